What follows belongs to an exercise in optimizing a design on an open flow for small area and a short achievable clock period; a production flow would make more cautious choices. Where RTL was checked, it was by simulation tests only, not by an equivalence proof against the original. The runs stand in the order in which they began. Some may have run side by side, so a run need not build on the results above it, and the first need not be the original design. Some runs may be left out. An edit can pass the tests and still lose a function that they never use. No functional check of the RTL was part of runs 3 to 12, 23, 24, 35, 38, 44 to 46, 49 and 50. Power and IR drop assume default switching activity.

==> design.v <==
module fp_add (
  input logic         clk,
  input logic         rst,
  input logic         in_vld,
  input logic [31:0]  a,
  input logic [31:0]  b,
  output logic        sum_vld,
  output logic [31:0] sum
);
  localparam OVFL_BIT_POS     = 24;
  localparam IMPLICIT_BIT_POS = 23;
  localparam PIPELINE_DLY     = 7;
  logic a_sign_q;
  logic a_sign_q2;
  logic b_sign_q;
  logic b_sign_q2;
  logic [7:0] a_exp;
  logic [7:0] b_exp;
  logic [7:0] exp_norm;
  logic [7:0] exp_norm_q;
  logic [7:0] exp_norm_q2;
  logic [7:0] exp_norm_q3;
  logic [7:0] exp_norm_q4;
  logic [7:0] exp_norm_adj;
  logic a_exp_larger;
  logic [7:0] exp_diff;
  logic [22:0] a_mant_q;
  logic [22:0] b_mant_q;
  logic [23:0] a_mant_norm;
  logic [23:0] b_mant_norm;
  logic [22:0] sum_mant_adj;
  logic signed [24:0] a_mant_norm_signed;
  logic signed [24:0] b_mant_norm_signed;
  logic signed [25:0] sum_mant_signed;
  logic        [24:0] sum_mant_unsigned;
  logic [PIPELINE_DLY-1:0] sum_vld_sr;
  logic final_sign;
  logic final_sign_q;
  logic imp_bit;
  logic [4:0] mant_msb;
  assign a_exp = a[30:23];
  assign b_exp = b[30:23];
  always_ff @(posedge clk) begin
    if (rst) begin
      sum_vld_sr <= '0;
    end else begin
      sum_vld_sr <= {sum_vld_sr[$size(sum_vld_sr)-2:0], in_vld};
    end
  end
  assign sum_vld = sum_vld_sr[$size(sum_vld_sr)-1];
  always_ff @(posedge clk) begin
    a_sign_q <= a[31];
    b_sign_q <= b[31];
    a_mant_q <= a[22:0];
    b_mant_q <= b[22:0];
    if (a_exp >= b_exp) begin
      a_exp_larger <= 1;
      exp_norm     <= a_exp;
      exp_diff     <= a_exp - b_exp;
    end else begin
      a_exp_larger <= 0;
      exp_norm     <= b_exp;
      exp_diff     <= b_exp - a_exp;
    end
    a_sign_q2   <= a_sign_q;
    b_sign_q2   <= b_sign_q;
    exp_norm_q  <= exp_norm;
    a_mant_norm <= (a_exp_larger ) ? {1'b1, a_mant_q} : {1'b1, a_mant_q} >> exp_diff;
    b_mant_norm <= (!a_exp_larger) ? {1'b1, b_mant_q} : {1'b1, b_mant_q} >> exp_diff;
    exp_norm_q2        <= exp_norm_q;
    a_mant_norm_signed <= a_sign_q2 ? -a_mant_norm : a_mant_norm;
    b_mant_norm_signed <= b_sign_q2 ? -b_mant_norm : b_mant_norm;
    exp_norm_q3     <= exp_norm_q2;
    final_sign      <= sum_mant_signed[$size(sum_mant_signed)-1];
    sum_mant_signed <= a_mant_norm_signed + b_mant_norm_signed;
    final_sign_q      <= final_sign;
    exp_norm_q4       <= exp_norm_q3;
    sum_mant_unsigned <= sum_mant_signed[$size(sum_mant_signed)-1] ? -sum_mant_signed : sum_mant_signed[$size(sum_mant_signed)-2:0];
    if (!sum_mant_unsigned[OVFL_BIT_POS] && !sum_mant_unsigned[IMPLICIT_BIT_POS]) begin
      if (sum_mant_unsigned[$size(sum_mant_adj)-1:0] == '0) begin
        sum_mant_adj <= '0;
        exp_norm_adj <= '0;
      end else begin
        sum_mant_adj <= sum_mant_unsigned[$size(sum_mant_adj)-1:0] << ($size(sum_mant_adj) - mant_msb);
        exp_norm_adj <= exp_norm_q4 - ($size(sum_mant_adj) - mant_msb);
      end
    end else if (sum_mant_unsigned[OVFL_BIT_POS]) begin
      exp_norm_adj <= exp_norm_q4 + 1;
      sum_mant_adj <= sum_mant_unsigned[OVFL_BIT_POS-1:1];
    end else begin
      exp_norm_adj <= exp_norm_q4;
      sum_mant_adj <= sum_mant_unsigned[$size(sum_mant_adj)-1:0];
    end
    sum <= {final_sign_q, exp_norm_adj, sum_mant_adj};
  end
  always_comb begin
    mant_msb = 0;
    for (int i = 0; i < $size(sum_mant_adj); i++) begin
      if (sum_mant_unsigned[i]) begin
        mant_msb = i;
      end
    end
  end
endmodule
==> run.sh <==
#!/bin/bash
# synth_recipe.tcl (not shown) runs the flow's synth.tcl, then flattens the netlist and writes it again
# the make line also repeats each setting of config.mk as NAME=value (left out here)
make -C /OpenROAD-flow-scripts/flow DESIGN_CONFIG=/design/flow/config.mk WORK_HOME=/design/flow/orfs CLKGATE_MAP_FILE= SYNTH_SCRIPT=/design/flow/synth_recipe.tcl finish
==> config.mk <==
export PLATFORM = sky130hd
export DESIGN_NAME = fp_add
export DESIGN_NICKNAME = fp_add
export VERILOG_FILES = /design/flow/design.v
export SDC_FILE = /design/flow/constraint.sdc
export NUM_CORES = 4
export LEC_CHECK = 0
export CAP_MARGIN = 20
export CORE_MARGIN = 2
export CORE_UTILIZATION = 40
export PLACE_DENSITY = 0.6
export SLEW_MARGIN = 20
==> constraint.sdc <==
create_clock -name core_clock -period 3.5 [get_ports {clk}]
set_input_delay 0.7000 -clock core_clock [delete_from_list [all_inputs] [get_ports {clk}]]
set_output_delay 0.7000 -clock core_clock [all_outputs]
set_load 0.01 [all_outputs]
==> results of run 1 <==
final timing paths:
kind,startpoint,cells after the start,endpoint,slack (ns)
worst min-delay path,exp_norm_q3[1],0,exp_norm_q4[1],0.32
worst max-delay path,a[23],12,exp_diff[7],0.28
worst max register to register,sum_mant_unsigned[11],14,exp_norm_adj[6],0.29
worst min register to register,exp_norm_q3[1],0,exp_norm_q4[1],0.32
cells by family after synthesis:
kind of cell / after synthesis / share of synthesized area
and+or+nand+nor: 426 / 0.1338
buffers and inverters: 166 / 0.04464
muxes: 74 / 0.08134
AOI/OAI and AO/OA: 428 / 0.1968
xor gates and xnor gates: 102 / 0.06037
DFF: 320 / 0.4329
adders and majority gates: 57 / 0.05022
final cells by class:
class	count	area [µm²]	area share
Multi-Input combinational cell	1087	7734	0.4392
Timing Repair Buffer	147	1351	0.07675
Inverter	76	285.3	0.01620
Clock inverter	15	245.2	0.01393
Sequential cell	320	6409	0.3640
Tap cell	468	585.6	0.03326
Clock buffer	48	997.2	0.05664
per-layer routing:
layer	track usage	vias up	wire, µm	share of wire
met1	0.2612	5543	16790	0.46
met4	0.07604	0	1033	0.028
met5	0	-	0	0
li1	-	5863	-	-
met3	0.03029	67	2276	0.062
met2	0.2983	410	16620	0.45
power by group through the flow:
stage / clock network (µW) / logic [µW] / registers (µW)
global route: 4180 / 7150 / 5810
finish: 3890 / 6490 / 5670
detailed placement: 0 / 6420 / 5750
floorplan: 0 / 4800 / 5310
global placement: 0 / 6440 / 5720
CTS: 4010 / 6450 / 5680
synthesized netlist by cell type, types with 17 or more instances:
| library cell | n |
|---|---|
| a21oi_1 | 62 |
| mux4_2 | 36 |
| nand3_1 | 50 |
| a211oi_1 | 17 |
| nor3_1 | 19 |
| nor2_1 | 97 |
| o21ai_0 | 112 |
| o22ai_1 | 29 |
| ha_1 | 53 |
| xnor2_1 | 87 |
| mux2i_1 | 28 |
| nor2b_1 | 18 |
| a22oi_1 | 19 |
| o31ai_1 | 24 |
| nand2_1 | 157 |
| dfxtp_1 | 320 |
| inv_1 | 71 |
| clkbuf_1 | 63 |
through the flow:
stage	TNS (ns)	area, µm²	std cells
global route	0	17610	2161
CTS	0	17610	2161
detailed placement	-0.3976	16360	2098
finish	0	17610	2161
global placement	-0.6281	16360	2098
floorplan	0	14800	1573
layout by cell type (no fill, tap or decap), types with 17 or more instances in the layout:
cell | Yosys | layout
dfxtp_1 | 320 | 318
nand2_1 | 157 | 157
o21ai_0 | 112 | 112
clkdlybuf4s50_1 | 0 | 99
nor2_1 | 97 | 96
xnor2_1 | 87 | 87
inv_1 | 71 | 71
a21oi_1 | 62 | 62
ha_1 | 53 | 53
nand3_1 | 50 | 50
buf_4 | 3 | 48
clkbuf_16 | 0 | 37
mux4_2 | 36 | 36
o22ai_1 | 29 | 29
mux2i_1 | 28 | 28
o31ai_1 | 24 | 24
nor3_1 | 19 | 19
a22oi_1 | 19 | 19
nor2b_1 | 18 | 18
a211oi_1 | 17 | 17
state kept, by name, indices dropped and copies added, names as in the netlist, 23 cells and up:
signal              cells
sum                    32
b_mant_norm_signed     25
b_mant_q               23
a_mant_norm            24
a_mant_q               23
a_mant_norm_signed     25
sum_mant_signed        26
b_mant_norm            24
sum_mant_unsigned      25
sum_mant_adj           23
==> flow_summary_export.csv, run 1 <==
group,metric,value,unit
cts,cts_buffers,35,
cts,cts_root_buf,"clkbuf_16",
global_route,grt_max_degree,56,
routing,drc_errors,0,
yosys,synth_top_area_cell,"dfxtp_1",
timing,worst_pin_slew,1.046,ns
timing,finalSetupViolCount,0,
yosys,synth.cell_area,14800,µm²
power,sw_frac_of_total,0.3737,
placed_design,gp_congestion,0.9160,
placed_design,place_ws,-0.2148,ns
timing,min_period_over_period,0.9193,
cts,post_cts_buffers,0,
routing,via_per_inst,5.499,
routing,first_pass_iters,7,
global_route,antenna_found_initial,0,
cts,h-tree-depth,2,
power,peakVddDrop,363.6,µV
floorplanning,ioPinCount,100,
global_route,grt_pass1_wl,58910,µm
setup_path,critical-path-slowest-cell,"clkdlybuf4s50_1",
finish,final_util,0.4821,
power,clockPowerShare,0.242,
floorplanning,die_w,196.3,µm
timing,clock_skew,0.01366,ns
routing,ant_nets,0,
power,p_per_area,911.5,nW/µm²
cts,clk_pin_slew,0.05,ns
yosys,ys_top_cells_by_area,"dfxtp_1, mux4_2, xnor2_1, ha_1, nand2_1",
yosys,synthArstFlopShare,0,
yosys,synth.distinct_cells,76,
setup_path,crit_family,"compound AO/OA/AOI/OAI gates",
flow_run,drv_cap,0,
finish,area_growth,18.98,%
routing,drtIter0Drc,1006,
floorplanning,core,36520,µm²
routing,num_vias,11880,
global_route,grt_usage,0.1898,
cts,clkSinkCount,320,
setup_path,worstSetupStartpointType,"primary input",
timing,rsz0062_at_grt,"no",
cts,postCtsHoldBufs,0,
outcome,status,"timing/DRC/antenna clean",
yosys,yosys_warnings,1,
cts,clockBufferDepth,3,
setup_path,crit_buf_inv,2,
yosys,synth_edf_count,0,
floorplanning,core.rowCount,70,
finish,fill_cells,3439,
floorplanning,die_h,196.3,µm
timing,finalWorstSetupSlack,0.2825,ns
timing,final_hold_viol_count,0,
yosys,synth_nets,1697,
finish,layout-drive-gt1-share,0.1087,
power,p_total,16050,µW
routing,drt_wl_total,36720,µm
yosys,ys_seq_elements,320,
placed_design,hpwl,27780,µm
power,seqPwrFrac,0.353,
power,p_leak,0.006972,µW
setup_path,arrival,3.67,ns
cts,cts_resized,0,
timing,drv_slew,0,
finish,antenna_cells,0,
setup_path,max_stage_delay,0.53,ns
power,internal-power,10050,µW
setup_path,critPathMaxFanout,7,
power,comb_power_share,0.405,
yosys,synthCells,1573,
global_route,grt-ovfl-total,0,
cts,cts_tree,"done",
yosys,synth_area_per_cell,9.407,µm²
yosys,yosysTopAreaCellShare,0.4329,
setup_path,crit_required,3.96,ns
power,power.switching,5998,µW
setup_path,endpoint_kind,"flop",
yosys,ys.flop_type,"dfxtp_1",
floorplanning,dieArea,38550,µm²
finish,fin_nets,1791,
timing,fin_hold_ws,0.3160,ns
yosys,synth.yosys.seq_area_share,0.4329,
routing,detail_route.wl_per_cell,16.99,µm
cts,clk-insertion-delay-late,0.53,ns
timing,finalWorstPathRequiredPeriod,3.218,ns
floorplanning,initial_utilization,0.4052,
placed_design,port_buffers,99,
worst_hold_path,min_path_type,"reg2reg",
timing,max_freq,310.8,MHz
setup_path,critical_path_class,"in2reg",
global_route,first_global_vias,11140,
timing,maxSlewHeadroom,0.3017,
setup_path,path_cells,"clkdlybuf4s50_1 -> inv_1 -> ha_1 -> fa_1 -> o31ai_1 -> o22a_1 -> a31o_2 -> mux2_2 -> a2bb2oi_1 -> nand3b_1 -> a21oi_1 -> xnor2_1",
==> run 2, diff against run 1 <==
==> design.v (replaced) <==
module fp_add (
  input  logic        clk,
  input  logic        rst,
  input  logic        in_vld,
  input  logic [31:0] a,
  input  logic [31:0] b,
  output logic        sum_vld,
  output logic [31:0] sum
);
  logic        swap;
  logic [31:0] x, y;
  logic [7:0]  d;
  logic [23:0] ys;
  logic        sub;
  logic [24:0] u;
  assign swap = a[30:0] < b[30:0];
  assign x    = swap ? b : a;
  assign y    = swap ? a : b;
  assign d    = x[30:23] - y[30:23];
  assign ys   = (d[7:5] != 3'd0) ? 24'd0 : ({1'b1, y[22:0]} >> d[4:0]);
  assign sub  = a[31] ^ b[31];
  assign u    = sub ? ({1'b0, 1'b1, x[22:0]} - {1'b0, ys})
                    : ({1'b0, 1'b1, x[22:0]} + {1'b0, ys});
  logic        vld_q;
  logic        sign_q;
  logic [7:0]  e_q;
  logic [24:0] u_q;
  always_ff @(posedge clk) begin
    if (rst) vld_q <= 1'b0;
    else     vld_q <= in_vld;
    sign_q <= x[31];
    e_q    <= x[30:23];
    u_q    <= u;
  end
  logic [24:0] n0, n1, n2, n3, n4, n5;
  logic [4:0]  lz;
  assign n0    = u_q;
  assign lz[4] = n0[24:9] == 16'd0;
  assign n1    = lz[4] ? {n0[8:0], 16'd0} : n0;
  assign lz[3] = n1[24:17] == 8'd0;
  assign n2    = lz[3] ? {n1[16:0], 8'd0} : n1;
  assign lz[2] = n2[24:21] == 4'd0;
  assign n3    = lz[2] ? {n2[20:0], 4'd0} : n2;
  assign lz[1] = n3[24:23] == 2'd0;
  assign n4    = lz[1] ? {n3[22:0], 2'd0} : n3;
  assign lz[0] = !n4[24];
  assign n5    = lz[0] ? {n4[23:0], 1'b0} : n4;
  logic zero;
  assign zero = !n5[24];
  assign sum_vld = vld_q;
  assign sum     = zero ? 32'd0 : {sign_q, e_q + 8'd1 - {3'd0, lz}, n5[23:1]};
endmodule
==> flow_summary_export.csv, run 2 <==
group,metric,value,unit
finish,regArea,706.9,µm²
routing,num_vias,10700,
timing,maxSlewHeadroom,0.4969,
setup_path,max_stage_delay,0.48,ns
outcome,status,"finished with violations",
yosys,synth.cell_area,7811,µm²
flow_run,drv_cap,0,
global_route,grt_max_degree,58,
yosys,synth_nets,1219,
placed_design,hpwl,25810,µm
timing,min_period_over_period,2.312,
setup_path,critPathMaxFanout,4,
timing,finalSetupViolCount,57,
routing,ant_nets,0,
yosys,synth.yosys.seq_area_share,0.08970,
power,p_leak,0.006609,µW
finish,reg_top3,"u_q: 25 flops, e_q: 8 flops",
yosys,synthArstFlopShare,0,
routing,via_per_inst,5.668,
floorplanning,die_h,143.7,µm
setup_path,crit_family,"compound AO/OA/AOI/OAI gates",
setup_path,crit_required,3.71,ns
floorplanning,initial_utilization,0.4040,
yosys,synth.distinct_cells,84,
timing,finalWorstPathRequiredPeriod,8.093,ns
power,p_per_area,785.3,nW/µm²
floorplanning,core,19330,µm²
yosys,yosysTopAreaCellShare,0.1205,
floorplanning,core.rowCount,51,
power,power.switching,5213,µW
cts,clk_pin_slew,0.06,ns
finish,fill_cells,1447,
setup_path,crit_buf_inv,2,
setup_path,crit_end,"u_q[24]",
yosys,ys.flop_type,"dfxtp_1",
finish,antenna_cells,0,
yosys,yosys_warnings,1,
cts,h-tree-depth,2,
setup_path,arrival,8.30,ns
power,sw_frac_of_total,0.4514,
timing,max_freq,123.6,MHz
timing,drv_slew,0,
global_route,grt_usage,0.3214,
global_route,grt_pass1_wl,52850,µm
setup_path,endpoint_kind,"flop",
yosys,ys_top_cells_by_area,"mux2i_1, ha_1, dfxtp_1, nand2_1, a21oi_1",
global_route,first_global_vias,10680,
setup_path,critPathLaunch,"a[14]",
setup_path,critical_path_class,"in2reg",
floorplanning,ioPinCount,100,
yosys,synthCells,1084,
finish,final_cell_mix,"buf_4, nand2_1, mux2i_1",
setup_path,worstSetupStartpointType,"primary input",
power,peakVddDrop,534.3,µV
yosys,synth.most_common_cell,"nand2_1",
global_route,antenna_found_initial,0,
placed_design,port_buffers,99,
floorplanning,dieArea,20660,µm²
finish,layout-drive-gt1-share,0.5465,
power,internal-power,6336,µW
yosys,synth_top_area_cell,"mux2i_1",
cts,cts_tree,"done",
routing,first_pass_iters,5,
cts,clkSinkCount,35,
timing,fin_hold_ws,0.6877,ns
placed_design,place_ws,-5.366,ns
routing,drc_errors,0,
finish,top_register,"u_q",
yosys,synth_area_per_cell,7.206,µm²
finish,fin_nets,1757,
finish,multiInputGateArea,8456,µm²
finish,final_common_cell,"buf_4",
finish,area_growth,88.27,%
timing,final_hold_viol_count,0,
cts,clockBufferDepth,2,
cts,cts_buffers,5,
power,comb_power_share,0.892,
worst_hold_path,min_path_type,"in2reg",
yosys,synth_edf_count,0,
power,clockPowerShare,0.045,
yosys,synthTopCellsByCount,"nand2_1, a21oi_1, mux2i_1",
placed_design,gp_congestion,0.9734,
finish,largest_reg_flops,25,
setup_path,cp.depth,32,
timing,worst_pin_slew,0.7547,ns
timing,finalWorstSetupSlack,-4.593,ns
floorplanning,die_w,143.7,µm
routing,drtIter0Drc,621,
power,p_total,11550,µW
yosys,ys_seq_elements,35,
setup_path,critical-path-slowest-cell,"mux4_2",
global_route,grt-ovfl-total,0,
power,seqPwrFrac,0.063,
cts,cts_root_buf,"clkbuf_16",
outcome,failed_checks,"negative setup slack",
timing,rsz0062_at_grt,"yes",
routing,drt_wl_total,34230,µm
routing,detail_route.wl_per_cell,18.13,µm
-- run 2: changes by cell type after synthesis, moves of 18 or more --
cell	change
a21oi_1	+33
a22oi_1	-18
clkbuf_1	-32
dfxtp_1	-285
inv_1	-21
mux2i_1	+66
mux4_2	-20
nand2_1	-28
nand3_1	-19
o21ai_0	-38
xnor2_1	-64
-- run 2: metal layers --
layer	GRT usage	vias up	share of wire
met2	0.5717	322	0.50
met3	0.03232	82	0.042
met5	0	-	0
met4	0.1594	0	0.052
li1	-	5158	-
met1	0.3845	5139	0.41
-- run 2: repair_timing --
| item | CTS | global route |
|---|---|---|
| hold endpoints to repair | 0 | 0 |
| setup buffers | 73 | 35 |
| endpoints found under the setup margin | 57 | 57 |
| hold buffers | 0 | 0 |
| gates cloned | 2 | 1 |
| pin swaps | 110 | 63 |
| resized for setup | 504 | 94 |
-- run 2: kinds of logic (layout without fill, tap and decap cells) --
group	Yosys count	after routing	synth area share
xor gates and xnor gates	35	35	0.04101
adders and majority gates	68	68	0.1108
muxes	130	130	0.1959
and+or+nand+nor	353	354	0.2124
DFF	35	35	0.08970
AOI/OAI and AO/OA	352	352	0.2914
buffers and inverters	111	649	0.05879
-- run 2: worst min path at each step --
stage               cells after the start  slack, ns   from  endpoint
finish                                  3       0.69  a[29]    e_q[6]
global placement                        2       1.24    rst     vld_q
CTS                                     3       0.68  a[29]    e_q[6]
global route                            3       0.73  a[29]    e_q[6]
detailed placement                      2       1.25    rst     vld_q
floorplan                               1       0.77    rst     vld_q
-- run 2: layout make-up --
class / instances / share of cell area
Inverter: 53 / 0.01727
Sequential cell: 35 / 0.04807
Clock buffer: 5 / 0.008508
Tap cell: 265 / 0.02255
Timing Repair Buffer: 588 / 0.3257
Multi-Input combinational cell: 939 / 0.5750
Clock inverter: 3 / 0.002978
-- run 2: power by group through the flow --
stage | combinational [µW] | sequential, µW | clock, µW
2_1_floorplan | 5140 | 717 | 0
3_3_place_gp | 8280 | 708 | 0
6_report | 10300 | 730 | 520
5_1_grt | 11000 | 744 | 544
3_5_place_dp | 8360 | 718 | 0
4_1_cts | 9060 | 725 | 532
-- run 2: stage by stage --
step	instance area, µm²	TNS, ns	std cells	util
2_1_floorplan	8972	-111.31	1084	-
3_3_place_gp	12970	-139.40	1804	0.6709
3_5_place_dp	12970	-144.45	1804	0.6709
4_1_cts	14170	-121.54	1876	0.7327
5_1_grt	14710	-135.83	1888	0.7606
6_report	14710	-127.23	1888	0.7606
==> run 3, diff against run 2 <==
==> design.v (replaced) <==
module fp_add (
  input  logic        clk,
  input  logic        rst,
  input  logic        in_vld,
  input  logic [31:0] a,
  input  logic [31:0] b,
  output logic        sum_vld,
  output logic [31:0] sum
);
  localparam bit CUT1 = 1;   
  localparam bit CUT2 = 1;   
  localparam bit CUT3 = 1;   
  localparam bit CUT4 = 1;   
  localparam bit CUT5 = 1;   
  logic        swap;
  logic [31:0] x, y;
  logic [7:0]  dd;
  logic        sub;
  assign swap = a[30:0] < b[30:0];
  assign x    = swap ? b : a;
  assign y    = swap ? a : b;
  assign dd   = swap ? b[30:23] - a[30:23] : a[30:23] - b[30:23];
  assign sub  = a[31] ^ b[31];
  logic        v1, s1, sub1, far1;
  logic [7:0]  e1;
  logic [22:0] mx1, my1;
  logic [4:0]  d1;
  if (CUT1) begin : g_cut1
    always_ff @(posedge clk) begin
      if (rst) v1 <= 1'b0;
      else     v1 <= in_vld;
      s1   <= x[31];
      e1   <= x[30:23];
      mx1  <= x[22:0];
      my1  <= y[22:0];
      d1   <= dd[4:0];
      far1 <= dd[7:5] != 3'd0;
      sub1 <= sub;
    end
  end else begin : g_nocut1
    assign v1   = in_vld;
    assign s1   = x[31];
    assign e1   = x[30:23];
    assign mx1  = x[22:0];
    assign my1  = y[22:0];
    assign d1   = dd[4:0];
    assign far1 = dd[7:5] != 3'd0;
    assign sub1 = sub;
  end
  logic [23:0] ys;
  assign ys = far1 ? 24'd0 : ({1'b1, my1} >> d1);
  logic        v2, s2, sub2;
  logic [7:0]  e2;
  logic [22:0] mx2;
  logic [23:0] ys2;
  if (CUT2) begin : g_cut2
    always_ff @(posedge clk) begin
      if (rst) v2 <= 1'b0;
      else     v2 <= v1;
      s2   <= s1;
      e2   <= e1;
      mx2  <= mx1;
      ys2  <= ys;
      sub2 <= sub1;
    end
  end else begin : g_nocut2
    assign v2   = v1;
    assign s2   = s1;
    assign e2   = e1;
    assign mx2  = mx1;
    assign ys2  = ys;
    assign sub2 = sub1;
  end
  logic [24:0] u;
  assign u = sub2 ? ({2'b01, mx2} - {1'b0, ys2}) : ({2'b01, mx2} + {1'b0, ys2});
  logic        v3, s3;
  logic [7:0]  e3;
  logic [24:0] u3;
  if (CUT3) begin : g_cut3
    always_ff @(posedge clk) begin
      if (rst) v3 <= 1'b0;
      else     v3 <= v2;
      s3 <= s2;
      e3 <= e2;
      u3 <= u;
    end
  end else begin : g_nocut3
    assign v3 = v2;
    assign s3 = s2;
    assign e3 = e2;
    assign u3 = u;
  end
  logic [24:0] n1, n2;
  logic [1:0]  lzh;
  assign lzh[1] = u3[24:9] == 16'd0;
  assign n1     = lzh[1] ? {u3[8:0], 16'd0} : u3;
  assign lzh[0] = n1[24:17] == 8'd0;
  assign n2     = lzh[0] ? {n1[16:0], 8'd0} : n1;
  logic        v4, s4;
  logic [7:0]  e4;
  logic [24:0] n24;
  logic [1:0]  lzh4;
  if (CUT4) begin : g_cut4
    always_ff @(posedge clk) begin
      if (rst) v4 <= 1'b0;
      else     v4 <= v3;
      s4   <= s3;
      e4   <= e3;
      n24  <= n2;
      lzh4 <= lzh;
    end
  end else begin : g_nocut4
    assign v4   = v3;
    assign s4   = s3;
    assign e4   = e3;
    assign n24  = n2;
    assign lzh4 = lzh;
  end
  logic [24:0] n3, n4, n5;
  logic [2:0]  lzl;
  assign lzl[2] = n24[24:21] == 4'd0;
  assign n3     = lzl[2] ? {n24[20:0], 4'd0} : n24;
  assign lzl[1] = n3[24:23] == 2'd0;
  assign n4     = lzl[1] ? {n3[22:0], 2'd0} : n3;
  assign lzl[0] = !n4[24];
  assign n5     = lzl[0] ? {n4[23:0], 1'b0} : n4;
  logic        nz;
  logic [31:0] res;
  assign nz  = n5[24];
  assign res = {s4 & nz, (e4 + 8'd1 - {3'd0, lzh4, lzl}) & {8{nz}}, n5[23:1]};
  if (CUT5) begin : g_cut5
    always_ff @(posedge clk) begin
      if (rst) sum_vld <= 1'b0;
      else     sum_vld <= v4;
      sum <= res;
    end
  end else begin : g_nocut5
    assign sum_vld = v4;
    assign sum     = res;
  end
endmodule
==> flow_summary_export.csv, run 3 <==
group,metric,value,unit
floorplanning,initial_utilization,0.4062,
routing,via_per_inst,4.906,
routing,detail_route.wl_per_cell,13.58,µm
flow_run,drv_cap,0,
yosys,ys_top_cells_by_area,"dfxtp_1, ha_1, mux2i_1, mux2_2, nand2_1",
timing,drv_slew,0,
finish,final_cell_mix,"dfxtp_1, clkdlybuf4s50_1, nand2_1",
global_route,grt_usage,0.1522,
setup_path,r2r_cells,15,
power,power.switching,3946,µW
global_route,antenna_found_initial,0,
yosys,synth.yosys.seq_area_share,0.4299,
finish,reg_top3,"sum: 32 flops, n24: 25 flops, u3: 25 flops",
global_route,first_global_vias,7299,
setup_path,critical_path_class,"reg2reg",
setup_path,arrival,3.79,ns
timing,final_hold_viol_count,0,
timing,max_freq,298.1,MHz
finish,layout-drive-gt1-share,0.1219,
routing,num_vias,7722,
global_route,grt_use_met3,0.02455,
power,clockPowerShare,0.223,
power,peakVddDrop,501.8,µV
setup_path,reg2reg_to,"u3[23]",
worst_hold_path,hold_depth,0,
floorplanning,core.rowCount,59,
timing,fin_hold_ws,0.3252,ns
yosys,synth.distinct_cells,67,
placed_design,hpwl,16800,µm
yosys,synth_area_per_cell,9.507,µm²
global_route,met1_usage,0.2027,
finish,antenna_cells,0,
yosys,synth_edf_count,0,
routing,drc_errors,0,
setup_path,crit_required,3.94,ns
yosys,synth_nets,1250,
cts,clk-insertion-delay-late,0.51,ns
yosys,synth.cell_area,10520,µm²
floorplanning,core,25910,µm²
finish,regArea,4527,µm²
placed_design,port_buffers,99,
setup_path,worstSetupStartpointType,"flop",
cts,cts_tree,"done",
yosys,synthTopCellsByCount,"dfxtp_1, nand2_1, nor2_1",
cts,h-tree-depth,1,
yosys,ys_seq_elements,226,
cts,cts_root_buf,"clkbuf_16",
finish,fill_cells,2427,
global_route,grt_busiest_layer,"met2",
placed_design,place_ws,-0.05998,ns
setup_path,critPathLaunch,"ys2[4]",
global_route,grt_pass1_wl,35410,µm
timing,rsz0062_at_grt,"yes",
cts,clk_pin_slew,0.06,ns
cts,clockBufferDepth,3,
setup_path,r2r-start,"ys2[4]",
power,p_leak,0.005510,µW
finish,final_common_cell,"dfxtp_1",
worst_hold_path,min_to,"e3[1]",
cts,cts_buffers,25,
yosys,ys.flop_type,"dfxtp_1",
setup_path,r2r_setup_slack,0.15,ns
power,p_per_area,875.9,nW/µm²
worst_hold_path,min_path_type,"reg2reg",
floorplanning,die_w,166.2,µm
cts,postCtsHoldBufs,0,
timing,maxSlewHeadroom,0.4404,
yosys,yosysTopAreaCellShare,0.4299,
yosys,yosys_warnings,1,
worst_hold_path,min_from,"e2[1]",
finish,largest_reg_flops,32,
yosys,synth_top_area_cell,"dfxtp_1",
setup_path,critPathMaxFanout,5,
setup_path,crit_end,"u3[23]",
global_route,grt-ovfl-total,0,
timing,finalSetupViolCount,0,
outcome,status,"timing/DRC/antenna clean",
routing,drtIter0Drc,377,
finish,multiInputGateArea,5569,µm²
yosys,synthArstFlopShare,0,
cts,clkSinkCount,226,
finish,top_register,"sum",
floorplanning,ioPinCount,100,
timing,clock_skew,0.009329,ns
power,internal-power,7327,µW
power,comb_power_share,0.440,
power,seqPwrFrac,0.338,
floorplanning,die_h,166.2,µm
finish,final_util,0.4967,
timing,min_period_over_period,0.9585,
routing,first_pass_iters,4,
timing,worst_pin_slew,0.8383,ns
yosys,synthCells,1107,
global_route,met2_usage,0.2569,
finish,area_growth,22.30,%
global_route,grt_max_degree,53,
power,sw_frac_of_total,0.3501,
finish,fin_nets,1365,
yosys,synth.most_common_cell,"dfxtp_1",
routing,ant_nets,0,
routing,drt_wl_total,21370,µm
floorplanning,dieArea,27620,µm²
placed_design,gp_congestion,0.9431,
timing,finalWorstPathRequiredPeriod,3.355,ns
timing,finalWorstSetupSlack,0.1451,ns
setup_path,endpoint_kind,"flop",
[run 3: cell types whose count changed in the layout (fill, tap and decap cells not counted), sizes merged, moves of 28 or more]
cell,before,now
a21oi,96,68
buf,556,36
clkdlybuf4s50,8,99
dfxtp,35,226
mux2,20,51
mux2i,94,54
nand2,129,98
[run 3: critical path, stage by stage (launching register included)]
cell	delay, ns
dfxtp_2	0.33
or3_4	0.38
or2_4	0.27
nor4_4	0.14
nand2_2	0.10
nor4b_4	0.30
nor2_1	0.09
xnor2_1	0.13
ha_1	0.37
a21o_1	0.20
a21oi_2	0.15
nand2_1	0.07
a21oi_2	0.15
o21ai_2	0.10
o41ai_2	0.30
xor2_1	0.18
[run 3: stage by stage]
stage	std cells	area (µm²)	total power [µW]	setup TNS, ns
final	1574	12870	11270	0
after global routing	1574	12870	12120	-0.05926
after CTS	1572	12800	11280	0
after detailed placement	1528	12000	8702	-1.108
after global placement	1528	12000	8656	-0.4296
after floorplan	1107	10520	7234	0
[run 3: repair_timing]
item | 4_1_cts | 5_1_grt
setup buffers | 0 | 2
setup endpoints to repair | 0 | 7
hold endpoints to repair | 0 | 0
gates resized for setup | 0 | 12
[run 3: area by class of cell]
class / count / share of cell area
Clock buffer: 30 / 0.05162
Multi-Input combinational cell: 759 / 0.4327
Tap cell: 335 / 0.03257
Inverter: 75 / 0.02187
Timing Repair Buffer: 135 / 0.09896
Clock inverter: 14 / 0.01060
Sequential cell: 226 / 0.3517
[run 3: logic make-up (layout without fill, tap and decap cells)]
group                      after synthesis  count (layout)  share of synthesized area
AOI/OAI and AO/OA                      226             226                     0.1338
xor gates and xnor gates                55              55                    0.04649
adders and majority gates               76              76                    0.09321
buffers and inverters                  122             254                    0.04696
DFF                                    226             226                     0.4299
muxes                                  110             110                     0.1166
and+or+nand+nor                        292             292                     0.1330
[run 3: power by group through the flow]
stage / Sequential, µW / Clock, µW / Combinational [µW]
after floorplan: 3740 / 0 / 3490
after global placement: 3850 / 0 / 4810
after detailed placement: 3860 / 0 / 4840
after CTS: 3800 / 2600 / 4880
after global routing: 3880 / 2690 / 5550
final: 3810 / 2510 / 4960
[run 3: layer usage]
layer  vias up  wire, µm
met3        32       811
met1      3462     10180
li1       4064         -
met2       164      9930
met4         0       450
met5         -         0
==> run 4, diff against run 3 <==
--- a/config.mk
+++ b/config.mk
@@ -6,4 +6,5 @@
 export NUM_CORES = 4
 export LEC_CHECK = 0
+export ABC_AREA = 1
 export CAP_MARGIN = 20
 export CORE_MARGIN = 2
==> flow_summary_export.csv, run 4 <==
group,metric,value,unit
global_route,met1_usage,0.2424,
routing,routed-wl-met3,1175,µm
cts,cts_resized,0,
timing,max_freq,324.3,MHz
global_route,grt_pass1_wl,44440,µm
routing,m1WireLength,13030,µm
timing,worst_pin_slew,0.6313,ns
setup_path,arrival,3.51,ns
finish,top_register,"sum",
worst_hold_path,min_from,"e2[5]",
setup_path,reg2reg_to,"sum[30]",
cts,cts_root_buf,"clkbuf_16",
power,seqPwrFrac,0.307,
outcome,status,"timing/DRC/antenna clean",
global_route,grt_usage,0.1789,
yosys,synthArstFlopShare,0,
routing,drtIter0Drc,516,
placed_design,port_buffers,99,
yosys,ys_seq_elements,226,
cts,post_cts_buffers,0,
yosys,synth_nets,1698,
global_route,grt_use_met3,0.02067,
timing,final_hold_viol_count,0,
finish,reg_top3,"sum: 32 flops, n24: 25 flops, u3: 25 flops",
finish,largest_reg_flops,32,
floorplanning,core,27930,µm²
setup_path,r2r-start,"n24[23]",
global_route,met2_usage,0.3008,
timing,drv_slew,0,
routing,topRoutingLayerUsed,"met4",
timing,finalWorstPathRequiredPeriod,3.084,ns
yosys,synth.cell_area,11440,µm²
yosys,ys_top_cells_by_area,"dfxtp_1, nand2_1, ha_1, inv_1, o21ai_0",
yosys,yosys_warnings,1,
routing,wl_met2,12670,µm
floorplanning,die_w,173.1,µm
cts,postCtsHoldBufs,0,
routing,num_vias,9645,
routing,ant_nets,0,
timing,clock_skew,0.01706,ns
floorplanning,core.rowCount,61,
power,p_total,12190,µW
floorplanning,initial_utilization,0.4095,
floorplanning,die_h,173.1,µm
finish,fin_nets,1787,
yosys,synth.distinct_cells,47,
finish,area_growth,19.11,%
global_route,first_global_vias,9045,
routing,detail_route.wl_per_cell,13.47,µm
timing,maxSlewHeadroom,0.5787,
cts,cts_tree,"done",
flow_run,drv_cap,0,
yosys,synthTopCellsByCount,"nand2_1, dfxtp_1, inv_1",
setup_path,worstSetupStartpointType,"flop",
power,clockPowerShare,0.231,
global_route,antenna_found_initial,0,
worst_hold_path,min_to,"e3[5]",
setup_path,crit_buf_inv,4,
worst_hold_path,hold_depth,0,
yosys,synth.yosys.seq_area_share,0.3955,
cts,clockBufferDepth,3,
power,sw_frac_of_total,0.4087,
power,p_leak,0.006629,µW
cts,clkSinkCount,226,
yosys,synthCells,1555,
cts,clk_pin_slew,0.06,ns
setup_path,crit_family,"simple AND/OR/NAND/NOR gates",
power,internal-power,7210,µW
power,peakVddDrop,403.9,µV
routing,drc_errors,0,
floorplanning,ioPinCount,100,
yosys,synth_area_per_cell,7.356,µm²
timing,rsz0062_at_grt,"no",
floorplanning,dieArea,29970,µm²
yosys,yosysTopAreaCellShare,0.3955,
placed_design,gp_congestion,0.9115,
setup_path,r2r_setup_slack,0.42,ns
setup_path,crit_required,3.93,ns
finish,layout-drive-gt1-share,0.06859,
global_route,grt_busiest_layer,"met2",
setup_path,critPathMaxFanout,11,
yosys,synth_edf_count,0,
timing,min_period_over_period,0.8811,
setup_path,critical_path_class,"reg2reg",
cts,h-tree-depth,1,
routing,first_pass_iters,5,
power,power.switching,4984,µW
finish,antenna_cells,0,
routing,drt_wl_total,27470,µm
finish,final_util,0.4877,
finish,final_common_cell,"nand2_1",
yosys,ys.flop_type,"dfxtp_1",
worst_hold_path,min_path_type,"reg2reg",
global_route,grt-ovfl-total,0,
global_route,grt_max_degree,47,
cts,clk-insertion-delay-late,0.54,ns
setup_path,max_stage_delay,0.41,ns
cts,cts_buffers,26,
yosys,synth_top_area_cell,"dfxtp_1",
timing,finalSetupViolCount,0,
routing,via_per_inst,4.728,
setup_path,critical-path-slowest-cell,"o21ai_2",
yosys,synth.most_common_cell,"nand2_1",
setup_path,r2r_cells,18,
power,comb_power_share,0.462,
power,p_per_area,895.0,nW/µm²
setup_path,endpoint_kind,"flop",
timing,timing.setup.tns,0,ns
finish,final_cell_mix,"nand2_1, dfxtp_1, inv_1",
placed_design,hpwl,22330,µm
setup_path,path_cells,"inv_2 -> nand4_2 -> o21ai_1 -> inv_1 -> o21ai_2 -> ha_1 -> ha_1 -> inv_1 -> fa_1 -> nor2_1 -> o21ai_0 -> nand2_1 -> nand2_1 -> nand2_1 -> a21oi_1 -> or2_2 -> nand3_1 -> inv_1",
## run 4: cell count changes after synthesis, sizes merged, moves of 8 or more
| cell | before | now |
|---|---|---|
| nor2 | 95 | 129 |
| mux2 | 51 | 0 |
| a21o | 12 | 4 |
| o21ai | 66 | 169 |
| nand2 | 98 | 446 |
| nor2b | 28 | 0 |
| mux2i | 54 | 12 |
| xnor2 | 40 | 16 |
| a221o | 8 | 0 |
| nand3 | 17 | 70 |
| a211oi | 30 | 1 |
| xor2 | 15 | 36 |
| inv | 74 | 194 |
| buf | 26 | 35 |
## run 4: kinds of logic (layout without fill, tap and decap cells)
logic type	Yosys count	in the layout	synth area share
xor gates and xnor gates	52	52	0.03982
and+or+nand+nor	682	682	0.2483
adders and majority gates	76	76	0.08576
muxes	12	12	0.01050
DFF	226	226	0.3955
buffers and inverters	244	351	0.09024
AOI/OAI and AO/OA	263	263	0.1298
## run 4: how the worst max path moves through the flow
stage,from,endpoint,cells past startpoint
final,n24[23],sum[30],18
after global routing,n24[23],sum[30],18
after CTS,n24[24],sum[30],18
after detailed placement,a[26],mx1[12],11
after global placement,a[26],mx1[12],11
after floorplan,n24[23],sum[30],20
## run 4: power by group through the flow
stage	Sequential [µW]	Combinational (µW)	Clock [µW]
floorplan	3740	4040	0
global placement	3800	5610	0
detailed placement	3800	5640	0
CTS	3750	5670	2900
global route	3800	6410	3010
finish	3740	5640	2820
## run 4: cell type report
class | instances | area, µm²
Inverter | 195 | 737.0
Clock buffer | 27 | 664.4
Tap cell | 378 | 473.0
Clock inverter | 19 | 257.7
Multi-Input combinational cell | 1085 | 5882
Timing Repair Buffer | 110 | 1086
Fill cell | 2834 | 14310
Sequential cell | 226 | 4524
## run 4: worst register-to-register path: stages (launching register included)
cell     delay (ns)
dfxtp_1        0.32
inv_2          0.06
nand4_2        0.15
o21ai_1        0.21
inv_1          0.07
o21ai_2        0.41
ha_1           0.25
ha_1           0.17
inv_1          0.06
fa_1           0.38
nor2_1         0.13
o21ai_0        0.09
nand2_1        0.08
nand2_1        0.06
nand2_1        0.06
a21oi_1        0.07
or2_2          0.27
nand3_1        0.07
inv_1          0.05
## run 4: stage by stage
step	cell area (µm²)	setup slack [ns]	hold WS, ns	std cells
final	13620	0.4163	0.3251	2040
after global routing	13620	0.1505	0.3285	2040
after CTS	13620	0.4160	0.3262	2040
after detailed placement	12700	0.2116	0.3121	1994
after global placement	12700	0.3260	0.3103	1994
after floorplan	11440	0.6579	0.3096	1555
==> run 5, diff against run 4 <==
--- a/config.mk
+++ b/config.mk
@@ -6,8 +6,9 @@
 export NUM_CORES = 4
 export LEC_CHECK = 0
-export ABC_AREA = 1
+export ABC_CLOCK_PERIOD_IN_PS = 2500
 export CAP_MARGIN = 20
 export CORE_MARGIN = 2
 export CORE_UTILIZATION = 40
 export PLACE_DENSITY = 0.6
+export SETUP_SLACK_MARGIN = 1.0
 export SLEW_MARGIN = 20
==> flow_summary_export.csv, run 5 <==
group,metric,value,unit
outcome,status,"timing/DRC/antenna clean",
cts,clk-insertion-delay-late,0.51,ns
timing,max_freq,303.3,MHz
routing,via_per_inst,4.945,
power,p_total,12360,µW
finish,antenna_cells,0,
setup_path,critical_path_class,"reg2reg",
yosys,ys_top_cells_by_area,"dfxtp_1, ha_1, mux2i_1, mux2_2, nand2_1",
cts,cts_buffers,24,
power,clockPowerShare,0.199,
cts,h-tree-depth,1,
finish,top_register,"sum",
finish,fin_nets,1426,
power,sw_frac_of_total,0.3530,
power,seqPwrFrac,0.312,
yosys,ys_seq_elements,226,
timing,rsz0062_at_grt,"yes",
timing,finalWorstPathRequiredPeriod,3.297,ns
yosys,synthArstFlopShare,0,
finish,finalNonFillerCells,1635,
setup_path,worstSetupStartpointType,"flop",
setup_path,critical-path-slowest-cell,"or3_4",
timing,maxSlewHeadroom,0.4381,
finish,layout-drive-gt1-share,0.2785,
floorplanning,core.rowCount,59,
yosys,yosysTopAreaCellShare,0.4299,
power,power.switching,4362,µW
placed_design,port_buffers,99,
yosys,ys.flop_type,"dfxtp_1",
timing,drv_slew,0,
finish,final_cell_mix,"dfxtp_1, nor2_1, nand2_1",
global_route,grt-ovfl-total,0,
routing,drc_errors,0,
placed_design,gp_congestion,0.9644,
routing,drtIter0Drc,253,
floorplanning,core,25910,µm²
power,peakVddDrop,697.5,µV
finish,reg_top3,"sum: 32 flops, n24: 25 flops, u3: 25 flops",
timing,finalWorstSetupSlack,0.2026,ns
setup_path,critPathMaxFanout,4,
floorplanning,ioPinCount,100,
timing,clock_skew,0.01510,ns
global_route,antenna_found_initial,0,
routing,detail_route.wl_per_cell,14.30,µm
finish,largest_reg_flops,32,
yosys,synthCells,1107,
cts,cts_root_buf,"clkbuf_16",
setup_path,crit_required,3.89,ns
yosys,synthTopCellsByCount,"dfxtp_1, nand2_1, nor2_1",
cts,clk_pin_slew,0.06,ns
timing,finalSetupViolCount,0,
cts,clockBufferDepth,3,
floorplanning,dieArea,27620,µm²
routing,ant_nets,0,
yosys,synth_edf_count,0,
yosys,yosys_warnings,1,
yosys,synth.yosys.seq_area_share,0.4299,
timing,worst_pin_slew,0.8418,ns
finish,final_area,14360,µm²
placed_design,dpl_cell_area,12310,µm²
flow_run,drv_cap,0,
global_route,grt_pass1_wl,37630,µm
routing,drt_wl_total,23380,µm
placed_design,place_ws,-0.1111,ns
placed_design,hpwl,16840,µm
floorplanning,initial_utilization,0.4062,
yosys,synth.most_common_cell,"dfxtp_1",
timing,final_hold_viol_count,0,
routing,first_pass_iters,5,
timing,min_period_over_period,0.9421,
power,p_leak,0.006164,µW
finish,final_common_cell,"dfxtp_1",
placed_design,dp.cells,1525,
global_route,grt_usage,0.1598,
worst_hold_path,min_path_type,"reg2reg",
floorplanning,die_w,166.2,µm
power,internal-power,7995,µW
yosys,synth_nets,1250,
global_route,first_global_vias,7933,
setup_path,endpoint_kind,"flop",
timing,fin_hold_ws,0.3229,ns
yosys,synth_area_per_cell,9.507,µm²
yosys,synth.distinct_cells,67,
setup_path,max_stage_delay,0.38,ns
cts,cts_tree,"done",
cts,clkSinkCount,226,
global_route,grt_max_degree,33,
power,p_per_area,860.5,nW/µm²
setup_path,arrival,3.69,ns
power,comb_power_share,0.488,
floorplanning,die_h,166.2,µm
finish,area_growth,36.46,%
routing,num_vias,8085,
setup_path,path_cells,"or3_4 -> or2_4 -> buf_4 -> buf_6 -> nor2_4 -> nor2_1 -> xnor2_1 -> ha_1 -> a21o_1 -> a21oi_2 -> o21ai_1 -> nand2_1 -> a31oi_4 -> o22ai_4 -> buf_4 -> o21ai_2 -> xnor2_1",
yosys,synth.cell_area,10520,µm²
yosys,synth_top_area_cell,"dfxtp_1",
==> run 5: cell count changes after synthesis, sizes merged, moves of 42 or more <==
cell / delta
nand2: -348
o21ai: -103
mux2i: +42
nand3: -53
inv: -120
mux2: +51
==> run 5: worst paths after layout <==
| kind | from | endpoint | slack [ns] | depth (start not counted) |
|---|---|---|---|---|
| min | e3[1] | e4[1] | 0.32 | 0 |
| min reg2reg | e3[1] | e4[1] | 0.32 | 0 |
| max reg2reg | ys2[4] | u3[24] | 0.20 | 17 |
| max | ys2[4] | u3[24] | 0.20 | 17 |
==> run 5: cell families (layout without fill, tap and decap cells) <==
group / Yosys count / count (layout) / synth area share
AND/OR/NAND/NOR: 292 / 292 / 0.1330
adder cells (fa/ha/maj): 76 / 76 / 0.09321
multiplexers: 110 / 110 / 0.1166
XOR/XNOR: 55 / 55 / 0.04649
AO/OA/AOI/OAI: 226 / 226 / 0.1338
buffers and inverters: 122 / 315 / 0.04696
flip-flops: 226 / 226 / 0.4299
==> run 5: final cells by class <==
type,instances,area (µm²)
inverter,75,296.5
tap,335,419.2
clock inverter,10,90.09
sequential,226,4542
multi-input combinational,759,6351
timing repair buffer,197,1957
clock buffer,33,705.7
fill,2269,11550
==> run 5: power by group through the flow <==
stage / sequential (µW) / clock, µW / combinational, µW
final: 3860 / 2460 / 6040
after global routing: 3940 / 2640 / 6620
after CTS: 3860 / 2530 / 5500
after detailed placement: 3910 / 0 / 4990
after global placement: 3890 / 0 / 4960
after floorplan: 3770 / 0 / 3780
==> run 5: routing by layer <==
metal	wire (µm)	track usage	share of wire	vias to the layer above
met5	0	0	0	-
met2	11630	0.2849	0.50	154
met4	555	0.05255	0.024	0
li1	-	-	-	4188
met1	10310	0.1965	0.44	3700
met3	883	0.02526	0.038	43
==> run 5: critical path: cells and delay by family, from the launching register on <==
kind	cells	cell delay, ns
flip-flops	1	0.32
buffers and inverters	3	0.41
AND/OR/NAND/NOR	5	0.97
adder cells (fa/ha/maj)	1	0.37
XOR/XNOR	2	0.25
AO/OA/AOI/OAI	6	0.85
==> run 5: stage by stage <==
stage                     TNS [ns]  utilization
after floorplan                  0            -
after global placement      -1.421       0.4749
after detailed placement    -1.939       0.4749
after CTS                        0       0.5302
after global routing             0       0.5543
final                            0       0.5543
==> run 5: timing repair <==
item,CTS,global route
cloned,2,7
hold buffers,0,0
pin swaps,55,44
buffers inserted,33,25
gates resized for setup,156,95
endpoints found under the setup margin,78,71
==> run 6, diff against run 5 <==
--- a/design.v
+++ b/design.v
@@ -73,5 +73,5 @@
   end
   logic [24:0] u;
-  assign u = sub2 ? ({2'b01, mx2} - {1'b0, ys2}) : ({2'b01, mx2} + {1'b0, ys2});
+  assign u = {2'b01, mx2} + ({1'b0, ys2} ^ {25{sub2}}) + {24'd0, sub2};
   logic        v3, s3;
   logic [7:0]  e3;
--- a/config.mk
+++ b/config.mk
@@ -6,9 +6,8 @@
 export NUM_CORES = 4
 export LEC_CHECK = 0
-export ABC_CLOCK_PERIOD_IN_PS = 2500
 export CAP_MARGIN = 20
 export CORE_MARGIN = 2
 export CORE_UTILIZATION = 40
+export CTS_BUF_LIST = sky130_fd_sc_hd__clkbuf_4
 export PLACE_DENSITY = 0.6
-export SETUP_SLACK_MARGIN = 1.0
 export SLEW_MARGIN = 20
==> flow_summary_export.csv, run 6 <==
group,metric,value,unit
flow_run,drv_cap,0,
yosys,ys_seq_elements,226,
power,p_per_area,741.6,nW/µm²
cts,clk-insertion-delay-late,0.68,ns
yosys,synth_area_per_cell,9.789,µm²
global_route,met2_usage,0.2684,
cts,clkSinkCount,226,
timing,worst_pin_slew,0.7303,ns
global_route,grt_use_met3,0.03241,
yosys,synthArstFlopShare,0,
placed_design,hpwl,16910,µm
finish,final_cell_mix,"dfxtp_1, clkdlybuf4s50_1, nand2_1",
yosys,synth.yosys.seq_area_share,0.4296,
yosys,yosysTopAreaCellShare,0.4296,
cts,h-tree-depth,2,
routing,drc_errors,0,
yosys,ys.flop_type,"dfxtp_1",
timing,finalWorstSetupSlack,0.3492,ns
setup_path,path_cells,"buf_4 -> xor2_1 -> ha_1 -> a21o_1 -> a21oi_1 -> o21bai_1 -> a21o_1 -> a311oi_1 -> o31ai_1 -> xnor2_1",
setup_path,critical_path_class,"reg2reg",
finish,layout-drive-gt1-share,0.1418,
yosys,synth_edf_count,0,
cts,clockBufferDepth,3,
routing,detail_route.wl_per_cell,13.92,µm
setup_path,critPathMaxFanout,15,
floorplanning,die_w,166.3,µm
timing,fin_hold_ws,0.3028,ns
global_route,antenna_found_initial,1,
finish,final_common_cell,"dfxtp_1",
timing,drv_slew,0,
power,peakVddDrop,455.7,µV
yosys,synthTopCellsByCount,"dfxtp_1, nand2_1, a21oi_1",
finish,fill_cells,2505,
cts,cts_buffers,57,
timing,maxSlewHeadroom,0.5125,
finish,reg_top3,"sum: 32 flops, n24: 25 flops, u3: 25 flops",
setup_path,max_stage_delay,0.67,ns
cts,postCtsHoldBufs,0,
finish,largest_reg_flops,32,
global_route,first_global_vias,7668,
global_route,grt_usage,0.1598,
cts,cts_root_buf,"clkbuf_4",
cts,cts_tree,"done",
timing,finalWorstPathRequiredPeriod,3.151,ns
global_route,grt-ovfl-total,0,
yosys,synthCells,1076,
setup_path,worstSetupStartpointType,"flop",
setup_path,crit_family,"compound AO/OA/AOI/OAI gates",
yosys,synth.distinct_cells,66,
timing,rsz0062_at_grt,"no",
setup_path,crit_required,4.01,ns
setup_path,crit_buf_inv,1,
timing,min_period_over_period,0.9002,
global_route,grt_max_degree,51,
cts,clk_pin_slew,0.07,ns
placed_design,gp_congestion,0.8605,
timing,finalSetupViolCount,0,
routing,via_per_inst,4.883,
finish,fin_nets,1355,
cts,cts_resized,0,
worst_hold_path,min_path_type,"reg2reg",
yosys,synth_nets,1217,
placed_design,port_buffers,99,
global_route,grt_pass1_wl,36740,µm
finish,final_util,0.4883,
finish,area_growth,20.46,%
routing,drtIter0Drc,390,
setup_path,arrival,3.66,ns
setup_path,critical-path-slowest-cell,"dfxtp_1",
timing,final_hold_viol_count,0,
floorplanning,core.rowCount,59,
global_route,met1_usage,0.2012,
floorplanning,dieArea,27650,µm²
timing,clock_skew,0.05693,ns
routing,num_vias,7773,
yosys,yosys_warnings,1,
global_route,grt_busiest_layer,"met2",
yosys,synth_top_area_cell,"dfxtp_1",
timing,max_freq,317.4,MHz
routing,drt_wl_total,22160,µm
finish,top_register,"sum",
setup_path,cpMostUsedCell,"a21o_1",
placed_design,place_ws,-0.05022,ns
floorplanning,core,25980,µm²
routing,ant_nets,0,
floorplanning,ioPinCount,100,
routing,first_pass_iters,6,
cts,post_cts_buffers,0,
yosys,synth.most_common_cell,"dfxtp_1",
power,p_leak,0.005538,µW
setup_path,endpoint_kind,"flop",
floorplanning,die_h,166.3,µm
outcome,status,"timing/DRC/antenna clean",
yosys,ys_top_cells_by_area,"dfxtp_1, ha_1, mux2i_1, a21oi_1, mux2_2",
yosys,synth.cell_area,10530,µm²
floorplanning,initial_utilization,0.4053,
run 6: area by class of cell:
class	count	area, µm²	area share
inverters	65	244.0	0.01923
flip-flops and latches	226	4526	0.3567
diodes	2	5.005	0.0003945
repair buffers	125	1199	0.09448
well taps	335	419.2	0.03304
clock inverters	19	107.6	0.008481
clock buffers	81	608.1	0.04793
multi-input cells	739	5579	0.4397
run 6: kinds of logic after synthesis:
kind of cell	after synthesis	share of synthesized area
XOR/XNOR	55	0.04574
flip-flops	226	0.4296
adder cells (fa/ha/maj)	74	0.09076
AO/OA/AOI/OAI	228	0.1366
multiplexers	114	0.1321
buffers and inverters	111	0.04324
AND/OR/NAND/NOR	268	0.1220
run 6: path summary, 6_finish.rpt:
| kind | from | endpoint | slack, ns | cells past startpoint |
|---|---|---|---|---|
| worst max-delay path | sub2 | u3[23] | 0.35 | 10 |
| worst min-delay path | e2[1] | e3[1] | 0.30 | 0 |
| worst max register to register | sub2 | u3[23] | 0.35 | 10 |
| worst min register to register | e2[1] | e3[1] | 0.30 | 0 |
run 6: metrics by stage:
step / power, µW / cell area (µm²) / TNS, ns / cells
floorplan: 6110 / 10530 / 0 / 1076
global route: 10100 / 12690 / 0 / 1592
CTS: 9539 / 12680 / 0 / 1590
global placement: 7303 / 11970 / 0 / 1490
detailed placement: 7319 / 11970 / -0.8739 / 1490
finish: 9409 / 12690 / 0 / 1592
run 6: layer usage:
layer  wire length, µm  vias up  part of all wire
li1                  -     4082                 -
met1             10360     3463              0.47
met3               885       48             0.040
met4               587        0             0.026
met2             10330      180              0.47
met5                 0        -                 0
run 6: power by group:
group / leakage (µW) / total (µW) / switching, µW / internal (µW)
Combinational: 0.00321 / 3470 / 1690 / 1780
Sequential: 0.00190 / 3780 / 490 / 3290
Clock: 0.000430 / 2150 / 1020 / 1140
Total: 0.00554 / 9410 / 3200 / 6210
==> run 7, diff against run 6 <==
--- a/config.mk
+++ b/config.mk
@@ -9,5 +9,6 @@
 export CORE_MARGIN = 2
 export CORE_UTILIZATION = 40
-export CTS_BUF_LIST = sky130_fd_sc_hd__clkbuf_4
+export CTS_BUF_LIST = sky130_fd_sc_hd__clkbuf_8
+export CTS_CLUSTER_SIZE = 40
 export PLACE_DENSITY = 0.6
 export SLEW_MARGIN = 20
==> flow_summary_export.csv, run 7 <==
group,metric,value,unit
power,seqPwrFrac,0.393,
placed_design,gp_congestion,0.8605,
floorplanning,die_h,166.3,µm
timing,maxSlewHeadroom,0.5229,
routing,drt_wl_total,21850,µm
power,internal-power,6460,µW
finish,final_area,12750,µm²
yosys,synthCells,1076,
cts,cts_tree,"done",
timing,timing.setup.tns,0,ns
routing,num_vias,7612,
setup_path,max_stage_delay,0.67,ns
routing,detail_route.wl_per_cell,14.06,µm
power,peakVddDrop,449.7,µV
cts,postCtsHoldBufs,0,
yosys,ys_seq_elements,226,
finish,antenna_cells,0,
finish,largest_reg_flops,32,
timing,clock_skew,0.02339,ns
routing,drtIter0Drc,377,
placed_design,port_buffers,99,
setup_path,critPathMaxFanout,15,
floorplanning,die_w,166.3,µm
timing,drv_slew,0,
setup_path,endpoint_kind,"flop",
cts,clk_pin_slew,0.06,ns
placed_design,hpwl,16910,µm
yosys,yosysTopAreaCellShare,0.4296,
setup_path,crit_family,"compound AO/OA/AOI/OAI gates",
timing,min_period_over_period,0.9048,
setup_path,crit_buf_inv,1,
placed_design,place_ws,-0.05022,ns
finish,layout-drive-gt1-share,0.1181,
yosys,synth_edf_count,0,
yosys,synth_area_per_cell,9.789,µm²
setup_path,crit_required,3.88,ns
setup_path,r2r-start,"sub2",
cts,clkSinkCount,226,
power,sw_frac_of_total,0.3289,
floorplanning,core.rowCount,59,
timing,max_freq,315.8,MHz
floorplanning,ioPinCount,100,
outcome,status,"timing/DRC/antenna clean",
global_route,grt-ovfl-total,0,
cts,h-tree-depth,2,
setup_path,arrival,3.55,ns
timing,finalWorstSetupSlack,0.3333,ns
yosys,synth.distinct_cells,66,
power,p_total,9626,µW
cts,clk-insertion-delay-late,0.52,ns
power,p_per_area,755.2,nW/µm²
global_route,antenna_found_initial,0,
finish,final_cell_mix,"dfxtp_1, clkdlybuf4s50_1, nand2_1",
placed_design,dpl_cell_area,11970,µm²
cts,cts_buffers,38,
routing,ant_nets,0,
finish,top_register,"sum",
global_route,grt_usage,0.1580,
power,comb_power_share,0.361,
finish,fin_nets,1336,
global_route,grt_max_degree,51,
yosys,ys_top_cells_by_area,"dfxtp_1, ha_1, mux2i_1, a21oi_1, mux2_2",
flow_run,drv_cap,0,
global_route,first_global_vias,7469,
cts,clockBufferDepth,3,
floorplanning,initial_utilization,0.4053,
yosys,synthTopCellsByCount,"dfxtp_1, nand2_1, a21oi_1",
finish,fill_cells,2486,
cts,cts_resized,0,
timing,rsz0062_at_grt,"no",
power,power.switching,3166,µW
timing,finalSetupViolCount,0,
timing,worst_pin_slew,0.7147,ns
yosys,synth.most_common_cell,"dfxtp_1",
yosys,synth_nets,1217,
finish,area_growth,21.01,%
setup_path,path_cells,"buf_4 -> xor2_1 -> ha_1 -> a21o_1 -> a21oi_1 -> nor2_1 -> or4_1 -> o31a_2 -> a2111oi_4 -> a211oi_1",
finish,final_common_cell,"dfxtp_1",
routing,drc_errors,0,
global_route,grt_pass1_wl,36180,µm
floorplanning,dieArea,27650,µm²
worst_hold_path,min_path_type,"reg2reg",
finish,finalNonFillerCells,1554,
setup_path,critical_path_class,"reg2reg",
yosys,synth.yosys.seq_area_share,0.4296,
power,clockPowerShare,0.246,
yosys,synth_top_area_cell,"dfxtp_1",
setup_path,critical-path-slowest-cell,"dfxtp_1",
floorplanning,core,25980,µm²
setup_path,worstSetupStartpointType,"flop",
power,p_leak,0.005547,µW
timing,finalWorstPathRequiredPeriod,3.167,ns
yosys,synth.cell_area,10530,µm²
yosys,synthArstFlopShare,0,
yosys,ys.flop_type,"dfxtp_1",
timing,final_hold_viol_count,0,
cts,cts_root_buf,"clkbuf_8",
worst_hold_path,min_from,"e1[0]",
setup_path,critPathLaunch,"sub2",
yosys,yosys_warnings,1,
cts,post_cts_buffers,0,
placed_design,dp.cells,1490,
finish,reg_top3,"sum: 32 flops, n24: 25 flops, u3: 25 flops",
routing,via_per_inst,4.898,
routing,first_pass_iters,4,
run 7: power groups by stage:
stage | sequential (µW) | clock, µW | combinational (µW)
2_1_floorplan | 3700 | 0 | 2410
3_3_place_gp | 3830 | 0 | 3470
3_5_place_dp | 3840 | 0 | 3480
4_1_cts | 3780 | 2450 | 3510
5_1_grt | 3860 | 2580 | 3850
6_report | 3780 | 2370 | 3470
run 7: cells by family (layout without fill, tap and decap cells):
logic type | Yosys count | in the layout | synth area share
buffers and inverters | 111 | 254 | 0.04324
and+or+nand+nor | 268 | 268 | 0.1220
adders and majority gates | 74 | 74 | 0.09076
DFF | 226 | 226 | 0.4296
xor gates and xnor gates | 55 | 55 | 0.04574
AOI/OAI and AO/OA | 228 | 228 | 0.1366
muxes | 114 | 114 | 0.1321
run 7: worst register-to-register path: stages, from the launching register on:
cell and delay, ns:
dfxtp_1 0.67, buf_4 0.35, xor2_1 0.17, ha_1 0.31, a21o_1 0.20, a21oi_1 0.14, nor2_1 0.08, or4_1 0.50
o31a_2 0.16, a2111oi_4 0.34, a211oi_1 0.10
run 7: cell type report:
| type | count | area, µm² | area share |
|---|---|---|---|
| multi-input combinational | 739 | 5579 | 0.4377 |
| tap | 335 | 419.2 | 0.03288 |
| sequential | 226 | 4526 | 0.3551 |
| clock buffer | 45 | 619.3 | 0.04859 |
| timing repair buffer | 125 | 1199 | 0.09404 |
| clock inverter | 19 | 160.2 | 0.01257 |
| inverter | 65 | 244.0 | 0.01914 |
run 7: worst paths after layout:
path	slack [ns]	cells after the start	to
min reg2reg	0.32	0	e2[0]
min	0.32	0	e2[0]
max reg2reg	0.33	10	u3[24]
max	0.33	10	u3[24]
run 7: metal layers:
metal	GRT usage	share of wire
met2	0.2629	0.46
met4	0.06822	0.030
met1	0.2029	0.47
met5	0	0
met3	0.02693	0.040
run 7: through the flow:
stage / hold WS [ns] / util
6_report: 0.3230 / 0.4905
5_1_grt: 0.3270 / 0.4905
4_1_cts: 0.3232 / 0.4905
3_5_place_dp: 0.3121 / 0.4605
3_3_place_gp: 0.3103 / 0.4605
2_1_floorplan: 0.3096 / -
==> run 8, diff against run 7 <==
==> design.v (replaced) <==
module fp_add (
  input  logic        clk,
  input  logic        rst,
  input  logic        in_vld,
  input  logic [31:0] a,
  input  logic [31:0] b,
  output logic        sum_vld,
  output logic [31:0] sum
);
  localparam bit CUT1 = 1;   
  localparam bit CUT2 = 1;   
  localparam bit CUT3 = 1;   
  localparam bit CUT4 = 1;   
  localparam bit CUT5 = 1;   
  function automatic logic lt31(input logic [30:0] xa, input logic [30:0] ya);
    logic [31:0] g, e;
    integer w, i;
    g = {1'b0, ~xa & ya};
    e = {1'b1, ~(xa ^ ya)};
    for (w = 1; w < 32; w = w * 2)
      for (i = 0; i + w < 32; i = i + 2 * w) begin
        g[i] = g[i + w] | (e[i + w] & g[i]);
        e[i] = e[i + w] & e[i];
      end
    lt31 = g[0];
  endfunction
  function automatic logic [24:0] psum25(input logic [24:0] gi, input logic [24:0] pi,
                                         input logic ci);
    logic [25:0] g, p;
    integer w, i;
    g = {gi, ci};
    p = {pi, 1'b0};
    for (w = 1; w < 26; w = w * 2)
      for (i = 25; i >= 0; i--)
        if ((i / w) % 2 == 1) begin
          g[i] = g[i] | (p[i] & g[(i / w) * w - 1]);
          p[i] = p[i] & p[(i / w) * w - 1];
        end
    psum25 = pi ^ g[24:0];
  endfunction
  logic        swap;
  logic [31:0] x, y;
  logic [7:0]  dd;
  logic        sub;
  logic [8:0]  dab, dba;
  assign swap = lt31(a[30:0], b[30:0]);
  assign x    = swap ? b : a;
  assign y    = swap ? a : b;
  assign dab  = {1'b0, a[30:23]} - {1'b0, b[30:23]};
  assign dba  = {1'b0, b[30:23]} - {1'b0, a[30:23]};
  assign dd   = dab[8] ? dba[7:0] : dab[7:0];
  assign sub  = a[31] ^ b[31];
  logic        v1, s1, sub1, far1;
  logic [7:0]  e1;
  logic [22:0] mx1, my1;
  logic [4:0]  d1;
  if (CUT1) begin : g_cut1
    always_ff @(posedge clk) begin
      if (rst) v1 <= 1'b0;
      else     v1 <= in_vld;
      s1   <= x[31];
      e1   <= x[30:23];
      mx1  <= x[22:0];
      my1  <= y[22:0];
      d1   <= dd[4:0];
      far1 <= dd[7:5] != 3'd0;
      sub1 <= sub;
    end
  end else begin : g_nocut1
    assign v1   = in_vld;
    assign s1   = x[31];
    assign e1   = x[30:23];
    assign mx1  = x[22:0];
    assign my1  = y[22:0];
    assign d1   = dd[4:0];
    assign far1 = dd[7:5] != 3'd0;
    assign sub1 = sub;
  end
  logic [23:0] ys;
  logic [24:0] yo, gg, pp;
  assign ys = far1 ? 24'd0 : ({1'b1, my1} >> d1);
  assign yo = {1'b0, ys} ^ {25{sub1}};
  assign gg = {2'b01, mx1} & yo;
  assign pp = {2'b01, mx1} ^ yo;
  logic        v2, s2, c2;
  logic [7:0]  e2;
  logic [24:0] g2, p2;
  if (CUT2) begin : g_cut2
    always_ff @(posedge clk) begin
      if (rst) v2 <= 1'b0;
      else     v2 <= v1;
      s2 <= s1;
      e2 <= e1;
      g2 <= gg;
      p2 <= pp;
      c2 <= sub1;
    end
  end else begin : g_nocut2
    assign v2 = v1;
    assign s2 = s1;
    assign e2 = e1;
    assign g2 = gg;
    assign p2 = pp;
    assign c2 = sub1;
  end
  logic [24:0] u;
  assign u = psum25(g2, p2, c2);
  logic        v3, s3;
  logic [7:0]  e3;
  logic [24:0] u3;
  if (CUT3) begin : g_cut3
    always_ff @(posedge clk) begin
      if (rst) v3 <= 1'b0;
      else     v3 <= v2;
      s3 <= s2;
      e3 <= e2;
      u3 <= u;
    end
  end else begin : g_nocut3
    assign v3 = v2;
    assign s3 = s2;
    assign e3 = e2;
    assign u3 = u;
  end
  logic [24:0] n1, n2, n3;
  logic [2:0]  lzh;
  logic [7:0]  eh;
  assign lzh[2] = u3[24:9] == 16'd0;
  assign n1     = lzh[2] ? {u3[8:0], 16'd0} : u3;
  assign lzh[1] = n1[24:17] == 8'd0;
  assign n2     = lzh[1] ? {n1[16:0], 8'd0} : n1;
  assign lzh[0] = n2[24:21] == 4'd0;
  assign n3     = lzh[0] ? {n2[20:0], 4'd0} : n2;
  assign eh     = e3 + 8'd1 - {3'd0, lzh, 2'd0};
  logic        v4, s4;
  logic [7:0]  e4;
  logic [24:0] n34;
  if (CUT4) begin : g_cut4
    always_ff @(posedge clk) begin
      if (rst) v4 <= 1'b0;
      else     v4 <= v3;
      s4  <= s3;
      e4  <= eh;
      n34 <= n3;
    end
  end else begin : g_nocut4
    assign v4  = v3;
    assign s4  = s3;
    assign e4  = eh;
    assign n34 = n3;
  end
  logic [24:0] n4, n5;
  logic [1:0]  lzl;
  assign lzl[1] = n34[24:23] == 2'd0;
  assign n4     = lzl[1] ? {n34[22:0], 2'd0} : n34;
  assign lzl[0] = !n4[24];
  assign n5     = lzl[0] ? {n4[23:0], 1'b0} : n4;
  logic        nz;
  logic [31:0] res;
  assign nz  = n5[24];
  assign res = {s4 & nz, (e4 - {6'd0, lzl}) & {8{nz}}, n5[23:1]};
  if (CUT5) begin : g_cut5
    always_ff @(posedge clk) begin
      if (rst) sum_vld <= 1'b0;
      else     sum_vld <= v4;
      sum <= res;
    end
  end else begin : g_nocut5
    assign sum_vld = v4;
    assign sum     = res;
  end
endmodule
--- a/config.mk
+++ b/config.mk
@@ -9,6 +9,5 @@
 export CORE_MARGIN = 2
 export CORE_UTILIZATION = 40
-export CTS_BUF_LIST = sky130_fd_sc_hd__clkbuf_8
-export CTS_CLUSTER_SIZE = 40
 export PLACE_DENSITY = 0.6
+export SETUP_SLACK_MARGIN = 0.7
 export SLEW_MARGIN = 20
==> flow_summary_export.csv, run 8 <==
group,metric,value,unit
finish,layout-drive-gt1-share,0.2169,
setup_path,crit_end,"e4[7]",
timing,timing.setup.tns,0,ns
timing,finalWorstPathRequiredPeriod,2.756,ns
finish,final_cell_mix,"dfxtp_1, ha_1, mux2i_1",
setup_path,critPathMaxFanout,3,
floorplanning,core,25980,µm²
setup_path,critical_path_class,"reg2reg",
cts,cts_root_buf,"clkbuf_16",
power,internal-power,6714,µW
cts,clkSinkCount,225,
floorplanning,core.rowCount,59,
finish,top_register,"sum",
yosys,synth.cell_area,10540,µm²
yosys,ys_top_cells_by_area,"dfxtp_1, ha_1, mux2i_1, mux2_4, mux4_2",
floorplanning,initial_utilization,0.4056,
routing,first_pass_iters,5,
finish,finalNonFillerCells,1483,
worst_hold_path,min_to,"e3[2]",
setup_path,path_cells,"or3_4 -> or3b_4 -> o21ai_2 -> nor2_2 -> nor2_4 -> inv_2 -> ha_4 -> inv_2 -> ha_4 -> inv_2 -> a21o_1 -> a21oi_2 -> o21bai_1 -> a21oi_1 -> xnor2_1",
power,peakVddDrop,500.4,µV
global_route,grt_usage,0.1559,
yosys,synth_edf_count,0,
yosys,synth-adder-area-share,0.09830,
cts,cts_tree,"done",
setup_path,r2r_cells,15,
setup_path,r2r_setup_slack,0.74,ns
global_route,grt_max_degree,30,
yosys,synth_nets,1126,
setup_path,reg2reg_to,"e4[7]",
timing,final_hold_viol_count,0,
yosys,synth_top_family_by_area,"multiplexers",
yosys,synth_top_area_cell,"dfxtp_1",
yosys,synth.yosys.seq_area_share,0.4274,
setup_path,r2r-start,"u3[14]",
global_route,grt_pass1_wl,36020,µm
timing,min_period_over_period,0.7874,
yosys,ys.flop_type,"dfxtp_1",
yosys,synthCells,978,
finish,fin_nets,1279,
setup_path,critPathLaunch,"u3[14]",
timing,finalSetupViolCount,0,
power,sw_frac_of_total,0.3114,
power,p_per_area,725.6,nW/µm²
finish,final_util,0.5170,
power,p_total,9749,µW
timing,worst_pin_slew,0.9834,ns
flow_run,drv_cap,0,
timing,maxSlewHeadroom,0.3435,
yosys,synth-compound-area-share,0.1178,
setup_path,arrival,3.19,ns
setup_path,worstSetupStartpointType,"flop",
cts,h-tree-depth,1,
cts,clockBufferDepth,3,
yosys,synth_xor_area_frac,0.05069,
global_route,antenna_found_initial,0,
setup_path,crit_family,"simple AND/OR/NAND/NOR gates",
floorplanning,die_w,166.3,µm
yosys,synth_simple_gate_area_frac,0.08667,
placed_design,dp.cells,1410,
setup_path,cp.depth,15,
routing,ant_nets,0,
outcome,status,"timing/DRC/antenna clean",
cts,cts_buffers,25,
finish,reg_top3,"sum: 32 flops, n34: 25 flops, u3: 25 flops",
routing,num_vias,7295,
cts,clk-insertion-delay-late,0.51,ns
timing,drv_slew,0,
power,p_leak,0.006079,µW
worst_hold_path,hold_depth,0,
yosys,synthTopCellsByCount,"dfxtp_1, ha_1, inv_1",
power,power.switching,3035,µW
placed_design,hpwl,16270,µm
setup_path,critical-path-slowest-cell,"or3_4",
routing,drc_errors,0,
floorplanning,die_h,166.3,µm
cts,postCtsHoldBufs,0,
yosys,synthArstFlopShare,0,
timing,max_freq,362.9,MHz
floorplanning,ioPinCount,100,
finish,final_common_cell,"dfxtp_1",
finish,largest_reg_flops,32,
setup_path,endpoint_kind,"flop",
finish,fill_cells,2321,
setup_path,max_stage_delay,0.40,ns
finish,antenna_cells,0,
timing,rsz0062_at_grt,"yes",
routing,via_per_inst,4.919,
setup_path,crit_buf_inv,3,
yosys,synth.distinct_cells,68,
cts,clk_pin_slew,0.06,ns
yosys,yosys_warnings,1,
yosys,synth.most_common_cell,"dfxtp_1",
power,clockPowerShare,0.267,
yosys,ys_seq_elements,225,
yosys,synth_area_per_cell,10.78,µm²
routing,drtIter0Drc,355,
routing,detail_route.wl_per_cell,14.80,µm
setup_path,crit_required,3.93,ns
placed_design,gp_congestion,0.8910,
finish,area_growth,27.48,%
floorplanning,dieArea,27660,µm²
power,seqPwrFrac,0.418,
placed_design,port_buffers,99,
power,comb_power_share,0.316,
global_route,grt-ovfl-total,0,
finish,final_area,13440,µm²
setup_path,cpMostUsedCell,"inv_2",
routing,drt_wl_total,21940,µm
placed_design,dpl_cell_area,12030,µm²
worst_hold_path,min_from,"e2[2]",
yosys,synthMuxAreaShare,0.1656,
yosys,yosysTopAreaCellShare,0.4274,
global_route,first_global_vias,7179,
timing,clock_skew,0.01473,ns
worst_hold_path,min_path_type,"reg2reg",
[run 8: changes by cell type after synthesis, sizes merged, moves of 7 or more]
cell / previous run / this run
a21oi: 72 / 59
o21ai: 65 / 29
nand2: 90 / 48
a211o: 2 / 11
xnor2: 22 / 33
a211oi: 22 / 12
mux2: 50 / 57
clkbuf: 25 / 14
nand3: 19 / 8
nor2: 70 / 58
mux2i: 49 / 63
ha: 70 / 78
nor2b: 34 / 20
[run 8: repair_timing]
item | in CTS | in global routing
gates cloned | 4 | 0
gates resized for setup | 79 | 39
setup endpoints to repair | 64 | 60
pin swaps | 22 | 25
setup buffers | 19 | 6
[run 8: kinds of logic (layout without fill, tap and decap cells)]
| kind of cell | Yosys count | after routing |
|---|---|---|
| flops | 225 | 225 |
| simple gates | 187 | 187 |
| compound gates | 185 | 185 |
| mux | 134 | 134 |
| buf+inv | 105 | 275 |
| fa+ha+maj | 81 | 81 |
| xor+xnor | 61 | 61 |
[run 8: power groups by stage]
stage          combinational (µW)  clock, µW  sequential, µW
2_1_floorplan                2060          0            3890
3_3_place_gp                 2900          0            4110
3_5_place_dp                 2920          0            4110
4_1_cts                      3050       2660            4060
5_1_grt                      3410       2790            4180
6_report                     3080       2600            4070
[run 8: cell type report]
class                      instances  area [µm²]  area share
tap                              335       419.2     0.03120
multi-input combinational        648        5784      0.4305
sequential                       225        4516      0.3361
clock buffer                      37       750.7     0.05588
timing repair buffer             163        1610      0.1199
clock inverter                     7       92.59    0.006891
inverter                          68       262.8     0.01956
[run 8: worst reg2reg max path, delay by kind of cell (launching register included)]
kind	cells	cell delay (ns)
AO/OA/AOI/OAI	5	0.75
XOR/XNOR	1	0.13
adder cells (fa/ha/maj)	2	0.35
buffers and inverters	3	0.16
flip-flops	1	0.32
AND/OR/NAND/NOR	4	1.00
[run 8: metal layers]
metal	part of all wire	track usage	routed length (µm)
met1	0.46	0.1999	10050
met2	0.48	0.2717	10520
met3	0.033	0.02073	714
met4	0.030	0.05135	661
met5	0	0	0
[run 8: metrics by stage]
step / setup WS (ns) / hold slack [ns]
finish: 0.7442 / 0.3251
global route: 0.6182 / 0.3343
CTS: 0.7014 / 0.3266
detailed placement: -0.1793 / 0.3128
global placement: -0.09826 / 0.3128
floorplan: 0.6492 / 0.3096
==> run 9, diff against run 8 <==
--- a/config.mk
+++ b/config.mk
@@ -10,4 +10,3 @@
 export CORE_UTILIZATION = 40
 export PLACE_DENSITY = 0.6
-export SETUP_SLACK_MARGIN = 0.7
 export SLEW_MARGIN = 20
==> flow_summary_export.csv, run 9 <==
group,metric,value,unit
routing,drtIter0Drc,257,
cts,clkSinkCount,225,
finish,final_common_cell,"dfxtp_1",
yosys,synthArstFlopShare,0,
routing,first_pass_iters,5,
setup_path,critical-path-slowest-cell,"or3b_1",
floorplanning,initial_utilization,0.4056,
timing,worst_pin_slew,0.9447,ns
timing,drv_slew,0,
yosys,synth.distinct_cells,68,
yosys,synth-compound-area-share,0.1178,
power,p_per_area,740.4,nW/µm²
routing,ant_nets,0,
setup_path,critical_path_class,"reg2reg",
yosys,synth_edf_count,0,
global_route,grt_pass1_wl,34850,µm
finish,fin_nets,1271,
timing,rsz0062_at_grt,"no",
yosys,synth_xor_area_frac,0.05069,
worst_hold_path,hold_depth,0,
finish,final_util,0.5000,
worst_hold_path,min_path_type,"reg2reg",
finish,antenna_cells,0,
finish,final_cell_mix,"dfxtp_1, clkdlybuf4s50_1, ha_1",
setup_path,r2r-start,"u3[13]",
yosys,synth_simple_gate_area_frac,0.08667,
routing,drt_wl_total,20930,µm
finish,largest_reg_flops,32,
setup_path,crit_family,"simple AND/OR/NAND/NOR gates",
finish,top_register,"sum",
timing,finalSetupViolCount,0,
yosys,ys.flop_type,"dfxtp_1",
yosys,ys_seq_elements,225,
yosys,synthTopCellsByCount,"dfxtp_1, ha_1, inv_1",
setup_path,endpoint_kind,"flop",
floorplanning,die_w,166.3,µm
cts,clockBufferDepth,3,
yosys,synth_top_area_cell,"dfxtp_1",
cts,postCtsHoldBufs,0,
yosys,yosysTopAreaCellShare,0.4274,
setup_path,path_cells,"or3_1 -> or3b_1 -> o21ai_0 -> nor2_1 -> nor2_4 -> inv_2 -> ha_1 -> inv_1 -> ha_1 -> inv_1 -> a21o_1 -> a21oi_1 -> o21bai_1 -> a21oi_1 -> xnor2_1",
global_route,first_global_vias,7218,
routing,detail_route.wl_per_cell,14.19,µm
timing,min_period_over_period,0.9120,
cts,cts_buffers,24,
cts,clk-insertion-delay-late,0.51,ns
setup_path,worstSetupStartpointType,"flop",
setup_path,reg2reg_to,"e4[7]",
power,p_leak,0.005849,µW
finish,area_growth,23.27,%
setup_path,crit_required,3.93,ns
yosys,synth.cell_area,10540,µm²
timing,max_freq,313.3,MHz
worst_hold_path,min_to,"e3[7]",
setup_path,critPathMaxFanout,10,
global_route,grt_usage,0.1494,
timing,maxSlewHeadroom,0.3693,
finish,reg_top3,"sum: 32 flops, n34: 25 flops, u3: 25 flops",
timing,final_hold_viol_count,0,
cts,h-tree-depth,1,
cts,cts_tree,"done",
cts,clk_pin_slew,0.06,ns
setup_path,arrival,3.62,ns
floorplanning,dieArea,27660,µm²
setup_path,max_stage_delay,0.45,ns
worst_hold_path,min_from,"e2[7]",
routing,via_per_inst,4.885,
yosys,synth_nets,1126,
floorplanning,core,25980,µm²
yosys,synth_area_per_cell,10.78,µm²
yosys,synth_top_family_by_area,"multiplexers",
floorplanning,ioPinCount,100,
global_route,grt_max_degree,29,
yosys,synthMuxAreaShare,0.1656,
yosys,yosys_warnings,1,
setup_path,crit_buf_inv,3,
yosys,synth.most_common_cell,"dfxtp_1",
timing,finalWorstPathRequiredPeriod,3.192,ns
power,p_total,9619,µW
flow_run,drv_cap,0,
placed_design,gp_congestion,0.9303,
timing,clock_skew,0.01055,ns
routing,num_vias,7205,
yosys,synth-adder-area-share,0.09830,
finish,layout-drive-gt1-share,0.1614,
global_route,antenna_found_initial,0,
yosys,synthCells,978,
power,peakVddDrop,486.7,µV
placed_design,hpwl,16630,µm
floorplanning,core.rowCount,59,
floorplanning,die_h,166.3,µm
finish,fill_cells,2439,
placed_design,port_buffers,99,
routing,drc_errors,0,
outcome,status,"timing/DRC/antenna clean",
setup_path,r2r_cells,15,
cts,cts_root_buf,"clkbuf_16",
yosys,ys_top_cells_by_area,"dfxtp_1, ha_1, mux2i_1, mux2_4, mux4_2",
setup_path,r2r_setup_slack,0.31,ns
yosys,synth.yosys.seq_area_share,0.4274,
global_route,grt-ovfl-total,0,
## run 9: changes by cell type in the layout (fill, tap and decap cells not counted), moves of 11 or more
| cell | change |
|---|---|
| inv_2 | -11 |
| dlymetal6s2s_1 | -11 |
| clkdlybuf4s50_1 | +45 |
| inv_1 | +12 |
| ha_1 | +14 |
| dlygate4sd2_1 | -25 |
| ha_4 | -13 |
## run 9: worst register-to-register path, delay by kind of cell, from the launching register on
kind | cells | cell delay (ns)
AND/OR/NAND/NOR | 4 | 1.21
AO/OA/AOI/OAI | 5 | 0.82
adder cells (fa/ha/maj) | 2 | 0.46
flip-flops | 1 | 0.32
buffers and inverters | 3 | 0.19
XOR/XNOR | 1 | 0.13
## run 9: cell type report
cell class / count / area, µm² / share of cell area
tap: 335 / 419.2 / 0.03226
multi-input combinational: 648 / 5499 / 0.4233
clock inverter: 11 / 165.2 / 0.01271
inverter: 68 / 255.2 / 0.01965
sequential: 225 / 4504 / 0.3467
timing repair buffer: 156 / 1456 / 0.1121
clock buffer: 32 / 691.9 / 0.05326
## run 9: report_power, final
part           switching, µW  total (µW)  internal [µW]
Combinational           1310        2920           1610
Sequential               665        4040           3370
Clock                    972        2660           1680
## run 9: how the worst max path moves through the flow
stage,to,from,slack [ns],depth (start not counted)
finish,e4[7],u3[13],0.31,15
global route,e4[7],u3[13],0.05,15
CTS,e4[7],u3[9],0.25,15
detailed placement,mx1[0],a[9],-0.18,12
global placement,mx1[1],a[27],-0.13,12
floorplan,sum[29],n34[23],0.25,11
## run 9: layer usage
layer	global-route usage	vias up	wire length, µm
li1	-	3727	-
met1	0.1901	3270	9634
met2	0.2618	160	9886
met3	0.02264	48	865
met4	0.04573	0	547
met5	0	-	0
## run 9: what timing repair did
| item | CTS | global route |
|---|---|---|
| setup buffers | 0 | 0 |
| endpoints found under the setup margin | 0 | 1 |
| gates resized for setup | 0 | 1 |
## run 9: per-stage QoR
stage	cell area (µm²)	std cells	TNS [ns]	hold slack, ns	setup WS [ns]
floorplan	10540	978	0	0.3096	0.2493
global placement	12130	1432	-5.438	0.3143	-0.1304
detailed placement	12130	1432	-7.827	0.3128	-0.1781
CTS	12990	1475	0	0.3270	0.2533
global route	12990	1475	0	0.3314	0.05136
finish	12990	1475	0	0.3262	0.3078
==> run 10, diff against run 9 <==
--- a/config.mk
+++ b/config.mk
@@ -10,3 +10,4 @@
 export CORE_UTILIZATION = 40
 export PLACE_DENSITY = 0.6
+export SETUP_SLACK_MARGIN = 1.4
 export SLEW_MARGIN = 20
==> flow_summary_export.csv, run 10 <==
group,metric,value,unit
setup_path,r2r-start,"u3[14]",
timing,max_freq,369.7,MHz
routing,drt_wl_total,23740,µm
yosys,synth_edf_count,0,
timing,rsz0062_at_grt,"yes",
global_route,grt_usage,0.1639,
yosys,synthArstFlopShare,0,
setup_path,critical_path_class,"reg2reg",
placed_design,gp_congestion,0.9086,
routing,ant_nets,0,
power,clockPowerShare,0.232,
setup_path,critPathLaunch,"u3[14]",
global_route,grt_max_degree,29,
finish,layout-drive-gt1-share,0.3574,
finish,largest_reg_flops,32,
timing,worst_pin_slew,0.8384,ns
routing,num_vias,7731,
worst_hold_path,min_path_type,"reg2reg",
yosys,synthTopCellsByCount,"dfxtp_1, ha_1, inv_1",
cts,cts_tree,"done",
global_route,antenna_found_initial,0,
yosys,synth.yosys.seq_area_share,0.4274,
global_route,grt_pass1_wl,38040,µm
finish,final_util,0.5644,
placed_design,port_buffers,99,
finish,reg_top3,"sum: 32 flops, n34: 25 flops, u3: 25 flops",
floorplanning,die_w,166.3,µm
cts,clk_pin_slew,0.06,ns
yosys,ys_top_cells_by_area,"dfxtp_1, ha_1, mux2i_1, mux2_4, mux4_2",
setup_path,worstSetupStartpointType,"flop",
setup_path,arrival,3.13,ns
finish,antenna_cells,0,
global_route,grt-ovfl-total,0,
timing,drv_slew,0,
yosys,synthCells,978,
routing,drtIter0Drc,370,
finish,final_area,14670,µm²
timing,final_hold_viol_count,0,
yosys,synth.distinct_cells,68,
yosys,synth_nets,1126,
floorplanning,ioPinCount,100,
power,p_per_area,700.6,nW/µm²
yosys,synth_top_area_cell,"dfxtp_1",
setup_path,endpoint_kind,"flop",
yosys,ys.flop_type,"dfxtp_1",
power,internal-power,6932,µW
finish,area_growth,39.17,%
power,comb_power_share,0.371,
cts,cts_root_buf,"clkbuf_16",
power,peakVddDrop,518.6,µV
worst_hold_path,min_from,"s2",
cts,h-tree-depth,1,
finish,final_common_cell,"dfxtp_1",
global_route,first_global_vias,7745,
yosys,yosys_warnings,1,
cts,clockBufferDepth,3,
placed_design,place_ws,-0.1081,ns
flow_run,drv_cap,0,
power,p_leak,0.006485,µW
power,power.switching,3343,µW
routing,drc_errors,0,
routing,first_pass_iters,5,
timing,timing.setup.tns,0,ns
finish,final_cell_mix,"dfxtp_1, buf_4, ha_1",
yosys,synth.most_common_cell,"dfxtp_1",
outcome,status,"timing/DRC/antenna clean",
timing,clock_skew,0.01017,ns
cts,clk-insertion-delay-late,0.51,ns
setup_path,r2r_cells,15,
finish,fin_nets,1350,
routing,detail_route.wl_per_cell,15.27,µm
floorplanning,initial_utilization,0.4056,
cts,postCtsHoldBufs,0,
yosys,yosysTopAreaCellShare,0.4274,
floorplanning,die_h,166.3,µm
power,seqPwrFrac,0.397,
yosys,synth.cell_area,10540,µm²
setup_path,crit_required,3.93,ns
worst_hold_path,hold_depth,0,
timing,maxSlewHeadroom,0.4368,
power,sw_frac_of_total,0.3254,
floorplanning,core.rowCount,59,
setup_path,critPathMaxFanout,2,
finish,top_register,"sum",
cts,clkSinkCount,225,
cts,cts_buffers,25,
timing,min_period_over_period,0.7728,
placed_design,dpl_cell_area,12200,µm²
yosys,synth_area_per_cell,10.78,µm²
routing,via_per_inst,4.972,
timing,finalSetupViolCount,0,
timing,finalWorstSetupSlack,0.7950,ns
yosys,ys_seq_elements,225,
floorplanning,core,25980,µm²
floorplanning,dieArea,27660,µm²
timing,finalWorstPathRequiredPeriod,2.705,ns
placed_design,hpwl,16220,µm
run 10: power by group through the flow:
stage	Combinational, µW	Clock, µW	Sequential (µW)
floorplan	2120	0	3900
global placement	2980	0	4080
detailed placement	3000	0	4080
CTS	3560	2460	4030
global route	4180	2570	4170
finish	3810	2390	4080
run 10: layout make-up:
cell class / count / area, µm²
well taps: 335 / 419.2
clock inverters: 10 / 85.08
fillers: 2232 / 11320
clock buffers: 35 / 673.1
multi-input cells: 649 / 6431
inverters: 68 / 286.5
repair inverters: 1 / 7.507
repair buffers: 232 / 2221
flip-flops and latches: 225 / 4543
run 10: repair_timing:
| item | CTS | global route |
|---|---|---|
| pin swaps | 77 | 69 |
| endpoints found under the setup margin | 137 | 119 |
| resized for setup | 242 | 108 |
| cloned | 7 | 0 |
| hold endpoints to repair | 0 | 0 |
| setup buffers | 70 | 19 |
run 10: stage by stage:
| stage | hold slack [ns] | power, µW | cells |
|---|---|---|---|
| 6_report | 0.3223 | 10270 | 1555 |
| 4_1_cts | 0.3208 | 10050 | 1536 |
| 3_3_place_gp | 0.3118 | 7065 | 1414 |
| 5_1_grt | 0.3293 | 10930 | 1555 |
| 2_1_floorplan | 0.3096 | 6025 | 978 |
| 3_5_place_dp | 0.3121 | 7087 | 1414 |
run 10: final timing paths:
kind | to | slack, ns
max | e4[7] | 0.80
min | s3 | 0.32
max reg2reg | e4[7] | 0.80
min reg2reg | s3 | 0.32
run 10: kinds of logic (layout without fill, tap and decap cells):
family	Yosys count	count (layout)	share of synthesized area
flops	225	225	0.4274
buf+inv	105	346	0.05354
mux	134	134	0.1656
compound gates	185	186	0.1178
xor+xnor	61	61	0.05070
fa+ha+maj	81	81	0.09830
simple gates	187	187	0.08667
run 10: worst max-delay path, stage by stage (launching register included):
cell and delay, ns:
dfxtp_2 0.32, or3_4 0.39, or3b_4 0.39, o21ai_2 0.13
nor2_2 0.07, nor2_4 0.15, inv_2 0.07, ha_4 0.22
inv_2 0.06, ha_4 0.13, inv_2 0.03, a21o_1 0.17
a21oi_2 0.13, o21bai_1 0.07, a21oi_1 0.16, xnor2_1 0.14
run 10: metal layers:
metal,vias up,global-route usage,share of wire
met5,-,0,0
met3,67,0.02574,0.042
met2,208,0.2865,0.48
met4,0,0.05772,0.035
met1,3552,0.2055,0.44
li1,3904,-,-
==> run 11, diff against run 10 <==
--- a/config.mk
+++ b/config.mk
@@ -10,4 +10,4 @@
 export CORE_UTILIZATION = 40
 export PLACE_DENSITY = 0.6
-export SETUP_SLACK_MARGIN = 1.4
+export SETUP_SLACK_MARGIN = 1.0
 export SLEW_MARGIN = 20
==> flow_summary_export.csv, run 11 <==
group,metric,value,unit
outcome,status,"timing/DRC/antenna clean",
timing,max_freq,366.9,MHz
cts,clk-insertion-delay-late,0.51,ns
yosys,synthCells,978,
placed_design,gp_congestion,0.9094,
finish,top_register,"sum",
timing,final_hold_viol_count,0,
finish,layout-drive-gt1-share,0.2650,
finish,final_common_cell,"dfxtp_1",
timing,min_period_over_period,0.7786,
finish,area_growth,30.39,%
power,peakVddDrop,533.2,µV
cts,clk_pin_slew,0.06,ns
finish,largest_reg_flops,32,
worst_hold_path,min_path_type,"reg2reg",
yosys,ys_seq_elements,225,
yosys,synth_edf_count,0,
timing,finalSetupViolCount,0,
setup_path,worstSetupStartpointType,"flop",
placed_design,hpwl,16310,µm
yosys,synthArstFlopShare,0,
setup_path,endpoint_kind,"flop",
finish,finalNonFillerCells,1501,
placed_design,dp.cells,1417,
routing,via_per_inst,4.971,
setup_path,critical-path-slowest-cell,"or3_4",
floorplanning,initial_utilization,0.4056,
placed_design,port_buffers,99,
power,comb_power_share,0.330,
routing,num_vias,7461,
floorplanning,die_h,166.3,µm
power,p_per_area,717.7,nW/µm²
timing,rsz0062_at_grt,"yes",
timing,worst_pin_slew,0.8449,ns
cts,cts_tree,"done",
power,clockPowerShare,0.257,
setup_path,critPathMaxFanout,3,
global_route,grt_max_degree,29,
setup_path,critical_path_class,"reg2reg",
finish,antenna_cells,0,
timing,maxSlewHeadroom,0.4324,
yosys,synth.cell_area,10540,µm²
power,p_leak,0.006209,µW
floorplanning,die_w,166.3,µm
cts,cts_root_buf,"clkbuf_16",
floorplanning,core,25980,µm²
cts,postCtsHoldBufs,0,
timing,clock_skew,0.009043,ns
routing,detail_route.wl_per_cell,14.98,µm
routing,first_pass_iters,4,
yosys,synth.most_common_cell,"dfxtp_1",
floorplanning,ioPinCount,100,
routing,drc_errors,0,
power,internal-power,6735,µW
flow_run,drv_cap,0,
finish,final_cell_mix,"dfxtp_1, mux2i_1, buf_4",
yosys,yosys_warnings,1,
global_route,grt-ovfl-total,0,
timing,drv_slew,0,
power,power.switching,3127,µW
setup_path,path_cells,"or3_4 -> or3b_4 -> o21ai_2 -> nor2_2 -> nor2_4 -> inv_2 -> ha_4 -> inv_4 -> ha_4 -> inv_2 -> a21o_1 -> a21oi_2 -> o21bai_1 -> a21oi_1 -> xnor2_1",
yosys,synth.distinct_cells,68,
setup_path,crit_required,3.93,ns
finish,fin_nets,1296,
setup_path,arrival,3.16,ns
cts,clkSinkCount,225,
timing,timing.setup.tns,0,ns
finish,reg_top3,"sum: 32 flops, n34: 25 flops, u3: 25 flops",
global_route,grt_pass1_wl,35820,µm
global_route,first_global_vias,7422,
global_route,grt_usage,0.1547,
routing,ant_nets,0,
yosys,synthTopCellsByCount,"dfxtp_1, ha_1, inv_1",
timing,finalWorstPathRequiredPeriod,2.725,ns
global_route,antenna_found_initial,0,
power,sw_frac_of_total,0.3171,
yosys,synth_top_area_cell,"dfxtp_1",
power,seqPwrFrac,0.413,
yosys,synth.yosys.seq_area_share,0.4274,
floorplanning,dieArea,27660,µm²
setup_path,max_stage_delay,0.41,ns
cts,cts_buffers,25,
yosys,yosysTopAreaCellShare,0.4274,
cts,clockBufferDepth,3,
yosys,ys.flop_type,"dfxtp_1",
floorplanning,core.rowCount,59,
routing,drtIter0Drc,349,
yosys,ys_top_cells_by_area,"dfxtp_1, ha_1, mux2i_1, mux2_4, mux4_2",
yosys,synth_area_per_cell,10.78,µm²
cts,h-tree-depth,1,
yosys,synth_nets,1126,
routing,drt_wl_total,22480,µm
[run 11: cell counts after synthesis]
Identical to the previous run, type by type.
[run 11: worst paths after layout]
path / start / to / slack, ns / cells after the start
worst max register to register: u3[13] / e4[7] / 0.77 / 15
worst max-delay path: u3[13] / e4[7] / 0.77 / 15
worst min-delay path: e1[5] / e2[5] / 0.32 / 0
worst min register to register: e1[5] / e2[5] / 0.32 / 0
[run 11: power by group through the flow]
stage	Combinational, µW	Clock, µW	Sequential (µW)
final	3250	2530	4080
after global routing	3590	2700	4170
after CTS	3140	2600	4040
after detailed placement	2980	0	4080
after global placement	2970	0	4070
after floorplan	2070	0	3890
[run 11: kinds of logic after synthesis]
family | after synthesis | synth area share
AND/OR/NAND/NOR | 187 | 0.08667
flip-flops | 225 | 0.4274
AO/OA/AOI/OAI | 185 | 0.1178
multiplexers | 134 | 0.1656
XOR/XNOR | 61 | 0.05070
buffers and inverters | 105 | 0.05354
adder cells (fa/ha/maj) | 81 | 0.09830
[run 11: metrics by stage]
stage | power, µW | area, µm² | hold slack, ns | utilization | setup WS (ns)
after floorplan | 5960 | 10670 | 0.3096 | - | 0.6492
after global placement | 7037 | 12140 | 0.3112 | 0.4672 | -0.07981
after detailed placement | 7062 | 12140 | 0.3128 | 0.4672 | -0.1259
after CTS | 9787 | 13440 | 0.3179 | 0.5174 | 0.8117
after global routing | 10460 | 13740 | 0.3310 | 0.5288 | 0.6791
final | 9862 | 13740 | 0.3225 | 0.5288 | 0.7748
[run 11: cell type report]
type                       instances  area (µm²)
sequential                       225        4526
inverter                          68       274.0
multi-input combinational        648        5981
tap                              335       419.2
fill                            2293       12240
clock buffer                      35       703.2
clock inverter                    10       105.1
timing repair buffer             180        1734
[run 11: layer usage]
layer,wire length [µm],share of wire,GRT usage,vias to the layer above
li1,-,-,-,3789
met1,10020,0.45,0.1967,3411
met2,10540,0.47,0.2623,204
met3,935,0.042,0.02502,57
met4,982,0.044,0.06334,0
met5,0,0,0,-
[run 11: what timing repair did]
item | 4_1_cts | 5_1_grt
cloned | 2 | 2
setup endpoints to repair | 91 | 84
pin swaps | 38 | 35
buffers inserted | 24 | 11
resized for setup | 155 | 89
[run 11: worst max-delay path, delay by kind of cell (launching register included)]
family,cells,cell delay (ns)
and+or+nand+nor,4,1.03
AOI/OAI and AO/OA,5,0.66
adders and majority gates,2,0.35
DFF,1,0.32
buffers and inverters,3,0.15
xor gates and xnor gates,1,0.14
==> run 12, diff against run 11 <==
==> flow/run.sh (new file) <==
#!/bin/bash
# The standard layout, with the ports buffered by the smallest plain buffer
# (buf_1) instead of the delay buffer ORFS picks by default.
set -euo pipefail
bash standard.sh BUFFER_PORTS_ARGS="-buffer_cell sky130_fd_sc_hd__buf_1" finish > standard.log 2>&1
==> standard.sh (new file) <==
#!/bin/bash
# synth_recipe.tcl (not shown) runs the flow's synth.tcl, then flattens the netlist and writes it again
# the make line also repeats each setting of config.mk as NAME=value (left out here)
make -C /OpenROAD-flow-scripts/flow DESIGN_CONFIG=/design/flow/config.mk WORK_HOME=/design/flow/orfs CLKGATE_MAP_FILE= SYNTH_SCRIPT=/design/flow/synth_recipe.tcl "${@:-finish}"
--- a/config.mk
+++ b/config.mk
@@ -10,4 +10,4 @@
 export CORE_UTILIZATION = 40
 export PLACE_DENSITY = 0.6
-export SETUP_SLACK_MARGIN = 1.0
+export SETUP_SLACK_MARGIN = 0.7
 export SLEW_MARGIN = 20
removed: run.sh
==> flow_summary_export.csv, run 12 <==
group,metric,value,unit
timing,final_hold_viol_count,0,
timing,drv_slew,0,
placed_design,gp_congestion,0.8906,
flow_run,drv_cap,0,
floorplanning,core,25980,µm²
placed_design,dpl_cell_area,11330,µm²
finish,final_util,0.4780,
cts,h-tree-depth,1,
yosys,ys.flop_type,"dfxtp_1",
setup_path,r2r_cells,15,
global_route,grt_usage,0.1447,
cts,clk-insertion-delay-late,0.52,ns
global_route,grt-ovfl-total,0,
yosys,synth_nets,1126,
global_route,grt_max_degree,30,
yosys,yosysTopAreaCellShare,0.4274,
worst_hold_path,min_path_type,"reg2reg",
setup_path,critical-path-slowest-cell,"or3_4",
timing,min_period_over_period,0.7955,
timing,finalWorstSetupSlack,0.7158,ns
timing,max_freq,359.2,MHz
timing,timing.setup.tns,0,ns
placed_design,port_buffers,99,
routing,drt_wl_total,20710,µm
yosys,synth_edf_count,0,
yosys,synthArstFlopShare,0,
routing,num_vias,7097,
cts,cts_root_buf,"clkbuf_16",
yosys,synth.cell_area,10540,µm²
yosys,synthTopCellsByCount,"dfxtp_1, ha_1, inv_1",
timing,rsz0062_at_grt,"yes",
yosys,yosys_warnings,1,
setup_path,path_cells,"or3_4 -> or3b_4 -> o21ai_2 -> nor2_2 -> nor2_4 -> inv_2 -> ha_4 -> inv_4 -> ha_4 -> inv_2 -> a21o_1 -> a21oi_2 -> o21bai_1 -> a21oi_1 -> xnor2_1",
setup_path,critical_path_class,"reg2reg",
cts,cts_buffers,24,
power,p_per_area,754.1,nW/µm²
finish,fin_nets,1254,
floorplanning,initial_utilization,0.4056,
global_route,first_global_vias,6869,
finish,final_cell_mix,"dfxtp_1, buf_1, ha_1",
timing,finalSetupViolCount,0,
floorplanning,die_h,166.3,µm
timing,worst_pin_slew,0.9012,ns
yosys,synthCells,978,
cts,clockBufferDepth,3,
setup_path,max_stage_delay,0.39,ns
setup_path,critPathMaxFanout,3,
cts,clk_pin_slew,0.06,ns
power,peakVddDrop,429.7,µV
finish,reg_top3,"sum: 32 flops, n34: 25 flops, u3: 25 flops",
placed_design,place_ws,0.1345,ns
routing,ant_nets,0,
global_route,grt_pass1_wl,33530,µm
floorplanning,dieArea,27660,µm²
setup_path,endpoint_kind,"flop",
floorplanning,ioPinCount,100,
floorplanning,die_w,166.3,µm
cts,clkSinkCount,225,
yosys,synth.yosys.seq_area_share,0.4274,
finish,final_common_cell,"dfxtp_1",
yosys,ys_seq_elements,225,
setup_path,crit_required,3.94,ns
yosys,synth_top_area_cell,"dfxtp_1",
global_route,antenna_found_initial,0,
routing,first_pass_iters,4,
finish,top_register,"sum",
finish,area_growth,17.86,%
routing,via_per_inst,4.864,
finish,final_area,12420,µm²
setup_path,arrival,3.23,ns
timing,finalWorstPathRequiredPeriod,2.784,ns
outcome,status,"timing/DRC/antenna clean",
setup_path,worstSetupStartpointType,"flop",
power,p_leak,0.005516,µW
finish,layout-drive-gt1-share,0.1797,
yosys,synth.most_common_cell,"dfxtp_1",
routing,detail_route.wl_per_cell,14.19,µm
routing,drc_errors,0,
worst_hold_path,hold_depth,0,
floorplanning,core.rowCount,59,
placed_design,hpwl,15720,µm
finish,antenna_cells,0,
cts,cts_tree,"done",
yosys,synth_area_per_cell,10.78,µm²
timing,clock_skew,0.01051,ns
yosys,ys_top_cells_by_area,"dfxtp_1, ha_1, mux2i_1, mux2_4, mux4_2",
routing,drtIter0Drc,409,
finish,largest_reg_flops,32,
timing,maxSlewHeadroom,0.3946,
yosys,synth.distinct_cells,68,
run 12: final timing paths:
check / slack [ns] / end / from
max: 0.72 / e4[7] / u3[14]
min: 0.33 / s3 / s2
max reg2reg: 0.72 / e4[7] / u3[14]
min reg2reg: 0.33 / s3 / s2
run 12: routing by layer:
metal	wire (µm)	GRT usage
met4	589	0.05060
met2	9617	0.2401
met3	833	0.02383
met1	9664	0.1915
met5	0	0
run 12: layout make-up:
class | count | area, µm²
Tap cell | 335 | 419.2
Clock inverter | 10 | 113.9
Sequential cell | 225 | 4514
Inverter | 68 | 269.0
Multi-Input combinational cell | 648 | 5633
Clock buffer | 34 | 719.4
Fill cell | 2447 | 13560
Timing Repair Buffer | 139 | 752.0
run 12: timing repair:
action | 4_1_cts | 5_1_grt
cloned | 0 | 2
setup buffers | 1 | 14
endpoints found under the hold margin | 0 | 0
pin swaps | 1 | 13
setup endpoints to repair | 10 | 25
resized for setup | 3 | 25
hold buffers | 0 | 0
run 12: worst max-delay path: cells and delay by family, from the launching register on:
kind	cells	cell delay (ns)
buf+inv	3	0.15
simple gates	4	1.00
flops	1	0.32
compound gates	5	0.74
xor+xnor	1	0.13
fa+ha+maj	2	0.35
run 12: cell families (layout without fill, tap and decap cells):
group	count (synthesis)	in the layout	synth area share
buf+inv	105	251	0.05354
mux	134	134	0.1656
simple gates	187	187	0.08667
xor+xnor	61	61	0.05070
fa+ha+maj	81	81	0.09830
flops	225	225	0.4274
compound gates	185	185	0.1178
run 12: through the flow:
stage | hold WS (ns) | power, µW | instances
after CTS | 0.3250 | 9353 | 1443
after floorplan | 0.3096 | 5949 | 978
after global routing | 0.3286 | 9976 | 1459
final | 0.3252 | 9367 | 1459
after global placement | 0.3127 | 6700 | 1398
after detailed placement | 0.3121 | 6724 | 1398
run 12: report_power, final:
group	switching (µW)	internal, µW	total (µW)
Combinational	1330	1380	2710
Sequential	686	3380	4070
Clock	1000	1580	2580
Total	3020	6340	9370
==> run 13, diff against run 12 <==
--- a/design.v
+++ b/design.v
@@ -60,5 +60,5 @@
       else     v1 <= in_vld;
       s1   <= x[31];
-      e1   <= x[30:23];
+      e1   <= dab[8] ? b[30:23] : a[30:23];
       mx1  <= x[22:0];
       my1  <= y[22:0];
@@ -70,5 +70,5 @@
     assign v1   = in_vld;
     assign s1   = x[31];
-    assign e1   = x[30:23];
+    assign e1   = dab[8] ? b[30:23] : a[30:23];
     assign mx1  = x[22:0];
     assign my1  = y[22:0];
@@ -125,5 +125,4 @@
   logic [24:0] n1, n2, n3;
   logic [2:0]  lzh;
-  logic [7:0]  eh;
   assign lzh[2] = u3[24:9] == 16'd0;
   assign n1     = lzh[2] ? {u3[8:0], 16'd0} : u3;
@@ -132,7 +131,7 @@
   assign lzh[0] = n2[24:21] == 4'd0;
   assign n3     = lzh[0] ? {n2[20:0], 4'd0} : n2;
-  assign eh     = e3 + 8'd1 - {3'd0, lzh, 2'd0};
   logic        v4, s4;
   logic [7:0]  e4;
+  logic [2:0]  lzh4;
   logic [24:0] n34;
   if (CUT4) begin : g_cut4
@@ -141,12 +140,14 @@
       else     v4 <= v3;
       s4  <= s3;
-      e4  <= eh;
-      n34 <= n3;
+      e4   <= e3 + 8'd1;
+      lzh4 <= lzh;
+      n34  <= n3;
     end
   end else begin : g_nocut4
     assign v4  = v3;
     assign s4  = s3;
-    assign e4  = eh;
-    assign n34 = n3;
+    assign e4   = e3 + 8'd1;
+    assign lzh4 = lzh;
+    assign n34  = n3;
   end
   logic [24:0] n4, n5;
@@ -159,5 +160,5 @@
   logic [31:0] res;
   assign nz  = n5[24];
-  assign res = {s4 & nz, (e4 - {6'd0, lzl}) & {8{nz}}, n5[23:1]};
+  assign res = {s4 & nz, (e4 - {3'd0, lzh4, lzl}) & {8{nz}}, n5[23:1]};
   if (CUT5) begin : g_cut5
     always_ff @(posedge clk) begin
==> run.sh (new file) <==
#!/bin/bash
# synth_recipe.tcl (not shown) runs the flow's synth.tcl, then flattens the netlist and writes it again
# the make line also repeats each setting of config.mk as NAME=value (left out here)
make -C /OpenROAD-flow-scripts/flow DESIGN_CONFIG=/design/flow/config.mk WORK_HOME=/design/flow/orfs CLKGATE_MAP_FILE= SYNTH_SCRIPT=/design/flow/synth_recipe.tcl finish
removed: flow/run.sh
removed: standard.sh
==> flow_summary_export.csv, run 13 <==
group,metric,value,unit
outcome,status,"timing/DRC/antenna clean",
yosys,synth_area_per_cell,10.28,µm²
routing,drc_errors,0,
setup_path,critical_path_class,"in2reg",
finish,fill_cells,2432,
routing,num_vias,7382,
yosys,ys_seq_elements,228,
power,p_per_area,751.0,nW/µm²
floorplanning,core.rowCount,59,
finish,final_area,12820,µm²
finish,final_common_cell,"dfxtp_1",
cts,cts_tree,"done",
yosys,synth.cell_area,10410,µm²
global_route,grt_max_degree,26,
floorplanning,die_h,165.3,µm
power,internal-power,6593,µW
yosys,synthCells,1013,
finish,top_register,"sum",
flow_run,drv_cap,0,
routing,via_per_inst,4.998,
finish,final_util,0.4963,
cts,clk_pin_slew,0.06,ns
routing,first_pass_iters,4,
power,power.switching,3038,µW
yosys,synthArstFlopShare,0,
timing,timing.setup.tns,0,ns
worst_hold_path,min_path_type,"reg2reg",
power,p_total,9631,µW
floorplanning,initial_utilization,0.4029,
routing,ant_nets,0,
yosys,synth.most_common_cell,"dfxtp_1",
placed_design,hpwl,17210,µm
finish,reg_top3,"sum: 32 flops, n34: 25 flops, u3: 25 flops",
finish,area_growth,23.18,%
power,clockPowerShare,0.282,
timing,finalSetupViolCount,0,
yosys,yosys_warnings,1,
floorplanning,dieArea,27330,µm²
global_route,antenna_found_initial,0,
placed_design,port_buffers,99,
global_route,grt-ovfl-total,0,
finish,final_cell_mix,"dfxtp_1, clkdlybuf4s50_1, ha_1",
yosys,synth_top_area_cell,"dfxtp_1",
yosys,ys_top_cells_by_area,"dfxtp_1, ha_1, mux2_2, mux2i_1, mux4_2",
cts,cts_root_buf,"clkbuf_16",
floorplanning,die_w,165.3,µm
yosys,ys.flop_type,"dfxtp_1",
floorplanning,ioPinCount,100,
timing,finalWorstPathRequiredPeriod,2.718,ns
routing,drtIter0Drc,261,
finish,largest_reg_flops,32,
yosys,synth.yosys.seq_area_share,0.4385,
timing,fin_hold_ws,0.3243,ns
cts,h-tree-depth,1,
yosys,synth_nets,1155,
finish,finalNonFillerCells,1477,
timing,min_period_over_period,0.7766,
timing,max_freq,367.9,MHz
routing,drt_wl_total,22170,µm
timing,maxSlewHeadroom,0.5149,
setup_path,critPathMaxFanout,18,
power,comb_power_share,0.301,
timing,drv_slew,0,
cts,cts_buffers,26,
yosys,synthTopCellsByCount,"dfxtp_1, ha_1, inv_1, mux2_2, mux2i_1",
power,peakVddDrop,515.9,µV
setup_path,crit_required,3.91,ns
finish,antenna_cells,0,
timing,clock_skew,0.009008,ns
timing,finalWorstSetupSlack,0.7820,ns
global_route,first_global_vias,7126,
finish,layout-drive-gt1-share,0.1541,
timing,rsz0062_at_grt,"no",
yosys,synth.distinct_cells,70,
yosys,synth_edf_count,0,
placed_design,gp_congestion,0.9240,
timing,worst_pin_slew,0.7266,ns
power,p_leak,0.005433,µW
cts,clkSinkCount,228,
setup_path,arrival,3.13,ns
floorplanning,core,25840,µm²
cts,clockBufferDepth,3,
yosys,yosysTopAreaCellShare,0.4385,
finish,fin_nets,1266,
setup_path,endpoint_kind,"flop",
placed_design,place_ws,0.01102,ns
routing,detail_route.wl_per_cell,15.01,µm
timing,final_hold_viol_count,0,
placed_design,dpl_cell_area,11810,µm²
power,sw_frac_of_total,0.3154,
cts,postCtsHoldBufs,0,
global_route,grt_pass1_wl,36030,µm
global_route,grt_usage,0.1652,
cts,clk-insertion-delay-late,0.53,ns
placed_design,dp.cells,1426,
power,seqPwrFrac,0.416,
setup_path,worstSetupStartpointType,"primary input",
==> run 13: changes by cell type in the layout (fill, tap and decap cells not counted), sizes merged, moves of 8 or more <==
cell / delta
buf: -110
clkdlybuf4s50: +99
a22oi: +17
o21ai: +14
a211oi: -10
nand2: +10
a211o: -8
a221o: -8
mux2: +8
nor3: +8
o211ai: +8
==> run 13: layout make-up <==
class	instances	area [µm²]	area share
clock inverters	12	157.7	0.01229
clock buffers	34	720.7	0.05620
well taps	335	419.2	0.03269
repair buffers	123	1216	0.09484
inverters	67	259.0	0.02020
multi-input cells	678	5484	0.4277
flip-flops and latches	228	4567	0.3561
==> run 13: cells by family after synthesis <==
logic type,after synthesis,share of synthesized area
multiplexers,138,0.1561
AO/OA/AOI/OAI,193,0.1198
flip-flops,228,0.4385
adder cells (fa/ha/maj),75,0.09231
buffers and inverters,107,0.04351
XOR/XNOR,54,0.04543
AND/OR/NAND/NOR,218,0.1043
==> run 13: layer usage <==
metal / share of wire / track usage
met2: 0.48 / 0.2839
met1: 0.45 / 0.2127
met4: 0.022 / 0.05133
met3: 0.041 / 0.02697
met5: 0 / 0
==> run 13: timing repair <==
| action | in CTS | in global routing |
|---|---|---|
| hold endpoints to repair | 0 | 0 |
| buffers inserted | 2 | 2 |
| setup endpoints to repair | 49 | 54 |
| pin swaps | 0 | 1 |
| gates cloned | 1 | 0 |
| resized for setup | 6 | 15 |
==> run 13: power by group through the flow <==
stage / registers, µW / logic (µW) / clock network (µW)
after floorplan: 3890 / 1940 / 0
after global placement: 4060 / 2850 / 0
after detailed placement: 4060 / 2880 / 0
after CTS: 4010 / 2920 / 2800
after global routing: 4110 / 3250 / 2910
final: 4010 / 2900 / 2720
==> run 13: critical path: stages <==
cell and delay, ns:
clkdlybuf4s50_1 0.51, inv_1 0.07, ha_2 0.38, nand3_2 0.12
nor3_2 0.23, buf_4 0.17, o21ai_0 0.08, o21bai_1 0.23
a31oi_4 0.06, buf_4 0.16, buf_12 0.14, mux2_2 0.27
==> run 13: worst paths after layout <==
kind / from / depth (start not counted) / slack (ns) / endpoint
worst max-delay path: a[26] / 12 / 0.78 / mx1[4]
worst min-delay path: e1[0] / 0 / 0.32 / e2[0]
worst max register to register: u3[21] / 6 / 0.84 / n34[12]
worst min register to register: e1[0] / 0 / 0.32 / e2[0]
==> run 14, diff against run 13 <==
==> flow/run.sh (new file) <==
#!/bin/bash
# The standard layout, with the ports buffered by the smallest plain buffer
# (buf_1) instead of the delay buffer ORFS picks by default.
set -euo pipefail
bash standard.sh BUFFER_PORTS_ARGS="-buffer_cell sky130_fd_sc_hd__buf_1" finish > standard.log 2>&1
==> standard.sh (new file) <==
#!/bin/bash
# synth_recipe.tcl (not shown) runs the flow's synth.tcl, then flattens the netlist and writes it again
# the make line also repeats each setting of config.mk as NAME=value (left out here)
make -C /OpenROAD-flow-scripts/flow DESIGN_CONFIG=/design/flow/config.mk WORK_HOME=/design/flow/orfs CLKGATE_MAP_FILE= SYNTH_SCRIPT=/design/flow/synth_recipe.tcl "${@:-finish}"
removed: run.sh
==> flow_summary_export.csv, run 14 <==
group,metric,value,unit
setup_path,critical-path-slowest-cell,"or4_1",
floorplanning,initial_utilization,0.4029,
yosys,synth_edf_count,0,
yosys,synthCells,1013,
setup_path,path_cells,"or4_1 -> or2_0 -> a21oi_2 -> mux2_1 -> mux2i_1 -> o21ai_1",
placed_design,dpl_cell_area,11140,µm²
placed_design,dp.cells,1420,
cts,cts_root_buf,"clkbuf_16",
finish,final_cell_mix,"dfxtp_1, buf_1, ha_1",
yosys,yosys_warnings,1,
power,internal-power,6178,µW
routing,detail_route.wl_per_cell,14.56,µm
global_route,antenna_found_initial,0,
finish,final_area,11970,µm²
power,comb_power_share,0.281,
timing,finalSetupViolCount,0,
cts,clk-insertion-delay-late,0.52,ns
timing,maxSlewHeadroom,0.5328,
cts,post_cts_buffers,0,
yosys,synthTopCellsByCount,"dfxtp_1, ha_1, inv_1, mux2_2, mux2i_1",
yosys,synth.most_common_cell,"dfxtp_1",
yosys,synth_top_area_cell,"dfxtp_1",
finish,layout-drive-gt1-share,0.1320,
floorplanning,dieArea,27330,µm²
setup_path,critical_path_class,"reg2reg",
yosys,synth.distinct_cells,70,
power,peakVddDrop,513.9,µV
timing,finalWorstPathRequiredPeriod,2.637,ns
setup_path,crit_family,"simple AND/OR/NAND/NOR gates",
routing,drt_wl_total,21320,µm
global_route,grt-ovfl-total,0,
cts,clkSinkCount,228,
finish,fin_nets,1254,
power,p_leak,0.005061,µW
setup_path,max_stage_delay,0.69,ns
cts,clockBufferDepth,3,
global_route,grt_usage,0.1577,
global_route,grt_max_degree,31,
setup_path,crit_buf_inv,0,
yosys,synthArstFlopShare,0,
floorplanning,core.rowCount,59,
finish,final_common_cell,"dfxtp_1",
yosys,yosysTopAreaCellShare,0.4385,
floorplanning,ioPinCount,100,
setup_path,arrival,3.02,ns
routing,drtIter0Drc,392,
yosys,ys_seq_elements,228,
timing,rsz0062_at_grt,"no",
setup_path,critPathMaxFanout,8,
cts,clk_pin_slew,0.06,ns
cts,cts_buffers,24,
outcome,status,"timing/DRC/antenna clean",
flow_run,drv_cap,0,
routing,first_pass_iters,5,
finish,top_register,"sum",
finish,antenna_cells,0,
finish,finalNonFillerCells,1464,
timing,worst_pin_slew,0.6998,ns
yosys,synth_nets,1155,
timing,min_period_over_period,0.7535,
worst_hold_path,min_path_type,"reg2reg",
power,sw_frac_of_total,0.3241,
timing,max_freq,379.2,MHz
yosys,ys.flop_type,"dfxtp_1",
global_route,grt_pass1_wl,34890,µm
power,seqPwrFrac,0.437,
finish,final_util,0.4633,
setup_path,worstSetupStartpointType,"flop",
finish,reg_top3,"sum: 32 flops, n34: 25 flops, u3: 25 flops",
finish,fill_cells,2519,
floorplanning,core,25840,µm²
timing,clock_skew,0.01447,ns
routing,num_vias,7250,
yosys,ys_top_cells_by_area,"dfxtp_1, ha_1, mux2_2, mux2i_1, mux4_2",
global_route,first_global_vias,7044,
finish,area_growth,14.99,%
routing,via_per_inst,4.952,
timing,drv_slew,0,
power,clockPowerShare,0.281,
setup_path,crit_required,3.89,ns
cts,h-tree-depth,1,
yosys,synth.cell_area,10410,µm²
timing,final_hold_viol_count,0,
power,p_per_area,763.6,nW/µm²
timing,timing.setup.tns,0,ns
placed_design,hpwl,16690,µm
routing,ant_nets,0,
placed_design,port_buffers,99,
finish,largest_reg_flops,32,
setup_path,endpoint_kind,"flop",
cts,cts_tree,"done",
floorplanning,die_w,165.3,µm
yosys,synth.yosys.seq_area_share,0.4385,
yosys,synth_area_per_cell,10.28,µm²
floorplanning,die_h,165.3,µm
power,power.switching,2963,µW
routing,drc_errors,0,
placed_design,gp_congestion,0.9593,
## run 14: path summary, 6_finish.rpt
| path | from | endpoint | slack (ns) | depth (start not counted) |
|---|---|---|---|---|
| setup / recovery | u3[21] | n34[12] | 0.86 | 6 |
| hold / removal | e2[5] | e3[5] | 0.33 | 0 |
| setup reg to reg | u3[21] | n34[12] | 0.86 | 6 |
| hold reg to reg | e2[5] | e3[5] | 0.33 | 0 |
## run 14: cell families (layout without fill, tap and decap cells)
kind of cell             after synthesis  after routing  share of synthesized area
AO/OA/AOI/OAI                        193            193                     0.1198
XOR/XNOR                              54             54                    0.04543
adder cells (fa/ha/maj)               75             75                    0.09231
buffers and inverters                107            223                    0.04351
flip-flops                           228            228                     0.4385
multiplexers                         138            138                     0.1561
AND/OR/NAND/NOR                      218            218                     0.1043
## run 14: layer usage
metal | GRT usage | vias up | wire length, µm
met5 | 0 | - | 0
met4 | 0.05956 | 0 | 676
met3 | 0.02522 | 45 | 944
met2 | 0.2623 | 164 | 9797
met1 | 0.2063 | 3266 | 9897
li1 | - | 3775 | -
## run 14: through the flow
step                total power (µW)  worst slack [ns]  hold WS (ns)
global placement                6603            0.3931        0.3126
global route                    9760            0.7600        0.3285
CTS                             9241            0.7397        0.3261
detailed placement              6636            0.3547        0.3121
finish                          9140            0.8628        0.3254
floorplan                       5825            0.7262        0.3096
## run 14: what timing repair did
item	CTS	global route
hold buffers	0	0
cloned	0	0
gates resized for setup	1	2
setup endpoints to repair	2	3
## run 14: layout make-up
class	instances	area [µm²]	share of cell area
repair buffers	113	486.7	0.04066
inverters	67	259.0	0.02164
clock buffers	31	666.9	0.05571
multi-input cells	678	5414	0.4523
clock inverters	12	157.7	0.01317
well taps	335	419.2	0.03502
flip-flops and latches	228	4567	0.3815
## run 14: worst register-to-register path, stage by stage, from the launching register on
cell and delay (ns):
dfxtp_1 0.32, or4_1 0.69, or2_0 0.39, a21oi_2 0.41, mux2_1 0.39, mux2i_1 0.23, o21ai_1 0.09
## run 14: power groups by stage
| stage | Clock [µW] | Sequential [µW] | Combinational (µW) |
|---|---|---|---|
| after CTS | 2640 | 4000 | 2600 |
| final | 2570 | 4000 | 2570 |
| after global placement | 0 | 4060 | 2540 |
| after detailed placement | 0 | 4060 | 2580 |
| after floorplan | 0 | 3890 | 1940 |
| after global routing | 2760 | 4100 | 2900 |
==> run 15, diff against run 14 <==
--- a/design.v
+++ b/design.v
@@ -13,9 +13,9 @@
   localparam bit CUT4 = 1;   
   localparam bit CUT5 = 1;   
-  function automatic logic lt31(input logic [30:0] xa, input logic [30:0] ya);
+  function automatic logic lt32(input logic [31:0] xa, input logic [31:0] ya);
     logic [31:0] g, e;
     integer w, i;
-    g = {1'b0, ~xa & ya};
-    e = {1'b1, ~(xa ^ ya)};
+    g = ~xa & ya;
+    e = ~(xa ^ ya);
     for (w = 1; w < 32; w = w * 2)
       for (i = 0; i + w < 32; i = i + 2 * w) begin
@@ -23,5 +23,5 @@
         e[i] = e[i + w] & e[i];
       end
-    lt31 = g[0];
+    lt32 = g[0];
   endfunction
   function automatic logic [24:0] psum25(input logic [24:0] gi, input logic [24:0] pi,
@@ -39,17 +39,17 @@
     psum25 = pi ^ g[24:0];
   endfunction
-  logic        swap;
+  logic        swap, sub, ls;
   logic [31:0] x, y;
+  logic [8:0]  dab, dba;
   logic [7:0]  dd;
-  logic        sub;
-  logic [8:0]  dab, dba;
-  assign swap = lt31(a[30:0], b[30:0]);
+  assign dab  = {1'b0, a[30:23]} - {1'b0, b[30:23]};
+  assign dba  = {1'b0, b[30:23]} - {1'b0, a[30:23]};
+  assign swap = dab[8];
   assign x    = swap ? b : a;
   assign y    = swap ? a : b;
-  assign dab  = {1'b0, a[30:23]} - {1'b0, b[30:23]};
-  assign dba  = {1'b0, b[30:23]} - {1'b0, a[30:23]};
-  assign dd   = dab[8] ? dba[7:0] : dab[7:0];
+  assign dd   = swap ? dba[7:0] : dab[7:0];
   assign sub  = a[31] ^ b[31];
-  logic        v1, s1, sub1, far1;
+  assign ls   = sub & (a[30:23] == b[30:23]) & lt32({9'd0, a[22:0]}, {9'd0, b[22:0]});
+  logic        v1, s1, sub1, ls1, far1;
   logic [7:0]  e1;
   logic [22:0] mx1, my1;
@@ -59,6 +59,6 @@
       if (rst) v1 <= 1'b0;
       else     v1 <= in_vld;
-      s1   <= x[31];
-      e1   <= dab[8] ? b[30:23] : a[30:23];
+      s1   <= ls ? b[31] : x[31];
+      e1   <= x[30:23];
       mx1  <= x[22:0];
       my1  <= y[22:0];
@@ -66,9 +66,10 @@
       far1 <= dd[7:5] != 3'd0;
       sub1 <= sub;
+      ls1  <= ls;
     end
   end else begin : g_nocut1
     assign v1   = in_vld;
-    assign s1   = x[31];
-    assign e1   = dab[8] ? b[30:23] : a[30:23];
+    assign s1   = ls ? b[31] : x[31];
+    assign e1   = x[30:23];
     assign mx1  = x[22:0];
     assign my1  = y[22:0];
@@ -76,11 +77,13 @@
     assign far1 = dd[7:5] != 3'd0;
     assign sub1 = sub;
+    assign ls1  = ls;
   end
   logic [23:0] ys;
-  logic [24:0] yo, gg, pp;
+  logic [24:0] xo, yo, gg, pp;
   assign ys = far1 ? 24'd0 : ({1'b1, my1} >> d1);
-  assign yo = {1'b0, ys} ^ {25{sub1}};
-  assign gg = {2'b01, mx1} & yo;
-  assign pp = {2'b01, mx1} ^ yo;
+  assign xo = {2'b01, mx1} ^ {25{ls1}};
+  assign yo = {1'b0, ys} ^ {25{sub1 & ~ls1}};
+  assign gg = xo & yo;
+  assign pp = xo ^ yo;
   logic        v2, s2, c2;
   logic [7:0]  e2;
==> flow_summary_export.csv, run 15 <==
group,metric,value,unit
routing,m1WireLength,9499,µm
global_route,grt_pass1_wl,32430,µm
yosys,ys_top_cells_by_area,"dfxtp_1, ha_1, mux2i_1, mux4_2, mux2_2",
yosys,synth.cell_area,10480,µm²
power,peakVddDrop,443.7,µV
finish,final_cell_mix,"dfxtp_1, buf_1, ha_1",
cts,clk-insertion-delay-late,0.52,ns
power,sw_frac_of_total,0.3146,
routing,drt_wl_total,19810,µm
finish,fill_cells,2434,
yosys,synth_nets,1157,
yosys,synthTopCellsByCount,"dfxtp_1, ha_1, nand2_1",
power,p_per_area,773.8,nW/µm²
cts,cts_tree,"done",
routing,via_per_inst,4.892,
outcome,status,"timing/DRC/antenna clean",
floorplanning,die_h,165.9,µm
finish,finalNonFillerCells,1457,
cts,h-tree-depth,1,
yosys,yosysTopAreaCellShare,0.4393,
placed_design,gp_congestion,0.9095,
global_route,met2_usage,0.2288,
global_route,antenna_found_initial,0,
yosys,synthArstFlopShare,0,
setup_path,critical_path_class,"in2reg",
setup_path,endpoint_kind,"flop",
global_route,grt_use_met3,0.02479,
cts,clk_pin_slew,0.06,ns
timing,drv_slew,0,
timing,worst_pin_slew,1.005,ns
yosys,ys.flop_type,"dfxtp_1",
yosys,synth.most_common_cell,"dfxtp_1",
flow_run,drv_cap,0,
timing,clock_skew,0.01609,ns
floorplanning,core.rowCount,59,
routing,first_pass_iters,5,
power,power.switching,2937,µW
timing,max_freq,380.2,MHz
cts,cts_buffers,25,
floorplanning,dieArea,27510,µm²
finish,final_common_cell,"dfxtp_1",
timing,final_hold_viol_count,0,
finish,top_register,"sum",
setup_path,crit_required,3.95,ns
floorplanning,core,25910,µm²
cts,clockBufferDepth,3,
placed_design,dp.cells,1414,
floorplanning,ioPinCount,100,
setup_path,critPathMaxFanout,25,
timing,rsz0062_at_grt,"yes",
power,clockPowerShare,0.293,
global_route,first_global_vias,6716,
yosys,yosys_warnings,1,
timing,maxSlewHeadroom,0.3289,
finish,fin_nets,1248,
finish,layout-drive-gt1-share,0.1150,
routing,detail_route.wl_per_cell,13.60,µm
global_route,grt-ovfl-total,0,
power,p_leak,0.005175,µW
timing,timing.setup.tns,0,ns
placed_design,port_buffers,99,
routing,wl_met2,8912,µm
global_route,grt_max_degree,76,
power,seqPwrFrac,0.437,
power,internal-power,6401,µW
worst_hold_path,min_path_type,"reg2reg",
routing,drtIter0Drc,336,
timing,finalSetupViolCount,0,
routing,topRoutingLayerUsed,"met4",
finish,antenna_cells,0,
yosys,synth.distinct_cells,61,
yosys,ys_seq_elements,230,
cts,cts_root_buf,"clkbuf_16",
floorplanning,die_w,165.9,µm
timing,finalWorstPathRequiredPeriod,2.630,ns
setup_path,worstSetupStartpointType,"primary input",
power,comb_power_share,0.270,
global_route,grt_usage,0.1389,
routing,drc_errors,0,
yosys,synth_edf_count,0,
cts,clkSinkCount,230,
cts,postCtsHoldBufs,0,
yosys,synth_area_per_cell,10.33,µm²
yosys,synth.yosys.seq_area_share,0.4393,
yosys,synthCells,1015,
floorplanning,initial_utilization,0.4045,
routing,routed-wl-met3,907,µm
setup_path,arrival,3.08,ns
routing,ant_nets,0,
global_route,met1_usage,0.1861,
placed_design,hpwl,15270,µm
finish,area_growth,15.15,%
global_route,grt_busiest_layer,"met2",
finish,largest_reg_flops,32,
yosys,synth_top_area_cell,"dfxtp_1",
routing,num_vias,7127,
timing,min_period_over_period,0.7514,
## run 15: cell types whose count changed after synthesis, sizes merged, moves of 11 or more
cell / delta
xnor2: +11
a22oi: -11
nand2: +11
o21ai: +13
xor2: +15
mux2: -29
## run 15: repair_timing
action,4_1_cts,5_1_grt
buffers inserted,0,0
setup endpoints to repair,10,12
gates resized for setup,1,5
pin swaps,0,1
## run 15: worst max-delay path: stages
cell      delay (ns)
buf_1           0.09
inv_1           0.06
ha_1            0.36
a21o_1          0.20
a21o_1          0.17
a21oi_1         0.26
o21a_4          0.38
mux2i_1         0.13
a221o_1         0.30
a221oi_1        0.30
xnor2_1         0.15
## run 15: through the flow
| step | utilization | power, µW | setup slack [ns] | hold WS (ns) | cell area, µm² |
|---|---|---|---|---|---|
| after floorplan | - | 5886 | 0.7103 | 0.3096 | 10480 |
| after global placement | 0.4308 | 6632 | 0.3954 | 0.3111 | 11160 |
| after detailed placement | 0.4308 | 6666 | 0.3288 | 0.3121 | 11160 |
| after CTS | 0.4650 | 9433 | 0.7328 | 0.3255 | 12050 |
| after global routing | 0.4658 | 9930 | 0.6726 | 0.3298 | 12070 |
| final | 0.4658 | 9339 | 0.8701 | 0.3252 | 12070 |
## run 15: cell type report
class,instances,area [µm²],share of cell area
well taps,335,419.2,0.03473
clock inverters,9,153.9,0.01275
inverters,63,239.0,0.01980
flip-flops and latches,230,4607,0.3817
clock buffers,34,729.5,0.06044
repair buffers,106,440.4,0.03649
multi-input cells,680,5480,0.4541
## run 15: worst paths after layout
check             slack (ns)  depth (start not counted)   start  endpoint
hold / removal          0.33                          0   e2[4]     e3[4]
setup / recovery        0.87                         11   a[28]     d1[3]
hold reg to reg         0.33                          0   e2[4]     e3[4]
setup reg to reg        0.87                          6  u3[17]   n34[12]
## run 15: cells by family (layout without fill, tap and decap cells)
logic type	count (synthesis)	count (layout)	share of synthesized area
DFF	230	230	0.4393
and+or+nand+nor	214	214	0.1000
AOI/OAI and AO/OA	195	195	0.1197
muxes	116	116	0.1417
buffers and inverters	105	212	0.04071
xor gates and xnor gates	80	80	0.06685
adders and majority gates	75	75	0.09168
## run 15: power groups by stage
stage / Sequential (µW) / Combinational (µW) / Clock (µW)
floorplan: 3940 / 1950 / 0
global placement: 4130 / 2500 / 0
detailed placement: 4140 / 2530 / 0
CTS: 4080 / 2550 / 2810
global route: 4180 / 2840 / 2910
finish: 4080 / 2520 / 2740
==> run 16, diff against run 15 <==
--- a/config.mk
+++ b/config.mk
@@ -9,4 +9,6 @@
 export CORE_MARGIN = 2
 export CORE_UTILIZATION = 40
+export CTS_CLUSTER_DIAMETER = 80
+export CTS_CLUSTER_SIZE = 30
 export PLACE_DENSITY = 0.6
 export SETUP_SLACK_MARGIN = 0.7
==> flow_summary_export.csv, run 16 <==
group,metric,value,unit
yosys,synth_edf_count,0,
floorplanning,die_h,165.9,µm
setup_path,r2r_setup_slack,0.88,ns
power,clockPowerShare,0.210,
finish,layout-drive-gt1-share,0.1006,
finish,final_common_cell,"dfxtp_1",
yosys,ys_top_cells_by_area,"dfxtp_1, ha_1, mux2i_1, mux4_2, mux2_2",
global_route,grt_pass1_wl,32020,µm
routing,num_vias,7016,
timing,clock_skew,0.02399,ns
placed_design,dp.cells,1414,
power,p_leak,0.004973,µW
power,internal-power,5483,µW
finish,top_register,"sum",
placed_design,port_buffers,99,
cts,clockBufferDepth,3,
cts,cts_root_buf,"clkbuf_16",
floorplanning,dieArea,27510,µm²
timing,maxSlewHeadroom,0.3279,
routing,drc_errors,0,
timing,drv_slew,0,
finish,fill_cells,2464,
placed_design,gp_congestion,0.9095,
yosys,synth.yosys.seq_area_share,0.4393,
floorplanning,die_w,165.9,µm
setup_path,arrival,3.05,ns
setup_path,critPathMaxFanout,13,
power,sw_frac_of_total,0.3425,
timing,timing.setup.tns,0,ns
setup_path,crit_required,3.90,ns
cts,h-tree-depth,1,
outcome,status,"timing/DRC/antenna clean",
floorplanning,initial_utilization,0.4045,
placed_design,dpl_cell_area,11160,µm²
global_route,antenna_found_initial,0,
routing,first_pass_iters,4,
cts,cts_tree,"done",
yosys,yosysTopAreaCellShare,0.4393,
power,peakVddDrop,535.1,µV
worst_hold_path,min_path_type,"reg2reg",
setup_path,critical_path_class,"in2reg",
yosys,synth.most_common_cell,"dfxtp_1",
cts,clkSinkCount,230,
routing,ant_nets,0,
finish,multiInputGateArea,5489,µm²
global_route,grt-ovfl-total,0,
finish,final_area,11670,µm²
power,seqPwrFrac,0.488,
yosys,synth_nets,1157,
setup_path,worstSetupStartpointType,"primary input",
yosys,yosys_warnings,1,
yosys,synth_area_per_cell,10.33,µm²
yosys,synthTopCellsByCount,"dfxtp_1, ha_1, nand2_1",
yosys,synthArstFlopShare,0,
yosys,ys.flop_type,"dfxtp_1",
yosys,synthCells,1015,
routing,drt_wl_total,19550,µm
power,p_per_area,714.4,nW/µm²
setup_path,endpoint_kind,"flop",
yosys,ys_seq_elements,230,
finish,regArea,4607,µm²
timing,final_hold_viol_count,0,
cts,postCtsHoldBufs,0,
power,comb_power_share,0.302,
timing,min_period_over_period,0.7564,
routing,via_per_inst,4.879,
finish,final_cell_mix,"dfxtp_1, buf_1, ha_1",
global_route,first_global_vias,6581,
power,power.switching,2856,µW
floorplanning,ioPinCount,100,
cts,clk-insertion-delay-late,0.49,ns
timing,finalWorstPathRequiredPeriod,2.647,ns
global_route,grt_usage,0.1373,
finish,area_growth,11.36,%
timing,worst_pin_slew,1.007,ns
cts,cts_buffers,14,
worst_hold_path,hold_depth,0,
setup_path,r2r_cells,6,
finish,antenna_cells,0,
floorplanning,core,25910,µm²
yosys,synth_top_area_cell,"dfxtp_1",
yosys,synth.distinct_cells,61,
timing,max_freq,377.7,MHz
placed_design,hpwl,15270,µm
floorplanning,core.rowCount,59,
flow_run,drv_cap,0,
timing,finalSetupViolCount,0,
finish,largest_reg_flops,32,
yosys,synth.cell_area,10480,µm²
routing,detail_route.wl_per_cell,13.59,µm
timing,rsz0062_at_grt,"yes",
finish,finalNonFillerCells,1438,
global_route,grt_max_degree,76,
routing,drtIter0Drc,320,
cts,clk_pin_slew,0.10,ns
finish,fin_nets,1238,
-- run 16: cell counts after synthesis --
Identical to the previous run, type by type.
-- run 16: cell families (layout without fill, tap and decap cells) --
group	after synthesis	in the layout	share of synthesized area
DFF	230	230	0.4393
and+or+nand+nor	214	214	0.1000
AOI/OAI and AO/OA	195	196	0.1197
muxes	116	116	0.1417
buffers and inverters	105	192	0.04071
xor gates and xnor gates	80	80	0.06685
adders and majority gates	75	75	0.09168
-- run 16: worst paths after layout --
check,startpoint,endpoint
min,e1[3],e2[3]
max reg2reg,u3[17],n34[12]
min reg2reg,e1[3],e2[3]
max,a[28],d1[3]
-- run 16: through the flow --
step	power, µW	utilization	worst slack, ns	hold WS, ns
2_1_floorplan	5886	-	0.7103	0.3096
3_3_place_gp	6632	0.4308	0.3954	0.3111
3_5_place_dp	6666	0.4308	0.3288	0.3121
4_1_cts	8438	0.4493	0.7221	0.3347
5_1_grt	8930	0.4505	0.6688	0.3336
6_report	8339	0.4505	0.8525	0.3287
-- run 16: power groups by stage --
stage               Sequential [µW]  Clock, µW  Combinational [µW]
floorplan                      3940          0                1950
global placement               4130          0                2500
detailed placement             4140          0                2530
CTS                            4070       1820                2540
global route                   4170       1910                2840
finish                         4070       1750                2520
-- run 16: critical path: stages --
cell and delay [ns]:
buf_1 0.09, inv_1 0.06, ha_1 0.36, a21o_1 0.20, a21o_1 0.17, a21oi_1 0.30, o21a_4 0.32, mux2i_1 0.11
a221o_1 0.30, a221oi_1 0.30, xnor2_1 0.15
-- run 16: timing repair --
action                     4_1_cts  5_1_grt
setup endpoints to repair       11       13
gates resized for setup          1        5
buffers inserted                 0        0
gates cloned                     0        1
-- run 16: area by class of cell --
cell class / instances / area share
clock buffer: 16 / 0.03248
inverter: 63 / 0.02047
tap: 335 / 0.03591
timing repair buffer: 106 / 0.03773
clock inverter: 7 / 0.008468
multi-input combinational: 681 / 0.4703
sequential: 230 / 0.3947
-- run 16: routing by layer --
metal,up-vias,routed length [µm],part of all wire,global-route usage
li1,3698,-,-,-
met3,24,898,0.046,0.02359
met1,3151,9428,0.48,0.1880
met5,-,0,0,0
met4,0,346,0.018,0.03516
met2,143,8874,0.45,0.2257
==> run 17, diff against run 16 <==
--- a/config.mk
+++ b/config.mk
@@ -8,8 +8,8 @@
 export CAP_MARGIN = 20
 export CORE_MARGIN = 2
-export CORE_UTILIZATION = 40
+export CORE_UTILIZATION = 60
 export CTS_CLUSTER_DIAMETER = 80
 export CTS_CLUSTER_SIZE = 30
-export PLACE_DENSITY = 0.6
-export SETUP_SLACK_MARGIN = 0.7
+export PLACE_DENSITY = 0.75
+export SETUP_SLACK_MARGIN = 1.0
 export SLEW_MARGIN = 20
==> flow_summary_export.csv, run 17 <==
group,metric,value,unit
finish,largest_reg_flops,32,
yosys,synth.most_common_cell,"dfxtp_1",
floorplanning,core,17180,µm²
timing,min_period_over_period,0.7053,
setup_path,worstSetupStartpointType,"flop",
setup_path,r2r-start,"d1[0]",
finish,final_common_cell,"dfxtp_1",
flow_run,drv_cap,0,
placed_design,gp_congestion,0.9330,
finish,top_register,"sum",
routing,drtIter0Drc,349,
floorplanning,die_h,136.2,µm
finish,final_cell_mix,"dfxtp_1, buf_1, ha_1",
yosys,synth.cell_area,10480,µm²
cts,h-tree-depth,1,
timing,final_hold_viol_count,0,
floorplanning,core.rowCount,48,
timing,drv_slew,0,
setup_path,arrival,2.83,ns
timing,max_freq,405.1,MHz
setup_path,endpoint_kind,"flop",
cts,clk-insertion-delay-late,0.47,ns
cts,cts_root_buf,"clkbuf_16",
outcome,status,"timing/DRC/antenna clean",
yosys,synth_area_per_cell,10.33,µm²
routing,detail_route.wl_per_cell,14.73,µm
cts,clockBufferDepth,3,
yosys,synthArstFlopShare,0,
floorplanning,die_w,136.2,µm
setup_path,crit_required,3.86,ns
floorplanning,initial_utilization,0.6102,
routing,via_per_inst,5.489,
cts,postCtsHoldBufs,0,
global_route,first_global_vias,6798,
placed_design,hpwl,14700,µm
routing,drt_wl_total,19770,µm
yosys,yosys_warnings,1,
floorplanning,ioPinCount,100,
setup_path,critPathMaxFanout,8,
finish,layout-drive-gt1-share,0.1307,
yosys,synthCells,1015,
timing,timing.setup.tns,0,ns
power,p_per_area,702.6,nW/µm²
global_route,antenna_found_initial,0,
timing,worst_pin_slew,1.030,ns
floorplanning,dieArea,18540,µm²
timing,maxSlewHeadroom,0.3122,
finish,antenna_cells,0,
cts,cts_buffers,12,
finish,fill_cells,1392,
cts,clk_pin_slew,0.10,ns
timing,finalWorstPathRequiredPeriod,2.469,ns
finish,finalNonFillerCells,1342,
global_route,grt_max_degree,81,
routing,first_pass_iters,4,
yosys,synth_top_area_cell,"dfxtp_1",
timing,finalSetupViolCount,0,
setup_path,critPathLaunch,"d1[0]",
finish,fin_nets,1255,
routing,num_vias,7366,
yosys,ys_top_cells_by_area,"dfxtp_1, ha_1, mux2i_1, mux4_2, mux2_2",
yosys,ys_seq_elements,230,
placed_design,port_buffers,99,
global_route,grt_usage,0.2114,
routing,ant_nets,0,
power,peakVddDrop,397.2,µV
routing,drc_errors,0,
yosys,yosysTopAreaCellShare,0.4393,
cts,clkSinkCount,230,
yosys,synth_nets,1157,
global_route,grt-ovfl-total,0,
power,p_leak,0.005063,µW
yosys,synth_edf_count,0,
placed_design,dp.cells,1305,
yosys,ys.flop_type,"dfxtp_1",
worst_hold_path,min_path_type,"reg2reg",
timing,clock_skew,0.01140,ns
finish,area_growth,12.13,%
yosys,synth.yosys.seq_area_share,0.4393,
yosys,synthTopCellsByCount,"dfxtp_1, ha_1, nand2_1",
setup_path,critical_path_class,"reg2reg",
global_route,grt_pass1_wl,32020,µm
yosys,synth.distinct_cells,61,
cts,cts_tree,"done",
timing,rsz0062_at_grt,"yes",
worst_hold_path,min_from,"e2[7]",
==> run 17: cell counts after synthesis <==
No cell type changed its count.
==> run 17: path summary, 6_finish.rpt <==
kind | to | slack, ns | depth (start not counted)
setup / recovery | p2[1] | 1.03 | 10
hold / removal | e3[7] | 0.33 | 0
setup reg to reg | p2[1] | 1.03 | 10
hold reg to reg | e3[7] | 0.33 | 0
==> run 17: area by class of cell <==
class                   count  area (µm²)  share of cell area
clock buffers              13       325.3             0.02768
inverters                  63       251.5             0.02140
repair buffers            125       630.6             0.05366
clock inverters             5       57.56            0.004897
multi-input cells         681        5592              0.4758
well taps                 225       281.5             0.02395
flip-flops and latches    230        4614              0.3926
==> run 17: repair_timing <==
action	in CTS	in global routing
resized for setup	17	14
endpoints found under the setup margin	46	19
buffers inserted	2	15
cloned	1	1
pin swaps	2	23
==> run 17: metrics by stage <==
stage | hold slack [ns] | power [µW] | setup slack (ns) | instance area [µm²] | utilization
2_1_floorplan | 0.3096 | 5914 | 0.8797 | 10590 | -
5_1_grt | 0.3287 | 8819 | 0.9342 | 11750 | 0.6842
3_5_place_dp | 0.3121 | 6636 | 0.4475 | 11090 | 0.6455
3_3_place_gp | 0.3118 | 6574 | 0.4846 | 11090 | 0.6455
6_report | 0.3261 | 8257 | 1.031 | 11750 | 0.6842
4_1_cts | 0.3257 | 8212 | 1.001 | 11580 | 0.6742
==> run 17: routing by layer <==
layer | GRT usage | up-vias | wire [µm]
met3 | 0.02796 | 44 | 700
met2 | 0.3666 | 167 | 9561
met5 | 0 | - | 0
li1 | - | 3748 | -
met1 | 0.2746 | 3407 | 9041
met4 | 0.06481 | 0 | 462
==> run 17: power breakdown <==
group | switching [µW] | internal, µW
Sequential | 655 | 3430
Combinational | 1340 | 1300
Clock | 833 | 701
Total | 2830 | 5430
==> run 17: logic make-up after synthesis <==
family | after synthesis | share of synthesized area
flip-flops | 230 | 0.4393
AND/OR/NAND/NOR | 214 | 0.1000
AO/OA/AOI/OAI | 195 | 0.1197
multiplexers | 116 | 0.1417
buffers and inverters | 105 | 0.04071
XOR/XNOR | 80 | 0.06685
adder cells (fa/ha/maj) | 75 | 0.09168
==> run 17: critical path: stages, from the launching register on <==
cell and delay [ns]:
dfxtp_4 0.38, buf_12 0.14, buf_12 0.14, mux4_2 0.51, mux2_4 0.30, nand2_2 0.07
o21ai_1 0.08, a21oi_1 0.17, nor2_1 0.07, xnor2_1 0.25, ha_1 0.28
==> run 18, diff against run 17 <==
--- a/config.mk
+++ b/config.mk
@@ -8,8 +8,8 @@
 export CAP_MARGIN = 20
 export CORE_MARGIN = 2
-export CORE_UTILIZATION = 60
+export CORE_UTILIZATION = 40
 export CTS_CLUSTER_DIAMETER = 80
 export CTS_CLUSTER_SIZE = 30
-export PLACE_DENSITY = 0.75
-export SETUP_SLACK_MARGIN = 1.0
+export PLACE_DENSITY = 0.6
+export SETUP_SLACK_MARGIN = 1.3
 export SLEW_MARGIN = 20
==> flow_summary_export.csv, run 18 <==
group,metric,value,unit
timing,final_hold_viol_count,0,
yosys,synth_top_area_cell,"dfxtp_1",
yosys,synth.distinct_cells,61,
timing,finalWorstPathRequiredPeriod,2.367,ns
cts,clkSinkCount,230,
global_route,first_global_vias,7237,
routing,drtIter0Drc,317,
routing,detail_route.wl_per_cell,14.91,µm
routing,ant_nets,0,
finish,largest_reg_flops,32,
yosys,synthCells,1015,
finish,fin_nets,1301,
floorplanning,initial_utilization,0.4045,
timing,timing.setup.tns,0,ns
global_route,grt-ovfl-total,0,
finish,final_common_cell,"dfxtp_1",
cts,cts_tree,"done",
timing,finalSetupViolCount,0,
cts,clk-insertion-delay-late,0.50,ns
flow_run,drv_cap,0,
yosys,ys_top_cells_by_area,"dfxtp_1, ha_1, mux2i_1, mux4_2, mux2_2",
timing,fin_hold_ws,0.3286,ns
worst_hold_path,min_path_type,"reg2reg",
timing,min_period_over_period,0.6763,
cts,cts_buffers,14,
yosys,synth.yosys.seq_area_share,0.4393,
yosys,synth_nets,1157,
finish,top_register,"sum",
yosys,ys.flop_type,"dfxtp_1",
global_route,grt_pass1_wl,35760,µm
yosys,synth_edf_count,0,
global_route,met1_usage,0.1994,
yosys,yosys_warnings,1,
global_route,grt_max_degree,38,
yosys,synth.cell_area,10480,µm²
timing,maxSlewHeadroom,0.5610,
setup_path,crit_required,3.89,ns
timing,drv_slew,0,
global_route,grt_use_met3,0.02288,
setup_path,endpoint_kind,"flop",
global_route,grt_usage,0.1554,
floorplanning,die_h,165.9,µm
routing,via_per_inst,4.978,
cts,h-tree-depth,1,
global_route,grt_busiest_layer,"met2",
finish,final_cell_mix,"dfxtp_1, buf_1, nand2_1",
floorplanning,die_w,165.9,µm
floorplanning,core,25910,µm²
setup_path,r2r_cells,7,
setup_path,critPathMaxFanout,7,
routing,drc_errors,0,
global_route,met2_usage,0.2675,
power,peakVddDrop,464.3,µV
placed_design,hpwl,15860,µm
setup_path,arrival,2.76,ns
timing,clock_skew,0.02878,ns
placed_design,port_buffers,99,
finish,layout-drive-gt1-share,0.2296,
routing,drt_wl_total,22390,µm
yosys,synthTopCellsByCount,"dfxtp_1, ha_1, nand2_1",
worst_hold_path,hold_depth,0,
setup_path,worstSetupStartpointType,"flop",
global_route,antenna_found_initial,0,
yosys,synth_area_per_cell,10.33,µm²
power,p_leak,0.005420,µW
cts,cts_root_buf,"clkbuf_16",
floorplanning,dieArea,27510,µm²
timing,worst_pin_slew,0.6585,ns
timing,max_freq,422.4,MHz
cts,clk_pin_slew,0.10,ns
finish,area_growth,22.31,%
floorplanning,ioPinCount,100,
power,p_per_area,699.2,nW/µm²
routing,first_pass_iters,5,
routing,num_vias,7477,
yosys,synth.most_common_cell,"dfxtp_1",
yosys,ys_seq_elements,230,
finish,antenna_cells,0,
yosys,synthArstFlopShare,0,
floorplanning,core.rowCount,59,
outcome,status,"timing/DRC/antenna clean",
setup_path,critical_path_class,"reg2reg",
timing,rsz0062_at_grt,"yes",
cts,clockBufferDepth,3,
placed_design,gp_congestion,0.8846,
yosys,yosysTopAreaCellShare,0.4393,
-- run 18: cell count changes in the layout (fill, tap and decap cells not counted), sizes merged --
cell,change
clkbuf,+6
inv,+2
buf,+41
nand2b,+1
-- run 18: path summary, 6_finish.rpt --
check | from | endpoint | slack, ns
setup / recovery | d1[0] | p2[2] | 1.13
hold / removal | e2[1] | e3[1] | 0.33
setup reg to reg | d1[0] | p2[2] | 1.13
hold reg to reg | e2[1] | e3[1] | 0.33
-- run 18: what timing repair did --
| item | CTS | global route |
|---|---|---|
| cloned | 4 | 0 |
| endpoints found under the setup margin | 100 | 78 |
| setup buffers | 39 | 22 |
| gates resized for setup | 65 | 61 |
| pin swaps | 29 | 46 |
| hold buffers | 0 | 0 |
-- run 18: power by group --
part	internal, µW	switching [µW]
Clock	844	921
Combinational	1550	1480
Sequential	3440	733
-- run 18: critical path, stage by stage (launching register included) --
cell,delay (ns)
dfxtp_4,0.42
buf_12,0.15
mux4_2,0.53
mux4_2,0.50
a21oi_2,0.16
nor2_1,0.07
xnor2_1,0.20
ha_1,0.25
-- run 18: cells by family (layout without fill, tap and decap cells) --
group	count (synthesis)	count (layout)	synth area share
AOI/OAI and AO/OA	195	196	0.1197
xor gates and xnor gates	80	80	0.06685
adders and majority gates	75	75	0.09168
buffers and inverters	105	255	0.04071
DFF	230	230	0.4393
muxes	116	116	0.1417
and+or+nand+nor	214	215	0.1000
-- run 18: per-layer routing --
| metal | wire (µm) | up-vias |
|---|---|---|
| li1 | - | 3828 |
| met1 | 10060 | 3385 |
| met2 | 10580 | 210 |
| met3 | 969 | 54 |
| met4 | 777 | 0 |
| met5 | 0 | - |
-- run 18: final cells by class --
class | count | area, µm²
clock buffers | 17 | 392.9
clock inverters | 7 | 80.08
fillers | 2379 | 13090
inverters | 63 | 256.5
multi-input cells | 682 | 5996
flip-flops and latches | 230 | 4626
well taps | 335 | 419.2
repair buffers | 168 | 1050
-- run 18: through the flow --
step           total power [µW]  worst slack [ns]    util  cells  area (µm²)
2_1_floorplan              6005            0.8797       -   1015       10710
3_3_place_gp               6743            0.4497  0.4358   1413       11290
3_5_place_dp               6767            0.4007  0.4358   1413       11290
4_1_cts                    8801             1.105  0.4774   1480       12370
5_1_grt                    9577             1.067  0.4948   1502       12820
6_report                   8964             1.133  0.4948   1502       12820
==> run 19, diff against run 18 <==
--- a/design.v
+++ b/design.v
@@ -25,4 +25,19 @@
     lt32 = g[0];
   endfunction
+  function automatic logic [7:0] sub8(input logic [7:0] xa, input logic [7:0] ya);
+    logic [8:0] g, p;
+    logic [7:0] h;
+    integer w, i;
+    h = xa ^ ~ya;
+    g = {xa & ~ya, 1'b1};
+    p = {h, 1'b0};
+    for (w = 1; w < 9; w = w * 2)
+      for (i = 8; i >= 0; i--)
+        if ((i / w) % 2 == 1) begin
+          g[i] = g[i] | (p[i] & g[(i / w) * w - 1]);
+          p[i] = p[i] & p[(i / w) * w - 1];
+        end
+    sub8 = h ^ g[7:0];
+  endfunction
   function automatic logic [24:0] psum25(input logic [24:0] gi, input logic [24:0] pi,
                                          input logic ci);
@@ -45,8 +60,8 @@
   assign dab  = {1'b0, a[30:23]} - {1'b0, b[30:23]};
   assign dba  = {1'b0, b[30:23]} - {1'b0, a[30:23]};
-  assign swap = dab[8];
+  assign swap = lt32({24'd0, a[30:23]}, {24'd0, b[30:23]});
   assign x    = swap ? b : a;
   assign y    = swap ? a : b;
-  assign dd   = swap ? dba[7:0] : dab[7:0];
+  assign dd   = dab[8] ? dba[7:0] : dab[7:0];
   assign sub  = a[31] ^ b[31];
   assign ls   = sub & (a[30:23] == b[30:23]) & lt32({9'd0, a[22:0]}, {9'd0, b[22:0]});
@@ -163,5 +178,5 @@
   logic [31:0] res;
   assign nz  = n5[24];
-  assign res = {s4 & nz, (e4 - {3'd0, lzh4, lzl}) & {8{nz}}, n5[23:1]};
+  assign res = {s4 & nz, sub8(e4, {3'd0, lzh4, lzl}) & {8{nz}}, n5[23:1]};
   if (CUT5) begin : g_cut5
     always_ff @(posedge clk) begin
--- a/config.mk
+++ b/config.mk
@@ -12,4 +12,4 @@
 export CTS_CLUSTER_SIZE = 30
 export PLACE_DENSITY = 0.6
-export SETUP_SLACK_MARGIN = 1.3
+export SETUP_SLACK_MARGIN = 1.15
 export SLEW_MARGIN = 20
==> flow_summary_export.csv, run 19 <==
group,metric,value,unit
outcome,status,"timing/DRC/antenna clean",
global_route,met2_usage,0.2421,
finish,area_growth,16.03,%
global_route,grt-ovfl-total,0,
finish,fin_nets,1312,
yosys,synth_edf_count,0,
routing,first_pass_iters,5,
cts,cts_tree,"done",
global_route,grt_max_degree,75,
placed_design,dp.cells,1462,
routing,m1WireLength,10180,µm
timing,clock_skew,0.02009,ns
floorplanning,dieArea,27600,µm²
power,p_total,8692,µW
setup_path,worstSetupStartpointType,"primary input",
yosys,synthTopCellsByCount,"dfxtp_1, mux2i_1, ha_1, nand2_1, nor2_1",
placed_design,port_buffers,99,
global_route,met1_usage,0.1982,
power,p_per_area,712.5,nW/µm²
timing,timing.setup.tns,0,ns
setup_path,endpoint_kind,"flop",
global_route,grt_busiest_layer,"met2",
setup_path,crit_required,3.87,ns
cts,clkSinkCount,230,
floorplanning,die_w,166.1,µm
routing,routed-wl-met3,926,µm
cts,clk_pin_slew,0.10,ns
setup_path,reg2reg_to,"n34[15]",
finish,antenna_cells,0,
floorplanning,core.rowCount,59,
yosys,synth.cell_area,10510,µm²
routing,via_per_inst,4.981,
routing,drc_errors,0,
setup_path,critPathMaxFanout,3,
timing,finalWorstPathRequiredPeriod,2.385,ns
yosys,yosysTopAreaCellShare,0.4379,
yosys,synth.yosys.seq_area_share,0.4379,
cts,clockBufferDepth,3,
setup_path,r2r-start,"u3[11]",
flow_run,drv_cap,0,
global_route,antenna_found_initial,0,
yosys,synth_top_area_cell,"dfxtp_1",
yosys,ys.flop_type,"dfxtp_1",
placed_design,dpl_cell_area,11280,µm²
finish,finalNonFillerCells,1510,
global_route,grt_pass1_wl,34510,µm
setup_path,r2r_setup_slack,1.16,ns
cts,h-tree-depth,1,
timing,max_freq,419.3,MHz
cts,cts_buffers,14,
setup_path,critical_path_class,"in2reg",
yosys,synth_nets,1204,
routing,wl_met2,10000,µm
cts,clk-insertion-delay-late,0.50,ns
setup_path,arrival,2.76,ns
placed_design,hpwl,16170,µm
finish,final_common_cell,"dfxtp_1",
yosys,synthCells,1060,
routing,drt_wl_total,21790,µm
global_route,first_global_vias,7058,
setup_path,r2r_cells,7,
placed_design,gp_congestion,0.8656,
worst_hold_path,min_from,"e2[6]",
timing,worst_pin_slew,0.9169,ns
power,p_leak,0.005265,µW
worst_hold_path,min_to,"e3[6]",
finish,final_cell_mix,"dfxtp_1, buf_1, mux2i_1",
global_route,grt_usage,0.1472,
yosys,synth.most_common_cell,"dfxtp_1",
finish,largest_reg_flops,32,
routing,ant_nets,0,
finish,final_area,12200,µm²
cts,cts_root_buf,"clkbuf_16",
global_route,grt_use_met3,0.02383,
timing,final_hold_viol_count,0,
routing,drtIter0Drc,329,
routing,detail_route.wl_per_cell,14.43,µm
finish,layout-drive-gt1-share,0.1149,
floorplanning,ioPinCount,100,
placed_design,place_ws,0.4476,ns
timing,min_period_over_period,0.6813,
worst_hold_path,min_path_type,"reg2reg",
yosys,synth_area_per_cell,9.919,µm²
floorplanning,initial_utilization,0.4058,
yosys,yosys_warnings,1,
yosys,ys_seq_elements,230,
timing,drv_slew,0,
timing,finalWorstSetupSlack,1.115,ns
yosys,synth.distinct_cells,61,
power,peakVddDrop,464.3,µV
timing,finalSetupViolCount,0,
timing,rsz0062_at_grt,"yes",
routing,num_vias,7522,
floorplanning,die_h,166.1,µm
floorplanning,core,25910,µm²
routing,topRoutingLayerUsed,"met4",
worst_hold_path,hold_depth,0,
yosys,ys_top_cells_by_area,"dfxtp_1, ha_1, mux2i_1, mux2_2, xor2_1",
finish,top_register,"sum",
timing,maxSlewHeadroom,0.3841,
cts,postCtsHoldBufs,0,
yosys,synthArstFlopShare,0,
run 19: cell types whose count changed after synthesis, sizes merged, moves of 5 or more:
cell,change
a211o,+6
a21o,-5
buf,-10
clkbuf,+9
mux2i,+25
mux4,-18
nand2b,+6
nand3,+6
nor2,+8
o211ai,+5
or3,+5
run 19: layout make-up:
| type | count | area, µm² |
|---|---|---|
| clock inverters | 8 | 120.1 |
| well taps | 335 | 419.2 |
| clock buffers | 15 | 375.4 |
| inverters | 64 | 252.7 |
| flip-flops and latches | 230 | 4621 |
| repair buffers | 133 | 769.5 |
| multi-input cells | 725 | 5642 |
| fillers | 2500 | 13710 |
run 19: worst max path at each step:
stage / start / to / slack, ns / depth (start not counted)
after global placement: a[23] / my1[0] / 0.49 / 10
after CTS: u3[11] / n34[15] / 1.09 / 7
after global routing: a[23] / far1 / 1.02 / 11
after detailed placement: a[23] / far1 / 0.45 / 11
after floorplan: a[23] / far1 / 0.94 / 10
final: a[23] / far1 / 1.12 / 11
run 19: stage by stage:
stage,util,hold WS [ns]
CTS,0.4595,0.3231
global route,0.4708,0.3165
detailed placement,0.4352,0.3121
finish,0.4708,0.3242
floorplan,-,0.3096
global placement,0.4352,0.3134
run 19: cell families after synthesis:
| family | count (synthesis) | share of synthesized area |
|---|---|---|
| adder cells (fa/ha/maj) | 77 | 0.09449 |
| buffers and inverters | 105 | 0.03784 |
| XOR/XNOR | 80 | 0.06664 |
| AND/OR/NAND/NOR | 241 | 0.1110 |
| multiplexers | 120 | 0.1229 |
| AO/OA/AOI/OAI | 207 | 0.1291 |
| flip-flops | 230 | 0.4379 |
run 19: repair_timing:
action / 4_1_cts / 5_1_grt
hold endpoints to repair: 0 / 0
setup endpoints to repair: 61 / 52
resized for setup: 18 / 26
pin swaps: 7 / 4
buffers inserted: 10 / 11
cloned: 0 / 4
run 19: critical path, stage by stage:
cell      delay [ns]
clkbuf_4        0.16
inv_12          0.03
ha_4            0.16
fa_2            0.37
nand3b_1        0.22
a21oi_2         0.23
buf_4           0.14
nor3_1          0.05
o211ai_1        0.28
nor3b_1         0.30
o31ai_1         0.11
run 19: power breakdown:
group	internal, µW	leakage (µW)	switching [µW]
clock network	856	0.000242	978
logic	1340	0.00309	1440
registers	3440	0.00194	634
total	5640	0.00526	3050
==> run 20, diff against run 19 <==
--- a/config.mk
+++ b/config.mk
@@ -12,4 +12,4 @@
 export CTS_CLUSTER_SIZE = 30
 export PLACE_DENSITY = 0.6
-export SETUP_SLACK_MARGIN = 1.15
+export SETUP_SLACK_MARGIN = 1.0
 export SLEW_MARGIN = 20
==> flow_summary_export.csv, run 20 <==
group,metric,value,unit
outcome,status,"timing/DRC/antenna clean",
cts,clockBufferDepth,3,
setup_path,critical_path_class,"reg2reg",
yosys,synthCells,1060,
power,peakVddDrop,500.7,µV
setup_path,endpoint_kind,"flop",
yosys,yosys_warnings,1,
yosys,synthTopCellsByCount,"dfxtp_1, mux2i_1, ha_1, nand2_1, nor2_1",
global_route,grt_pass1_wl,35090,µm
routing,drtIter0Drc,299,
global_route,grt-ovfl-total,0,
yosys,synth-compound-area-share,0.1291,
setup_path,max_stage_delay,0.56,ns
yosys,yosysTopAreaCellShare,0.4379,
timing,clock_skew,0.03913,ns
finish,area_growth,13.70,%
power,p_leak,0.005120,µW
yosys,synthArstFlopShare,0,
routing,via_per_inst,4.984,
timing,max_freq,409.3,MHz
floorplanning,core.rowCount,59,
floorplanning,ioPinCount,100,
yosys,synth.distinct_cells,61,
placed_design,place_ws,0.5748,ns
finish,fin_nets,1295,
finish,final_common_cell,"dfxtp_1",
floorplanning,die_w,166.1,µm
floorplanning,core,25910,µm²
yosys,synth.yosys.seq_area_share,0.4379,
setup_path,critPathMaxFanout,6,
routing,drc_errors,0,
yosys,synth_nets,1204,
timing,finalWorstSetupSlack,1.057,ns
routing,drt_wl_total,21020,µm
setup_path,crit_required,3.90,ns
timing,drv_slew,0,
yosys,ys.flop_type,"dfxtp_1",
global_route,grt_max_degree,73,
setup_path,critical-path-slowest-cell,"or4_4",
setup_path,crit_family,"simple AND/OR/NAND/NOR gates",
routing,ant_nets,0,
flow_run,drv_cap,0,
finish,largest_reg_flops,32,
finish,multiInputGateArea,5614,µm²
cts,cts_buffers,14,
global_route,grt_usage,0.1490,
cts,h-tree-depth,1,
finish,layout-drive-gt1-share,0.09680,
cts,cts_tree,"done",
finish,antenna_cells,0,
finish,final_area,11950,µm²
placed_design,port_buffers,99,
finish,regArea,4609,µm²
global_route,antenna_found_initial,0,
yosys,synth_top_area_cell,"dfxtp_1",
timing,rsz0062_at_grt,"yes",
cts,postCtsHoldBufs,0,
finish,fill_cells,2498,
yosys,synth_xor_area_frac,0.06664,
yosys,synth_area_per_cell,9.919,µm²
setup_path,path_cells,"or4_4 -> or3_4 -> o31ai_4 -> o21ai_4 -> mux2i_2 -> nor2_1 -> a221o_1",
placed_design,dpl_cell_area,11240,µm²
yosys,synth_top_family_by_area,"compound AO/OA/AOI/OAI gates",
timing,finalSetupViolCount,0,
finish,final_cell_mix,"dfxtp_1, buf_1, mux2i_1",
yosys,synth.most_common_cell,"dfxtp_1",
setup_path,arrival,2.84,ns
floorplanning,die_h,166.1,µm
setup_path,crit_buf_inv,0,
global_route,first_global_vias,7294,
placed_design,hpwl,16110,µm
cts,clk_pin_slew,0.11,ns
placed_design,dp.cells,1461,
finish,finalNonFillerCells,1492,
timing,timing.setup.tns,0,ns
yosys,ys_top_cells_by_area,"dfxtp_1, ha_1, mux2i_1, mux2_2, xor2_1",
routing,detail_route.wl_per_cell,14.09,µm
timing,worst_pin_slew,0.9035,ns
timing,maxSlewHeadroom,0.3930,
setup_path,r2r_setup_slack,1.06,ns
worst_hold_path,min_path_type,"reg2reg",
routing,first_pass_iters,5,
setup_path,worstSetupStartpointType,"flop",
timing,final_hold_viol_count,0,
power,p_per_area,718.9,nW/µm²
timing,min_period_over_period,0.6980,
cts,clk-insertion-delay-late,0.50,ns
floorplanning,dieArea,27600,µm²
yosys,synth-adder-area-share,0.09449,
cts,clkSinkCount,230,
finish,top_register,"sum",
cts,cts_root_buf,"clkbuf_16",
placed_design,gp_congestion,0.8923,
timing,finalWorstPathRequiredPeriod,2.443,ns
yosys,ys_seq_elements,230,
floorplanning,initial_utilization,0.4058,
yosys,synth_edf_count,0,
yosys,synthMuxAreaShare,0.1229,
yosys,synth_simple_gate_area_frac,0.1110,
routing,num_vias,7436,
yosys,synth.cell_area,10510,µm²
[run 20: worst paths after layout]
path               start      end  cells past startpoint
setup reg to reg  u3[10]  n34[15]                      7
hold reg to reg    e2[6]    e3[6]                      0
setup / recovery  u3[10]  n34[15]                      7
hold / removal     e2[6]    e3[6]                      0
[run 20: power breakdown]
group | total (µW) | internal [µW] | leakage, µW | switching (µW)
registers | 4070 | 3430 | 0.00193 | 640
logic | 2660 | 1260 | 0.00294 | 1400
clock network | 1860 | 915 | 0.000243 | 949
total | 8590 | 5610 | 0.00512 | 2990
[run 20: worst reg2reg max path: cells and delay by family (launching register included)]
kind | cells | cell delay [ns]
and+or+nand+nor | 3 | 1.00
DFF | 1 | 0.35
muxes | 1 | 0.23
AOI/OAI and AO/OA | 3 | 0.76
[run 20: per-layer routing]
layer / global-route usage / share of wire
met1: 0.1983 / 0.47
met2: 0.2511 / 0.47
met3: 0.02598 / 0.043
met4: 0.03819 / 0.019
met5: 0 / 0
[run 20: layout make-up]
type | count | area share
multi-input cells | 725 | 0.4696
flip-flops and latches | 230 | 0.3856
repair buffers | 116 | 0.04595
well taps | 335 | 0.03506
clock buffers | 15 | 0.03140
inverters | 64 | 0.02010
clock inverters | 7 | 0.01225
[run 20: kinds of logic (layout without fill, tap and decap cells)]
group           after synthesis  count (layout)
fa+ha+maj                    77              77
mux                         120             120
xor+xnor                     80              80
flops                       230             230
simple gates                241             241
buf+inv                     105             202
compound gates              207             207
[run 20: per-stage QoR]
stage / util / hold slack [ns] / power (µW)
final: 0.4613 / 0.2993 / 8593
after CTS: 0.4550 / 0.2959 / 8628
after detailed placement: 0.4339 / 0.3121 / 6716
after global placement: 0.4339 / 0.3146 / 6687
after floorplan: - / 0.3096 / 5927
after global routing: 0.4613 / 0.2951 / 9233
[run 20: what timing repair did]
action,CTS,global route
cloned,0,1
pin swaps,2,6
gates resized for setup,3,24
hold endpoints to repair,0,0
setup endpoints to repair,12,41
buffers inserted,2,6
==> run 21, diff against run 20 <==
--- a/design.v
+++ b/design.v
@@ -25,19 +25,4 @@
     lt32 = g[0];
   endfunction
-  function automatic logic [7:0] sub8(input logic [7:0] xa, input logic [7:0] ya);
-    logic [8:0] g, p;
-    logic [7:0] h;
-    integer w, i;
-    h = xa ^ ~ya;
-    g = {xa & ~ya, 1'b1};
-    p = {h, 1'b0};
-    for (w = 1; w < 9; w = w * 2)
-      for (i = 8; i >= 0; i--)
-        if ((i / w) % 2 == 1) begin
-          g[i] = g[i] | (p[i] & g[(i / w) * w - 1]);
-          p[i] = p[i] & p[(i / w) * w - 1];
-        end
-    sub8 = h ^ g[7:0];
-  endfunction
   function automatic logic [24:0] psum25(input logic [24:0] gi, input logic [24:0] pi,
                                          input logic ci);
@@ -60,8 +45,8 @@
   assign dab  = {1'b0, a[30:23]} - {1'b0, b[30:23]};
   assign dba  = {1'b0, b[30:23]} - {1'b0, a[30:23]};
-  assign swap = lt32({24'd0, a[30:23]}, {24'd0, b[30:23]});
+  assign swap = dab[8];
   assign x    = swap ? b : a;
   assign y    = swap ? a : b;
-  assign dd   = dab[8] ? dba[7:0] : dab[7:0];
+  assign dd   = swap ? dba[7:0] : dab[7:0];
   assign sub  = a[31] ^ b[31];
   assign ls   = sub & (a[30:23] == b[30:23]) & lt32({9'd0, a[22:0]}, {9'd0, b[22:0]});
@@ -178,5 +163,5 @@
   logic [31:0] res;
   assign nz  = n5[24];
-  assign res = {s4 & nz, sub8(e4, {3'd0, lzh4, lzl}) & {8{nz}}, n5[23:1]};
+  assign res = {s4 & nz, (e4 - {3'd0, lzh4, lzl}) & {8{nz}}, n5[23:1]};
   if (CUT5) begin : g_cut5
     always_ff @(posedge clk) begin
==> flow_summary_export.csv, run 21 <==
group,metric,value,unit
outcome,status,"timing/DRC/antenna clean",
yosys,yosysTopAreaCellShare,0.4393,
setup_path,critical-path-slowest-cell,"mux4_2",
yosys,yosys_warnings,1,
floorplanning,core.rowCount,59,
flow_run,drv_cap,0,
timing,rsz0062_at_grt,"yes",
setup_path,crit_required,3.89,ns
setup_path,crit_family,"multiplexers",
finish,fill_cells,2469,
finish,fin_nets,1254,
floorplanning,ioPinCount,100,
setup_path,path_cells,"bufbuf_16 -> mux4_2 -> mux4_2 -> a21oi_2 -> nor2_1 -> xnor2_1 -> ha_1",
placed_design,port_buffers,99,
yosys,ys_seq_elements,230,
power,peakVddDrop,435.3,µV
setup_path,endpoint_kind,"flop",
finish,top_register,"sum",
global_route,antenna_found_initial,0,
global_route,grt-ovfl-total,0,
setup_path,cpMostUsedCell,"mux4_2",
global_route,first_global_vias,6719,
yosys,ys.flop_type,"dfxtp_1",
yosys,synth_nets,1157,
finish,largest_reg_flops,32,
finish,finalNonFillerCells,1454,
setup_path,crit_buf_inv,1,
cts,h-tree-depth,1,
cts,cts_buffers,14,
yosys,synthCells,1015,
routing,num_vias,7119,
timing,maxSlewHeadroom,0.3791,
setup_path,max_stage_delay,0.50,ns
setup_path,critPathMaxFanout,14,
power,p_leak,0.005108,µW
cts,cts_tree,"done",
floorplanning,die_h,165.9,µm
yosys,synthArstFlopShare,0,
global_route,grt_use_met3,0.02383,
floorplanning,initial_utilization,0.4045,
yosys,synth.yosys.seq_area_share,0.4393,
yosys,synth.distinct_cells,61,
routing,first_pass_iters,5,
routing,drc_errors,0,
worst_hold_path,hold_depth,0,
yosys,synth.most_common_cell,"dfxtp_1",
routing,ant_nets,0,
finish,final_cell_mix,"dfxtp_1, buf_1, nand2_1, ha_1, inv_1",
worst_hold_path,min_path_type,"reg2reg",
setup_path,arrival,2.84,ns
finish,layout-drive-gt1-share,0.1332,
routing,via_per_inst,4.896,
yosys,ys_top_cells_by_area,"dfxtp_1, ha_1, mux2i_1, mux4_2, mux2_2",
placed_design,place_ws,0.4297,ns
global_route,grt_usage,0.1414,
routing,drt_wl_total,20110,µm
placed_design,dp.cells,1415,
cts,clockBufferDepth,3,
setup_path,r2r_cells,7,
timing,finalWorstSetupSlack,1.054,ns
worst_hold_path,min_from,"e2[4]",
setup_path,r2r_setup_slack,1.05,ns
finish,final_common_cell,"dfxtp_1",
floorplanning,core,25910,µm²
timing,worst_pin_slew,0.9243,ns
setup_path,worstSetupStartpointType,"flop",
placed_design,hpwl,15260,µm
timing,finalSetupViolCount,0,
yosys,synth.cell_area,10480,µm²
global_route,grt_pass1_wl,32980,µm
cts,cts_root_buf,"clkbuf_16",
timing,min_period_over_period,0.6987,
routing,detail_route.wl_per_cell,13.83,µm
timing,clock_skew,0.03707,ns
global_route,met2_usage,0.2356,
placed_design,gp_congestion,0.8930,
setup_path,r2r-start,"d1[0]",
global_route,met1_usage,0.1905,
yosys,synth_edf_count,0,
finish,area_growth,14.17,%
global_route,grt_max_degree,74,
worst_hold_path,min_to,"e3[4]",
cts,clk_pin_slew,0.10,ns
cts,postCtsHoldBufs,0,
setup_path,critical_path_class,"reg2reg",
global_route,grt_busiest_layer,"met2",
cts,clkSinkCount,230,
power,p_per_area,711.0,nW/µm²
timing,fin_hold_ws,0.3258,ns
timing,final_hold_viol_count,0,
yosys,synth_area_per_cell,10.33,µm²
finish,antenna_cells,0,
yosys,synthTopCellsByCount,"dfxtp_1, ha_1, nand2_1",
timing,drv_slew,0,
yosys,synth_top_area_cell,"dfxtp_1",
timing,finalWorstPathRequiredPeriod,2.446,ns
floorplanning,die_w,165.9,µm
timing,timing.setup.tns,0,ns
floorplanning,dieArea,27510,µm²
setup_path,reg2reg_to,"p2[2]",
cts,clk-insertion-delay-late,0.51,ns
timing,max_freq,408.9,MHz
routing,drtIter0Drc,415,
-- run 21: cell families after synthesis --
logic type,count (synthesis),synth area share
simple gates,214,0.1000
buf+inv,105,0.04071
fa+ha+maj,75,0.09168
xor+xnor,80,0.06685
compound gates,195,0.1197
mux,116,0.1417
flops,230,0.4393
-- run 21: how the worst max path moves through the flow --
| stage | from | to | cells past startpoint |
|---|---|---|---|
| final | d1[0] | p2[2] | 7 |
| after global routing | d1[0] | p2[2] | 7 |
| after CTS | u3[23] | n34[12] | 6 |
| after detailed placement | a[23] | d1[3] | 12 |
| after global placement | a[23] | d1[3] | 12 |
| after floorplan | a[23] | d1[3] | 12 |
-- run 21: cell type report --
cell class | instances | area [µm²] | share of cell area
clock buffer | 17 | 402.9 | 0.03367
clock inverter | 6 | 90.09 | 0.007528
inverter | 63 | 251.5 | 0.02102
multi-input combinational | 681 | 5563 | 0.4649
sequential | 230 | 4614 | 0.3856
tap | 335 | 419.2 | 0.03503
timing repair buffer | 122 | 625.6 | 0.05228
-- run 21: what timing repair did --
item	in CTS	in global routing
pin swaps	4	9
setup endpoints to repair	34	32
gates resized for setup	15	8
gates cloned	1	2
setup buffers	2	11
-- run 21: stage by stage --
stage | instance area [µm²] | utilization | power (µW)
after floorplan | 10590 | - | 5914
after global placement | 11230 | 0.4332 | 6646
after detailed placement | 11230 | 0.4332 | 6679
after CTS | 11820 | 0.4560 | 8552
after global routing | 11970 | 0.4618 | 9099
final | 11970 | 0.4618 | 8508
-- run 21: where the power goes --
part	internal [µW]	leakage, µW	switching [µW]
sequential	3430	0.00193	646
clock	874	0.000241	932
combinational	1290	0.00293	1330
total	5600	0.00511	2910
-- run 21: worst register-to-register path, cell delays in order (launching register included) --
cell       delay [ns]
dfxtp_4          0.40
bufbuf_16        0.30
mux4_2           0.51
mux4_2           0.49
a21oi_2          0.15
nor2_1           0.06
xnor2_1          0.15
ha_1             0.30
-- run 21: metal layers --
layer | vias to the layer above | share of wire
li1 | 3727 | -
met1 | 3208 | 0.48
met2 | 155 | 0.46
met3 | 29 | 0.040
met4 | 0 | 0.022
met5 | - | 0
==> run 22, diff against run 21 <==
--- a/config.mk
+++ b/config.mk
@@ -14,2 +14,3 @@
 export SETUP_SLACK_MARGIN = 1.0
 export SLEW_MARGIN = 20
+export TNS_END_PERCENT = 50
==> flow_summary_export.csv, run 22 <==
group,metric,value,unit
yosys,synth_top_family_by_area,"multiplexers",
timing,min_period_over_period,0.6901,
setup_path,path_cells,"buf_12 -> mux4_2 -> mux2_2 -> nand2_1 -> o21ai_1 -> a21oi_1 -> nor2_2 -> xnor2_2 -> ha_1",
timing,clock_skew,0.01793,ns
finish,final_common_cell,"dfxtp_1",
timing,final_hold_viol_count,0,
placed_design,place_ws,0.3894,ns
routing,first_pass_iters,5,
finish,finalNonFillerCells,1463,
timing,maxSlewHeadroom,0.3396,
yosys,synth_nets,1157,
yosys,synth_area_per_cell,10.33,µm²
yosys,ys_top_cells_by_area,"dfxtp_1, ha_1, mux2i_1, mux4_2, mux2_2",
floorplanning,dieArea,27510,µm²
placed_design,hpwl,15360,µm
setup_path,crit_required,3.89,ns
floorplanning,die_h,165.9,µm
timing,rsz0062_at_grt,"yes",
cts,h-tree-depth,1,
flow_run,drv_cap,0,
power,p_per_area,715.8,nW/µm²
yosys,synth-adder-area-share,0.09168,
cts,cts_root_buf,"clkbuf_16",
yosys,synth.yosys.seq_area_share,0.4393,
timing,finalWorstPathRequiredPeriod,2.415,ns
cts,cts_tree,"done",
placed_design,dp.cells,1416,
global_route,antenna_found_initial,0,
finish,final_util,0.4661,
routing,detail_route.wl_per_cell,13.81,µm
cts,clkSinkCount,230,
finish,fin_nets,1262,
timing,drv_slew,0,
routing,via_per_inst,4.876,
global_route,grt-ovfl-total,0,
yosys,yosys_warnings,1,
finish,final_cell_mix,"dfxtp_1, buf_1, ha_1",
timing,timing.setup.tns,0,ns
yosys,yosysTopAreaCellShare,0.4393,
yosys,ys.flop_type,"dfxtp_1",
yosys,synth.most_common_cell,"dfxtp_1",
yosys,synth_top_area_cell,"dfxtp_1",
cts,cts_buffers,14,
routing,num_vias,7133,
yosys,synth_simple_gate_area_frac,0.1000,
outcome,status,"timing/DRC/antenna clean",
yosys,synth.cell_area,10480,µm²
yosys,synthMuxAreaShare,0.1417,
setup_path,critical_path_class,"reg2reg",
routing,ant_nets,0,
finish,antenna_cells,0,
timing,max_freq,414.0,MHz
global_route,grt_usage,0.1408,
finish,largest_reg_flops,32,
floorplanning,core,25910,µm²
setup_path,arrival,2.81,ns
floorplanning,initial_utilization,0.4045,
yosys,synthArstFlopShare,0,
routing,drc_errors,0,
power,peakVddDrop,494.4,µV
finish,top_register,"sum",
placed_design,gp_congestion,0.8935,
cts,clk_pin_slew,0.10,ns
finish,area_growth,15.22,%
timing,finalWorstSetupSlack,1.085,ns
global_route,first_global_vias,6637,
cts,postCtsHoldBufs,0,
timing,worst_pin_slew,0.9893,ns
cts,clk-insertion-delay-late,0.49,ns
setup_path,critical-path-slowest-cell,"mux4_2",
timing,finalSetupViolCount,0,
floorplanning,ioPinCount,100,
worst_hold_path,min_path_type,"reg2reg",
setup_path,max_stage_delay,0.52,ns
setup_path,critPathMaxFanout,7,
floorplanning,core.rowCount,59,
setup_path,endpoint_kind,"flop",
yosys,ys_seq_elements,230,
routing,drt_wl_total,20200,µm
routing,drtIter0Drc,325,
power,p_leak,0.005149,µW
floorplanning,die_w,165.9,µm
yosys,synth_edf_count,0,
global_route,grt_max_degree,71,
yosys,synth-compound-area-share,0.1197,
cts,clockBufferDepth,3,
setup_path,worstSetupStartpointType,"flop",
yosys,synthCells,1015,
yosys,synth_xor_area_frac,0.06685,
yosys,synth.distinct_cells,61,
yosys,synthTopCellsByCount,"dfxtp_1, ha_1, nand2_1",
placed_design,port_buffers,99,
global_route,grt_pass1_wl,32800,µm
finish,layout-drive-gt1-share,0.1418,
run 22: kinds of logic (layout without fill, tap and decap cells):
| family | after synthesis | in the layout |
|---|---|---|
| DFF | 230 | 230 |
| and+or+nand+nor | 214 | 215 |
| AOI/OAI and AO/OA | 195 | 196 |
| muxes | 116 | 116 |
| buffers and inverters | 105 | 216 |
| xor gates and xnor gates | 80 | 80 |
| adders and majority gates | 75 | 75 |
run 22: metal layers:
layer / share of wire / GRT usage
met1: 0.48 / 0.1961
met2: 0.45 / 0.2241
met3: 0.045 / 0.02359
met4: 0.024 / 0.04348
met5: 0 / 0
run 22: area by class of cell:
type	count	area [µm²]
clock inverter	9	138.9
tap	335	419.2
timing repair buffer	129	658.1
multi-input combinational	682	5622
fill	2479	13830
inverter	63	251.5
sequential	230	4612
clock buffer	15	375.4
run 22: through the flow:
stage                     instance area (µm²)  hold slack (ns)  power [µW]
final                                   12080           0.3289        8645
after global routing                    12080           0.3413        9251
after CTS                               11800           0.3282        8615
after detailed placement                11230           0.3121        6689
after global placement                  11230           0.3125        6657
after floorplan                         10570           0.3096        5908
run 22: repair_timing:
item / in CTS / in global routing
gates resized for setup: 12 / 23
setup buffers: 2 / 17
endpoints found under the setup margin: 35 / 31
gates cloned: 0 / 4
pin swaps: 2 / 17
run 22: worst paths after layout:
check	cells after the start	slack [ns]	start	to
setup / recovery	9	1.08	d1[0]	p2[4]
hold / removal	0	0.33	e1[1]	e2[1]
setup reg to reg	9	1.08	d1[0]	p2[4]
hold reg to reg	0	0.33	e1[1]	e2[1]
run 22: critical path, delay by kind of cell, from the launching register on:
kind | cells | cell delay [ns]
buffers and inverters | 1 | 0.14
XOR/XNOR | 1 | 0.17
flip-flops | 1 | 0.42
AND/OR/NAND/NOR | 2 | 0.15
adder cells (fa/ha/maj) | 1 | 0.29
AO/OA/AOI/OAI | 2 | 0.31
multiplexers | 2 | 0.82
run 22: report_power, final:
group	total [µW]	leakage (µW)	switching [µW]	internal (µW)
sequential	4080	0.00193	656	3420
clock	1880	0.000248	963	920
combinational	2680	0.00297	1360	1320
total	8640	0.00515	2980	5670
==> run 23, diff against run 22 <==
--- a/design.v
+++ b/design.v
@@ -39,5 +39,5 @@
     psum25 = pi ^ g[24:0];
   endfunction
-  logic        swap, sub, ls;
+  logic        swap, sub, eqe;
   logic [31:0] x, y;
   logic [8:0]  dab, dba;
@@ -50,6 +50,6 @@
   assign dd   = swap ? dba[7:0] : dab[7:0];
   assign sub  = a[31] ^ b[31];
-  assign ls   = sub & (a[30:23] == b[30:23]) & lt32({9'd0, a[22:0]}, {9'd0, b[22:0]});
-  logic        v1, s1, sub1, ls1, far1;
+  assign eqe  = dab == 9'd0;
+  logic        v1, s1, sub1, eqe1, far1;
   logic [7:0]  e1;
   logic [22:0] mx1, my1;
@@ -59,5 +59,5 @@
       if (rst) v1 <= 1'b0;
       else     v1 <= in_vld;
-      s1   <= ls ? b[31] : x[31];
+      s1   <= x[31];
       e1   <= x[30:23];
       mx1  <= x[22:0];
@@ -66,9 +66,9 @@
       far1 <= dd[7:5] != 3'd0;
       sub1 <= sub;
-      ls1  <= ls;
+      eqe1 <= eqe;
     end
   end else begin : g_nocut1
     assign v1   = in_vld;
-    assign s1   = ls ? b[31] : x[31];
+    assign s1   = x[31];
     assign e1   = x[30:23];
     assign mx1  = x[22:0];
@@ -77,11 +77,13 @@
     assign far1 = dd[7:5] != 3'd0;
     assign sub1 = sub;
-    assign ls1  = ls;
+    assign eqe1 = eqe;
   end
+  logic        ls;
   logic [23:0] ys;
   logic [24:0] xo, yo, gg, pp;
+  assign ls = sub1 & eqe1 & lt32({9'd0, mx1}, {9'd0, my1});
   assign ys = far1 ? 24'd0 : ({1'b1, my1} >> d1);
-  assign xo = {2'b01, mx1} ^ {25{ls1}};
-  assign yo = {1'b0, ys} ^ {25{sub1 & ~ls1}};
+  assign xo = {2'b01, mx1} ^ {25{ls}};
+  assign yo = {1'b0, ys} ^ {25{sub1 & ~ls}};
   assign gg = xo & yo;
   assign pp = xo ^ yo;
@@ -93,5 +95,5 @@
       if (rst) v2 <= 1'b0;
       else     v2 <= v1;
-      s2 <= s1;
+      s2 <= s1 ^ ls;
       e2 <= e1;
       g2 <= gg;
@@ -101,5 +103,5 @@
   end else begin : g_nocut2
     assign v2 = v1;
-    assign s2 = s1;
+    assign s2 = s1 ^ ls;
     assign e2 = e1;
     assign g2 = gg;
--- a/config.mk
+++ b/config.mk
@@ -14,3 +14,2 @@
 export SETUP_SLACK_MARGIN = 1.0
 export SLEW_MARGIN = 20
-export TNS_END_PERCENT = 50
==> flow_summary_export.csv, run 23 <==
group,metric,value,unit
timing,finalWorstPathRequiredPeriod,2.531,ns
placed_design,hpwl,15930,µm
yosys,yosys_warnings,1,
setup_path,path_cells,"ha_1 -> a21o_1 -> a21o_1 -> nor3_2 -> o21ai_2 -> a22oi_2 -> buf_4 -> nand2_8 -> clkbuf_16 -> xor2_1 -> ha_1",
setup_path,crit_required,3.87,ns
timing,timing.setup.tns,0,ns
power,comb_power_share,0.312,
yosys,synth.most_common_cell,"dfxtp_1",
worst_hold_path,min_path_type,"reg2reg",
timing,clock_skew,0.02950,ns
power,internal-power,5634,µW
setup_path,max_stage_delay,0.36,ns
routing,drtIter0Drc,309,
power,p_leak,0.005279,µW
finish,final_util,0.4818,
cts,clk-insertion-delay-late,0.50,ns
setup_path,cp.depth,11,
power,peakVddDrop,545.6,µV
setup_path,crit_end,"p2[13]",
finish,largest_reg_flops,32,
power,power.switching,2955,µW
setup_path,critPathLaunch,"my1[9]",
yosys,synth_top_area_cell,"dfxtp_1",
setup_path,r2r-start,"my1[9]",
finish,area_growth,18.30,%
global_route,antenna_found_initial,0,
cts,clockBufferDepth,3,
yosys,synthCells,1032,
timing,final_hold_viol_count,0,
yosys,synthArstFlopShare,0,
global_route,grt_max_degree,57,
placed_design,dp.cells,1433,
power,clockPowerShare,0.217,
global_route,grt_usage,0.1494,
setup_path,critPathMaxFanout,6,
yosys,yosysTopAreaCellShare,0.4351,
yosys,synth.distinct_cells,67,
cts,clk_pin_slew,0.10,ns
placed_design,port_buffers,99,
cts,cts_buffers,14,
routing,detail_route.wl_per_cell,15.05,µm
yosys,synth_nets,1174,
floorplanning,ioPinCount,100,
timing,maxSlewHeadroom,0.3409,
yosys,synth.cell_area,10580,µm²
timing,min_period_over_period,0.7231,
finish,finalNonFillerCells,1485,
setup_path,critical-path-slowest-cell,"dfxtp_2",
routing,num_vias,7397,
floorplanning,dieArea,27770,µm²
cts,cts_tree,"done",
routing,ant_nets,0,
floorplanning,core,25980,µm²
setup_path,critical_path_class,"reg2reg",
cts,h-tree-depth,1,
yosys,ys_seq_elements,230,
timing,worst_pin_slew,0.9811,ns
routing,routed-wl-met3,819,µm
routing,drt_wl_total,22350,µm
finish,layout-drive-gt1-share,0.1704,
yosys,synth_edf_count,0,
floorplanning,initial_utilization,0.4072,
routing,topRoutingLayerUsed,"met4",
setup_path,arrival,2.90,ns
setup_path,worstSetupStartpointType,"flop",
outcome,status,"timing/DRC/antenna clean",
timing,drv_slew,0,
global_route,grt-ovfl-total,0,
finish,final_common_cell,"dfxtp_1",
routing,drc_errors,0,
power,seqPwrFrac,0.471,
timing,finalSetupViolCount,0,
finish,top_register,"sum",
flow_run,drv_cap,0,
routing,wl_met2,10660,µm
global_route,grt_pass1_wl,35110,µm
floorplanning,core.rowCount,59,
routing,first_pass_iters,4,
finish,fin_nets,1285,
yosys,synth_area_per_cell,10.25,µm²
yosys,ys_top_cells_by_area,"dfxtp_1, ha_1, mux2i_1, mux2_2, xnor2_1",
setup_path,crit_family,"compound AO/OA/AOI/OAI gates",
cts,postCtsHoldBufs,0,
setup_path,reg2reg_to,"p2[13]",
floorplanning,die_w,166.6,µm
placed_design,gp_congestion,0.9097,
timing,fin_hold_ws,0.3231,ns
setup_path,endpoint_kind,"flop",
finish,final_cell_mix,"dfxtp_1, buf_1, mux2i_1",
cts,clkSinkCount,230,
routing,m1WireLength,10260,µm
cts,cts_root_buf,"clkbuf_16",
setup_path,r2r_cells,11,
power,p_per_area,686.1,nW/µm²
yosys,synthTopCellsByCount,"dfxtp_1, mux2i_1, ha_1",
floorplanning,die_h,166.6,µm
setup_path,r2r_setup_slack,0.97,ns
routing,via_per_inst,4.981,
timing,rsz0062_at_grt,"yes",
power,sw_frac_of_total,0.3441,
finish,antenna_cells,0,
yosys,ys.flop_type,"dfxtp_1",
global_route,first_global_vias,7067,
timing,max_freq,395.1,MHz
setup_path,crit_buf_inv,2,
yosys,synth.yosys.seq_area_share,0.4351,
run 23: what timing repair did:
| item | 4_1_cts | 5_1_grt |
|---|---|---|
| gates cloned | 3 | 8 |
| setup endpoints to repair | 55 | 97 |
| resized for setup | 27 | 46 |
| buffers inserted | 9 | 9 |
| pin swaps | 4 | 28 |
run 23: area by class of cell:
cell class,count,area (µm²)
Clock buffer,15,375.4
Tap cell,335,419.2
Fill cell,2498,13470
Sequential cell,230,4631
Clock inverter,8,152.6
Timing Repair Buffer,138,899.6
Inverter,60,235.2
Multi-Input combinational cell,699,5806
run 23: logic make-up (layout without fill, tap and decap cells):
| logic type | count (synthesis) | count (layout) | share of synthesized area |
|---|---|---|---|
| xor gates and xnor gates | 84 | 84 | 0.06953 |
| adders and majority gates | 75 | 75 | 0.09081 |
| AOI/OAI and AO/OA | 187 | 187 | 0.1162 |
| and+or+nand+nor | 208 | 208 | 0.09696 |
| muxes | 145 | 145 | 0.1496 |
| buffers and inverters | 103 | 221 | 0.04174 |
| DFF | 230 | 230 | 0.4351 |
run 23: power by group through the flow:
stage               registers (µW)  clock network [µW]  logic, µW
finish                        4040                1860       2680
global route                  4140                2050       3030
global placement              4090                   0       2500
CTS                           4030                1950       2590
floorplan                     3910                   0       1960
detailed placement            4100                   0       2530
run 23: worst min-delay path by stage:
stage                     slack (ns)  start  cells past startpoint  endpoint
final                           0.32  e1[4]                      0     e2[4]
after global routing            0.31  e1[4]                      0     e2[4]
after CTS                       0.32  e1[4]                      0     e2[4]
after detailed placement        0.31  e1[5]                      0     e2[5]
after global placement          0.31  e2[7]                      0     e3[7]
after floorplan                 0.31  e1[0]                      0     e2[0]
run 23: per-layer routing:
| layer | track usage | up-vias |
|---|---|---|
| met5 | 0 | - |
| met4 | 0.04123 | 0 |
| met1 | 0.1968 | 3388 |
| met3 | 0.02067 | 36 |
| met2 | 0.2567 | 154 |
| li1 | - | 3819 |
run 23: per-stage QoR:
stage | area, µm² | worst slack [ns] | power, µW
floorplan | 10670 | 0.8488 | 5877
global placement | 11310 | 0.5320 | 6584
detailed placement | 11310 | 0.4985 | 6628
CTS | 12060 | 1.006 | 8575
global route | 12520 | 0.8933 | 9208
finish | 12520 | 0.9690 | 8589
==> run 24, diff against run 23 <==
--- a/config.mk
+++ b/config.mk
@@ -12,4 +12,4 @@
 export CTS_CLUSTER_SIZE = 30
 export PLACE_DENSITY = 0.6
-export SETUP_SLACK_MARGIN = 1.0
+export SETUP_SLACK_MARGIN = 1.15
 export SLEW_MARGIN = 20
==> flow_summary_export.csv, run 24 <==
group,metric,value,unit
worst_hold_path,hold_depth,0,
power,p_per_area,669.8,nW/µm²
placed_design,dp.cells,1433,
timing,finalSetupViolCount,0,
worst_hold_path,min_from,"e1[6]",
cts,cts_root_buf,"clkbuf_16",
timing,min_period_over_period,0.6957,
placed_design,port_buffers,99,
routing,drc_errors,0,
yosys,synthTopCellsByCount,"dfxtp_1, mux2i_1, ha_1",
yosys,synth_edf_count,0,
cts,h-tree-depth,1,
cts,cts_tree,"done",
setup_path,r2r_cells,12,
yosys,synth_top_area_cell,"dfxtp_1",
floorplanning,core.rowCount,59,
cts,clk-insertion-delay-late,0.50,ns
yosys,synth_nets,1174,
timing,finalWorstPathRequiredPeriod,2.435,ns
power,power.switching,3050,µW
setup_path,max_stage_delay,0.34,ns
setup_path,reg2reg_to,"p2[8]",
finish,final_area,13030,µm²
yosys,synth-compound-area-share,0.1162,
cts,clk_pin_slew,0.10,ns
global_route,grt_usage,0.1510,
timing,fin_hold_ws,0.3357,ns
setup_path,r2r-start,"mx1[9]",
floorplanning,dieArea,27770,µm²
yosys,yosys_warnings,1,
finish,fill_cells,2392,
setup_path,critical_path_class,"reg2reg",
flow_run,drv_cap,0,
setup_path,crit_required,3.90,ns
floorplanning,die_w,166.6,µm
power,sw_frac_of_total,0.3493,
cts,cts_buffers,14,
yosys,synthArstFlopShare,0,
yosys,yosysTopAreaCellShare,0.4351,
finish,final_common_cell,"dfxtp_1",
finish,finalNonFillerCells,1497,
floorplanning,ioPinCount,100,
finish,top_register,"sum",
placed_design,gp_congestion,0.8796,
setup_path,critical-path-slowest-cell,"dfxtp_2",
routing,drtIter0Drc,357,
global_route,grt-ovfl-total,0,
floorplanning,initial_utilization,0.4072,
yosys,synth_xor_area_frac,0.06953,
yosys,ys.flop_type,"dfxtp_1",
cts,clockBufferDepth,3,
floorplanning,core,25980,µm²
setup_path,critPathMaxFanout,6,
power,peakVddDrop,434.8,µV
setup_path,r2r_setup_slack,1.07,ns
placed_design,dpl_cell_area,11310,µm²
timing,timing.setup.tns,0,ns
yosys,synth.distinct_cells,67,
setup_path,arrival,2.84,ns
cts,postCtsHoldBufs,0,
power,internal-power,5680,µW
finish,final_cell_mix,"dfxtp_1, buf_1, mux2i_1",
floorplanning,die_h,166.6,µm
yosys,synth.most_common_cell,"dfxtp_1",
setup_path,endpoint_kind,"flop",
timing,drv_slew,0,
worst_hold_path,min_to,"e2[6]",
yosys,ys_top_cells_by_area,"dfxtp_1, ha_1, mux2i_1, mux2_2, xnor2_1",
timing,rsz0062_at_grt,"yes",
yosys,synth_top_family_by_area,"multiplexers",
global_route,grt_pass1_wl,35180,µm
setup_path,path_cells,"inv_2 -> ha_4 -> a21o_1 -> a21o_1 -> nor3_2 -> o21ai_2 -> a22oi_2 -> nand2_2 -> buf_6 -> buf_16 -> xor2_1 -> ha_2",
yosys,synthMuxAreaShare,0.1496,
routing,detail_route.wl_per_cell,15.04,µm
routing,first_pass_iters,5,
timing,maxSlewHeadroom,0.3689,
routing,ant_nets,0,
power,seqPwrFrac,0.464,
outcome,status,"timing/DRC/antenna clean",
yosys,ys_seq_elements,230,
routing,drt_wl_total,22520,µm
timing,worst_pin_slew,0.9394,ns
yosys,synthCells,1032,
setup_path,cpMostUsedCell,"a21o_1",
timing,final_hold_viol_count,0,
routing,num_vias,7473,
routing,via_per_inst,4.992,
yosys,synth_area_per_cell,10.25,µm²
power,p_leak,0.005465,µW
cts,clkSinkCount,230,
global_route,first_global_vias,7002,
power,comb_power_share,0.326,
placed_design,hpwl,15620,µm
finish,largest_reg_flops,32,
yosys,synth.yosys.seq_area_share,0.4351,
yosys,synth_simple_gate_area_frac,0.09696,
global_route,antenna_found_initial,0,
yosys,synth-adder-area-share,0.09081,
timing,max_freq,410.7,MHz
finish,layout-drive-gt1-share,0.2255,
finish,fin_nets,1297,
power,p_total,8730,µW
setup_path,worstSetupStartpointType,"flop",
setup_path,critPathLaunch,"mx1[9]",
power,clockPowerShare,0.210,
finish,area_growth,23.18,%
global_route,grt_max_degree,31,
finish,antenna_cells,0,
timing,clock_skew,0.01946,ns
worst_hold_path,min_path_type,"reg2reg",
yosys,synth.cell_area,10580,µm²
## run 24: cell type report
cell class | count | area, µm² | area share
sequential | 230 | 4644 | 0.3563
inverter | 60 | 239.0 | 0.01834
timing repair buffer | 150 | 1040 | 0.07977
clock inverter | 8 | 126.4 | 0.009696
tap | 335 | 419.2 | 0.03216
clock buffer | 15 | 375.4 | 0.02880
multi-input combinational | 699 | 6190 | 0.4749
## run 24: layer usage
metal,up-vias,global-route usage,wire length [µm]
li1,3848,-,-
met1,3371,0.2007,10180
met2,196,0.2519,10480
met3,58,0.02163,971
met4,0,0.05210,893
met5,-,0,0
## run 24: kinds of logic after synthesis
family | count (synthesis)
flops | 230
simple gates | 208
compound gates | 187
mux | 145
buf+inv | 103
xor+xnor | 84
fa+ha+maj | 75
## run 24: worst max-delay path: cells and delay by family, from the launching register on
| family | cells | cell delay, ns |
|---|---|---|
| AO/OA/AOI/OAI | 4 | 0.62 |
| adder cells (fa/ha/maj) | 2 | 0.49 |
| AND/OR/NAND/NOR | 2 | 0.36 |
| buffers and inverters | 3 | 0.35 |
| flip-flops | 1 | 0.34 |
| XOR/XNOR | 1 | 0.18 |
## run 24: what timing repair did
item                                    CTS  global route
endpoints found under the setup margin  116           121
pin swaps                                50            15
resized for setup                        74           104
setup buffers                            18            13
gates cloned                              6             4
## run 24: power groups by stage
stage                     registers, µW  logic, µW  clock network (µW)
after global routing               4140       3190                1980
after detailed placement           4100       2520                   0
after floorplan                    3910       1960                   0
after global placement             4100       2490                   0
after CTS                          4030       2700                1890
final                              4050       2850                1830
## run 24: per-stage QoR
| stage | setup WS, ns | utilization |
|---|---|---|
| floorplan | 0.8488 | - |
| global placement | 0.5194 | 0.4352 |
| detailed placement | 0.4807 | 0.4352 |
| CTS | 1.007 | 0.4774 |
| global route | 0.9774 | 0.5016 |
| finish | 1.065 | 0.5016 |
## run 24: worst max path at each step
| stage | cells past startpoint | to | slack (ns) |
|---|---|---|---|
| 2_1_floorplan | 11 | d1[2] | 0.85 |
| 3_3_place_gp | 11 | mx1[0] | 0.52 |
| 3_5_place_dp | 11 | my1[1] | 0.48 |
| 4_1_cts | 11 | p2[7] | 1.01 |
| 5_1_grt | 12 | p2[18] | 0.98 |
| 6_report | 12 | p2[8] | 1.07 |
==> run 25, diff against run 24 <==
--- a/design.v
+++ b/design.v
@@ -39,5 +39,5 @@
     psum25 = pi ^ g[24:0];
   endfunction
-  logic        swap, sub, eqe;
+  logic        swap, sub, ls;
   logic [31:0] x, y;
   logic [8:0]  dab, dba;
@@ -50,6 +50,6 @@
   assign dd   = swap ? dba[7:0] : dab[7:0];
   assign sub  = a[31] ^ b[31];
-  assign eqe  = dab == 9'd0;
-  logic        v1, s1, sub1, eqe1, far1;
+  assign ls   = sub & (a[30:23] == b[30:23]) & lt32({9'd0, a[22:0]}, {9'd0, b[22:0]});
+  logic        v1, s1, sub1, ls1, far1;
   logic [7:0]  e1;
   logic [22:0] mx1, my1;
@@ -59,5 +59,5 @@
       if (rst) v1 <= 1'b0;
       else     v1 <= in_vld;
-      s1   <= x[31];
+      s1   <= ls ? b[31] : x[31];
       e1   <= x[30:23];
       mx1  <= x[22:0];
@@ -66,9 +66,9 @@
       far1 <= dd[7:5] != 3'd0;
       sub1 <= sub;
-      eqe1 <= eqe;
+      ls1  <= ls;
     end
   end else begin : g_nocut1
     assign v1   = in_vld;
-    assign s1   = x[31];
+    assign s1   = ls ? b[31] : x[31];
     assign e1   = x[30:23];
     assign mx1  = x[22:0];
@@ -77,13 +77,11 @@
     assign far1 = dd[7:5] != 3'd0;
     assign sub1 = sub;
-    assign eqe1 = eqe;
+    assign ls1  = ls;
   end
-  logic        ls;
   logic [23:0] ys;
   logic [24:0] xo, yo, gg, pp;
-  assign ls = sub1 & eqe1 & lt32({9'd0, mx1}, {9'd0, my1});
   assign ys = far1 ? 24'd0 : ({1'b1, my1} >> d1);
-  assign xo = {2'b01, mx1} ^ {25{ls}};
-  assign yo = {1'b0, ys} ^ {25{sub1 & ~ls}};
+  assign xo = {2'b01, mx1} ^ {25{ls1}};
+  assign yo = {1'b0, ys} ^ {25{sub1 & ~ls1}};
   assign gg = xo & yo;
   assign pp = xo ^ yo;
@@ -95,5 +93,5 @@
       if (rst) v2 <= 1'b0;
       else     v2 <= v1;
-      s2 <= s1 ^ ls;
+      s2 <= s1;
       e2 <= e1;
       g2 <= gg;
@@ -103,5 +101,5 @@
   end else begin : g_nocut2
     assign v2 = v1;
-    assign s2 = s1 ^ ls;
+    assign s2 = s1;
     assign e2 = e1;
     assign g2 = gg;
--- a/config.mk
+++ b/config.mk
@@ -6,4 +6,5 @@
 export NUM_CORES = 4
 export LEC_CHECK = 0
+export ABC_AREA = 1
 export CAP_MARGIN = 20
 export CORE_MARGIN = 2
@@ -12,4 +13,4 @@
 export CTS_CLUSTER_SIZE = 30
 export PLACE_DENSITY = 0.6
-export SETUP_SLACK_MARGIN = 1.15
+export SETUP_SLACK_MARGIN = 1.0
 export SLEW_MARGIN = 20
==> flow_summary_export.csv, run 25 <==
group,metric,value,unit
yosys,synth_top_area_cell,"dfxtp_1",
yosys,ys_seq_elements,230,
power,peakVddDrop,271.4,µV
timing,finalWorstPathRequiredPeriod,2.321,ns
finish,area_growth,10.93,%
global_route,grt_max_degree,51,
yosys,ys_top_cells_by_area,"dfxtp_1, nand2_1, ha_1, xor2_1, o21ai_0",
routing,first_pass_iters,5,
setup_path,r2r-start,"d1[0]",
placed_design,port_buffers,99,
timing,max_freq,430.9,MHz
finish,regArea,4611,µm²
setup_path,critical-path-slowest-cell,"fa_1",
finish,layout-drive-gt1-share,0.04821,
timing,drv_slew,0,
floorplanning,die_h,168.1,µm
global_route,first_global_vias,7638,
power,comb_power_share,0.336,
yosys,synth_xor_area_frac,0.05937,
power,seqPwrFrac,0.458,
yosys,synth_edf_count,0,
setup_path,critPathLaunch,"a[23]",
timing,final_hold_viol_count,0,
routing,drc_errors,0,
outcome,status,"timing/DRC/antenna clean",
floorplanning,dieArea,28250,µm²
yosys,synthMuxAreaShare,0.02231,
power,power.switching,3158,µW
floorplanning,die_w,168.1,µm
global_route,grt-ovfl-total,0,
cts,clk-insertion-delay-late,0.48,ns
yosys,yosys_warnings,1,
worst_hold_path,min_path_type,"reg2reg",
yosys,ys.flop_type,"dfxtp_1",
finish,antenna_cells,0,
finish,final_cell_mix,"nand2_1, dfxtp_1, inv_1",
power,sw_frac_of_total,0.3702,
finish,fin_nets,1587,
yosys,yosysTopAreaCellShare,0.4276,
timing,worst_pin_slew,0.4675,ns
cts,h-tree-depth,1,
power,p_leak,0.005699,µW
routing,drt_wl_total,21690,µm
cts,cts_tree,"done",
setup_path,crit_required,3.87,ns
flow_run,drv_cap,0,
timing,min_period_over_period,0.6631,
yosys,synth_simple_gate_area_frac,0.2131,
timing,clock_skew,0.01261,ns
global_route,antenna_found_initial,0,
setup_path,critPathMaxFanout,15,
power,internal-power,5372,µW
routing,num_vias,8347,
yosys,synthTopCellsByCount,"nand2_1, dfxtp_1, inv_1",
setup_path,arrival,2.69,ns
global_route,grt_usage,0.1509,
yosys,synth-adder-area-share,0.08923,
cts,clkSinkCount,230,
yosys,synth.most_common_cell,"nand2_1",
setup_path,r2r_setup_slack,1.21,ns
yosys,synth-compound-area-share,0.1172,
yosys,synth_top_family_by_area,"simple AND/OR/NAND/NOR gates",
floorplanning,initial_utilization,0.4029,
floorplanning,ioPinCount,100,
routing,via_per_inst,4.655,
finish,top_register,"sum",
yosys,synth.yosys.seq_area_share,0.4276,
cts,clockBufferDepth,3,
routing,ant_nets,0,
setup_path,worstSetupStartpointType,"primary input",
finish,multiInputGateArea,5434,µm²
power,p_total,8530,µW
cts,cts_root_buf,"clkbuf_16",
power,p_per_area,714.1,nW/µm²
setup_path,critical_path_class,"in2reg",
setup_path,endpoint_kind,"flop",
placed_design,hpwl,17060,µm
yosys,synthArstFlopShare,0,
finish,fill_cells,2724,
timing,timing.setup.tns,0,ns
yosys,synth.distinct_cells,44,
timing,rsz0062_at_grt,"no",
timing,finalSetupViolCount,0,
finish,largest_reg_flops,32,
yosys,synthCells,1371,
power,clockPowerShare,0.206,
routing,drtIter0Drc,322,
timing,maxSlewHeadroom,0.6880,
setup_path,max_stage_delay,0.44,ns
yosys,synth.cell_area,10770,µm²
setup_path,path_cells,"buf_1 -> inv_1 -> ha_1 -> fa_1 -> o21ai_1 -> nand2_1 -> nand2_4 -> buf_6 -> nand2_1 -> o21ai_1 -> xor2_1 -> nand4_1",
finish,final_util,0.4470,
finish,final_common_cell,"nand2_1",
cts,cts_buffers,14,
routing,detail_route.wl_per_cell,12.10,µm
floorplanning,core,26730,µm²
yosys,synth_nets,1513,
floorplanning,core.rowCount,60,
cts,clk_pin_slew,0.09,ns
worst_hold_path,min_from,"e2[5]",
yosys,synth_area_per_cell,7.855,µm²
setup_path,crit_buf_inv,3,
setup_path,crit_family,"adder cells",
global_route,grt_pass1_wl,35870,µm
placed_design,gp_congestion,0.9317,
==> run 25: logic make-up after synthesis <==
kind of cell	after synthesis
AOI/OAI and AO/OA	234
xor gates and xnor gates	73
adders and majority gates	75
DFF	230
and+or+nand+nor	542
buffers and inverters	193
muxes	24
==> run 25: repair_timing <==
item / CTS / global route
hold buffers: 0 / 0
setup endpoints to repair: 6 / 85
resized for setup: 3 / 10
gates cloned: 1 / 3
setup buffers: 0 / 2
pin swaps: 0 / 2
==> run 25: power by group through the flow <==
stage                     logic [µW]  registers, µW  clock network [µW]
final                           2860           3910                1760
after CTS                       2830           3910                1830
after detailed placement        2810           3980                   0
after global placement          2790           3960                   0
after global routing            3320           4000                1920
after floorplan                 2140           3880                   0
==> run 25: metal layers <==
layer | track usage | wire length (µm)
met1 | 0.2012 | 10340
met2 | 0.2584 | 10100
met3 | 0.02069 | 759
met4 | 0.03898 | 485
met5 | 0 | 0
==> run 25: layout make-up <==
cell class	instances	area share
clock buffer	17	0.03372
sequential	230	0.3859
inverter	138	0.04399
timing repair inverter	2	0.001047
timing repair buffer	109	0.03833
clock inverter	6	0.006389
tap	341	0.03571
multi-input combinational	950	0.4549
==> run 25: path summary, 6_finish.rpt <==
kind | end | depth (start not counted)
worst min register to register | e3[5] | 0
worst max-delay path | far1 | 12
worst max register to register | p2[7] | 11
worst min-delay path | e3[5] | 0
==> run 25: stage by stage <==
stage | worst slack (ns) | hold slack, ns | std cells | cell area, µm²
after global placement | 0.5998 | 0.3128 | 1764 | 11390
final | 1.179 | 0.3338 | 1793 | 11950
after detailed placement | 0.4919 | 0.3121 | 1764 | 11390
after global routing | 1.023 | 0.3410 | 1793 | 11950
after CTS | 1.009 | 0.3346 | 1788 | 11880
after floorplan | 1.061 | 0.3096 | 1371 | 10770
==> run 26, diff against run 25 <==
--- a/config.mk
+++ b/config.mk
@@ -13,4 +13,4 @@
 export CTS_CLUSTER_SIZE = 30
 export PLACE_DENSITY = 0.6
-export SETUP_SLACK_MARGIN = 1.0
+export SETUP_SLACK_MARGIN = 1.6
 export SLEW_MARGIN = 20
==> flow_summary_export.csv, run 26 <==
group,metric,value,unit
routing,detail_route.wl_per_cell,13.86,µm
floorplanning,dieArea,28250,µm²
global_route,first_global_vias,8346,
power,peakVddDrop,270.0,µV
finish,fill_cells,2488,
worst_hold_path,min_from,"e1[0]",
placed_design,place_ws,0.6823,ns
cts,cts_root_buf,"clkbuf_16",
power,p_total,9682,µW
finish,final_common_cell,"nand2_1",
setup_path,r2r-start,"u3[14]",
cts,clk_pin_slew,0.10,ns
floorplanning,core,26730,µm²
yosys,ys_top_cells_by_area,"dfxtp_1, nand2_1, ha_1, xor2_1, o21ai_0",
floorplanning,initial_utilization,0.4029,
cts,postCtsHoldBufs,0,
global_route,grt_busiest_layer,"met2",
yosys,synthCells,1371,
timing,min_period_over_period,0.6321,
setup_path,r2r_setup_slack,1.29,ns
timing,max_freq,452.0,MHz
cts,cts_buffers,14,
yosys,synth_area_per_cell,7.855,µm²
timing,rsz0062_at_grt,"yes",
timing,worst_pin_slew,0.4791,ns
timing,final_hold_viol_count,0,
routing,drc_errors,0,
yosys,synth_top_area_cell,"dfxtp_1",
worst_hold_path,min_path_type,"reg2reg",
global_route,met1_usage,0.2102,
yosys,yosysTopAreaCellShare,0.4276,
global_route,grt_usage,0.1672,
timing,finalWorstSetupSlack,1.288,ns
placed_design,gp_congestion,0.9094,
global_route,met2_usage,0.2990,
finish,fin_nets,1670,
routing,ant_nets,0,
timing,finalSetupViolCount,0,
global_route,grt_pass1_wl,39470,µm
finish,regArea,4649,µm²
cts,cts_tree,"done",
yosys,synthArstFlopShare,0,
worst_hold_path,hold_depth,0,
global_route,grt-ovfl-total,0,
setup_path,arrival,2.59,ns
power,p_per_area,687.3,nW/µm²
routing,drt_wl_total,26010,µm
setup_path,crit_required,3.88,ns
yosys,synth_nets,1513,
setup_path,reg2reg_to,"n34[12]",
yosys,synth.cell_area,10770,µm²
setup_path,worstSetupStartpointType,"flop",
cts,clockBufferDepth,3,
routing,drtIter0Drc,488,
yosys,yosys_warnings,1,
finish,layout-drive-gt1-share,0.2469,
routing,num_vias,9134,
finish,final_cell_mix,"nand2_1, dfxtp_1, inv_1",
timing,finalWorstPathRequiredPeriod,2.212,ns
routing,first_pass_iters,5,
cts,clkSinkCount,230,
floorplanning,core.rowCount,60,
worst_hold_path,min_to,"e2[0]",
setup_path,endpoint_kind,"flop",
placed_design,hpwl,17550,µm
timing,clock_skew,0.02241,ns
flow_run,drv_cap,0,
global_route,grt_use_met3,0.02092,
global_route,antenna_found_initial,0,
timing,fin_hold_ws,0.3261,ns
yosys,ys_seq_elements,230,
finish,largest_reg_flops,32,
yosys,synth.yosys.seq_area_share,0.4276,
floorplanning,die_h,168.1,µm
routing,via_per_inst,4.869,
setup_path,r2r_cells,16,
finish,multiInputGateArea,6631,µm²
power,p_leak,0.006403,µW
yosys,synth.most_common_cell,"nand2_1",
timing,maxSlewHeadroom,0.6803,
yosys,synth.distinct_cells,44,
setup_path,critPathMaxFanout,12,
yosys,synthTopCellsByCount,"nand2_1, dfxtp_1, inv_1",
cts,h-tree-depth,1,
floorplanning,ioPinCount,100,
timing,timing.setup.tns,0,ns
global_route,grt_max_degree,51,
yosys,ys.flop_type,"dfxtp_1",
finish,area_growth,30.81,%
yosys,synth_edf_count,0,
cts,clk-insertion-delay-late,0.49,ns
outcome,status,"timing/DRC/antenna clean",
placed_design,port_buffers,99,
setup_path,critical_path_class,"reg2reg",
floorplanning,die_w,168.1,µm
finish,antenna_cells,0,
timing,drv_slew,0,
finish,top_register,"sum",
[run 26: cell counts after synthesis]
No cell type changed its count.
[run 26: what timing repair did]
item,CTS,global route
setup endpoints to repair,138,136
resized for setup,139,217
pin swaps,54,113
buffers inserted,41,34
gates cloned,6,9
[run 26: kinds of logic after synthesis]
logic type | share of synthesized area
AOI/OAI and AO/OA | 0.1172
and+or+nand+nor | 0.2131
muxes | 0.02231
xor gates and xnor gates | 0.05937
DFF | 0.4276
adders and majority gates | 0.08923
buffers and inverters | 0.07122
[run 26: stage by stage]
stage / utilization / instances / instance area (µm²)
CTS: 0.4783 / 1833 / 12780
detailed placement: 0.4301 / 1763 / 11490
finish: 0.5271 / 1876 / 14090
global route: 0.5271 / 1876 / 14090
floorplan: - / 1371 / 11010
global placement: 0.4301 / 1763 / 11490
[run 26: worst max-delay path, stage by stage (launching register included)]
cell and delay [ns]:
dfxtp_4 0.38, nor2_4 0.10, nand2_2 0.06, nor2_4 0.18, buf_6 0.13, buf_6 0.08, nand3b_1 0.14, nand2_2 0.13
nand2_2 0.07, nor2_4 0.10, buf_12 0.14, nand3_4 0.08, nand2_4 0.12, nor2_8 0.08, buf_12 0.15, nand3_1 0.09
nand2_1 0.07
[run 26: layer usage]
metal / part of all wire / wire (µm)
met1: 0.43 / 11140
met5: 0 / 0
met2: 0.50 / 12940
met3: 0.039 / 1010
met4: 0.035 / 917
[run 26: where the power goes]
| part | leakage [µW] | internal, µW | switching (µW) |
|---|---|---|---|
| Clock | 0.000217 | 836 | 888 |
| Sequential | 0.00194 | 3470 | 539 |
| Combinational | 0.00425 | 1640 | 2310 |
[run 26: worst max path at each step]
stage	end	slack [ns]	startpoint
2_1_floorplan	far1	1.41	a[23]
3_3_place_gp	my1[1]	0.75	a[23]
3_5_place_dp	my1[0]	0.68	a[23]
4_1_cts	n34[12]	1.40	u3[24]
5_1_grt	n34[16]	1.18	u3[9]
6_report	n34[12]	1.29	u3[14]
[run 26: final cells by class]
class | count | share of cell area
Clock buffer | 19 | 0.02842
Multi-Input combinational cell | 955 | 0.4707
Inverter | 138 | 0.04148
Timing Repair inverter | 6 | 0.003997
Tap cell | 341 | 0.03029
Sequential cell | 230 | 0.3300
Timing Repair Buffer | 183 | 0.09130
Clock inverter | 4 | 0.003730
==> run 27, diff against run 26 <==
--- a/config.mk
+++ b/config.mk
@@ -13,4 +13,4 @@
 export CTS_CLUSTER_SIZE = 30
 export PLACE_DENSITY = 0.6
-export SETUP_SLACK_MARGIN = 1.6
+export SETUP_SLACK_MARGIN = 1.4
 export SLEW_MARGIN = 20
==> flow_summary_export.csv, run 27 <==
group,metric,value,unit
finish,n_sequential_cell,230,
finish,final_area,12930,µm²
setup_path,critPathMaxFanout,18,
setup_path,r2r_setup_slack,1.36,ns
placed_design,hpwl,17480,µm
yosys,yosys_warnings,1,
timing,rsz0062_at_grt,"yes",
setup_path,critPathLaunch,"u3[13]",
setup_path,endpoint_kind,"flop",
timing,timing.setup.tns,0,ns
placed_design,port_buffers,99,
floorplanning,die_w,168.1,µm
power,p_leak,0.006038,µW
setup_path,worstSetupStartpointType,"flop",
yosys,synth_xor_area_frac,0.05937,
yosys,synth-compound-area-share,0.1172,
cts,clockBufferDepth,3,
finish,signal_buffers,137,
finish,final_common_cell,"nand2_1",
floorplanning,dieArea,28250,µm²
yosys,ys.flop_type,"dfxtp_1",
routing,via_per_inst,4.769,
finish,multiInputGateArea,5877,µm²
finish,inverters,142,
finish,area_growth,20.05,%
cts,h-tree-depth,1,
yosys,synth.yosys.seq_area_share,0.4276,
finish,largest_reg_flops,32,
yosys,synth.most_common_cell,"nand2_1",
finish,seq_share,0.3580,
flow_run,drv_cap,0,
floorplanning,core,26730,µm²
setup_path,r2r_cells,12,
cts,cts_root_buf,"clkbuf_16",
outcome,status,"timing/DRC/antenna clean",
finish,non_clock_buffer_area_share,0.06358,
finish,antenna_cells,0,
yosys,synth_top_area_cell,"dfxtp_1",
yosys,synth_area_per_cell,7.855,µm²
yosys,synth-adder-area-share,0.08923,
yosys,synth_nets,1513,
setup_path,crit_end,"n34[15]",
worst_hold_path,min_path_type,"reg2reg",
yosys,synth_top_family_by_area,"simple AND/OR/NAND/NOR gates",
timing,finalWorstPathRequiredPeriod,2.141,ns
floorplanning,die_h,168.1,µm
yosys,synth_edf_count,0,
cts,clk_pin_slew,0.10,ns
floorplanning,ioPinCount,100,
finish,multi_input_area_share,0.4546,
placed_design,dpl_cell_area,11430,µm²
global_route,grt_pass1_wl,37350,µm
finish,finalNonFillerCells,1829,
yosys,synthCells,1371,
power,peakVddDrop,331.2,µV
finish,multi_input_cells,953,
cts,clk-insertion-delay-late,0.50,ns
routing,num_vias,8723,
finish,top_register,"sum",
timing,final_hold_viol_count,0,
placed_design,gp_congestion,0.8746,
power,p_per_area,724.1,nW/µm²
setup_path,critical_path_class,"reg2reg",
routing,drc_errors,0,
floorplanning,taps,341,
finish,layout-drive-gt1-share,0.1344,
routing,first_pass_iters,5,
global_route,grt_usage,0.1584,
timing,maxSlewHeadroom,0.6757,
yosys,yosysTopAreaCellShare,0.4276,
yosys,synthTopCellsByCount,"nand2_1, dfxtp_1, inv_1",
routing,drtIter0Drc,356,
routing,drt_wl_total,23790,µm
routing,ant_nets,0,
global_route,antenna_found_initial,0,
floorplanning,initial_utilization,0.4029,
setup_path,reg2reg_to,"n34[15]",
cts,clkSinkCount,230,
placed_design,dp.cells,1765,
timing,worst_pin_slew,0.4859,ns
yosys,synth_simple_gate_area_frac,0.2131,
timing,drv_slew,0,
timing,min_period_over_period,0.6118,
floorplanning,core.rowCount,60,
routing,detail_route.wl_per_cell,13.01,µm
setup_path,r2r-start,"u3[13]",
global_route,first_global_vias,7967,
yosys,ys_top_cells_by_area,"dfxtp_1, nand2_1, ha_1, xor2_1, o21ai_0",
yosys,synthArstFlopShare,0,
yosys,synthMuxAreaShare,0.02231,
finish,nClkBuffers,16,
setup_path,arrival,2.58,ns
yosys,ys_seq_elements,230,
yosys,synth.distinct_cells,44,
finish,final_cell_mix,"nand2_1, dfxtp_1, inv_1",
yosys,synth.cell_area,10770,µm²
cts,cts_tree,"done",
finish,fin_nets,1621,
setup_path,crit_required,3.94,ns
global_route,grt-ovfl-total,0,
finish,final-clk-cell-share,0.04471,
timing,max_freq,467.0,MHz
global_route,grt_max_degree,55,
finish,largest_class,"multi-input combinational cells",
finish,regArea,4628,µm²
finish,fill_cells,2642,
timing,clock_skew,0.02524,ns
cts,cts_buffers,15,
timing,finalSetupViolCount,0,
[run 27: changes by cell type in the layout (fill, tap and decap cells not counted), sizes merged]
| cell | previous run | this run |
|---|---|---|
| buf | 175 | 132 |
| bufinv | 0 | 2 |
| clkbuf | 27 | 21 |
| clkinv | 8 | 7 |
| clkinvlp | 6 | 3 |
| inv | 134 | 140 |
| nand2 | 369 | 366 |
| nand3 | 74 | 75 |
[run 27: layer usage]
metal	GRT usage	vias up	share of wire
met5	0	-	0
li1	-	4635	-
met1	0.1975	3853	0.45
met4	0.05097	0	0.032
met3	0.02139	48	0.035
met2	0.2833	187	0.49
[run 27: through the flow]
stage,power (µW),setup WS [ns],hold WS (ns),util
final,9362,1.359,0.3237,0.4838
after global routing,10060,1.256,0.3188,0.4838
after CTS,9016,1.343,0.3222,0.4564
after detailed placement,6824,0.6632,0.3121,0.4276
after global placement,6798,0.7338,0.3122,0.4276
after floorplan,6043,1.312,0.3096,-
[run 27: report_power, final]
part	leakage (µW)	total (µW)	internal, µW	switching, µW
Sequential	0.00194	3930	3450	482
Clock	0.000277	2040	1020	1020
Combinational	0.00383	3390	1360	2040
[run 27: how the worst min path moves through the flow]
| stage | start | endpoint | slack [ns] | cells past startpoint |
|---|---|---|---|---|
| floorplan | e1[0] | e2[0] | 0.31 | 0 |
| global placement | e1[2] | e2[2] | 0.31 | 0 |
| detailed placement | e1[2] | e2[2] | 0.31 | 0 |
| CTS | e2[7] | e3[7] | 0.32 | 0 |
| global route | e1[1] | e2[1] | 0.32 | 0 |
| finish | e2[6] | e3[6] | 0.32 | 0 |
[run 27: worst max-delay path: stages (launching register included)]
cell and delay [ns]:
dfxtp_4 0.37, nor2_4 0.11, nand2_2 0.07, nor2_4 0.21
buf_6 0.14, nand3b_1 0.09, nand2_2 0.10, nand2_2 0.07
nor2_4 0.21, nand2_4 0.17, o21ai_0 0.33, nand3_1 0.13
nand2_1 0.09
[run 27: cell families (layout without fill, tap and decap cells)]
family | Yosys count | in the layout
XOR/XNOR | 73 | 73
multiplexers | 24 | 24
AND/OR/NAND/NOR | 542 | 547
buffers and inverters | 193 | 305
AO/OA/AOI/OAI | 234 | 234
flip-flops | 230 | 230
adder cells (fa/ha/maj) | 75 | 75
[run 27: what timing repair did]
action | 4_1_cts | 5_1_grt
cloned | 5 | 8
hold buffers | 0 | 0
pin swaps | 4 | 50
gates resized for setup | 39 | 123
setup endpoints to repair | 122 | 112
setup buffers | 3 | 22
==> run 28, diff against run 27 <==
--- a/config.mk
+++ b/config.mk
@@ -13,4 +13,4 @@
 export CTS_CLUSTER_SIZE = 30
 export PLACE_DENSITY = 0.6
-export SETUP_SLACK_MARGIN = 1.4
+export SETUP_SLACK_MARGIN = 1.2
 export SLEW_MARGIN = 20
==> flow_summary_export.csv, run 28 <==
group,metric,value,unit
outcome,status,"timing/DRC/antenna clean",
cts,h-tree-depth,1,
routing,first_pass_iters,5,
finish,largest_reg_flops,32,
cts,clk-insertion-delay-late,0.49,ns
finish,fin_nets,1594,
finish,layout-drive-gt1-share,0.07055,
yosys,synth.most_common_cell,"nand2_1",
yosys,synth_nets,1513,
timing,finalWorstSetupSlack,1.264,ns
finish,final_common_cell,"nand2_1",
yosys,synth.cell_area,10770,µm²
setup_path,path_cells,"nor2_1 -> nand2_1 -> nor2_4 -> nand3b_1 -> nand2_2 -> nand2_1 -> nor2_4 -> nand3_1 -> nand2_2 -> nor2_8 -> buf_12 -> nand3_1 -> nand2_1",
yosys,ys_top_cells_by_area,"dfxtp_1, nand2_1, ha_1, xor2_1, o21ai_0",
setup_path,critical-path-slowest-cell,"dfxtp_1",
floorplanning,core.rowCount,60,
timing,min_period_over_period,0.6387,
timing,maxSlewHeadroom,0.6809,
setup_path,crit_family,"simple AND/OR/NAND/NOR gates",
finish,final_cell_mix,"nand2_1, dfxtp_1, inv_1",
flow_run,drv_cap,0,
floorplanning,ioPinCount,100,
placed_design,gp_congestion,0.8815,
setup_path,r2r_cells,13,
placed_design,port_buffers,99,
timing,timing.setup.tns,0,ns
setup_path,critPathLaunch,"u3[24]",
yosys,synthArstFlopShare,0,
setup_path,max_stage_delay,0.32,ns
setup_path,crit_end,"n34[12]",
global_route,grt_usage,0.1574,
yosys,ys_seq_elements,230,
global_route,grt-ovfl-total,0,
setup_path,r2r_setup_slack,1.26,ns
yosys,yosys_warnings,1,
setup_path,reg2reg_to,"n34[12]",
finish,antenna_cells,0,
setup_path,worstSetupStartpointType,"flop",
worst_hold_path,min_path_type,"reg2reg",
power,peakVddDrop,295.9,µV
setup_path,critical_path_class,"reg2reg",
timing,finalSetupViolCount,0,
timing,fin_hold_ws,0.3249,ns
cts,clkSinkCount,230,
setup_path,r2r-start,"u3[24]",
floorplanning,initial_utilization,0.4029,
timing,finalWorstPathRequiredPeriod,2.236,ns
routing,via_per_inst,4.665,
global_route,grt_pass1_wl,37210,µm
setup_path,arrival,2.61,ns
setup_path,cp.depth,13,
timing,rsz0062_at_grt,"yes",
floorplanning,dieArea,28250,µm²
timing,drv_slew,0,
routing,drt_wl_total,22620,µm
global_route,grt_max_degree,49,
global_route,first_global_vias,7924,
timing,clock_skew,0.01949,ns
yosys,synth.distinct_cells,44,
timing,worst_pin_slew,0.4769,ns
floorplanning,die_h,168.1,µm
floorplanning,core,26730,µm²
cts,cts_tree,"done",
routing,detail_route.wl_per_cell,12.56,µm
finish,finalNonFillerCells,1801,
routing,ant_nets,0,
routing,num_vias,8401,
cts,clockBufferDepth,3,
yosys,synth.yosys.seq_area_share,0.4276,
placed_design,dp.cells,1765,
setup_path,crit_required,3.87,ns
yosys,synthTopCellsByCount,"nand2_1, dfxtp_1, inv_1",
placed_design,place_ws,0.4749,ns
setup_path,crit_buf_inv,1,
yosys,synth_top_area_cell,"dfxtp_1",
worst_hold_path,hold_depth,0,
setup_path,cpMostUsedCell,"nand2_1",
finish,area_growth,14.26,%
cts,cts_buffers,14,
setup_path,critPathMaxFanout,12,
power,p_leak,0.005793,µW
yosys,synthCells,1371,
routing,drc_errors,0,
finish,top_register,"sum",
cts,clk_pin_slew,0.10,ns
yosys,yosysTopAreaCellShare,0.4276,
global_route,antenna_found_initial,0,
timing,max_freq,447.3,MHz
power,p_per_area,728.7,nW/µm²
setup_path,endpoint_kind,"flop",
yosys,synth_edf_count,0,
yosys,ys.flop_type,"dfxtp_1",
yosys,synth_area_per_cell,7.855,µm²
floorplanning,die_w,168.1,µm
timing,final_hold_viol_count,0,
cts,cts_root_buf,"clkbuf_16",
routing,drtIter0Drc,426,
placed_design,hpwl,17590,µm
finish,final_util,0.4604,
## run 28: cell types whose count changed in the layout (fill, tap and decap cells not counted), sizes merged
cell and change:
clkinvlp +2, clkbuf -3, clkinv -3, nor2 -1, bufinv +1, nand3 -1, inv -5, buf -18
## run 28: cells by family after synthesis
logic type	after synthesis	share of synthesized area
flops	230	0.4276
xor+xnor	73	0.05937
simple gates	542	0.2131
buf+inv	193	0.07122
mux	24	0.02231
fa+ha+maj	75	0.08923
compound gates	234	0.1172
## run 28: power by group
part / total, µW / switching (µW) / leakage (µW) / internal [µW]
registers: 3890 / 452 / 0.00193 / 3440
clock network: 2030 / 937 / 0.000274 / 1100
logic: 3040 / 1900 / 0.00358 / 1150
## run 28: what timing repair did
action	in CTS	in global routing
endpoints found under the setup margin	79	97
hold buffers	0	0
resized for setup	8	53
pin swaps	2	14
gates cloned	4	1
setup buffers	2	5
## run 28: worst min path at each step
stage,to,start,slack (ns)
after CTS,e2[7],e1[7],0.32
after floorplan,e2[0],e1[0],0.31
after global placement,e3[0],e2[0],0.31
after detailed placement,e2[7],e1[7],0.31
final,e2[7],e1[7],0.32
after global routing,e2[3],e1[3],0.33
## run 28: through the flow
step,area (µm²),power [µW]
finish,12300,8966
floorplan,10780,6023
CTS,12060,8944
global placement,11400,6795
global route,12300,9668
detailed placement,11400,6817
## run 28: layout make-up
cell class	instances	area [µm²]
Fill cell	2705	14420
Multi-Input combinational cell	951	5600
Sequential cell	230	4613
Inverter	138	538.0
Timing Repair Buffer	115	533.0
Tap cell	341	426.7
Clock buffer	17	402.9
Clock inverter	7	177.7
Timing Repair inverter	2	12.51
## run 28: layer usage
layer	GRT usage	part of all wire
met5	0	0
met3	0.02022	0.033
met1	0.2028	0.47
met4	0.04535	0.027
met2	0.2767	0.47
==> run 29, diff against run 28 <==
--- a/config.mk
+++ b/config.mk
@@ -13,4 +13,4 @@
 export CTS_CLUSTER_SIZE = 30
 export PLACE_DENSITY = 0.6
-export SETUP_SLACK_MARGIN = 1.2
+export SETUP_SLACK_MARGIN = 1.3
 export SLEW_MARGIN = 20
==> flow_summary_export.csv, run 29 <==
group,metric,value,unit
outcome,status,"timing/DRC/antenna clean",
yosys,ys_top_cells_by_area,"dfxtp_1, nand2_1, ha_1, xor2_1, o21ai_0",
yosys,synth.distinct_cells,44,
yosys,synth_nets,1513,
finish,signal_buffers,125,
yosys,ys_seq_elements,230,
routing,drc_errors,0,
floorplanning,die_h,168.1,µm
power,comb_power_share,0.360,
finish,final-clk-cell-share,0.04049,
routing,drtIter0Drc,542,
finish,n_sequential_cell,230,
routing,detail_route.wl_per_cell,12.79,µm
finish,largest_class,"multi-input combinational cells",
finish,fill_cells,2696,
routing,ant_nets,0,
timing,timing.setup.tns,0,ns
finish,final_common_cell,"nand2_1",
worst_hold_path,min_path_type,"reg2reg",
timing,finalSetupViolCount,0,
finish,top_register,"sum",
flow_run,drv_cap,0,
placed_design,port_buffers,99,
yosys,synth_top_area_cell,"dfxtp_1",
floorplanning,dieArea,28250,µm²
global_route,grt_pass1_wl,36990,µm
power,power.switching,3368,µW
floorplanning,core.rowCount,60,
floorplanning,ioPinCount,100,
setup_path,endpoint_kind,"flop",
yosys,synth_simple_gate_area_frac,0.2131,
setup_path,r2r-start,"u3[21]",
placed_design,gp_congestion,0.8947,
setup_path,crit_end,"n34[19]",
floorplanning,initial_utilization,0.4029,
yosys,synthMuxAreaShare,0.02231,
global_route,grt-ovfl-total,0,
power,p_per_area,719.0,nW/µm²
floorplanning,taps,341,
finish,inverters,141,
cts,clk-insertion-delay-late,0.48,ns
global_route,grt_max_degree,51,
power,p_leak,0.005855,µW
setup_path,r2r_setup_slack,1.34,ns
cts,h-tree-depth,1,
floorplanning,die_w,168.1,µm
yosys,synthTopCellsByCount,"nand2_1, dfxtp_1, inv_1",
setup_path,worstSetupStartpointType,"flop",
placed_design,hpwl,17320,µm
finish,layout-drive-gt1-share,0.1061,
setup_path,crit_required,3.89,ns
power,internal-power,5653,µW
cts,cts_tree,"done",
finish,multiInputGateArea,5732,µm²
global_route,grt_usage,0.1564,
yosys,synth_edf_count,0,
finish,area_growth,16.50,%
setup_path,reg2reg_to,"n34[19]",
global_route,first_global_vias,7790,
timing,final_hold_viol_count,0,
finish,multi_input_cells,951,
global_route,antenna_found_initial,0,
yosys,synth.yosys.seq_area_share,0.4276,
power,seqPwrFrac,0.436,
yosys,yosysTopAreaCellShare,0.4276,
setup_path,arrival,2.55,ns
timing,drv_slew,0,
power,sw_frac_of_total,0.3733,
yosys,synth-compound-area-share,0.1172,
routing,first_pass_iters,6,
finish,nClkBuffers,19,
cts,clockBufferDepth,3,
routing,drt_wl_total,23170,µm
finish,largest_reg_flops,32,
finish,antenna_cells,0,
routing,num_vias,8543,
cts,clk_pin_slew,0.10,ns
timing,maxSlewHeadroom,0.6894,
yosys,synth.cell_area,10770,µm²
finish,non_clock_buffer_area_share,0.05455,
power,peakVddDrop,276.2,µV
setup_path,critical_path_class,"reg2reg",
yosys,synth_area_per_cell,7.855,µm²
cts,cts_root_buf,"clkbuf_16",
finish,seq_share,0.3687,
cts,cts_buffers,14,
finish,final_cell_mix,"nand2_1, dfxtp_1, inv_1",
yosys,synth_xor_area_frac,0.05937,
yosys,synth_top_family_by_area,"simple AND/OR/NAND/NOR gates",
yosys,yosys_warnings,1,
yosys,ys.flop_type,"dfxtp_1",
finish,fin_nets,1605,
setup_path,critPathLaunch,"u3[21]",
yosys,synthCells,1371,
placed_design,place_ws,0.5616,ns
floorplanning,core,26730,µm²
power,clockPowerShare,0.204,
timing,worst_pin_slew,0.4654,ns
yosys,synth.most_common_cell,"nand2_1",
timing,min_period_over_period,0.6177,
yosys,synth-adder-area-share,0.08923,
yosys,synthArstFlopShare,0,
cts,clkSinkCount,230,
routing,via_per_inst,4.715,
timing,finalWorstSetupSlack,1.338,ns
finish,multi_input_area_share,0.4569,
timing,clock_skew,0.01595,ns
setup_path,r2r_cells,13,
timing,finalWorstPathRequiredPeriod,2.162,ns
setup_path,critPathMaxFanout,8,
timing,max_freq,462.5,MHz
timing,rsz0062_at_grt,"yes",
finish,regArea,4626,µm²
## run 29: how the worst min path moves through the flow
| stage | cells past startpoint | endpoint | start | slack, ns |
|---|---|---|---|---|
| 2_1_floorplan | 0 | e2[0] | e1[0] | 0.31 |
| 3_3_place_gp | 0 | e2[2] | e1[2] | 0.31 |
| 3_5_place_dp | 0 | e2[2] | e1[2] | 0.31 |
| 4_1_cts | 0 | e2[2] | e1[2] | 0.32 |
| 5_1_grt | 0 | e2[2] | e1[2] | 0.32 |
| 6_report | 0 | e2[2] | e1[2] | 0.32 |
## run 29: power groups by stage
stage / combinational (µW) / clock (µW) / sequential (µW)
after global placement: 2800 / 0 / 3970
after global routing: 3690 / 1990 / 4030
final: 3250 / 1840 / 3940
after floorplan: 2150 / 0 / 3880
after CTS: 2910 / 1900 / 3920
after detailed placement: 2820 / 0 / 3980
## run 29: cell families after synthesis
group	after synthesis
AND/OR/NAND/NOR	542
AO/OA/AOI/OAI	234
flip-flops	230
buffers and inverters	193
adder cells (fa/ha/maj)	75
XOR/XNOR	73
multiplexers	24
## run 29: worst max-delay path: stages (launching register included)
cell      delay, ns
dfxtp_2        0.33
nor2_1         0.10
nand2_1        0.11
nor2_4         0.28
nand3b_1       0.19
nand2_2        0.14
nand2_2        0.08
nor2_4         0.21
nand3_2        0.13
nand2_4        0.15
nor2_8         0.08
buf_8          0.14
nand3_1        0.08
nand2_1        0.06
## run 29: metal layers
layer	up-vias	part of all wire	wire length, µm	GRT usage
met5	-	0	0	0
met4	0	0.027	628	0.03786
met3	46	0.034	797	0.02280
met2	177	0.47	10920	0.2745
met1	3713	0.47	10830	0.2031
li1	4607	-	-	-
## run 29: stage by stage
step | instances | total power [µW] | hold slack [ns] | util | cell area [µm²]
floorplan | 1371 | 6031 | 0.3096 | - | 10810
CTS | 1796 | 8735 | 0.3193 | 0.4501 | 12030
global route | 1812 | 9708 | 0.3205 | 0.4694 | 12550
global placement | 1764 | 6775 | 0.3122 | 0.4265 | 11400
detailed placement | 1764 | 6802 | 0.3128 | 0.4265 | 11400
finish | 1812 | 9021 | 0.3215 | 0.4694 | 12550
## run 29: what timing repair did
action                                  in CTS  in global routing
pin swaps                                    3                 32
resized for setup                           23                 97
buffers inserted                             3                 12
gates cloned                                 5                  4
hold buffers                                 0                  0
endpoints found under the setup margin     110                 95
==> run 30, diff against run 29 <==
--- a/design.v
+++ b/design.v
@@ -25,4 +25,19 @@
     lt32 = g[0];
   endfunction
+  function automatic logic [7:0] sub8(input logic [7:0] xa, input logic [7:0] ya);
+    logic [8:0] g, p;
+    logic [7:0] h;
+    integer w, i;
+    h = xa ^ ~ya;
+    g = {xa & ~ya, 1'b1};
+    p = {h, 1'b0};
+    for (w = 1; w < 9; w = w * 2)
+      for (i = 8; i >= 0; i--)
+        if ((i / w) % 2 == 1) begin
+          g[i] = g[i] | (p[i] & g[(i / w) * w - 1]);
+          p[i] = p[i] & p[(i / w) * w - 1];
+        end
+    sub8 = h ^ g[7:0];
+  endfunction
   function automatic logic [24:0] psum25(input logic [24:0] gi, input logic [24:0] pi,
                                          input logic ci);
@@ -45,8 +60,8 @@
   assign dab  = {1'b0, a[30:23]} - {1'b0, b[30:23]};
   assign dba  = {1'b0, b[30:23]} - {1'b0, a[30:23]};
-  assign swap = dab[8];
+  assign swap = lt32({24'd0, a[30:23]}, {24'd0, b[30:23]});
   assign x    = swap ? b : a;
   assign y    = swap ? a : b;
-  assign dd   = swap ? dba[7:0] : dab[7:0];
+  assign dd   = dab[8] ? dba[7:0] : dab[7:0];
   assign sub  = a[31] ^ b[31];
   assign ls   = sub & (a[30:23] == b[30:23]) & lt32({9'd0, a[22:0]}, {9'd0, b[22:0]});
@@ -163,5 +178,5 @@
   logic [31:0] res;
   assign nz  = n5[24];
-  assign res = {s4 & nz, (e4 - {3'd0, lzh4, lzl}) & {8{nz}}, n5[23:1]};
+  assign res = {s4 & nz, sub8(e4, {3'd0, lzh4, lzl}) & {8{nz}}, n5[23:1]};
   if (CUT5) begin : g_cut5
     always_ff @(posedge clk) begin
--- a/config.mk
+++ b/config.mk
@@ -13,4 +13,4 @@
 export CTS_CLUSTER_SIZE = 30
 export PLACE_DENSITY = 0.6
-export SETUP_SLACK_MARGIN = 1.3
+export SETUP_SLACK_MARGIN = 1.45
 export SLEW_MARGIN = 20
==> flow_summary_export.csv, run 30 <==
group,metric,value,unit
finish,layout-drive-gt1-share,0.1857,
routing,drt_wl_total,23720,µm
timing,final_hold_viol_count,0,
power,internal-power,5844,µW
routing,wl_met2,11360,µm
power,power.switching,3671,µW
routing,drc_errors,0,
setup_path,arrival,2.54,ns
yosys,synth_top_area_cell,"dfxtp_1",
cts,cts_tree,"done",
cts,postCtsHoldBufs,0,
setup_path,endpoint_kind,"flop",
power,p_total,9515,µW
yosys,yosys_warnings,1,
finish,top_register,"sum",
power,p_leak,0.006123,µW
yosys,synth_nets,1508,
timing,max_freq,476.9,MHz
timing,finalWorstPathRequiredPeriod,2.097,ns
yosys,synth_edf_count,0,
routing,m1WireLength,10810,µm
power,comb_power_share,0.387,
timing,timing.setup.tns,0,ns
routing,detail_route.wl_per_cell,12.87,µm
routing,drtIter0Drc,383,
cts,cts_root_buf,"clkbuf_16",
timing,finalWorstSetupSlack,1.403,ns
power,sw_frac_of_total,0.3858,
worst_hold_path,min_from,"e1[6]",
outcome,status,"timing/DRC/antenna clean",
timing,drv_slew,0,
finish,fill_cells,2534,
floorplanning,die_w,167.7,µm
floorplanning,core,26210,µm²
global_route,grt_max_degree,64,
finish,area_growth,24.35,%
placed_design,place_ws,0.5306,ns
global_route,first_global_vias,8119,
setup_path,reg2reg_to,"n34[15]",
setup_path,r2r_cells,11,
finish,multiInputGateArea,6152,µm²
worst_hold_path,min_path_type,"reg2reg",
yosys,ys_top_cells_by_area,"dfxtp_1, nand2_1, ha_1, xor2_1, inv_1",
yosys,yosysTopAreaCellShare,0.4296,
yosys,synth.yosys.seq_area_share,0.4296,
finish,largest_reg_flops,32,
power,peakVddDrop,319.5,µV
routing,routed-wl-met3,953,µm
floorplanning,dieArea,28120,µm²
finish,fin_nets,1644,
finish,final_common_cell,"nand2_1",
setup_path,critical-path-slowest-cell,"dfxtp_4",
timing,maxSlewHeadroom,0.6869,
setup_path,r2r-start,"u3[14]",
finish,antenna_cells,0,
global_route,grt-ovfl-total,0,
setup_path,path_cells,"nor2_4 -> nand2_2 -> nor2_4 -> nand3b_1 -> nand2_2 -> nand2_2 -> nor2_4 -> nand2_4 -> o21ai_0 -> nand2_1 -> nand2_2",
finish,final_cell_mix,"nand2_1, dfxtp_1, inv_1",
global_route,grt_pass1_wl,37720,µm
finish,regArea,4636,µm²
timing,finalSetupViolCount,0,
routing,ant_nets,0,
floorplanning,initial_utilization,0.4090,
cts,cts_buffers,15,
timing,clock_skew,0.02737,ns
placed_design,hpwl,17310,µm
placed_design,port_buffers,99,
setup_path,cpMostUsedCell,"nand2_2",
flow_run,drv_cap,0,
cts,h-tree-depth,1,
worst_hold_path,hold_depth,0,
setup_path,r2r_setup_slack,1.40,ns
global_route,grt_usage,0.1602,
setup_path,critical_path_class,"reg2reg",
setup_path,max_stage_delay,0.38,ns
setup_path,worstSetupStartpointType,"flop",
yosys,synthCells,1364,
cts,clk_pin_slew,0.10,ns
yosys,synth.cell_area,10720,µm²
timing,rsz0062_at_grt,"yes",
floorplanning,die_h,167.7,µm
global_route,antenna_found_initial,0,
worst_hold_path,min_to,"e2[6]",
timing,min_period_over_period,0.5992,
yosys,synth_area_per_cell,7.858,µm²
placed_design,gp_congestion,0.8825,
power,seqPwrFrac,0.414,
cts,clockBufferDepth,3,
floorplanning,ioPinCount,100,
routing,topRoutingLayerUsed,"met4",
yosys,synthTopCellsByCount,"nand2_1, dfxtp_1, inv_1",
routing,via_per_inst,4.757,
setup_path,crit_required,3.94,ns
yosys,synth.distinct_cells,42,
cts,clk-insertion-delay-late,0.50,ns
timing,worst_pin_slew,0.4690,ns
setup_path,critPathLaunch,"u3[14]",
cts,clkSinkCount,230,
yosys,synth.most_common_cell,"nand2_1",
yosys,synthArstFlopShare,0,
finish,final_util,0.5086,
yosys,ys_seq_elements,230,
routing,first_pass_iters,5,
routing,num_vias,8768,
power,clockPowerShare,0.199,
power,p_per_area,713.9,nW/µm²
yosys,ys.flop_type,"dfxtp_1",
floorplanning,core.rowCount,59,
setup_path,critPathMaxFanout,18,
[run 30: cell type report]
| class | count | share of cell area |
|---|---|---|
| well taps | 335 | 0.03145 |
| inverters | 134 | 0.04112 |
| flip-flops and latches | 230 | 0.3478 |
| repair buffers | 160 | 0.07454 |
| clock inverters | 9 | 0.01220 |
| repair inverters | 4 | 0.002816 |
| clock buffers | 16 | 0.02845 |
| multi-input cells | 955 | 0.4616 |
[run 30: logic make-up after synthesis]
group                      count (synthesis)  synth area share
xor gates and xnor gates                  74           0.06047
adders and majority gates                 77           0.09269
buffers and inverters                    182           0.06666
and+or+nand+nor                          549            0.2163
AOI/OAI and AO/OA                        230            0.1136
muxes                                     22           0.02066
DFF                                      230            0.4296
[run 30: layer usage]
layer / vias to the layer above / track usage
met5: - / 0
met4: 0 / 0.04537
met3: 49 / 0.02553
met2: 197 / 0.2800
met1: 3871 / 0.2047
li1: 4651 / -
[run 30: how the worst max path moves through the flow]
stage / endpoint / slack, ns
5_1_grt: n34[12] / 1.25
3_3_place_gp: mx1[0] / 0.59
3_5_place_dp: my1[3] / 0.53
4_1_cts: p2[4] / 1.36
2_1_floorplan: my1[10] / 1.31
6_report: n34[15] / 1.40
[run 30: metrics by stage]
step / hold slack (ns) / instances / cell area, µm²
finish: 0.3263 / 1843 / 13330
global route: 0.3296 / 1843 / 13330
CTS: 0.3227 / 1803 / 12450
detailed placement: 0.3121 / 1760 / 11600
global placement: 0.3118 / 1760 / 11600
floorplan: 0.3096 / 1364 / 10990
[run 30: worst max-delay path, delay by kind of cell (launching register included)]
kind	cells	cell delay (ns)
compound gates	1	0.33
flops	1	0.38
simple gates	10	1.32
[run 30: power groups by stage]
stage | clock network [µW] | registers (µW) | logic (µW)
3_3_place_gp | 0 | 3950 | 2890
2_1_floorplan | 0 | 3880 | 2210
4_1_cts | 1970 | 3900 | 3140
6_report | 1900 | 3940 | 3680
5_1_grt | 2080 | 4030 | 4140
3_5_place_dp | 0 | 3960 | 2930
[run 30: timing repair]
item,in CTS,in global routing
hold endpoints to repair,0,0
pin swaps,18,71
resized for setup,55,147
setup endpoints to repair,144,66
buffers inserted,13,32
gates cloned,5,8
==> run 31, diff against run 30 <==
--- a/config.mk
+++ b/config.mk
@@ -13,4 +13,4 @@
 export CTS_CLUSTER_SIZE = 30
 export PLACE_DENSITY = 0.6
-export SETUP_SLACK_MARGIN = 1.45
+export SETUP_SLACK_MARGIN = 1.3
 export SLEW_MARGIN = 20
==> flow_summary_export.csv, run 31 <==
group,metric,value,unit
timing,finalSetupViolCount,0,
routing,m1WireLength,10290,µm
power,p_per_area,707.2,nW/µm²
cts,clockBufferDepth,3,
power,p_leak,0.005808,µW
setup_path,reg2reg_to,"n34[12]",
timing,finalWorstPathRequiredPeriod,2.118,ns
routing,first_pass_iters,5,
setup_path,critPathMaxFanout,12,
routing,drt_wl_total,22430,µm
yosys,yosys_warnings,1,
cts,clk-insertion-delay-late,0.49,ns
global_route,antenna_found_initial,0,
global_route,grt_max_degree,31,
yosys,synth_top_area_cell,"dfxtp_1",
yosys,yosysTopAreaCellShare,0.4296,
finish,finalNonFillerCells,1806,
setup_path,critical-path-slowest-cell,"dfxtp_1",
routing,via_per_inst,4.702,
yosys,synth_area_per_cell,7.858,µm²
setup_path,crit_family,"simple AND/OR/NAND/NOR gates",
routing,detail_route.wl_per_cell,12.42,µm
global_route,grt-ovfl-total,0,
timing,max_freq,472.1,MHz
yosys,ys_top_cells_by_area,"dfxtp_1, nand2_1, ha_1, xor2_1, inv_1",
routing,ant_nets,0,
finish,layout-drive-gt1-share,0.1047,
setup_path,critical_path_class,"reg2reg",
setup_path,crit_buf_inv,1,
yosys,synthCells,1364,
worst_hold_path,min_to,"e2[0]",
yosys,synth.cell_area,10720,µm²
setup_path,arrival,2.48,ns
finish,final_common_cell,"nand2_1",
floorplanning,initial_utilization,0.4090,
floorplanning,die_w,167.7,µm
routing,num_vias,8492,
setup_path,max_stage_delay,0.33,ns
timing,rsz0062_at_grt,"no",
floorplanning,ioPinCount,100,
finish,largest_reg_flops,32,
finish,area_growth,16.05,%
finish,antenna_cells,0,
floorplanning,core.rowCount,59,
outcome,status,"timing/DRC/antenna clean",
cts,cts_buffers,14,
cts,cts_root_buf,"clkbuf_16",
yosys,synth_nets,1508,
setup_path,path_cells,"nor2_1 -> nand2_2 -> nor2_4 -> nand3b_1 -> nand2_2 -> nand2_1 -> nor2_4 -> nand3_2 -> nand2_4 -> nor2_8 -> buf_4 -> nand3_1 -> nand2_1",
yosys,synth.distinct_cells,42,
yosys,synth.most_common_cell,"nand2_1",
worst_hold_path,hold_depth,0,
finish,top_register,"sum",
yosys,synth_edf_count,0,
power,peakVddDrop,282.4,µV
setup_path,endpoint_kind,"flop",
placed_design,dp.cells,1765,
global_route,first_global_vias,7870,
floorplanning,dieArea,28120,µm²
timing,worst_pin_slew,0.5769,ns
setup_path,crit_required,3.87,ns
routing,drtIter0Drc,421,
floorplanning,core,26210,µm²
flow_run,drv_cap,0,
cts,cts_tree,"done",
worst_hold_path,min_path_type,"reg2reg",
yosys,ys_seq_elements,230,
cts,clk_pin_slew,0.10,ns
timing,min_period_over_period,0.6052,
setup_path,r2r-start,"u3[17]",
global_route,grt_usage,0.1558,
routing,routed-wl-met3,912,µm
timing,drv_slew,0,
placed_design,port_buffers,99,
finish,fin_nets,1609,
cts,clkSinkCount,230,
yosys,synth.yosys.seq_area_share,0.4296,
finish,final_cell_mix,"nand2_1, dfxtp_1, inv_1",
setup_path,critPathLaunch,"u3[17]",
setup_path,r2r_cells,13,
setup_path,worstSetupStartpointType,"flop",
routing,wl_met2,10650,µm
yosys,synthTopCellsByCount,"nand2_1, dfxtp_1, inv_1",
yosys,synthArstFlopShare,0,
setup_path,r2r_setup_slack,1.38,ns
placed_design,gp_congestion,0.9119,
timing,final_hold_viol_count,0,
worst_hold_path,min_from,"e1[0]",
timing,maxSlewHeadroom,0.6150,
routing,topRoutingLayerUsed,"met4",
timing,clock_skew,0.02101,ns
floorplanning,die_h,167.7,µm
timing,timing.setup.tns,0,ns
yosys,ys.flop_type,"dfxtp_1",
cts,h-tree-depth,1,
routing,drc_errors,0,
placed_design,hpwl,17540,µm
global_route,grt_pass1_wl,36630,µm
run 31: cell counts after synthesis:
No cell type changed its count.
run 31: stage by stage:
step	setup slack [ns]	hold slack [ns]	power (µW)	area, µm²	utilization
6_report	1.382	0.3253	8797	12440	0.4746
5_1_grt	1.252	0.3270	9511	12440	0.4746
4_1_cts	1.302	0.3249	8730	12180	0.4646
3_5_place_dp	0.6892	0.3121	6891	11630	0.4438
3_3_place_gp	0.7045	0.3124	6853	11630	0.4438
2_1_floorplan	1.301	0.3096	6085	10970	-
run 31: timing repair:
action,in CTS,in global routing
gates resized for setup,6,50
hold endpoints to repair,0,0
pin swaps,3,15
hold buffers,0,0
setup buffers,4,8
endpoints found under the setup margin,56,65
cloned,3,4
run 31: layout make-up:
class | instances | area, µm²
multi-input cells | 958 | 5781
inverters | 134 | 519.2
clock buffers | 17 | 382.9
clock inverters | 5 | 83.83
repair inverters | 1 | 7.507
flip-flops and latches | 230 | 4614
well taps | 335 | 419.2
repair buffers | 126 | 630.6
fillers | 2613 | 13770
run 31: worst register-to-register path, stage by stage (launching register included):
cell	delay, ns
dfxtp_1	0.33
nor2_1	0.12
nand2_2	0.10
nor2_4	0.20
nand3b_1	0.16
nand2_2	0.10
nand2_1	0.08
nor2_4	0.22
nand3_2	0.15
nand2_4	0.14
nor2_8	0.06
buf_4	0.17
nand3_1	0.08
nand2_1	0.08
run 31: where the power goes:
group | total [µW] | internal (µW) | switching, µW
clock | 1750 | 835 | 914
combinational | 3150 | 1220 | 1930
sequential | 3900 | 3440 | 462
total | 8800 | 5490 | 3310
run 31: metal layers:
metal	vias to the layer above	global-route usage
met5	-	0
met4	0	0.04234
met3	39	0.02458
met2	187	0.2717
met1	3686	0.2005
li1	4580	-
run 31: cells by family after synthesis:
| group | count (synthesis) | synth area share |
|---|---|---|
| buffers and inverters | 182 | 0.06666 |
| AO/OA/AOI/OAI | 230 | 0.1136 |
| flip-flops | 230 | 0.4296 |
| adder cells (fa/ha/maj) | 77 | 0.09269 |
| multiplexers | 22 | 0.02066 |
| AND/OR/NAND/NOR | 549 | 0.2163 |
| XOR/XNOR | 74 | 0.06047 |
run 31: worst max-delay path by stage:
stage                    to  cells after the start  slack [ns]
floorplan           my1[18]                      7        1.30
global route        n34[12]                     13        1.25
global placement         s1                      9        0.70
detailed placement       s1                      9        0.69
CTS                   p2[4]                      9        1.30
finish              n34[12]                     13        1.38
==> run 32, diff against run 31 <==
--- a/design.v
+++ b/design.v
@@ -143,9 +143,11 @@
   logic [24:0] n1, n2, n3;
   logic [2:0]  lzh;
+  logic [3:0] z4;
   assign lzh[2] = u3[24:9] == 16'd0;
+  assign lzh[1] = lzh[2] ? u3[8:1] == 8'd0 : u3[24:17] == 8'd0;
+  assign z4     = {u3[24:21] == 4'd0, u3[16:13] == 4'd0, u3[8:5] == 4'd0, !u3[0]};
+  assign lzh[0] = z4[~lzh[2:1]];
   assign n1     = lzh[2] ? {u3[8:0], 16'd0} : u3;
-  assign lzh[1] = n1[24:17] == 8'd0;
   assign n2     = lzh[1] ? {n1[16:0], 8'd0} : n1;
-  assign lzh[0] = n2[24:21] == 4'd0;
   assign n3     = lzh[0] ? {n2[20:0], 4'd0} : n2;
   logic        v4, s4;
==> flow_summary_export.csv, run 32 <==
group,metric,value,unit
global_route,first_global_vias,8163,
finish,area_growth,11.60,%
yosys,synth_simple_gate_area_frac,0.2308,
floorplanning,core.rowCount,60,
setup_path,crit_required,3.93,ns
placed_design,gp_congestion,0.8819,
timing,max_freq,472.3,MHz
worst_hold_path,min_path_type,"reg2reg",
routing,ant_nets,0,
power,p_per_area,712.3,nW/µm²
timing,worst_pin_slew,0.6267,ns
yosys,synth-adder-area-share,0.09025,
yosys,synthCells,1423,
setup_path,worstSetupStartpointType,"primary input",
yosys,synth_edf_count,0,
cts,cts_tree,"done",
setup_path,critPathMaxFanout,23,
finish,final_cell_mix,"nand2_1, dfxtp_1, inv_1",
cts,clk-insertion-delay-late,0.51,ns
yosys,synth.distinct_cells,46,
yosys,synth_nets,1567,
yosys,synth.yosys.seq_area_share,0.4183,
placed_design,dp.cells,1817,
timing,fin_hold_ws,0.3125,ns
yosys,synthTopCellsByCount,"nand2_1, dfxtp_1, inv_1",
timing,drv_slew,0,
yosys,ys.flop_type,"dfxtp_1",
timing,clock_skew,0.04549,ns
timing,final_hold_viol_count,0,
finish,antenna_cells,0,
timing,maxSlewHeadroom,0.5822,
global_route,grt_usage,0.1641,
yosys,yosysTopAreaCellShare,0.4183,
finish,top_register,"sum",
floorplanning,die_h,169.9,µm
setup_path,crit_buf_inv,3,
setup_path,path_cells,"buf_1 -> inv_1 -> ha_1 -> a21oi_1 -> o211ai_4 -> clkbuf_16 -> o21ai_0",
timing,finalSetupViolCount,0,
yosys,synth.most_common_cell,"nand2_1",
setup_path,crit_family,"compound AO/OA/AOI/OAI gates",
yosys,synth_top_family_by_area,"simple AND/OR/NAND/NOR gates",
yosys,ys_seq_elements,230,
cts,clkSinkCount,230,
yosys,synth-compound-area-share,0.1088,
floorplanning,ioPinCount,100,
placed_design,place_ws,0.8132,ns
timing,finalWorstSetupSlack,1.383,ns
routing,via_per_inst,4.755,
global_route,grt_max_degree,93,
cts,cts_root_buf,"clkbuf_16",
setup_path,endpoint_kind,"flop",
floorplanning,core,26950,µm²
routing,drt_wl_total,24340,µm
setup_path,critical_path_class,"in2reg",
power,p_leak,0.005887,µW
routing,detail_route.wl_per_cell,13.11,µm
setup_path,critical-path-slowest-cell,"a21oi_1",
finish,final_common_cell,"nand2_1",
yosys,ys_top_cells_by_area,"dfxtp_1, nand2_1, ha_1, inv_1, nand3_1",
power,peakVddDrop,306.4,µV
global_route,grt_pass1_wl,39250,µm
global_route,antenna_found_initial,0,
routing,drtIter0Drc,486,
finish,finalNonFillerCells,1857,
global_route,grt-ovfl-total,0,
floorplanning,initial_utilization,0.4084,
setup_path,max_stage_delay,0.54,ns
yosys,synth_top_area_cell,"dfxtp_1",
yosys,synth_area_per_cell,7.736,µm²
finish,fin_nets,1652,
outcome,status,"timing/DRC/antenna clean",
routing,num_vias,8830,
timing,finalWorstPathRequiredPeriod,2.117,ns
yosys,synth_xor_area_frac,0.05092,
finish,largest_reg_flops,32,
yosys,synthArstFlopShare,0,
timing,rsz0062_at_grt,"yes",
timing,timing.setup.tns,0,ns
finish,layout-drive-gt1-share,0.06530,
cts,clk_pin_slew,0.10,ns
placed_design,hpwl,18190,µm
cts,cts_buffers,15,
cts,clockBufferDepth,3,
yosys,synth.cell_area,11010,µm²
floorplanning,die_w,169.9,µm
cts,h-tree-depth,1,
floorplanning,dieArea,28860,µm²
timing,min_period_over_period,0.6049,
flow_run,drv_cap,0,
yosys,yosys_warnings,1,
yosys,synthMuxAreaShare,0.01819,
setup_path,arrival,2.54,ns
routing,first_pass_iters,5,
routing,drc_errors,0,
placed_design,port_buffers,99,
## run 32: cell count changes after synthesis, sizes merged, moves of 6 or more
| cell | previous run | this run |
|---|---|---|
| nand2 | 347 | 383 |
| buf | 15 | 45 |
| clkbuf | 33 | 8 |
| inv | 132 | 154 |
| o21ai | 125 | 104 |
| nand3 | 75 | 94 |
| nor2 | 106 | 95 |
| o211ai | 4 | 14 |
| xor2 | 61 | 53 |
| a21oi | 77 | 84 |
| or2 | 8 | 15 |
| and2 | 0 | 6 |
## run 32: per-layer routing
| layer | wire length [µm] | global-route usage | up-vias |
|---|---|---|---|
| met2 | 11490 | 0.2802 | 196 |
| met1 | 11520 | 0.2198 | 3899 |
| li1 | - | - | 4712 |
| met4 | 348 | 0.04013 | 0 |
| met5 | 0 | 0 | - |
| met3 | 986 | 0.02209 | 23 |
## run 32: through the flow
step                power, µW  instance area [µm²]    util
finish                   8751                12290  0.4559
global route             9514                12290  0.4559
CTS                      8772                12120  0.4496
detailed placement       6850                11550  0.4287
global placement         6821                11550  0.4287
floorplan                6043                11010       -
## run 32: path summary, 6_finish.rpt
check	from	to	slack, ns	depth (start not counted)
max reg2reg	n34[23]	sum[26]	1.47	11
min	e2[7]	e3[7]	0.31	0
min reg2reg	e2[7]	e3[7]	0.31	0
max	a[28]	mx1[20]	1.38	7
## run 32: what timing repair did
item / CTS / global route
hold buffers: 0 / 0
resized for setup: 6 / 12
pin swaps: 1 / 0
buffers inserted: 0 / 5
setup endpoints to repair: 60 / 100
gates cloned: 3 / 7
## run 32: kinds of logic after synthesis
family,Yosys count
flops,230
mux,20
xor+xnor,64
simple gates,610
fa+ha+maj,77
compound gates,215
buf+inv,207
## run 32: cell type report
type                    count  area [µm²]
repair buffers            116       555.5
multi-input cells         989        5549
repair inverters            2       15.01
inverters                 154       595.6
fillers                  2692       14670
well taps                 341       426.7
clock inverters             8       126.4
clock buffers              17       402.9
flip-flops and latches    230        4614
## run 32: worst reg2reg max path: stages, from the launching register on
cell	delay [ns]
dfxtp_2	0.37
inv_1	0.07
a21oi_2	0.19
buf_6	0.18
ha_1	0.16
inv_1	0.06
nand3_1	0.06
nand2_1	0.08
inv_1	0.07
fa_1	0.40
or2_2	0.30
inv_1	0.05
## run 32: power by group
group	internal (µW)	leakage [µW]	switching [µW]
Combinational	1100	0.00369	1850
Clock	901	0.000258	970
Sequential	3440	0.00193	495
Total	5430	0.00589	3320
==> run 33, diff against run 32 <==
--- a/config.mk
+++ b/config.mk
@@ -10,6 +10,7 @@
 export CORE_MARGIN = 2
 export CORE_UTILIZATION = 40
-export CTS_CLUSTER_DIAMETER = 80
-export CTS_CLUSTER_SIZE = 30
+export CTS_BUF_LIST = sky130_fd_sc_hd__clkbuf_8
+export CTS_CLUSTER_DIAMETER = 60
+export CTS_CLUSTER_SIZE = 20
 export PLACE_DENSITY = 0.6
 export SETUP_SLACK_MARGIN = 1.3
==> flow_summary_export.csv, run 33 <==
group,metric,value,unit
finish,final_common_cell,"nand2_1",
setup_path,worstSetupStartpointType,"flop",
cts,cts_root_buf,"clkbuf_8",
finish,antenna_cells,0,
routing,detail_route.wl_per_cell,12.79,µm
timing,worst_pin_slew,0.5668,ns
global_route,grt_max_degree,93,
finish,fill_cells,2733,
setup_path,critical-path-slowest-cell,"dfxtp_2",
power,sw_frac_of_total,0.3927,
cts,h-tree-depth,1,
setup_path,crit_buf_inv,1,
power,clock_net_power,1600,µW
floorplanning,core,26950,µm²
placed_design,gp_congestion,0.8819,
finish,top_register,"sum",
yosys,synthTopCellsByCount,"nand2_1, dfxtp_1, inv_1",
setup_path,crit_family,"flip-flops",
power,power.switching,3320,µW
yosys,synth_top_area_cell,"dfxtp_1",
global_route,grt_usage,0.1631,
routing,ant_nets,0,
timing,maxSlewHeadroom,0.6217,
yosys,ys_top_cells_by_area,"dfxtp_1, nand2_1, ha_1, inv_1, nand3_1",
power,clockPowerShare,0.189,
finish,area_growth,10.24,%
setup_path,crit_required,3.94,ns
yosys,synth.distinct_cells,46,
yosys,synth_area_per_cell,7.736,µm²
setup_path,arrival,2.50,ns
floorplanning,die_w,169.9,µm
yosys,yosys_warnings,1,
placed_design,port_buffers,99,
timing,drv_slew,0,
setup_path,cpMostUsedCell,"nand3_1",
yosys,synth_edf_count,0,
power,seqPwrFrac,0.464,
routing,via_per_inst,4.695,
routing,drt_wl_total,23850,µm
global_route,grt-ovfl-total,0,
routing,first_pass_iters,6,
timing,final_hold_viol_count,0,
yosys,ys.flop_type,"dfxtp_1",
setup_path,critical_path_class,"reg2reg",
floorplanning,ioPinCount,100,
finish,fin_nets,1653,
yosys,yosysTopAreaCellShare,0.4183,
routing,drtIter0Drc,445,
setup_path,max_stage_delay,0.60,ns
finish,final_area,12140,µm²
timing,max_freq,485.8,MHz
finish,layout-drive-gt1-share,0.06960,
timing,rsz0062_at_grt,"no",
cts,postCtsHoldBufs,0,
power,comb_power_share,0.347,
global_route,antenna_found_initial,0,
routing,drc_errors,0,
cts,cts_tree,"done",
yosys,synthCells,1423,
finish,largest_reg_flops,32,
outcome,status,"timing/DRC/antenna clean",
cts,clkSinkCount,230,
power,pg_comb,2930,µW
yosys,ys_seq_elements,230,
finish,final_cell_mix,"nand2_1, dfxtp_1, inv_1",
timing,min_period_over_period,0.5881,
global_route,grt_pass1_wl,39130,µm
floorplanning,dieArea,28860,µm²
power,p_leak,0.005822,µW
yosys,synth_nets,1567,
yosys,synth.yosys.seq_area_share,0.4183,
cts,cts_buffers,20,
power,p_per_area,696.7,nW/µm²
timing,timing.setup.tns,0,ns
timing,clock_skew,0.02737,ns
floorplanning,core.rowCount,60,
yosys,synthArstFlopShare,0,
floorplanning,initial_utilization,0.4084,
cts,clk_pin_slew,0.11,ns
routing,num_vias,8752,
worst_hold_path,min_path_type,"reg2reg",
yosys,synth.cell_area,11010,µm²
power,peakVddDrop,249.3,µV
power,internal-power,5135,µW
setup_path,path_cells,"clkinvlp_2 -> nand3_1 -> a21oi_1 -> nand3_1 -> nand2_1 -> ha_1",
setup_path,endpoint_kind,"flop",
timing,finalSetupViolCount,0,
global_route,first_global_vias,8164,
power,seq-power,3930,µW
floorplanning,die_h,169.9,µm
cts,clk-insertion-delay-late,0.55,ns
setup_path,critPathMaxFanout,20,
power,power-top-group,"sequential cells",
timing,finalWorstPathRequiredPeriod,2.058,ns
placed_design,hpwl,18190,µm
yosys,synth.most_common_cell,"nand2_1",
placed_design,dpl_cell_area,11550,µm²
cts,clockBufferDepth,3,
flow_run,drv_cap,0,
## run 33: changes by cell type in the layout (fill, tap and decap cells not counted), sizes merged
cell      before  now
clkinvlp       4    6
clkinv         4    3
o211ai        16   15
clkbuf        19   21
inv          156  163
buf          114  112
## run 33: through the flow
step | instances | hold slack [ns] | util | total power, µW | setup WS [ns]
global route | 1864 | 0.3119 | 0.4503 | 9209 | 1.302
floorplan | 1423 | 0.3096 | - | 6043 | 1.303
detailed placement | 1817 | 0.3121 | 0.4287 | 6850 | 0.8132
global placement | 1817 | 0.3125 | 0.4287 | 6821 | 0.8840
finish | 1864 | 0.3302 | 0.4503 | 8454 | 1.442
CTS | 1854 | 0.3002 | 0.4452 | 8471 | 1.300
## run 33: worst register-to-register path: cells and delay by family, from the launching register on
family / cells / cell delay (ns)
AO/OA/AOI/OAI: 1 / 0.12
adder cells (fa/ha/maj): 1 / 0.28
buffers and inverters: 1 / 0.50
flip-flops: 1 / 0.60
AND/OR/NAND/NOR: 3 / 0.44
## run 33: cell type report
type	instances	area, µm²	area share
repair inverters	2	12.51	0.001031
clock inverters	16	151.4	0.01248
well taps	341	426.7	0.03516
repair buffers	113	508.0	0.04186
flip-flops and latches	230	4614	0.3802
clock buffers	20	275.3	0.02268
inverters	154	593.1	0.04887
multi-input cells	988	5554	0.4577
## run 33: timing repair
action                     in CTS  in global routing
buffers inserted                0                  5
cloned                          1                  5
setup endpoints to repair      49                105
resized for setup               5                 14
pin swaps                       1                  1
## run 33: metal layers
metal  GRT usage  part of all wire
met5           0                 0
met4     0.04013             0.022
met3     0.01977             0.035
met2      0.2802              0.46
met1      0.2183              0.48
## run 33: kinds of logic (layout without fill, tap and decap cells)
kind of cell,count (synthesis),after routing,synth area share
AO/OA/AOI/OAI,215,217,0.1088
XOR/XNOR,64,64,0.05092
adder cells (fa/ha/maj),77,77,0.09025
buffers and inverters,207,305,0.08275
flip-flops,230,230,0.4183
multiplexers,20,20,0.01819
AND/OR/NAND/NOR,610,610,0.2308
## run 33: path summary, 6_finish.rpt
| path | start | end | slack [ns] | depth (start not counted) |
|---|---|---|---|---|
| setup / recovery | d1[3] | p2[1] | 1.44 | 6 |
| hold / removal | e2[7] | e3[7] | 0.33 | 0 |
| setup reg to reg | d1[3] | p2[1] | 1.44 | 6 |
| hold reg to reg | e2[7] | e3[7] | 0.33 | 0 |
==> run 34, diff against run 33 <==
--- a/config.mk
+++ b/config.mk
@@ -10,7 +10,7 @@
 export CORE_MARGIN = 2
 export CORE_UTILIZATION = 40
-export CTS_BUF_LIST = sky130_fd_sc_hd__clkbuf_8
-export CTS_CLUSTER_DIAMETER = 60
-export CTS_CLUSTER_SIZE = 20
+export CTS_BUF_LIST = sky130_fd_sc_hd__clkbuf_4 sky130_fd_sc_hd__clkbuf_8
+export CTS_CLUSTER_DIAMETER = 50
+export CTS_CLUSTER_SIZE = 16
 export PLACE_DENSITY = 0.6
 export SETUP_SLACK_MARGIN = 1.3
==> flow_summary_export.csv, run 34 <==
group,metric,value,unit
outcome,status,"timing/DRC/antenna clean",
setup_path,cp.depth,10,
yosys,synth_top_family_by_area,"simple AND/OR/NAND/NOR gates",
yosys,synth-compound-area-share,0.1088,
routing,drt_wl_total,23840,µm
timing,finalWorstSetupSlack,1.464,ns
floorplanning,initial_utilization,0.4084,
routing,via_per_inst,4.725,
routing,num_vias,8817,
finish,final_common_cell,"nand2_1",
finish,regArea,4614,µm²
yosys,synth.cell_area,11010,µm²
yosys,synthTopCellsByCount,"nand2_1, dfxtp_1, inv_1",
timing,drv_slew,0,
yosys,synth_xor_area_frac,0.05092,
finish,largest_reg_flops,32,
power,p_leak,0.005865,µW
finish,layout-drive-gt1-share,0.07082,
yosys,ys.flop_type,"dfxtp_1",
yosys,synthCells,1423,
placed_design,gp_congestion,0.8819,
routing,first_pass_iters,5,
setup_path,crit_buf_inv,4,
yosys,synth.most_common_cell,"nand2_1",
cts,cts_tree,"done",
yosys,synth_area_per_cell,7.736,µm²
timing,maxSlewHeadroom,0.6298,
placed_design,hpwl,18190,µm
finish,fill_cells,2730,
flow_run,drv_cap,0,
finish,antenna_cells,0,
finish,final_cell_mix,"nand2_1, dfxtp_1, inv_1",
power,p_per_area,713.2,nW/µm²
yosys,synth-adder-area-share,0.09025,
timing,clock_skew,0.02248,ns
finish,finalNonFillerCells,1866,
yosys,yosys_warnings,1,
worst_hold_path,hold_depth,0,
yosys,synth_nets,1567,
floorplanning,ioPinCount,100,
worst_hold_path,min_path_type,"reg2reg",
setup_path,cpMostUsedCell,"inv_1",
yosys,ys_seq_elements,230,
floorplanning,die_w,169.9,µm
setup_path,max_stage_delay,0.37,ns
yosys,synth_top_area_cell,"dfxtp_1",
timing,max_freq,491.0,MHz
routing,drc_errors,0,
setup_path,crit_family,"compound AO/OA/AOI/OAI gates",
yosys,ys_top_cells_by_area,"dfxtp_1, nand2_1, ha_1, inv_1, nand3_1",
finish,fin_nets,1653,
cts,clk_pin_slew,0.09,ns
setup_path,critical-path-slowest-cell,"fa_2",
cts,clockBufferDepth,3,
setup_path,r2r_cells,9,
floorplanning,dieArea,28860,µm²
setup_path,arrival,2.46,ns
timing,finalWorstPathRequiredPeriod,2.036,ns
yosys,synth_simple_gate_area_frac,0.2308,
global_route,grt_usage,0.1652,
yosys,synthMuxAreaShare,0.01819,
timing,finalSetupViolCount,0,
global_route,first_global_vias,8252,
finish,final_util,0.4533,
setup_path,path_cells,"buf_1 -> inv_1 -> ha_1 -> fa_2 -> inv_1 -> nor2_1 -> o21ai_2 -> o211ai_4 -> buf_4 -> o21ai_0",
global_route,grt-ovfl-total,0,
routing,drtIter0Drc,439,
placed_design,port_buffers,99,
setup_path,worstSetupStartpointType,"primary input",
cts,cts_buffers,23,
cts,clk-insertion-delay-late,0.55,ns
finish,top_register,"sum",
cts,h-tree-depth,1,
placed_design,dp.cells,1817,
global_route,grt_pass1_wl,39580,µm
yosys,synth_edf_count,0,
global_route,antenna_found_initial,0,
yosys,yosysTopAreaCellShare,0.4183,
yosys,synthArstFlopShare,0,
cts,cts_root_buf,"clkbuf_8",
cts,clkSinkCount,230,
yosys,synth.yosys.seq_area_share,0.4183,
floorplanning,core,26950,µm²
floorplanning,die_h,169.9,µm
timing,rsz0062_at_grt,"no",
setup_path,endpoint_kind,"flop",
timing,worst_pin_slew,0.5547,ns
floorplanning,core.rowCount,60,
cts,postCtsHoldBufs,0,
yosys,synth.distinct_cells,46,
finish,area_growth,10.98,%
setup_path,crit_required,3.93,ns
setup_path,critPathMaxFanout,6,
routing,detail_route.wl_per_cell,12.77,µm
power,peakVddDrop,214.6,µV
timing,timing.setup.tns,0,ns
timing,final_hold_viol_count,0,
routing,ant_nets,0,
finish,multiInputGateArea,5544,µm²
placed_design,place_ws,0.8132,ns
setup_path,critical_path_class,"in2reg",
global_route,grt_max_degree,93,
timing,min_period_over_period,0.5819,
## run 34: changes by cell type in the layout (fill, tap and decap cells not counted), moves of 3 or more
cell       previous run  this run
clkinv_2              1         6
clkbuf_8             20        24
buf_4                10         7
bufinv_16             0         3
inv_1               146       143
inv_12                3         0
## run 34: power breakdown
part,switching (µW),internal [µW]
Clock,948,917
Sequential,499,3440
Combinational,1830,1080
## run 34: metal layers
metal,global-route usage,wire [µm],vias up
met2,0.2852,11050,192
met4,0.04571,448,0
met5,0,0,-
met3,0.02209,1056,37
met1,0.2169,11290,3865
li1,-,-,4723
## run 34: metrics by stage
stage	cell area [µm²]	hold WS [ns]	power (µW)
2_1_floorplan	11010	0.3096	6043
3_3_place_gp	11550	0.3125	6821
3_5_place_dp	11550	0.3121	6850
4_1_cts	12120	0.2970	8772
5_1_grt	12220	0.3114	9482
6_report	12220	0.3201	8712
## run 34: final timing paths
check / slack (ns) / to / startpoint
setup reg to reg: 1.47 / p2[6] / d1[2]
setup / recovery: 1.46 / e1[7] / a[23]
hold / removal: 0.32 / e2[5] / e1[5]
hold reg to reg: 0.32 / e2[5] / e1[5]
## run 34: repair_timing
action / in CTS / in global routing
pin swaps: 1 / 0
resized for setup: 5 / 12
endpoints found under the setup margin: 53 / 99
cloned: 3 / 3
buffers inserted: 0 / 2
## run 34: logic make-up (layout without fill, tap and decap cells)
kind of cell,after synthesis,after routing
AND/OR/NAND/NOR,610,610
flip-flops,230,230
AO/OA/AOI/OAI,215,217
buffers and inverters,207,307
adder cells (fa/ha/maj),77,77
XOR/XNOR,64,64
multiplexers,20,20
## run 34: area by class of cell
class,count,area share
sequential,230,0.3777
clock buffer,25,0.02765
inverter,154,0.04875
timing repair buffer,110,0.03974
multi-input combinational,988,0.4538
clock inverter,16,0.01639
tap,341,0.03492
timing repair inverter,2,0.001024
==> run 35, diff against run 34 <==
--- a/design.v
+++ b/design.v
@@ -68,5 +68,5 @@
   logic        v1, s1, sub1, ls1, far1;
   logic [7:0]  e1;
-  logic [22:0] mx1, my1;
+  logic [22:0] mq1, my1;   
   logic [4:0]  d1;
   if (CUT1) begin : g_cut1
@@ -76,5 +76,5 @@
       s1   <= ls ? b[31] : x[31];
       e1   <= x[30:23];
-      mx1  <= x[22:0];
+      mq1  <= a[22:0] ^ b[22:0];
       my1  <= y[22:0];
       d1   <= dd[4:0];
@@ -87,5 +87,5 @@
     assign s1   = ls ? b[31] : x[31];
     assign e1   = x[30:23];
-    assign mx1  = x[22:0];
+    assign mq1  = a[22:0] ^ b[22:0];
     assign my1  = y[22:0];
     assign d1   = dd[4:0];
@@ -96,4 +96,6 @@
   logic [23:0] ys;
   logic [24:0] xo, yo, gg, pp;
+  logic [22:0] mx1;
+  assign mx1 = mq1 ^ my1;   
   assign ys = far1 ? 24'd0 : ({1'b1, my1} >> d1);
   assign xo = {2'b01, mx1} ^ {25{ls1}};
==> flow_summary_export.csv, run 35 <==
group,metric,value,unit
outcome,status,"timing/DRC/antenna clean",
global_route,grt_pass1_wl,37360,µm
finish,final_common_cell,"nand2_1",
timing,max_freq,478.8,MHz
setup_path,arrival,2.60,ns
global_route,antenna_found_initial,0,
global_route,grt-ovfl-total,0,
placed_design,gp_congestion,0.9152,
timing,min_period_over_period,0.5968,
power,p_leak,0.006296,µW
cts,cts_buffers,25,
timing,timing.setup.tns,0,ns
worst_hold_path,min_path_type,"reg2reg",
yosys,synth.yosys.seq_area_share,0.4148,
finish,antenna_cells,0,
yosys,synth_nets,1624,
setup_path,worstSetupStartpointType,"flop",
power,peakVddDrop,278.1,µV
yosys,synthArstFlopShare,0,
finish,finalNonFillerCells,1970,
routing,first_pass_iters,6,
cts,cts_tree,"done",
routing,drtIter0Drc,522,
finish,top_register,"sum",
routing,via_per_inst,4.552,
finish,final_cell_mix,"nand2_1, dfxtp_1, inv_1",
floorplanning,ioPinCount,100,
timing,final_hold_viol_count,0,
yosys,ys.flop_type,"dfxtp_1",
placed_design,dpl_cell_area,11850,µm²
power,p_per_area,734.5,nW/µm²
yosys,yosys_warnings,1,
timing,finalSetupViolCount,0,
finish,fin_nets,1725,
setup_path,critPathMaxFanout,12,
finish,largest_reg_flops,32,
routing,detail_route.wl_per_cell,11.70,µm
flow_run,drv_cap,0,
finish,final_area,12610,µm²
timing,maxSlewHeadroom,0.6371,
yosys,synthCells,1479,
finish,regArea,4607,µm²
routing,drc_errors,0,
yosys,ys_seq_elements,230,
setup_path,crit_required,4.01,ns
floorplanning,dieArea,29100,µm²
yosys,synth_top_area_cell,"dfxtp_1",
timing,clock_skew,0.02551,ns
yosys,synth_edf_count,0,
placed_design,port_buffers,99,
timing,drv_slew,0,
yosys,synth.most_common_cell,"nand2_1",
floorplanning,initial_utilization,0.4096,
timing,worst_pin_slew,0.5437,ns
global_route,grt_max_degree,49,
cts,clockBufferDepth,3,
finish,layout-drive-gt1-share,0.05820,
routing,ant_nets,0,
routing,num_vias,8967,
floorplanning,core.rowCount,60,
yosys,synth.distinct_cells,36,
cts,h-tree-depth,1,
finish,fill_cells,2772,
global_route,first_global_vias,8053,
global_route,grt_usage,0.1547,
timing,finalWorstPathRequiredPeriod,2.089,ns
cts,clk-insertion-delay-late,0.57,ns
floorplanning,core,27100,µm²
placed_design,hpwl,17680,µm
cts,clk_pin_slew,0.09,ns
cts,postCtsHoldBufs,0,
cts,clkSinkCount,230,
yosys,yosysTopAreaCellShare,0.4148,
floorplanning,die_h,170.6,µm
yosys,synth.cell_area,11100,µm²
floorplanning,die_w,170.6,µm
routing,drt_wl_total,23060,µm
finish,multiInputGateArea,5514,µm²
placed_design,dp.cells,1917,
timing,fin_hold_ws,0.3277,ns
yosys,ys_top_cells_by_area,"dfxtp_1, nand2_1, ha_1, inv_1, nand3_1",
timing,rsz0062_at_grt,"yes",
setup_path,critical_path_class,"reg2reg",
cts,cts_root_buf,"clkbuf_8",
yosys,synth_area_per_cell,7.506,µm²
finish,area_growth,13.57,%
cts,post_cts_buffers,1,
setup_path,endpoint_kind,"flop",
yosys,synthTopCellsByCount,"nand2_1, dfxtp_1, inv_1",
cts,cts_resized,4,
[run 35: changes by cell type after synthesis, sizes merged, moves of 10 or more]
| cell | before | now |
|---|---|---|
| xnor2 | 11 | 31 |
| nor2 | 95 | 105 |
| nand2 | 383 | 365 |
| buf | 45 | 27 |
| inv | 154 | 213 |
| o21ai | 104 | 67 |
| clkbuf | 8 | 18 |
| nand3 | 94 | 145 |
[run 35: logic make-up (layout without fill, tap and decap cells)]
group,count (synthesis),count (layout),share of synthesized area
compound gates,166,166,0.07980
xor+xnor,80,80,0.06312
fa+ha+maj,78,78,0.09062
buf+inv,260,379,0.09096
flops,230,230,0.4148
mux,20,20,0.01803
simple gates,645,645,0.2427
[run 35: where the power goes]
group / leakage (µW) / switching (µW) / total, µW / internal (µW)
sequential: 0.00193 / 479 / 3960 / 3480
combinational: 0.00407 / 2040 / 3320 / 1280
clock: 0.000296 / 1020 / 1980 / 962
[run 35: area by class of cell]
| cell class | count | share of cell area |
|---|---|---|
| Multi-Input combinational cell | 989 | 0.4374 |
| Clock inverter | 16 | 0.01608 |
| Timing Repair inverter | 3 | 0.001786 |
| Timing Repair Buffer | 116 | 0.04575 |
| Inverter | 215 | 0.06550 |
| Tap cell | 372 | 0.03692 |
| Sequential cell | 230 | 0.3654 |
| Clock buffer | 29 | 0.03116 |
[run 35: stage by stage]
step	total power (µW)	utilization	setup slack (ns)
after floorplan	6333	-	1.316
after global placement	7196	0.4374	0.8221
after detailed placement	7219	0.4374	0.8639
after CTS	9248	0.4605	1.315
after global routing	10060	0.4652	1.253
final	9260	0.4652	1.411
[run 35: final timing paths]
| kind | to | depth (start not counted) | startpoint | slack [ns] |
|---|---|---|---|---|
| hold reg to reg | e3[4] | 0 | e2[4] | 0.33 |
| setup / recovery | sum[26] | 10 | n34[23] | 1.41 |
| setup reg to reg | sum[26] | 10 | n34[23] | 1.41 |
| hold / removal | e3[4] | 0 | e2[4] | 0.33 |
[run 35: critical path, cell delays in order, from the launching register on]
cell and delay [ns]:
dfxtp_2 0.35, nor2_4 0.18, buf_12 0.17, inv_1 0.07
ha_1 0.27, nand3_1 0.07, nand2_1 0.09, inv_1 0.05
fa_1 0.43, or2_2 0.30, inv_1 0.05
[run 35: per-layer routing]
layer,global-route usage,share of wire,vias up
met1,0.2054,0.48,3880
met4,0.05723,0.034,0
met5,0,0,-
met2,0.2561,0.46,177
met3,0.02151,0.034,51
li1,-,-,4859
==> run 36, diff against run 35 <==
--- a/design.v
+++ b/design.v
@@ -68,5 +68,5 @@
   logic        v1, s1, sub1, ls1, far1;
   logic [7:0]  e1;
-  logic [22:0] mq1, my1;   
+  logic [22:0] mx1, my1;
   logic [4:0]  d1;
   if (CUT1) begin : g_cut1
@@ -76,5 +76,5 @@
       s1   <= ls ? b[31] : x[31];
       e1   <= x[30:23];
-      mq1  <= a[22:0] ^ b[22:0];
+      mx1  <= x[22:0];
       my1  <= y[22:0];
       d1   <= dd[4:0];
@@ -87,5 +87,5 @@
     assign s1   = ls ? b[31] : x[31];
     assign e1   = x[30:23];
-    assign mq1  = a[22:0] ^ b[22:0];
+    assign mx1  = x[22:0];
     assign my1  = y[22:0];
     assign d1   = dd[4:0];
@@ -96,6 +96,4 @@
   logic [23:0] ys;
   logic [24:0] xo, yo, gg, pp;
-  logic [22:0] mx1;
-  assign mx1 = mq1 ^ my1;   
   assign ys = far1 ? 24'd0 : ({1'b1, my1} >> d1);
   assign xo = {2'b01, mx1} ^ {25{ls1}};
--- a/config.mk
+++ b/config.mk
@@ -13,4 +13,5 @@
 export CTS_CLUSTER_DIAMETER = 50
 export CTS_CLUSTER_SIZE = 16
+export GPL_ROUTABILITY_DRIVEN = 0
 export PLACE_DENSITY = 0.6
 export SETUP_SLACK_MARGIN = 1.3
==> flow_summary_export.csv, run 36 <==
group,metric,value,unit
outcome,status,"timing/DRC/antenna clean",
power,peakVddDrop,277.5,µV
routing,num_vias,8827,
finish,final_common_cell,"nand2_1",
finish,final_cell_mix,"nand2_1, dfxtp_1, inv_1",
power,internal-power,5390,µW
finish,fin_nets,1656,
power,p_per_area,711.1,nW/µm²
finish,antenna_cells,0,
yosys,synth.yosys.seq_area_share,0.4183,
cts,cts_root_buf,"clkbuf_8",
yosys,synth.cell_area,11010,µm²
global_route,grt-ovfl-total,0,
yosys,ys_top_cells_by_area,"dfxtp_1, nand2_1, ha_1, inv_1, nand3_1",
timing,finalSetupViolCount,0,
timing,finalWorstPathRequiredPeriod,2.067,ns
global_route,grt_usage,0.1537,
timing,worst_pin_slew,0.5563,ns
routing,ant_nets,0,
global_route,antenna_found_initial,0,
global_route,grt_max_degree,99,
power,p_total,8681,µW
power,p_leak,0.005844,µW
setup_path,critPathMaxFanout,19,
timing,timing.setup.tns,0,ns
setup_path,critical-path-slowest-cell,"dfxtp_4",
placed_design,port_buffers,99,
setup_path,max_stage_delay,0.42,ns
floorplanning,initial_utilization,0.4084,
yosys,synth.distinct_cells,46,
setup_path,path_cells,"buf_4 -> or2_2 -> o21ai_2 -> nand2_1 -> nand2_1 -> o21ai_0 -> nand2_1 -> nand3_1 -> nand2_1 -> nand2_1 -> nand2_1 -> ha_1",
yosys,synth.most_common_cell,"nand2_1",
timing,finalWorstSetupSlack,1.433,ns
power,seqPwrFrac,0.454,
cts,clkSinkCount,230,
finish,fill_cells,2765,
yosys,yosys_warnings,1,
timing,maxSlewHeadroom,0.6287,
timing,clock_skew,0.02229,ns
placed_design,hpwl,17610,µm
cts,cts_tree,"done",
worst_hold_path,min_path_type,"reg2reg",
floorplanning,die_w,169.9,µm
finish,layout-drive-gt1-share,0.07199,
timing,max_freq,483.8,MHz
setup_path,crit_required,3.95,ns
floorplanning,die_h,169.9,µm
setup_path,crit_buf_inv,1,
placed_design,place_ws,0.8604,ns
floorplanning,core.rowCount,60,
yosys,synth_top_area_cell,"dfxtp_1",
yosys,synth_nets,1567,
yosys,synth_edf_count,0,
yosys,synthCells,1423,
yosys,synthArstFlopShare,0,
cts,clockBufferDepth,3,
yosys,synth_area_per_cell,7.736,µm²
cts,clk_pin_slew,0.09,ns
setup_path,arrival,2.52,ns
routing,drtIter0Drc,468,
setup_path,critical_path_class,"reg2reg",
floorplanning,core,26950,µm²
global_route,first_global_vias,8040,
yosys,ys.flop_type,"dfxtp_1",
routing,first_pass_iters,5,
setup_path,worstSetupStartpointType,"flop",
flow_run,drv_cap,0,
global_route,grt_pass1_wl,36930,µm
timing,final_hold_viol_count,0,
finish,area_growth,10.89,%
yosys,synthTopCellsByCount,"nand2_1, dfxtp_1, inv_1",
cts,cts_buffers,25,
power,clockPowerShare,0.212,
routing,drc_errors,0,
setup_path,crit_family,"simple AND/OR/NAND/NOR gates",
yosys,ys_seq_elements,230,
yosys,yosysTopAreaCellShare,0.4183,
timing,rsz0062_at_grt,"yes",
setup_path,endpoint_kind,"flop",
finish,top_register,"sum",
timing,drv_slew,0,
power,power.switching,3290,µW
cts,h-tree-depth,1,
power,sw_frac_of_total,0.3790,
timing,min_period_over_period,0.5906,
power,comb_power_share,0.334,
routing,via_per_inst,4.723,
routing,drt_wl_total,22800,µm
finish,largest_reg_flops,32,
floorplanning,ioPinCount,100,
routing,detail_route.wl_per_cell,12.20,µm
cts,clk-insertion-delay-late,0.56,ns
setup_path,cpMostUsedCell,"nand2_1",
floorplanning,dieArea,28860,µm²
## run 36: cell types whose count changed in the layout (fill, tap and decap cells not counted), sizes merged, moves of 5 or more
cell | previous run | this run
or2 | 8 | 15
nor2 | 105 | 95
o211ai | 8 | 14
o21ai | 67 | 105
nand3 | 145 | 94
nand2 | 365 | 383
xnor2 | 31 | 11
inv | 216 | 157
and2 | 1 | 6
## run 36: area by class of cell
cell class	instances	area (µm²)	area share
Clock buffer	30	394.1	0.03229
Clock inverter	13	155.1	0.01271
Inverter	154	593.1	0.04859
Multi-Input combinational cell	987	5517	0.4519
Sequential cell	230	4614	0.3780
Tap cell	341	426.7	0.03495
Timing Repair Buffer	112	491.7	0.04028
Timing Repair inverter	2	15.01	0.001230
## run 36: final timing paths
| check | cells after the start | slack [ns] | end | from |
|---|---|---|---|---|
| max reg2reg | 12 | 1.43 | p2[6] | d1[0] |
| max | 12 | 1.43 | p2[6] | d1[0] |
| min | 0 | 0.32 | e2[3] | e1[3] |
| min reg2reg | 0 | 0.32 | e2[3] | e1[3] |
## run 36: kinds of logic after synthesis
group,synth area share
AND/OR/NAND/NOR,0.2308
flip-flops,0.4183
AO/OA/AOI/OAI,0.1088
buffers and inverters,0.08275
adder cells (fa/ha/maj),0.09025
XOR/XNOR,0.05092
multiplexers,0.01819
## run 36: timing repair
action | in CTS | in global routing
setup buffers | 0 | 4
pin swaps | 0 | 1
hold buffers | 0 | 0
cloned | 2 | 3
gates resized for setup | 7 | 8
setup endpoints to repair | 43 | 34
## run 36: power groups by stage
stage	clock (µW)	combinational (µW)	sequential [µW]
floorplan	0	2160	3880
global placement	0	2810	3980
detailed placement	0	2840	3990
CTS	1910	2870	3940
global route	2020	3360	4030
finish	1840	2900	3940
## run 36: metal layers
metal	vias to the layer above	wire (µm)	GRT usage
met5	-	0	0
met4	0	682	0.05574
met2	234	10250	0.2602
met3	52	1072	0.02209
li1	4723	-	-
met1	3818	10790	0.1998
## run 36: per-stage QoR
stage          hold WS, ns  cells  utilization  area, µm²
2_1_floorplan       0.3096   1423            -      11010
3_3_place_gp        0.3122   1817       0.4287      11550
3_5_place_dp        0.3121   1817       0.4287      11550
4_1_cts             0.3049   1862       0.4501      12130
5_1_grt             0.3203   1869       0.4529      12210
6_report            0.3178   1869       0.4529      12210
==> run 37, diff against run 36 <==
--- a/config.mk
+++ b/config.mk
@@ -13,6 +13,5 @@
 export CTS_CLUSTER_DIAMETER = 50
 export CTS_CLUSTER_SIZE = 16
-export GPL_ROUTABILITY_DRIVEN = 0
-export PLACE_DENSITY = 0.6
+export PLACE_DENSITY = 0.75
 export SETUP_SLACK_MARGIN = 1.3
 export SLEW_MARGIN = 20
==> flow_summary_export.csv, run 37 <==
group,metric,value,unit
setup_path,critical_path_class,"reg2reg",
finish,final_common_cell,"nand2_1",
placed_design,hpwl,17590,µm
timing,finalWorstPathRequiredPeriod,2.060,ns
setup_path,arrival,2.51,ns
finish,layout-drive-gt1-share,0.06833,
setup_path,critPathMaxFanout,12,
power,sw_frac_of_total,0.3754,
cts,clk-insertion-delay-late,0.55,ns
timing,worst_pin_slew,0.5771,ns
floorplanning,core,26950,µm²
cts,clk_pin_slew,0.09,ns
power,p_leak,0.005821,µW
timing,final_hold_viol_count,0,
power,peakVddDrop,274.9,µV
cts,cts_buffers,24,
power,seqPwrFrac,0.453,
power,clockPowerShare,0.214,
routing,num_vias,8915,
timing,min_period_over_period,0.5887,
yosys,yosysTopAreaCellShare,0.4183,
floorplanning,die_h,169.9,µm
power,internal-power,5415,µW
routing,drc_errors,0,
yosys,synth_edf_count,0,
setup_path,crit_family,"flip-flops",
floorplanning,core.rowCount,60,
yosys,synth.distinct_cells,46,
setup_path,endpoint_kind,"flop",
floorplanning,die_w,169.9,µm
routing,detail_route.wl_per_cell,12.26,µm
yosys,synth_area_per_cell,7.736,µm²
yosys,ys_top_cells_by_area,"dfxtp_1, nand2_1, ha_1, inv_1, nand3_1",
power,comb_power_share,0.334,
setup_path,cp.depth,6,
cts,clockBufferDepth,3,
worst_hold_path,min_path_type,"reg2reg",
timing,rsz0062_at_grt,"no",
yosys,synthTopCellsByCount,"nand2_1, dfxtp_1, inv_1",
flow_run,drv_cap,0,
setup_path,r2r-start,"d1[4]",
placed_design,gp_congestion,0.9392,
global_route,grt_pass1_wl,38010,µm
yosys,synth_nets,1567,
global_route,grt_max_degree,99,
yosys,synth_top_area_cell,"dfxtp_1",
timing,drv_slew,0,
setup_path,r2r_cells,6,
floorplanning,dieArea,28860,µm²
global_route,antenna_found_initial,0,
yosys,yosys_warnings,1,
outcome,status,"timing/DRC/antenna clean",
global_route,first_global_vias,8197,
finish,area_growth,10.73,%
floorplanning,ioPinCount,100,
yosys,synth.yosys.seq_area_share,0.4183,
finish,multiInputGateArea,5524,µm²
timing,clock_skew,0.03545,ns
setup_path,critPathLaunch,"d1[4]",
setup_path,crit_required,3.95,ns
timing,finalSetupViolCount,0,
finish,top_register,"sum",
cts,h-tree-depth,1,
cts,postCtsHoldBufs,0,
yosys,synth.cell_area,11010,µm²
cts,cts_tree,"done",
setup_path,critical-path-slowest-cell,"dfxtp_1",
finish,regArea,4613,µm²
global_route,grt-ovfl-total,0,
setup_path,crit_buf_inv,1,
setup_path,worstSetupStartpointType,"flop",
routing,ant_nets,0,
yosys,synthCells,1423,
power,p_total,8671,µW
yosys,synthArstFlopShare,0,
timing,maxSlewHeadroom,0.6149,
finish,fin_nets,1651,
timing,max_freq,485.3,MHz
finish,antenna_cells,0,
yosys,synth.most_common_cell,"nand2_1",
routing,drtIter0Drc,564,
routing,drt_wl_total,22840,µm
power,power.switching,3255,µW
floorplanning,initial_utilization,0.4084,
yosys,ys_seq_elements,230,
finish,fill_cells,2698,
setup_path,max_stage_delay,0.45,ns
timing,timing.setup.tns,0,ns
finish,largest_reg_flops,32,
setup_path,path_cells,"nor2_1 -> inv_1 -> a21oi_1 -> o21ai_1 -> xor2_1 -> ha_1",
cts,clkSinkCount,230,
routing,via_per_inst,4.785,
cts,cts_root_buf,"clkbuf_8",
setup_path,crit_end,"p2[12]",
finish,final_cell_mix,"nand2_1, dfxtp_1, inv_1",
power,p_per_area,711.3,nW/µm²
routing,first_pass_iters,8,
setup_path,r2r_setup_slack,1.44,ns
global_route,grt_usage,0.1568,
placed_design,port_buffers,99,
yosys,ys.flop_type,"dfxtp_1",
setup_path,reg2reg_to,"p2[12]",
-- run 37: cell counts after synthesis --
Identical to the previous run, type by type.
-- run 37: kinds of logic (layout without fill, tap and decap cells) --
group	count (synthesis)	count (layout)	share of synthesized area
xor+xnor	64	64	0.05092
mux	20	20	0.01819
flops	230	230	0.4183
simple gates	610	610	0.2308
fa+ha+maj	77	77	0.09025
compound gates	215	216	0.1088
buf+inv	207	305	0.08275
-- run 37: area by class of cell --
cell class,instances,share of cell area
Clock inverter,13,0.01427
Multi-Input combinational cell,987,0.4532
Clock buffer,28,0.03110
Timing Repair Buffer,108,0.03808
Inverter,154,0.04866
Tap cell,341,0.03500
Sequential cell,230,0.3785
Timing Repair inverter,2,0.001232
-- run 37: power groups by stage --
| stage | clock (µW) | combinational (µW) | sequential (µW) |
|---|---|---|---|
| finish | 1850 | 2890 | 3930 |
| global route | 2040 | 3360 | 4010 |
| CTS | 1920 | 2860 | 3930 |
| detailed placement | 0 | 2830 | 3990 |
| global placement | 0 | 2780 | 3970 |
| floorplan | 0 | 2160 | 3880 |
-- run 37: worst min-delay path by stage --
stage / startpoint / endpoint / slack (ns) / cells past startpoint
after floorplan: e1[0] / e2[0] / 0.31 / 0
after global placement: e1[4] / e2[4] / 0.31 / 0
after detailed placement: e1[5] / e2[5] / 0.31 / 0
after CTS: in_vld / v1 / 0.31 / 3
after global routing: in_vld / v1 / 0.33 / 3
final: e2[4] / e3[4] / 0.32 / 0
-- run 37: metal layers --
layer | vias up | GRT usage | part of all wire
li1 | 4709 | - | -
met1 | 3913 | 0.2103 | 0.47
met2 | 253 | 0.2630 | 0.45
met3 | 40 | 0.02419 | 0.057
met4 | 0 | 0.04311 | 0.023
met5 | - | 0 | 0
-- run 37: what timing repair did --
action,CTS,global route
gates resized for setup,6,10
endpoints found under the setup margin,44,65
cloned,2,2
setup buffers,0,2
pin swaps,0,1
-- run 37: stage by stage --
| stage | util | hold slack, ns | worst slack, ns | cells | area (µm²) |
|---|---|---|---|---|---|
| after CTS | 0.4499 | 0.3111 | 1.312 | 1859 | 12120 |
| after global placement | 0.4285 | 0.3131 | 0.8716 | 1816 | 11550 |
| after global routing | 0.4523 | 0.3291 | 1.315 | 1863 | 12190 |
| final | 0.4523 | 0.3234 | 1.440 | 1863 | 12190 |
| after floorplan | - | 0.3096 | 1.303 | 1423 | 11010 |
| after detailed placement | 0.4285 | 0.3121 | 0.8160 | 1816 | 11550 |
==> run 38, diff against run 37 <==
--- a/design.v
+++ b/design.v
@@ -66,5 +66,5 @@
   assign sub  = a[31] ^ b[31];
   assign ls   = sub & (a[30:23] == b[30:23]) & lt32({9'd0, a[22:0]}, {9'd0, b[22:0]});
-  logic        v1, s1, sub1, ls1, far1;
+  logic        v1, s1, sub1, ls1;
   logic [7:0]  e1;
   logic [22:0] mx1, my1;
@@ -78,6 +78,5 @@
       mx1  <= x[22:0];
       my1  <= y[22:0];
-      d1   <= dd[4:0];
-      far1 <= dd[7:5] != 3'd0;
+      d1   <= (dd[7:5] != 3'd0) ? 5'd31 : dd[4:0];   
       sub1 <= sub;
       ls1  <= ls;
@@ -89,6 +88,5 @@
     assign mx1  = x[22:0];
     assign my1  = y[22:0];
-    assign d1   = dd[4:0];
-    assign far1 = dd[7:5] != 3'd0;
+    assign d1   = (dd[7:5] != 3'd0) ? 5'd31 : dd[4:0];
     assign sub1 = sub;
     assign ls1  = ls;
@@ -96,5 +94,5 @@
   logic [23:0] ys;
   logic [24:0] xo, yo, gg, pp;
-  assign ys = far1 ? 24'd0 : ({1'b1, my1} >> d1);
+  assign ys = {1'b1, my1} >> d1;
   assign xo = {2'b01, mx1} ^ {25{ls1}};
   assign yo = {1'b0, ys} ^ {25{sub1 & ~ls1}};
--- a/config.mk
+++ b/config.mk
@@ -13,5 +13,5 @@
 export CTS_CLUSTER_DIAMETER = 50
 export CTS_CLUSTER_SIZE = 16
-export PLACE_DENSITY = 0.75
+export PLACE_DENSITY = 0.6
 export SETUP_SLACK_MARGIN = 1.3
 export SLEW_MARGIN = 20
==> flow_summary_export.csv, run 38 <==
group,metric,value,unit
outcome,status,"timing/DRC/antenna clean",
timing,max_freq,489.8,MHz
cts,cts_tree,"done",
placed_design,place_ws,0.7622,ns
routing,drc_errors,0,
yosys,synthMuxAreaShare,0.01814,
power,p_per_area,665.0,nW/µm²
yosys,synthCells,1435,
yosys,yosys_warnings,1,
routing,first_pass_iters,5,
global_route,grt_max_degree,81,
yosys,synth_simple_gate_area_frac,0.2495,
timing,min_period_over_period,0.5834,
setup_path,worstSetupStartpointType,"flop",
yosys,ys_seq_elements,229,
timing,rsz0062_at_grt,"no",
placed_design,hpwl,18080,µm
placed_design,port_buffers,99,
cts,h-tree-depth,1,
cts,cts_root_buf,"clkbuf_8",
routing,drt_wl_total,23350,µm
setup_path,r2r_cells,8,
timing,finalSetupViolCount,0,
timing,maxSlewHeadroom,0.5625,
routing,num_vias,8766,
yosys,synth_xor_area_frac,0.05159,
timing,timing.setup.tns,0,ns
floorplanning,ioPinCount,100,
yosys,synth.distinct_cells,47,
finish,fin_nets,1672,
cts,postCtsHoldBufs,0,
worst_hold_path,min_path_type,"reg2reg",
power,p_leak,0.005866,µW
global_route,first_global_vias,8097,
floorplanning,dieArea,28930,µm²
flow_run,drv_cap,0,
timing,worst_pin_slew,0.6543,ns
yosys,synth.yosys.seq_area_share,0.4155,
yosys,synth-compound-area-share,0.09366,
setup_path,critical_path_class,"reg2reg",
cts,clk_pin_slew,0.09,ns
finish,final_common_cell,"nand2_1",
yosys,ys_top_cells_by_area,"dfxtp_1, nand2_1, ha_1, nand3_1, inv_1",
routing,via_per_inst,4.658,
cts,clockBufferDepth,3,
setup_path,cpMostUsedCell,"o21ai_1",
yosys,synth_top_area_cell,"dfxtp_1",
finish,area_growth,11.00,%
placed_design,gp_congestion,0.9276,
yosys,synthArstFlopShare,0,
worst_hold_path,hold_depth,0,
setup_path,crit_required,3.92,ns
cts,clk-insertion-delay-late,0.54,ns
timing,clock_skew,0.01639,ns
yosys,synth_top_family_by_area,"simple AND/OR/NAND/NOR gates",
setup_path,critical-path-slowest-cell,"dfxtp_1",
finish,fill_cells,2743,
yosys,synth_area_per_cell,7.689,µm²
yosys,yosysTopAreaCellShare,0.4155,
yosys,synth_nets,1579,
floorplanning,initial_utilization,0.4083,
yosys,ys.flop_type,"dfxtp_1",
setup_path,critPathMaxFanout,26,
yosys,synth.most_common_cell,"nand2_1",
floorplanning,die_w,170.1,µm
cts,clkSinkCount,229,
finish,largest_reg_flops,32,
setup_path,path_cells,"buf_6 -> clkinvlp_4 -> o21ai_1 -> nand2_1 -> a21oi_1 -> o21ai_1 -> xor2_1 -> ha_1",
floorplanning,core.rowCount,60,
yosys,synth-adder-area-share,0.09003,
timing,finalWorstPathRequiredPeriod,2.042,ns
finish,antenna_cells,0,
timing,finalWorstSetupSlack,1.458,ns
finish,top_register,"sum",
global_route,antenna_found_initial,0,
routing,ant_nets,0,
finish,final_cell_mix,"nand2_1, dfxtp_1, inv_1",
routing,detail_route.wl_per_cell,12.40,µm
global_route,grt_usage,0.1604,
global_route,grt-ovfl-total,0,
setup_path,arrival,2.46,ns
finish,final_util,0.4532,
finish,layout-drive-gt1-share,0.06749,
timing,final_hold_viol_count,0,
yosys,synth_edf_count,0,
cts,cts_buffers,23,
global_route,grt_pass1_wl,38480,µm
yosys,synthTopCellsByCount,"nand2_1, dfxtp_1, inv_1",
timing,drv_slew,0,
yosys,synth.cell_area,11030,µm²
routing,drtIter0Drc,598,
floorplanning,die_h,170.1,µm
setup_path,endpoint_kind,"flop",
power,peakVddDrop,253.7,µV
floorplanning,core,27030,µm²
setup_path,max_stage_delay,0.33,ns
[run 38: changes by cell type in the layout (fill, tap and decap cells not counted), moves of 4 or more]
cell      delta
nand2_1     +13
a21oi_1     -11
o211ai_1     -7
nor2_1       -5
o21ai_2      -5
nand3b_1     +4
nand3_1     +16
and2_1       +6
or2_2        -5
[run 38: per-layer routing]
metal	up-vias	track usage	share of wire
met1	3794	0.2143	0.48
met2	168	0.2732	0.46
li1	4764	-	-
met4	0	0.04571	0.024
met3	40	0.01860	0.034
met5	-	0	0
[run 38: layout make-up]
class	count	area [µm²]	share of cell area
Clock buffer	25	344.1	0.02809
Clock inverter	13	143.9	0.01175
Inverter	154	598.1	0.04883
Multi-Input combinational cell	1003	5590	0.4564
Sequential cell	229	4591	0.3748
Tap cell	341	426.7	0.03483
Timing Repair Buffer	113	526.8	0.04301
Timing Repair inverter	4	27.53	0.002247
[run 38: critical path, delay by kind of cell (launching register included)]
kind,cells,cell delay (ns)
AOI/OAI and AO/OA,3,0.49
buffers and inverters,2,0.47
DFF,1,0.33
adders and majority gates,1,0.30
xor gates and xnor gates,1,0.17
and+or+nand+nor,1,0.15
[run 38: final timing paths]
path	slack, ns	start	end
hold / removal	0.33	s3	s4
hold reg to reg	0.33	s3	s4
setup / recovery	1.46	d1[1]	p2[12]
setup reg to reg	1.46	d1[1]	p2[12]
[run 38: report_power, final]
part           switching, µW  leakage (µW)  internal, µW
clock                    941      0.000242           780
combinational           1640       0.00370           985
sequential               419       0.00192          3380
[run 38: timing repair]
action / in CTS / in global routing
setup endpoints to repair: 34 / 99
pin swaps: 0 / 3
resized for setup: 9 / 13
buffers inserted: 0 / 6
gates cloned: 2 / 6
[run 38: kinds of logic (layout without fill, tap and decap cells)]
logic type,after synthesis,count (layout)
adder cells (fa/ha/maj),77,77
buffers and inverters,206,309
AO/OA/AOI/OAI,191,193
multiplexers,20,20
flip-flops,229,229
AND/OR/NAND/NOR,647,648
XOR/XNOR,65,65
[run 38: metrics by stage]
step | hold WS, ns | instance area, µm² | cells | power [µW]
4_1_cts | 0.2963 | 12110 | 1870 | 8203
3_3_place_gp | 0.3103 | 11590 | 1830 | 6413
6_report | 0.3261 | 12250 | 1882 | 8144
3_5_place_dp | 0.3121 | 11590 | 1830 | 6442
2_1_floorplan | 0.3096 | 11040 | 1435 | 5705
5_1_grt | 0.3144 | 12250 | 1882 | 8852
==> run 39, diff against run 38 <==
--- a/design.v
+++ b/design.v
@@ -66,5 +66,5 @@
   assign sub  = a[31] ^ b[31];
   assign ls   = sub & (a[30:23] == b[30:23]) & lt32({9'd0, a[22:0]}, {9'd0, b[22:0]});
-  logic        v1, s1, sub1, ls1;
+  logic        v1, s1, sub1, ls1, far1;
   logic [7:0]  e1;
   logic [22:0] mx1, my1;
@@ -78,5 +78,6 @@
       mx1  <= x[22:0];
       my1  <= y[22:0];
-      d1   <= (dd[7:5] != 3'd0) ? 5'd31 : dd[4:0];   
+      d1   <= dd[4:0];
+      far1 <= dd[7:5] != 3'd0;
       sub1 <= sub;
       ls1  <= ls;
@@ -88,5 +89,6 @@
     assign mx1  = x[22:0];
     assign my1  = y[22:0];
-    assign d1   = (dd[7:5] != 3'd0) ? 5'd31 : dd[4:0];
+    assign d1   = dd[4:0];
+    assign far1 = dd[7:5] != 3'd0;
     assign sub1 = sub;
     assign ls1  = ls;
@@ -94,5 +96,5 @@
   logic [23:0] ys;
   logic [24:0] xo, yo, gg, pp;
-  assign ys = {1'b1, my1} >> d1;
+  assign ys = far1 ? 24'd0 : ({1'b1, my1} >> d1);
   assign xo = {2'b01, mx1} ^ {25{ls1}};
   assign yo = {1'b0, ys} ^ {25{sub1 & ~ls1}};
--- a/config.mk
+++ b/config.mk
@@ -7,5 +7,5 @@
 export LEC_CHECK = 0
 export ABC_AREA = 1
-export CAP_MARGIN = 20
+export CAP_MARGIN = 0
 export CORE_MARGIN = 2
 export CORE_UTILIZATION = 40
@@ -15,3 +15,3 @@
 export PLACE_DENSITY = 0.6
 export SETUP_SLACK_MARGIN = 1.3
-export SLEW_MARGIN = 20
+export SLEW_MARGIN = 0
==> flow_summary_export.csv, run 39 <==
group,metric,value,unit
outcome,status,"timing/DRC/antenna clean",
cts,cts_resized,5,
power,internal-power,5434,µW
yosys,synth-compound-area-share,0.1088,
floorplanning,core.rowCount,60,
cts,clk_pin_slew,0.09,ns
yosys,synth_top_family_by_area,"simple AND/OR/NAND/NOR gates",
floorplanning,initial_utilization,0.4084,
timing,worst_pin_slew,0.5547,ns
placed_design,gp_congestion,0.8819,
setup_path,crit_buf_inv,4,
placed_design,port_buffers,99,
timing,clock_skew,0.02248,ns
cts,clockBufferDepth,3,
global_route,antenna_found_initial,0,
setup_path,r2r_setup_slack,1.47,ns
setup_path,path_cells,"buf_1 -> inv_1 -> ha_1 -> fa_2 -> inv_1 -> nor2_1 -> o21ai_2 -> o211ai_4 -> buf_4 -> o21ai_0",
setup_path,crit_required,3.93,ns
finish,top_register,"sum",
finish,antenna_cells,0,
finish,largest_reg_flops,32,
yosys,synth.cell_area,11010,µm²
timing,finalSetupViolCount,0,
global_route,grt_pass1_wl,39580,µm
floorplanning,die_w,169.9,µm
yosys,synthArstFlopShare,0,
routing,num_vias,8817,
yosys,synth.distinct_cells,46,
yosys,synth_xor_area_frac,0.05092,
timing,final_hold_viol_count,0,
finish,fin_nets,1653,
flow_run,drv_cap,0,
power,power.switching,3279,µW
setup_path,critical-path-slowest-cell,"fa_2",
placed_design,hpwl,18190,µm
yosys,synth_nets,1567,
yosys,synth_top_area_cell,"dfxtp_1",
cts,clk-insertion-delay-late,0.55,ns
floorplanning,core,26950,µm²
global_route,grt_usage,0.1652,
finish,layout-drive-gt1-share,0.07082,
timing,timing.setup.tns,0,ns
finish,final_cell_mix,"nand2_1, dfxtp_1, inv_1",
routing,drtIter0Drc,439,
timing,min_period_over_period,0.5819,
cts,clkSinkCount,230,
yosys,ys_top_cells_by_area,"dfxtp_1, nand2_1, ha_1, inv_1, nand3_1",
yosys,synth.yosys.seq_area_share,0.4183,
cts,cts_tree,"done",
power,peakVddDrop,214.6,µV
yosys,ys_seq_elements,230,
floorplanning,dieArea,28860,µm²
setup_path,critPathMaxFanout,6,
cts,cts_buffers,23,
finish,final_common_cell,"nand2_1",
yosys,synth_simple_gate_area_frac,0.2308,
yosys,synth_area_per_cell,7.736,µm²
worst_hold_path,min_path_type,"reg2reg",
yosys,yosys_warnings,1,
power,sw_frac_of_total,0.3763,
routing,drc_errors,0,
setup_path,cpMostUsedCell,"inv_1",
routing,via_per_inst,4.725,
setup_path,endpoint_kind,"flop",
power,comb_power_share,0.334,
power,p_per_area,713.2,nW/µm²
yosys,synth-adder-area-share,0.09025,
cts,postCtsHoldBufs,0,
timing,drv_slew,0,
power,seqPwrFrac,0.452,
floorplanning,ioPinCount,100,
setup_path,critical_path_class,"in2reg",
setup_path,max_stage_delay,0.37,ns
power,p_leak,0.005865,µW
global_route,grt_max_degree,93,
finish,finalNonFillerCells,1866,
timing,maxSlewHeadroom,0.6298,
finish,area_growth,10.98,%
finish,final_util,0.4533,
timing,rsz0062_at_grt,"no",
cts,post_cts_buffers,0,
routing,ant_nets,0,
routing,detail_route.wl_per_cell,12.77,µm
yosys,synthTopCellsByCount,"nand2_1, dfxtp_1, inv_1",
global_route,grt-ovfl-total,0,
global_route,first_global_vias,8252,
floorplanning,die_h,169.9,µm
yosys,yosysTopAreaCellShare,0.4183,
setup_path,arrival,2.46,ns
cts,cts_root_buf,"clkbuf_8",
yosys,synthMuxAreaShare,0.01819,
yosys,synth_edf_count,0,
routing,first_pass_iters,5,
power,clockPowerShare,0.214,
yosys,ys.flop_type,"dfxtp_1",
cts,h-tree-depth,1,
timing,max_freq,491.0,MHz
placed_design,dp.cells,1817,
routing,drt_wl_total,23840,µm
setup_path,crit_family,"compound AO/OA/AOI/OAI gates",
timing,finalWorstPathRequiredPeriod,2.036,ns
setup_path,worstSetupStartpointType,"primary input",
yosys,synth.most_common_cell,"nand2_1",
yosys,synthCells,1423,
-- run 39: changes by cell type in the layout (fill, tap and decap cells not counted), moves of 3 or more --
cell	delta
clkinvlp_4	-5
or2_2	+5
and2_1	-6
a21oi_1	+12
nand2_2	-4
o211ai_1	+7
clkinv_2	+3
nand3b_1	-4
nand3_1	-16
nand2_1	-13
o21ai_2	+6
nor2_1	+5
a21oi_2	-3
-- run 39: worst register-to-register path, delay by kind of cell, from the launching register on --
kind,cells,cell delay [ns]
compound gates,1,0.39
buf+inv,2,0.59
simple gates,5,0.37
fa+ha+maj,1,0.28
flops,1,0.31
-- run 39: kinds of logic after synthesis --
| group | Yosys count |
|---|---|
| compound gates | 215 |
| xor+xnor | 64 |
| fa+ha+maj | 77 |
| buf+inv | 207 |
| flops | 230 |
| mux | 20 |
| simple gates | 610 |
-- run 39: final timing paths --
| kind | depth (start not counted) | end | from |
|---|---|---|---|
| setup reg to reg | 9 | p2[6] | d1[2] |
| hold / removal | 0 | e2[5] | e1[5] |
| setup / recovery | 10 | e1[7] | a[23] |
| hold reg to reg | 0 | e2[5] | e1[5] |
-- run 39: power by group through the flow --
stage / logic (µW) / registers, µW / clock network [µW]
finish: 2910 / 3940 / 1870
global route: 3410 / 4040 / 2030
CTS: 2890 / 3940 / 1940
detailed placement: 2860 / 3990 / 0
global placement: 2830 / 3990 / 0
floorplan: 2160 / 3880 / 0
-- run 39: layout make-up --
cell class              instances  area (µm²)
fillers                      2730       14730
multi-input cells             988        5544
flip-flops and latches        230        4614
inverters                     154       595.6
repair buffers                110       485.5
well taps                     341       426.7
clock buffers                  25       337.8
clock inverters                16       200.2
repair inverters                2       12.51
-- run 39: stage by stage --
step / area (µm²) / hold WS (ns) / power, µW / setup slack (ns)
2_1_floorplan: 11010 / 0.3096 / 6043 / 1.303
3_3_place_gp: 11550 / 0.3125 / 6821 / 0.8840
3_5_place_dp: 11550 / 0.3121 / 6850 / 0.8132
4_1_cts: 12120 / 0.2970 / 8772 / 1.310
5_1_grt: 12220 / 0.3114 / 9482 / 1.303
6_report: 12220 / 0.3201 / 8712 / 1.464
-- run 39: routing by layer --
| metal | global-route usage | share of wire | up-vias |
|---|---|---|---|
| met1 | 0.2169 | 0.47 | 3865 |
| met4 | 0.04571 | 0.019 | 0 |
| li1 | - | - | 4723 |
| met5 | 0 | 0 | - |
| met2 | 0.2852 | 0.46 | 192 |
| met3 | 0.02209 | 0.044 | 37 |
==> run 40, diff against run 39 <==
--- a/config.mk
+++ b/config.mk
@@ -7,5 +7,5 @@
 export LEC_CHECK = 0
 export ABC_AREA = 1
-export CAP_MARGIN = 0
+export CAP_MARGIN = 20
 export CORE_MARGIN = 2
 export CORE_UTILIZATION = 40
@@ -14,4 +14,4 @@
 export CTS_CLUSTER_SIZE = 16
 export PLACE_DENSITY = 0.6
-export SETUP_SLACK_MARGIN = 1.3
-export SLEW_MARGIN = 0
+export SETUP_SLACK_MARGIN = 1.4
+export SLEW_MARGIN = 20
==> flow_summary_export.csv, run 40 <==
group,metric,value,unit
finish,final_area,12300,µm²
setup_path,crit_family,"simple AND/OR/NAND/NOR gates",
yosys,synth_xor_area_frac,0.05092,
finish,final_common_cell,"nand2_1",
yosys,synth_nets,1567,
finish,multiInputGateArea,5550,µm²
global_route,grt_pass1_wl,37920,µm
cts,cts_buffers,23,
yosys,ys.flop_type,"dfxtp_1",
global_route,met2_usage,0.2767,
setup_path,critPathMaxFanout,47,
timing,drv_slew,0,
global_route,antenna_found_initial,0,
finish,final_util,0.4562,
yosys,synth_edf_count,0,
yosys,ys_seq_elements,230,
timing,timing.setup.tns,0,ns
flow_run,drv_cap,0,
power,p_per_area,707.1,nW/µm²
finish,fill_cells,2736,
placed_design,gp_congestion,0.8943,
floorplanning,die_w,169.9,µm
routing,drc_errors,0,
global_route,grt_usage,0.1585,
finish,largest_reg_flops,32,
routing,detail_route.wl_per_cell,12.42,µm
floorplanning,die_h,169.9,µm
timing,final_hold_viol_count,0,
cts,h-tree-depth,1,
yosys,synth_top_family_by_area,"simple AND/OR/NAND/NOR gates",
setup_path,max_stage_delay,0.40,ns
cts,clk-insertion-delay-late,0.55,ns
routing,num_vias,8820,
setup_path,endpoint_kind,"flop",
placed_design,dpl_cell_area,11580,µm²
finish,antenna_cells,0,
setup_path,arrival,2.48,ns
setup_path,critical_path_class,"in2reg",
timing,min_period_over_period,0.5688,
yosys,synth_simple_gate_area_frac,0.2308,
yosys,synth.most_common_cell,"nand2_1",
timing,finalWorstPathRequiredPeriod,1.991,ns
global_route,grt_max_degree,95,
yosys,synth.distinct_cells,46,
timing,max_freq,502.3,MHz
timing,worst_pin_slew,0.5727,ns
yosys,synth.yosys.seq_area_share,0.4183,
cts,clk_pin_slew,0.09,ns
yosys,synth_area_per_cell,7.736,µm²
finish,top_register,"sum",
yosys,ys_top_cells_by_area,"dfxtp_1, nand2_1, ha_1, inv_1, nand3_1",
outcome,status,"timing/DRC/antenna clean",
setup_path,crit_buf_inv,3,
routing,ant_nets,0,
cts,clkSinkCount,230,
yosys,synth.cell_area,11010,µm²
cts,cts_root_buf,"clkbuf_8",
cts,clockBufferDepth,3,
yosys,synthArstFlopShare,0,
global_route,first_global_vias,8137,
placed_design,hpwl,17940,µm
setup_path,worstSetupStartpointType,"primary input",
finish,fin_nets,1662,
routing,drt_wl_total,23280,µm
yosys,synthCells,1423,
finish,regArea,4614,µm²
setup_path,crit_required,3.99,ns
timing,clock_skew,0.03284,ns
power,peakVddDrop,245.5,µV
yosys,synth-compound-area-share,0.1088,
yosys,yosys_warnings,1,
finish,area_growth,11.70,%
setup_path,cpMostUsedCell,"nand2_1",
yosys,yosysTopAreaCellShare,0.4183,
setup_path,path_cells,"buf_1 -> inv_1 -> ha_1 -> nand2_1 -> nor2_4 -> o21ai_1 -> o211ai_4 -> buf_12 -> nand2_1 -> o21ai_1 -> nand2_1 -> nand2_1",
timing,rsz0062_at_grt,"yes",
floorplanning,dieArea,28860,µm²
floorplanning,initial_utilization,0.4084,
routing,drtIter0Drc,434,
yosys,synthMuxAreaShare,0.01819,
yosys,synthTopCellsByCount,"nand2_1, dfxtp_1, inv_1",
floorplanning,core,26950,µm²
global_route,grt_use_met3,0.02465,
yosys,synth-adder-area-share,0.09025,
global_route,grt_busiest_layer,"met2",
routing,via_per_inst,4.707,
power,p_leak,0.005880,µW
routing,first_pass_iters,5,
power,p_total,8694,µW
placed_design,port_buffers,99,
setup_path,critical-path-slowest-cell,"ha_1",
timing,finalSetupViolCount,0,
worst_hold_path,min_path_type,"reg2reg",
floorplanning,ioPinCount,100,
finish,layout-drive-gt1-share,0.07893,
global_route,met1_usage,0.2018,
yosys,synth_top_area_cell,"dfxtp_1",
global_route,grt-ovfl-total,0,
floorplanning,core.rowCount,60,
finish,final_cell_mix,"nand2_1, dfxtp_1, inv_1",
cts,cts_tree,"done",
timing,maxSlewHeadroom,0.6178,
-- run 40: kinds of logic (layout without fill, tap and decap cells) --
| family | count (synthesis) | in the layout |
|---|---|---|
| flip-flops | 230 | 230 |
| AND/OR/NAND/NOR | 610 | 610 |
| XOR/XNOR | 64 | 64 |
| adder cells (fa/ha/maj) | 77 | 77 |
| multiplexers | 20 | 20 |
| AO/OA/AOI/OAI | 215 | 216 |
| buffers and inverters | 207 | 316 |
-- run 40: path summary, 6_finish.rpt --
path	depth (start not counted)	start	slack, ns	to
hold / removal	0	e2[7]	0.32	e3[7]
setup reg to reg	11	d1[0]	1.55	p2[3]
setup / recovery	12	a[28]	1.51	s1
hold reg to reg	0	e2[7]	0.32	e3[7]
-- run 40: area by class of cell --
class,count,area share
multi-input cells,987,0.4514
flip-flops and latches,230,0.3753
inverters,154,0.04823
repair buffers,120,0.04691
well taps,341,0.03470
clock buffers,25,0.02748
clock inverters,15,0.01476
repair inverters,2,0.001221
-- run 40: what timing repair did --
action | in CTS | in global routing
setup buffers | 0 | 11
pin swaps | 1 | 0
hold buffers | 0 | 0
endpoints found under the setup margin | 62 | 95
cloned | 3 | 2
gates resized for setup | 7 | 14
-- run 40: metrics by stage --
stage | setup slack, ns | hold WS, ns | std cells
finish | 1.509 | 0.3177 | 1874
global placement | 0.8612 | 0.3131 | 1818
detailed placement | 0.8317 | 0.3121 | 1818
global route | 1.368 | 0.3182 | 1874
floorplan | 1.371 | 0.3096 | 1423
CTS | 1.396 | 0.2858 | 1861
-- run 40: power breakdown --
group	leakage [µW]	switching (µW)	internal, µW
clock	0.000243	956	839
combinational	0.00370	1850	1130
sequential	0.00193	488	3440
-- run 40: routing by layer --
layer  share of wire  wire [µm]
met1            0.47      10970
met4           0.025        572
met3           0.046       1063
met5               0          0
met2            0.46      10670
==> run 41, diff against run 40 <==
--- a/config.mk
+++ b/config.mk
@@ -14,4 +14,4 @@
 export CTS_CLUSTER_SIZE = 16
 export PLACE_DENSITY = 0.6
-export SETUP_SLACK_MARGIN = 1.4
+export SETUP_SLACK_MARGIN = 1.6
 export SLEW_MARGIN = 20
==> flow_summary_export.csv, run 41 <==
group,metric,value,unit
cts,clk_pin_slew,0.09,ns
yosys,synthTopCellsByCount,"nand2_1, dfxtp_1, inv_1",
setup_path,max_stage_delay,0.47,ns
power,power-top-group,"sequential cells",
timing,worst_pin_slew,0.6001,ns
cts,cts_tree,"done",
placed_design,port_buffers,99,
yosys,synth.distinct_cells,46,
power,sw_frac_of_total,0.3825,
floorplanning,die_h,169.9,µm
timing,drv_slew,0,
placed_design,dpl_cell_area,11620,µm²
routing,ant_nets,0,
yosys,ys.flop_type,"dfxtp_1",
cts,cts_buffers,26,
floorplanning,die_w,169.9,µm
outcome,status,"timing/DRC/antenna clean",
timing,timing.setup.tns,0,ns
routing,topRoutingLayerUsed,"met4",
setup_path,critPathLaunch,"d1[0]",
placed_design,gp_congestion,0.8913,
global_route,grt-ovfl-total,0,
global_route,antenna_found_initial,0,
setup_path,r2r_cells,11,
setup_path,reg2reg_to,"p2[2]",
timing,min_period_over_period,0.5561,
yosys,synth.cell_area,11010,µm²
setup_path,critical-path-slowest-cell,"dfxtp_4",
timing,finalSetupViolCount,0,
cts,clk-insertion-delay-late,0.57,ns
yosys,synthCells,1423,
setup_path,endpoint_kind,"flop",
timing,finalWorstPathRequiredPeriod,1.946,ns
flow_run,drv_cap,0,
floorplanning,ioPinCount,100,
setup_path,arrival,2.41,ns
timing,final_hold_viol_count,0,
finish,final_area,13120,µm²
setup_path,crit_required,3.96,ns
power,clockPowerShare,0.222,
setup_path,r2r_setup_slack,1.55,ns
worst_hold_path,min_path_type,"in2reg",
routing,drt_wl_total,25250,µm
timing,max_freq,513.8,MHz
yosys,ys_top_cells_by_area,"dfxtp_1, nand2_1, ha_1, inv_1, nand3_1",
yosys,synth_top_area_cell,"dfxtp_1",
finish,top_register,"sum",
power,p_leak,0.006164,µW
floorplanning,core.rowCount,60,
finish,final_common_cell,"nand2_1",
global_route,first_global_vias,8269,
global_route,grt_usage,0.1668,
setup_path,cpMostUsedCell,"nand2_1",
power,peakVddDrop,283.6,µV
finish,final_cell_mix,"nand2_1, dfxtp_1, inv_1",
setup_path,r2r-start,"d1[0]",
cts,cts_root_buf,"clkbuf_8",
routing,first_pass_iters,4,
finish,fill_cells,2687,
finish,largest_reg_flops,32,
yosys,synthArstFlopShare,0,
worst_hold_path,min_to,"v1",
floorplanning,core,26950,µm²
routing,drc_errors,0,
timing,maxSlewHeadroom,0.5995,
floorplanning,dieArea,28860,µm²
yosys,yosys_warnings,1,
power,p_total,9322,µW
routing,wl_met2,11880,µm
routing,via_per_inst,4.751,
setup_path,critical_path_class,"reg2reg",
routing,m1WireLength,11620,µm
yosys,synth_edf_count,0,
timing,clock_skew,0.01526,ns
setup_path,critPathMaxFanout,22,
routing,drtIter0Drc,442,
floorplanning,initial_utilization,0.4084,
setup_path,path_cells,"clkinv_8 -> o21ai_0 -> nand2_1 -> nand3_1 -> nand3_1 -> nand2_1 -> nand2_1 -> nand2_1 -> nand2_1 -> nand2_1 -> ha_2",
power,p_per_area,710.3,nW/µm²
finish,fin_nets,1682,
yosys,synth_area_per_cell,7.736,µm²
finish,area_growth,19.22,%
routing,num_vias,9018,
timing,rsz0062_at_grt,"yes",
setup_path,worstSetupStartpointType,"flop",
yosys,synth.most_common_cell,"nand2_1",
global_route,grt_max_degree,50,
yosys,ys_seq_elements,230,
finish,layout-drive-gt1-share,0.1561,
cts,clkSinkCount,230,
yosys,yosysTopAreaCellShare,0.4183,
power,seqPwrFrac,0.424,
routing,detail_route.wl_per_cell,13.30,µm
finish,antenna_cells,0,
placed_design,hpwl,18060,µm
power,clock_net_power,2070,µW
power,pg_comb,3290,µW
global_route,grt_pass1_wl,39700,µm
cts,clockBufferDepth,3,
power,seq-power,3960,µW
power,power.switching,3566,µW
yosys,synth.yosys.seq_area_share,0.4183,
yosys,synth_nets,1567,
worst_hold_path,min_from,"in_vld",
cts,h-tree-depth,1,
routing,routed-wl-met3,1002,µm
power,internal-power,5756,µW
worst_hold_path,hold_depth,3,
power,comb_power_share,0.353,
==> run 41: cell count changes in the layout (fill, tap and decap cells not counted), moves of 7 or more <==
cell	delta
nand2_2	+19
nand2_1	-21
nand3_2	+24
a21oi_2	+12
nand3_1	-24
o21ai_2	+11
o21ai_1	-11
a21oi_1	-13
ha_1	-7
==> run 41: worst max path at each step <==
stage / slack (ns) / endpoint / depth (start not counted)
2_1_floorplan: 1.39 / s1 / 13
3_3_place_gp: 0.76 / s1 / 13
3_5_place_dp: 0.74 / s1 / 13
4_1_cts: 1.57 / p2[6] / 12
5_1_grt: 1.47 / p2[2] / 11
6_report: 1.55 / p2[2] / 11
==> run 41: metal layers <==
| metal | vias to the layer above | global-route usage |
|---|---|---|
| li1 | 4790 | - |
| met1 | 3956 | 0.2192 |
| met2 | 209 | 0.2816 |
| met3 | 63 | 0.02279 |
| met4 | 0 | 0.05834 |
| met5 | - | 0 |
==> run 41: cell families after synthesis <==
kind of cell             share of synthesized area
AND/OR/NAND/NOR                             0.2308
flip-flops                                  0.4183
AO/OA/AOI/OAI                               0.1088
buffers and inverters                      0.08275
adder cells (fa/ha/maj)                    0.09025
XOR/XNOR                                   0.05092
multiplexers                               0.01819
==> run 41: critical path, delay by kind of cell, from the launching register on <==
kind / cells / cell delay, ns
and+or+nand+nor: 8 / 0.63
DFF: 1 / 0.47
buffers and inverters: 1 / 0.15
AOI/OAI and AO/OA: 1 / 0.32
adders and majority gates: 1 / 0.26
==> run 41: final cells by class <==
type	instances	area, µm²	share of cell area
Multi-Input combinational cell	987	5967	0.4547
Tap cell	341	426.7	0.03251
Clock buffer	28	385.4	0.02936
Timing Repair Buffer	136	834.6	0.06359
Inverter	154	615.6	0.04691
Sequential cell	230	4624	0.3524
Timing Repair inverter	3	22.52	0.001716
Clock inverter	19	247.7	0.01888
==> run 41: through the flow <==
step | instances | setup slack, ns | utilization | hold slack (ns)
after floorplan | 1423 | 1.387 | - | 0.3096
after global placement | 1817 | 0.7611 | 0.4313 | 0.3115
after detailed placement | 1817 | 0.7370 | 0.4313 | 0.3121
after CTS | 1882 | 1.575 | 0.4675 | 0.2731
after global routing | 1898 | 1.472 | 0.4870 | 0.2751
final | 1898 | 1.554 | 0.4870 | 0.3101
==> run 41: repair_timing <==
item                                    4_1_cts  5_1_grt
hold buffers                                  0        0
buffers inserted                             11        9
gates resized for setup                      46       96
pin swaps                                    14       31
cloned                                        7        7
endpoints found under the setup margin      130      110
==> run 42, diff against run 41 <==
--- a/config.mk
+++ b/config.mk
@@ -14,4 +14,4 @@
 export CTS_CLUSTER_SIZE = 16
 export PLACE_DENSITY = 0.6
-export SETUP_SLACK_MARGIN = 1.6
+export SETUP_SLACK_MARGIN = 1.7
 export SLEW_MARGIN = 20
==> flow_summary_export.csv, run 42 <==
group,metric,value,unit
outcome,status,"timing/DRC/antenna clean",
global_route,grt-ovfl-total,0,
timing,finalWorstSetupSlack,1.548,ns
global_route,grt_pass1_wl,40960,µm
finish,final_common_cell,"nand2_1",
cts,cts_root_buf,"clkbuf_8",
timing,timing.setup.tns,0,ns
cts,clockBufferDepth,3,
timing,min_period_over_period,0.5578,
cts,clkSinkCount,230,
yosys,ys_top_cells_by_area,"dfxtp_1, nand2_1, ha_1, inv_1, nand3_1",
yosys,synth.distinct_cells,46,
setup_path,critPathLaunch,"d1[0]",
cts,clk_pin_slew,0.09,ns
floorplanning,initial_utilization,0.4084,
yosys,synthCells,1423,
cts,h-tree-depth,1,
placed_design,hpwl,18040,µm
placed_design,place_ws,0.7335,ns
setup_path,arrival,2.40,ns
yosys,synth.most_common_cell,"nand2_1",
timing,clock_skew,0.02608,ns
timing,max_freq,512.2,MHz
yosys,synthTopCellsByCount,"nand2_1, dfxtp_1, inv_1",
global_route,antenna_found_initial,0,
power,p_leak,0.006631,µW
power,p_per_area,688.0,nW/µm²
timing,rsz0062_at_grt,"yes",
setup_path,worstSetupStartpointType,"flop",
yosys,synth.cell_area,11010,µm²
timing,worst_pin_slew,0.4245,ns
power,p_total,9954,µW
routing,drc_errors,0,
flow_run,drv_cap,0,
routing,ant_nets,0,
global_route,grt_usage,0.1728,
cts,postCtsHoldBufs,0,
yosys,synth_nets,1567,
placed_design,gp_congestion,0.8997,
cts,cts_buffers,25,
finish,fill_cells,2498,
finish,top_register,"sum",
yosys,synth_edf_count,0,
finish,largest_reg_flops,32,
routing,via_per_inst,4.888,
cts,cts_tree,"done",
floorplanning,core,26950,µm²
finish,layout-drive-gt1-share,0.2666,
yosys,yosys_warnings,1,
routing,num_vias,9532,
finish,antenna_cells,0,
worst_hold_path,min_from,"e2[7]",
placed_design,port_buffers,99,
timing,final_hold_viol_count,0,
yosys,yosysTopAreaCellShare,0.4183,
yosys,ys.flop_type,"dfxtp_1",
floorplanning,die_w,169.9,µm
global_route,first_global_vias,8495,
finish,fin_nets,1736,
timing,drv_slew,0,
routing,first_pass_iters,5,
routing,drt_wl_total,28380,µm
setup_path,crit_required,3.94,ns
floorplanning,ioPinCount,100,
routing,drtIter0Drc,578,
routing,detail_route.wl_per_cell,14.55,µm
setup_path,critPathMaxFanout,22,
yosys,synth_area_per_cell,7.736,µm²
setup_path,critical_path_class,"reg2reg",
placed_design,dp.cells,1816,
global_route,grt_max_degree,50,
timing,finalWorstPathRequiredPeriod,1.952,ns
power,peakVddDrop,296.8,µV
finish,final_cell_mix,"nand2_1, dfxtp_1, inv_1",
yosys,synthArstFlopShare,0,
floorplanning,core.rowCount,60,
floorplanning,die_h,169.9,µm
worst_hold_path,min_path_type,"reg2reg",
floorplanning,dieArea,28860,µm²
setup_path,endpoint_kind,"flop",
setup_path,r2r-start,"d1[0]",
cts,clk-insertion-delay-late,0.56,ns
yosys,synth.yosys.seq_area_share,0.4183,
yosys,synth_top_area_cell,"dfxtp_1",
timing,finalSetupViolCount,0,
finish,area_growth,31.43,%
finish,finalNonFillerCells,1950,
timing,maxSlewHeadroom,0.7170,
yosys,ys_seq_elements,230,
==> run 42: worst paths after layout <==
path / slack (ns) / depth (start not counted) / end
worst min register to register: 0.33 / 0 / e3[7]
worst max register to register: 1.55 / 10 / p2[12]
worst max-delay path: 1.55 / 10 / p2[12]
worst min-delay path: 0.33 / 0 / e3[7]
==> run 42: area by class of cell <==
cell class / instances / area (µm²) / area share
Clock inverter: 14 / 217.7 / 0.01505
Sequential cell: 230 / 4627 / 0.3198
Timing Repair Buffer: 188 / 1406 / 0.09721
Inverter: 154 / 633.1 / 0.04376
Multi-Input combinational cell: 987 / 6725 / 0.4648
Clock buffer: 30 / 394.1 / 0.02724
Timing Repair inverter: 6 / 37.54 / 0.002594
Tap cell: 341 / 426.7 / 0.02949
==> run 42: layer usage <==
layer,up-vias,wire (µm),track usage
met1,4336,12210,0.2227
met3,69,1076,0.02488
met5,-,0,0
met2,246,13930,0.2957
met4,0,1161,0.06132
li1,4881,-,-
==> run 42: power by group <==
| group | switching, µW | internal [µW] | total [µW] |
|---|---|---|---|
| Clock | 994 | 1090 | 2080 |
| Sequential | 539 | 3450 | 3980 |
| Combinational | 2290 | 1600 | 3890 |
| Total | 3820 | 6130 | 9950 |
==> run 42: worst max-delay path, stage by stage, from the launching register on <==
cell,delay (ns)
dfxtp_4,0.41
inv_8,0.17
nand2_1,0.09
nand2_1,0.08
nand2_1,0.07
o21ai_1,0.13
nand2_1,0.08
a21oi_1,0.23
o21ai_2,0.10
xor2_1,0.17
ha_1,0.31
==> run 42: logic make-up (layout without fill, tap and decap cells) <==
group | Yosys count | after routing | share of synthesized area
xor+xnor | 64 | 64 | 0.05092
buf+inv | 207 | 392 | 0.08275
simple gates | 610 | 610 | 0.2308
flops | 230 | 230 | 0.4183
compound gates | 215 | 216 | 0.1088
mux | 20 | 20 | 0.01819
fa+ha+maj | 77 | 77 | 0.09025
==> run 42: through the flow <==
step / utilization / area [µm²] / hold slack (ns)
after floorplan: - / 11120 / 0.3096
after global placement: 0.4317 / 11630 / 0.3114
after detailed placement: 0.4317 / 11630 / 0.3121
after CTS: 0.4805 / 12950 / 0.2947
after global routing: 0.5368 / 14470 / 0.2989
final: 0.5368 / 14470 / 0.3291
==> run 42: what timing repair did <==
action / in CTS / in global routing
gates cloned: 7 / 17
setup endpoints to repair: 142 / 144
pin swaps: 50 / 75
resized for setup: 112 / 290
buffers inserted: 29 / 37
==> run 43, diff against run 42 <==
--- a/config.mk
+++ b/config.mk
@@ -14,4 +14,4 @@
 export CTS_CLUSTER_SIZE = 16
 export PLACE_DENSITY = 0.6
-export SETUP_SLACK_MARGIN = 1.7
+export SETUP_SLACK_MARGIN = 1.5
 export SLEW_MARGIN = 20
==> flow_summary_export.csv, run 43 <==
group,metric,value,unit
outcome,status,"timing/DRC/antenna clean",
setup_path,crit_required,3.94,ns
power,p_per_area,715.1,nW/µm²
timing,clock_skew,0.01661,ns
yosys,synth.distinct_cells,46,
timing,min_period_over_period,0.5549,
finish,antenna_cells,0,
flow_run,drv_cap,0,
timing,fin_hold_ws,0.3207,ns
yosys,synth.most_common_cell,"nand2_1",
yosys,synthMuxAreaShare,0.01819,
worst_hold_path,hold_depth,3,
setup_path,critPathMaxFanout,8,
global_route,first_global_vias,8147,
setup_path,worstSetupStartpointType,"flop",
cts,cts_tree,"done",
routing,first_pass_iters,5,
yosys,synth_top_area_cell,"dfxtp_1",
routing,drt_wl_total,23850,µm
finish,largest_reg_flops,32,
floorplanning,initial_utilization,0.4084,
timing,finalSetupViolCount,0,
placed_design,gp_congestion,0.9029,
yosys,synth_edf_count,0,
finish,layout-drive-gt1-share,0.1115,
floorplanning,core,26950,µm²
yosys,synth.cell_area,11010,µm²
global_route,antenna_found_initial,0,
routing,drtIter0Drc,386,
yosys,ys_top_cells_by_area,"dfxtp_1, nand2_1, ha_1, inv_1, nand3_1",
routing,detail_route.wl_per_cell,12.66,µm
setup_path,r2r_cells,9,
yosys,synth-adder-area-share,0.09025,
placed_design,port_buffers,99,
timing,max_freq,514.9,MHz
finish,finalNonFillerCells,1884,
yosys,synth_area_per_cell,7.736,µm²
setup_path,critical_path_class,"reg2reg",
cts,postCtsHoldBufs,0,
routing,drc_errors,0,
cts,clkSinkCount,230,
finish,fin_nets,1669,
yosys,synthTopCellsByCount,"nand2_1, dfxtp_1, inv_1",
yosys,yosys_warnings,1,
yosys,synth_nets,1567,
floorplanning,dieArea,28860,µm²
timing,drv_slew,0,
yosys,synthArstFlopShare,0,
timing,worst_pin_slew,0.5562,ns
setup_path,arrival,2.38,ns
floorplanning,ioPinCount,100,
power,peakVddDrop,270.5,µV
routing,num_vias,8810,
placed_design,place_ws,0.7558,ns
cts,h-tree-depth,1,
timing,rsz0062_at_grt,"yes",
timing,finalWorstPathRequiredPeriod,1.942,ns
yosys,synth_top_family_by_area,"simple AND/OR/NAND/NOR gates",
timing,finalWorstSetupSlack,1.558,ns
yosys,synth_simple_gate_area_frac,0.2308,
yosys,synth-compound-area-share,0.1088,
cts,clockBufferDepth,3,
yosys,synthCells,1423,
timing,final_hold_viol_count,0,
setup_path,endpoint_kind,"flop",
cts,clk-insertion-delay-late,0.56,ns
cts,cts_buffers,25,
global_route,grt_usage,0.1648,
yosys,synth_xor_area_frac,0.05092,
power,p_leak,0.006015,µW
finish,final_common_cell,"nand2_1",
yosys,ys_seq_elements,230,
placed_design,dp.cells,1816,
finish,final_cell_mix,"nand2_1, dfxtp_1, inv_1",
cts,clk_pin_slew,0.09,ns
cts,cts_root_buf,"clkbuf_8",
floorplanning,die_h,169.9,µm
yosys,synth.yosys.seq_area_share,0.4183,
global_route,grt_pass1_wl,39210,µm
worst_hold_path,min_path_type,"in2reg",
finish,top_register,"sum",
routing,ant_nets,0,
placed_design,hpwl,17990,µm
yosys,yosysTopAreaCellShare,0.4183,
floorplanning,core.rowCount,60,
timing,maxSlewHeadroom,0.6288,
routing,via_per_inst,4.676,
floorplanning,die_w,169.9,µm
yosys,ys.flop_type,"dfxtp_1",
global_route,grt-ovfl-total,0,
finish,area_growth,14.92,%
timing,timing.setup.tns,0,ns
global_route,grt_max_degree,50,
[run 43: cell counts after synthesis]
No cell type changed its count.
[run 43: path summary, 6_finish.rpt]
| kind | startpoint | to | slack (ns) |
|---|---|---|---|
| max | d1[0] | p2[11] | 1.56 |
| min | in_vld | v1 | 0.32 |
| max reg2reg | d1[0] | p2[11] | 1.56 |
| min reg2reg | e2[5] | e3[5] | 0.32 |
[run 43: layout make-up]
class,instances,area (µm²)
tap,341,426.7
inverter,154,610.6
multi-input combinational,987,5722
fill,2701,14300
sequential,230,4621
clock buffer,28,379.1
timing repair buffer,125,654.4
timing repair inverter,2,15.01
clock inverter,17,222.7
[run 43: worst max-delay path: stages (launching register included)]
cell	delay, ns
dfxtp_4	0.40
buf_6	0.15
or2_2	0.30
o21ai_2	0.08
nand2_1	0.12
nand3_2	0.10
nand3_1	0.07
nand3_1	0.13
xor2_1	0.22
ha_1	0.26
[run 43: cell families (layout without fill, tap and decap cells)]
| logic type | Yosys count | after routing |
|---|---|---|
| simple gates | 610 | 610 |
| flops | 230 | 230 |
| compound gates | 215 | 216 |
| buf+inv | 207 | 326 |
| fa+ha+maj | 77 | 77 |
| xor+xnor | 64 | 64 |
| mux | 20 | 20 |
[run 43: report_power, final]
group	switching, µW	internal [µW]	leakage (µW)
Combinational	1900	1190	0.00378
Sequential	500	3440	0.00194
Clock	1010	1000	0.000297
Total	3410	5630	0.00602
[run 43: metrics by stage]
stage               power (µW)    util  cell area [µm²]
finish                    9046  0.4694            12650
global route              9796  0.4694            12650
CTS                       8998  0.4591            12370
detailed placement        6850  0.4305            11600
global placement          6822  0.4305            11600
floorplan                 6072       -            11080
[run 43: timing repair]
item / CTS / global route
cloned: 6 / 0
gates resized for setup: 17 / 57
pin swaps: 1 / 12
setup buffers: 5 / 12
endpoints found under the hold margin: 0 / 0
endpoints found under the setup margin: 120 / 94
[run 43: metal layers]
layer | wire [µm] | global-route usage | vias up
met2 | 10910 | 0.2790 | 179
met4 | 584 | 0.05425 | 0
li1 | - | - | 4754
met5 | 0 | 0 | -
met1 | 11370 | 0.2174 | 3837
met3 | 985 | 0.02209 | 40
==> run 44, diff against run 43 <==
--- a/design.v
+++ b/design.v
@@ -66,5 +66,5 @@
   assign sub  = a[31] ^ b[31];
   assign ls   = sub & (a[30:23] == b[30:23]) & lt32({9'd0, a[22:0]}, {9'd0, b[22:0]});
-  logic        v1, s1, sub1, ls1, far1;
+  logic        v1, s1, sub1, ls1;
   logic [7:0]  e1;
   logic [22:0] mx1, my1;
@@ -78,6 +78,5 @@
       mx1  <= x[22:0];
       my1  <= y[22:0];
-      d1   <= dd[4:0];
-      far1 <= dd[7:5] != 3'd0;
+      d1   <= (dd[7:5] != 3'd0) ? 5'd31 : dd[4:0];   
       sub1 <= sub;
       ls1  <= ls;
@@ -89,6 +88,5 @@
     assign mx1  = x[22:0];
     assign my1  = y[22:0];
-    assign d1   = dd[4:0];
-    assign far1 = dd[7:5] != 3'd0;
+    assign d1   = (dd[7:5] != 3'd0) ? 5'd31 : dd[4:0];
     assign sub1 = sub;
     assign ls1  = ls;
@@ -96,5 +94,5 @@
   logic [23:0] ys;
   logic [24:0] xo, yo, gg, pp;
-  assign ys = far1 ? 24'd0 : ({1'b1, my1} >> d1);
+  assign ys = {1'b1, my1} >> d1;
   assign xo = {2'b01, mx1} ^ {25{ls1}};
   assign yo = {1'b0, ys} ^ {25{sub1 & ~ls1}};
==> flow_summary_export.csv, run 44 <==
group,metric,value,unit
setup_path,r2r_cells,11,
yosys,ys_seq_elements,229,
yosys,ys.flop_type,"dfxtp_1",
floorplanning,die_w,170.1,µm
yosys,synthCells,1435,
routing,drc_errors,0,
yosys,ys_top_cells_by_area,"dfxtp_1, nand2_1, ha_1, nand3_1, inv_1",
power,peakVddDrop,225.4,µV
finish,fin_nets,1691,
finish,antenna_cells,0,
worst_hold_path,min_to,"e2[2]",
yosys,synth_area_per_cell,7.689,µm²
setup_path,critical_path_class,"reg2reg",
timing,timing.setup.tns,0,ns
floorplanning,ioPinCount,100,
worst_hold_path,min_from,"e1[2]",
routing,wl_met2,11720,µm
setup_path,r2r_setup_slack,1.48,ns
cts,cts_tree,"done",
finish,layout-drive-gt1-share,0.1240,
power,clockPowerShare,0.221,
global_route,grt_usage,0.1621,
global_route,met2_usage,0.2805,
yosys,synth_top_area_cell,"dfxtp_1",
yosys,synth.cell_area,11030,µm²
placed_design,gp_congestion,0.9273,
cts,cts_buffers,24,
global_route,grt_use_met3,0.02140,
floorplanning,dieArea,28930,µm²
timing,worst_pin_slew,0.5725,ns
finish,area_growth,16.83,%
routing,ant_nets,0,
setup_path,worstSetupStartpointType,"flop",
global_route,antenna_found_initial,0,
power,power.switching,3183,µW
placed_design,place_ws,0.8205,ns
yosys,synth.most_common_cell,"nand2_1",
placed_design,dp.cells,1832,
finish,finalNonFillerCells,1905,
global_route,met1_usage,0.2127,
setup_path,reg2reg_to,"p2[0]",
timing,finalWorstPathRequiredPeriod,2.018,ns
finish,final_area,12890,µm²
global_route,first_global_vias,8269,
power,comb_power_share,0.335,
timing,final_hold_viol_count,0,
timing,clock_skew,0.01940,ns
global_route,grt_max_degree,99,
timing,maxSlewHeadroom,0.6183,
placed_design,port_buffers,99,
worst_hold_path,min_path_type,"reg2reg",
routing,topRoutingLayerUsed,"met4",
routing,detail_route.wl_per_cell,12.97,µm
finish,top_register,"sum",
yosys,synth.yosys.seq_area_share,0.4155,
finish,largest_reg_flops,32,
floorplanning,die_h,170.1,µm
cts,clkSinkCount,229,
timing,finalSetupViolCount,0,
finish,fill_cells,2726,
floorplanning,initial_utilization,0.4083,
routing,m1WireLength,11400,µm
yosys,synthTopCellsByCount,"nand2_1, dfxtp_1, inv_1",
global_route,grt_pass1_wl,38850,µm
finish,final_cell_mix,"nand2_1, dfxtp_1, inv_1",
timing,drv_slew,0,
timing,max_freq,495.6,MHz
floorplanning,core.rowCount,60,
yosys,yosys_warnings,1,
timing,finalWorstSetupSlack,1.482,ns
placed_design,dpl_cell_area,11700,µm²
cts,h-tree-depth,1,
yosys,synth_edf_count,0,
power,sw_frac_of_total,0.3711,
setup_path,r2r-start,"d1[1]",
yosys,synthArstFlopShare,0,
setup_path,endpoint_kind,"flop",
yosys,yosysTopAreaCellShare,0.4155,
flow_run,drv_cap,0,
setup_path,arrival,2.48,ns
timing,rsz0062_at_grt,"yes",
routing,drt_wl_total,24710,µm
setup_path,crit_required,3.96,ns
timing,min_period_over_period,0.5765,
yosys,synth.distinct_cells,47,
power,seqPwrFrac,0.444,
power,internal-power,5394,µW
cts,clk_pin_slew,0.09,ns
global_route,grt-ovfl-total,0,
power,p_per_area,665.4,nW/µm²
routing,num_vias,9081,
yosys,synth_nets,1579,
floorplanning,core,27030,µm²
routing,via_per_inst,4.767,
routing,routed-wl-met3,1157,µm
cts,clk-insertion-delay-late,0.56,ns
routing,drtIter0Drc,538,
worst_hold_path,hold_depth,0,
cts,cts_root_buf,"clkbuf_8",
placed_design,hpwl,18220,µm
outcome,status,"timing/DRC/antenna clean",
finish,final_common_cell,"nand2_1",
routing,first_pass_iters,5,
global_route,grt_busiest_layer,"met2",
setup_path,critPathMaxFanout,8,
cts,clockBufferDepth,3,
power,p_leak,0.006112,µW
## run 44: changes by cell type in the layout (fill, tap and decap cells not counted), sizes merged, moves of 3 or more
cell	delta
clkbuf	+3
nor2	-4
o21ai	-5
clkinv	+9
inv	-9
or2	-4
o211ai	-7
nand3b	+4
buf	+5
nand2	+17
and2	+6
a21oi	-11
nand3	+16
## run 44: per-stage QoR
stage,util,hold slack [ns],power [µW]
floorplan,-,0.3096,5757
global placement,0.4330,0.3122,6455
detailed placement,0.4330,0.3121,6493
CTS,0.4583,0.2823,8467
global route,0.4770,0.2883,9262
finish,0.4770,0.3201,8577
## run 44: final cells by class
class / count / area [µm²] / share of cell area
inverter: 154 / 631.9 / 0.04901
clock inverter: 16 / 202.7 / 0.01572
timing repair buffer: 134 / 778.2 / 0.06037
clock buffer: 27 / 359.1 / 0.02786
tap: 341 / 426.7 / 0.03310
timing repair inverter: 2 / 15.01 / 0.001165
sequential: 229 / 4598 / 0.3567
multi-input combinational: 1002 / 5879 / 0.4561
## run 44: repair_timing
item | 4_1_cts | 5_1_grt
cloned | 3 | 7
pin swaps | 2 | 22
hold endpoints to repair | 0 | 0
buffers inserted | 7 | 13
resized for setup | 20 | 77
hold buffers | 0 | 0
endpoints found under the setup margin | 97 | 115
## run 44: how the worst max path moves through the flow
stage          startpoint  endpoint  slack, ns
5_1_grt             d1[1]     p2[0]       1.38
6_report            d1[1]     p2[0]       1.48
2_1_floorplan       a[23]     d1[0]       1.41
3_3_place_gp        a[23]        s1       0.84
4_1_cts             a[27]        s1       1.50
3_5_place_dp        a[23]        s1       0.82
## run 44: kinds of logic after synthesis
logic type / share of synthesized area
flops: 0.4155
xor+xnor: 0.05159
compound gates: 0.09366
simple gates: 0.2495
fa+ha+maj: 0.09003
buf+inv: 0.08164
mux: 0.01814
## run 44: power groups by stage
| stage | logic [µW] | clock network, µW | registers, µW |
|---|---|---|---|
| floorplan | 1940 | 0 | 3810 |
| global route | 3290 | 2070 | 3890 |
| global placement | 2580 | 0 | 3870 |
| CTS | 2680 | 1970 | 3820 |
| detailed placement | 2620 | 0 | 3870 |
| finish | 2880 | 1890 | 3810 |
## run 44: critical path, stage by stage (launching register included)
cell        delay, ns
dfxtp_4          0.37
buf_12           0.11
clkinvlp_4       0.20
buf_6            0.19
clkbuf_16        0.15
nand3_1          0.08
nand3_1          0.10
nand3_1          0.12
nand3_1          0.14
nand3_1          0.12
nand2_1          0.06
ha_1             0.28
==> run 45, diff against run 44 <==
--- a/design.v
+++ b/design.v
@@ -14,29 +14,14 @@
   localparam bit CUT5 = 1;   
   function automatic logic lt32(input logic [31:0] xa, input logic [31:0] ya);
-    logic [31:0] g, e;
+    logic [31:0] g, k;
     integer w, i;
-    g = ~xa & ya;
-    e = ~(xa ^ ya);
+    g = ~xa & ya;   
+    k = ~xa | ya;   
     for (w = 1; w < 32; w = w * 2)
       for (i = 0; i + w < 32; i = i + 2 * w) begin
-        g[i] = g[i + w] | (e[i + w] & g[i]);
-        e[i] = e[i + w] & e[i];
+        g[i] = g[i + w] | (k[i + w] & g[i]);
+        k[i] = k[i + w] & k[i];
       end
     lt32 = g[0];
-  endfunction
-  function automatic logic [7:0] sub8(input logic [7:0] xa, input logic [7:0] ya);
-    logic [8:0] g, p;
-    logic [7:0] h;
-    integer w, i;
-    h = xa ^ ~ya;
-    g = {xa & ~ya, 1'b1};
-    p = {h, 1'b0};
-    for (w = 1; w < 9; w = w * 2)
-      for (i = 8; i >= 0; i--)
-        if ((i / w) % 2 == 1) begin
-          g[i] = g[i] | (p[i] & g[(i / w) * w - 1]);
-          p[i] = p[i] & p[(i / w) * w - 1];
-        end
-    sub8 = h ^ g[7:0];
   endfunction
   function automatic logic [24:0] psum25(input logic [24:0] gi, input logic [24:0] pi,
@@ -66,5 +51,5 @@
   assign sub  = a[31] ^ b[31];
   assign ls   = sub & (a[30:23] == b[30:23]) & lt32({9'd0, a[22:0]}, {9'd0, b[22:0]});
-  logic        v1, s1, sub1, ls1;
+  logic        v1, s1, sub1, ls1, far1;
   logic [7:0]  e1;
   logic [22:0] mx1, my1;
@@ -77,6 +62,7 @@
       e1   <= x[30:23];
       mx1  <= x[22:0];
-      my1  <= y[22:0];
-      d1   <= (dd[7:5] != 3'd0) ? 5'd31 : dd[4:0];   
+      my1  <= y[22:0] ^ {23{sub}};
+      d1   <= dd[4:0];
+      far1 <= dd[7:5] != 3'd0;
       sub1 <= sub;
       ls1  <= ls;
@@ -87,6 +73,7 @@
     assign e1   = x[30:23];
     assign mx1  = x[22:0];
-    assign my1  = y[22:0];
-    assign d1   = (dd[7:5] != 3'd0) ? 5'd31 : dd[4:0];
+    assign my1  = y[22:0] ^ {23{sub}};
+    assign d1   = dd[4:0];
+    assign far1 = dd[7:5] != 3'd0;
     assign sub1 = sub;
     assign ls1  = ls;
@@ -94,10 +81,12 @@
   logic [23:0] ys;
   logic [24:0] xo, yo, gg, pp;
-  assign ys = {1'b1, my1} >> d1;
-  assign xo = {2'b01, mx1} ^ {25{ls1}};
-  assign yo = {1'b0, ys} ^ {25{sub1 & ~ls1}};
+  logic [55:0] yw;
+  assign yw = {{32{sub1}}, ~sub1, my1} >> d1;
+  assign ys = far1 ? {24{sub1}} : yw[23:0];
+  assign xo = {2'b01, mx1};
+  assign yo = {sub1, ys};
   assign gg = xo & yo;
   assign pp = xo ^ yo;
-  logic        v2, s2, c2;
+  logic        v2, s2, c2, ls2;
   logic [7:0]  e2;
   logic [24:0] g2, p2;
@@ -107,19 +96,21 @@
       else     v2 <= v1;
       s2 <= s1;
-      e2 <= e1;
       g2 <= gg;
       p2 <= pp;
-      c2 <= sub1;
+      c2  <= sub1 & ~ls1;
+      ls2 <= ls1;
+      e2  <= e1 + 8'd1;
     end
   end else begin : g_nocut2
     assign v2 = v1;
     assign s2 = s1;
-    assign e2 = e1;
-    assign g2 = gg;
-    assign p2 = pp;
-    assign c2 = sub1;
+    assign e2  = e1 + 8'd1;
+    assign g2  = gg;
+    assign p2  = pp;
+    assign c2  = sub1 & ~ls1;
+    assign ls2 = ls1;
   end
   logic [24:0] u;
-  assign u = psum25(g2, p2, c2);
+  assign u = psum25(g2, p2, c2) ^ {25{ls2}};
   logic        v3, s3;
   logic [7:0]  e3;
@@ -151,5 +142,4 @@
   logic        v4, s4;
   logic [7:0]  e4;
-  logic [2:0]  lzh4;
   logic [24:0] n34;
   if (CUT4) begin : g_cut4
@@ -158,14 +148,12 @@
       else     v4 <= v3;
       s4  <= s3;
-      e4   <= e3 + 8'd1;
-      lzh4 <= lzh;
-      n34  <= n3;
+      e4  <= {e3[7:2] - {3'd0, lzh}, e3[1:0]};
+      n34 <= n3;
     end
   end else begin : g_nocut4
     assign v4  = v3;
     assign s4  = s3;
-    assign e4   = e3 + 8'd1;
-    assign lzh4 = lzh;
-    assign n34  = n3;
+    assign e4  = {e3[7:2] - {3'd0, lzh}, e3[1:0]};
+    assign n34 = n3;
   end
   logic [24:0] n4, n5;
@@ -175,8 +163,14 @@
   assign lzl[0] = !n4[24];
   assign n5     = lzl[0] ? {n4[23:0], 1'b0} : n4;
+  logic [2:0] el;
+  logic [5:0] eu;
+  logic [7:0] ef;
+  assign el = {1'b0, e4[1:0]} - {1'b0, lzl};
+  assign eu = e4[7:2] - 6'd1;
+  assign ef = {el[2] ? eu : e4[7:2], el[1:0]};
   logic        nz;
   logic [31:0] res;
   assign nz  = n5[24];
-  assign res = {s4 & nz, sub8(e4, {3'd0, lzh4, lzl}) & {8{nz}}, n5[23:1]};
+  assign res = {s4 & nz, ef & {8{nz}}, n5[23:1]};
   if (CUT5) begin : g_cut5
     always_ff @(posedge clk) begin
--- a/config.mk
+++ b/config.mk
@@ -14,4 +14,4 @@
 export CTS_CLUSTER_SIZE = 16
 export PLACE_DENSITY = 0.6
-export SETUP_SLACK_MARGIN = 1.5
+export SETUP_SLACK_MARGIN = 1.6
 export SLEW_MARGIN = 20
==> flow_summary_export.csv, run 45 <==
group,metric,value,unit
finish,area_growth,23.11,%
floorplanning,dieArea,29510,µm²
finish,fin_nets,1819,
yosys,ys.flop_type,"dfxtp_1",
power,p_per_area,730.7,nW/µm²
yosys,synth_edf_count,0,
cts,clk_pin_slew,0.09,ns
yosys,yosysTopAreaCellShare,0.4053,
routing,first_pass_iters,6,
setup_path,arrival,2.59,ns
floorplanning,initial_utilization,0.4053,
placed_design,gp_congestion,0.9120,
timing,rsz0062_at_grt,"yes",
yosys,ys_top_cells_by_area,"dfxtp_1, nand2_1, inv_1, ha_1, o21ai_0",
routing,drt_wl_total,27710,µm
placed_design,hpwl,19810,µm
finish,regArea,4583,µm²
cts,clk-insertion-delay-late,0.56,ns
timing,worst_pin_slew,0.5523,ns
yosys,synthCells,1535,
timing,min_period_over_period,0.5991,
finish,final_cell_mix,"nand2_1, dfxtp_1, inv_1",
power,peakVddDrop,310.3,µV
placed_design,port_buffers,99,
yosys,synth.most_common_cell,"nand2_1",
yosys,synth.cell_area,11260,µm²
setup_path,critPathMaxFanout,2,
global_route,grt_pass1_wl,43710,µm
yosys,synth_area_per_cell,7.336,µm²
setup_path,critical_path_class,"reg2reg",
cts,clockBufferDepth,3,
global_route,grt_max_degree,30,
timing,finalSetupViolCount,0,
yosys,synthArstFlopShare,0,
routing,via_per_inst,4.753,
floorplanning,core,27780,µm²
routing,num_vias,9962,
routing,drc_errors,0,
timing,final_hold_viol_count,0,
routing,detail_route.wl_per_cell,13.22,µm
global_route,antenna_found_initial,0,
flow_run,drv_cap,0,
yosys,synth.distinct_cells,46,
finish,multiInputGateArea,6107,µm²
finish,antenna_cells,0,
global_route,first_global_vias,9143,
yosys,ys_seq_elements,228,
finish,top_register,"sum",
timing,maxSlewHeadroom,0.6305,
yosys,synth_nets,1656,
routing,ant_nets,0,
setup_path,worstSetupStartpointType,"flop",
setup_path,critPathLaunch,"u3[11]",
cts,cts_tree,"done",
setup_path,crit_required,3.99,ns
cts,postCtsHoldBufs,0,
finish,final_common_cell,"nand2_1",
yosys,synthTopCellsByCount,"nand2_1, dfxtp_1, inv_1",
global_route,grt-ovfl-total,0,
outcome,status,"timing/DRC/antenna clean",
floorplanning,ioPinCount,100,
timing,timing.setup.tns,0,ns
timing,drv_slew,0,
finish,layout-drive-gt1-share,0.1688,
yosys,synth.yosys.seq_area_share,0.4053,
cts,cts_buffers,26,
yosys,yosys_warnings,1,
setup_path,r2r-start,"u3[11]",
setup_path,endpoint_kind,"flop",
floorplanning,die_w,171.8,µm
timing,clock_skew,0.01630,ns
floorplanning,core.rowCount,61,
cts,clkSinkCount,228,
power,p_leak,0.006598,µW
cts,h-tree-depth,1,
worst_hold_path,min_from,"in_vld",
timing,max_freq,476.9,MHz
timing,finalWorstPathRequiredPeriod,2.097,ns
finish,largest_reg_flops,32,
yosys,synth_top_area_cell,"dfxtp_1",
routing,drtIter0Drc,568,
worst_hold_path,min_path_type,"in2reg",
finish,fill_cells,2820,
placed_design,dp.cells,1969,
finish,finalNonFillerCells,2096,
cts,cts_root_buf,"clkbuf_8",
global_route,grt_usage,0.1806,
floorplanning,die_h,171.8,µm
[run 45: kinds of logic (layout without fill, tap and decap cells)]
logic type	Yosys count	in the layout	synth area share
compound gates	228	228	0.1176
xor+xnor	59	59	0.04656
fa+ha+maj	54	54	0.06267
buf+inv	251	432	0.09411
flops	228	228	0.4053
mux	26	26	0.02311
simple gates	689	691	0.2507
[run 45: power by group]
part           internal (µW)  total [µW]  switching [µW]
clock network            965        2030            1070
registers               3500        3980             477
logic                   1710        4120            2400
total                   6180       10100            3950
[run 45: area by class of cell]
cell class,instances,share of cell area
clock buffers,28,0.02780
well taps,378,0.03412
flip-flops and latches,228,0.3306
multi-input cells,1058,0.4405
repair buffers,186,0.09242
repair inverters,4,0.002076
inverters,194,0.05532
clock inverters,20,0.01715
[run 45: final timing paths]
check        endpoint  slack [ns]  depth (start not counted)
max             e4[6]        1.40                         13
min                v1        0.32                          3
max reg2reg     e4[6]        1.40                         13
min reg2reg     e3[5]        0.33                          0
[run 45: repair_timing]
action	CTS	global route
pin swaps	18	34
setup endpoints to repair	118	131
setup buffers	45	22
gates resized for setup	66	114
cloned	5	7
[run 45: routing by layer]
metal,up-vias,share of wire,track usage
met5,-,0,0
met1,4437,0.44,0.2233
met4,0,0.031,0.05992
met3,60,0.044,0.02554
li1,5209,-,-
met2,256,0.48,0.3218
[run 45: stage by stage]
stage	worst slack (ns)	util	total power, µW	area [µm²]	hold WS [ns]
3_3_place_gp	0.5748	0.4349	7361	12080	0.3121
5_1_grt	1.320	0.4990	10930	13860	0.2989
2_1_floorplan	1.470	-	6490	11490	0.3096
4_1_cts	1.457	0.4773	9808	13260	0.2837
6_report	1.403	0.4990	10130	13860	0.3204
3_5_place_dp	0.5949	0.4349	7395	12080	0.3135
[run 45: worst max-delay path: stages, from the launching register on]
cell	delay (ns)
dfxtp_2	0.34
inv_2	0.06
nand4_1	0.19
buf_4	0.21
inv_2	0.04
nor2_1	0.03
nor2_1	0.10
o22ai_2	0.11
nand2_4	0.13
inv_8	0.05
ha_4	0.16
fa_2	0.35
o21ai_2	0.14
xor2_1	0.13
==> run 46, diff against run 45 <==
--- a/config.mk
+++ b/config.mk
@@ -14,4 +14,4 @@
 export CTS_CLUSTER_SIZE = 16
 export PLACE_DENSITY = 0.6
-export SETUP_SLACK_MARGIN = 1.6
+export SETUP_SLACK_MARGIN = 1.5
 export SLEW_MARGIN = 20
==> flow_summary_export.csv, run 46 <==
group,metric,value,unit
finish,area_growth,19.24,%
worst_hold_path,min_path_type,"reg2reg",
cts,cts_root_buf,"clkbuf_8",
yosys,synth_simple_gate_area_frac,0.2507,
yosys,synthCells,1535,
timing,clock_skew,0.05097,ns
yosys,yosysTopAreaCellShare,0.4053,
yosys,synthArstFlopShare,0,
global_route,grt-ovfl-total,0,
power,internal-power,6040,µW
finish,fin_nets,1789,
setup_path,r2r_cells,12,
global_route,antenna_found_initial,1,
timing,maxSlewHeadroom,0.4155,
setup_path,crit_buf_inv,3,
finish,final_cell_mix,"nand2_1, dfxtp_1, inv_1",
setup_path,crit_family,"simple AND/OR/NAND/NOR gates",
routing,drtIter0Drc,528,
routing,drc_errors,0,
floorplanning,dieArea,29510,µm²
finish,top_register,"sum",
setup_path,endpoint_kind,"flop",
floorplanning,ioPinCount,100,
yosys,synth-adder-area-share,0.06267,
flow_run,drv_cap,0,
cts,cts_buffers,24,
timing,min_period_over_period,0.5898,
placed_design,gp_congestion,0.9035,
routing,ant_nets,0,
global_route,grt_pass1_wl,43680,µm
setup_path,arrival,2.49,ns
setup_path,critical_path_class,"reg2reg",
finish,layout-drive-gt1-share,0.1371,
power,sw_frac_of_total,0.3865,
routing,first_pass_iters,5,
timing,max_freq,484.4,MHz
power,peakVddDrop,305.3,µV
setup_path,max_stage_delay,0.33,ns
cts,clkSinkCount,228,
placed_design,hpwl,19540,µm
floorplanning,die_h,171.8,µm
worst_hold_path,min_to,"e3[4]",
routing,num_vias,9699,
timing,rsz0062_at_grt,"yes",
power,clockPowerShare,0.197,
finish,final_area,13430,µm²
yosys,yosys_warnings,1,
worst_hold_path,min_from,"e2[4]",
cts,clk-insertion-delay-late,0.56,ns
cts,postCtsHoldBufs,0,
yosys,synth.most_common_cell,"nand2_1",
floorplanning,initial_utilization,0.4053,
timing,final_hold_viol_count,0,
placed_design,port_buffers,99,
yosys,synth_xor_area_frac,0.04656,
timing,finalWorstPathRequiredPeriod,2.064,ns
yosys,synthTopCellsByCount,"nand2_1, dfxtp_1, inv_1",
routing,detail_route.wl_per_cell,12.99,µm
yosys,ys.flop_type,"dfxtp_1",
finish,antenna_cells,0,
floorplanning,core.rowCount,61,
yosys,ys_seq_elements,228,
timing,finalSetupViolCount,0,
yosys,synth.cell_area,11260,µm²
global_route,first_global_vias,9044,
yosys,synth.yosys.seq_area_share,0.4053,
yosys,ys_top_cells_by_area,"dfxtp_1, nand2_1, inv_1, ha_1, o21ai_0",
setup_path,critical-path-slowest-cell,"dfxtp_2",
yosys,synthMuxAreaShare,0.02311,
finish,final_common_cell,"nand2_1",
timing,worst_pin_slew,0.8755,ns
setup_path,cp.depth,12,
setup_path,r2r_setup_slack,1.44,ns
global_route,grt_max_degree,37,
power,power.switching,3804,µW
setup_path,critPathMaxFanout,3,
setup_path,crit_required,3.93,ns
cts,clk_pin_slew,0.09,ns
cts,clockBufferDepth,3,
yosys,synth_nets,1656,
floorplanning,core,27780,µm²
power,p_per_area,733.1,nW/µm²
worst_hold_path,hold_depth,0,
outcome,status,"timing/DRC/antenna clean",
global_route,grt_usage,0.1804,
cts,cts_tree,"done",
routing,drt_wl_total,26800,µm
power,p_total,9844,µW
yosys,synth_area_per_cell,7.336,µm²
routing,via_per_inst,4.701,
finish,largest_reg_flops,32,
yosys,synth.distinct_cells,46,
setup_path,path_cells,"inv_2 -> nand4_1 -> nor2_4 -> nand2_4 -> buf_6 -> o22ai_4 -> nand2_4 -> inv_8 -> ha_4 -> fa_2 -> o21ai_2 -> xor2_1",
yosys,synth_top_family_by_area,"simple AND/OR/NAND/NOR gates",
yosys,synth_edf_count,0,
setup_path,r2r-start,"u3[11]",
placed_design,dpl_cell_area,12040,µm²
setup_path,reg2reg_to,"e4[6]",
setup_path,worstSetupStartpointType,"flop",
floorplanning,die_w,171.8,µm
power,p_leak,0.006420,µW
yosys,synth-compound-area-share,0.1176,
setup_path,cpMostUsedCell,"nand2_4",
cts,h-tree-depth,1,
timing,drv_slew,0,
yosys,synth_top_area_cell,"dfxtp_1",
power,seqPwrFrac,0.403,
timing,timing.setup.tns,0,ns
power,comb_power_share,0.400,
-- run 46: cell counts after synthesis --
Identical to the previous run, type by type.
-- run 46: layer usage --
metal  up-vias  global-route usage  wire, µm
met4         0             0.06759       921
met5         -                   0         0
met1      4232              0.2270     12090
met3        64             0.02324      1126
li1       5148                   -         -
met2       255              0.3148     12660
-- run 46: worst register-to-register path, stage by stage, from the launching register on --
cell	delay [ns]
dfxtp_2	0.33
inv_2	0.06
nand4_1	0.19
nor2_4	0.26
nand2_4	0.08
buf_6	0.13
o22ai_4	0.18
nand2_4	0.11
inv_8	0.07
ha_4	0.13
fa_2	0.22
o21ai_2	0.06
xor2_1	0.15
-- run 46: per-stage QoR --
| stage | cells | util | setup WS (ns) | hold WS [ns] |
|---|---|---|---|---|
| 5_1_grt | 2063 | 0.4833 | 1.326 | 0.3348 |
| 3_3_place_gp | 1968 | 0.4335 | 0.6272 | 0.3126 |
| 2_1_floorplan | 1535 | - | 1.470 | 0.3096 |
| 6_report | 2063 | 0.4833 | 1.436 | 0.3353 |
| 4_1_cts | 2049 | 0.4714 | 1.395 | 0.3141 |
| 3_5_place_dp | 1968 | 0.4335 | 0.6621 | 0.3128 |
-- run 46: cells by family after synthesis --
family / Yosys count
simple gates: 689
buf+inv: 251
compound gates: 228
flops: 228
xor+xnor: 59
fa+ha+maj: 54
mux: 26
-- run 46: repair_timing --
item / in CTS / in global routing
pin swaps: 21 / 33
gates cloned: 6 / 3
resized for setup: 68 / 71
buffers inserted: 32 / 11
setup endpoints to repair: 96 / 111
-- run 46: worst max-delay path by stage --
| stage | from | to |
|---|---|---|
| 6_report | u3[11] | e4[6] |
| 5_1_grt | u3[11] | e4[6] |
| 4_1_cts | u3[9] | e4[6] |
| 3_5_place_dp | u3[21] | e4[6] |
| 3_3_place_gp | u3[21] | e4[6] |
| 2_1_floorplan | b[28] | d1[4] |
-- run 46: area by class of cell --
class                   instances  area [µm²]
clock inverters                14       186.4
repair inverters                3       16.27
flip-flops and latches        228        4581
inverters                     194       767.0
well taps                     378       473.0
multi-input cells            1057        6042
clock buffers                  29       392.9
fillers                      2831       14350
repair buffers                160       969.7
-- run 46: power by group through the flow --
stage               clock network (µW)  logic, µW  registers (µW)
floorplan                            0       2510            3970
global placement                     0       3340            4000
detailed placement                   0       3370            4000
CTS                               2000       3680            3960
global route                      2100       4470            4060
finish                            1940       3940            3970
==> run 47, diff against run 46 <==
==> design.v: back to that of run 32 <==
--- a/config.mk
+++ b/config.mk
@@ -9,9 +9,9 @@
 export CAP_MARGIN = 20
 export CORE_MARGIN = 2
-export CORE_UTILIZATION = 40
+export CORE_UTILIZATION = 50
 export CTS_BUF_LIST = sky130_fd_sc_hd__clkbuf_4 sky130_fd_sc_hd__clkbuf_8
 export CTS_CLUSTER_DIAMETER = 50
 export CTS_CLUSTER_SIZE = 16
-export PLACE_DENSITY = 0.6
+export PLACE_DENSITY = 0.7
 export SETUP_SLACK_MARGIN = 1.5
 export SLEW_MARGIN = 20
==> flow_summary_export.csv, run 47 <==
group,metric,value,unit
setup_path,crit_required,3.93,ns
setup_path,r2r-start,"d1[0]",
cts,h-tree-depth,1,
timing,rsz0062_at_grt,"yes",
global_route,grt_busiest_layer,"met2",
yosys,synthArstFlopShare,0,
yosys,yosys_warnings,1,
power,seqPwrFrac,0.431,
routing,num_vias,9103,
yosys,synthTopCellsByCount,"nand2_1, dfxtp_1, inv_1",
setup_path,arrival,2.41,ns
floorplanning,ioPinCount,100,
global_route,grt_max_degree,44,
floorplanning,die_w,152.4,µm
timing,finalWorstPathRequiredPeriod,1.979,ns
setup_path,worstSetupStartpointType,"flop",
power,peakVddDrop,361.3,µV
cts,clk-insertion-delay-late,0.56,ns
finish,final_common_cell,"nand2_1",
timing,clock_skew,0.02941,ns
routing,drc_errors,0,
finish,area_growth,15.50,%
cts,clkSinkCount,230,
yosys,synth_top_area_cell,"dfxtp_1",
floorplanning,core,21690,µm²
placed_design,port_buffers,99,
worst_hold_path,min_path_type,"reg2reg",
flow_run,drv_cap,0,
timing,drv_slew,0,
global_route,grt-ovfl-total,0,
timing,max_freq,505.2,MHz
worst_hold_path,min_from,"s3",
finish,final_cell_mix,"nand2_1, dfxtp_1, inv_1",
power,comb_power_share,0.350,
routing,first_pass_iters,5,
timing,maxSlewHeadroom,0.5780,
cts,cts_buffers,24,
placed_design,gp_congestion,0.9249,
cts,cts_tree,"done",
finish,top_register,"sum",
finish,antenna_cells,0,
setup_path,r2r_cells,11,
floorplanning,core.rowCount,54,
power,p_per_area,717.7,nW/µm²
setup_path,reg2reg_to,"p2[2]",
timing,finalSetupViolCount,0,
yosys,synth_nets,1567,
yosys,synth.yosys.seq_area_share,0.4183,
yosys,ys_seq_elements,230,
floorplanning,initial_utilization,0.5076,
global_route,met1_usage,0.2426,
setup_path,max_stage_delay,0.39,ns
setup_path,critical-path-slowest-cell,"dfxtp_4",
yosys,ys.flop_type,"dfxtp_1",
timing,worst_pin_slew,0.6312,ns
yosys,synth.cell_area,11010,µm²
timing,final_hold_viol_count,0,
setup_path,r2r_setup_slack,1.52,ns
power,sw_frac_of_total,0.3770,
routing,drt_wl_total,23650,µm
global_route,grt_use_met3,0.02873,
timing,timing.setup.tns,0,ns
outcome,status,"timing/DRC/antenna clean",
finish,fill_cells,2024,
setup_path,crit_buf_inv,1,
timing,min_period_over_period,0.5656,
yosys,synthCells,1423,
yosys,ys_top_cells_by_area,"dfxtp_1, nand2_1, ha_1, inv_1, nand3_1",
floorplanning,die_h,152.4,µm
yosys,synth_area_per_cell,7.736,µm²
cts,clk_pin_slew,0.09,ns
power,internal-power,5685,µW
floorplanning,dieArea,23220,µm²
power,power.switching,3441,µW
routing,ant_nets,0,
cts,clockBufferDepth,3,
routing,via_per_inst,4.958,
global_route,met2_usage,0.3494,
setup_path,critPathMaxFanout,19,
finish,layout-drive-gt1-share,0.1240,
finish,largest_reg_flops,32,
worst_hold_path,hold_depth,0,
setup_path,endpoint_kind,"flop",
global_route,grt_pass1_wl,38950,µm
finish,fin_nets,1685,
cts,cts_root_buf,"clkbuf_8",
yosys,synth.most_common_cell,"nand2_1",
global_route,first_global_vias,8546,
routing,drtIter0Drc,413,
yosys,synth.distinct_cells,46,
power,p_leak,0.006090,µW
global_route,grt_usage,0.1974,
setup_path,crit_family,"simple AND/OR/NAND/NOR gates",
worst_hold_path,min_to,"s4",
yosys,synth_edf_count,0,
timing,fin_hold_ws,0.3242,ns
global_route,antenna_found_initial,0,
setup_path,path_cells,"buf_12 -> or2_2 -> o21ai_2 -> nand2_1 -> nand2_2 -> nand2_2 -> nand3_2 -> a21oi_1 -> nand3_1 -> nand2_1 -> ha_1",
yosys,yosysTopAreaCellShare,0.4183,
routing,detail_route.wl_per_cell,12.88,µm
placed_design,hpwl,17440,µm
power,clockPowerShare,0.219,
setup_path,critical_path_class,"reg2reg",
==> run 47: worst max path at each step <==
stage / from / endpoint / depth (start not counted)
floorplan: a[23] / s1 / 13
global placement: a[23] / my1[11] / 11
detailed placement: a[23] / mx1[10] / 11
CTS: d1[0] / p2[2] / 11
global route: d1[0] / p2[5] / 12
finish: d1[0] / p2[2] / 11
==> run 47: cell families after synthesis <==
kind of cell	synth area share
compound gates	0.1088
xor+xnor	0.05092
fa+ha+maj	0.09025
buf+inv	0.08275
flops	0.4183
mux	0.01819
simple gates	0.2308
==> run 47: metrics by stage <==
stage,worst slack (ns),power [µW],instances,util,instance area [µm²]
3_5_place_dp,0.6992,6849,1757,0.5321,11540
2_1_floorplan,1.387,6072,1423,-,11080
3_3_place_gp,0.7479,6782,1757,0.5321,11540
6_report,1.521,9125,1836,0.5862,12710
5_1_grt,1.444,9820,1836,0.5862,12710
4_1_cts,1.511,8980,1812,0.5680,12320
==> run 47: repair_timing <==
item                       CTS  global route
hold buffers                 0             0
gates resized for setup     19            61
hold endpoints to repair     0             0
buffers inserted             9            21
setup endpoints to repair  111            93
pin swaps                    3            13
gates cloned                 5             3
==> run 47: power groups by stage <==
stage,Clock (µW),Combinational [µW],Sequential (µW)
floorplan,0,2190,3880
global placement,0,2820,3970
detailed placement,0,2880,3970
CTS,2060,3010,3920
global route,2160,3640,4020
finish,2000,3190,3940
==> run 47: worst register-to-register path: stages (launching register included) <==
cell	delay, ns
dfxtp_4	0.39
buf_12	0.15
or2_2	0.30
o21ai_2	0.08
nand2_1	0.08
nand2_2	0.11
nand2_2	0.07
nand3_2	0.10
a21oi_1	0.10
nand3_1	0.12
nand2_1	0.07
ha_1	0.29
==> run 47: cell type report <==
type                            instances  area (µm²)  area share
Inverter                              154       613.1     0.04822
Clock inverter                         13       200.2     0.01574
Clock buffer                           28       385.4     0.03031
Tap cell                              280       350.3     0.02755
Timing Repair inverter                  2       15.01    0.001181
Multi-Input combinational cell        989        5777      0.4543
Timing Repair Buffer                  140       755.7     0.05944
Sequential cell                       230        4618      0.3632
==> run 47: routing by layer <==
metal  share of wire  up-vias  routed length, µm
met2            0.48      226              11410
li1                -     4796                  -
met4           0.036        0                859
met1            0.44     4021              10330
met5               0        -                  0
met3           0.044       60               1049
==> run 48, diff against run 47 <==
--- a/config.mk
+++ b/config.mk
@@ -9,5 +9,5 @@
 export CAP_MARGIN = 20
 export CORE_MARGIN = 2
-export CORE_UTILIZATION = 50
+export CORE_UTILIZATION = 40
 export CTS_BUF_LIST = sky130_fd_sc_hd__clkbuf_4 sky130_fd_sc_hd__clkbuf_8
 export CTS_CLUSTER_DIAMETER = 50
==> flow_summary_export.csv, run 48 <==
group,metric,value,unit
outcome,status,"timing/DRC/antenna clean",
power,p_leak,0.006060,µW
finish,final_area,12730,µm²
finish,top_register,"sum",
power,peakVddDrop,278.4,µV
yosys,ys.flop_type,"dfxtp_1",
setup_path,critical_path_class,"in2reg",
setup_path,crit_end,"my1[14]",
finish,fin_nets,1681,
timing,timing.setup.tns,0,ns
routing,via_per_inst,4.817,
cts,clockBufferDepth,3,
flow_run,drv_cap,0,
yosys,synthArstFlopShare,0,
floorplanning,initial_utilization,0.4084,
cts,h-tree-depth,1,
routing,drt_wl_total,24470,µm
setup_path,endpoint_kind,"flop",
setup_path,worstSetupStartpointType,"primary input",
placed_design,port_buffers,99,
setup_path,r2r_setup_slack,1.51,ns
cts,cts_root_buf,"clkbuf_8",
timing,max_freq,500.0,MHz
power,p_total,8886,µW
floorplanning,ioPinCount,100,
placed_design,dpl_cell_area,11600,µm²
timing,rsz0062_at_grt,"yes",
yosys,synth.yosys.seq_area_share,0.4183,
finish,largest_reg_flops,32,
yosys,yosys_warnings,1,
floorplanning,core,26950,µm²
global_route,antenna_found_initial,0,
finish,finalNonFillerCells,1893,
yosys,synth.distinct_cells,46,
setup_path,path_cells,"buf_1 -> inv_1 -> ha_2 -> nand2_4 -> nor2_4 -> o21ai_2 -> buf_4 -> o211ai_4 -> clkbuf_16 -> nor2_1 -> a21oi_1",
setup_path,critPathLaunch,"a[29]",
cts,cts_tree,"done",
placed_design,hpwl,17600,µm
yosys,synth.most_common_cell,"nand2_1",
setup_path,critPathMaxFanout,21,
routing,num_vias,9118,
yosys,yosysTopAreaCellShare,0.4183,
finish,layout-drive-gt1-share,0.1211,
finish,final_cell_mix,"nand2_1, dfxtp_1, inv_1",
timing,worst_pin_slew,0.6018,ns
timing,min_period_over_period,0.5714,
setup_path,crit_required,3.99,ns
cts,postCtsHoldBufs,0,
global_route,first_global_vias,8246,
cts,clk_pin_slew,0.09,ns
global_route,grt_pass1_wl,38220,µm
floorplanning,die_h,169.9,µm
global_route,grt-ovfl-total,0,
floorplanning,dieArea,28860,µm²
yosys,ys_top_cells_by_area,"dfxtp_1, nand2_1, ha_1, inv_1, nand3_1",
finish,area_growth,15.69,%
finish,antenna_cells,0,
setup_path,critical-path-slowest-cell,"ha_2",
yosys,synth_area_per_cell,7.736,µm²
timing,clock_skew,0.02250,ns
global_route,grt_max_degree,43,
cts,cts_buffers,24,
yosys,synth_edf_count,0,
setup_path,r2r-start,"d1[4]",
finish,final_common_cell,"nand2_1",
placed_design,gp_congestion,0.9198,
routing,drc_errors,0,
global_route,grt_usage,0.1591,
placed_design,dp.cells,1816,
yosys,synthCells,1423,
timing,final_hold_viol_count,0,
timing,finalWorstPathRequiredPeriod,2.000,ns
yosys,synth_nets,1567,
setup_path,arrival,2.49,ns
routing,drtIter0Drc,529,
yosys,ys_seq_elements,230,
routing,ant_nets,0,
timing,finalSetupViolCount,0,
yosys,synthTopCellsByCount,"nand2_1, dfxtp_1, inv_1",
floorplanning,die_w,169.9,µm
power,p_per_area,697.8,nW/µm²
cts,clk-insertion-delay-late,0.55,ns
timing,maxSlewHeadroom,0.5976,
routing,first_pass_iters,5,
yosys,synth.cell_area,11010,µm²
cts,clkSinkCount,230,
timing,drv_slew,0,
setup_path,max_stage_delay,0.41,ns
setup_path,reg2reg_to,"p2[13]",
floorplanning,core.rowCount,60,
setup_path,r2r_cells,6,
worst_hold_path,min_path_type,"reg2reg",
yosys,synth_top_area_cell,"dfxtp_1",
routing,detail_route.wl_per_cell,12.92,µm
## run 48: cell counts after synthesis
Identical to the previous run, type by type.
## run 48: worst min path at each step
stage	startpoint	to	slack [ns]	cells after the start
2_1_floorplan	e1[0]	e2[0]	0.31	0
3_3_place_gp	e2[3]	e3[3]	0.31	0
3_5_place_dp	e1[3]	e2[3]	0.31	0
4_1_cts	in_vld	v1	0.31	3
5_1_grt	s2	s3	0.34	0
6_report	e2[4]	e3[4]	0.33	0
## run 48: cells by family after synthesis
group,count (synthesis),share of synthesized area
xor+xnor,64,0.05092
buf+inv,207,0.08275
simple gates,610,0.2308
fa+ha+maj,77,0.09025
mux,20,0.01819
flops,230,0.4183
compound gates,215,0.1088
## run 48: report_power, final
| part | switching, µW | internal [µW] | leakage (µW) |
|---|---|---|---|
| registers | 497 | 3440 | 0.00194 |
| logic | 1930 | 1210 | 0.00386 |
| clock network | 986 | 830 | 0.000266 |
## run 48: area by class of cell
cell class	count	area [µm²]
flip-flops and latches	230	4619
clock buffers	27	365.4
repair inverters	2	15.01
well taps	341	426.7
fillers	2658	14220
multi-input cells	989	5754
repair buffers	136	777.0
inverters	154	615.6
clock inverters	14	161.4
## run 48: metrics by stage
step                      worst slack [ns]  hold slack (ns)  utilization
final                                1.500           0.3313       0.4725
after global routing                 1.461           0.3365       0.4725
after CTS                            1.509           0.3148       0.4542
after detailed placement            0.6462           0.3121       0.4305
after global placement              0.6716           0.3126       0.4305
after floorplan                      1.387           0.3096            -
## run 48: routing by layer
| metal | track usage | part of all wire | vias up |
|---|---|---|---|
| met5 | 0 | 0 | - |
| met4 | 0.05946 | 0.035 | 0 |
| met3 | 0.02326 | 0.038 | 59 |
| met2 | 0.2634 | 0.47 | 205 |
| met1 | 0.2110 | 0.46 | 4073 |
| li1 | - | - | 4781 |
## run 48: worst max-delay path, delay by kind of cell
family | cells | cell delay (ns)
AO/OA/AOI/OAI | 3 | 0.40
adder cells (fa/ha/maj) | 1 | 0.41
buffers and inverters | 4 | 0.61
AND/OR/NAND/NOR | 3 | 0.36
## run 48: what timing repair did
action,CTS,global route
setup endpoints to repair,111,77
endpoints found under the hold margin,0,0
setup buffers,2,22
resized for setup,15,66
pin swaps,3,10
cloned,5,7
==> run 49, diff against run 48 <==
--- a/design.v
+++ b/design.v
@@ -14,29 +14,14 @@
   localparam bit CUT5 = 1;   
   function automatic logic lt32(input logic [31:0] xa, input logic [31:0] ya);
-    logic [31:0] g, e;
+    logic [31:0] g, k;
     integer w, i;
-    g = ~xa & ya;
-    e = ~(xa ^ ya);
+    g = ~xa & ya;   
+    k = ~xa | ya;   
     for (w = 1; w < 32; w = w * 2)
       for (i = 0; i + w < 32; i = i + 2 * w) begin
-        g[i] = g[i + w] | (e[i + w] & g[i]);
-        e[i] = e[i + w] & e[i];
+        g[i] = g[i + w] | (k[i + w] & g[i]);
+        k[i] = k[i + w] & k[i];
       end
     lt32 = g[0];
-  endfunction
-  function automatic logic [7:0] sub8(input logic [7:0] xa, input logic [7:0] ya);
-    logic [8:0] g, p;
-    logic [7:0] h;
-    integer w, i;
-    h = xa ^ ~ya;
-    g = {xa & ~ya, 1'b1};
-    p = {h, 1'b0};
-    for (w = 1; w < 9; w = w * 2)
-      for (i = 8; i >= 0; i--)
-        if ((i / w) % 2 == 1) begin
-          g[i] = g[i] | (p[i] & g[(i / w) * w - 1]);
-          p[i] = p[i] & p[(i / w) * w - 1];
-        end
-    sub8 = h ^ g[7:0];
   endfunction
   function automatic logic [24:0] psum25(input logic [24:0] gi, input logic [24:0] pi,
@@ -177,8 +162,16 @@
   assign lzl[0] = !n4[24];
   assign n5     = lzl[0] ? {n4[23:0], 1'b0} : n4;
+  logic [7:0] ea;
+  logic [5:0] eu;
+  logic [2:0] el;
+  logic [7:0] ef;
+  assign ea = {e4[7:2] - {3'd0, lzh4}, e4[1:0]};
+  assign eu = ea[7:2] - 6'd1;
+  assign el = {1'b0, ea[1:0]} - {1'b0, lzl};
+  assign ef = {el[2] ? eu : ea[7:2], el[1:0]};
   logic        nz;
   logic [31:0] res;
   assign nz  = n5[24];
-  assign res = {s4 & nz, sub8(e4, {3'd0, lzh4, lzl}) & {8{nz}}, n5[23:1]};
+  assign res = {s4 & nz, ef & {8{nz}}, n5[23:1]};
   if (CUT5) begin : g_cut5
     always_ff @(posedge clk) begin
--- a/config.mk
+++ b/config.mk
@@ -13,5 +13,5 @@
 export CTS_CLUSTER_DIAMETER = 50
 export CTS_CLUSTER_SIZE = 16
-export PLACE_DENSITY = 0.7
+export PLACE_DENSITY = 0.6
 export SETUP_SLACK_MARGIN = 1.5
 export SLEW_MARGIN = 20
==> flow_summary_export.csv, run 49 <==
group,metric,value,unit
outcome,status,"timing/DRC/antenna clean",
timing,max_freq,477.3,MHz
cts,clockBufferDepth,3,
cts,postCtsHoldBufs,0,
routing,via_per_inst,4.795,
routing,detail_route.wl_per_cell,13.35,µm
global_route,grt_usage,0.1650,
finish,final_util,0.4918,
floorplanning,die_h,169.5,µm
yosys,synth_top_area_cell,"dfxtp_1",
setup_path,critPathMaxFanout,8,
yosys,synth.distinct_cells,45,
timing,min_period_over_period,0.5986,
floorplanning,ioPinCount,100,
finish,antenna_cells,0,
worst_hold_path,min_to,"s2",
power,p_per_area,700.8,nW/µm²
yosys,yosysTopAreaCellShare,0.4201,
worst_hold_path,min_from,"s1",
yosys,synthCells,1453,
cts,cts_root_buf,"clkbuf_8",
finish,top_register,"sum",
global_route,grt-ovfl-total,0,
routing,drt_wl_total,25870,µm
timing,maxSlewHeadroom,0.6894,
power,p_total,9288,µW
finish,final_cell_mix,"nand2_1, dfxtp_1, inv_1",
setup_path,crit_required,3.96,ns
finish,fill_cells,2663,
cts,clk-insertion-delay-late,0.58,ns
yosys,synthTopCellsByCount,"nand2_1, dfxtp_1, inv_1",
setup_path,worstSetupStartpointType,"flop",
worst_hold_path,hold_depth,0,
cts,clk_pin_slew,0.09,ns
timing,rsz0062_at_grt,"yes",
yosys,ys_top_cells_by_area,"dfxtp_1, nand2_1, ha_1, inv_1, o21ai_0",
global_route,grt_pass1_wl,39330,µm
setup_path,reg2reg_to,"p2[9]",
routing,num_vias,9293,
routing,drtIter0Drc,372,
floorplanning,dieArea,28740,µm²
floorplanning,core,26950,µm²
worst_hold_path,min_path_type,"reg2reg",
cts,cts_tree,"done",
power,p_leak,0.006231,µW
yosys,yosys_warnings,1,
routing,ant_nets,0,
yosys,synth.cell_area,10960,µm²
yosys,synthArstFlopShare,0,
routing,drc_errors,0,
setup_path,critical_path_class,"reg2reg",
timing,clock_skew,0.04283,ns
setup_path,endpoint_kind,"flop",
power,peakVddDrop,353.8,µV
timing,drv_slew,0,
setup_path,arrival,2.56,ns
floorplanning,die_w,169.5,µm
floorplanning,initial_utilization,0.4066,
placed_design,dp.cells,1853,
cts,post_cts_buffers,10,
routing,first_pass_iters,6,
flow_run,drv_cap,0,
global_route,first_global_vias,8392,
yosys,ys.flop_type,"dfxtp_1",
placed_design,port_buffers,99,
yosys,synth.yosys.seq_area_share,0.4201,
setup_path,r2r-start,"d1[0]",
setup_path,r2r_setup_slack,1.40,ns
setup_path,r2r_cells,12,
floorplanning,core.rowCount,60,
yosys,synth_area_per_cell,7.543,µm²
yosys,synth_nets,1575,
global_route,antenna_found_initial,0,
finish,layout-drive-gt1-share,0.1572,
finish,final_common_cell,"nand2_1",
cts,h-tree-depth,1,
cts,clkSinkCount,230,
finish,largest_reg_flops,32,
global_route,grt_max_degree,78,
placed_design,gp_congestion,0.8922,
cts,cts_resized,45,
yosys,synth_edf_count,0,
timing,final_hold_viol_count,0,
yosys,ys_seq_elements,230,
timing,finalSetupViolCount,0,
finish,fin_nets,1701,
finish,final_area,13250,µm²
finish,area_growth,20.94,%
yosys,synth.most_common_cell,"nand2_1",
timing,timing.setup.tns,0,ns
timing,worst_pin_slew,0.4659,ns
cts,cts_buffers,25,
placed_design,dpl_cell_area,11620,µm²
placed_design,hpwl,17930,µm
timing,finalWorstPathRequiredPeriod,2.095,ns
finish,finalNonFillerCells,1938,
==> run 49: cell count changes after synthesis, sizes merged, moves of 9 or more <==
cell / change
nand2: +14
clkbuf: +9
ha: -22
buf: -11
o21ai: +33
inv: +15
a21oi: -18
==> run 49: worst max-delay path, cell delays in order (launching register included) <==
cell and delay, ns:
dfxtp_4 0.40, buf_12 0.15, clkinvlp_4 0.22, nand2_1 0.13, and2_4 0.14, nand2_1 0.07
nand2_1 0.08, nand2_1 0.07, nand2_1 0.08, nand2_1 0.06, nand3_2 0.11, xor2_1 0.19
ha_1 0.27
==> run 49: area by class of cell <==
| class | count | area (µm²) | share of cell area |
|---|---|---|---|
| multi-input combinational | 1003 | 5856 | 0.4418 |
| sequential | 230 | 4614 | 0.3482 |
| timing repair buffer | 144 | 1054 | 0.07949 |
| inverter | 170 | 669.4 | 0.05050 |
| tap | 341 | 426.7 | 0.03219 |
| clock buffer | 29 | 392.9 | 0.02964 |
| clock inverter | 16 | 209.0 | 0.01577 |
| timing repair inverter | 5 | 32.53 | 0.002454 |
==> run 49: layer usage <==
layer | wire length [µm] | track usage | share of wire | vias up
li1 | - | - | - | 4895
met1 | 11640 | 0.2126 | 0.45 | 4140
met2 | 12470 | 0.2864 | 0.48 | 202
met3 | 1073 | 0.02542 | 0.041 | 56
met4 | 691 | 0.04719 | 0.027 | 0
met5 | 0 | 0 | 0 | -
==> run 49: logic make-up (layout without fill, tap and decap cells) <==
family	count (synthesis)	count (layout)	share of synthesized area
AOI/OAI and AO/OA	233	233	0.1227
adders and majority gates	55	55	0.06553
DFF	230	230	0.4201
buffers and inverters	221	364	0.08323
xor gates and xnor gates	66	66	0.05275
muxes	20	20	0.01827
and+or+nand+nor	628	629	0.2374
==> run 49: per-stage QoR <==
step / hold WS (ns) / setup WS (ns)
after global routing: 0.3147 / 1.316
final: 0.3281 / 1.405
after floorplan: 0.3096 / 1.283
after detailed placement: 0.3121 / 0.4868
after CTS: 0.3021 / 1.469
after global placement: 0.3134 / 0.5501
==> run 49: where the power goes <==
part | switching, µW | total (µW) | internal (µW)
Clock | 1040 | 2010 | 965
Combinational | 2030 | 3360 | 1330
Sequential | 486 | 3920 | 3430
Total | 3560 | 9290 | 5730
==> run 49: worst max path at each step <==
stage,from,to,depth (start not counted)
floorplan,a[23],mx1[12],12
global placement,a[23],mx1[12],13
detailed placement,a[23],mx1[12],13
CTS,e4[2],sum[27],11
global route,d1[0],p2[9],12
finish,d1[0],p2[9],12
==> run 50, diff against run 49 <==
--- a/config.mk
+++ b/config.mk
@@ -14,4 +14,4 @@
 export CTS_CLUSTER_SIZE = 16
 export PLACE_DENSITY = 0.6
-export SETUP_SLACK_MARGIN = 1.5
+export SETUP_SLACK_MARGIN = 1.6
 export SLEW_MARGIN = 20
==> flow_summary_export.csv, run 50 <==
group,metric,value,unit
outcome,status,"timing/DRC/antenna clean",
yosys,yosysTopAreaCellShare,0.4201,
timing,worst_pin_slew,0.5960,ns
finish,regArea,4618,µm²
timing,min_period_over_period,0.5809,
power,p_leak,0.006478,µW
timing,finalSetupViolCount,0,
finish,fin_nets,1721,
setup_path,worstSetupStartpointType,"flop",
finish,top_register,"sum",
cts,cts_root_buf,"clkbuf_8",
yosys,synth.distinct_cells,45,
timing,clock_skew,0.03206,ns
finish,final_cell_mix,"nand2_1, dfxtp_1, inv_1",
cts,clk-insertion-delay-late,0.56,ns
routing,num_vias,9377,
power,seqPwrFrac,0.410,
timing,finalWorstPathRequiredPeriod,2.033,ns
routing,first_pass_iters,5,
yosys,ys_top_cells_by_area,"dfxtp_1, nand2_1, ha_1, inv_1, o21ai_0",
yosys,synthCells,1453,
floorplanning,dieArea,28740,µm²
finish,layout-drive-gt1-share,0.2331,
setup_path,critical_path_class,"reg2reg",
routing,detail_route.wl_per_cell,13.56,µm
global_route,grt_usage,0.1725,
worst_hold_path,min_path_type,"reg2reg",
global_route,grt_max_degree,33,
setup_path,critPathMaxFanout,7,
finish,largest_reg_flops,32,
floorplanning,core.rowCount,60,
cts,h-tree-depth,1,
setup_path,endpoint_kind,"flop",
timing,timing.setup.tns,0,ns
yosys,synth_edf_count,0,
finish,fill_cells,2525,
routing,drc_errors,0,
yosys,synthTopCellsByCount,"nand2_1, dfxtp_1, inv_1",
yosys,ys_seq_elements,230,
placed_design,gp_congestion,0.9068,
yosys,synth.most_common_cell,"nand2_1",
cts,cts_tree,"done",
finish,final_util,0.5231,
floorplanning,die_h,169.5,µm
power,p_per_area,681.2,nW/µm²
routing,drtIter0Drc,454,
placed_design,port_buffers,99,
yosys,synthArstFlopShare,0,
global_route,grt-ovfl-total,0,
routing,via_per_inst,4.789,
floorplanning,core,26950,µm²
routing,ant_nets,0,
yosys,synth.cell_area,10960,µm²
finish,area_growth,28.63,%
power,power.switching,3684,µW
yosys,synth_nets,1575,
timing,drv_slew,0,
placed_design,dp.cells,1854,
finish,final_area,14100,µm²
routing,drt_wl_total,26550,µm
timing,max_freq,491.9,MHz
floorplanning,die_w,169.5,µm
global_route,first_global_vias,8641,
cts,cts_buffers,25,
global_route,antenna_found_initial,0,
timing,maxSlewHeadroom,0.6021,
flow_run,drv_cap,0,
power,peakVddDrop,321.3,µV
yosys,synth_top_area_cell,"dfxtp_1",
finish,multiInputGateArea,6457,µm²
timing,rsz0062_at_grt,"yes",
finish,antenna_cells,0,
global_route,grt_pass1_wl,40970,µm
yosys,synth.yosys.seq_area_share,0.4201,
timing,final_hold_viol_count,0,
setup_path,arrival,2.48,ns
cts,clkSinkCount,230,
placed_design,dpl_cell_area,11630,µm²
power,clockPowerShare,0.209,
power,internal-power,5920,µW
finish,finalNonFillerCells,1958,
yosys,yosys_warnings,1,
yosys,ys.flop_type,"dfxtp_1",
cts,clockBufferDepth,3,
placed_design,hpwl,17880,µm
setup_path,crit_required,3.94,ns
power,sw_frac_of_total,0.3836,
yosys,synth_area_per_cell,7.543,µm²
floorplanning,ioPinCount,100,
cts,clk_pin_slew,0.09,ns
power,comb_power_share,0.381,
finish,final_common_cell,"nand2_1",
floorplanning,initial_utilization,0.4066,
run 50: logic make-up (layout without fill, tap and decap cells):
group / Yosys count / in the layout / share of synthesized area
compound gates: 233 / 233 / 0.1227
xor+xnor: 66 / 66 / 0.05275
fa+ha+maj: 55 / 55 / 0.06553
buf+inv: 221 / 380 / 0.08323
flops: 230 / 230 / 0.4201
mux: 20 / 20 / 0.01827
simple gates: 628 / 633 / 0.2374
run 50: per-stage QoR:
step	total power, µW	hold slack (ns)	setup slack (ns)
after CTS	9221	0.3065	1.452
after global placement	6819	0.3134	0.5660
after floorplan	6036	0.3096	1.283
after detailed placement	6854	0.3121	0.5347
final	9603	0.3300	1.467
after global routing	10330	0.3145	1.351
run 50: what timing repair did:
action | in CTS | in global routing
buffers inserted | 21 | 14
setup endpoints to repair | 109 | 136
cloned | 14 | 10
endpoints found under the hold margin | 0 | 0
hold buffers | 0 | 0
pin swaps | 48 | 62
gates resized for setup | 126 | 240
run 50: path summary, 6_finish.rpt:
kind              start    end  slack (ns)  depth (start not counted)
setup / recovery  d1[0]  p2[3]        1.47                         14
hold / removal    e1[3]  e2[3]        0.33                          0
setup reg to reg  d1[0]  p2[3]        1.47                         14
hold reg to reg   e1[3]  e2[3]        0.33                          0
run 50: critical path, stage by stage (launching register included):
cell	delay, ns
dfxtp_4	0.37
buf_12	0.13
buf_8	0.13
buf_16	0.13
or2_1	0.23
o21ai_2	0.09
nand2_1	0.08
o211ai_2	0.08
nand3_1	0.11
nand2_2	0.08
nand2_2	0.06
nand2_1	0.08
nand2_1	0.06
nand2_2	0.09
ha_4	0.19
run 50: layer usage:
metal,vias to the layer above,wire length [µm],GRT usage
met5,-,0,0
met3,64,966,0.02355
met2,197,13190,0.3065
met1,4175,11660,0.2175
li1,4941,-,-
met4,0,729,0.05128
run 50: layout make-up:
type / instances / area share
clock buffer: 29 / 0.02743
sequential: 230 / 0.3276
timing repair buffer: 160 / 0.09124
tap: 341 / 0.03027
timing repair inverter: 5 / 0.002485
clock inverter: 16 / 0.01527
inverter: 170 / 0.04766
multi-input combinational: 1007 / 0.4581
run 50: power by group through the flow:
stage	logic [µW]	registers [µW]	clock network (µW)
4_1_cts	3230	3920	2070
2_1_floorplan	2160	3880	0
3_5_place_dp	2890	3960	0
3_3_place_gp	2860	3960	0
5_1_grt	4130	4020	2180
6_report	3660	3940	2000
==> run 51, diff against run 50 <==
==> design.v: back to that of run 13 <==
--- a/config.mk
+++ b/config.mk
@@ -14,4 +14,4 @@
 export CTS_CLUSTER_SIZE = 16
 export PLACE_DENSITY = 0.6
-export SETUP_SLACK_MARGIN = 1.6
+export SETUP_SLACK_MARGIN = 1.5
 export SLEW_MARGIN = 20
==> flow_summary_export.csv, run 51 <==
group,metric,value,unit
outcome,status,"timing/DRC/antenna clean",
cts,cts_resized,88,
timing,finalWorstPathRequiredPeriod,2.111,ns
yosys,synthTopCellsByCount,"nand2_1, dfxtp_1, inv_1",
routing,first_pass_iters,16,
finish,fill_cells,2567,
setup_path,worstSetupStartpointType,"flop",
setup_path,crit_required,3.96,ns
setup_path,arrival,2.57,ns
worst_hold_path,hold_depth,0,
yosys,ys_seq_elements,228,
yosys,synth_area_per_cell,7.633,µm²
yosys,synth_nets,1542,
cts,clkSinkCount,228,
yosys,synth.cell_area,10690,µm²
global_route,grt_pass1_wl,40230,µm
finish,antenna_cells,0,
finish,reg_top3,"sum: 32 flops, n34: 25 flops, u3: 25 flops",
cts,cts_tree,"done",
yosys,synth_simple_gate_area_frac,0.2556,
global_route,first_global_vias,8549,
timing,timing.setup.tns,0,ns
routing,drt_wl_total,25320,µm
routing,drtIter0Drc,434,
cts,post_cts_buffers,13,
finish,top_register,"sum",
setup_path,reg2reg_to,"p2[3]",
yosys,yosys_warnings,1,
finish,fin_nets,1684,
setup_path,r2r-start,"d1[0]",
yosys,synth_top_area_cell,"dfxtp_1",
setup_path,r2r_setup_slack,1.39,ns
yosys,synth_edf_count,0,
routing,ant_nets,0,
setup_path,endpoint_kind,"flop",
timing,final_hold_viol_count,0,
global_route,antenna_found_initial,0,
placed_design,hpwl,17880,µm
power,p_leak,0.006283,µW
finish,final_util,0.5086,
cts,h-tree-depth,1,
cts,cts_root_buf,"clkbuf_8",
yosys,synthCells,1400,
timing,worst_pin_slew,0.5234,ns
flow_run,drv_cap,0,
routing,drc_errors,0,
yosys,synth.most_common_cell,"nand2_1",
yosys,synth_xor_area_frac,0.04098,
worst_hold_path,min_from,"e1[7]",
yosys,ys_top_cells_by_area,"dfxtp_1, nand2_1, ha_1, nand3_1, inv_1",
setup_path,critPathMaxFanout,7,
power,p_total,9345,µW
global_route,grt-ovfl-total,0,
finish,final_common_cell,"nand2_1",
yosys,synthArstFlopShare,0,
cts,postCtsHoldBufs,0,
floorplanning,die_h,167.5,µm
floorplanning,initial_utilization,0.4089,
placed_design,gp_congestion,0.9230,
power,p_per_area,703.1,nW/µm²
timing,maxSlewHeadroom,0.6506,
timing,drv_slew,0,
yosys,synth-compound-area-share,0.09706,
cts,clk-insertion-delay-late,0.57,ns
timing,min_period_over_period,0.6032,
finish,area_growth,24.38,%
cts,clk_pin_slew,0.09,ns
floorplanning,dieArea,28040,µm²
routing,via_per_inst,4.836,
global_route,grt_usage,0.1719,
yosys,synthMuxAreaShare,0.01873,
timing,clock_skew,0.02248,ns
yosys,synth.yosys.seq_area_share,0.4271,
yosys,synth.distinct_cells,45,
cts,clockBufferDepth,3,
floorplanning,ioPinCount,100,
timing,max_freq,473.7,MHz
finish,final_cell_mix,"nand2_1, dfxtp_1, inv_1",
yosys,synth-adder-area-share,0.08992,
setup_path,r2r_cells,12,
floorplanning,core,26130,µm²
global_route,grt_max_degree,48,
finish,largest_reg_flops,32,
setup_path,critical_path_class,"reg2reg",
floorplanning,die_w,167.5,µm
cts,cts_buffers,25,
finish,layout-drive-gt1-share,0.1936,
yosys,synth_top_family_by_area,"simple AND/OR/NAND/NOR gates",
timing,rsz0062_at_grt,"yes",
floorplanning,core.rowCount,59,
timing,finalSetupViolCount,0,
yosys,yosysTopAreaCellShare,0.4271,
yosys,ys.flop_type,"dfxtp_1",
worst_hold_path,min_to,"e2[7]",
worst_hold_path,min_path_type,"reg2reg",
placed_design,port_buffers,99,
power,peakVddDrop,274.9,µV
routing,num_vias,9164,
routing,detail_route.wl_per_cell,13.36,µm
-- run 51: area by class of cell --
| type | count | area [µm²] | share of cell area |
|---|---|---|---|
| Sequential cell | 228 | 4603 | 0.3463 |
| Timing Repair inverter | 3 | 20.02 | 0.001506 |
| Multi-Input combinational cell | 989 | 6117 | 0.4602 |
| Clock inverter | 16 | 143.9 | 0.01083 |
| Timing Repair Buffer | 155 | 1044 | 0.07851 |
| Inverter | 140 | 558.0 | 0.04198 |
| Tap cell | 335 | 419.2 | 0.03154 |
| Clock buffer | 29 | 386.6 | 0.02909 |
-- run 51: per-layer routing --
metal	routed length, µm	GRT usage	vias up	part of all wire
li1	-	-	4780	-
met1	11040	0.2109	4108	0.44
met2	12480	0.3085	212	0.49
met3	897	0.02411	64	0.035
met4	901	0.05974	0	0.036
met5	0	0	-	0
-- run 51: worst max-delay path by stage --
stage | to | depth (start not counted) | from | slack (ns)
6_report | p2[3] | 12 | d1[0] | 1.39
5_1_grt | n34[18] | 13 | u3[13] | 1.32
4_1_cts | p2[3] | 13 | d1[0] | 1.44
3_5_place_dp | far1 | 15 | a[23] | 0.62
3_3_place_gp | far1 | 15 | a[23] | 0.64
2_1_floorplan | far1 | 13 | a[23] | 1.34
-- run 51: per-stage QoR --
step                      std cells  hold WS, ns  setup slack [ns]  instance area, µm²
final                          1895       0.3284             1.389               13290
after global routing           1895       0.3333             1.315               13290
after detailed placement       1792       0.3121            0.6201               11430
after global placement         1792       0.3121            0.6390               11430
after CTS                      1863       0.3030             1.445               12520
after floorplan                1400       0.3096             1.342               10930
-- run 51: power breakdown --
part           leakage (µW)  switching, µW  internal [µW]
clock network      0.000269           1010            799
logic               0.00409           2110           1490
registers           0.00192            505           3430
total               0.00628           3630           5720
-- run 51: cells by family (layout without fill, tap and decap cells) --
logic type	after synthesis	in the layout
compound gates	191	191
simple gates	645	653
buf+inv	191	343
fa+ha+maj	75	75
xor+xnor	50	50
mux	20	20
flops	228	228
-- run 51: worst max-delay path: stages, from the launching register on --
cell,delay [ns]
dfxtp_4,0.44
buf_12,0.14
buf_8,0.12
nand2_4,0.05
nand2_4,0.07
o21ai_4,0.06
nand2_2,0.06
o21ai_2,0.06
or2_1,0.27
a21oi_2,0.20
nand2_1,0.09
xor2_1,0.15
ha_2,0.29
==> run 52, diff against run 51 <==
==> design.v: back to that of run 19 <==
==> flow_summary_export.csv, run 52 <==
group,metric,value,unit
routing,drtIter0Drc,456,
yosys,synth.distinct_cells,42,
global_route,antenna_found_initial,0,
cts,h-tree-depth,1,
floorplanning,initial_utilization,0.4090,
cts,clkSinkCount,230,
finish,fin_nets,1635,
power,comb_power_share,0.379,
timing,clock_skew,0.03300,ns
timing,min_period_over_period,0.5937,
routing,num_vias,8864,
finish,top_register,"sum",
power,seqPwrFrac,0.426,
yosys,ys.flop_type,"dfxtp_1",
floorplanning,ioPinCount,100,
placed_design,hpwl,17200,µm
placed_design,gp_congestion,0.8816,
floorplanning,dieArea,28120,µm²
placed_design,port_buffers,99,
flow_run,drv_cap,0,
timing,finalSetupViolCount,0,
routing,drc_errors,0,
power,clockPowerShare,0.195,
global_route,first_global_vias,8351,
yosys,synth_area_per_cell,7.858,µm²
power,peakVddDrop,254.1,µV
routing,ant_nets,0,
routing,via_per_inst,4.810,
cts,postCtsHoldBufs,0,
global_route,grt_pass1_wl,38640,µm
finish,largest_reg_flops,32,
yosys,synthCells,1364,
finish,fill_cells,2603,
power,p_leak,0.005970,µW
timing,max_freq,481.2,MHz
yosys,yosysTopAreaCellShare,0.4296,
finish,regArea,4629,µm²
floorplanning,die_w,167.7,µm
finish,final_util,0.4972,
finish,final_common_cell,"nand2_1",
timing,fin_hold_ws,0.3291,ns
placed_design,dp.cells,1757,
timing,maxSlewHeadroom,0.6073,
setup_path,worstSetupStartpointType,"flop",
timing,finalWorstSetupSlack,1.422,ns
timing,final_hold_viol_count,0,
routing,drt_wl_total,23580,µm
power,sw_frac_of_total,0.3829,
cts,clk-insertion-delay-late,0.57,ns
outcome,status,"timing/DRC/antenna clean",
timing,worst_pin_slew,0.5884,ns
global_route,grt-ovfl-total,0,
global_route,grt_max_degree,55,
yosys,synthArstFlopShare,0,
timing,timing.setup.tns,0,ns
yosys,synth.cell_area,10720,µm²
finish,antenna_cells,0,
floorplanning,core.rowCount,59,
timing,rsz0062_at_grt,"yes",
yosys,ys_top_cells_by_area,"dfxtp_1, nand2_1, ha_1, xor2_1, inv_1",
cts,clk_pin_slew,0.09,ns
setup_path,endpoint_kind,"flop",
global_route,grt_usage,0.1639,
setup_path,critPathMaxFanout,6,
yosys,synth.most_common_cell,"nand2_1",
worst_hold_path,min_path_type,"reg2reg",
setup_path,critical_path_class,"reg2reg",
power,power.switching,3534,µW
yosys,synthTopCellsByCount,"nand2_1, dfxtp_1, inv_1",
yosys,synth_nets,1508,
floorplanning,die_h,167.7,µm
finish,layout-drive-gt1-share,0.1784,
finish,area_growth,21.56,%
power,p_per_area,708.3,nW/µm²
finish,final_area,13030,µm²
timing,drv_slew,0,
setup_path,arrival,2.52,ns
setup_path,crit_required,3.94,ns
finish,multiInputGateArea,6070,µm²
routing,first_pass_iters,6,
floorplanning,core,26210,µm²
cts,clockBufferDepth,3,
finish,finalNonFillerCells,1843,
timing,finalWorstPathRequiredPeriod,2.078,ns
yosys,ys_seq_elements,230,
yosys,synth.yosys.seq_area_share,0.4296,
power,p_total,9228,µW
power,internal-power,5694,µW
placed_design,dpl_cell_area,11570,µm²
cts,cts_buffers,24,
finish,final_cell_mix,"nand2_1, dfxtp_1, inv_1",
cts,cts_tree,"done",
placed_design,place_ws,0.7844,ns
yosys,yosys_warnings,1,
yosys,synth_edf_count,0,
cts,cts_root_buf,"clkbuf_8",
routing,detail_route.wl_per_cell,12.79,µm
yosys,synth_top_area_cell,"dfxtp_1",
run 52: cell types whose count changed after synthesis, sizes merged, moves of 5 or more:
cell   delta
nor2     +23
nand2    -72
a21oi    +20
and2      -5
inv       -6
o21ai    +22
nand3    -35
xor2     +20
run 52: kinds of logic after synthesis:
logic type,after synthesis,share of synthesized area
AOI/OAI and AO/OA,230,0.1136
xor gates and xnor gates,74,0.06047
adders and majority gates,77,0.09269
buffers and inverters,182,0.06666
DFF,230,0.4296
muxes,22,0.02066
and+or+nand+nor,549,0.2163
run 52: worst paths after layout:
path | startpoint | to | depth (start not counted) | slack, ns
max | u3[18] | n34[20] | 13 | 1.42
min | e1[4] | e2[4] | 0 | 0.33
max reg2reg | u3[18] | n34[20] | 13 | 1.42
min reg2reg | e1[4] | e2[4] | 0 | 0.33
run 52: power groups by stage:
stage | Clock, µW | Sequential [µW] | Combinational (µW)
final | 1800 | 3930 | 3500
after global routing | 1970 | 4020 | 3950
after CTS | 1870 | 3910 | 3290
after detailed placement | 0 | 3950 | 2920
after global placement | 0 | 3950 | 2880
after floorplan | 0 | 3880 | 2210
run 52: layout make-up:
cell class / instances / area share
tap: 335 / 0.03217
multi-input combinational: 957 / 0.4659
timing repair buffer: 143 / 0.06444
inverter: 134 / 0.04139
clock buffer: 29 / 0.02919
timing repair inverter: 1 / 0.0005762
sequential: 230 / 0.3553
clock inverter: 14 / 0.01104
run 52: repair_timing:
item	in CTS	in global routing
setup endpoints to repair	90	81
gates cloned	11	1
gates resized for setup	77	91
pin swaps	29	35
buffers inserted	22	9
run 52: layer usage:
layer | part of all wire | wire, µm | global-route usage | vias up
met5 | 0 | 0 | 0 | -
met4 | 0.032 | 755 | 0.05671 | 0
met3 | 0.041 | 964 | 0.02623 | 58
met2 | 0.48 | 11380 | 0.2966 | 215
met1 | 0.44 | 10480 | 0.1971 | 3941
li1 | - | - | - | 4650
run 52: critical path, stage by stage, from the launching register on:
cell and delay [ns]:
dfxtp_2 0.33, nor2_2 0.11, nand2_2 0.10, nor2_4 0.19, nand3b_1 0.16, nand2_2 0.12
nand2_2 0.07, nor2_4 0.23, nand3_2 0.15, nand2_4 0.14, nor2_8 0.08, buf_6 0.14
nand3_1 0.07, nand2_1 0.06
==> run 53, diff against run 52 <==
--- a/design.v
+++ b/design.v
@@ -143,9 +143,11 @@
   logic [24:0] n1, n2, n3;
   logic [2:0]  lzh;
+  logic [3:0] z4;
   assign lzh[2] = u3[24:9] == 16'd0;
+  assign lzh[1] = lzh[2] ? u3[8:1] == 8'd0 : u3[24:17] == 8'd0;
+  assign z4     = {u3[24:21] == 4'd0, u3[16:13] == 4'd0, u3[8:5] == 4'd0, !u3[0]};
+  assign lzh[0] = z4[~lzh[2:1]];
   assign n1     = lzh[2] ? {u3[8:0], 16'd0} : u3;
-  assign lzh[1] = n1[24:17] == 8'd0;
   assign n2     = lzh[1] ? {n1[16:0], 8'd0} : n1;
-  assign lzh[0] = n2[24:21] == 4'd0;
   assign n3     = lzh[0] ? {n2[20:0], 4'd0} : n2;
   logic        v4, s4;
--- a/config.mk
+++ b/config.mk
@@ -10,7 +10,7 @@
 export CORE_MARGIN = 2
 export CORE_UTILIZATION = 40
-export CTS_BUF_LIST = sky130_fd_sc_hd__clkbuf_4 sky130_fd_sc_hd__clkbuf_8
-export CTS_CLUSTER_DIAMETER = 50
-export CTS_CLUSTER_SIZE = 16
+export CTS_BUF_LIST = sky130_fd_sc_hd__clkbuf_8
+export CTS_CLUSTER_DIAMETER = 60
+export CTS_CLUSTER_SIZE = 20
 export PLACE_DENSITY = 0.6
 export SETUP_SLACK_MARGIN = 1.5
==> flow_summary_export.csv, run 53 <==
group,metric,value,unit
global_route,grt_usage,0.1626,
timing,maxSlewHeadroom,0.6249,
setup_path,critPathLaunch,"d1[0]",
routing,first_pass_iters,5,
timing,finalWorstPathRequiredPeriod,1.960,ns
finish,final_cell_mix,"nand2_1, dfxtp_1, inv_1",
global_route,grt_max_degree,50,
worst_hold_path,min_path_type,"reg2reg",
setup_path,endpoint_kind,"flop",
setup_path,critical_path_class,"reg2reg",
cts,cts_tree,"done",
timing,max_freq,510.1,MHz
power,p_per_area,704.0,nW/µm²
finish,layout-drive-gt1-share,0.1032,
yosys,synth.most_common_cell,"nand2_1",
yosys,synth_edf_count,0,
routing,detail_route.wl_per_cell,12.78,µm
yosys,synth.distinct_cells,46,
yosys,ys_seq_elements,230,
global_route,grt_pass1_wl,38740,µm
setup_path,worstSetupStartpointType,"flop",
timing,final_hold_viol_count,0,
setup_path,crit_required,3.94,ns
finish,area_growth,13.59,%
yosys,yosysTopAreaCellShare,0.4183,
cts,clkSinkCount,230,
finish,final_common_cell,"nand2_1",
floorplanning,die_w,169.9,µm
setup_path,r2r_setup_slack,1.54,ns
floorplanning,core,26950,µm²
floorplanning,dieArea,28860,µm²
finish,final_area,12500,µm²
global_route,antenna_found_initial,0,
yosys,synth.cell_area,11010,µm²
cts,cts_root_buf,"clkbuf_8",
finish,top_register,"sum",
yosys,synth_top_area_cell,"dfxtp_1",
worst_hold_path,min_from,"e1[3]",
routing,via_per_inst,4.708,
yosys,yosys_warnings,1,
timing,timing.setup.tns,0,ns
power,peakVddDrop,259.2,µV
yosys,synthCells,1423,
routing,drtIter0Drc,393,
placed_design,gp_congestion,0.9029,
finish,antenna_cells,0,
cts,clk_pin_slew,0.11,ns
global_route,grt-ovfl-total,0,
cts,cts_buffers,20,
cts,clockBufferDepth,3,
yosys,synthArstFlopShare,0,
routing,drt_wl_total,23930,µm
routing,ant_nets,0,
timing,drv_slew,0,
floorplanning,initial_utilization,0.4084,
cts,clk-insertion-delay-late,0.55,ns
yosys,synth_area_per_cell,7.736,µm²
placed_design,dpl_cell_area,11600,µm²
routing,num_vias,8813,
timing,finalSetupViolCount,0,
yosys,synth_nets,1567,
routing,drc_errors,0,
yosys,ys.flop_type,"dfxtp_1",
setup_path,arrival,2.40,ns
setup_path,r2r-start,"d1[0]",
flow_run,drv_cap,0,
timing,min_period_over_period,0.5601,
timing,rsz0062_at_grt,"yes",
placed_design,hpwl,17990,µm
floorplanning,die_h,169.9,µm
timing,worst_pin_slew,0.5619,ns
placed_design,port_buffers,99,
yosys,ys_top_cells_by_area,"dfxtp_1, nand2_1, ha_1, inv_1, nand3_1",
global_route,first_global_vias,8035,
floorplanning,ioPinCount,100,
floorplanning,core.rowCount,60,
outcome,status,"timing/DRC/antenna clean",
power,p_leak,0.005952,µW
finish,largest_reg_flops,32,
cts,h-tree-depth,1,
yosys,synth.yosys.seq_area_share,0.4183,
timing,clock_skew,0.03205,ns
setup_path,critPathMaxFanout,7,
finish,fin_nets,1663,
yosys,synthTopCellsByCount,"nand2_1, dfxtp_1, inv_1",
-- run 53: cell types whose count changed in the layout (fill, tap and decap cells not counted), moves of 9 or more --
cell	change
buf_4	-14
a21oi_2	-23
o211ai_1	+9
nand2_1	+59
nand3_2	-17
o21ai_1	-36
inv_1	+16
o21ai_0	+16
nand3_1	+37
dfxtp_2	-9
a21oi_1	+28
nand2_2	-16
-- run 53: area by class of cell --
| cell class | instances | area (µm²) |
|---|---|---|
| repair inverters | 2 | 15.01 |
| well taps | 341 | 426.7 |
| repair buffers | 124 | 644.4 |
| clock inverters | 12 | 185.2 |
| inverters | 154 | 610.6 |
| multi-input cells | 987 | 5698 |
| fillers | 2738 | 14450 |
| clock buffers | 22 | 302.8 |
| flip-flops and latches | 230 | 4622 |
-- run 53: per-stage QoR --
stage                     hold slack, ns    util  setup slack (ns)  instances  total power, µW
after detailed placement          0.3121  0.4305            0.7558       1816             6850
after floorplan                   0.3096       -             1.387       1423             6072
after CTS                         0.3135  0.4524             1.466       1856             8723
final                             0.3232  0.4640             1.540       1872             8803
after global placement            0.3116  0.4305            0.7745       1816             6822
after global routing              0.3188  0.4640             1.408       1872             9536
-- run 53: timing repair --
item / in CTS / in global routing
setup endpoints to repair: 121 / 105
gates resized for setup: 19 / 47
pin swaps: 1 / 8
gates cloned: 5 / 1
hold buffers: 0 / 0
setup buffers: 1 / 15
-- run 53: layer usage --
layer,GRT usage,share of wire,up-vias
li1,-,-,4735
met3,0.02186,0.038,44
met4,0.04905,0.028,0
met5,0,0,-
met2,0.2742,0.46,191
met1,0.2171,0.48,3843
-- run 53: cells by family (layout without fill, tap and decap cells) --
family          after synthesis  in the layout  synth area share
compound gates              215            216            0.1088
xor+xnor                     64             64           0.05092
fa+ha+maj                    77             77           0.09025
buf+inv                     207            314           0.08275
flops                       230            230            0.4183
mux                          20             20           0.01819
simple gates                610            610            0.2308
-- run 53: worst max-delay path: stages (launching register included) --
cell     delay, ns
dfxtp_4       0.41
buf_4         0.16
or2_2         0.29
o21ai_2       0.07
nand2_1       0.08
nand2_2       0.08
nand2_1       0.07
nand2_1       0.07
nand2_1       0.06
nand3_1       0.15
xor2_2        0.17
ha_1          0.25
-- run 53: power by group --
group	internal (µW)	switching [µW]	total [µW]
Sequential	3440	501	3940
Combinational	1180	1900	3080
Clock	799	982	1780
-- run 53: final timing paths --
path | end | cells past startpoint
max | p2[11] | 11
min | e2[3] | 0
max reg2reg | p2[11] | 11
min reg2reg | e2[3] | 0

-- port drivers added, routing unchanged --
No port has a modelled driver above. Below, the same layouts with a new extraction and two added sets of constraints.
Step 1 sets driving cells, clkbuf_16 on the clock port and buf_2 on the other inputs (assumed; they add their load-dependent delay and slew).
Step 2 adds t to the input delays and takes it off the output delays; t is the mean of the earliest and latest rising clock arrival at the registers after step 1. Input paths then give back, and output paths get back, about the clock's delay inside the block.
Three values: ideal ports, drivers, drivers and shift; two values: the first two.
| run | shift t [ns] | slack for setup (ns) | hold slack, ns | worst setup path at the end |
|---|---|---|---|---|
| run 1 | 0.573 | 0.282 / 0.291 / -0.283 | 0.316 / 0.316 / 0.316 | input to register |
| run 2 | 0.326 | -4.593 / -4.590 / -4.916 | 0.688 / 0.671 / 0.997 | input to register |
| run 3 | 0.554 | 0.145 / 0.145 / -0.035 | 0.325 / 0.325 / 0.325 | input to register |
| run 4 | 0.579 | 0.416 / 0.416 / 0.222 | 0.325 / 0.325 / 0.325 | input to register |
| run 5 | 0.552 | 0.203 / 0.203 / 0.203 | 0.323 / 0.323 / 0.323 | register to register |
| run 6 | 0.698 | 0.349 / 0.349 / -0.040 | 0.303 / 0.303 / 0.303 | input to register |
| run 7 | 0.557 | 0.333 / 0.333 / -0.046 | 0.323 / 0.323 / 0.323 | input to register |
| run 8 | 0.549 | 0.744 / 0.744 / 0.223 | 0.325 / 0.325 / 0.325 | input to register |
| run 9 | 0.549 | 0.308 / 0.308 / -0.163 | 0.326 / 0.326 / 0.326 | input to register |
| run 10 | 0.546 | 0.795 / 0.795 / 0.361 | 0.322 / 0.322 / 0.322 | input to register |
| run 11 | 0.555 | 0.775 / 0.775 / 0.355 | 0.322 / 0.322 / 0.322 | input to register |
| run 12 | 0.557 | 0.716 / 0.716 / 0.229 | 0.325 / 0.325 / 0.325 | input to register |
| run 13 | 0.573 | 0.782 / 0.809 / 0.235 | 0.324 / 0.324 / 0.324 | input to register |
| run 14 | 0.556 | 0.863 / 0.863 / 0.402 | 0.325 / 0.325 / 0.325 | input to register |
| run 15 | 0.558 | 0.870 / 0.872 / 0.335 | 0.325 / 0.325 / 0.325 | input to register |
| run 16 | 0.526 | 0.853 / 0.874 / 0.348 | 0.329 / 0.329 / 0.329 | input to register |
| run 17 | 0.510 | 1.031 / 1.031 / 0.593 | 0.326 / 0.326 / 0.326 | input to register |
| run 18 | 0.530 | 1.133 / 1.130 / 0.599 | 0.329 / 0.329 / 0.329 | input to register |
| run 19 | 0.532 | 1.115 / 1.143 / 0.611 | 0.324 / 0.324 / 0.324 | input to register |
| run 20 | 0.527 | 1.057 / 1.057 / 0.604 | 0.299 / 0.299 / 0.299 | input to register |
| run 21 | 0.530 | 1.054 / 1.054 / 0.628 | 0.326 / 0.326 / 0.326 | input to register |
| run 22 | 0.533 | 1.085 / 1.085 / 0.599 | 0.329 / 0.329 / 0.329 | input to register |
| run 23 | 0.524 | 0.969 / 0.969 / 0.568 | 0.323 / 0.323 / 0.323 | input to register |
| run 24 | 0.534 | 1.065 / 1.065 / 0.579 | 0.336 / 0.336 / 0.336 | input to register |
| run 25 | 0.520 | 1.179 / 1.205 / 0.685 | 0.334 / 0.334 / 0.334 | input to register |
| run 26 | 0.526 | 1.288 / 1.288 / 1.108 | 0.326 / 0.326 / 0.326 | input to register |
| run 27 | 0.539 | 1.359 / 1.359 / 1.037 | 0.324 / 0.324 / 0.324 | input to register |
| run 28 | 0.528 | 1.264 / 1.264 / 0.792 | 0.325 / 0.325 / 0.325 | input to register |
| run 29 | 0.526 | 1.338 / 1.338 / 0.902 | 0.322 / 0.322 / 0.322 | input to register |
| run 30 | 0.532 | 1.403 / 1.403 / 1.035 | 0.326 / 0.326 / 0.326 | input to register |
| run 31 | 0.530 | 1.382 / 1.382 / 0.983 | 0.325 / 0.325 / 0.325 | input to register |
| run 32 | 0.532 | 1.383 / 1.408 / 0.876 | 0.312 / 0.312 / 0.312 | input to register |
| run 33 | 0.581 | 1.442 / 1.442 / 0.897 | 0.330 / 0.319 / 0.330 | input to register |
| run 34 | 0.583 | 1.464 / 1.468 / 0.899 | 0.320 / 0.319 / 0.320 | input to register |
| run 35 | 0.599 | 1.411 / 1.411 / 0.941 | 0.328 / 0.316 / 0.328 | input to register |
| run 36 | 0.592 | 1.433 / 1.433 / 0.868 | 0.318 / 0.307 / 0.318 | input to register |
| run 37 | 0.579 | 1.440 / 1.440 / 0.900 | 0.323 / 0.323 / 0.323 | input to register |
| run 38 | 0.579 | 1.458 / 1.458 / 0.939 | 0.326 / 0.326 / 0.326 | input to register |
| run 39 | 0.583 | 1.464 / 1.468 / 0.899 | 0.320 / 0.319 / 0.320 | input to register |
| run 40 | 0.585 | 1.509 / 1.532 / 0.946 | 0.318 / 0.301 / 0.318 | input to register |
| run 41 | 0.603 | 1.554 / 1.554 / 1.051 | 0.310 / 0.288 / 0.322 | input to register |
| run 42 | 0.589 | 1.548 / 1.548 / 0.961 | 0.329 / 0.307 / 0.329 | input to register |
| run 43 | 0.592 | 1.558 / 1.558 / 1.011 | 0.321 / 0.299 / 0.324 | input to register |
| run 44 | 0.599 | 1.482 / 1.482 / 1.051 | 0.320 / 0.301 / 0.320 | input to register |
| run 45 | 0.596 | 1.403 / 1.403 / 1.110 | 0.320 / 0.296 / 0.329 | input to register |
| run 46 | 0.588 | 1.436 / 1.436 / 1.065 | 0.335 / 0.327 / 0.335 | input to register |
| run 47 | 0.585 | 1.521 / 1.521 / 1.003 | 0.324 / 0.316 / 0.324 | input to register |
| run 48 | 0.585 | 1.500 / 1.508 / 0.929 | 0.331 / 0.321 / 0.331 | input to register |
| run 49 | 0.601 | 1.405 / 1.405 / 0.868 | 0.328 / 0.313 / 0.328 | input to register |
| run 50 | 0.588 | 1.467 / 1.457 / 0.869 | 0.330 / 0.320 / 0.330 | input to register |
| run 51 | 0.594 | 1.389 / 1.389 / 0.991 | 0.328 / 0.319 / 0.328 | input to register |
| run 52 | 0.595 | 1.422 / 1.422 / 1.002 | 0.329 / 0.317 / 0.329 | input to register |
| run 53 | 0.574 | 1.540 / 1.540 / 1.045 | 0.323 / 0.323 / 0.323 | input to register |
Met with ideal ports but missed after step 2: setup timing in 5 of these runs. The setup slack of run 50, which loses most, moves by -0.010 ns with the drivers and by -0.598 ns with both steps.
